From an optimization exercise on the open Yosys and OpenROAD flow, aimed at small area; shortcuts taken in it are not production practice.
At most, simulation tests tie the RTL to the original design; equivalence was not proved.
Order is by start time. A run may have started before the one above it ended, and the first run may already hold edits.
Some runs may be left out. An edit can pass the tests and still lose a function that they never use.
Function not checked in run 1: the RTL went through the layout flow alone.
Power and IR drop assume default switching activity.

==> design.v <==
`timescale 1ns / 1ps
module ALU32Bit(ALUControl, A, B, ALUResult, ALUHiResult, Zero);
	input [4:0] ALUControl;  
	input [31:0] A, B;	     
	integer i;
	reg [31:0] A_temp;
	output reg [31:0] ALUResult;	 
	output reg [31:0] ALUHiResult;   
	output reg Zero;	     
     always @(*) begin
          if(ALUResult == 0)
          begin
               Zero = 1;
          end
          else
          begin
               Zero = 0;
          end
     end
    always @(*) 
    begin
          ALUHiResult = 32'b0;
          ALUResult = 32'b0;
          case(ALUControl)
               5'b00000:
               begin
                    ALUResult = A + B;
               end
               5'b00001:
               begin
                    ALUResult = A - B;
               end
               5'b00010:
               begin 
                    {ALUHiResult, ALUResult} = A * B;
               end
               5'b00011:
               begin
                    ALUResult = 32'b0;  
               end
               5'b00100:
               begin 
                    ALUResult = B << A;
               end
               5'b00101:
               begin
                    ALUResult = B >> A;
               end
               5'b00110: 
               begin  
                    ALUResult = (B[10:6] != 0) ? {A[30:0],A[31]} : A;  
               end
               5'b00111: begin
                    ALUResult = (B[10:6] != 0) ? {A[0], A[31:1]} : A;  
               end
               5'b01000:
               begin
                    ALUResult = A & B;
               end
               5'b01001:
               begin 
                    ALUResult = A | B;
               end
               5'b01010:
               begin
                    ALUResult =  A ^ B;
               end
               5'b01011:
               begin
                    ALUResult = ~(A | B);
               end
               5'b01100:
               begin 
                    ALUResult = ~(A & B);
               end
               5'b01101:
               begin
                    ALUResult = ~(A ^ B);
               end
               5'b01110:
               begin
                    if (!(A>B)) 
                    begin
                         ALUResult = 0;
                    end
                    else 
                    begin
                         ALUResult = 1;
                    end
               end    
               5'b01111:
               begin
                    if (A < B) begin
                         ALUResult = 1;
                    end 
                    else
                    begin
                         ALUResult = 0;
                    end
               end
               5'b10000:
               begin
                    if(A >= 0)
                    begin
                         ALUResult = 1;
                    end
                    else
                    begin
                         ALUResult = 0;
                    end
               end
               5'b10001:
               begin
                    if(A <= 0)
                    begin
                         ALUResult = 1;
                    end
                    else
                    begin
                         ALUResult = 0;
                    end
               end
               5'b10010:
               begin 
                    if(A == B)
                    begin
                         ALUResult = 1;
                    end
                    else
                    begin
                         ALUResult = 0;
                    end
               end
               5'b10011:
               begin
                    if(~(A == B))
                    begin
                         ALUResult = 1;
                    end
                    else
                    begin
                         ALUResult = 0;
                    end
               end
               5'b10100:
               begin 
                    if(A < 0)
                    begin
                         ALUResult = 1;
                    end
                    else
                    begin
                         ALUResult = 0;
                    end
               end
               5'b10101:
               begin
                    if(A > 0)
                    begin
                         ALUResult = 1;
                    end
                    else
                    begin
                         ALUResult = 0;
                    end
               end
               5'b10110: 
               begin
                    ALUResult = B >> A;
               end
               5'b10111: 
               begin
                    ALUResult = A >>> B[4:0];
               end
               5'b11000:
               begin
                    ALUResult = A >>> B[10:6];
               end
               5'b11001:
               begin 
                    if (A == 0) begin
                        ALUResult = B;
                    end
               end
               5'b11010:
               begin
                    if (A != 0) begin
                        ALUResult = B;
                    end
               end
               5'b11011:
               begin
                    ALUResult = 0;
               end
               5'b11100:
               begin 
               end
               5'b11101:
               begin
               end
               5'b11110:
               begin
               end    
               5'b11111:
               begin
               end
               default: 
               begin
                ALUResult = 32'b0;
               end
          endcase
     end
endmodule
`timescale 1ns / 1ps
module Add4_32Bit(
    in, out
    );
    input [31:0] in;
    output reg [31:0] out;
    always @(*)
    begin
    out <= in + 32'h4;
    end
endmodule
`timescale 1ns / 1ps
module Adder_32Bit(
    inA,
    inB,
    out
    );
    input [31:0]inA;
    input [31:0]inB;
    output reg [31:0]out;
    always @(*)
    begin
        out <= inA + inB;
    end
endmodule
`timescale 1ns / 1ps
module Adder_Subtractor_64Bit(
    inA,
    inB,
    out,
    control
    );
    input [63:0]inA;
    input [63:0]inB;
    input control;
    output reg [63:0]out;
    always @(*)
    begin
        if(control == 1)
        begin
            out <= inA + inB;    
        end
        else 
        begin
            out <= inA - inB;
        end
    end
endmodule
`timescale 1ns / 1ps
module Branch_ALU(instruction, rs, rt, opcode, control,  branchFlag, SEL_OP);
input [31:0] instruction; 
input [31:0]rs;
input [31:0]rt; 
input [5:0]opcode;
input control;
output reg branchFlag;
output reg [1:0]SEL_OP;
always@(*) begin
    if (control == 0 ) begin
      branchFlag <=0;
      SEL_OP <= 2'b00; 
    end
    else begin
    case(opcode)
    6'b000001:
    if (rs >= 0) begin
    branchFlag <= 1; 
    SEL_OP  <= 2'b10;
    end
    else begin
    branchFlag <= 0;
    SEL_OP <= 2'b00;
    end
    6'b000100:
    if(rs == rt) begin
    branchFlag <= 1;
    SEL_OP <= 2'b10;
    end
    else begin
    branchFlag <= 0; 
    SEL_OP <= 2'b00;
    end
     6'b000101:
    if(!(rs == rt)) begin
    branchFlag <= 1;
    SEL_OP <= 2'b10;
    end
    else begin
    branchFlag <= 0; 
    SEL_OP <= 2'b00;
    end
    6'b000111:
    if(rs > 0 ) begin
    branchFlag <= 1; 
    SEL_OP <= 2'b10;
    end
    else begin
    branchFlag <= 0;
    SEL_OP <= 2'b00;
    end
    6'b000110:
    if( rs <= 0) begin
    branchFlag <= 1;
    SEL_OP <= 2'b10;
    end
    else begin
    branchFlag <= 0;
    SEL_OP <= 2'b00;
    end
    6'b000001:
    if ( rs < 0) begin
    branchFlag <= 1;
    SEL_OP <= 2'b10;
    end
    else begin
    branchFlag <= 0;
    SEL_OP <= 2'b00;
    end
    6'b000010:
    begin
    branchFlag <= 0;
    SEL_OP <= 2'b01;
    end 
    6'b000000:
    begin
    if (instruction == 32'h00000000)begin
    branchFlag <= 0;
    SEL_OP <= 2'b0;
    end
    else begin
    branchFlag  <= 0;
    SEL_OP <= 2'b11;  
    end
    end
    6'b000011:
    begin
    branchFlag <= 0;
    SEL_OP <= 2'b01;
    end
     default: 
    begin
    branchFlag <= 0;
    SEL_OP <= 2'b00;
    end
    endcase
end
end
endmodule
`timescale 1ns / 1ps
module Comparitor(
sadAdderFinal,
minSad,
out
    );
    input [31:0] sadAdderFinal;
    input [31:0] minSad; 
    output reg [31:0]out;
    always@ (*) begin
    if (sadAdderFinal <=  minSad) begin
    out <= sadAdderFinal; 
    end
    else begin
    out <= minSad;
    end
    end
endmodule
`timescale 1ns / 1ps
module Controller(instruction, ALUOp, RegDst, SEH_Mux, RegWrite, ALUSrc,
MemWrite, MemRead, MemToReg, BitsIn, Branch_ALU_op, JAL_Mux, MAS_Control, HiLo_Zero,
HiLoOut, WriteDataHi, WriteDataLo, HiLoWB, SeOpt, Sel_MAdd, HiLoSel, Alu_RS_mux,
D1_sadMux_sel, D1_sadMem_control,D1_sadRegWrite,D1_minRegWrite);
input [31:0]instruction;
wire [5:0]FunctCode;
wire [5:0]instruct;
output reg [4:0]ALUOp; 
output reg [1:0]RegDst;
output reg [1:0]SEH_Mux;
output reg RegWrite;
output reg ALUSrc;
output reg MemWrite;
output reg MemRead;
output reg MemToReg; 
output reg [1:0]BitsIn;
output reg Branch_ALU_op;
output reg JAL_Mux;
output reg MAS_Control;
output reg HiLo_Zero;
output reg HiLoOut;
output reg WriteDataHi;
output reg WriteDataLo;
output reg Sel_MAdd;
output reg SeOpt;
output reg HiLoSel;
output reg HiLoWB; 
output reg Alu_RS_mux;
output reg D1_sadMux_sel;
output reg D1_sadMem_control;
output reg [1:0]D1_sadRegWrite;
output reg D1_minRegWrite;
assign FunctCode = instruction[5:0];
assign instruct = instruction[31:26];
always @(instruction,instruct, FunctCode)
begin
    Alu_RS_mux <= 0;
    ALUOp <= 5'b00000; RegDst <= 2'b00; SEH_Mux <= 2'b00; RegWrite <= 0;
    ALUSrc <= 0; MemWrite <= 0; MemRead <= 0; MemToReg <= 0; BitsIn <= 2'b00;
    Branch_ALU_op <= 0; JAL_Mux <= 0; MAS_Control <= 0; HiLo_Zero <= 0;
    HiLoOut <= 0; WriteDataHi <= 0; WriteDataLo <= 0; HiLoWB <= 0; SeOpt <= 0;
    Sel_MAdd <= 0; HiLoSel <= 0; D1_sadMux_sel <= 0; D1_sadMem_control <= 0;
    D1_sadRegWrite <= 0; D1_minRegWrite <= 0;
  case (instruct)
        6'b000000:
        begin
          case (FunctCode)
            6'b100000:
            begin
              ALUOp <= 5'b00000;
              RegDst <= 2'b01;
              SEH_Mux <= 2'b01;
              RegWrite <= 1;
              ALUSrc <= 0;
              MemWrite <= 0;
              MemRead <= 0;
              MemToReg <= 0;
              BitsIn <= 2'b00;
              Branch_ALU_op <= 0;
              JAL_Mux <= 0;
              MAS_Control <= 0;
              HiLo_Zero <= 0;
              HiLoOut <= 0;
              WriteDataHi <= 0;
              WriteDataLo <= 0;
              HiLoWB <= 0;
              SeOpt <= 0;
              Sel_MAdd <= 0;
              HiLoSel <= 0;
              Alu_RS_mux <= 0;
              D1_sadMux_sel <= 0; 
              D1_sadMem_control<=0;
              D1_sadRegWrite <= 0;
              D1_minRegWrite <= 0;
            end
            6'b100001:
            begin
              ALUOp <= 5'b00000;
              RegDst<= 2'b01;
              SEH_Mux <= 2'b01;
              RegWrite <= 1;
              ALUSrc <= 0;
              MemWrite <= 0;
              MemRead <= 0;
              MemToReg <= 0;
              BitsIn <= 2'b00;
              Branch_ALU_op <= 0;
              JAL_Mux <= 0;
              MAS_Control <= 0;
              HiLo_Zero <= 0;
              HiLoOut <= 0;
              WriteDataHi <= 0;
              WriteDataLo <= 0;
              HiLoWB <= 0;
              SeOpt <= 1;
              Sel_MAdd <= 0;
              HiLoSel <= 0;
              D1_sadMux_sel <= 0; 
              D1_sadMem_control<=0;
              D1_sadRegWrite <= 0;
              D1_minRegWrite <= 0;
            end
            6'b100010:
            begin
              ALUOp <= 5'b00001;
              RegDst<= 2'b01;
              SEH_Mux <= 2'b01;
              RegWrite <= 1;
              ALUSrc <= 0;
              MemWrite <= 0;
              MemRead <= 0;
              MemToReg <= 0;
              BitsIn <= 2'b00;
              Branch_ALU_op <= 0;
              JAL_Mux <= 0;
              MAS_Control <= 0;
              HiLo_Zero <= 0;
              HiLoOut <= 0;
              WriteDataHi <= 0;
              WriteDataLo <= 0;
              HiLoWB <= 0;
              SeOpt <= 0;
              Sel_MAdd <= 0;
              HiLoSel <= 0;
              D1_sadMux_sel <= 0; 
              D1_sadMem_control<=0;
              D1_sadRegWrite <= 0;
              D1_minRegWrite <= 0;
            end
            6'b011000: 
            begin
              ALUOp <= 5'b00010;
              RegDst<= 2'b01;
              SEH_Mux <= 2'b01;
              RegWrite <= 0;
              ALUSrc <= 0;
              MemWrite <= 0;
              MemRead <= 0;
              MemToReg <= 0;
              BitsIn <= 2'b00;
              Branch_ALU_op <= 0;
              JAL_Mux <= 0;
              MAS_Control <= 0;
              HiLo_Zero <= 0;
              HiLoOut <= 0;
              WriteDataHi <= 1;
              WriteDataLo <= 1;
              HiLoWB <= 0;
              SeOpt <= 1;
              Sel_MAdd <= 0;
              HiLoSel <= 0;
              D1_sadMux_sel <= 0; 
              D1_sadMem_control<=0;
              D1_sadRegWrite <= 0;
              D1_minRegWrite <= 0;
            end
            6'b011001:
            begin
              ALUOp <= 5'b00010;
              RegDst<= 2'b01;
              SEH_Mux <= 2'b01;
              RegWrite <= 0;
              ALUSrc <= 0;
              MemWrite <= 0;
              MemRead <= 0;
              MemToReg <= 0;
              BitsIn <= 2'b00;
              Branch_ALU_op <= 0;
              JAL_Mux <= 0;
              MAS_Control <= 0;
              HiLo_Zero <= 0;
              HiLoOut <= 0;
              WriteDataHi <= 1;
              WriteDataLo <= 1;
              HiLoWB <= 0;
              SeOpt <= 0;
              Sel_MAdd <= 0;
              HiLoSel <= 0;
              D1_sadMux_sel <= 0; 
              D1_sadMem_control<=0;
              D1_sadRegWrite <= 0;
              D1_minRegWrite <= 0;
            end
            6'b001000:
            begin
              ALUOp <= 5'b00000;
              RegDst<= 2'b00;
              SEH_Mux <= 2'b01;
              RegWrite <= 0;
              ALUSrc <= 0;
              MemWrite <= 0;
              MemRead <= 0;
              MemToReg <= 0;
              BitsIn <= 2'b00;
              Branch_ALU_op <= 1;
              JAL_Mux <= 0;
              MAS_Control <= 0;
              HiLo_Zero <= 0;
              HiLoOut <= 0;
              WriteDataHi <= 0;
              WriteDataLo <= 0;
              HiLoWB <= 0;
              SeOpt <= 1;
              Sel_MAdd <= 0;
              HiLoSel <= 0;
              D1_sadMux_sel <= 0; 
              D1_sadMem_control<=0;
              D1_sadRegWrite <= 0;
              D1_minRegWrite <= 0;
            end
            6'b100100: 
            begin
              ALUOp <= 5'b01000;
              RegDst<= 2'b01;
              SEH_Mux <= 2'b01;
              RegWrite <= 1;
              ALUSrc <= 0;
              MemWrite <= 0;
              MemRead <= 0;
              MemToReg <= 0;
              BitsIn <= 2'b00;
              Branch_ALU_op <= 0;
              JAL_Mux <= 0;
              MAS_Control <= 0;
              HiLo_Zero <= 0;
              HiLoOut <= 0;
              WriteDataHi <= 0;
              WriteDataLo <= 0;
              HiLoWB <= 0;
              SeOpt <= 1;
              Sel_MAdd <= 0;
              HiLoSel <= 0;
              D1_sadMux_sel <= 0; 
              D1_sadMem_control<=0;
              D1_sadRegWrite <= 0;
              D1_minRegWrite <= 0;
            end
            6'b100101: 
            begin
              ALUOp <= 5'b01001;
              RegDst<= 2'b01;
              SEH_Mux <= 2'b01;
              RegWrite <= 1;
              ALUSrc <= 0;
              MemWrite <= 0;
              MemRead <= 0;
              MemToReg <= 0;
              BitsIn <= 2'b00;
              Branch_ALU_op <= 0;
              JAL_Mux <= 0;
              MAS_Control <= 0;
              HiLo_Zero <= 0;
              HiLoOut <= 0;
              WriteDataHi <= 0;
              WriteDataLo <= 0;
              HiLoWB <= 0;
              SeOpt <= 1;
              Sel_MAdd <= 0;
              HiLoSel <= 0;
              D1_sadMux_sel <= 0; 
              D1_sadMem_control<=0;
              D1_sadRegWrite <= 0;
              D1_minRegWrite <= 0;
            end
            6'b100111: 
            begin
              ALUOp <= 5'b01011;
              RegDst<= 2'b01;
              SEH_Mux <= 2'b01;
              RegWrite <= 1;
              ALUSrc <= 0;
              MemWrite <= 0;
              MemRead <= 0;
              MemToReg <= 0;
              BitsIn <= 2'b00;
              Branch_ALU_op <= 0;
              JAL_Mux <= 0;
              MAS_Control <= 0;
              HiLo_Zero <= 0;
              HiLoOut <= 0;
              WriteDataHi <= 0;
              WriteDataLo <= 0;
              HiLoWB <= 0;
              SeOpt <= 1;
              Sel_MAdd <= 0;
              HiLoSel <= 0;
              D1_sadMux_sel <= 0;
              D1_sadMem_control<=0; 
              D1_sadRegWrite <= 0;
              D1_minRegWrite <= 0;
            end
            6'b100110: 
            begin
              ALUOp <= 5'b01010;
              RegDst<= 2'b01;
              SEH_Mux <= 2'b01;
              RegWrite <= 1;
              ALUSrc <= 0;
              MemWrite <= 0;
              MemRead <= 0;
              MemToReg <= 0;
              BitsIn <= 2'b00;
              Branch_ALU_op <= 0;
              JAL_Mux <= 0;
              MAS_Control <= 0;
              HiLo_Zero <= 0;
              HiLoOut <= 0;
              WriteDataHi <= 0;
              WriteDataLo <= 0;
              HiLoWB <= 0;
              SeOpt <= 1;
              Sel_MAdd <= 0;
              HiLoSel <= 0;
              D1_sadMux_sel <= 0; 
              D1_sadMem_control<=0;
              D1_sadRegWrite <= 0;
              D1_minRegWrite <= 0;
            end
            6'b000000: 
            begin
              ALUOp <= 5'b00100;
              RegDst<= 2'b01;
              SEH_Mux <= 2'b10;
              RegWrite <= 1;
              ALUSrc <= 0;
              MemWrite <= 0;
              MemRead <= 0;
              MemToReg <= 0;
              BitsIn <= 2'b00;
              Branch_ALU_op <= 0;
              JAL_Mux <= 0;
              MAS_Control <= 0;
              HiLo_Zero <= 0;
              HiLoOut <= 0;
              WriteDataHi <= 0;
              WriteDataLo <= 0;
              HiLoWB <= 0;
              SeOpt <= 1;
              Sel_MAdd <= 0;
              HiLoSel <= 0;
              Alu_RS_mux <= 1;
              D1_sadMux_sel <= 0;
              D1_sadMem_control<=0; 
              D1_sadRegWrite <= 0;
              D1_minRegWrite <= 0;
            end
            6'b000010: 
            begin
              ALUOp <= 5'b00101;
              RegDst<= 2'b01;
              SEH_Mux <= 2'b10;
              RegWrite <= 1;
              ALUSrc <= 0;
              MemWrite <= 0;
              MemRead <= 0;
              MemToReg <= 0;
              BitsIn <= 2'b00;
              Branch_ALU_op <= 0;
              JAL_Mux <= 0;
              MAS_Control <= 0;
              HiLo_Zero <= 0;
              HiLoOut <= 0;
              WriteDataHi <= 0;
              WriteDataLo <= 0;
              HiLoWB <= 0;
              SeOpt <= 1;
              Sel_MAdd <= 0;
              HiLoSel <= 0;
              Alu_RS_mux <= 1;
              D1_sadMux_sel <= 0; 
              D1_sadMem_control<=0;
              D1_sadRegWrite <= 0;
              D1_minRegWrite <= 0;
            end
            6'b000110: 
            begin
              ALUOp <= 5'b10110;
              RegDst<= 2'b01;
              SEH_Mux <= 2'b01;
              RegWrite <= 1;
              ALUSrc <= 0;
              MemWrite <= 0;
              MemRead <= 0;
              MemToReg <= 0;
              BitsIn <= 2'b00;
              Branch_ALU_op <= 0;
              JAL_Mux <= 0;
              MAS_Control <= 0;
              HiLo_Zero <= 0;
              HiLoOut <= 0;
              WriteDataHi <= 0;
              WriteDataLo <= 0;
              HiLoWB <= 0;
              SeOpt <= 1;
              Sel_MAdd <= 0;
              HiLoSel <= 0;
              D1_sadMux_sel <= 0; 
              D1_sadMem_control<=0;
              D1_sadRegWrite <= 0;
              D1_minRegWrite <= 0;
            end
            6'b101010: 
            begin
              ALUOp <= 5'b01111;
              RegDst<= 2'b01;
              SEH_Mux <= 2'b01;
              RegWrite <= 1;
              ALUSrc <= 0;
              MemWrite <= 0;
              MemRead <= 0;
              MemToReg <= 0;
              BitsIn <= 2'b00;
              Branch_ALU_op <= 0;
              JAL_Mux <= 0;
              MAS_Control <= 0;
              HiLo_Zero <= 0;
              HiLoOut <= 0;
              WriteDataHi <= 0;
              WriteDataLo <= 0;
              HiLoWB <= 0;
              SeOpt <= 1;
              Sel_MAdd <= 0;
              HiLoSel <= 0;
              D1_sadMux_sel <= 0; 
              D1_sadMem_control<=0;
              D1_sadRegWrite <= 0;
              D1_minRegWrite <= 0;
            end
            6'b001011: 
            begin
              ALUOp <= 5'b11010;
              RegDst<= 2'b01;
              SEH_Mux <= 2'b01;
              RegWrite <= 1;
              ALUSrc <= 0;
              MemWrite <= 0;
              MemRead <= 0;
              MemToReg <= 0;
              BitsIn <= 2'b00;
              Branch_ALU_op <= 0;
              JAL_Mux <= 0;
              MAS_Control <= 0;
              HiLo_Zero <= 0;
              HiLoOut <= 0;
              WriteDataHi <= 0;
              WriteDataLo <= 0;
              HiLoWB <= 0;
              SeOpt <= 1;
              Sel_MAdd <= 0;
              HiLoSel <= 0;
              D1_sadMux_sel <= 0; 
              D1_sadMem_control<=0;
              D1_sadRegWrite <= 0;
              D1_minRegWrite <= 0;
            end
            6'b001010: 
            begin
              ALUOp <= 5'b11001;
              RegDst<= 2'b01;
              SEH_Mux <= 2'b01;
              RegWrite <= 1;
              ALUSrc <= 0;
              MemWrite <= 0;
              MemRead <= 0;
              MemToReg <= 0;
              BitsIn <= 2'b00;
              Branch_ALU_op <= 0;
              JAL_Mux <= 0;
              MAS_Control <= 0;
              HiLo_Zero <= 0;
              HiLoOut <= 0;
              WriteDataHi <= 0;
              WriteDataLo <= 0;
              HiLoWB <= 0;
              SeOpt <= 1;
              Sel_MAdd <= 0;
              HiLoSel <= 0;
              D1_sadMux_sel <= 0; 
              D1_sadMem_control<=0;
              D1_sadRegWrite <= 0;
              D1_minRegWrite <= 0;
            end
            6'b000110:
            begin
              ALUOp <= 5'b00111;
              RegDst<= 2'b01;
              SEH_Mux <= 2'b01;
              RegWrite <= 1;
              ALUSrc <= 0;
              MemWrite <= 0;
              MemRead <= 0;
              MemToReg <= 0;
              BitsIn <= 2'b00;
              Branch_ALU_op <= 0;
              JAL_Mux <= 0;
              MAS_Control <= 0;
              HiLo_Zero <= 0;
              HiLoOut <= 0;
              WriteDataHi <= 0;
              WriteDataLo <= 0;
              HiLoWB <= 0;
              SeOpt <= 1;
              Sel_MAdd <= 0;
              HiLoSel <= 0;
              D1_sadMux_sel <= 0; 
              D1_sadMem_control<=0;
              D1_sadRegWrite <= 0;
              D1_minRegWrite <= 0;
            end
            6'b000011: 
            begin
              ALUOp <= 5'b11000;
              RegDst<= 2'b01;
              SEH_Mux <= 2'b01;
              RegWrite <= 1;
              ALUSrc <= 1;
              MemWrite <= 0;
              MemRead <= 0;
              MemToReg <= 0;
              BitsIn <= 2'b00;
              Branch_ALU_op <= 0;
              JAL_Mux <= 0;
              MAS_Control <= 0;
              HiLo_Zero <= 0;
              HiLoOut <= 0;
              WriteDataHi <= 0;
              WriteDataLo <= 0;
              HiLoWB <= 0;
              SeOpt <= 1;
              Sel_MAdd <= 0;
              HiLoSel <= 0;
              D1_sadMux_sel <= 0; 
              D1_sadMem_control<=0;
              D1_sadRegWrite <= 0;
              D1_minRegWrite <= 0;
            end
            6'b000111: 
            begin
              ALUOp <= 5'b10111;
              RegDst<= 2'b01;
              SEH_Mux <= 2'b01;
              RegWrite <= 1;
              ALUSrc <= 0;
              MemWrite <= 0;
              MemRead <= 0;
              MemToReg <= 0;
              BitsIn <= 2'b00;
              Branch_ALU_op <= 0;
              JAL_Mux <= 0;
              MAS_Control <= 0;
              HiLo_Zero <= 0;
              HiLoOut <= 0;
              WriteDataHi <= 0;
              WriteDataLo <= 0;
              HiLoWB <= 0;
              SeOpt <= 1;
              Sel_MAdd <= 0;
              HiLoSel <= 0;
              D1_sadMux_sel <= 0; 
              D1_sadMem_control<=0;
              D1_sadRegWrite <= 0;
              D1_minRegWrite <= 0;
            end
            6'b101011: 
            begin
              ALUOp <= 5'b01111;
              RegDst<= 2'b00;
              SEH_Mux <= 2'b01;
              RegWrite <= 1;
              ALUSrc <= 0;
              MemWrite <= 0;
              MemRead <= 0;
              MemToReg <= 0;
              BitsIn <= 2'b00;
              Branch_ALU_op <= 0;
              JAL_Mux <= 0;
              MAS_Control <= 0;
              HiLo_Zero <= 0;
              HiLoOut <= 0;
              WriteDataHi <= 0;
              WriteDataLo <= 0;
              HiLoWB <= 0;
              SeOpt <= 1;
              Sel_MAdd <= 0;
              HiLoSel <= 0;
              D1_sadMux_sel <= 0; 
              D1_sadMem_control<=0;
              D1_sadRegWrite <= 0;
              D1_minRegWrite <= 0;
            end
            6'b010000: 
            begin
              ALUOp <= 5'b00000;
              RegDst<= 2'b01;
              SEH_Mux <= 2'b01;
              RegWrite <= 1;
              ALUSrc <= 0;
              MemWrite <= 0;
              MemRead <= 0;
              MemToReg <= 0;
              BitsIn <= 2'b00;
              Branch_ALU_op <= 0;
              JAL_Mux <= 0;
              MAS_Control <= 0;
              HiLo_Zero <= 0;
              HiLoOut <= 0;
              WriteDataHi <= 1;
              WriteDataLo <= 0;
              HiLoWB <= 1;
              SeOpt <= 1;
              Sel_MAdd <= 0;
              HiLoSel <= 1;
              D1_sadMux_sel <= 0; 
              D1_sadMem_control<=0;
              D1_sadRegWrite <= 0;
              D1_minRegWrite <= 0;
            end
            6'b010010:
            begin
              ALUOp <= 5'b00000;
              RegDst<= 2'b01;
              SEH_Mux <= 2'b01;
              RegWrite <= 1;
              ALUSrc <= 0;
              MemWrite <= 0;
              MemRead <= 0;
              MemToReg <= 0;
              BitsIn <= 2'b00;
              Branch_ALU_op <= 0;
              JAL_Mux <= 0;
              MAS_Control <= 0;
              HiLo_Zero <= 0;
              HiLoOut <= 0;
              WriteDataHi <= 0;
              WriteDataLo <= 1;
              HiLoWB <= 1;
              SeOpt <= 1;
              Sel_MAdd <= 0;
              HiLoSel <= 0;
              D1_sadMux_sel <= 0; 
              D1_sadMem_control<=0;
              D1_sadRegWrite <= 0;
              D1_minRegWrite <= 0;
            end
     default:
        begin
              ALUOp <= 5'b00000;
              RegDst <= 2'b00;
              SEH_Mux <= 2'b00;
              RegWrite <= 0;
              ALUSrc <= 0;
              MemWrite <= 0;
              MemRead <= 0;
              MemToReg <= 0;
              BitsIn <= 2'b00;
              Branch_ALU_op <= 0;
              JAL_Mux <= 0;
              MAS_Control <= 0;
              HiLo_Zero <= 0;
              HiLoOut <= 0;
              WriteDataHi <= 0;
              WriteDataLo <= 0;
              HiLoWB <= 0;
              SeOpt <= 0;
              Sel_MAdd <= 0;
              HiLoSel <= 0;
              D1_sadMux_sel <= 0; 
              D1_sadMem_control<=0;
              D1_sadRegWrite <= 0;
              D1_minRegWrite <= 0;
        end
          endcase
        end
        6'b001001:
        begin
              ALUOp <= 5'b00000;
              RegDst<= 2'b00;
              SEH_Mux <= 2'b01;
              RegWrite <= 1;
              ALUSrc <= 1;
              MemWrite <= 0;
              MemRead <= 0;
              MemToReg <= 0;
              BitsIn <= 2'b00;
              Branch_ALU_op <= 0;
              JAL_Mux <= 0;
              MAS_Control <= 0;
              HiLo_Zero <= 0;
              HiLoOut <= 0;
              WriteDataHi <= 0;
              WriteDataLo <= 0;
              HiLoWB <= 0;
              SeOpt <= 0;
              Sel_MAdd <= 0;
              HiLoSel <= 0;
              D1_sadMux_sel <= 0; 
              D1_sadMem_control<=0;
              D1_sadRegWrite <= 0;
              D1_minRegWrite <= 0;
        end
        6'b001000:
        begin
              ALUOp <= 5'b00000;
              RegDst<= 2'b00;
              SEH_Mux <= 2'b01;
              RegWrite <= 1;
              ALUSrc <= 1;
              MemWrite <= 0;
              MemRead <= 0;
              MemToReg <= 0;
              BitsIn <= 2'b00;
              Branch_ALU_op <= 0;
              JAL_Mux <= 0;
              MAS_Control <= 0;
              HiLo_Zero <= 0;
              HiLoOut <= 0;
              WriteDataHi <= 0;
              WriteDataLo <= 0;
              HiLoWB <= 0;
              SeOpt <= 1;
              Sel_MAdd <= 0;
              HiLoSel <= 0;
              D1_sadMux_sel <= 0; 
              D1_sadMem_control<=0;
              D1_sadRegWrite <= 0;
              D1_minRegWrite <= 0;
        end
        6'b011100:
        begin
          if (FunctCode == 6'b000000) begin
              ALUOp <= 5'b00010;
              RegDst<= 2'b01;
              SEH_Mux <= 2'b01;
              RegWrite <= 0;
              ALUSrc <= 0;
              MemWrite <= 0;
              MemRead <= 0;
              MemToReg <= 0;
              BitsIn <= 2'b00;
              Branch_ALU_op <= 0;
              JAL_Mux <= 0;
              MAS_Control <= 1;
              HiLo_Zero <= 1;
              HiLoOut <= 0;
              WriteDataHi <= 1;
              WriteDataLo <= 1;
              HiLoWB <= 0;
              SeOpt <= 1;
              Sel_MAdd <= 1;
              HiLoSel <= 0;
              D1_sadMux_sel <= 0; 
              D1_sadMem_control<=0;
              D1_sadRegWrite <= 0;
              D1_minRegWrite <= 0;
          end
          else if (FunctCode == 6'b000100) begin
              ALUOp <= 5'b00010;
              RegDst<= 2'b01;
              SEH_Mux <= 2'b01;
              RegWrite <= 0;
              ALUSrc <= 0;
              MemWrite <= 0;
              MemRead <= 0;
              MemToReg <= 0;
              BitsIn <= 2'b00;
              Branch_ALU_op <= 0;
              JAL_Mux <= 0;
              MAS_Control <= 0;
              HiLo_Zero <= 1;
              HiLoOut <= 1;
              WriteDataHi <= 1;
              WriteDataLo <= 1;
              HiLoWB <= 0;
              SeOpt <= 1;
              Sel_MAdd <= 1;
              HiLoSel <= 0;
              D1_sadMux_sel <= 0; 
              D1_sadMem_control<=0;
              D1_sadRegWrite <= 0;
              D1_minRegWrite <= 0;
          end
          else if (FunctCode == 6'b000010) begin
              ALUOp <= 5'b00010;
              RegDst<= 2'b01;
              SEH_Mux <= 2'b01;
              RegWrite <= 1;
              ALUSrc <= 0;
              MemWrite <= 0;
              MemRead <= 0;
              MemToReg <= 0;
              BitsIn <= 2'b00;
              Branch_ALU_op <= 0;
              JAL_Mux <= 0;
              MAS_Control <= 0;
              HiLo_Zero <= 0;
              HiLoOut <= 0;
              WriteDataHi <= 0;
              WriteDataLo <= 0;
              HiLoWB <= 0;
              SeOpt <= 1;
              Sel_MAdd <= 0;
              HiLoSel <= 0;
              D1_sadMux_sel <= 0; 
              D1_sadMem_control<=0;
              D1_sadRegWrite <= 0;
              D1_minRegWrite <= 0;
            end
        end
        6'b100011:
        begin
              ALUOp <= 5'b00000;
              RegDst<= 2'b00;
              SEH_Mux <= 2'b01;
              RegWrite <= 1;
              ALUSrc <= 1;
              MemWrite <= 0;
              MemRead <= 1;
              MemToReg <= 1;
              BitsIn <= 2'b00;
              Branch_ALU_op <= 0;
              JAL_Mux <= 0;
              MAS_Control <= 0;
              HiLo_Zero <= 0;
              HiLoOut <= 0;
              WriteDataHi <= 0;
              WriteDataLo <= 0;
              HiLoWB <= 0;
              SeOpt <= 1;
              Sel_MAdd <= 0;
              HiLoSel <= 0;
              D1_sadMux_sel <= 0; 
              D1_sadMem_control<=0;
              D1_sadRegWrite <= 0;
              D1_minRegWrite <= 0;
        end
        6'b101011:
        begin
              ALUOp <= 5'b00000;
              RegDst<= 2'b01;
              SEH_Mux <= 2'b01;
              RegWrite <= 0;
              ALUSrc <= 1;
              MemWrite <= 1;
              MemRead <= 0;
              MemToReg <= 0;
              BitsIn <= 2'b00;
              Branch_ALU_op <= 0;
              JAL_Mux <= 0;
              MAS_Control <= 0;
              HiLo_Zero <= 0;
              HiLoOut <= 0;
              WriteDataHi <= 0;
              WriteDataLo <= 0;
              HiLoWB <= 0;
              SeOpt <= 1;
              Sel_MAdd <= 0;
              HiLoSel <= 0;
              D1_sadMux_sel <= 0; 
              D1_sadMem_control<=0;
              D1_sadRegWrite <= 0;
              D1_minRegWrite <= 0;
        end
        6'b101000:
        begin
              ALUOp <= 5'b00000;
              RegDst<= 2'b00;
              SEH_Mux <= 2'b01;
              RegWrite <= 0;
              ALUSrc <= 1;
              MemWrite <= 1;
              MemRead <= 0;
              MemToReg <= 0;
              BitsIn <= 2'b10;
              Branch_ALU_op <= 0;
              JAL_Mux <= 0;
              MAS_Control <= 0;
              HiLo_Zero <= 0;
              HiLoOut <= 0;
              WriteDataHi <= 0;
              WriteDataLo <= 0;
              HiLoWB <= 0;
              SeOpt <= 1;
              Sel_MAdd <= 0;
              HiLoSel <= 0;
              D1_sadMux_sel <= 0; 
              D1_sadMem_control<=0;
              D1_sadRegWrite <= 0;
              D1_minRegWrite <= 0;
        end
        6'b100001:
        begin
              ALUOp <= 5'b00000;
              RegDst<= 2'b00;
              SEH_Mux <= 2'b01;
              RegWrite <= 1;
              ALUSrc <= 1;
              MemWrite <= 0;
              MemRead <= 1;
              MemToReg <= 1;
              BitsIn <= 2'b01;
              Branch_ALU_op <= 0;
              JAL_Mux <= 0;
              MAS_Control <= 0;
              HiLo_Zero <= 0;
              HiLoOut <= 0;
              WriteDataHi <= 0;
              WriteDataLo <= 0;
              HiLoWB <= 0;
              SeOpt <= 1;
              Sel_MAdd <= 0;
              HiLoSel <= 0;
              D1_sadMux_sel <= 0; 
              D1_sadMem_control<=0;
              D1_sadRegWrite <= 0;
              D1_minRegWrite <= 0;
        end
        6'b100000:
        begin
              ALUOp <= 5'b00000;
              RegDst<= 2'b00;
              SEH_Mux <= 2'b01;
              RegWrite <= 1;
              ALUSrc <= 1;
              MemWrite <= 0;
              MemRead <= 1;
              MemToReg <= 1;
              BitsIn <= 2'b10;
              Branch_ALU_op <= 0;
              JAL_Mux <= 0;
              MAS_Control <= 0;
              HiLo_Zero <= 0;
              HiLoOut <= 0;
              WriteDataHi <= 0;
              WriteDataLo <= 0;
              HiLoWB <= 0;
              SeOpt <= 1;
              Sel_MAdd <= 0;
              HiLoSel <= 0;
              D1_sadMux_sel <= 0; 
              D1_sadMem_control<=0;
              D1_sadRegWrite <= 0;
              D1_minRegWrite <= 0;
        end
        6'b101001:
        begin
              ALUOp <= 5'b00000;
              RegDst<= 2'b00;
              SEH_Mux <= 2'b01;
              RegWrite <= 0;
              ALUSrc <= 1;
              MemWrite <= 1;
              MemRead <= 0;
              MemToReg <= 0;
              BitsIn <= 2'b01;
              Branch_ALU_op <= 0;
              JAL_Mux <= 0;
              MAS_Control <= 0;
              HiLo_Zero <= 0;
              HiLoOut <= 0;
              WriteDataHi <= 0;
              WriteDataLo <= 0;
              HiLoWB <= 0;
              SeOpt <= 1;
              Sel_MAdd <= 0;
              HiLoSel <= 0;
              D1_sadMux_sel <= 0; 
              D1_sadMem_control<=0;
              D1_sadRegWrite <= 0;
              D1_minRegWrite <= 0;
        end
        6'b001111:
        begin
              ALUOp <= 5'b00000;
              RegDst<= 2'b00;
              SEH_Mux <= 2'b01;
              RegWrite <= 1;
              ALUSrc <= 1;
              MemWrite <= 0;
              MemRead <= 0;
              MemToReg <= 0;
              BitsIn <= 2'b00;
              Branch_ALU_op <= 0;
              JAL_Mux <= 0;
              MAS_Control <= 0;
              HiLo_Zero <= 0;
              HiLoOut <= 0;
              WriteDataHi <= 0;
              WriteDataLo <= 0;
              HiLoWB <= 0;
              SeOpt <= 0;
              Sel_MAdd <= 0;
              HiLoSel <= 0;
              D1_sadMux_sel <= 0; 
              D1_sadMem_control<=0;
              D1_sadRegWrite <= 0;
              D1_minRegWrite <= 0;
        end
        6'b000001:
        begin
          if (instruction [16] == 1 ) begin
              ALUOp <= 5'b10100;
              RegDst<= 2'b00;
              SEH_Mux <= 2'b01;
              RegWrite <= 0;
              ALUSrc <= 1;
              MemWrite <= 0;
              MemRead <= 0;
              MemToReg <= 0;
              BitsIn <= 2'b00;
              Branch_ALU_op <= 1;
              JAL_Mux <= 0;
              MAS_Control <= 0;
              HiLo_Zero <= 0;
              HiLoOut <= 0;
              WriteDataHi <= 0;
              WriteDataLo <= 0;
              HiLoWB <= 0;
              SeOpt <= 1;
              Sel_MAdd <= 0;
              HiLoSel <= 0;
              D1_sadMux_sel <= 0; 
              D1_sadMem_control<=0;
              D1_sadRegWrite <= 0;
              D1_minRegWrite <= 0;
          end
          else 
          begin
              ALUOp <= 5'b10000;
              RegDst<= 2'b00;
              SEH_Mux <= 2'b01;
              RegWrite <= 0;
              ALUSrc <= 1;
              MemWrite <= 0;
              MemRead <= 0;
              MemToReg <= 0;
              BitsIn <= 2'b00;
              Branch_ALU_op <= 1;
              JAL_Mux <= 0;
              MAS_Control <= 0;
              HiLo_Zero <= 0;
              HiLoOut <= 0;
              WriteDataHi <= 0;
              WriteDataLo <= 0;
              HiLoWB <= 0;
              SeOpt <= 1;
              Sel_MAdd <= 0;
              HiLoSel <= 0;
              D1_sadMux_sel <= 0;
              D1_sadMem_control<=0; 
              D1_sadRegWrite <= 0;
              D1_minRegWrite <= 0;
          end
        end
        6'b000100:
        begin
              ALUOp <= 5'b10011;
              RegDst<= 2'b01;
              SEH_Mux <= 2'b01;
              RegWrite <= 1'b0;
              ALUSrc <= 1;
              MemWrite <= 0;
              MemRead <= 0;
              MemToReg <= 0;
              BitsIn <= 2'b00;
              Branch_ALU_op <= 1;
              JAL_Mux <= 0;
              MAS_Control <= 0;
              HiLo_Zero <= 0;
              HiLoOut <= 0;
              WriteDataHi <= 0;
              WriteDataLo <= 0;
              HiLoWB <= 0;
              SeOpt <= 1;
              Sel_MAdd <= 0;
              HiLoSel <= 0;
              D1_sadMux_sel <= 0; 
              D1_sadMem_control<=0;
              D1_sadRegWrite <= 0;
              D1_minRegWrite <= 0;
        end
        6'b000101:
        begin
              ALUOp <= 5'b10010;
              RegDst<= 2'b01;
              SEH_Mux <= 2'b01;
              RegWrite <= 0;
              ALUSrc <= 1;
              MemWrite <= 0;
              MemRead <= 0;
              MemToReg <= 0;
              BitsIn <= 2'b00;
              Branch_ALU_op <= 1;
              JAL_Mux <= 0;
              MAS_Control <= 0;
              HiLo_Zero <= 0;
              HiLoOut <= 0;
              WriteDataHi <= 0;
              WriteDataLo <= 0;
              HiLoWB <= 0;
              SeOpt <= 1;
              Sel_MAdd <= 0;
              HiLoSel <= 0;
              D1_sadMux_sel <= 0; 
              D1_sadMem_control<=0;
              D1_sadRegWrite <= 0;
              D1_minRegWrite <= 0;
        end
        6'b000111:
        begin
              ALUOp <= 5'b10001;
              RegDst<= 2'b01;
              SEH_Mux <= 2'b01;
              RegWrite <= 0;
              ALUSrc <= 1;
              MemWrite <= 0;
              MemRead <= 0;
              MemToReg <= 0;
              BitsIn <= 2'b00;
              Branch_ALU_op <= 1;
              JAL_Mux <= 0;
              MAS_Control <= 0;
              HiLo_Zero <= 0;
              HiLoOut <= 0;
              WriteDataHi <= 0;
              WriteDataLo <= 0;
              HiLoWB <= 0;
              SeOpt <= 1;
              Sel_MAdd <= 0;
              HiLoSel <= 0;
              D1_sadMux_sel <= 0; 
              D1_sadMem_control<=0;
              D1_sadRegWrite <= 0;
              D1_minRegWrite <= 0;
        end
        6'b000110:
        begin
            ALUOp <= 5'b10101;
              RegDst<= 2'b01;
              SEH_Mux <= 2'b01;
              RegWrite <= 0;
              ALUSrc <= 1;
              MemWrite <= 0;
              MemRead <= 0;
              MemToReg <= 0;
              BitsIn <= 2'b00;
              Branch_ALU_op <= 1;
              JAL_Mux <= 0;
              MAS_Control <= 0;
              HiLo_Zero <= 0;
              HiLoOut <= 0;
              WriteDataHi <= 0;
              WriteDataLo <= 0;
              HiLoWB <= 0;
              SeOpt <= 1;
              Sel_MAdd <= 0;
              HiLoSel <= 0;
              D1_sadMux_sel <= 0;
              D1_sadMem_control<=0; 
              D1_sadRegWrite <= 0;
              D1_minRegWrite <= 0;
        end
        6'b000010:
        begin
              ALUOp <= 5'b00000;
              RegDst<= 2'b00;
              SEH_Mux <= 2'b01;
              RegWrite <= 0;
              ALUSrc <= 0;
              MemWrite <= 0;
              MemRead <= 0;
              MemToReg <= 0;
              BitsIn <= 2'b00;
              Branch_ALU_op <= 1;
              JAL_Mux <= 0;
              MAS_Control <= 0;
              HiLo_Zero <= 0;
              HiLoOut <= 0;
              WriteDataHi <= 0;
              WriteDataLo <= 0;
              HiLoWB <= 0;
              SeOpt <= 1;
              Sel_MAdd <= 0;
              HiLoSel <= 0;
              D1_sadMux_sel <= 0; 
              D1_sadMem_control<=0;
              D1_sadRegWrite <= 0;
              D1_minRegWrite <= 0;
        end
        6'b000011:
        begin
          ALUOp <= 5'b00000;
          RegDst<= 2'b10;
          SEH_Mux <= 2'b01;
          RegWrite <= 1;
          ALUSrc <= 0;
          MemWrite <= 0;
          MemRead <= 0;
          MemToReg <= 0;
          BitsIn <= 2'b00;
          Branch_ALU_op <= 1;
          JAL_Mux <= 1;
          MAS_Control <= 0;
          HiLo_Zero <= 0;
          HiLoOut <= 0;
          WriteDataHi <= 0;
          WriteDataLo <= 0;
          HiLoWB <= 0;
          SeOpt <= 1;
          Sel_MAdd <= 0;
          HiLoSel <= 0;
          D1_sadMux_sel <= 0;
          D1_sadMem_control<=0; 
          D1_sadRegWrite <= 0;
          D1_minRegWrite <= 0;
        end 
        6'b001100:
        begin
          ALUOp <= 5'b01000;
          RegDst<= 2'b00;
          SEH_Mux <= 2'b01;
          RegWrite <= 1;
          ALUSrc <= 1;
          MemWrite <= 0;
          MemRead <= 0;
          MemToReg <= 0;
          BitsIn <= 2'b00;
          Branch_ALU_op <= 0;
          JAL_Mux <= 0;
          MAS_Control <= 0;
          HiLo_Zero <= 0;
          HiLoOut <= 0;
          WriteDataHi <= 0;
          WriteDataLo <= 0;
          HiLoWB <= 0;
          SeOpt <= 1;
          Sel_MAdd <= 0;
          HiLoSel <= 0;
          D1_sadMux_sel <= 0; 
          D1_sadMem_control<=0;
          D1_sadRegWrite <= 0;
          D1_minRegWrite <= 0;
        end
        6'b001101:
        begin
          ALUOp <= 5'b01001;
          RegDst<= 2'b00;
          SEH_Mux <= 2'b01;
          RegWrite <= 1;
          ALUSrc <= 1;
          MemWrite <= 0;
          MemRead <= 0;
          MemToReg <= 0;
          BitsIn <= 2'b00;
          Branch_ALU_op <= 0;
          JAL_Mux <= 0;
          MAS_Control <= 0;
          HiLo_Zero <= 0;
          HiLoOut <= 0;
          WriteDataHi <= 0;
          WriteDataLo <= 0;
          HiLoWB <= 0;
          SeOpt <= 0;
          Sel_MAdd <= 0;
          HiLoSel <= 0;
          D1_sadMux_sel <= 0; 
          D1_sadMem_control<=0;
          D1_sadRegWrite <= 0;
          D1_minRegWrite <= 0;
        end
        6'b001110:
        begin
          ALUOp <= 5'b01010;
          RegDst<= 2'b00;
          SEH_Mux <= 2'b01;
          RegWrite <= 1;
          ALUSrc <= 1;
          MemWrite <= 0;
          MemRead <= 0;
          MemToReg <= 0;
          BitsIn <= 2'b00;
          Branch_ALU_op <= 0;
          JAL_Mux <= 0;
          MAS_Control <= 0;
          HiLo_Zero <= 0;
          HiLoOut <= 0;
          WriteDataHi <= 0;
          WriteDataLo <= 0;
          HiLoWB <= 0;
          SeOpt <= 1;
          Sel_MAdd <= 0;
          HiLoSel <= 0;
          D1_sadMux_sel <= 0;
          D1_sadMem_control<=0; 
          D1_sadRegWrite <= 0;
          D1_minRegWrite <= 0;
        end
        6'b011111:
        begin
          ALUOp <= 5'b00000;
          RegDst<= 2'b01;
          SEH_Mux <= 2'b00;
          RegWrite <= 1;
          ALUSrc <= 1;
          MemWrite <= 0;
          MemRead <= 0;
          MemToReg <= 0;
          BitsIn <= 2'b00;
          Branch_ALU_op <= 0;
          JAL_Mux <= 0;
          MAS_Control <= 0;
          HiLo_Zero <= 0;
          HiLoOut <= 0;
          WriteDataHi <= 0;
          WriteDataLo <= 0;
          HiLoWB <= 0;
          SeOpt <= 1;
          Sel_MAdd <= 0;
          HiLoSel <= 0;
          D1_sadMux_sel <= 0; 
          D1_sadMem_control<=0;
          D1_sadRegWrite <= 0;
          D1_minRegWrite <= 0;
        end
        6'b001010:
        begin
          ALUOp <= 5'b01111;
          RegDst<= 2'b00;
          SEH_Mux <= 2'b01;
          RegWrite <= 1;
          ALUSrc <= 1;
          MemWrite <= 0;
          MemRead <= 0;
          MemToReg <= 0;
          BitsIn <= 2'b00;
          Branch_ALU_op <= 0;
          JAL_Mux <= 0;
          MAS_Control <= 0;
          HiLo_Zero <= 0;
          HiLoOut <= 0;
          WriteDataHi <= 0;
          WriteDataLo <= 0;
          HiLoWB <= 0;
          SeOpt <= 1;
          Sel_MAdd <= 0;
          HiLoSel <= 0;
          D1_sadMux_sel <= 0;
          D1_sadMem_control<=0; 
          D1_sadRegWrite <= 0;
          D1_minRegWrite <= 0;
        end
        6'b011111:
        begin
          ALUOp <= 5'b00000;
          RegDst<= 2'b01;
          SEH_Mux <= 2'b01;
          RegWrite <= 1;
          ALUSrc <= 0;
          MemWrite <= 0;
          MemRead <= 0;
          MemToReg <= 0;
          BitsIn <= 2'b00;
          Branch_ALU_op <= 0;
          JAL_Mux <= 0;
          MAS_Control <= 0;
          HiLo_Zero <= 0;
          HiLoOut <= 0;
          WriteDataHi <= 0;
          WriteDataLo <= 0;
          HiLoWB <= 0;
          SeOpt <= 1;
          Sel_MAdd <= 0;
          HiLoSel <= 0;
          D1_sadMux_sel <= 0; 
          D1_sadMem_control<=0;
          D1_sadRegWrite <= 0;
          D1_minRegWrite <= 0;
        end
        6'b001011:
        begin
          ALUOp <= 5'b01111;
          RegDst<= 2'b00;
          SEH_Mux <= 2'b01;
          RegWrite <= 1;
          ALUSrc <= 1;
          MemWrite <= 0;
          MemRead <= 0;
          MemToReg <= 0;
          BitsIn <= 2'b00;
          Branch_ALU_op <= 0;
          JAL_Mux <= 0;
          MAS_Control <= 0;
          HiLo_Zero <= 0;
          HiLoOut <= 0;
          WriteDataHi <= 0;
          WriteDataLo <= 0;
          HiLoWB <= 0;
          SeOpt <= 1;
          Sel_MAdd <= 0;
          HiLoSel <= 0;
          D1_sadMux_sel <= 0; 
          D1_sadMem_control<=0;
          D1_sadRegWrite <= 0;
          D1_minRegWrite <= 0;
        end
        6'b010000:
        begin
          ALUOp <= 5'b00000;
          RegDst<= 2'b01;
          SEH_Mux <= 2'b01;
          RegWrite <= 0;
          ALUSrc <= 1;
          MemWrite <= 0;
          MemRead <= 0;
          MemToReg <= 0;
          BitsIn <= 2'b11;
          Branch_ALU_op <= 0;
          JAL_Mux <= 0;
          MAS_Control <= 0;
          HiLo_Zero <= 0;
          HiLoOut <= 0;
          WriteDataHi <= 0;
          WriteDataLo <= 0;
          HiLoWB <= 0;
          SeOpt <= 0;
          Sel_MAdd <= 0;
          HiLoSel <= 0;
          D1_sadMux_sel <= 0; 
          D1_sadMem_control<=1;
          D1_sadRegWrite <= 2'b01;
          D1_minRegWrite <= 0;
        end
        6'b010001:
        begin
          ALUOp <= 5'b00000;
          RegDst<= 2'b01;
          SEH_Mux <= 2'b01;
          RegWrite <= 0;
          ALUSrc <= 1;
          MemWrite <= 0;
          MemRead <= 0;
          MemToReg <= 0;
          BitsIn <= 2'b11;
          Branch_ALU_op <= 0;
          JAL_Mux <= 0;
          MAS_Control <= 0;
          HiLo_Zero <= 0;
          HiLoOut <= 0;
          WriteDataHi <= 0;
          WriteDataLo <= 0;
          HiLoWB <= 0;
          SeOpt <= 0;
          Sel_MAdd <= 0;
          HiLoSel <= 0;
          D1_sadMux_sel <= 1; 
          D1_sadMem_control<=1;
          D1_sadRegWrite <= 2'b11;
          D1_minRegWrite <= 1;
        end
        6'b010010:
        begin
          ALUOp <= 5'b00000;
          RegDst<= 2'b00;
          SEH_Mux <= 2'b01;
          RegWrite <= 1;
          ALUSrc <= 1;
          MemWrite <= 0;
          MemRead <= 0;
          MemToReg <= 0;
          BitsIn <= 2'b11;
          Branch_ALU_op <= 0;
          JAL_Mux <= 0;
          MAS_Control <= 0;
          HiLo_Zero <= 0;
          HiLoOut <= 0;
          WriteDataHi <= 0;
          WriteDataLo <= 0;
          HiLoWB <= 0;
          SeOpt <= 0;
          Sel_MAdd <= 0;
          HiLoSel <= 0;
          D1_sadMux_sel <= 0; 
          D1_sadMem_control<=0;
          D1_sadRegWrite <= 2'b00;
          D1_minRegWrite <= 0;
        end        
        default:
        begin
              ALUOp <= 5'b00000;
              RegDst <= 2'b00;
              SEH_Mux <= 2'b00;
              RegWrite <= 0;
              ALUSrc <= 0;
              MemWrite <= 0;
              MemRead <= 0;
              MemToReg <= 0;
              BitsIn <= 2'b00;
              Branch_ALU_op <= 0;
              JAL_Mux <= 0;
              MAS_Control <= 0;
              HiLo_Zero <= 0;
              HiLoOut <= 0;
              WriteDataHi <= 0;
              WriteDataLo <= 0;
              HiLoWB <= 0;
              SeOpt <= 0;
              Sel_MAdd <= 0;
              HiLoSel <= 0;
              D1_sadMux_sel <= 0; 
              D1_sadMem_control<=0;
              D1_sadRegWrite <= 0;
              D1_minRegWrite <= 0;
        end
    endcase
    if (instruction == 32'h00000000) begin
              ALUOp <= 5'b00000;
              RegDst <= 2'b00;
              SEH_Mux <= 2'b00;
              RegWrite <= 0;
              ALUSrc <= 0;
              MemWrite <= 0;
              MemRead <= 0;
              MemToReg <= 0;
              BitsIn <= 2'b00;
              Branch_ALU_op <= 0;
              JAL_Mux <= 0;
              MAS_Control <= 0;
              HiLo_Zero <= 0;
              HiLoOut <= 0;
              WriteDataHi <= 0;
              WriteDataLo <= 0;
              HiLoWB <= 0;
              SeOpt <= 0;
              Sel_MAdd <= 0;
              HiLoSel <= 0;
              D1_sadMux_sel <= 0; 
              D1_sadMem_control<=0;
              D1_sadRegWrite <= 0;
              D1_minRegWrite <= 0;
          end
  end
endmodule
`timescale 1ns / 1ps
module EX_MEM_piplineRegister(
    EX_Instruction,
    EX_PC_Add4,
    EX_Address,
    EX_toMemToReg,
    EX_Rt,
    EX_ALUResult,
    EX_HiLoMadd,
    EX_ReadHiLo,
    EX_WriteRegCarry,
    EX_sadRegWrite,
    EX_MemWrite,
	EX_MemRead,
	EX_MAS,
	EX_MemToReg,
	EX_BitsIn,
	EX_Jal_Mux,
	EX_SEL_Madd,
	EX_HiLo_WB,
	EX_RegWrite,
	EX_WriteDataHi,
	EX_WriteDataLo,
	EX_sadMux_sel,
	EX_sadMem_control,
	EX_minRegWrite, 
    MEM_Instruction,
    MEM_PC_Add4,
    MEM_Address,
    MEM_toMemToReg,
    MEM_Rt,
    MEM_ALUResult,
    MEM_HiLoMadd,
    MEM_ReadHiLo,
    MEM_WriteRegCarry,
    MEM_sadRegWrite,
    MEM_MemWrite,
	MEM_MemRead,
	MEM_MAS,
	MEM_MemToReg,
	MEM_BitsIn,
	MEM_Jal_Mux,
	MEM_SEL_Madd,
	MEM_HiLo_WB,
    MEM_RegWrite,
    MEM_WriteDataHi,
    MEM_WriteDataLo,
    MEM_sadMux_sel,
	MEM_sadMem_control,
	MEM_minRegWrite,
    Clk,  
    Reset
    );
    input Clk;
    input Reset;
    input [31:0]EX_Instruction;
    input [31:0]EX_PC_Add4;
    input [31:0]EX_Address;
    input [31:0]EX_toMemToReg;
    input [31:0]EX_Rt;  
    input [63:0]EX_ALUResult;
    input [63:0]EX_HiLoMadd;
    input [31:0]EX_ReadHiLo;
    input [4:0]EX_WriteRegCarry;
    input [1:0] EX_sadRegWrite;
    input EX_MemWrite;
	input EX_MemRead;
	input EX_MAS;
	input EX_MemToReg;
	input [1:0]EX_BitsIn;
	input EX_Jal_Mux;
	input EX_SEL_Madd;
	input EX_HiLo_WB;
	input EX_RegWrite;
	input EX_WriteDataHi;
	input EX_WriteDataLo;
	input EX_sadMux_sel;
	input EX_sadMem_control;
	input EX_minRegWrite; 
    output reg [31:0]MEM_Instruction;
    output reg [31:0]MEM_PC_Add4;
    output reg [31:0]MEM_Address;
    output reg [31:0]MEM_toMemToReg;
    output reg [31:0]MEM_Rt; 
    output reg [63:0]MEM_ALUResult;
    output reg [63:0]MEM_HiLoMadd;
    output reg [31:0]MEM_ReadHiLo;
    output reg [4:0]MEM_WriteRegCarry;
    output reg [1:0] MEM_sadRegWrite;
    output reg MEM_MemWrite;
	output reg MEM_MemRead;
	output reg MEM_MAS;
	output reg MEM_MemToReg;
	output reg [1:0]MEM_BitsIn;
	output reg MEM_Jal_Mux;
	output reg MEM_SEL_Madd;
	output reg MEM_HiLo_WB;
	output reg MEM_RegWrite;
	output reg MEM_WriteDataHi;
	output reg MEM_WriteDataLo;
	output reg MEM_sadMux_sel;
	output reg MEM_sadMem_control;
	output reg MEM_minRegWrite;
    always @(posedge Clk)
    begin
    if (Reset == 1) begin
    MEM_Instruction <= 0;
    MEM_PC_Add4 <= 0;
        MEM_Address <= 0;
        MEM_toMemToReg <= 0;
        MEM_Rt <= 0;
        MEM_ALUResult <= 0;
        MEM_HiLoMadd <= 0;
        MEM_ReadHiLo <= 0;
        MEM_MemWrite <= 0;
	    MEM_MemRead <= 0;
	    MEM_MAS <= 0;
        MEM_MemToReg <= 0;
        MEM_BitsIn <= 0;
        MEM_Jal_Mux <= 0;
	    MEM_SEL_Madd <= 0;
	    MEM_HiLo_WB <= 0;    
	    MEM_RegWrite <= 0;
	    MEM_WriteRegCarry <= 0;
        MEM_WriteDataHi <= 0;        
        MEM_WriteDataLo <= 0;
        MEM_sadMux_sel <= 0;
    	MEM_sadMem_control <= 0;
    	MEM_sadRegWrite <= 0;
    	MEM_minRegWrite <= 0; 
    end
    else begin
        MEM_Instruction <= EX_Instruction;
        MEM_PC_Add4 <= EX_PC_Add4;
        MEM_Address <= EX_Address;
        MEM_toMemToReg <= EX_toMemToReg;
        MEM_Rt <= EX_Rt;
        MEM_ALUResult <= EX_ALUResult;
        MEM_HiLoMadd <= EX_HiLoMadd;
        MEM_ReadHiLo <= EX_ReadHiLo;
        MEM_MemWrite <= EX_MemWrite;
	    MEM_MemRead <= EX_MemRead;
	    MEM_MAS <= EX_MAS;
        MEM_MemToReg <= EX_MemToReg;
        MEM_BitsIn <= EX_BitsIn;
        MEM_Jal_Mux <= EX_Jal_Mux;
	    MEM_SEL_Madd <= EX_SEL_Madd;
	    MEM_HiLo_WB <= EX_HiLo_WB;    
	    MEM_RegWrite <= EX_RegWrite;
	    MEM_WriteRegCarry <= EX_WriteRegCarry;
        MEM_WriteDataHi <= EX_WriteDataHi;        
        MEM_WriteDataLo <= EX_WriteDataLo;
        MEM_sadMux_sel <= EX_sadMux_sel;
	    MEM_sadMem_control <= EX_sadMem_control;
	    MEM_sadRegWrite <= EX_sadRegWrite;
	    MEM_minRegWrite <= EX_minRegWrite;
    end
    end
endmodule
`timescale 1ns / 1ps
module HazardMux(ALUOp, RegDst, SEH_Mux, RegWrite, ALUSrc,
MemWrite, MemRead, MemToReg, BitsIn, Branch_ALU_op, JAL_Mux, MAS_Control, HiLo_Zero,
HiLoOut, WriteDataHi, WriteDataLo, HiLoWB, SeOpt, Sel_MAdd, HiLoSel, Alu_RS_mux,D2_sadMux_sel,
D2_sadMem_control,D2_sadRegWrite,D2_minRegWrite,
in_ALUOp, in_RegDst, in_SEH_Mux, in_RegWrite, in_ALUSrc,
in_MemWrite, in_MemRead, in_MemToReg, in_BitsIn, in_Branch_ALU_op, in_JAL_Mux, in_MAS_Control, in_HiLo_Zero,
in_HiLoOut, in_WriteDataHi, in_WriteDataLo, in_HiLoWB, in_SeOpt, in_Sel_MAdd, in_HiLoSel, in_Alu_RS_mux, HazardControl,D1_sadMux_sel,
D1_sadMem_control,D1_sadRegWrite, D1_minRegWrite);
input [4:0]in_ALUOp; 
input [1:0]in_RegDst;
input [1:0]in_SEH_Mux;
input in_RegWrite;
input in_ALUSrc;
input in_MemWrite;
input in_MemRead;
input in_MemToReg; 
input [1:0]in_BitsIn;
input in_Branch_ALU_op;
input in_JAL_Mux;
input in_MAS_Control;
input in_HiLo_Zero;
input in_HiLoOut;
input in_WriteDataHi;
input in_WriteDataLo;
input in_Sel_MAdd;
input in_SeOpt;
input in_HiLoSel;
input in_HiLoWB; 
input in_Alu_RS_mux;
input HazardControl;
input D1_sadMux_sel;
input D1_sadMem_control;
input [1:0] D1_sadRegWrite;
input D1_minRegWrite;
output reg [4:0]ALUOp; 
output reg [1:0]RegDst;
output reg [1:0]SEH_Mux;
output reg RegWrite;
output reg ALUSrc;
output reg MemWrite;
output reg MemRead;
output reg MemToReg; 
output reg [1:0]BitsIn;
output reg Branch_ALU_op;
output reg JAL_Mux;
output reg MAS_Control;
output reg HiLo_Zero;
output reg HiLoOut;
output reg WriteDataHi;
output reg WriteDataLo;
output reg Sel_MAdd;
output reg SeOpt;
output reg HiLoSel;
output reg HiLoWB; 
output reg Alu_RS_mux;
output reg D2_sadMux_sel;
output reg D2_sadMem_control;
output reg [1:0] D2_sadRegWrite;
output reg D2_minRegWrite; 
always @(*)begin
    if (HazardControl == 0) begin
        ALUOp <= in_ALUOp; 
        RegDst <= in_RegDst;
        SEH_Mux <= in_SEH_Mux;
        RegWrite <= in_RegWrite;
        ALUSrc <= in_ALUSrc;
        MemWrite <= in_MemWrite;
        MemRead <= in_MemRead;
        MemToReg <= in_MemToReg; 
        BitsIn <= in_BitsIn;
        Branch_ALU_op <= in_Branch_ALU_op;
        JAL_Mux <= in_JAL_Mux;
        MAS_Control <= in_MAS_Control;
        HiLo_Zero <= in_HiLo_Zero;
        HiLoOut <= in_HiLoOut;
        WriteDataHi <= in_WriteDataHi;
        WriteDataLo <= in_WriteDataLo;
        Sel_MAdd <= in_Sel_MAdd;
        SeOpt <= in_SeOpt;
        HiLoSel <= in_HiLoSel;
        HiLoWB <= in_HiLoWB; 
        Alu_RS_mux <= in_Alu_RS_mux;
        D2_sadMux_sel <= D1_sadMux_sel;
        D2_sadRegWrite <= D1_sadRegWrite;
        D2_minRegWrite <= D1_minRegWrite;
        D2_sadMem_control <= D1_sadMem_control;
    end
    else begin
        ALUOp <= 5'b11011; 
        RegDst <= in_RegDst; 
        SEH_Mux <= 0;
        RegWrite <= 0;
        ALUSrc <= 0;
        MemWrite <= 0;
        MemRead <= 0;
        MemToReg <= 0; 
        BitsIn <= 0;
        Branch_ALU_op <= 0;
        JAL_Mux <= 0;
        MAS_Control <= 0;
        HiLo_Zero <= 0;
        HiLoOut <= 0;
        WriteDataHi <= 0;
        WriteDataLo <= 0;
        Sel_MAdd <= 0;
        SeOpt <= 0;
        HiLoSel <= 0;
        HiLoWB <= 0; 
        Alu_RS_mux <= 0;
        D2_sadMux_sel <=0;
        D2_sadRegWrite <= 0;
        D2_minRegWrite <= 0;
        D2_sadMem_control <= 0;
    end
end
endmodule
`timescale 1ns / 1ps
module ID_EX_piplineRegister(
    ID_Instruction,
    ID_PCAdd4,
    ID_ReadData1,
    ID_ReadData2,
    ID_Hi,
    ID_Lo,
    ID_SignExtentsion,
    ID_WriteRegCarry,
    ID_ALUOp,
	ID_ALUSrc,
	ID_HiLo_Sel,
	ID_HiLo_Zero,
	ID_MemWrite,
	ID_MemRead,
	ID_MAS,
	ID_MemToReg,
	ID_BitsIn,
	ID_Jal_Mux,
	ID_SEL_Madd,
	ID_HiLo_WB,
	ID_RegWrite,
	ID_WriteDataHi,
	ID_WriteDataLo,
	ID_Alu_RS_mux_D,
	D2_sadMux_sel,
    D2_sadMem_control,
    D2_sadRegWrite,
    D2_minRegWrite,
    EX_Instruction,
    EX_PCAdd4,
    EX_ReadData1,
    EX_ReadData2,
    EX_Hi,
    EX_Lo,
    EX_SignExtentsion,
    EX_WriteRegCarry,
    EX_ALUOp,
	EX_ALUSrc,
	EX_HiLo_Sel,
	EX_HiLo_Zero,
	EX_MemWrite,
	EX_MemRead,
	EX_MAS,
	EX_MemToReg,
	EX_BitsIn,
	EX_Jal_Mux,
	EX_SEL_Madd,
	EX_HiLo_WB,
    EX_RegWrite,
    EX_WriteDataHi,
    EX_WriteDataLo,
    EX_Alu_RS_mux_D,
    EX_sadMux_sel,
    EX_sadMem_control,
    EX_sadRegWrite,
    EX_minRegWrite,
    Clk,  
    Reset
    );
    input Clk;
    input Reset;
    input [31:0] ID_Instruction;
    input [31:0]ID_PCAdd4;
    input [31:0]ID_ReadData1;
    input [31:0]ID_ReadData2;
    input [31:0]ID_Hi;
    input [31:0]ID_Lo;
    input [31:0]ID_SignExtentsion;
    input [4:0] ID_WriteRegCarry;
    input ID_Alu_RS_mux_D;
    input [4:0]ID_ALUOp;
	input ID_ALUSrc;
	input ID_HiLo_Sel;
	input ID_HiLo_Zero;
	input ID_MemWrite;
	input ID_MemRead;
	input ID_MAS;
	input ID_MemToReg;
	input [1:0]ID_BitsIn;
	input ID_Jal_Mux;
	input ID_SEL_Madd;
	input ID_HiLo_WB;
    input ID_RegWrite;
    input ID_WriteDataHi;
    input ID_WriteDataLo;
    input D2_sadMux_sel;
    input D2_sadMem_control;
    input [1:0] D2_sadRegWrite;
    input D2_minRegWrite; 
    output reg [31:0]EX_Instruction;
    output reg [31:0]EX_ReadData1;  
    output reg [31:0]EX_ReadData2;  
    output reg [31:0]EX_Hi;  
    output reg [31:0]EX_Lo;   
    output reg [31:0]EX_SignExtentsion;
    output reg [4:0]EX_WriteRegCarry;
    output reg [31:0]EX_PCAdd4;
    output reg [4:0]EX_ALUOp;
	output reg EX_ALUSrc;
	output reg EX_HiLo_Sel;
	output reg EX_HiLo_Zero;
	output reg EX_MemWrite;
	output reg EX_MemRead;
	output reg EX_MAS;
	output reg EX_MemToReg;
	output reg [1:0]EX_BitsIn;
	output reg EX_Jal_Mux;
	output reg EX_SEL_Madd;
	output reg EX_HiLo_WB;
	output reg EX_RegWrite;
    output reg EX_WriteDataHi;
    output reg EX_WriteDataLo;
    output reg EX_Alu_RS_mux_D;
    output reg EX_sadMux_sel;
    output reg EX_sadMem_control;
    output reg [1:0] EX_sadRegWrite;
    output reg EX_minRegWrite;
    always @(posedge Clk)
    begin
        if (Reset == 1)begin
        EX_Instruction <= 0 ;
        EX_PCAdd4 <= 0;
        EX_ReadData1 <= 0;
        EX_ReadData2 <= 0;
        EX_Hi <= 0;
        EX_Lo <= 0;
        EX_SignExtentsion <= 0;
        EX_WriteRegCarry <= 0;
    EX_ALUOp <= 0;
	EX_ALUSrc <= 0;
	EX_HiLo_Sel <= 0;
	EX_HiLo_Zero <= 0;
	EX_MemWrite <= 0;
	EX_MemRead <= 0;
	EX_MAS <= 0;
	EX_MemToReg <= 0;
	EX_BitsIn <= 0;
	EX_Jal_Mux <= 0;
	EX_SEL_Madd <= 0;
    EX_HiLo_WB <= 0;
    EX_RegWrite <= 0;
    EX_WriteDataHi <= 0;
    EX_WriteDataLo <= 0;
    EX_Alu_RS_mux_D <= 0;
    EX_sadMux_sel <= 0;
    EX_sadMem_control <= 0;
    EX_sadRegWrite <= 0;
    EX_minRegWrite <= 0; 
        end
        else begin
        EX_Instruction <= ID_Instruction;
        EX_PCAdd4 <= ID_PCAdd4;
        EX_ReadData1 <= ID_ReadData1;
        EX_ReadData2 <= ID_ReadData2;
        EX_Hi <= ID_Hi;
        EX_Lo <= ID_Lo;
        EX_SignExtentsion <= ID_SignExtentsion;
        EX_WriteRegCarry <= ID_WriteRegCarry;
    EX_ALUOp <= ID_ALUOp;
	EX_ALUSrc <= ID_ALUSrc;
	EX_HiLo_Sel <= ID_HiLo_Sel;
	EX_HiLo_Zero <= ID_HiLo_Zero;
	EX_MemWrite <= ID_MemWrite;
	EX_MemRead <= ID_MemRead;
	EX_MAS <= ID_MAS;
	EX_MemToReg <= ID_MemToReg;
	EX_BitsIn <= ID_BitsIn;
	EX_Jal_Mux <= ID_Jal_Mux;
	EX_SEL_Madd <= ID_SEL_Madd;
    EX_HiLo_WB <= ID_HiLo_WB;
    EX_RegWrite <= ID_RegWrite;
    EX_WriteDataHi <= ID_WriteDataHi;
    EX_WriteDataLo <= ID_WriteDataLo;
    EX_Alu_RS_mux_D <= ID_Alu_RS_mux_D;
    EX_sadMux_sel <= D2_sadMux_sel;
    EX_sadMem_control <= D2_sadMem_control;
    EX_sadRegWrite <= D2_sadRegWrite;
    EX_minRegWrite <= D2_minRegWrite;
    end
    end
endmodule
`timescale 1ns / 1ps
module IF_ID_piplineRegister(
	IF_PCAdd4,
	IF_InstructionMemory,
	ID_PCAdd4,
	ID_InstructionMemory,	
	Clk,
	Reset,  
    IF_ID_Write);
	input Clk;
	input [31:0]IF_PCAdd4;
	input [31:0]IF_InstructionMemory;
	input Reset;
    input IF_ID_Write;
	output reg [31:0]ID_PCAdd4;
	output reg [31:0]ID_InstructionMemory;
	always @(posedge Clk)    
	begin
	   if (Reset == 1) begin
		  ID_InstructionMemory <= 0;
		  ID_PCAdd4 <= 0;	
		end
		else if (IF_ID_Write != 1) begin
		 ID_InstructionMemory <= IF_InstructionMemory;
	     ID_PCAdd4 <= IF_PCAdd4;
		end
	end
endmodule
`timescale 1ns / 1ps
module MEM_X1_pipelineRegister(
    MEM_Instruction,
    MEM_PCAdd4,
    MEM_DataMemOut,
    MEM_ALUOut,
    MEM_MaddOut,
    MEM_HiLoOut,
    MEM_WriteRegCarry,
    MEM_MemToReg,
	MEM_BitsIn,
	MEM_Jal_Mux,
	MEM_SEL_Madd,
	MEM_HiLo_WB,
	MEM_RegWrite,
	MEM_WriteDataHi,
	MEM_WriteDataLo,
	MEM_sadRegWrite,
	MEM_sadMem0_out,
	MEM_sadMem1_out,
	MEM_sadMem2_out,
	MEM_sadMem3_out,
	MEM_sadMem4_out,
	MEM_sadMem5_out,
	MEM_sadMem6_out,
	MEM_sadMem7_out,
	MEM_sadMem8_out,
	MEM_sadMem9_out,
	MEM_sadMem10_out,
	MEM_sadMem11_out,
	MEM_sadMem12_out,
	MEM_sadMem13_out,
	MEM_sadMem14_out,
	MEM_sadMem15_out,
	MEM_minRegWrite,
    X1_Instruction,
    X1_PCAdd4,
    X1_DataMemOut,
    X1_ALUOut,
    X1_MaddOut,
    X1_HiLoOut,
    X1_WriteRegCarry,
    X1_MemToReg,
	X1_BitsIn,
	X1_Jal_Mux,
	X1_SEL_Madd,
	X1_HiLo_WB,
	X1_RegWrite,
	X1_WriteDataHi,
	X1_WriteDataLo,
    X1_sadRegWrite,
   	X1_sadMem0_out,
	X1_sadMem1_out,
	X1_sadMem2_out,
	X1_sadMem3_out,
	X1_sadMem4_out,
	X1_sadMem5_out,
	X1_sadMem6_out,
	X1_sadMem7_out,
	X1_sadMem8_out,
	X1_sadMem9_out,
	X1_sadMem10_out,
	X1_sadMem11_out,
	X1_sadMem12_out,
	X1_sadMem13_out,
	X1_sadMem14_out,
	X1_sadMem15_out,
	X1_minRegWrite,
    Clk,
    Reset
    );
    input Clk;
    input Reset;
    input [31:0] MEM_Instruction;
    input [31:0]MEM_PCAdd4;
    input [31:0]MEM_DataMemOut;
    input [31:0]MEM_ALUOut;
    input [63:0]MEM_MaddOut;
    input [31:0]MEM_HiLoOut;
    input [4:0]MEM_WriteRegCarry;
    input MEM_MemToReg;
	input [1:0]MEM_BitsIn;
	input MEM_Jal_Mux;
	input MEM_SEL_Madd;
	input MEM_HiLo_WB;
	input MEM_RegWrite;
	input MEM_WriteDataHi;
	input MEM_WriteDataLo;
	input [1:0] MEM_sadRegWrite;
    input [31:0]MEM_sadMem0_out;
	input [31:0]MEM_sadMem1_out;
	input [31:0]MEM_sadMem2_out;
	input [31:0]MEM_sadMem3_out;
	input [31:0]MEM_sadMem4_out;
	input [31:0]MEM_sadMem5_out;
	input [31:0]MEM_sadMem6_out;
	input [31:0]MEM_sadMem7_out;
	input [31:0]MEM_sadMem8_out;
	input [31:0]MEM_sadMem9_out;
	input [31:0]MEM_sadMem10_out;
	input [31:0]MEM_sadMem11_out;
	input [31:0]MEM_sadMem12_out;
	input [31:0]MEM_sadMem13_out;
	input [31:0]MEM_sadMem14_out;
	input [31:0]MEM_sadMem15_out;
	input MEM_minRegWrite; 
    output reg [31:0]X1_Instruction;
    output reg [31:0]X1_PCAdd4;
    output reg [31:0]X1_DataMemOut;
    output reg [31:0]X1_ALUOut;
    output reg [63:0]X1_MaddOut;
    output reg [31:0]X1_HiLoOut;
    output reg [4:0]X1_WriteRegCarry;
    output reg X1_MemToReg;
	output reg [1:0]X1_BitsIn;
	output reg X1_Jal_Mux;
	output reg X1_SEL_Madd;
	output reg X1_HiLo_WB;
	output reg X1_RegWrite;
	output reg X1_WriteDataHi;
	output reg X1_WriteDataLo;
	output reg [1:0] X1_sadRegWrite;
    output reg [31:0]X1_sadMem0_out;
	output reg [31:0]X1_sadMem1_out;
	output reg [31:0]X1_sadMem2_out;
	output reg [31:0]X1_sadMem3_out;
	output reg [31:0]X1_sadMem4_out;
	output reg [31:0]X1_sadMem5_out;
	output reg [31:0]X1_sadMem6_out;
	output reg [31:0]X1_sadMem7_out;
	output reg [31:0]X1_sadMem8_out;
	output reg [31:0]X1_sadMem9_out;
	output reg [31:0]X1_sadMem10_out;
	output reg [31:0]X1_sadMem11_out;
	output reg [31:0]X1_sadMem12_out;
	output reg [31:0]X1_sadMem13_out;
	output reg [31:0]X1_sadMem14_out;
	output reg [31:0]X1_sadMem15_out;
	output reg X1_minRegWrite;
    always @(posedge Clk)
    begin
    if(Reset == 1) begin
        X1_Instruction <= 0;
        X1_PCAdd4 <= 0;
        X1_DataMemOut <= 0;
        X1_ALUOut <= 0;
        X1_MaddOut <= 0;
        X1_HiLoOut <= 0;
        X1_MemToReg <= 0;
	    X1_BitsIn <= 0;
	    X1_Jal_Mux <= 0;
	    X1_SEL_Madd <= 0;
	    X1_HiLo_WB <= 0;
	    X1_RegWrite <= 0;
	    X1_WriteRegCarry <= 0;
	    X1_WriteDataHi <= 0;
	    X1_WriteDataLo <= 0;
	    X1_sadRegWrite <= 0;
	    X1_sadMem0_out <= 0;
	    X1_sadMem1_out <= 0;
	    X1_sadMem2_out <= 0;
	    X1_sadMem3_out <= 0;
	    X1_sadMem4_out <= 0;
	    X1_sadMem5_out <= 0;
	    X1_sadMem6_out <= 0;
	    X1_sadMem7_out <= 0;
	    X1_sadMem8_out <= 0;
	    X1_sadMem9_out <= 0;
	    X1_sadMem10_out <= 0;
	    X1_sadMem11_out <= 0;
	    X1_sadMem12_out <= 0;
	    X1_sadMem13_out <= 0;
	    X1_sadMem14_out <= 0;
	    X1_sadMem15_out <= 0;
	    X1_minRegWrite <= 0;
    end
    else begin
        X1_Instruction <= MEM_Instruction;
        X1_PCAdd4 <= MEM_PCAdd4;
        X1_DataMemOut <= MEM_DataMemOut;
        X1_ALUOut <= MEM_ALUOut;
        X1_MaddOut <= MEM_MaddOut;
        X1_HiLoOut <= MEM_HiLoOut;
        X1_MemToReg <= MEM_MemToReg;
	    X1_BitsIn <= MEM_BitsIn;
	    X1_Jal_Mux <= MEM_Jal_Mux;
	    X1_SEL_Madd <= MEM_SEL_Madd;
	    X1_HiLo_WB <= MEM_HiLo_WB;
	    X1_RegWrite <= MEM_RegWrite;
	    X1_WriteRegCarry <= MEM_WriteRegCarry;
	    X1_WriteDataHi <= MEM_WriteDataHi;
	    X1_WriteDataLo <= MEM_WriteDataLo;
	    X1_sadRegWrite <= MEM_sadRegWrite;
	    X1_sadMem0_out <= MEM_sadMem0_out;
	    X1_sadMem1_out <= MEM_sadMem1_out;
	    X1_sadMem2_out <= MEM_sadMem2_out;
	    X1_sadMem3_out <= MEM_sadMem3_out;
	    X1_sadMem4_out <= MEM_sadMem4_out;
	    X1_sadMem5_out <= MEM_sadMem5_out;
	    X1_sadMem6_out <= MEM_sadMem6_out;
	    X1_sadMem7_out <= MEM_sadMem7_out;
	    X1_sadMem8_out <= MEM_sadMem8_out;
	    X1_sadMem9_out <= MEM_sadMem9_out;
	    X1_sadMem10_out <= MEM_sadMem10_out;
	    X1_sadMem11_out <= MEM_sadMem11_out;
	    X1_sadMem12_out <= MEM_sadMem12_out;
	    X1_sadMem13_out <= MEM_sadMem13_out;
	    X1_sadMem14_out <= MEM_sadMem14_out;
	    X1_sadMem15_out <= MEM_sadMem15_out;
	    X1_minRegWrite <= MEM_minRegWrite;
    end
    end
endmodule
`timescale 1ns / 1ps
module MINregister(
        dataIn, dataOut, WriteEnable, Clk, Reset 
    );
input [31:0]dataIn;
output reg[31:0] dataOut;
input WriteEnable;
input Clk;
input Reset;
always @(posedge Clk)
begin
    if (Reset) begin
        dataOut <= 32'h00FFFFFF;
    end
    else if (WriteEnable == 1) begin
        dataOut <= dataIn;
    end
end
endmodule
`timescale 1ns / 1ps
module Mux_1Bit_2To1(out, inA, inB, select);
    input inA;
    input inB;
    input select;
    output reg out;
    always @(*)begin 
        case (select)
            1'b0:
            begin
                out <= inA;
            end
            1'b1:
            begin
                out <= inB;
            end
        endcase
    end
endmodule
`timescale 1ns / 1ps
module Mux_32Bit_2To1(
    out,
    inA,
    inB,
    sel
    );
    output reg [31:0] out;
    input [31:0] inA;
    input [31:0] inB;
    input sel;
    always @(*)begin 
        if(sel == 0)begin
            out <= inA;
        end
        else begin 
            out <= inB;
        end
    end
endmodule
`timescale 1ns / 1ps
module Mux_32Bit_4To1(out, inA, inB, inC, inD, select);
    output reg [31:0] out;
    input [31:0] inA;
    input [31:0] inB;
    input [31:0] inC;
    input [31:0] inD;
    input [1:0]select;
    always @(*)begin 
        case (select)
            4'b00:
            begin
                out <= inA;
            end
            4'b01:
            begin
                out <= inB;
            end
            4'b10:
            begin
                out <= inC;
            end
            4'b11:
            begin
                out <= inD;
            end
        endcase
    end
endmodule
`timescale 1ns / 1ps
module Mux_5Bit_4To1(out, inA, inB, inC, inD, select);
    input [4:0] inA;
    input [4:0] inB;
    input [4:0] inC;
    input [4:0] inD;
    input [1:0]select;
    output reg [4:0] out;
    always @(*)begin 
        case (select)
            2'b00:
            begin
                out <= inA;
            end
            2'b01:
            begin
                out <= inB;
            end
            2'b10:
            begin
                out <= inC;
            end
            2'b11:
            begin
                out <= inD;
            end
        endcase
    end
endmodule
`timescale 1ns / 1ps
module Mux_64Bit_2To1(
    out,
    inA,
    inB,
    sel
    );
    output reg [63:0] out;
    input [63:0] inA;
    input [63:0] inB;
    input sel;
    always @(*)begin 
        if(sel == 0)begin
        out <= inA;
        end
        else begin 
        out <= inB;
        end
    end
endmodule
`timescale 1ns / 1ps
module Mux_PC(
    out,
    inA,
    inB,
    sel
    );
    output reg [31:0] out;
    input [31:0] inA;
    input [31:0] inB;
    input sel;
    always @(*)begin 
        if (sel == 1) begin 
            out <= inB;
        end
        else begin
            out <= inA;
        end
    end
endmodule
`timescale 1ns / 1ps
module ProgramCounter(PCIn, PCOut,Clk,Reset,PCWrite);
    input [31:0] PCIn;
    input Clk;
    input Reset;
    input PCWrite;
    output reg [31:0] PCOut;
    always @(posedge Clk) begin
        if ( Reset == 1) begin
                PCOut <= 0;
            end
            else if (PCWrite != 1)  begin
                PCOut <= PCIn;
            end
    end
endmodule
`timescale 1ns / 1ps
module RegisterFile(ReadRegister1, ReadRegister2, WriteRegister, WriteData, RegWrite, Clk, ReadData1, ReadData2, Reset,v0,
   v1
    );
    input [4:0] ReadRegister1;
    input [4:0] ReadRegister2;
    input [4:0] WriteRegister;
    input [31:0] WriteData;
    input RegWrite;
    input Clk;
    input Reset;
    integer i;
    reg [31:0] registers[31:0]; 
    output reg [31:0] ReadData1;
    output reg [31:0] ReadData2;
    output [31:0] v0;
    output [31:0] v1;
	always @(negedge Clk)begin 
	   ReadData1 <= registers[ReadRegister1]; 
	   ReadData2 <= registers[ReadRegister2]; 
	end
	always@ (posedge Clk)begin
        if (Reset) begin
            for (i = 0; i < 32; i = i + 1) begin
                registers[i] <= 32'b0;
            end
        end
	    else if(RegWrite == 1) begin 
	       registers[WriteRegister] <= WriteData;
	   end
	end
    assign v0 = registers[2];
    assign  v1 = registers[3];
endmodule
`timescale 1ns / 1ps
module SadRegister(
RegWrite,
Clk,
Reset,
WriteData0,
WriteData1,
WriteData2,
WriteData3,
WriteData4,
WriteData5,
WriteData6,
WriteData7,
WriteData8,
WriteData9,
WriteData10,
WriteData11,
WriteData12,
WriteData13,
WriteData14,
WriteData15,
OutWindowRegister0,
OutWindowRegister1,
OutWindowRegister2,
OutWindowRegister3,
OutWindowRegister4,
OutWindowRegister5,
OutWindowRegister6,
OutWindowRegister7,
OutWindowRegister8,
OutWindowRegister9,
OutWindowRegister10,
OutWindowRegister11,
OutWindowRegister12,
OutWindowRegister13,
OutWindowRegister14,
OutWindowRegister15,
OutFrameRegister0,
OutFrameRegister1,
OutFrameRegister2,
OutFrameRegister3,
OutFrameRegister4,
OutFrameRegister5,
OutFrameRegister6,
OutFrameRegister7,
OutFrameRegister8,
OutFrameRegister9,
OutFrameRegister10,
OutFrameRegister11,
OutFrameRegister12,
OutFrameRegister13,
OutFrameRegister14,
OutFrameRegister15
);
    input [31:0] WriteData0;
    input [31:0] WriteData1;
    input [31:0] WriteData2;
    input [31:0] WriteData3;
    input [31:0] WriteData4;
    input [31:0] WriteData5;
    input [31:0] WriteData6;
    input [31:0] WriteData7;
    input [31:0] WriteData8;
    input [31:0] WriteData9;
    input [31:0] WriteData10;
    input [31:0] WriteData11;
    input [31:0] WriteData12;
    input [31:0] WriteData13;
    input [31:0] WriteData14;
    input [31:0] WriteData15;
    output reg [31:0] OutWindowRegister0;
    output reg [31:0] OutWindowRegister1;
    output reg [31:0] OutWindowRegister2;
    output reg [31:0] OutWindowRegister3;
    output reg [31:0] OutWindowRegister4;
    output reg [31:0] OutWindowRegister5;
    output reg [31:0] OutWindowRegister6;
    output reg [31:0] OutWindowRegister7;
    output reg [31:0] OutWindowRegister8;
    output reg [31:0] OutWindowRegister9;
    output reg [31:0] OutWindowRegister10;
    output reg [31:0] OutWindowRegister11;
    output reg [31:0] OutWindowRegister12;
    output reg [31:0] OutWindowRegister13;
    output reg [31:0] OutWindowRegister14;
    output reg [31:0] OutWindowRegister15;
    output reg [31:0] OutFrameRegister0;
    output reg [31:0] OutFrameRegister1;
    output reg [31:0] OutFrameRegister2;
    output reg [31:0] OutFrameRegister3;
    output reg [31:0] OutFrameRegister4;
    output reg [31:0] OutFrameRegister5;
    output reg [31:0] OutFrameRegister6;
    output reg [31:0] OutFrameRegister7;
    output reg [31:0] OutFrameRegister8;
    output reg [31:0] OutFrameRegister9;
    output reg [31:0] OutFrameRegister10;
    output reg [31:0] OutFrameRegister11;
    output reg [31:0] OutFrameRegister12;
    output reg [31:0] OutFrameRegister13;
    output reg [31:0] OutFrameRegister14;
    output reg [31:0] OutFrameRegister15;
    input [1:0] RegWrite;
    input Clk;
    input Reset;
    integer i;
    reg [31:0] registers[31:0];
	always @(*) begin 
        OutWindowRegister0 <= registers[0];
        OutWindowRegister1 <= registers[1];
        OutWindowRegister2 <= registers[2];
        OutWindowRegister3 <= registers[3];
        OutWindowRegister4 <= registers[4];
        OutWindowRegister5 <= registers[5];
        OutWindowRegister6 <= registers[6];
        OutWindowRegister7 <= registers[7];
        OutWindowRegister8 <= registers[8];
        OutWindowRegister9 <= registers[9];
        OutWindowRegister10 <= registers[10];
        OutWindowRegister11 <= registers[11];
        OutWindowRegister12 <= registers[12];
        OutWindowRegister13 <= registers[13];
        OutWindowRegister14 <= registers[14];
        OutWindowRegister15 <= registers[15];
        OutFrameRegister0 <= registers[16];
        OutFrameRegister1 <= registers[17];
        OutFrameRegister2 <= registers[18];
        OutFrameRegister3 <= registers[19];
        OutFrameRegister4 <= registers[20];
        OutFrameRegister5 <= registers[21];
        OutFrameRegister6 <= registers[22];
        OutFrameRegister7 <= registers[23];
        OutFrameRegister8 <= registers[24];
        OutFrameRegister9 <= registers[25];
        OutFrameRegister10 <= registers[26];
        OutFrameRegister11 <= registers[27];
        OutFrameRegister12 <= registers[28];
        OutFrameRegister13 <= registers[29];
        OutFrameRegister14 <= registers[30];
        OutFrameRegister15 <= registers[31];
	end
	always @(negedge Clk) begin
        if (Reset) begin
            for (i = 0; i < 32; i = i + 1) begin
                registers[i] <= 32'b0;
            end
        end
	    else if(RegWrite == 2'b01) begin
	       registers[0] <= WriteData0;
	       registers[1] <= WriteData1;
	       registers[2] <= WriteData2;
	       registers[3] <= WriteData3;
	       registers[4] <= WriteData4;
	       registers[5] <= WriteData5;
	       registers[6] <= WriteData6;
	       registers[7] <= WriteData7;
	       registers[8] <= WriteData8;
	       registers[9] <= WriteData9;
	       registers[10] <= WriteData10;
	       registers[11] <= WriteData11;
	       registers[12] <= WriteData12;
	       registers[13] <= WriteData13;
	       registers[14] <= WriteData14;
	       registers[15] <= WriteData15;
	    end
	    else if(RegWrite == 2'b11) begin
	       registers[16] <= WriteData0;
	       registers[17] <= WriteData1;
	       registers[18] <= WriteData2;
	       registers[19] <= WriteData3;
	       registers[20] <= WriteData4;
	       registers[21] <= WriteData5;
	       registers[22] <= WriteData6;
	       registers[23] <= WriteData7;
	       registers[24] <= WriteData8;
	       registers[25] <= WriteData9;
	       registers[26] <= WriteData10;
	       registers[27] <= WriteData11;
	       registers[28] <= WriteData12;
	       registers[29] <= WriteData13;
	       registers[30] <= WriteData14;
	       registers[31] <= WriteData15;
	   end
	end
endmodule
`timescale 1ns / 1ps
module ShiftLeft2_26Bit(in, out);
    input [25:0] in;
    output reg [27:0] out;
    always @(*)
    begin
        out <= in << 2;
    end
endmodule
`timescale 1ns / 1ps
module ShiftLeft2_32Bit(in, out);
    input [31:0] in;
    output reg [31:0] out;
    always @(*)
    begin
        out <= in << 2;
    end
endmodule
`timescale 1ns / 1ps
module SignExtension_16Bit_to_32_bit(in, out, control);
    input [15:0] in;
    input control;
    output reg [31:0] out;
    always @(*)
    begin
        if(control == 0)
        begin
            out <= {16'b0, in[15:0]};
        end
        else
        begin
            out <= { { 16 {in[15]} }, in[15:0] };
        end
    end
endmodule
`timescale 1ns / 1ps
module Subber(inA, inB, out);
    input [31:0] inA;
    input [31:0] inB; 
    output reg [31:0] out; 
    always @ (*) begin
        if(inA >= inB) begin
            out <= inA - inB;
        end
        else begin
            out <= inB - inA;
        end
    end
endmodule
`timescale 1ns / 1ps
module X1_X2_pipelineRegister(
    X1_Instruction,
    X1_PCAdd4,
    X1_DataMemOut,
    X1_ALUOut,
    X1_MaddOut,
    X1_HiLoOut,
    X1_WriteRegCarry,
    X1_MemToReg,
	X1_BitsIn,
	X1_Jal_Mux,
	X1_SEL_Madd,
	X1_HiLo_WB,
	X1_RegWrite,
	X1_WriteDataHi,
	X1_WriteDataLo,
	X1_Subber0_out,
	X1_Subber1_out,
	X1_Subber2_out,
	X1_Subber3_out,
	X1_Subber4_out,
	X1_Subber5_out,
	X1_Subber6_out,
	X1_Subber7_out,
	X1_Subber8_out,
	X1_Subber9_out,
	X1_Subber10_out,
	X1_Subber11_out,
	X1_Subber12_out,
	X1_Subber13_out,
	X1_Subber14_out,
	X1_Subber15_out,
	X1_minRegWrite, 
    X2_Instruction,
    X2_PCAdd4,
    X2_DataMemOut,
    X2_ALUOut,
    X2_MaddOut,
    X2_HiLoOut,
    X2_WriteRegCarry,
    X2_MemToReg,
	X2_BitsIn,
	X2_Jal_Mux,
	X2_SEL_Madd,
	X2_HiLo_WB,
	X2_RegWrite,
	X2_WriteDataHi,
	X2_WriteDataLo,
	X2_Subber0_out,
	X2_Subber1_out,
	X2_Subber2_out,
	X2_Subber3_out,
	X2_Subber4_out,
	X2_Subber5_out,
	X2_Subber6_out,
	X2_Subber7_out,
	X2_Subber8_out,
	X2_Subber9_out,
	X2_Subber10_out,
	X2_Subber11_out,
	X2_Subber12_out,
	X2_Subber13_out,
	X2_Subber14_out,
	X2_Subber15_out,
	X2_minRegWrite,
    Clk,
    Reset
    );
    input Clk;
    input Reset;
    input [31:0] X1_Instruction;
    input [31:0]X1_PCAdd4;
    input [31:0]X1_DataMemOut;
    input [31:0]X1_ALUOut;
    input [63:0]X1_MaddOut;
    input [31:0]X1_HiLoOut;
    input [4:0]X1_WriteRegCarry;
    input X1_MemToReg;
	input [1:0]X1_BitsIn;
	input X1_Jal_Mux;
	input X1_SEL_Madd;
	input X1_HiLo_WB;
	input X1_RegWrite;
	input X1_WriteDataHi;
	input X1_WriteDataLo;
    input [31:0] X1_Subber0_out;
	input [31:0] X1_Subber1_out;
	input [31:0] X1_Subber2_out;
	input [31:0] X1_Subber3_out;
	input [31:0] X1_Subber4_out;
	input [31:0] X1_Subber5_out;
	input [31:0] X1_Subber6_out;
	input [31:0] X1_Subber7_out;
	input [31:0] X1_Subber8_out;
	input [31:0] X1_Subber9_out;
	input [31:0] X1_Subber10_out;
	input [31:0] X1_Subber11_out;
	input [31:0] X1_Subber12_out;
	input [31:0] X1_Subber13_out;
	input [31:0] X1_Subber14_out;
	input [31:0] X1_Subber15_out;
	input X1_minRegWrite;
    output reg [31:0]X2_Instruction;
    output reg [31:0]X2_PCAdd4;
    output reg [31:0]X2_DataMemOut;
    output reg [31:0]X2_ALUOut;
    output reg [63:0]X2_MaddOut;
    output reg [31:0]X2_HiLoOut;
    output reg [4:0]X2_WriteRegCarry;
    output reg X2_MemToReg;
	output reg [1:0]X2_BitsIn;
	output reg X2_Jal_Mux;
	output reg X2_SEL_Madd;
	output reg X2_HiLo_WB;
	output reg X2_RegWrite;
	output reg X2_WriteDataHi;
	output reg X2_WriteDataLo;
	output reg [31:0] X2_Subber0_out;
	output reg [31:0] X2_Subber1_out;
	output reg [31:0] X2_Subber2_out;
	output reg [31:0] X2_Subber3_out;
	output reg [31:0] X2_Subber4_out;
	output reg [31:0] X2_Subber5_out;
	output reg [31:0] X2_Subber6_out;
	output reg [31:0] X2_Subber7_out;
	output reg [31:0] X2_Subber8_out;
	output reg [31:0] X2_Subber9_out;
	output reg [31:0] X2_Subber10_out;
	output reg [31:0] X2_Subber11_out;
	output reg [31:0] X2_Subber12_out;
	output reg [31:0] X2_Subber13_out;
	output reg [31:0] X2_Subber14_out;
	output reg [31:0] X2_Subber15_out;
	output reg X2_minRegWrite;
    always @(posedge Clk)
    begin
    if(Reset == 1) begin
        X2_Instruction <= 0;
        X2_PCAdd4 <= 0;
        X2_DataMemOut <= 0;
        X2_ALUOut <= 0;
        X2_MaddOut <= 0;
        X2_HiLoOut <= 0;
        X2_MemToReg <= 0;
	    X2_BitsIn <= 0;
	    X2_Jal_Mux <= 0;
	    X2_SEL_Madd <= 0;
	    X2_HiLo_WB <= 0;
	    X2_RegWrite <= 0;
	    X2_WriteRegCarry <= 0;
	    X2_WriteDataHi <= 0;
	    X2_WriteDataLo <= 0;
	    X2_Subber0_out <= 0;
	    X2_Subber1_out <= 0;
        X2_Subber2_out <= 0;
	    X2_Subber3_out <= 0;
	    X2_Subber4_out <= 0;
	    X2_Subber5_out <= 0;
	    X2_Subber6_out <= 0;
	    X2_Subber7_out <= 0;
	    X2_Subber8_out <= 0;
	    X2_Subber9_out <= 0;
	    X2_Subber10_out <= 0;
	    X2_Subber11_out <= 0;
	    X2_Subber12_out <= 0;
	    X2_Subber13_out <= 0;
	    X2_Subber14_out <= 0;
	    X2_Subber15_out <= 0;
	    X2_minRegWrite <= 0;
    end
    else begin
        X2_Instruction <= X1_Instruction;
        X2_PCAdd4 <= X1_PCAdd4;
        X2_DataMemOut <= X1_DataMemOut;
        X2_ALUOut <= X1_ALUOut;
        X2_MaddOut <= X1_MaddOut;
        X2_HiLoOut <= X1_HiLoOut;
        X2_MemToReg <= X1_MemToReg;
	    X2_BitsIn <= X1_BitsIn;
	    X2_Jal_Mux <= X1_Jal_Mux;
	    X2_SEL_Madd <= X1_SEL_Madd;
	    X2_HiLo_WB <= X1_HiLo_WB;
	    X2_RegWrite <= X1_RegWrite;
	    X2_WriteRegCarry <= X1_WriteRegCarry;
	    X2_WriteDataHi <= X1_WriteDataHi;
	    X2_WriteDataLo <= X1_WriteDataLo;
	    X2_Subber0_out <= X1_Subber0_out;
	    X2_Subber1_out <= X1_Subber1_out;
        X2_Subber2_out <= X1_Subber2_out;
	    X2_Subber3_out <= X1_Subber3_out;
	    X2_Subber4_out <= X1_Subber4_out;
	    X2_Subber5_out <= X1_Subber5_out;
	    X2_Subber6_out <= X1_Subber6_out;
	    X2_Subber7_out <= X1_Subber7_out;
	    X2_Subber8_out <= X1_Subber8_out;
	    X2_Subber9_out <= X1_Subber9_out;
	    X2_Subber10_out <= X1_Subber10_out;
	    X2_Subber11_out <= X1_Subber11_out;
	    X2_Subber12_out <= X1_Subber12_out;
	    X2_Subber13_out <= X1_Subber13_out;
	    X2_Subber14_out <= X1_Subber14_out;
	    X2_Subber15_out <= X1_Subber15_out;
	    X2_minRegWrite <= X1_minRegWrite;
    end
    end
endmodule
`timescale 1ns / 1ps
module X2_X3_pipelineRegister(
    X2_Instruction,
    X2_PCAdd4,
    X2_DataMemOut,
    X2_ALUOut,
    X2_MaddOut,
    X2_HiLoOut,
    X2_WriteRegCarry,
    X2_MemToReg,
	X2_BitsIn,
	X2_Jal_Mux,
	X2_SEL_Madd,
	X2_HiLo_WB,
	X2_RegWrite,
	X2_WriteDataHi,
	X2_WriteDataLo,
	X2_sad_add_b0_out,
	X2_sad_add_b1_out,
	X2_sad_add_b2_out,
	X2_sad_add_b3_out,
	X2_minRegWrite, 
    X3_Instruction,
    X3_PCAdd4,
    X3_DataMemOut,
    X3_ALUOut,
    X3_MaddOut,
    X3_HiLoOut,
    X3_WriteRegCarry,
    X3_MemToReg,
	X3_BitsIn,
	X3_Jal_Mux,
	X3_SEL_Madd,
	X3_HiLo_WB,
	X3_RegWrite,
	X3_WriteDataHi,
	X3_WriteDataLo,
	X3_sad_add_b0_out,
	X3_sad_add_b1_out,
	X3_sad_add_b2_out,
	X3_sad_add_b3_out,
	X3_minRegWrite,
    Clk,
    Reset
    );
    input Clk;
    input Reset;
    input [31:0] X2_Instruction;
    input [31:0]X2_PCAdd4;
    input [31:0]X2_DataMemOut;
    input [31:0]X2_ALUOut;
    input [63:0]X2_MaddOut;
    input [31:0]X2_HiLoOut;
    input [4:0]X2_WriteRegCarry;
    input X2_MemToReg;
	input [1:0]X2_BitsIn;
	input X2_Jal_Mux;
	input X2_SEL_Madd;
	input X2_HiLo_WB;
	input X2_RegWrite;
	input X2_WriteDataHi;
	input X2_WriteDataLo;
	input [31:0]X2_sad_add_b0_out;
	input [31:0]X2_sad_add_b1_out;
	input [31:0]X2_sad_add_b2_out;
	input [31:0]X2_sad_add_b3_out;
	input X2_minRegWrite;
    output reg [31:0]X3_Instruction;
    output reg [31:0]X3_PCAdd4;
    output reg [31:0]X3_DataMemOut;
    output reg [31:0]X3_ALUOut;
    output reg [63:0]X3_MaddOut;
    output reg [31:0]X3_HiLoOut;
    output reg [4:0]X3_WriteRegCarry;
    output reg X3_MemToReg;
	output reg [1:0]X3_BitsIn;
	output reg X3_Jal_Mux;
	output reg X3_SEL_Madd;
	output reg X3_HiLo_WB;
	output reg X3_RegWrite;
	output reg X3_WriteDataHi;
	output reg X3_WriteDataLo;
	output reg [31:0]X3_sad_add_b0_out;
	output reg [31:0]X3_sad_add_b1_out;
	output reg [31:0]X3_sad_add_b2_out;
	output reg [31:0]X3_sad_add_b3_out;
	output reg X3_minRegWrite;
    always @(posedge Clk)
    begin
    if(Reset == 1) begin
        X3_Instruction <= 0;
        X3_PCAdd4 <= 0;
        X3_DataMemOut <= 0;
        X3_ALUOut <= 0;
        X3_MaddOut <= 0;
        X3_HiLoOut <= 0;
        X3_MemToReg <= 0;
	    X3_BitsIn <= 0;
	    X3_Jal_Mux <= 0;
	    X3_SEL_Madd <= 0;
	    X3_HiLo_WB <= 0;
	    X3_RegWrite <= 0;
	    X3_WriteRegCarry <= 0;
	    X3_WriteDataHi <= 0;
	    X3_WriteDataLo <= 0;
	    X3_sad_add_b0_out <= 0;
	    X3_sad_add_b1_out <= 0;
	    X3_sad_add_b2_out <= 0;
	    X3_sad_add_b3_out <= 0;
	    X3_minRegWrite <= 0;
    end
    else begin
        X3_Instruction <= X2_Instruction;
        X3_PCAdd4 <= X2_PCAdd4;
        X3_DataMemOut <= X2_DataMemOut;
        X3_ALUOut <= X2_ALUOut;
        X3_MaddOut <= X2_MaddOut;
        X3_HiLoOut <= X2_HiLoOut;
        X3_MemToReg <= X2_MemToReg;
	    X3_BitsIn <= X2_BitsIn;
	    X3_Jal_Mux <= X2_Jal_Mux;
	    X3_SEL_Madd <= X2_SEL_Madd;
	    X3_HiLo_WB <= X2_HiLo_WB;
	    X3_RegWrite <= X2_RegWrite;
	    X3_WriteRegCarry <= X2_WriteRegCarry;
	    X3_WriteDataHi <= X2_WriteDataHi;
	    X3_WriteDataLo <= X2_WriteDataLo;
	    X3_sad_add_b0_out <= X2_sad_add_b0_out;
	    X3_sad_add_b1_out <= X2_sad_add_b1_out;
	    X3_sad_add_b2_out <= X2_sad_add_b2_out;
	    X3_sad_add_b3_out <= X2_sad_add_b3_out;
	    X3_minRegWrite <= X2_minRegWrite;
    end
    end
endmodule
`timescale 1ns / 1ps
module X3_WB_pipelineRegister(
    X3_Instruction,
    X3_PCAdd4,
    X3_DataMemOut,
    X3_ALUOut,
    X3_MaddOut,
    X3_HiLoOut,
    X3_WriteRegCarry,
    X3_MemToReg,
	X3_BitsIn,
	X3_Jal_Mux,
	X3_SEL_Madd,
	X3_HiLo_WB,
	X3_RegWrite,
	X3_WriteDataHi,
	X3_WriteDataLo,
	X3_sad_add_d0_out,
	X3_minVal,
	X3_minRegWrite,
    WB_Instruction,
    WB_PCAdd4,
    WB_DataMemOut,
    WB_ALUOut,
    WB_MaddOut,
    WB_HiLoOut,
    WB_WriteRegCarry,
    WB_MemToReg,
	WB_BitsIn,
	WB_Jal_Mux,
	WB_SEL_Madd,
	WB_HiLo_WB,
	WB_RegWrite,
	WB_WriteDataHi,
	WB_WriteDataLo,
	WB_sad_add_d0_out,
	WB_minVal,
	WB_minRegWrite,
    Clk,
    Reset
    );
    input Clk;
    input Reset;
    input [31:0] X3_Instruction;
    input [31:0]X3_PCAdd4;
    input [31:0]X3_DataMemOut;
    input [31:0]X3_ALUOut;
    input [63:0]X3_MaddOut;
    input [31:0]X3_HiLoOut;
    input [4:0]X3_WriteRegCarry;
    input X3_MemToReg;
	input [1:0]X3_BitsIn;
	input X3_Jal_Mux;
	input X3_SEL_Madd;
	input X3_HiLo_WB;
	input X3_RegWrite;
	input X3_WriteDataHi;
	input X3_WriteDataLo;
	input [31:0]X3_sad_add_d0_out;
	input [31:0]X3_minVal;
	input X3_minRegWrite; 
    output reg [31:0]WB_Instruction;
    output reg [31:0]WB_PCAdd4;
    output reg [31:0]WB_DataMemOut;
    output reg [31:0]WB_ALUOut;
    output reg [63:0]WB_MaddOut;
    output reg [31:0]WB_HiLoOut;
    output reg [4:0]WB_WriteRegCarry;
    output reg WB_MemToReg;
	output reg [1:0]WB_BitsIn;
	output reg WB_Jal_Mux;
	output reg WB_SEL_Madd;
	output reg WB_HiLo_WB;
	output reg WB_RegWrite;
	output reg WB_WriteDataHi;
	output reg WB_WriteDataLo;
	output reg [31:0]WB_sad_add_d0_out;
	output reg [31:0]WB_minVal;
	output reg WB_minRegWrite; 
    always @(posedge Clk)
    begin
    if(Reset == 1) begin
        WB_Instruction <= 0;
        WB_PCAdd4 <= 0;
        WB_DataMemOut <= 0;
        WB_ALUOut <= 0;
        WB_MaddOut <= 0;
        WB_HiLoOut <= 0;
        WB_MemToReg <= 0;
	    WB_BitsIn <= 0;
	    WB_Jal_Mux <= 0;
	    WB_SEL_Madd <= 0;
	    WB_HiLo_WB <= 0;
	    WB_RegWrite <= 0;
	    WB_WriteRegCarry <= 0;
	    WB_WriteDataHi <= 0;
	    WB_WriteDataLo <= 0;
	    WB_sad_add_d0_out <= 0;
	    WB_minVal <= 0;
	    WB_minRegWrite <= 0; 
    end
    else begin
        WB_Instruction <= X3_Instruction;
        WB_PCAdd4 <= X3_PCAdd4;
        WB_DataMemOut <= X3_DataMemOut;
        WB_ALUOut <= X3_ALUOut;
        WB_MaddOut <= X3_MaddOut;
        WB_HiLoOut <= X3_HiLoOut;
        WB_MemToReg <= X3_MemToReg;
	    WB_BitsIn <= X3_BitsIn;
	    WB_Jal_Mux <= X3_Jal_Mux;
	    WB_SEL_Madd <= X3_SEL_Madd;
	    WB_HiLo_WB <= X3_HiLo_WB;
	    WB_RegWrite <= X3_RegWrite;
	    WB_WriteRegCarry <= X3_WriteRegCarry;
	    WB_WriteDataHi <= X3_WriteDataHi;
	    WB_WriteDataLo <= X3_WriteDataLo;
	    WB_sad_add_d0_out <= X3_sad_add_d0_out;
	    WB_minVal <= X3_minVal;
	    WB_minRegWrite <= X3_minRegWrite;
    end
    end
endmodule
`timescale 1ns/1ps
module hazardDetection (
   RegDst,
   ID_EX_Rt,
   IF_ID_Rs,
   IF_ID_Rt,
   Sel_Op,
   ID_EX_memRead,
   PC_Write,
   flush,
   IF_ID_Write,
   hazardMuxControl,
   OpCode,
   EX_WriteRegCarry,
   MEM_WriteRegCarry,
   WB_WriteRegCarry,
   X1_WriteRegCarry,
   X2_WriteRegCarry,
   X3_WriteRegCarry,
   EX_RegWrite,
   MEM_RegWrite,
   WB_RegWrite,
   X1_RegWrite,
   X2_RegWrite,
   X3_RegWrite
);
input [1:0] RegDst;
input [4:0] ID_EX_Rt;
input [4:0] IF_ID_Rs;
input [4:0] IF_ID_Rt;
input [1:0] Sel_Op;
input [4:0] EX_WriteRegCarry;
input [4:0] MEM_WriteRegCarry;
input [4:0] WB_WriteRegCarry;
input [4:0] X1_WriteRegCarry;
input [4:0] X2_WriteRegCarry;
input [4:0] X3_WriteRegCarry;
input ID_EX_memRead;
input EX_RegWrite;
input MEM_RegWrite;
input WB_RegWrite;
input X1_RegWrite;
input X2_RegWrite;
input X3_RegWrite;
input [5:0] OpCode;
output reg PC_Write;
output reg flush; 
output reg IF_ID_Write;
output reg hazardMuxControl;
reg branchFlag;
always @(*)
begin
    PC_Write = 0;
    IF_ID_Write = 0;
    hazardMuxControl = 0;
    flush = 0;
    branchFlag = 0;
    case (OpCode)
        6'b000001: branchFlag = 1;
        6'b000100: branchFlag = 1;
        6'b000101: branchFlag = 1;
        6'b000111: branchFlag = 1;
        6'b000110: branchFlag = 1;
        default: branchFlag = 0;
    endcase
    if ((EX_RegWrite == 1) && ((EX_WriteRegCarry == IF_ID_Rs) || ((RegDst == 2'b01) && EX_WriteRegCarry == IF_ID_Rt))) begin
        PC_Write = 1;
        IF_ID_Write = 1;
        hazardMuxControl = 1;
    end
    else if ((MEM_RegWrite == 1) && ((MEM_WriteRegCarry == IF_ID_Rs) || ((RegDst == 2'b01) && MEM_WriteRegCarry == IF_ID_Rt))) begin
        PC_Write = 1;
        IF_ID_Write = 1;
        hazardMuxControl = 1;
    end
    else if ((X1_RegWrite == 1) && ((X1_WriteRegCarry == IF_ID_Rs) || ((RegDst == 2'b01) && X1_WriteRegCarry == IF_ID_Rt))) begin
        PC_Write = 1;
        IF_ID_Write = 1;
        hazardMuxControl = 1;
    end
    else if ((X2_RegWrite == 1) && ((X2_WriteRegCarry == IF_ID_Rs) || ((RegDst == 2'b01) && X2_WriteRegCarry == IF_ID_Rt))) begin
        PC_Write = 1;
        IF_ID_Write = 1;
        hazardMuxControl = 1;
    end
    else if ((X3_RegWrite == 1) && ((X3_WriteRegCarry == IF_ID_Rs) || ((RegDst == 2'b01) && X3_WriteRegCarry == IF_ID_Rt))) begin
        PC_Write = 1;
        IF_ID_Write = 1;
        hazardMuxControl = 1;
    end
    else if ((WB_RegWrite == 1) && ((WB_WriteRegCarry == IF_ID_Rs) || ((RegDst == 2'b01) && WB_WriteRegCarry == IF_ID_Rt))) begin
        PC_Write = 1;
        IF_ID_Write = 1;
        hazardMuxControl = 1;
    end
    else if (Sel_Op != 0) begin  
        flush = 1;
    end
end
endmodule
`timescale 1ns / 1ps
module hiLoRegister(
        dataIn, dataOut, WriteEnable, Clk, Reset 
    );
input [31:0]dataIn;
output reg[31:0] dataOut;
input WriteEnable;
input Clk;
input Reset;
always @(posedge Clk)
begin
    if (Reset) begin
        dataOut <= 0;
    end
    else if(WriteEnable == 1) begin
        dataOut <= dataIn;
    end
end
endmodule
`timescale 1ns / 1ps
module sadMemoryMux(
 address, 
 inA,
 inB, 
 sel,
 outReg
    );
    input [31:0]address;   
    input [31:0]inA; 
    input [31:0]inB;  
    input sel;
    output reg [31:0] outReg;
    always@ (*) begin
    if (sel) begin
    outReg <= address + inB; 
    end
    else begin
    outReg <= address + inA;
    end
    end
endmodule
`timescale 1ns / 1ps
module TopLevel(Clk, Rst, v0, v1, imem_addr, imem_data, dmem_addr, dmem_wdata, dmem_we, dmem_re, dmem_rdata, sad_re, sad_addr, sad_rdata);
input Clk, Rst;
output  [31:0] v0;
output  [31:0] v1;
output [9:0]   imem_addr;    
input  [31:0]  imem_data;    
output [14:0]  dmem_addr;    
output [31:0]  dmem_wdata;
output         dmem_we;      
output         dmem_re;
input  [31:0]  dmem_rdata;   
output         sad_re;       
output [239:0] sad_addr;     
input  [511:0] sad_rdata;    
wire [1:0] SEH_Mux;
wire [31:0]memToRegMuxOut;
wire [31:0]SE_byteOut;
wire [31:0]SE_halfWordOut;
wire [31:0]bitsInMuxOut;
wire [31:0]JAL_MuxOut;
wire [31:0]MaddMsubMuxOut; 
wire [31:0]hiLoWriteBackMuxOut;
wire [31:0]PCOut;
wire [31:0]PCAddOut_F;
wire [31:0]Instruction_F;
wire [31:0]PCAddOut_D;
wire [31:0]Instruction_D;
wire [31:0]Instruction_E;
wire [31:0]Instruction_M;
wire [31:0]Instruction_W;
wire [31:0]Trash;
wire [4:0]RegDstMuxOut;
wire [31:0]rt_D;
wire [31:0]SEHMuxOut;
wire [31:0]SignExtendOut;
wire [31:0]WriteData_D;
wire [31:0]Hi_D;
wire [31:0]Lo_D;
wire [31:0]rs_D;
wire BranchFlag_D; 
wire [1:0]SelOP_D;
wire [27:0]shiftOut;
wire [31:0]PCAddyMux_E;
wire [31:0]JumpLink_E;
wire [31:0]PCPlusFour_E;
wire [31:0]Branch_E;
wire [31:0]BranchFlag_E;
wire [31:0]SelOP_E;
wire [31:0]rs_E;
wire [31:0]rt_E;
wire [31:0]Hi_E;
wire [31:0]Lo_E;
wire [31:0]Alu_A;
wire [31:0]EX_ALU_A;
wire [31:0]SignExtend_E;
wire [31:0]WriteData_E;
wire [31:0]BranchSignExtendOut;
wire [31:0]BranchMuxIn;
wire [31:0]ALUResult;
wire [31:0]ALUHiResult;
wire Zero;
wire [31:0]MemoryPR_to_PcAdd4PR;
wire [31:0]MemoryPR_to_Address;
wire [31:0]MemoryPR_to_memToRegPR;
wire [31:0]MemoryPR_to_WriteDataMem;
wire [63:0]MemoryPR_to_MaubMsub_input0_ALU;
wire [63:0]MemoryPR_to_MaubMsub_input1_ALU;
wire [31:0]MemoryPR_to_HiLo;
wire [31:0]writeBackPR_to_MemoryPR;
wire [31:0]ALUMuxOut;
wire [63:0]MaddMsubOut;
wire [31:0]ReadHiLo_E;
wire [63:0]HiLoMadd_E;
wire [31:0]writeBackPR_to_PcAdd4Mux;
wire [31:0]writeBackPR_to_in0_memToRegMux;
wire [31:0]writeBackPR_to_in1_memToRegMux;
wire [63:0]writeBackPR_to_MaddMsubMux;
wire [31:0]writebackPR_to_HiLoWbMux;
wire [31:0] dataMemoryOut;
wire [31:0] PCMuxOut;
wire [31:0] _v0;
wire [31:0] _v1;
wire [1:0]ID_BitsIn; 
wire [4:0]ALUOp;
wire [4:0]EX_ALUOp;
wire EX_ALUSrc;
wire EX_HiLo_Sel;
wire EX_HiLo_Zero;
wire EX_MemWrite;
wire EX_MemRead;
wire EX_MAS;
wire EX_MemToReg;
wire [1:0]EX_BitsIn;
wire EX_Jal_Mux;
wire EX_SEL_Madd;
wire EX_HiLo_WB;
wire EX_RegWrite;
wire MEM1_MemWrite;
wire MEM1_MemRead;
wire MEM1_MAS;
wire MEM1_MemToReg;
wire [1:0]MEM1_BitsIn;
wire MEM1_Jal_Mux;
wire MEM1_SEL_Madd;
wire MEM1_HiLo_WB;
wire MEM_RegWrite;
wire WB_MemToReg;
wire [1:0]WB_BitsIn;
wire WB_Jal_Mux;
wire WB_SEL_Madd;
wire WB_HiLo_WB;
wire WB_RegWrite;
wire [4:0] ID_WriteRegCarry;
wire [4:0] EX_WriteRegCarry;
wire [4:0] MEM_WriteRegCarry;
wire [4:0] WB_WriteRegCarry;
wire WriteDataHi_E;
wire WriteDataLo_E;
wire WriteDataHi_M;
wire WriteDataLo_M;
wire WriteDataHi_W;
wire WriteDataLo_W;
wire Alu_RS_mux_D; 
wire Alu_RS_mux_E; 
wire [1:0]RegDst;
wire [1:0]BitsIn;
wire WriteDataHi;
wire WriteDataLo;
wire flush;
wire flushMuxOut;
wire [4:0]in_ALUOp; 
wire [1:0]in_RegDst;
wire [1:0]in_SEH_Mux;
wire in_RegWrite;
wire in_ALUSrc;
wire in_MemWrite;
wire in_MemRead;
wire in_MemToReg; 
wire [1:0]in_BitsIn;
wire in_Branch_ALU_op;
wire in_JAL_Mux;
wire in_MAS_Control;
wire in_HiLo_Zero;
wire in_HiLoOut;
wire in_WriteDataHi;
wire in_WriteDataLo;
wire in_Sel_MAdd;
wire in_SeOpt;
wire in_HiLoSel;
wire in_HiLoWB; 
wire in_Alu_RS_mux;
wire hazardMuxControl;
wire PCWrite;
wire rt_forward_D;
wire rd_forward_D;
wire rs_forward_D;
wire rt_forward_E;
wire rd_forward_E;
wire rs_forward_E;
wire rt_rd_mux_out_D;
wire rt_rd_mux_out_M;
wire [4:0] X1_WriteRegCarry;
wire [4:0] X2_WriteRegCarry;
wire [4:0] X3_WriteRegCarry;
wire X1_RegWrite;
wire X2_RegWrite;
wire X3_RegWrite;
wire [31:0] X1_Instruction_W;
wire [31:0] X1_writeBackPR_to_PcAdd4Mux;
wire [31:0] X1_writeBackPR_to_in0_memToRegMux;
wire [31:0] X1_writeBackPR_to_in1_memToRegMux;
wire [63:0] X1_writeBackPR_to_MaddMsubMux;
wire [31:0] X1_writebackPR_to_HiLoWbMux;
wire X1_MemToReg;
wire [1:0] X1_BitsIn;
wire X1_Jal_Mux;
wire X1_SEL_Madd;
wire X1_HiLo_WB;
wire X1_WriteDataHi_W;
wire X1_WriteDataLo_W;
wire [31:0] X2_Instruction_W;
wire [31:0] X2_writeBackPR_to_PcAdd4Mux;
wire [31:0] X2_writeBackPR_to_in0_memToRegMux;
wire [31:0] X2_writeBackPR_to_in1_memToRegMux;
wire [63:0] X2_writeBackPR_to_MaddMsubMux;
wire [31:0] X2_writebackPR_to_HiLoWbMux;
wire X2_MemToReg;
wire [1:0] X2_BitsIn;
wire X2_Jal_Mux;
wire X2_SEL_Madd;
wire X2_HiLo_WB;
wire X2_WriteDataHi_W;
wire X2_WriteDataLo_W;
wire [31:0] X3_Instruction_W;
wire [31:0] X3_writeBackPR_to_PcAdd4Mux;
wire [31:0] X3_writeBackPR_to_in0_memToRegMux;
wire [31:0] X3_writeBackPR_to_in1_memToRegMux;
wire [63:0] X3_writeBackPR_to_MaddMsubMux;
wire [31:0] X3_writebackPR_to_HiLoWbMux;
wire X3_MemToReg;
wire [1:0] X3_BitsIn;
wire X3_Jal_Mux;
wire X3_SEL_Madd;
wire X3_HiLo_WB;
wire X3_WriteDataHi_W;
wire X3_WriteDataLo_W;
wire D1_sadMux_sel; 
wire D2_sadMux_sel;
wire EX_sadMux_sel;
wire MEM_sadMux_sel;
wire D1_sadMem_control;
wire D2_sadMem_control;
wire EX_sadMem_control;
wire MEM_sadMem_control;
wire [31:0]sadMux0_Out;
wire [31:0]sadMux1_Out;
wire [31:0]sadMux2_Out;
wire [31:0]sadMux3_Out;
wire [31:0]sadMux4_Out;
wire [31:0]sadMux5_Out;
wire [31:0]sadMux6_Out;
wire [31:0]sadMux7_Out;
wire [31:0]sadMux8_Out;
wire [31:0]sadMux9_Out;
wire [31:0]sadMux10_Out;
wire [31:0]sadMux11_Out;
wire [31:0]sadMux12_Out;
wire [31:0]sadMux13_Out;
wire [31:0]sadMux14_Out;
wire [31:0]sadMux15_Out;
assign sad_re = MEM_sadMem_control;
wire [31:0]sadMem0_out;
wire [31:0]sadMem1_out;
wire [31:0]sadMem2_out;
wire [31:0]sadMem3_out;
wire [31:0]sadMem4_out;
wire [31:0]sadMem5_out;
wire [31:0]sadMem6_out;
wire [31:0]sadMem7_out;
wire [31:0]sadMem8_out;
wire [31:0]sadMem9_out;
wire [31:0]sadMem10_out;
wire [31:0]sadMem11_out;
wire [31:0]sadMem12_out;
wire [31:0]sadMem13_out;
wire [31:0]sadMem14_out;
wire [31:0]sadMem15_out;
wire [31:0] X1_sadMem0_out;
wire [31:0] X1_sadMem1_out;
wire [31:0] X1_sadMem2_out;
wire [31:0] X1_sadMem3_out;
wire [31:0] X1_sadMem4_out;
wire [31:0] X1_sadMem5_out;
wire [31:0] X1_sadMem6_out;
wire [31:0] X1_sadMem7_out;
wire [31:0] X1_sadMem8_out;
wire [31:0] X1_sadMem9_out;
wire [31:0] X1_sadMem10_out;
wire [31:0] X1_sadMem11_out;
wire [31:0] X1_sadMem12_out;
wire [31:0] X1_sadMem13_out;
wire [31:0] X1_sadMem14_out;
wire [31:0] X1_sadMem15_out;
wire [1:0] D1_sadRegWrite;
wire [1:0] D2_sadRegWrite;
wire [1:0] EX_sadRegWrite;
wire [1:0] MEM_sadRegWrite;
wire [1:0] X1_sadRegWrite;
wire [31:0] OutFrameRegister0;
wire [31:0] OutFrameRegister1;
wire [31:0] OutFrameRegister2;
wire [31:0] OutFrameRegister3;
wire [31:0] OutFrameRegister4;
wire [31:0] OutFrameRegister5;
wire [31:0] OutFrameRegister6;
wire [31:0] OutFrameRegister7;
wire [31:0] OutFrameRegister8;
wire [31:0] OutFrameRegister9;
wire [31:0] OutFrameRegister10;
wire [31:0] OutFrameRegister11;
wire [31:0] OutFrameRegister12;
wire [31:0] OutFrameRegister13;
wire [31:0] OutFrameRegister14;
wire [31:0] OutFrameRegister15;
wire [31:0] OutWindowRegister0;
wire [31:0] OutWindowRegister1;
wire [31:0] OutWindowRegister2;
wire [31:0] OutWindowRegister3;
wire [31:0] OutWindowRegister4;
wire [31:0] OutWindowRegister5;
wire [31:0] OutWindowRegister6;
wire [31:0] OutWindowRegister7;
wire [31:0] OutWindowRegister8;
wire [31:0] OutWindowRegister9;
wire [31:0] OutWindowRegister10;
wire [31:0] OutWindowRegister11;
wire [31:0] OutWindowRegister12;
wire [31:0] OutWindowRegister13;
wire [31:0] OutWindowRegister14;
wire [31:0] OutWindowRegister15;
wire [31:0] Subber0_out;
wire [31:0] Subber1_out;
wire [31:0] Subber2_out;
wire [31:0] Subber3_out;
wire [31:0] Subber4_out;
wire [31:0] Subber5_out;
wire [31:0] Subber6_out;
wire [31:0] Subber7_out;
wire [31:0] Subber8_out;
wire [31:0] Subber9_out;
wire [31:0] Subber10_out;
wire [31:0] Subber11_out;
wire [31:0] Subber12_out;
wire [31:0] Subber13_out;
wire [31:0] Subber14_out;
wire [31:0] Subber15_out;
wire [31:0] X2_Subber0_out;
wire [31:0] X2_Subber1_out;
wire [31:0] X2_Subber2_out;
wire [31:0] X2_Subber3_out;
wire [31:0] X2_Subber4_out;
wire [31:0] X2_Subber5_out;
wire [31:0] X2_Subber6_out;
wire [31:0] X2_Subber7_out;
wire [31:0] X2_Subber8_out;
wire [31:0] X2_Subber9_out;
wire [31:0] X2_Subber10_out;
wire [31:0] X2_Subber11_out;
wire [31:0] X2_Subber12_out;
wire [31:0] X2_Subber13_out;
wire [31:0] X2_Subber14_out;
wire [31:0] X2_Subber15_out;
wire [31:0] sad_add_a0_out;
wire [31:0] sad_add_a1_out;
wire [31:0] sad_add_a2_out;
wire [31:0] sad_add_a3_out;
wire [31:0] sad_add_a4_out;
wire [31:0] sad_add_a5_out;
wire [31:0] sad_add_a6_out;
wire [31:0] sad_add_a7_out;
wire [31:0] sad_add_b0_out;
wire [31:0] sad_add_b1_out;
wire [31:0] sad_add_b2_out;
wire [31:0] sad_add_b3_out;
wire [31:0] X3_sad_add_b0_out;
wire [31:0] X3_sad_add_b1_out;
wire [31:0] X3_sad_add_b2_out;
wire [31:0] X3_sad_add_b3_out;
wire [31: 0] sad_add_c0_out;
wire [31: 0] sad_add_c1_out;
wire [31: 0] sad_add_d0_out;
wire [31: 0] WB_sad_add_c0_out;
wire [31:0] sad_Comparitor_out;
wire WB_minRegWrite;
wire X3_minRegWrite;
wire X2_minRegWrite;
wire X1_minRegWrite;
wire MEM_minRegWrite;
wire EX_minRegWrite;
wire D2_minRegWrite;
wire D1_minRegWrite;
wire [31:0] X3_minVal; 
wire [31:0]WB_sad_add_d0_out;
wire [31:0]WB_minVal;
ProgramCounter PCComponent(
    .PCIn(PCMuxOut),
    .PCOut(PCOut),
    .Clk(Clk),
    .Reset(Rst),
    .PCWrite(PCWrite)
);
Mux_PC PCFeeder(
    .out(PCMuxOut),
    .inA(PCAddOut_F),
    .inB(PCAddyMux_E),
    .sel(SelOP_D[1]||SelOP_D[0])
);
Add4_32Bit PCAdd(
    .in(PCOut),
    .out(PCAddOut_F)
);
assign imem_addr = PCOut[11:2];
assign Instruction_F = imem_data;
Mux_1Bit_2To1 flushMux(flushMuxOut, Rst, 1'b1, flush);
IF_ID_piplineRegister FDPipelineReg (PCAddOut_F, Instruction_F, PCAddOut_D, Instruction_D, Clk, flushMuxOut,IF_ID_Write );
Mux_5Bit_4To1 RegDstMux( RegDstMuxOut, Instruction_D[20:16], Instruction_D[15:11], 5'b11111, 5'b0, RegDst);
Mux_32Bit_4To1 SEHMuxComponent(SEHMuxOut, rt_D, {16'b0,Instruction_D[15:0]},{27'b0,Instruction_D[10:6]}, 32'b0, SEH_Mux); 
SignExtension_16Bit_to_32_bit SignExtend(SEHMuxOut[15:0], SignExtendOut, SeOpt);
hiLoRegister Hi(writeBackPR_to_MaddMsubMux[63:32], Hi_D, WriteDataHi_W, Clk,Rst);
hiLoRegister Lo(hiLoWriteBackMuxOut, Lo_D, WriteDataLo_W, Clk, Rst);
RegisterFile Register(Instruction_D[25:21], Instruction_D[20:16], WB_WriteRegCarry, hiLoWriteBackMuxOut, WB_RegWrite, Clk, rs_D, rt_D, Rst,_v0,_v1);
Branch_ALU BlackBox(.instruction(Instruction_D),
        .rs(rs_D),
        .rt(rt_D),
        .opcode(Instruction_D[31:26]),
        .control(Branch_ALU_op),
        .branchFlag(BranchFlag_D),
        .SEL_OP( SelOP_D));
ShiftLeft2_26Bit shift1(.in(Instruction_D[25:0]), .out(shiftOut));
Controller ControllerModule(Instruction_D, in_ALUOp, in_RegDst, in_SEH_Mux, in_RegWrite, in_ALUSrc,
 in_MemWrite, in_MemRead, in_MemToReg, in_BitsIn, in_Branch_ALU_op, in_JAL_Mux, in_MAS_Control, in_HiLo_Zero,
 in_HiLoOut, in_WriteDataHi, in_WriteDataLo, in_HiLoWB, in_SeOpt, in_Sel_MAdd, in_HiLoSel, in_Alu_RS_mux_D,
 D1_sadMux_sel,D1_sadMem_control,D1_sadRegWrite, D1_minRegWrite
 );
hazardDetection Hazard_Detection(
   .RegDst(RegDst),
   .ID_EX_Rt(rt_E),
   .IF_ID_Rs(Instruction_D[25:21]),
   .IF_ID_Rt(Instruction_D[20:16]),
   .Sel_Op(SelOP_D),
   .ID_EX_memRead(EX_MemRead),
   .PC_Write(PCWrite),
   .flush(flush),
   .IF_ID_Write(IF_ID_Write),
   .hazardMuxControl(hazardMuxControl),
   .OpCode(Instruction_D[31:26]),
   .EX_WriteRegCarry(EX_WriteRegCarry),
   .MEM_WriteRegCarry(MEM_WriteRegCarry),
   .WB_WriteRegCarry(WB_WriteRegCarry),
   .X1_WriteRegCarry(X1_WriteRegCarry),
   .X2_WriteRegCarry(X2_WriteRegCarry),
   .X3_WriteRegCarry(X3_WriteRegCarry),
   .EX_RegWrite(EX_RegWrite),
   .MEM_RegWrite(MEM_RegWrite),
   .WB_RegWrite(WB_RegWrite),
   .X1_RegWrite(X1_RegWrite),
   .X2_RegWrite(X2_RegWrite),
   .X3_RegWrite(X3_RegWrite)
);
HazardMux Hazard_MUX(
.ALUOp(ALUOp),
.RegDst(RegDst),
.SEH_Mux(SEH_Mux),
.RegWrite(RegWrite),
.ALUSrc(ALUSrc),
.MemWrite(MemWrite),
.MemRead(MemRead),
.MemToReg(MemToReg),
.BitsIn(BitsIn),
.Branch_ALU_op(Branch_ALU_op),
.JAL_Mux(JAL_Mux),
.MAS_Control(MAS_Control),
.HiLo_Zero(HiLo_Zero),
.HiLoOut(HiLoOut),
.WriteDataHi(WriteDataHi),
.WriteDataLo(WriteDataLo),
.HiLoWB(HiLoWB),
.SeOpt(SeOpt),
.Sel_MAdd(Sel_MAdd),
.HiLoSel(HiLoSel),
.Alu_RS_mux(Alu_RS_mux_D),
.D2_sadMux_sel(D2_sadMux_sel),
.D2_sadMem_control(D2_sadMem_control),
.D2_sadRegWrite(D2_sadRegWrite),
.D2_minRegWrite(D2_minRegWrite),
.in_ALUOp(in_ALUOp),
.in_RegDst(in_RegDst),
.in_SEH_Mux(in_SEH_Mux),
.in_RegWrite(in_RegWrite),
.in_ALUSrc(in_ALUSrc),
.in_MemWrite(in_MemWrite),
.in_MemRead(in_MemRead),
.in_MemToReg(in_MemToReg),
.in_BitsIn(in_BitsIn),
.in_Branch_ALU_op(in_Branch_ALU_op),
.in_JAL_Mux(in_JAL_Mux),
.in_MAS_Control(in_MAS_Control),
.in_HiLo_Zero(in_HiLo_Zero),
.in_HiLoOut(in_HiLoOut),
.in_WriteDataHi(in_WriteDataHi),
.in_WriteDataLo(in_WriteDataLo),
.in_HiLoWB(in_HiLoWB),
.in_SeOpt(in_SeOpt),
.in_Sel_MAdd(in_Sel_MAdd),
.in_HiLoSel(in_HiLoSel),
.in_Alu_RS_mux(in_Alu_RS_mux_D),
.HazardControl(hazardMuxControl),
.D1_sadMux_sel(D1_sadMux_sel),
.D1_sadMem_control(D1_sadMem_control),
.D1_sadRegWrite(D1_sadRegWrite),
.D1_minRegWrite(D1_minRegWrite)
);
ShiftLeft2_32Bit shift2(SignExtendOut, BranchSignExtendOut);
Adder_32Bit BranchAdd(PCAddOut_D, BranchSignExtendOut, BranchMuxIn);
Mux_32Bit_4To1 BranchMuxComponent(PCAddyMux_E, PCAddOut_D, {PCAddOut_D[31:28],shiftOut[27:0]}, BranchMuxIn, rs_D, SelOP_D);
 ID_EX_piplineRegister DE_Pipeline(
    .ID_Instruction(Instruction_D),
    .ID_PCAdd4(PCAddOut_D),
    .ID_ReadData1(rs_D),
    .ID_ReadData2(rt_D),
    .ID_Hi(Hi_D),
    .ID_Lo(Lo_D),
    .ID_SignExtentsion(SignExtendOut),
    .ID_WriteRegCarry(RegDstMuxOut),
    .D2_sadRegWrite(D2_sadRegWrite),
    .D2_minRegWrite(D2_minRegWrite),
    .ID_ALUOp(ALUOp),
	.ID_ALUSrc(ALUSrc),
	.ID_HiLo_Sel(HiLoSel),
	.ID_HiLo_Zero(HiLo_Zero),
	.ID_MemWrite(MemWrite),
	.ID_MemRead(MemRead),
	.ID_MAS(MAS_Control),
	.ID_MemToReg(MemToReg),
	.ID_BitsIn(BitsIn),
	.ID_Jal_Mux(JAL_Mux),
	.ID_SEL_Madd(Sel_MAdd),
	.ID_HiLo_WB(HiLoWB),
	.ID_RegWrite(RegWrite),
	.ID_WriteDataHi(WriteDataHi),
	.ID_WriteDataLo(WriteDataLo),
	.ID_Alu_RS_mux_D(Alu_RS_mux_D),
    .D2_sadMux_sel(D2_sadMux_sel),
    .D2_sadMem_control(D2_sadMem_control),
    .EX_Instruction(Instruction_E),
    .EX_PCAdd4(PCPlusFour_E),
    .EX_ReadData1(rs_E),
    .EX_ReadData2(rt_E),
    .EX_Hi(Hi_E),
    .EX_Lo(Lo_E),
    .EX_SignExtentsion(SignExtend_E),
    .EX_WriteRegCarry(EX_WriteRegCarry),
    .EX_sadRegWrite(EX_sadRegWrite),
    .EX_ALUOp(EX_ALUOp),
	.EX_ALUSrc(EX_ALUSrc),
	.EX_HiLo_Sel(EX_HiLo_Sel),
	.EX_HiLo_Zero(EX_HiLo_Zero),
	.EX_MemWrite(EX_MemWrite),
	.EX_MemRead(EX_MemRead),
	.EX_MAS(EX_MAS),
	.EX_MemToReg(EX_MemToReg),
	.EX_BitsIn(EX_BitsIn),
	.EX_Jal_Mux(EX_Jal_Mux),
	.EX_SEL_Madd(EX_SEL_Madd),
	.EX_HiLo_WB(EX_HiLo_WB),
	.EX_RegWrite(EX_RegWrite),
	.EX_WriteDataHi(WriteDataHi_E),
	.EX_WriteDataLo(WriteDataLo_E),
	.EX_Alu_RS_mux_D(Alu_RS_mux_E),
	.EX_sadMux_sel(EX_sadMux_sel),
	.EX_sadMem_control(EX_sadMem_control),
	.EX_minRegWrite(EX_minRegWrite),
    .Clk(Clk),  
    .Reset(Rst)
    );
Mux_32Bit_2To1 ALUSrcMux (ALUMuxOut, rt_E, SignExtend_E, EX_ALUSrc);
Mux_32Bit_2To1 SLMUX (Alu_A, rs_E, SignExtend_E, Alu_RS_mux_E);
ALU32Bit ALU(EX_ALUOp, Alu_A, ALUMuxOut, ALUResult, ALUHiResult, Zero);
Mux_32Bit_2To1 HiLoReadMux(ReadHiLo_E, Lo_E, Hi_E, HiLoSel);
Mux_64Bit_2To1 HiLoZeroMux(HiLoMadd_E, 64'h0000000000000000, {Hi_E,Lo_E}, EX_HiLo_Zero);
EX_MEM_piplineRegister EM_MEM(
    .EX_Instruction(Instruction_E),
    .EX_PC_Add4(PCPlusFour_E),
    .EX_Address(ALUResult[31:0]),
    .EX_toMemToReg(ALUResult[31:0]),
    .EX_Rt(rt_E),
    .EX_ALUResult({ALUHiResult, ALUResult}),
    .EX_HiLoMadd(HiLoMadd_E),
    .EX_ReadHiLo(ReadHiLo_E),
    .EX_sadRegWrite(EX_sadRegWrite),
    .EX_MemWrite(EX_MemWrite),
	.EX_MemRead(EX_MemRead),
	.EX_MAS(EX_MAS),
	.EX_MemToReg(EX_MemToReg),
	.EX_BitsIn(EX_BitsIn),
	.EX_Jal_Mux(EX_Jal_Mux),
	.EX_SEL_Madd(EX_SEL_Madd),
	.EX_HiLo_WB(EX_HiLo_WB),
	.EX_RegWrite(EX_RegWrite),
	.EX_WriteRegCarry(EX_WriteRegCarry),
	.EX_WriteDataHi(WriteDataHi_E),
	.EX_WriteDataLo(WriteDataLo_E),
	.EX_sadMux_sel(EX_sadMux_sel),
	.EX_sadMem_control(EX_sadMem_control),
	.EX_minRegWrite(EX_minRegWrite),
    .MEM_Instruction(Instruction_M),
    .MEM_PC_Add4(MemoryPR_to_PcAdd4PR), 
    .MEM_Address(MemoryPR_to_Address), 
    .MEM_toMemToReg(MemoryPR_to_memToRegPR), 
    .MEM_Rt(MemoryPR_to_WriteDataMem), 
    .MEM_ALUResult(MemoryPR_to_MaubMsub_input0_ALU), 
    .MEM_HiLoMadd(MemoryPR_to_MaubMsub_input1_ALU), 
    .MEM_ReadHiLo(MemoryPR_to_HiLo), 
    .MEM_sadRegWrite(MEM_sadRegWrite),
    .MEM_MemWrite(MEM1_MemWrite),
	.MEM_MemRead(MEM1_MemRead),
	.MEM_MAS(MEM1_MAS),
	.MEM_MemToReg(MEM1_MemToReg),
	.MEM_BitsIn(MEM1_BitsIn),
	.MEM_Jal_Mux(MEM1_Jal_Mux),
	.MEM_SEL_Madd(MEM1_SEL_Madd),
	.MEM_HiLo_WB(MEM1_HiLo_WB),
	.MEM_RegWrite(MEM_RegWrite),
	.MEM_WriteRegCarry(MEM_WriteRegCarry),
	.MEM_WriteDataHi(WriteDataHi_M),
	.MEM_WriteDataLo(WriteDataLo_M),
	.MEM_sadMux_sel(MEM_sadMux_sel),
	.MEM_sadMem_control(MEM_sadMem_control),
	.MEM_minRegWrite(MEM_minRegWrite),
    .Clk(Clk),
    .Reset(Rst)
);
Adder_Subtractor_64Bit MaddMsubAdderSubtractor(
    .inA(MemoryPR_to_MaubMsub_input0_ALU),
    .inB(MemoryPR_to_MaubMsub_input1_ALU),
    .out(MaddMsubOut),
    .control(MEM1_MAS)
);
assign dmem_addr = MemoryPR_to_Address[16:2];
assign dmem_wdata = MemoryPR_to_WriteDataMem;
assign dmem_we = MEM1_MemWrite;
assign dmem_re = MEM1_MemRead;
assign dataMemoryOut = MEM1_MemRead ? dmem_rdata : 32'b0;
sadMemoryMux sadMux0(
 .address(MemoryPR_to_Address), 
 .inA(32'd0),
 .inB(32'd0), 
 .sel(MEM_sadMux_sel),
 .outReg(sadMux0_Out)
 );
 sadMemoryMux sadMux1(
 .address(MemoryPR_to_Address), 
 .inA(32'd4),
 .inB(32'd4), 
 .sel(MEM_sadMux_sel),
 .outReg(sadMux1_Out)
 );
 sadMemoryMux sadMux2(
 .address(MemoryPR_to_Address), 
 .inA(32'd8),
 .inB(32'd8), 
 .sel(MEM_sadMux_sel),
 .outReg(sadMux2_Out)
 );
 sadMemoryMux sadMux3(
 .address(MemoryPR_to_Address), 
 .inA(32'd12),
 .inB(32'd12), 
 .sel(MEM_sadMux_sel),
 .outReg(sadMux3_Out)
 );
 sadMemoryMux sadMux4(
 .address(MemoryPR_to_Address), 
 .inA(32'd16),
 .inB(32'd256), 
 .sel(MEM_sadMux_sel),
 .outReg(sadMux4_Out)
 );
 sadMemoryMux sadMux5(
 .address(MemoryPR_to_Address), 
 .inA(32'd20),
 .inB(32'd260), 
 .sel(MEM_sadMux_sel),
 .outReg(sadMux5_Out)
 );
 sadMemoryMux sadMux6(
 .address(MemoryPR_to_Address), 
 .inA(32'd24),
 .inB(32'd264), 
 .sel(MEM_sadMux_sel),
 .outReg(sadMux6_Out)
 );
 sadMemoryMux sadMux7(
 .address(MemoryPR_to_Address), 
 .inA(32'd28),
 .inB(32'd268), 
 .sel(MEM_sadMux_sel),
 .outReg(sadMux7_Out)
 );
 sadMemoryMux sadMux8(
 .address(MemoryPR_to_Address), 
 .inA(32'd32),
 .inB(32'd512), 
 .sel(MEM_sadMux_sel),
 .outReg(sadMux8_Out)
 );
 sadMemoryMux sadMux9(
 .address(MemoryPR_to_Address), 
 .inA(32'd36),
 .inB(32'd516), 
 .sel(MEM_sadMux_sel),
 .outReg(sadMux9_Out)
 );
 sadMemoryMux sadMux10(
 .address(MemoryPR_to_Address), 
 .inA(32'd40),
 .inB(32'd520), 
 .sel(MEM_sadMux_sel),
 .outReg(sadMux10_Out)
 );
 sadMemoryMux sadMux11(
 .address(MemoryPR_to_Address), 
 .inA(32'd44),
 .inB(32'd524), 
 .sel(MEM_sadMux_sel),
 .outReg(sadMux11_Out)
 );
 sadMemoryMux sadMux12(
 .address(MemoryPR_to_Address), 
 .inA(32'd48),
 .inB(32'd768), 
 .sel(MEM_sadMux_sel),
 .outReg(sadMux12_Out)
 );
 sadMemoryMux sadMux13(
 .address(MemoryPR_to_Address), 
 .inA(32'd52),
 .inB(32'd772), 
 .sel(MEM_sadMux_sel),
 .outReg(sadMux13_Out)
 );
 sadMemoryMux sadMux14(
 .address(MemoryPR_to_Address), 
 .inA(32'd56),
 .inB(32'd776), 
 .sel(MEM_sadMux_sel),
 .outReg(sadMux14_Out)
 );
 sadMemoryMux sadMux15(
 .address(MemoryPR_to_Address), 
 .inA(32'd60),
 .inB(32'd780), 
 .sel(MEM_sadMux_sel),
 .outReg(sadMux15_Out)
 );
assign sad_addr[0 +: 15] = sadMux0_Out[16:2];
assign sadMem0_out = MEM_sadMem_control ? sad_rdata[0 +: 32] : 32'b0;
assign sad_addr[15 +: 15] = sadMux1_Out[16:2];
assign sadMem1_out = MEM_sadMem_control ? sad_rdata[32 +: 32] : 32'b0;
assign sad_addr[30 +: 15] = sadMux2_Out[16:2];
assign sadMem2_out = MEM_sadMem_control ? sad_rdata[64 +: 32] : 32'b0;
assign sad_addr[45 +: 15] = sadMux3_Out[16:2];
assign sadMem3_out = MEM_sadMem_control ? sad_rdata[96 +: 32] : 32'b0;
assign sad_addr[60 +: 15] = sadMux4_Out[16:2];
assign sadMem4_out = MEM_sadMem_control ? sad_rdata[128 +: 32] : 32'b0;
assign sad_addr[75 +: 15] = sadMux5_Out[16:2];
assign sadMem5_out = MEM_sadMem_control ? sad_rdata[160 +: 32] : 32'b0;
assign sad_addr[90 +: 15] = sadMux6_Out[16:2];
assign sadMem6_out = MEM_sadMem_control ? sad_rdata[192 +: 32] : 32'b0;
assign sad_addr[105 +: 15] = sadMux7_Out[16:2];
assign sadMem7_out = MEM_sadMem_control ? sad_rdata[224 +: 32] : 32'b0;
assign sad_addr[120 +: 15] = sadMux8_Out[16:2];
assign sadMem8_out = MEM_sadMem_control ? sad_rdata[256 +: 32] : 32'b0;
assign sad_addr[135 +: 15] = sadMux9_Out[16:2];
assign sadMem9_out = MEM_sadMem_control ? sad_rdata[288 +: 32] : 32'b0;
assign sad_addr[150 +: 15] = sadMux10_Out[16:2];
assign sadMem10_out = MEM_sadMem_control ? sad_rdata[320 +: 32] : 32'b0;
assign sad_addr[165 +: 15] = sadMux11_Out[16:2];
assign sadMem11_out = MEM_sadMem_control ? sad_rdata[352 +: 32] : 32'b0;
assign sad_addr[180 +: 15] = sadMux12_Out[16:2];
assign sadMem12_out = MEM_sadMem_control ? sad_rdata[384 +: 32] : 32'b0;
assign sad_addr[195 +: 15] = sadMux13_Out[16:2];
assign sadMem13_out = MEM_sadMem_control ? sad_rdata[416 +: 32] : 32'b0;
assign sad_addr[210 +: 15] = sadMux14_Out[16:2];
assign sadMem14_out = MEM_sadMem_control ? sad_rdata[448 +: 32] : 32'b0;
assign sad_addr[225 +: 15] = sadMux15_Out[16:2];
assign sadMem15_out = MEM_sadMem_control ? sad_rdata[480 +: 32] : 32'b0;
MEM_X1_pipelineRegister MEM_X1(
    .MEM_Instruction(Instruction_M),
    .MEM_PCAdd4(MemoryPR_to_PcAdd4PR), 
    .MEM_DataMemOut(dataMemoryOut), 
    .MEM_ALUOut(MemoryPR_to_memToRegPR), 
    .MEM_MaddOut(MaddMsubOut),
    .MEM_HiLoOut(MemoryPR_to_HiLo),
    .MEM_MemToReg(MEM1_MemToReg),
	.MEM_BitsIn(MEM1_BitsIn),
	.MEM_Jal_Mux(MEM1_Jal_Mux),
	.MEM_SEL_Madd(MEM1_SEL_Madd),
	.MEM_HiLo_WB(MEM1_HiLo_WB), 
	.MEM_RegWrite(MEM_RegWrite),
	.MEM_WriteRegCarry(MEM_WriteRegCarry),
	.MEM_WriteDataHi(WriteDataHi_M),
	.MEM_WriteDataLo(WriteDataLo_M),
    .MEM_sadRegWrite(MEM_sadRegWrite),
	.MEM_sadMem0_out(sadMem0_out),
	.MEM_sadMem1_out(sadMem1_out),
	.MEM_sadMem2_out(sadMem2_out),
	.MEM_sadMem3_out(sadMem3_out),
	.MEM_sadMem4_out(sadMem4_out),
	.MEM_sadMem5_out(sadMem5_out),
	.MEM_sadMem6_out(sadMem6_out),
	.MEM_sadMem7_out(sadMem7_out),
	.MEM_sadMem8_out(sadMem8_out),
	.MEM_sadMem9_out(sadMem9_out),
	.MEM_sadMem10_out(sadMem10_out),
	.MEM_sadMem11_out(sadMem11_out),
	.MEM_sadMem12_out(sadMem12_out),
	.MEM_sadMem13_out(sadMem13_out),
	.MEM_sadMem14_out(sadMem14_out),
	.MEM_sadMem15_out(sadMem15_out),
	.MEM_minRegWrite(MEM_minRegWrite),
    .X1_Instruction(X1_Instruction_W),
    .X1_PCAdd4(X1_writeBackPR_to_PcAdd4Mux), 
    .X1_DataMemOut(X1_writeBackPR_to_in0_memToRegMux), 
    .X1_ALUOut(X1_writeBackPR_to_in1_memToRegMux),  
    .X1_MaddOut(X1_writeBackPR_to_MaddMsubMux), 
    .X1_HiLoOut(X1_writebackPR_to_HiLoWbMux), 
    .X1_MemToReg(X1_MemToReg),
	.X1_BitsIn(X1_BitsIn),
	.X1_Jal_Mux(X1_Jal_Mux),
	.X1_SEL_Madd(X1_SEL_Madd),
	.X1_HiLo_WB(X1_HiLo_WB),
	.X1_RegWrite(X1_RegWrite),
	.X1_WriteRegCarry(X1_WriteRegCarry),
	.X1_WriteDataHi(X1_WriteDataHi_W),
	.X1_WriteDataLo(X1_WriteDataLo_W),
	.X1_sadRegWrite(X1_sadRegWrite),
	.X1_sadMem0_out(X1_sadMem0_out),
	.X1_sadMem1_out(X1_sadMem1_out),
	.X1_sadMem2_out(X1_sadMem2_out),
	.X1_sadMem3_out(X1_sadMem3_out),
	.X1_sadMem4_out(X1_sadMem4_out),
	.X1_sadMem5_out(X1_sadMem5_out),
	.X1_sadMem6_out(X1_sadMem6_out),
	.X1_sadMem7_out(X1_sadMem7_out),
	.X1_sadMem8_out(X1_sadMem8_out),
	.X1_sadMem9_out(X1_sadMem9_out),
	.X1_sadMem10_out(X1_sadMem10_out),
	.X1_sadMem11_out(X1_sadMem11_out),
	.X1_sadMem12_out(X1_sadMem12_out),
	.X1_sadMem13_out(X1_sadMem13_out),
	.X1_sadMem14_out(X1_sadMem14_out),
	.X1_sadMem15_out(X1_sadMem15_out),
	.X1_minRegWrite(X1_minRegWrite),
    .Clk(Clk),
    .Reset(Rst)
);
SadRegister SadRegister(
.RegWrite(X1_sadRegWrite),
.Clk(Clk),
.Reset(Rst),
.WriteData0(X1_sadMem0_out),
.WriteData1(X1_sadMem1_out),
.WriteData2(X1_sadMem2_out),
.WriteData3(X1_sadMem3_out),
.WriteData4(X1_sadMem4_out),
.WriteData5(X1_sadMem5_out),
.WriteData6(X1_sadMem6_out),
.WriteData7(X1_sadMem7_out),
.WriteData8(X1_sadMem8_out),
.WriteData9(X1_sadMem9_out),
.WriteData10(X1_sadMem10_out),
.WriteData11(X1_sadMem11_out),
.WriteData12(X1_sadMem12_out),
.WriteData13(X1_sadMem13_out),
.WriteData14(X1_sadMem14_out),
.WriteData15(X1_sadMem15_out),
.OutWindowRegister0(OutWindowRegister0),
.OutWindowRegister1(OutWindowRegister1),
.OutWindowRegister2(OutWindowRegister2),
.OutWindowRegister3(OutWindowRegister3),
.OutWindowRegister4(OutWindowRegister4),
.OutWindowRegister5(OutWindowRegister5),
.OutWindowRegister6(OutWindowRegister6),
.OutWindowRegister7(OutWindowRegister7),
.OutWindowRegister8(OutWindowRegister8),
.OutWindowRegister9(OutWindowRegister9),
.OutWindowRegister10(OutWindowRegister10),
.OutWindowRegister11(OutWindowRegister11),
.OutWindowRegister12(OutWindowRegister12),
.OutWindowRegister13(OutWindowRegister13),
.OutWindowRegister14(OutWindowRegister14),
.OutWindowRegister15(OutWindowRegister15),
.OutFrameRegister0(OutFrameRegister0),
.OutFrameRegister1(OutFrameRegister1),
.OutFrameRegister2(OutFrameRegister2),
.OutFrameRegister3(OutFrameRegister3),
.OutFrameRegister4(OutFrameRegister4),
.OutFrameRegister5(OutFrameRegister5),
.OutFrameRegister6(OutFrameRegister6),
.OutFrameRegister7(OutFrameRegister7),
.OutFrameRegister8(OutFrameRegister8),
.OutFrameRegister9(OutFrameRegister9),
.OutFrameRegister10(OutFrameRegister10),
.OutFrameRegister11(OutFrameRegister11),
.OutFrameRegister12(OutFrameRegister12),
.OutFrameRegister13(OutFrameRegister13),
.OutFrameRegister14(OutFrameRegister14),
.OutFrameRegister15(OutFrameRegister15)
);
Subber Subber0(
    .inA(OutWindowRegister0),
    .inB(OutFrameRegister0),
    .out(Subber0_out)
    );
Subber Subber1(
    .inA(OutWindowRegister1),
    .inB(OutFrameRegister1),
    .out(Subber1_out)
    );
Subber Subber2(
    .inA(OutWindowRegister2),
    .inB(OutFrameRegister2),
    .out(Subber2_out)
    );
Subber Subber3(
    .inA(OutWindowRegister3),
    .inB(OutFrameRegister3),
    .out(Subber3_out)
    );
Subber Subber4(
    .inA(OutWindowRegister4),
    .inB(OutFrameRegister4),
    .out(Subber4_out)
    );
Subber Subber5(
    .inA(OutWindowRegister5),
    .inB(OutFrameRegister5),
    .out(Subber5_out)
    );
Subber Subber6(
    .inA(OutWindowRegister6),
    .inB(OutFrameRegister6),
    .out(Subber6_out)
    );
Subber Subber7(
    .inA(OutWindowRegister7),
    .inB(OutFrameRegister7),
    .out(Subber7_out)
    );
Subber Subber8(
    .inA(OutWindowRegister8),
    .inB(OutFrameRegister8),
    .out(Subber8_out)
    );
Subber Subber9(
    .inA(OutWindowRegister9),
    .inB(OutFrameRegister9),
    .out(Subber9_out)
    );
Subber Subber10(
    .inA(OutWindowRegister10),
    .inB(OutFrameRegister10),
    .out(Subber10_out)
    );
Subber Subber11(
    .inA(OutWindowRegister11),
    .inB(OutFrameRegister11),
    .out(Subber11_out)
    );
Subber Subber12(
    .inA(OutWindowRegister12),
    .inB(OutFrameRegister12),
    .out(Subber12_out)
    );
Subber Subber13(
    .inA(OutWindowRegister13),
    .inB(OutFrameRegister13),
    .out(Subber13_out)
    );
Subber Subber14(
    .inA(OutWindowRegister14),
    .inB(OutFrameRegister14),
    .out(Subber14_out)
    );
Subber Subber15(
    .inA(OutWindowRegister15),
    .inB(OutFrameRegister15),
    .out(Subber15_out)
    );
X1_X2_pipelineRegister X1_X2(
    .X1_Instruction(X1_Instruction_W),
    .X1_PCAdd4(X1_writeBackPR_to_PcAdd4Mux), 
    .X1_DataMemOut(X1_writeBackPR_to_in0_memToRegMux), 
    .X1_ALUOut(X1_writeBackPR_to_in1_memToRegMux),  
    .X1_MaddOut(X1_writeBackPR_to_MaddMsubMux), 
    .X1_HiLoOut(X1_writebackPR_to_HiLoWbMux), 
    .X1_MemToReg(X1_MemToReg),
	.X1_BitsIn(X1_BitsIn),
	.X1_Jal_Mux(X1_Jal_Mux),
	.X1_SEL_Madd(X1_SEL_Madd),
	.X1_HiLo_WB(X1_HiLo_WB),
	.X1_RegWrite(X1_RegWrite),
	.X1_WriteRegCarry(X1_WriteRegCarry),
	.X1_WriteDataHi(X1_WriteDataHi_W),
	.X1_WriteDataLo(X1_WriteDataLo_W),
	.X1_Subber0_out(Subber0_out),
	.X1_Subber1_out(Subber1_out),
	.X1_Subber2_out(Subber2_out),
	.X1_Subber3_out(Subber3_out),
	.X1_Subber4_out(Subber4_out),
	.X1_Subber5_out(Subber5_out),
	.X1_Subber6_out(Subber6_out),
	.X1_Subber7_out(Subber7_out),
	.X1_Subber8_out(Subber8_out),
	.X1_Subber9_out(Subber9_out),
	.X1_Subber10_out(Subber10_out),
	.X1_Subber11_out(Subber11_out),
	.X1_Subber12_out(Subber12_out),
	.X1_Subber13_out(Subber13_out),
	.X1_Subber14_out(Subber14_out),
	.X1_Subber15_out(Subber15_out),	
	.X1_minRegWrite(X1_minRegWrite),
    .X2_Instruction(X2_Instruction_W),
    .X2_PCAdd4(X2_writeBackPR_to_PcAdd4Mux), 
    .X2_DataMemOut(X2_writeBackPR_to_in0_memToRegMux), 
    .X2_ALUOut(X2_writeBackPR_to_in1_memToRegMux),  
    .X2_MaddOut(X2_writeBackPR_to_MaddMsubMux), 
    .X2_HiLoOut(X2_writebackPR_to_HiLoWbMux), 
    .X2_MemToReg(X2_MemToReg),
	.X2_BitsIn(X2_BitsIn),
	.X2_Jal_Mux(X2_Jal_Mux),
	.X2_SEL_Madd(X2_SEL_Madd),
	.X2_HiLo_WB(X2_HiLo_WB),
	.X2_RegWrite(X2_RegWrite),
	.X2_WriteRegCarry(X2_WriteRegCarry),
	.X2_WriteDataHi(X2_WriteDataHi_W),
	.X2_WriteDataLo(X2_WriteDataLo_W),
	.X2_Subber0_out(X2_Subber0_out),
	.X2_Subber1_out(X2_Subber1_out),
	.X2_Subber2_out(X2_Subber2_out),
	.X2_Subber3_out(X2_Subber3_out),
	.X2_Subber4_out(X2_Subber4_out),
	.X2_Subber5_out(X2_Subber5_out),
	.X2_Subber6_out(X2_Subber6_out),
	.X2_Subber7_out(X2_Subber7_out),
	.X2_Subber8_out(X2_Subber8_out),
	.X2_Subber9_out(X2_Subber9_out),
	.X2_Subber10_out(X2_Subber10_out),
	.X2_Subber11_out(X2_Subber11_out),
	.X2_Subber12_out(X2_Subber12_out),
	.X2_Subber13_out(X2_Subber13_out),
	.X2_Subber14_out(X2_Subber14_out),
	.X2_Subber15_out(X2_Subber15_out),
	.X2_minRegWrite(X2_minRegWrite),
    .Clk(Clk),
    .Reset(Rst)
);
Adder_32Bit sad_add_a0(
    .inA(X2_Subber0_out),
    .inB(X2_Subber1_out),
    .out(sad_add_a0_out)
    );
Adder_32Bit sad_add_a1(
    .inA(X2_Subber2_out),
    .inB(X2_Subber3_out),
    .out(sad_add_a1_out)
    );
Adder_32Bit sad_add_a2(
    .inA(X2_Subber4_out),
    .inB(X2_Subber5_out),
    .out(sad_add_a2_out)
    );
Adder_32Bit sad_add_a3(
    .inA(X2_Subber6_out),
    .inB(X2_Subber7_out),
    .out(sad_add_a3_out)
    );
Adder_32Bit sad_add_a4(
    .inA(X2_Subber8_out),
    .inB(X2_Subber9_out),
    .out(sad_add_a4_out)
    );
Adder_32Bit sad_add_a5(
    .inA(X2_Subber10_out),
    .inB(X2_Subber11_out),
    .out(sad_add_a5_out)
    );
Adder_32Bit sad_add_a6(
    .inA(X2_Subber12_out),
    .inB(X2_Subber13_out),
    .out(sad_add_a6_out)
    );
Adder_32Bit sad_add_a7(
    .inA(X2_Subber14_out),
    .inB(X2_Subber15_out),
    .out(sad_add_a7_out)
    );
    Adder_32Bit sad_add_b0(
    .inA(sad_add_a0_out),
    .inB(sad_add_a1_out),
    .out(sad_add_b0_out)
    );
    Adder_32Bit sad_add_b1(
    .inA(sad_add_a2_out),
    .inB(sad_add_a3_out),
    .out(sad_add_b1_out)
    );
    Adder_32Bit sad_add_b2(
    .inA(sad_add_a4_out),
    .inB(sad_add_a5_out),
    .out(sad_add_b2_out)
    );
    Adder_32Bit sad_add_b3(
    .inA(sad_add_a6_out),
    .inB(sad_add_a7_out),
    .out(sad_add_b3_out)
    );
X2_X3_pipelineRegister X2_X3(
    .X2_Instruction(X2_Instruction_W),
    .X2_PCAdd4(X2_writeBackPR_to_PcAdd4Mux), 
    .X2_DataMemOut(X2_writeBackPR_to_in0_memToRegMux), 
    .X2_ALUOut(X2_writeBackPR_to_in1_memToRegMux),  
    .X2_MaddOut(X2_writeBackPR_to_MaddMsubMux), 
    .X2_HiLoOut(X2_writebackPR_to_HiLoWbMux), 
    .X2_MemToReg(X2_MemToReg),
	.X2_BitsIn(X2_BitsIn),
	.X2_Jal_Mux(X2_Jal_Mux),
	.X2_SEL_Madd(X2_SEL_Madd),
	.X2_HiLo_WB(X2_HiLo_WB),
	.X2_RegWrite(X2_RegWrite),
	.X2_WriteRegCarry(X2_WriteRegCarry),
	.X2_WriteDataHi(X2_WriteDataHi_W),
	.X2_WriteDataLo(X2_WriteDataLo_W),
	.X2_sad_add_b0_out(sad_add_b0_out),
	.X2_sad_add_b1_out(sad_add_b1_out),
	.X2_sad_add_b2_out(sad_add_b2_out),
	.X2_sad_add_b3_out(sad_add_b3_out),
	.X2_minRegWrite(X2_minRegWrite),
    .X3_Instruction(X3_Instruction_W),
    .X3_PCAdd4(X3_writeBackPR_to_PcAdd4Mux), 
    .X3_DataMemOut(X3_writeBackPR_to_in0_memToRegMux), 
    .X3_ALUOut(X3_writeBackPR_to_in1_memToRegMux),  
    .X3_MaddOut(X3_writeBackPR_to_MaddMsubMux), 
    .X3_HiLoOut(X3_writebackPR_to_HiLoWbMux), 
    .X3_MemToReg(X3_MemToReg),
	.X3_BitsIn(X3_BitsIn),
	.X3_Jal_Mux(X3_Jal_Mux),
	.X3_SEL_Madd(X3_SEL_Madd),
	.X3_HiLo_WB(X3_HiLo_WB),
	.X3_RegWrite(X3_RegWrite),
	.X3_WriteRegCarry(X3_WriteRegCarry),
	.X3_WriteDataHi(X3_WriteDataHi_W),
	.X3_WriteDataLo(X3_WriteDataLo_W),
	.X3_sad_add_b0_out(X3_sad_add_b0_out),
	.X3_sad_add_b1_out(X3_sad_add_b1_out),
	.X3_sad_add_b2_out(X3_sad_add_b2_out),
	.X3_sad_add_b3_out(X3_sad_add_b3_out),
	.X3_minRegWrite(X3_minRegWrite),
    .Clk(Clk),
    .Reset(Rst)
);
     Adder_32Bit sad_add_c0(
    .inA(X3_sad_add_b0_out),
    .inB(X3_sad_add_b1_out),
    .out(sad_add_c0_out)
    );
     Adder_32Bit sad_add_c1(
    .inA(X3_sad_add_b2_out),
    .inB(X3_sad_add_b3_out),
    .out(sad_add_c1_out)
    );
    Adder_32Bit sad_add_d0(
    .inA(sad_add_c0_out),
    .inB(sad_add_c1_out),
    .out(sad_add_d0_out)
    );
MINregister minregister(
   .dataIn(sad_Comparitor_out), 
   .dataOut(X3_minVal), 
   .WriteEnable(WB_minRegWrite), 
   .Clk(Clk), 
   .Reset(Rst) 
    );
X3_WB_pipelineRegister X3_WB(
    .X3_Instruction(X3_Instruction_W),
    .X3_PCAdd4(X3_writeBackPR_to_PcAdd4Mux), 
    .X3_DataMemOut(X3_writeBackPR_to_in0_memToRegMux), 
    .X3_ALUOut(X3_writeBackPR_to_in1_memToRegMux),  
    .X3_MaddOut(X3_writeBackPR_to_MaddMsubMux), 
    .X3_HiLoOut(X3_writebackPR_to_HiLoWbMux), 
    .X3_MemToReg(X3_MemToReg),
	.X3_BitsIn(X3_BitsIn),
	.X3_Jal_Mux(X3_Jal_Mux),
	.X3_SEL_Madd(X3_SEL_Madd),
	.X3_HiLo_WB(X3_HiLo_WB),
	.X3_RegWrite(X3_RegWrite),
	.X3_WriteRegCarry(X3_WriteRegCarry),
	.X3_WriteDataHi(X3_WriteDataHi_W),
	.X3_WriteDataLo(X3_WriteDataLo_W),
	.X3_sad_add_d0_out(sad_add_d0_out),
	.X3_minVal(X3_minVal),
	.X3_minRegWrite(X3_minRegWrite),
    .WB_Instruction(Instruction_W),
    .WB_PCAdd4(writeBackPR_to_PcAdd4Mux), 
    .WB_DataMemOut(writeBackPR_to_in0_memToRegMux), 
    .WB_ALUOut(writeBackPR_to_in1_memToRegMux),  
    .WB_MaddOut(writeBackPR_to_MaddMsubMux), 
    .WB_HiLoOut(writebackPR_to_HiLoWbMux), 
    .WB_MemToReg(WB_MemToReg),
	.WB_BitsIn(WB_BitsIn),
	.WB_Jal_Mux(WB_Jal_Mux),
	.WB_SEL_Madd(WB_SEL_Madd),
	.WB_HiLo_WB(WB_HiLo_WB),
	.WB_RegWrite(WB_RegWrite),
	.WB_WriteRegCarry(WB_WriteRegCarry),
	.WB_WriteDataHi(WriteDataHi_W),
	.WB_WriteDataLo(WriteDataLo_W),
	.WB_sad_add_d0_out(WB_sad_add_d0_out),
	.WB_minVal(WB_minVal),
	.WB_minRegWrite(WB_minRegWrite),
    .Clk(Clk),
    .Reset(Rst)
);
Comparitor comparitor(
.sadAdderFinal(WB_sad_add_d0_out),
.minSad(WB_minVal),
.out(sad_Comparitor_out)
);
Mux_32Bit_2To1 memToRegMux(
    .out(memToRegMuxOut), 
    .inA(writeBackPR_to_in1_memToRegMux),
    .inB(writeBackPR_to_in0_memToRegMux),
    .sel(WB_MemToReg)
);
SignExtension_16Bit_to_32_bit SE_halfWord(
    .in(memToRegMuxOut[15:0]), 
    .out(SE_halfWordOut), 
    .control(0)
);
SignExtension_16Bit_to_32_bit SE_byte(
    .in(memToRegMuxOut[15:0]), 
    .out(SE_byteOut), 
    .control(0)
);
Mux_32Bit_4To1 bitsInMux(
    .out(bitsInMuxOut), 
    .inA(memToRegMuxOut), 
    .inB(SE_halfWordOut), 
    .inC(SE_byteOut), 
    .inD(sad_Comparitor_out), 
    .select(WB_BitsIn)
);
Mux_32Bit_2To1 JalMux(
    .out(JAL_MuxOut), 
    .inA(bitsInMuxOut), 
    .inB(writeBackPR_to_PcAdd4Mux), 
    .sel(WB_Jal_Mux)
);
Mux_32Bit_2To1 MaddMsubMux(
    .out(MaddMsubMuxOut), 
    .inA(JAL_MuxOut), 
    .inB(writeBackPR_to_MaddMsubMux[31:0]), 
    .sel(WB_SEL_Madd)
);
Mux_32Bit_2To1 HiLoWriteBackMux(
    .out(hiLoWriteBackMuxOut), 
    .inA(MaddMsubMuxOut), 
    .inB(writebackPR_to_HiLoWbMux), 
    .sel(WB_HiLo_WB)
);
   assign v0 = _v0;
   assign v1 = _v1;
endmodule
==> run.sh <==
#!/bin/bash
# synth_recipe.tcl (not shown) runs the flow's synth.tcl, then flattens the netlist and writes it again
# the make line also repeats each setting of config.mk as NAME=value (left out here)
make -C /OpenROAD-flow-scripts/flow DESIGN_CONFIG=/design/flow/config.mk WORK_HOME=/design/flow/orfs CLKGATE_MAP_FILE= SYNTH_SCRIPT=/design/flow/synth_recipe.tcl finish
==> config.mk <==
export PLATFORM = sky130hd
export DESIGN_NAME = TopLevel
export DESIGN_NICKNAME = TopLevel
export VERILOG_FILES = /design/flow/design.v
export SDC_FILE = /design/flow/constraint.sdc
export NUM_CORES = 4
export LEC_CHECK = 0
export CAP_MARGIN = 20
export CORE_MARGIN = 2
export CORE_UTILIZATION = 30
export PLACE_DENSITY = 0.45
export SLEW_MARGIN = 20
==> constraint.sdc <==
create_clock -name core_clock -period 20.0 [get_ports {Clk}]
set_input_delay 4.0000 -clock core_clock [delete_from_list [all_inputs] [get_ports {Clk}]]
set_output_delay 4.0000 -clock core_clock [all_outputs]
set_load 0.01 [all_outputs]
==> notes.md, run 1 <==
Run status
The run finished with no timing, DRC or antenna violations.

STA
The worst pin sits at a relative slew slack of 13.6%. The maximum clock skew at final layout is 89.9 ps. For the pin with the worst max-slew slack, the measured transition is 1290 ps. The max-slew violation count was 0.

After routing, the total negative slack on setup checks comes to 0 ps. The number of failing hold endpoints at the final stage is 0. The total of endpoints with negative setup slack in the final report is 0. Setup repair after global routing left no endpoint under its margin.

Global route
The number of antenna violations at the first check in global routing was 150. The overall routing resource usage is 24.4%. Entering global routing, the biggest net connects 214 pins. The total overflow left after global routing is 0.

The first global-routing pass estimated 1740000 um of wire. The number of global-route vias before repair was 237119.

Layout
After the last flow step, the layout net total stands at 36545. The layout cell share with drive strength beyond 1 is 7.62%. Leaving out fill and tap cells, the most frequent cell in the layout is sky130_fd_sc_hd__nand2_1.

For this run, the number of standard cells in the final layout without fillers is 46557. The post-synthesis to final-layout area growth is 15.9%. Leaving out fill and tap cells, the most frequent cells in the layout are sky130_fd_sc_hd__nand2_1 (4068), sky130_fd_sc_hd__dfxtp_1 (3736), sky130_fd_sc_hd__inv_1 (3522), sky130_fd_sc_hd__nor2_1 (3127), sky130_fd_sc_hd__a21oi_1 (2920). The filler cell count is 99500.

CTS
The later-pin clock latency in the skew report is 1090 ps. In this run, post-CTS hold repair placed 0 buffers. Buffers inserted during clock tree synthesis total 592. In this run the post-CTS setup repair buffer count came out at 0. The clock-pin slew on the worst setup and hold paths is 60 ps. The H-tree depth is 6. Clock tree synthesis found a total of 4794 sinks.

In this run, post-CTS repair resized a total of 0 instances. The CTS root buffer is sky130_fd_sc_hd__clkbuf_16. The maximum number of buffers from clock root to sink is 5.

TritonCTS built the clock tree.

Worst setup path
The gate family responsible for the most delay along the worst path is compound AO/OA/AOI/OAI gates. The kind of end point of the critical path is a flip-flop. The library cell contributing the largest single delay on the critical path is sky130_fd_sc_hd__a31oi_4.

The number of buffer and inverter instances along the worst setup path is 2. The maximum net fanout on the critical path is 27. The arrival time at the worst endpoint is 16020 ps. The endpoint required time on the critical path is 20930 ps. In this design, the stage delay of the slowest critical-path cell is 710 ps. The cell with the most instances on the worst path is sky130_fd_sc_hd__o21ai_0. Walking the worst path, the cells encountered are inv_1 -> ha_1 -> nand4_1 -> nor3_1 -> o21ai_0 -> a21oi_1 -> o211ai_1 -> a31oi_4 -> buf_4 -> mux2i_1 -> o31a_1 -> o21ai_0 -> a221oi_1 -> mux2_2. The kind of start point of the critical path is a flip-flop.

The class of the most critical setup path is flip-flop to flip-flop.

Pwr
The part of the total power dissipated in sequential elements is 28.7%. The switching share of power is 42.1%. Per report_power, the combinational group accounts for 41.4% of the total. For this design the ratio of total power to cell area is 116 mW/mm2. In this run the static leakage power is 139 nW. The internal power of the cells totals 22.5 mW. The largest vdd supply drop is 0.241 mV. In this run, the clock network consumes 29.9% of the power. The switching power total is 16.4 mW.

Synth
The number of nets handed over by synthesis was 35521. In the post-synthesis netlist, the biggest area contributors are sky130_fd_sc_hd__dfxtp_1 (26%), sky130_fd_sc_hd__edfxtp_1 (11%), sky130_fd_sc_hd__fa_1 (8.6%), sky130_fd_sc_hd__ha_1 (7.2%), sky130_fd_sc_hd__nand2_1 (5.3%). Yosys printed 52 warnings. The number of distinct library cells after synthesis is 105. The largest total area in the synthesized netlist belongs to sky130_fd_sc_hd__dfxtp_1.

Of all flip-flops after synthesis, the portion carrying an async set or reset was 0%. Sequential cells were found to cover 36.7% of the synthesized design area. For this run, the leading register cell type out of synthesis is sky130_fd_sc_hd__dfxtp_1. The post-synthesis register bit count is 4794.

Yosys mapped a number of flops with a built-in enable equal to 1024. In the synthesized netlist, the number of instances is 32031. A synthesized cell averages 9.04 um2. After synthesis the cells add up to 0.289 mm2. The share of the synthesized area in the top cell type is 26.1%.

Place
Port buffering added 941 buffers. At the end of routability-driven placement, the weighted congestion stood at 0.953. The number of placed instances with taps included is 44225.

The HPWL after detailed placement is 919000 um.

Drt
The remaining number of nets flagged by the antenna check after routing is 0. The via count of the routed design is 238639. The highest layer touched by signal routing is met5.

After detailed routing, the average wire length per cell comes to 26.3 um. The per-cell via count in the routed design is 5.13. The number of design-rule violations left by the first detailed-router iteration is 20154. For this block, the routed nets add up to 1220000 um of wire.

The detailed-routing iteration count for the pre-antenna-repair pass is 6. After detailed routing, the wire length on met1 is 532000 um. Summed over all nets, wire length on met2 after detailed routing comes to 569000 um. The routed wire length on met3 is 66600 um. The number of remaining DRC errors is 0.

Die
The area of the die is 0.973 mm2. The horizontal die dimension is 986 um. 942 I/O pins were placed. The area of the core is 0.961 mm2.

The floorplan has 360 rows. The initial core utilization is 30.1%. The die extent in y is 986 um.

Min path
The tightest min-delay check is of the flip-flop to flip-flop type.

Job
Max-cap violations in this run came to 0.
==> sequential cells by signal, indices dropped and copies added (netlist names), 64 cells and up <==
signal,count
SadRegister.registers,1024
X3_WB.WB_MaddOut,64
MEM_X1.X1_MaddOut,64
X1_X2.X2_MaddOut,64
EM_MEM.MEM_HiLoMadd,64
Register.registers,1024
X2_X3.X3_MaddOut,64
==> layer usage <==
layer,up-vias,global-route usage [%]
met4,46,10.0
li1,110166,-
met3,1865,3.49
met1,118842,32.2
met2,7720,40.0
met5,-,0
==> power groups by stage <==
stage                     Sequential [mW]  Combinational, mW  Clock, mW
after detailed placement             11.3               15.8      0.328
after global placement               11.3               15.8      0.328
after floorplan                      10.7               9.16      0.328
final                                11.1               16.1       11.6
after global routing                 11.2               17.0       12.5
after CTS                            11.2               15.9       11.9
==> worst paths after layout <==
| path | slack [ps] | end | from | cells after the start |
|---|---|---|---|---|
| max reg2reg | 4910 | X1_X2.X2_Subber12_out[30] | SadRegister.registers[28][14] | 14 |
| max | 4910 | X1_X2.X2_Subber12_out[30] | SadRegister.registers[28][14] | 14 |
| min | 360 | X3_WB.WB_DataMemOut[22] | X2_X3.X3_DataMemOut[22] | 1 |
| min reg2reg | 360 | X3_WB.WB_DataMemOut[22] | X2_X3.X3_DataMemOut[22] | 1 |
==> stage by stage <==
step           area (um2)  setup WS (ps)  hold WS, ps  util, %  total power [mW]
2_1_floorplan      289000           4730          414        -              20.2
3_3_place_gp       312000           4080          414     32.4              27.4
3_5_place_dp       312000           3900          420     32.4              27.4
4_1_cts            335000           4980          373     34.9              38.9
5_1_grt            335000           4630          388     34.9              40.7
6_report           336000           4910          362     34.9              38.8
==> worst register-to-register path, stage by stage, from the launching register on <==
cell and delay [ps]:
sky130_fd_sc_hd__dfxtp_1 350, sky130_fd_sc_hd__inv_1 50, sky130_fd_sc_hd__ha_1 510, sky130_fd_sc_hd__nand4_1 270
sky130_fd_sc_hd__nor3_1 390, sky130_fd_sc_hd__o21ai_0 170, sky130_fd_sc_hd__a21oi_1 270, sky130_fd_sc_hd__o211ai_1 180
sky130_fd_sc_hd__a31oi_4 710, sky130_fd_sc_hd__buf_4 480, sky130_fd_sc_hd__mux2i_1 390, sky130_fd_sc_hd__o31a_1 230
sky130_fd_sc_hd__o21ai_0 200, sky130_fd_sc_hd__a221oi_1 370, sky130_fd_sc_hd__mux2_2 380
==> area by class of cell <==
class / instances / area [um2] / area share [%]
multi-input combinational: 22645 / 167000 / 49.7
clock inverter: 1333 / 6440 / 1.92
tap: 12851 / 16100 / 4.79
antenna: 216 / 541 / 0.161
timing repair buffer: 1457 / 13600 / 4.04
sequential: 4794 / 106000 / 31.7
clock buffer: 784 / 16700 / 4.99
inverter: 2477 / 9300 / 2.77
==> synth_stat cells (108+ instances only) <==
cell                       count
sky130_fd_sc_hd__nand2_1    4076
sky130_fd_sc_hd__dfxtp_1    3770
sky130_fd_sc_hd__nor2_1     3131
sky130_fd_sc_hd__a21oi_1    2927
sky130_fd_sc_hd__inv_1      2454
sky130_fd_sc_hd__clkbuf_1   1779
sky130_fd_sc_hd__ha_1       1669
sky130_fd_sc_hd__nor2b_1    1257
sky130_fd_sc_hd__fa_1       1243
sky130_fd_sc_hd__edfxtp_1   1024
sky130_fd_sc_hd__o21ai_0     984
sky130_fd_sc_hd__and2_1      702
sky130_fd_sc_hd__a21o_1      669
sky130_fd_sc_hd__mux4_2      642
sky130_fd_sc_hd__xnor2_1     622
sky130_fd_sc_hd__xor2_1      509
sky130_fd_sc_hd__mux2i_1     362
sky130_fd_sc_hd__nor3_1      360
sky130_fd_sc_hd__o21bai_1    321
sky130_fd_sc_hd__a211oi_1    292
sky130_fd_sc_hd__nand4_1     248
sky130_fd_sc_hd__nand3_1     244
sky130_fd_sc_hd__buf_1       222
sky130_fd_sc_hd__mux2_2      214
sky130_fd_sc_hd__a31oi_1     171
sky130_fd_sc_hd__nand2b_1    171
sky130_fd_sc_hd__o22ai_1     150
sky130_fd_sc_hd__o211ai_1    147
sky130_fd_sc_hd__o21a_1      137
sky130_fd_sc_hd__and3_1      131
sky130_fd_sc_hd__a221oi_1    129
sky130_fd_sc_hd__nor4_1      108
==> kinds of logic after synthesis <==
family	count (synthesis)	synth area share (%)
muxes	1221	7.09
AOI/OAI and AO/OA	6677	14.2
adders and majority gates	2912	15.8
and+or+nand+nor	10704	16.7
buffers and inverters	4592	6.07
xor gates and xnor gates	1131	3.42
DFF	4794	36.7
==> run 2, diff against run 1 <==
==> design.v (replaced) <==
`timescale 1ns / 1ps
module ALU32Bit(ALUControl, A, B, ALUResult, ALUHiResult, Zero);
	input [4:0] ALUControl;  
	input [31:0] A, B;	     
	integer i;
	reg [31:0] A_temp;
	output reg [31:0] ALUResult;	 
	output reg [31:0] ALUHiResult;   
	output reg Zero;	     
     always @(*) begin
          if(ALUResult == 0)
          begin
               Zero = 1;
          end
          else
          begin
               Zero = 0;
          end
     end
    always @(*) 
    begin
          ALUHiResult = 32'b0;
          ALUResult = 32'b0;
          case(ALUControl)
               5'b00000:
               begin
                    ALUResult = A + B;
               end
               5'b00001:
               begin
                    ALUResult = A - B;
               end
               5'b00010:
               begin 
                    {ALUHiResult, ALUResult} = A * B;
               end
               5'b00011:
               begin
                    ALUResult = 32'b0;  
               end
               5'b00100:
               begin 
                    ALUResult = B << A;
               end
               5'b00101:
               begin
                    ALUResult = B >> A;
               end
               5'b00110: 
               begin  
                    ALUResult = (B[10:6] != 0) ? {A[30:0],A[31]} : A;  
               end
               5'b00111: begin
                    ALUResult = (B[10:6] != 0) ? {A[0], A[31:1]} : A;  
               end
               5'b01000:
               begin
                    ALUResult = A & B;
               end
               5'b01001:
               begin 
                    ALUResult = A | B;
               end
               5'b01010:
               begin
                    ALUResult =  A ^ B;
               end
               5'b01011:
               begin
                    ALUResult = ~(A | B);
               end
               5'b01100:
               begin 
                    ALUResult = ~(A & B);
               end
               5'b01101:
               begin
                    ALUResult = ~(A ^ B);
               end
               5'b01110:
               begin
                    if (!(A>B)) 
                    begin
                         ALUResult = 0;
                    end
                    else 
                    begin
                         ALUResult = 1;
                    end
               end    
               5'b01111:
               begin
                    if (A < B) begin
                         ALUResult = 1;
                    end 
                    else
                    begin
                         ALUResult = 0;
                    end
               end
               5'b10000:
               begin
                    if(A >= 0)
                    begin
                         ALUResult = 1;
                    end
                    else
                    begin
                         ALUResult = 0;
                    end
               end
               5'b10001:
               begin
                    if(A <= 0)
                    begin
                         ALUResult = 1;
                    end
                    else
                    begin
                         ALUResult = 0;
                    end
               end
               5'b10010:
               begin 
                    if(A == B)
                    begin
                         ALUResult = 1;
                    end
                    else
                    begin
                         ALUResult = 0;
                    end
               end
               5'b10011:
               begin
                    if(~(A == B))
                    begin
                         ALUResult = 1;
                    end
                    else
                    begin
                         ALUResult = 0;
                    end
               end
               5'b10100:
               begin 
                    if(A < 0)
                    begin
                         ALUResult = 1;
                    end
                    else
                    begin
                         ALUResult = 0;
                    end
               end
               5'b10101:
               begin
                    if(A > 0)
                    begin
                         ALUResult = 1;
                    end
                    else
                    begin
                         ALUResult = 0;
                    end
               end
               5'b10110: 
               begin
                    ALUResult = B >> A;
               end
               5'b10111: 
               begin
                    ALUResult = A >>> B[4:0];
               end
               5'b11000:
               begin
                    ALUResult = A >>> B[10:6];
               end
               5'b11001:
               begin 
                    if (A == 0) begin
                        ALUResult = B;
                    end
               end
               5'b11010:
               begin
                    if (A != 0) begin
                        ALUResult = B;
                    end
               end
               5'b11011:
               begin
                    ALUResult = 0;
               end
               5'b11100:
               begin 
               end
               5'b11101:
               begin
               end
               5'b11110:
               begin
               end    
               5'b11111:
               begin
               end
               default: 
               begin
                ALUResult = 32'b0;
               end
          endcase
     end
endmodule
`timescale 1ns / 1ps
module Branch_ALU(instruction, rs, rt, opcode, control,  branchFlag, SEL_OP);
input [31:0] instruction; 
input [31:0]rs;
input [31:0]rt; 
input [5:0]opcode;
input control;
output reg branchFlag;
output reg [1:0]SEL_OP;
always@(*) begin
    if (control == 0 ) begin
      branchFlag <=0;
      SEL_OP <= 2'b00; 
    end
    else begin
    case(opcode)
    6'b000001:
    if (rs >= 0) begin
    branchFlag <= 1; 
    SEL_OP  <= 2'b10;
    end
    else begin
    branchFlag <= 0;
    SEL_OP <= 2'b00;
    end
    6'b000100:
    if(rs == rt) begin
    branchFlag <= 1;
    SEL_OP <= 2'b10;
    end
    else begin
    branchFlag <= 0; 
    SEL_OP <= 2'b00;
    end
     6'b000101:
    if(!(rs == rt)) begin
    branchFlag <= 1;
    SEL_OP <= 2'b10;
    end
    else begin
    branchFlag <= 0; 
    SEL_OP <= 2'b00;
    end
    6'b000111:
    if(rs > 0 ) begin
    branchFlag <= 1; 
    SEL_OP <= 2'b10;
    end
    else begin
    branchFlag <= 0;
    SEL_OP <= 2'b00;
    end
    6'b000110:
    if( rs <= 0) begin
    branchFlag <= 1;
    SEL_OP <= 2'b10;
    end
    else begin
    branchFlag <= 0;
    SEL_OP <= 2'b00;
    end
    6'b000001:
    if ( rs < 0) begin
    branchFlag <= 1;
    SEL_OP <= 2'b10;
    end
    else begin
    branchFlag <= 0;
    SEL_OP <= 2'b00;
    end
    6'b000010:
    begin
    branchFlag <= 0;
    SEL_OP <= 2'b01;
    end 
    6'b000000:
    begin
    if (instruction == 32'h00000000)begin
    branchFlag <= 0;
    SEL_OP <= 2'b0;
    end
    else begin
    branchFlag  <= 0;
    SEL_OP <= 2'b11;  
    end
    end
    6'b000011:
    begin
    branchFlag <= 0;
    SEL_OP <= 2'b01;
    end
     default: 
    begin
    branchFlag <= 0;
    SEL_OP <= 2'b00;
    end
    endcase
end
end
endmodule
`timescale 1ns / 1ps
module Controller(instruction, ALUOp, RegDst, SEH_Mux, RegWrite, ALUSrc,
MemWrite, MemRead, MemToReg, BitsIn, Branch_ALU_op, JAL_Mux, MAS_Control, HiLo_Zero,
HiLoOut, WriteDataHi, WriteDataLo, HiLoWB, SeOpt, Sel_MAdd, HiLoSel, Alu_RS_mux,
D1_sadMux_sel, D1_sadMem_control,D1_sadRegWrite,D1_minRegWrite);
input [31:0]instruction;
wire [5:0]FunctCode;
wire [5:0]instruct;
output reg [4:0]ALUOp; 
output reg [1:0]RegDst;
output reg [1:0]SEH_Mux;
output reg RegWrite;
output reg ALUSrc;
output reg MemWrite;
output reg MemRead;
output reg MemToReg; 
output reg [1:0]BitsIn;
output reg Branch_ALU_op;
output reg JAL_Mux;
output reg MAS_Control;
output reg HiLo_Zero;
output reg HiLoOut;
output reg WriteDataHi;
output reg WriteDataLo;
output reg Sel_MAdd;
output reg SeOpt;
output reg HiLoSel;
output reg HiLoWB; 
output reg Alu_RS_mux;
output reg D1_sadMux_sel;
output reg D1_sadMem_control;
output reg [1:0]D1_sadRegWrite;
output reg D1_minRegWrite;
assign FunctCode = instruction[5:0];
assign instruct = instruction[31:26];
always @(instruction,instruct, FunctCode)
begin
    Alu_RS_mux <= 0;
    ALUOp <= 5'b00000; RegDst <= 2'b00; SEH_Mux <= 2'b00; RegWrite <= 0;
    ALUSrc <= 0; MemWrite <= 0; MemRead <= 0; MemToReg <= 0; BitsIn <= 2'b00;
    Branch_ALU_op <= 0; JAL_Mux <= 0; MAS_Control <= 0; HiLo_Zero <= 0;
    HiLoOut <= 0; WriteDataHi <= 0; WriteDataLo <= 0; HiLoWB <= 0; SeOpt <= 0;
    Sel_MAdd <= 0; HiLoSel <= 0; D1_sadMux_sel <= 0; D1_sadMem_control <= 0;
    D1_sadRegWrite <= 0; D1_minRegWrite <= 0;
  case (instruct)
        6'b000000:
        begin
          case (FunctCode)
            6'b100000:
            begin
              ALUOp <= 5'b00000;
              RegDst <= 2'b01;
              SEH_Mux <= 2'b01;
              RegWrite <= 1;
              ALUSrc <= 0;
              MemWrite <= 0;
              MemRead <= 0;
              MemToReg <= 0;
              BitsIn <= 2'b00;
              Branch_ALU_op <= 0;
              JAL_Mux <= 0;
              MAS_Control <= 0;
              HiLo_Zero <= 0;
              HiLoOut <= 0;
              WriteDataHi <= 0;
              WriteDataLo <= 0;
              HiLoWB <= 0;
              SeOpt <= 0;
              Sel_MAdd <= 0;
              HiLoSel <= 0;
              Alu_RS_mux <= 0;
              D1_sadMux_sel <= 0; 
              D1_sadMem_control<=0;
              D1_sadRegWrite <= 0;
              D1_minRegWrite <= 0;
            end
            6'b100001:
            begin
              ALUOp <= 5'b00000;
              RegDst<= 2'b01;
              SEH_Mux <= 2'b01;
              RegWrite <= 1;
              ALUSrc <= 0;
              MemWrite <= 0;
              MemRead <= 0;
              MemToReg <= 0;
              BitsIn <= 2'b00;
              Branch_ALU_op <= 0;
              JAL_Mux <= 0;
              MAS_Control <= 0;
              HiLo_Zero <= 0;
              HiLoOut <= 0;
              WriteDataHi <= 0;
              WriteDataLo <= 0;
              HiLoWB <= 0;
              SeOpt <= 1;
              Sel_MAdd <= 0;
              HiLoSel <= 0;
              D1_sadMux_sel <= 0; 
              D1_sadMem_control<=0;
              D1_sadRegWrite <= 0;
              D1_minRegWrite <= 0;
            end
            6'b100010:
            begin
              ALUOp <= 5'b00001;
              RegDst<= 2'b01;
              SEH_Mux <= 2'b01;
              RegWrite <= 1;
              ALUSrc <= 0;
              MemWrite <= 0;
              MemRead <= 0;
              MemToReg <= 0;
              BitsIn <= 2'b00;
              Branch_ALU_op <= 0;
              JAL_Mux <= 0;
              MAS_Control <= 0;
              HiLo_Zero <= 0;
              HiLoOut <= 0;
              WriteDataHi <= 0;
              WriteDataLo <= 0;
              HiLoWB <= 0;
              SeOpt <= 0;
              Sel_MAdd <= 0;
              HiLoSel <= 0;
              D1_sadMux_sel <= 0; 
              D1_sadMem_control<=0;
              D1_sadRegWrite <= 0;
              D1_minRegWrite <= 0;
            end
            6'b011000: 
            begin
              ALUOp <= 5'b00010;
              RegDst<= 2'b01;
              SEH_Mux <= 2'b01;
              RegWrite <= 0;
              ALUSrc <= 0;
              MemWrite <= 0;
              MemRead <= 0;
              MemToReg <= 0;
              BitsIn <= 2'b00;
              Branch_ALU_op <= 0;
              JAL_Mux <= 0;
              MAS_Control <= 0;
              HiLo_Zero <= 0;
              HiLoOut <= 0;
              WriteDataHi <= 1;
              WriteDataLo <= 1;
              HiLoWB <= 0;
              SeOpt <= 1;
              Sel_MAdd <= 0;
              HiLoSel <= 0;
              D1_sadMux_sel <= 0; 
              D1_sadMem_control<=0;
              D1_sadRegWrite <= 0;
              D1_minRegWrite <= 0;
            end
            6'b011001:
            begin
              ALUOp <= 5'b00010;
              RegDst<= 2'b01;
              SEH_Mux <= 2'b01;
              RegWrite <= 0;
              ALUSrc <= 0;
              MemWrite <= 0;
              MemRead <= 0;
              MemToReg <= 0;
              BitsIn <= 2'b00;
              Branch_ALU_op <= 0;
              JAL_Mux <= 0;
              MAS_Control <= 0;
              HiLo_Zero <= 0;
              HiLoOut <= 0;
              WriteDataHi <= 1;
              WriteDataLo <= 1;
              HiLoWB <= 0;
              SeOpt <= 0;
              Sel_MAdd <= 0;
              HiLoSel <= 0;
              D1_sadMux_sel <= 0; 
              D1_sadMem_control<=0;
              D1_sadRegWrite <= 0;
              D1_minRegWrite <= 0;
            end
            6'b001000:
            begin
              ALUOp <= 5'b00000;
              RegDst<= 2'b00;
              SEH_Mux <= 2'b01;
              RegWrite <= 0;
              ALUSrc <= 0;
              MemWrite <= 0;
              MemRead <= 0;
              MemToReg <= 0;
              BitsIn <= 2'b00;
              Branch_ALU_op <= 1;
              JAL_Mux <= 0;
              MAS_Control <= 0;
              HiLo_Zero <= 0;
              HiLoOut <= 0;
              WriteDataHi <= 0;
              WriteDataLo <= 0;
              HiLoWB <= 0;
              SeOpt <= 1;
              Sel_MAdd <= 0;
              HiLoSel <= 0;
              D1_sadMux_sel <= 0; 
              D1_sadMem_control<=0;
              D1_sadRegWrite <= 0;
              D1_minRegWrite <= 0;
            end
            6'b100100: 
            begin
              ALUOp <= 5'b01000;
              RegDst<= 2'b01;
              SEH_Mux <= 2'b01;
              RegWrite <= 1;
              ALUSrc <= 0;
              MemWrite <= 0;
              MemRead <= 0;
              MemToReg <= 0;
              BitsIn <= 2'b00;
              Branch_ALU_op <= 0;
              JAL_Mux <= 0;
              MAS_Control <= 0;
              HiLo_Zero <= 0;
              HiLoOut <= 0;
              WriteDataHi <= 0;
              WriteDataLo <= 0;
              HiLoWB <= 0;
              SeOpt <= 1;
              Sel_MAdd <= 0;
              HiLoSel <= 0;
              D1_sadMux_sel <= 0; 
              D1_sadMem_control<=0;
              D1_sadRegWrite <= 0;
              D1_minRegWrite <= 0;
            end
            6'b100101: 
            begin
              ALUOp <= 5'b01001;
              RegDst<= 2'b01;
              SEH_Mux <= 2'b01;
              RegWrite <= 1;
              ALUSrc <= 0;
              MemWrite <= 0;
              MemRead <= 0;
              MemToReg <= 0;
              BitsIn <= 2'b00;
              Branch_ALU_op <= 0;
              JAL_Mux <= 0;
              MAS_Control <= 0;
              HiLo_Zero <= 0;
              HiLoOut <= 0;
              WriteDataHi <= 0;
              WriteDataLo <= 0;
              HiLoWB <= 0;
              SeOpt <= 1;
              Sel_MAdd <= 0;
              HiLoSel <= 0;
              D1_sadMux_sel <= 0; 
              D1_sadMem_control<=0;
              D1_sadRegWrite <= 0;
              D1_minRegWrite <= 0;
            end
            6'b100111: 
            begin
              ALUOp <= 5'b01011;
              RegDst<= 2'b01;
              SEH_Mux <= 2'b01;
              RegWrite <= 1;
              ALUSrc <= 0;
              MemWrite <= 0;
              MemRead <= 0;
              MemToReg <= 0;
              BitsIn <= 2'b00;
              Branch_ALU_op <= 0;
              JAL_Mux <= 0;
              MAS_Control <= 0;
              HiLo_Zero <= 0;
              HiLoOut <= 0;
              WriteDataHi <= 0;
              WriteDataLo <= 0;
              HiLoWB <= 0;
              SeOpt <= 1;
              Sel_MAdd <= 0;
              HiLoSel <= 0;
              D1_sadMux_sel <= 0;
              D1_sadMem_control<=0; 
              D1_sadRegWrite <= 0;
              D1_minRegWrite <= 0;
            end
            6'b100110: 
            begin
              ALUOp <= 5'b01010;
              RegDst<= 2'b01;
              SEH_Mux <= 2'b01;
              RegWrite <= 1;
              ALUSrc <= 0;
              MemWrite <= 0;
              MemRead <= 0;
              MemToReg <= 0;
              BitsIn <= 2'b00;
              Branch_ALU_op <= 0;
              JAL_Mux <= 0;
              MAS_Control <= 0;
              HiLo_Zero <= 0;
              HiLoOut <= 0;
              WriteDataHi <= 0;
              WriteDataLo <= 0;
              HiLoWB <= 0;
              SeOpt <= 1;
              Sel_MAdd <= 0;
              HiLoSel <= 0;
              D1_sadMux_sel <= 0; 
              D1_sadMem_control<=0;
              D1_sadRegWrite <= 0;
              D1_minRegWrite <= 0;
            end
            6'b000000: 
            begin
              ALUOp <= 5'b00100;
              RegDst<= 2'b01;
              SEH_Mux <= 2'b10;
              RegWrite <= 1;
              ALUSrc <= 0;
              MemWrite <= 0;
              MemRead <= 0;
              MemToReg <= 0;
              BitsIn <= 2'b00;
              Branch_ALU_op <= 0;
              JAL_Mux <= 0;
              MAS_Control <= 0;
              HiLo_Zero <= 0;
              HiLoOut <= 0;
              WriteDataHi <= 0;
              WriteDataLo <= 0;
              HiLoWB <= 0;
              SeOpt <= 1;
              Sel_MAdd <= 0;
              HiLoSel <= 0;
              Alu_RS_mux <= 1;
              D1_sadMux_sel <= 0;
              D1_sadMem_control<=0; 
              D1_sadRegWrite <= 0;
              D1_minRegWrite <= 0;
            end
            6'b000010: 
            begin
              ALUOp <= 5'b00101;
              RegDst<= 2'b01;
              SEH_Mux <= 2'b10;
              RegWrite <= 1;
              ALUSrc <= 0;
              MemWrite <= 0;
              MemRead <= 0;
              MemToReg <= 0;
              BitsIn <= 2'b00;
              Branch_ALU_op <= 0;
              JAL_Mux <= 0;
              MAS_Control <= 0;
              HiLo_Zero <= 0;
              HiLoOut <= 0;
              WriteDataHi <= 0;
              WriteDataLo <= 0;
              HiLoWB <= 0;
              SeOpt <= 1;
              Sel_MAdd <= 0;
              HiLoSel <= 0;
              Alu_RS_mux <= 1;
              D1_sadMux_sel <= 0; 
              D1_sadMem_control<=0;
              D1_sadRegWrite <= 0;
              D1_minRegWrite <= 0;
            end
            6'b000110: 
            begin
              ALUOp <= 5'b10110;
              RegDst<= 2'b01;
              SEH_Mux <= 2'b01;
              RegWrite <= 1;
              ALUSrc <= 0;
              MemWrite <= 0;
              MemRead <= 0;
              MemToReg <= 0;
              BitsIn <= 2'b00;
              Branch_ALU_op <= 0;
              JAL_Mux <= 0;
              MAS_Control <= 0;
              HiLo_Zero <= 0;
              HiLoOut <= 0;
              WriteDataHi <= 0;
              WriteDataLo <= 0;
              HiLoWB <= 0;
              SeOpt <= 1;
              Sel_MAdd <= 0;
              HiLoSel <= 0;
              D1_sadMux_sel <= 0; 
              D1_sadMem_control<=0;
              D1_sadRegWrite <= 0;
              D1_minRegWrite <= 0;
            end
            6'b101010: 
            begin
              ALUOp <= 5'b01111;
              RegDst<= 2'b01;
              SEH_Mux <= 2'b01;
              RegWrite <= 1;
              ALUSrc <= 0;
              MemWrite <= 0;
              MemRead <= 0;
              MemToReg <= 0;
              BitsIn <= 2'b00;
              Branch_ALU_op <= 0;
              JAL_Mux <= 0;
              MAS_Control <= 0;
              HiLo_Zero <= 0;
              HiLoOut <= 0;
              WriteDataHi <= 0;
              WriteDataLo <= 0;
              HiLoWB <= 0;
              SeOpt <= 1;
              Sel_MAdd <= 0;
              HiLoSel <= 0;
              D1_sadMux_sel <= 0; 
              D1_sadMem_control<=0;
              D1_sadRegWrite <= 0;
              D1_minRegWrite <= 0;
            end
            6'b001011: 
            begin
              ALUOp <= 5'b11010;
              RegDst<= 2'b01;
              SEH_Mux <= 2'b01;
              RegWrite <= 1;
              ALUSrc <= 0;
              MemWrite <= 0;
              MemRead <= 0;
              MemToReg <= 0;
              BitsIn <= 2'b00;
              Branch_ALU_op <= 0;
              JAL_Mux <= 0;
              MAS_Control <= 0;
              HiLo_Zero <= 0;
              HiLoOut <= 0;
              WriteDataHi <= 0;
              WriteDataLo <= 0;
              HiLoWB <= 0;
              SeOpt <= 1;
              Sel_MAdd <= 0;
              HiLoSel <= 0;
              D1_sadMux_sel <= 0; 
              D1_sadMem_control<=0;
              D1_sadRegWrite <= 0;
              D1_minRegWrite <= 0;
            end
            6'b001010: 
            begin
              ALUOp <= 5'b11001;
              RegDst<= 2'b01;
              SEH_Mux <= 2'b01;
              RegWrite <= 1;
              ALUSrc <= 0;
              MemWrite <= 0;
              MemRead <= 0;
              MemToReg <= 0;
              BitsIn <= 2'b00;
              Branch_ALU_op <= 0;
              JAL_Mux <= 0;
              MAS_Control <= 0;
              HiLo_Zero <= 0;
              HiLoOut <= 0;
              WriteDataHi <= 0;
              WriteDataLo <= 0;
              HiLoWB <= 0;
              SeOpt <= 1;
              Sel_MAdd <= 0;
              HiLoSel <= 0;
              D1_sadMux_sel <= 0; 
              D1_sadMem_control<=0;
              D1_sadRegWrite <= 0;
              D1_minRegWrite <= 0;
            end
            6'b000110:
            begin
              ALUOp <= 5'b00111;
              RegDst<= 2'b01;
              SEH_Mux <= 2'b01;
              RegWrite <= 1;
              ALUSrc <= 0;
              MemWrite <= 0;
              MemRead <= 0;
              MemToReg <= 0;
              BitsIn <= 2'b00;
              Branch_ALU_op <= 0;
              JAL_Mux <= 0;
              MAS_Control <= 0;
              HiLo_Zero <= 0;
              HiLoOut <= 0;
              WriteDataHi <= 0;
              WriteDataLo <= 0;
              HiLoWB <= 0;
              SeOpt <= 1;
              Sel_MAdd <= 0;
              HiLoSel <= 0;
              D1_sadMux_sel <= 0; 
              D1_sadMem_control<=0;
              D1_sadRegWrite <= 0;
              D1_minRegWrite <= 0;
            end
            6'b000011: 
            begin
              ALUOp <= 5'b11000;
              RegDst<= 2'b01;
              SEH_Mux <= 2'b01;
              RegWrite <= 1;
              ALUSrc <= 1;
              MemWrite <= 0;
              MemRead <= 0;
              MemToReg <= 0;
              BitsIn <= 2'b00;
              Branch_ALU_op <= 0;
              JAL_Mux <= 0;
              MAS_Control <= 0;
              HiLo_Zero <= 0;
              HiLoOut <= 0;
              WriteDataHi <= 0;
              WriteDataLo <= 0;
              HiLoWB <= 0;
              SeOpt <= 1;
              Sel_MAdd <= 0;
              HiLoSel <= 0;
              D1_sadMux_sel <= 0; 
              D1_sadMem_control<=0;
              D1_sadRegWrite <= 0;
              D1_minRegWrite <= 0;
            end
            6'b000111: 
            begin
              ALUOp <= 5'b10111;
              RegDst<= 2'b01;
              SEH_Mux <= 2'b01;
              RegWrite <= 1;
              ALUSrc <= 0;
              MemWrite <= 0;
              MemRead <= 0;
              MemToReg <= 0;
              BitsIn <= 2'b00;
              Branch_ALU_op <= 0;
              JAL_Mux <= 0;
              MAS_Control <= 0;
              HiLo_Zero <= 0;
              HiLoOut <= 0;
              WriteDataHi <= 0;
              WriteDataLo <= 0;
              HiLoWB <= 0;
              SeOpt <= 1;
              Sel_MAdd <= 0;
              HiLoSel <= 0;
              D1_sadMux_sel <= 0; 
              D1_sadMem_control<=0;
              D1_sadRegWrite <= 0;
              D1_minRegWrite <= 0;
            end
            6'b101011: 
            begin
              ALUOp <= 5'b01111;
              RegDst<= 2'b00;
              SEH_Mux <= 2'b01;
              RegWrite <= 1;
              ALUSrc <= 0;
              MemWrite <= 0;
              MemRead <= 0;
              MemToReg <= 0;
              BitsIn <= 2'b00;
              Branch_ALU_op <= 0;
              JAL_Mux <= 0;
              MAS_Control <= 0;
              HiLo_Zero <= 0;
              HiLoOut <= 0;
              WriteDataHi <= 0;
              WriteDataLo <= 0;
              HiLoWB <= 0;
              SeOpt <= 1;
              Sel_MAdd <= 0;
              HiLoSel <= 0;
              D1_sadMux_sel <= 0; 
              D1_sadMem_control<=0;
              D1_sadRegWrite <= 0;
              D1_minRegWrite <= 0;
            end
            6'b010000: 
            begin
              ALUOp <= 5'b00000;
              RegDst<= 2'b01;
              SEH_Mux <= 2'b01;
              RegWrite <= 1;
              ALUSrc <= 0;
              MemWrite <= 0;
              MemRead <= 0;
              MemToReg <= 0;
              BitsIn <= 2'b00;
              Branch_ALU_op <= 0;
              JAL_Mux <= 0;
              MAS_Control <= 0;
              HiLo_Zero <= 0;
              HiLoOut <= 0;
              WriteDataHi <= 1;
              WriteDataLo <= 0;
              HiLoWB <= 1;
              SeOpt <= 1;
              Sel_MAdd <= 0;
              HiLoSel <= 1;
              D1_sadMux_sel <= 0; 
              D1_sadMem_control<=0;
              D1_sadRegWrite <= 0;
              D1_minRegWrite <= 0;
            end
            6'b010010:
            begin
              ALUOp <= 5'b00000;
              RegDst<= 2'b01;
              SEH_Mux <= 2'b01;
              RegWrite <= 1;
              ALUSrc <= 0;
              MemWrite <= 0;
              MemRead <= 0;
              MemToReg <= 0;
              BitsIn <= 2'b00;
              Branch_ALU_op <= 0;
              JAL_Mux <= 0;
              MAS_Control <= 0;
              HiLo_Zero <= 0;
              HiLoOut <= 0;
              WriteDataHi <= 0;
              WriteDataLo <= 1;
              HiLoWB <= 1;
              SeOpt <= 1;
              Sel_MAdd <= 0;
              HiLoSel <= 0;
              D1_sadMux_sel <= 0; 
              D1_sadMem_control<=0;
              D1_sadRegWrite <= 0;
              D1_minRegWrite <= 0;
            end
     default:
        begin
              ALUOp <= 5'b00000;
              RegDst <= 2'b00;
              SEH_Mux <= 2'b00;
              RegWrite <= 0;
              ALUSrc <= 0;
              MemWrite <= 0;
              MemRead <= 0;
              MemToReg <= 0;
              BitsIn <= 2'b00;
              Branch_ALU_op <= 0;
              JAL_Mux <= 0;
              MAS_Control <= 0;
              HiLo_Zero <= 0;
              HiLoOut <= 0;
              WriteDataHi <= 0;
              WriteDataLo <= 0;
              HiLoWB <= 0;
              SeOpt <= 0;
              Sel_MAdd <= 0;
              HiLoSel <= 0;
              D1_sadMux_sel <= 0; 
              D1_sadMem_control<=0;
              D1_sadRegWrite <= 0;
              D1_minRegWrite <= 0;
        end
          endcase
        end
        6'b001001:
        begin
              ALUOp <= 5'b00000;
              RegDst<= 2'b00;
              SEH_Mux <= 2'b01;
              RegWrite <= 1;
              ALUSrc <= 1;
              MemWrite <= 0;
              MemRead <= 0;
              MemToReg <= 0;
              BitsIn <= 2'b00;
              Branch_ALU_op <= 0;
              JAL_Mux <= 0;
              MAS_Control <= 0;
              HiLo_Zero <= 0;
              HiLoOut <= 0;
              WriteDataHi <= 0;
              WriteDataLo <= 0;
              HiLoWB <= 0;
              SeOpt <= 0;
              Sel_MAdd <= 0;
              HiLoSel <= 0;
              D1_sadMux_sel <= 0; 
              D1_sadMem_control<=0;
              D1_sadRegWrite <= 0;
              D1_minRegWrite <= 0;
        end
        6'b001000:
        begin
              ALUOp <= 5'b00000;
              RegDst<= 2'b00;
              SEH_Mux <= 2'b01;
              RegWrite <= 1;
              ALUSrc <= 1;
              MemWrite <= 0;
              MemRead <= 0;
              MemToReg <= 0;
              BitsIn <= 2'b00;
              Branch_ALU_op <= 0;
              JAL_Mux <= 0;
              MAS_Control <= 0;
              HiLo_Zero <= 0;
              HiLoOut <= 0;
              WriteDataHi <= 0;
              WriteDataLo <= 0;
              HiLoWB <= 0;
              SeOpt <= 1;
              Sel_MAdd <= 0;
              HiLoSel <= 0;
              D1_sadMux_sel <= 0; 
              D1_sadMem_control<=0;
              D1_sadRegWrite <= 0;
              D1_minRegWrite <= 0;
        end
        6'b011100:
        begin
          if (FunctCode == 6'b000000) begin
              ALUOp <= 5'b00010;
              RegDst<= 2'b01;
              SEH_Mux <= 2'b01;
              RegWrite <= 0;
              ALUSrc <= 0;
              MemWrite <= 0;
              MemRead <= 0;
              MemToReg <= 0;
              BitsIn <= 2'b00;
              Branch_ALU_op <= 0;
              JAL_Mux <= 0;
              MAS_Control <= 1;
              HiLo_Zero <= 1;
              HiLoOut <= 0;
              WriteDataHi <= 1;
              WriteDataLo <= 1;
              HiLoWB <= 0;
              SeOpt <= 1;
              Sel_MAdd <= 1;
              HiLoSel <= 0;
              D1_sadMux_sel <= 0; 
              D1_sadMem_control<=0;
              D1_sadRegWrite <= 0;
              D1_minRegWrite <= 0;
          end
          else if (FunctCode == 6'b000100) begin
              ALUOp <= 5'b00010;
              RegDst<= 2'b01;
              SEH_Mux <= 2'b01;
              RegWrite <= 0;
              ALUSrc <= 0;
              MemWrite <= 0;
              MemRead <= 0;
              MemToReg <= 0;
              BitsIn <= 2'b00;
              Branch_ALU_op <= 0;
              JAL_Mux <= 0;
              MAS_Control <= 0;
              HiLo_Zero <= 1;
              HiLoOut <= 1;
              WriteDataHi <= 1;
              WriteDataLo <= 1;
              HiLoWB <= 0;
              SeOpt <= 1;
              Sel_MAdd <= 1;
              HiLoSel <= 0;
              D1_sadMux_sel <= 0; 
              D1_sadMem_control<=0;
              D1_sadRegWrite <= 0;
              D1_minRegWrite <= 0;
          end
          else if (FunctCode == 6'b000010) begin
              ALUOp <= 5'b00010;
              RegDst<= 2'b01;
              SEH_Mux <= 2'b01;
              RegWrite <= 1;
              ALUSrc <= 0;
              MemWrite <= 0;
              MemRead <= 0;
              MemToReg <= 0;
              BitsIn <= 2'b00;
              Branch_ALU_op <= 0;
              JAL_Mux <= 0;
              MAS_Control <= 0;
              HiLo_Zero <= 0;
              HiLoOut <= 0;
              WriteDataHi <= 0;
              WriteDataLo <= 0;
              HiLoWB <= 0;
              SeOpt <= 1;
              Sel_MAdd <= 0;
              HiLoSel <= 0;
              D1_sadMux_sel <= 0; 
              D1_sadMem_control<=0;
              D1_sadRegWrite <= 0;
              D1_minRegWrite <= 0;
            end
        end
        6'b100011:
        begin
              ALUOp <= 5'b00000;
              RegDst<= 2'b00;
              SEH_Mux <= 2'b01;
              RegWrite <= 1;
              ALUSrc <= 1;
              MemWrite <= 0;
              MemRead <= 1;
              MemToReg <= 1;
              BitsIn <= 2'b00;
              Branch_ALU_op <= 0;
              JAL_Mux <= 0;
              MAS_Control <= 0;
              HiLo_Zero <= 0;
              HiLoOut <= 0;
              WriteDataHi <= 0;
              WriteDataLo <= 0;
              HiLoWB <= 0;
              SeOpt <= 1;
              Sel_MAdd <= 0;
              HiLoSel <= 0;
              D1_sadMux_sel <= 0; 
              D1_sadMem_control<=0;
              D1_sadRegWrite <= 0;
              D1_minRegWrite <= 0;
        end
        6'b101011:
        begin
              ALUOp <= 5'b00000;
              RegDst<= 2'b01;
              SEH_Mux <= 2'b01;
              RegWrite <= 0;
              ALUSrc <= 1;
              MemWrite <= 1;
              MemRead <= 0;
              MemToReg <= 0;
              BitsIn <= 2'b00;
              Branch_ALU_op <= 0;
              JAL_Mux <= 0;
              MAS_Control <= 0;
              HiLo_Zero <= 0;
              HiLoOut <= 0;
              WriteDataHi <= 0;
              WriteDataLo <= 0;
              HiLoWB <= 0;
              SeOpt <= 1;
              Sel_MAdd <= 0;
              HiLoSel <= 0;
              D1_sadMux_sel <= 0; 
              D1_sadMem_control<=0;
              D1_sadRegWrite <= 0;
              D1_minRegWrite <= 0;
        end
        6'b101000:
        begin
              ALUOp <= 5'b00000;
              RegDst<= 2'b00;
              SEH_Mux <= 2'b01;
              RegWrite <= 0;
              ALUSrc <= 1;
              MemWrite <= 1;
              MemRead <= 0;
              MemToReg <= 0;
              BitsIn <= 2'b10;
              Branch_ALU_op <= 0;
              JAL_Mux <= 0;
              MAS_Control <= 0;
              HiLo_Zero <= 0;
              HiLoOut <= 0;
              WriteDataHi <= 0;
              WriteDataLo <= 0;
              HiLoWB <= 0;
              SeOpt <= 1;
              Sel_MAdd <= 0;
              HiLoSel <= 0;
              D1_sadMux_sel <= 0; 
              D1_sadMem_control<=0;
              D1_sadRegWrite <= 0;
              D1_minRegWrite <= 0;
        end
        6'b100001:
        begin
              ALUOp <= 5'b00000;
              RegDst<= 2'b00;
              SEH_Mux <= 2'b01;
              RegWrite <= 1;
              ALUSrc <= 1;
              MemWrite <= 0;
              MemRead <= 1;
              MemToReg <= 1;
              BitsIn <= 2'b01;
              Branch_ALU_op <= 0;
              JAL_Mux <= 0;
              MAS_Control <= 0;
              HiLo_Zero <= 0;
              HiLoOut <= 0;
              WriteDataHi <= 0;
              WriteDataLo <= 0;
              HiLoWB <= 0;
              SeOpt <= 1;
              Sel_MAdd <= 0;
              HiLoSel <= 0;
              D1_sadMux_sel <= 0; 
              D1_sadMem_control<=0;
              D1_sadRegWrite <= 0;
              D1_minRegWrite <= 0;
        end
        6'b100000:
        begin
              ALUOp <= 5'b00000;
              RegDst<= 2'b00;
              SEH_Mux <= 2'b01;
              RegWrite <= 1;
              ALUSrc <= 1;
              MemWrite <= 0;
              MemRead <= 1;
              MemToReg <= 1;
              BitsIn <= 2'b10;
              Branch_ALU_op <= 0;
              JAL_Mux <= 0;
              MAS_Control <= 0;
              HiLo_Zero <= 0;
              HiLoOut <= 0;
              WriteDataHi <= 0;
              WriteDataLo <= 0;
              HiLoWB <= 0;
              SeOpt <= 1;
              Sel_MAdd <= 0;
              HiLoSel <= 0;
              D1_sadMux_sel <= 0; 
              D1_sadMem_control<=0;
              D1_sadRegWrite <= 0;
              D1_minRegWrite <= 0;
        end
        6'b101001:
        begin
              ALUOp <= 5'b00000;
              RegDst<= 2'b00;
              SEH_Mux <= 2'b01;
              RegWrite <= 0;
              ALUSrc <= 1;
              MemWrite <= 1;
              MemRead <= 0;
              MemToReg <= 0;
              BitsIn <= 2'b01;
              Branch_ALU_op <= 0;
              JAL_Mux <= 0;
              MAS_Control <= 0;
              HiLo_Zero <= 0;
              HiLoOut <= 0;
              WriteDataHi <= 0;
              WriteDataLo <= 0;
              HiLoWB <= 0;
              SeOpt <= 1;
              Sel_MAdd <= 0;
              HiLoSel <= 0;
              D1_sadMux_sel <= 0; 
              D1_sadMem_control<=0;
              D1_sadRegWrite <= 0;
              D1_minRegWrite <= 0;
        end
        6'b001111:
        begin
              ALUOp <= 5'b00000;
              RegDst<= 2'b00;
              SEH_Mux <= 2'b01;
              RegWrite <= 1;
              ALUSrc <= 1;
              MemWrite <= 0;
              MemRead <= 0;
              MemToReg <= 0;
              BitsIn <= 2'b00;
              Branch_ALU_op <= 0;
              JAL_Mux <= 0;
              MAS_Control <= 0;
              HiLo_Zero <= 0;
              HiLoOut <= 0;
              WriteDataHi <= 0;
              WriteDataLo <= 0;
              HiLoWB <= 0;
              SeOpt <= 0;
              Sel_MAdd <= 0;
              HiLoSel <= 0;
              D1_sadMux_sel <= 0; 
              D1_sadMem_control<=0;
              D1_sadRegWrite <= 0;
              D1_minRegWrite <= 0;
        end
        6'b000001:
        begin
          if (instruction [16] == 1 ) begin
              ALUOp <= 5'b10100;
              RegDst<= 2'b00;
              SEH_Mux <= 2'b01;
              RegWrite <= 0;
              ALUSrc <= 1;
              MemWrite <= 0;
              MemRead <= 0;
              MemToReg <= 0;
              BitsIn <= 2'b00;
              Branch_ALU_op <= 1;
              JAL_Mux <= 0;
              MAS_Control <= 0;
              HiLo_Zero <= 0;
              HiLoOut <= 0;
              WriteDataHi <= 0;
              WriteDataLo <= 0;
              HiLoWB <= 0;
              SeOpt <= 1;
              Sel_MAdd <= 0;
              HiLoSel <= 0;
              D1_sadMux_sel <= 0; 
              D1_sadMem_control<=0;
              D1_sadRegWrite <= 0;
              D1_minRegWrite <= 0;
          end
          else 
          begin
              ALUOp <= 5'b10000;
              RegDst<= 2'b00;
              SEH_Mux <= 2'b01;
              RegWrite <= 0;
              ALUSrc <= 1;
              MemWrite <= 0;
              MemRead <= 0;
              MemToReg <= 0;
              BitsIn <= 2'b00;
              Branch_ALU_op <= 1;
              JAL_Mux <= 0;
              MAS_Control <= 0;
              HiLo_Zero <= 0;
              HiLoOut <= 0;
              WriteDataHi <= 0;
              WriteDataLo <= 0;
              HiLoWB <= 0;
              SeOpt <= 1;
              Sel_MAdd <= 0;
              HiLoSel <= 0;
              D1_sadMux_sel <= 0;
              D1_sadMem_control<=0; 
              D1_sadRegWrite <= 0;
              D1_minRegWrite <= 0;
          end
        end
        6'b000100:
        begin
              ALUOp <= 5'b10011;
              RegDst<= 2'b01;
              SEH_Mux <= 2'b01;
              RegWrite <= 1'b0;
              ALUSrc <= 1;
              MemWrite <= 0;
              MemRead <= 0;
              MemToReg <= 0;
              BitsIn <= 2'b00;
              Branch_ALU_op <= 1;
              JAL_Mux <= 0;
              MAS_Control <= 0;
              HiLo_Zero <= 0;
              HiLoOut <= 0;
              WriteDataHi <= 0;
              WriteDataLo <= 0;
              HiLoWB <= 0;
              SeOpt <= 1;
              Sel_MAdd <= 0;
              HiLoSel <= 0;
              D1_sadMux_sel <= 0; 
              D1_sadMem_control<=0;
              D1_sadRegWrite <= 0;
              D1_minRegWrite <= 0;
        end
        6'b000101:
        begin
              ALUOp <= 5'b10010;
              RegDst<= 2'b01;
              SEH_Mux <= 2'b01;
              RegWrite <= 0;
              ALUSrc <= 1;
              MemWrite <= 0;
              MemRead <= 0;
              MemToReg <= 0;
              BitsIn <= 2'b00;
              Branch_ALU_op <= 1;
              JAL_Mux <= 0;
              MAS_Control <= 0;
              HiLo_Zero <= 0;
              HiLoOut <= 0;
              WriteDataHi <= 0;
              WriteDataLo <= 0;
              HiLoWB <= 0;
              SeOpt <= 1;
              Sel_MAdd <= 0;
              HiLoSel <= 0;
              D1_sadMux_sel <= 0; 
              D1_sadMem_control<=0;
              D1_sadRegWrite <= 0;
              D1_minRegWrite <= 0;
        end
        6'b000111:
        begin
              ALUOp <= 5'b10001;
              RegDst<= 2'b01;
              SEH_Mux <= 2'b01;
              RegWrite <= 0;
              ALUSrc <= 1;
              MemWrite <= 0;
              MemRead <= 0;
              MemToReg <= 0;
              BitsIn <= 2'b00;
              Branch_ALU_op <= 1;
              JAL_Mux <= 0;
              MAS_Control <= 0;
              HiLo_Zero <= 0;
              HiLoOut <= 0;
              WriteDataHi <= 0;
              WriteDataLo <= 0;
              HiLoWB <= 0;
              SeOpt <= 1;
              Sel_MAdd <= 0;
              HiLoSel <= 0;
              D1_sadMux_sel <= 0; 
              D1_sadMem_control<=0;
              D1_sadRegWrite <= 0;
              D1_minRegWrite <= 0;
        end
        6'b000110:
        begin
            ALUOp <= 5'b10101;
              RegDst<= 2'b01;
              SEH_Mux <= 2'b01;
              RegWrite <= 0;
              ALUSrc <= 1;
              MemWrite <= 0;
              MemRead <= 0;
              MemToReg <= 0;
              BitsIn <= 2'b00;
              Branch_ALU_op <= 1;
              JAL_Mux <= 0;
              MAS_Control <= 0;
              HiLo_Zero <= 0;
              HiLoOut <= 0;
              WriteDataHi <= 0;
              WriteDataLo <= 0;
              HiLoWB <= 0;
              SeOpt <= 1;
              Sel_MAdd <= 0;
              HiLoSel <= 0;
              D1_sadMux_sel <= 0;
              D1_sadMem_control<=0; 
              D1_sadRegWrite <= 0;
              D1_minRegWrite <= 0;
        end
        6'b000010:
        begin
              ALUOp <= 5'b00000;
              RegDst<= 2'b00;
              SEH_Mux <= 2'b01;
              RegWrite <= 0;
              ALUSrc <= 0;
              MemWrite <= 0;
              MemRead <= 0;
              MemToReg <= 0;
              BitsIn <= 2'b00;
              Branch_ALU_op <= 1;
              JAL_Mux <= 0;
              MAS_Control <= 0;
              HiLo_Zero <= 0;
              HiLoOut <= 0;
              WriteDataHi <= 0;
              WriteDataLo <= 0;
              HiLoWB <= 0;
              SeOpt <= 1;
              Sel_MAdd <= 0;
              HiLoSel <= 0;
              D1_sadMux_sel <= 0; 
              D1_sadMem_control<=0;
              D1_sadRegWrite <= 0;
              D1_minRegWrite <= 0;
        end
        6'b000011:
        begin
          ALUOp <= 5'b00000;
          RegDst<= 2'b10;
          SEH_Mux <= 2'b01;
          RegWrite <= 1;
          ALUSrc <= 0;
          MemWrite <= 0;
          MemRead <= 0;
          MemToReg <= 0;
          BitsIn <= 2'b00;
          Branch_ALU_op <= 1;
          JAL_Mux <= 1;
          MAS_Control <= 0;
          HiLo_Zero <= 0;
          HiLoOut <= 0;
          WriteDataHi <= 0;
          WriteDataLo <= 0;
          HiLoWB <= 0;
          SeOpt <= 1;
          Sel_MAdd <= 0;
          HiLoSel <= 0;
          D1_sadMux_sel <= 0;
          D1_sadMem_control<=0; 
          D1_sadRegWrite <= 0;
          D1_minRegWrite <= 0;
        end 
        6'b001100:
        begin
          ALUOp <= 5'b01000;
          RegDst<= 2'b00;
          SEH_Mux <= 2'b01;
          RegWrite <= 1;
          ALUSrc <= 1;
          MemWrite <= 0;
          MemRead <= 0;
          MemToReg <= 0;
          BitsIn <= 2'b00;
          Branch_ALU_op <= 0;
          JAL_Mux <= 0;
          MAS_Control <= 0;
          HiLo_Zero <= 0;
          HiLoOut <= 0;
          WriteDataHi <= 0;
          WriteDataLo <= 0;
          HiLoWB <= 0;
          SeOpt <= 1;
          Sel_MAdd <= 0;
          HiLoSel <= 0;
          D1_sadMux_sel <= 0; 
          D1_sadMem_control<=0;
          D1_sadRegWrite <= 0;
          D1_minRegWrite <= 0;
        end
        6'b001101:
        begin
          ALUOp <= 5'b01001;
          RegDst<= 2'b00;
          SEH_Mux <= 2'b01;
          RegWrite <= 1;
          ALUSrc <= 1;
          MemWrite <= 0;
          MemRead <= 0;
          MemToReg <= 0;
          BitsIn <= 2'b00;
          Branch_ALU_op <= 0;
          JAL_Mux <= 0;
          MAS_Control <= 0;
          HiLo_Zero <= 0;
          HiLoOut <= 0;
          WriteDataHi <= 0;
          WriteDataLo <= 0;
          HiLoWB <= 0;
          SeOpt <= 0;
          Sel_MAdd <= 0;
          HiLoSel <= 0;
          D1_sadMux_sel <= 0; 
          D1_sadMem_control<=0;
          D1_sadRegWrite <= 0;
          D1_minRegWrite <= 0;
        end
        6'b001110:
        begin
          ALUOp <= 5'b01010;
          RegDst<= 2'b00;
          SEH_Mux <= 2'b01;
          RegWrite <= 1;
          ALUSrc <= 1;
          MemWrite <= 0;
          MemRead <= 0;
          MemToReg <= 0;
          BitsIn <= 2'b00;
          Branch_ALU_op <= 0;
          JAL_Mux <= 0;
          MAS_Control <= 0;
          HiLo_Zero <= 0;
          HiLoOut <= 0;
          WriteDataHi <= 0;
          WriteDataLo <= 0;
          HiLoWB <= 0;
          SeOpt <= 1;
          Sel_MAdd <= 0;
          HiLoSel <= 0;
          D1_sadMux_sel <= 0;
          D1_sadMem_control<=0; 
          D1_sadRegWrite <= 0;
          D1_minRegWrite <= 0;
        end
        6'b011111:
        begin
          ALUOp <= 5'b00000;
          RegDst<= 2'b01;
          SEH_Mux <= 2'b00;
          RegWrite <= 1;
          ALUSrc <= 1;
          MemWrite <= 0;
          MemRead <= 0;
          MemToReg <= 0;
          BitsIn <= 2'b00;
          Branch_ALU_op <= 0;
          JAL_Mux <= 0;
          MAS_Control <= 0;
          HiLo_Zero <= 0;
          HiLoOut <= 0;
          WriteDataHi <= 0;
          WriteDataLo <= 0;
          HiLoWB <= 0;
          SeOpt <= 1;
          Sel_MAdd <= 0;
          HiLoSel <= 0;
          D1_sadMux_sel <= 0; 
          D1_sadMem_control<=0;
          D1_sadRegWrite <= 0;
          D1_minRegWrite <= 0;
        end
        6'b001010:
        begin
          ALUOp <= 5'b01111;
          RegDst<= 2'b00;
          SEH_Mux <= 2'b01;
          RegWrite <= 1;
          ALUSrc <= 1;
          MemWrite <= 0;
          MemRead <= 0;
          MemToReg <= 0;
          BitsIn <= 2'b00;
          Branch_ALU_op <= 0;
          JAL_Mux <= 0;
          MAS_Control <= 0;
          HiLo_Zero <= 0;
          HiLoOut <= 0;
          WriteDataHi <= 0;
          WriteDataLo <= 0;
          HiLoWB <= 0;
          SeOpt <= 1;
          Sel_MAdd <= 0;
          HiLoSel <= 0;
          D1_sadMux_sel <= 0;
          D1_sadMem_control<=0; 
          D1_sadRegWrite <= 0;
          D1_minRegWrite <= 0;
        end
        6'b011111:
        begin
          ALUOp <= 5'b00000;
          RegDst<= 2'b01;
          SEH_Mux <= 2'b01;
          RegWrite <= 1;
          ALUSrc <= 0;
          MemWrite <= 0;
          MemRead <= 0;
          MemToReg <= 0;
          BitsIn <= 2'b00;
          Branch_ALU_op <= 0;
          JAL_Mux <= 0;
          MAS_Control <= 0;
          HiLo_Zero <= 0;
          HiLoOut <= 0;
          WriteDataHi <= 0;
          WriteDataLo <= 0;
          HiLoWB <= 0;
          SeOpt <= 1;
          Sel_MAdd <= 0;
          HiLoSel <= 0;
          D1_sadMux_sel <= 0; 
          D1_sadMem_control<=0;
          D1_sadRegWrite <= 0;
          D1_minRegWrite <= 0;
        end
        6'b001011:
        begin
          ALUOp <= 5'b01111;
          RegDst<= 2'b00;
          SEH_Mux <= 2'b01;
          RegWrite <= 1;
          ALUSrc <= 1;
          MemWrite <= 0;
          MemRead <= 0;
          MemToReg <= 0;
          BitsIn <= 2'b00;
          Branch_ALU_op <= 0;
          JAL_Mux <= 0;
          MAS_Control <= 0;
          HiLo_Zero <= 0;
          HiLoOut <= 0;
          WriteDataHi <= 0;
          WriteDataLo <= 0;
          HiLoWB <= 0;
          SeOpt <= 1;
          Sel_MAdd <= 0;
          HiLoSel <= 0;
          D1_sadMux_sel <= 0; 
          D1_sadMem_control<=0;
          D1_sadRegWrite <= 0;
          D1_minRegWrite <= 0;
        end
        6'b010000:
        begin
          ALUOp <= 5'b00000;
          RegDst<= 2'b01;
          SEH_Mux <= 2'b01;
          RegWrite <= 0;
          ALUSrc <= 1;
          MemWrite <= 0;
          MemRead <= 0;
          MemToReg <= 0;
          BitsIn <= 2'b11;
          Branch_ALU_op <= 0;
          JAL_Mux <= 0;
          MAS_Control <= 0;
          HiLo_Zero <= 0;
          HiLoOut <= 0;
          WriteDataHi <= 0;
          WriteDataLo <= 0;
          HiLoWB <= 0;
          SeOpt <= 0;
          Sel_MAdd <= 0;
          HiLoSel <= 0;
          D1_sadMux_sel <= 0; 
          D1_sadMem_control<=1;
          D1_sadRegWrite <= 2'b01;
          D1_minRegWrite <= 0;
        end
        6'b010001:
        begin
          ALUOp <= 5'b00000;
          RegDst<= 2'b01;
          SEH_Mux <= 2'b01;
          RegWrite <= 0;
          ALUSrc <= 1;
          MemWrite <= 0;
          MemRead <= 0;
          MemToReg <= 0;
          BitsIn <= 2'b11;
          Branch_ALU_op <= 0;
          JAL_Mux <= 0;
          MAS_Control <= 0;
          HiLo_Zero <= 0;
          HiLoOut <= 0;
          WriteDataHi <= 0;
          WriteDataLo <= 0;
          HiLoWB <= 0;
          SeOpt <= 0;
          Sel_MAdd <= 0;
          HiLoSel <= 0;
          D1_sadMux_sel <= 1; 
          D1_sadMem_control<=1;
          D1_sadRegWrite <= 2'b11;
          D1_minRegWrite <= 1;
        end
        6'b010010:
        begin
          ALUOp <= 5'b00000;
          RegDst<= 2'b00;
          SEH_Mux <= 2'b01;
          RegWrite <= 1;
          ALUSrc <= 1;
          MemWrite <= 0;
          MemRead <= 0;
          MemToReg <= 0;
          BitsIn <= 2'b11;
          Branch_ALU_op <= 0;
          JAL_Mux <= 0;
          MAS_Control <= 0;
          HiLo_Zero <= 0;
          HiLoOut <= 0;
          WriteDataHi <= 0;
          WriteDataLo <= 0;
          HiLoWB <= 0;
          SeOpt <= 0;
          Sel_MAdd <= 0;
          HiLoSel <= 0;
          D1_sadMux_sel <= 0; 
          D1_sadMem_control<=0;
          D1_sadRegWrite <= 2'b00;
          D1_minRegWrite <= 0;
        end        
        default:
        begin
              ALUOp <= 5'b00000;
              RegDst <= 2'b00;
              SEH_Mux <= 2'b00;
              RegWrite <= 0;
              ALUSrc <= 0;
              MemWrite <= 0;
              MemRead <= 0;
              MemToReg <= 0;
              BitsIn <= 2'b00;
              Branch_ALU_op <= 0;
              JAL_Mux <= 0;
              MAS_Control <= 0;
              HiLo_Zero <= 0;
              HiLoOut <= 0;
              WriteDataHi <= 0;
              WriteDataLo <= 0;
              HiLoWB <= 0;
              SeOpt <= 0;
              Sel_MAdd <= 0;
              HiLoSel <= 0;
              D1_sadMux_sel <= 0; 
              D1_sadMem_control<=0;
              D1_sadRegWrite <= 0;
              D1_minRegWrite <= 0;
        end
    endcase
    if (instruction == 32'h00000000) begin
              ALUOp <= 5'b00000;
              RegDst <= 2'b00;
              SEH_Mux <= 2'b00;
              RegWrite <= 0;
              ALUSrc <= 0;
              MemWrite <= 0;
              MemRead <= 0;
              MemToReg <= 0;
              BitsIn <= 2'b00;
              Branch_ALU_op <= 0;
              JAL_Mux <= 0;
              MAS_Control <= 0;
              HiLo_Zero <= 0;
              HiLoOut <= 0;
              WriteDataHi <= 0;
              WriteDataLo <= 0;
              HiLoWB <= 0;
              SeOpt <= 0;
              Sel_MAdd <= 0;
              HiLoSel <= 0;
              D1_sadMux_sel <= 0; 
              D1_sadMem_control<=0;
              D1_sadRegWrite <= 0;
              D1_minRegWrite <= 0;
          end
  end
endmodule
`timescale 1ns / 1ps
module TopLevel(Clk, Rst, v0, v1, imem_addr, imem_data, dmem_addr, dmem_wdata, dmem_we, dmem_re, dmem_rdata, sad_re, sad_addr, sad_rdata);
input Clk, Rst;
output  [31:0] v0;
output  [31:0] v1;
output [9:0]   imem_addr;
input  [31:0]  imem_data;
output [14:0]  dmem_addr;
output [31:0]  dmem_wdata;
output         dmem_we;
output         dmem_re;
input  [31:0]  dmem_rdata;
output         sad_re;
output [239:0] sad_addr;
input  [511:0] sad_rdata;
integer k;
reg  [31:0] PC;
reg  [31:0] Instr_D;
reg         fl_D;           
wire [31:0] PC4_F = PC + 32'd4;
assign imem_addr = PC[11:2];
wire [31:0] PC4_D = fl_D ? 32'd0 : PC;
wire [4:0] rs_n = Instr_D[25:21];
wire [4:0] rt_n = Instr_D[20:16];
wire [4:0] rd_n = Instr_D[15:11];
wire [4:0] c_ALUOp; wire [1:0] c_RegDst, c_SEH_Mux, c_BitsIn, c_sadRW;
wire c_RegWrite, c_ALUSrc, c_MemWrite, c_MemRead, c_MemToReg, c_Branch, c_Jal, c_MAS,
     c_HiLoZero, c_HiLoOut, c_WDHi, c_WDLo, c_HiLoWB, c_SeOpt, c_SelMadd, c_HiLoSel,
     c_RSmux, c_sadSel, c_sadMem, c_minRW;
Controller ctl(Instr_D, c_ALUOp, c_RegDst, c_SEH_Mux, c_RegWrite, c_ALUSrc,
  c_MemWrite, c_MemRead, c_MemToReg, c_BitsIn, c_Branch, c_Jal, c_MAS, c_HiLoZero,
  c_HiLoOut, c_WDHi, c_WDLo, c_HiLoWB, c_SeOpt, c_SelMadd, c_HiLoSel, c_RSmux,
  c_sadSel, c_sadMem, c_sadRW, c_minRW);
reg        rw_E, rw_M, rw_1, rw_2, rw_3, rw_W;
reg [4:0]  ds_E, ds_M, ds_1, ds_2, ds_3, ds_W;
wire rtchk = (c_RegDst == 2'b01);
wire stall = (rw_E & ((ds_E == rs_n) | (rtchk & (ds_E == rt_n)))) |
             (rw_M & ((ds_M == rs_n) | (rtchk & (ds_M == rt_n)))) |
             (rw_1 & ((ds_1 == rs_n) | (rtchk & (ds_1 == rt_n)))) |
             (rw_2 & ((ds_2 == rs_n) | (rtchk & (ds_2 == rt_n)))) |
             (rw_3 & ((ds_3 == rs_n) | (rtchk & (ds_3 == rt_n)))) |
             (rw_W & ((ds_W == rs_n) | (rtchk & (ds_W == rt_n))));
wire go = ~stall;
reg  [31:0] rf [0:31];
wire [31:0] rs_D = rf[rs_n];
wire [31:0] rt_D = rf[rt_n];
assign v0 = rf[2];
assign v1 = rf[3];
reg  [31:0] Hi, Lo;
wire [1:0]  seh = go ? c_SEH_Mux : 2'b00;
wire        seo = go & c_SeOpt;
reg  [15:0] seh_v;
always @(*) begin
  case (seh)
    2'b00: seh_v = rt_D[15:0];
    2'b01: seh_v = Instr_D[15:0];
    2'b10: seh_v = {11'b0, Instr_D[10:6]};
    default: seh_v = 16'b0;
  endcase
end
wire        se_hi = seo & seh_v[15];
wire [31:0] SE_D  = {{16{se_hi}}, seh_v};
wire       brFlag;
wire [1:0] SelOP;
Branch_ALU bra(.instruction(Instr_D), .rs(rs_D), .rt(rt_D), .opcode(Instr_D[31:26]),
               .control(go & c_Branch), .branchFlag(brFlag), .SEL_OP(SelOP));
wire taken = (SelOP != 2'b00);
reg [31:0] target;
always @(*) begin
  case (SelOP)
    2'b01: target = {PC4_D[31:28], Instr_D[25:0], 2'b00};
    2'b10: target = PC4_D + {SE_D[29:0], 2'b00};
    default: target = rs_D;
  endcase
end
reg [4:0] dest_D;
always @(*) begin
  case (c_RegDst)
    2'b00: dest_D = rt_n;
    2'b01: dest_D = rd_n;
    2'b10: dest_D = 5'd31;
    default: dest_D = 5'd0;
  endcase
end
always @(posedge Clk) begin
  if (Rst) PC <= 32'd0;
  else if (go) PC <= taken ? target : PC4_F;
end
always @(posedge Clk) begin
  if (Rst | (go & taken)) begin
    Instr_D <= 32'd0;
    fl_D <= ~Rst;
  end else if (go) begin
    Instr_D <= imem_data;
    fl_D <= 1'b0;
  end
end
reg [31:0] rs_E, rt_E, Hi_E, Lo_E, PC4_E;
reg [15:0] se_E;
reg        sehi_E;
reg [4:0]  aop_E;
reg        asrc_E, hlz_E, mw_E, mr_E, mas_E, m2r_E, jal_E, smadd_E, hlwb_E,
           wdh_E, wdl_E, rsm_E, ssel_E, smem_E, minrw_E;
reg [1:0]  bits_E, srw_E;
always @(posedge Clk) begin
  if (Rst) begin
    rs_E <= 0; rt_E <= 0; Hi_E <= 0; Lo_E <= 0; PC4_E <= 0; se_E <= 0; sehi_E <= 0;
    aop_E <= 0; asrc_E <= 0; hlz_E <= 0; mw_E <= 0; mr_E <= 0; mas_E <= 0; m2r_E <= 0;
    jal_E <= 0; smadd_E <= 0; hlwb_E <= 0; wdh_E <= 0; wdl_E <= 0; rsm_E <= 0;
    ssel_E <= 0; smem_E <= 0; minrw_E <= 0; bits_E <= 0; srw_E <= 0;
    rw_E <= 0; ds_E <= 0;
  end else begin
    rs_E <= rs_D; rt_E <= rt_D; Hi_E <= Hi; Lo_E <= Lo; PC4_E <= PC4_D;
    se_E <= SE_D[15:0]; sehi_E <= se_hi;
    ds_E <= dest_D;
    aop_E   <= go ? c_ALUOp : 5'b11011;
    asrc_E  <= go & c_ALUSrc;
    hlz_E   <= go & c_HiLoZero;
    mw_E    <= go & c_MemWrite;
    mr_E    <= go & c_MemRead;
    mas_E   <= go & c_MAS;
    m2r_E   <= go & c_MemToReg;
    jal_E   <= go & c_Jal;
    smadd_E <= go & c_SelMadd;
    hlwb_E  <= go & c_HiLoWB;
    wdh_E   <= go & c_WDHi;
    wdl_E   <= go & c_WDLo;
    rsm_E   <= go & c_RSmux;
    ssel_E  <= go & c_sadSel;
    smem_E  <= go & c_sadMem;
    minrw_E <= go & c_minRW;
    bits_E  <= go ? c_BitsIn : 2'b00;
    srw_E   <= go ? c_sadRW : 2'b00;
    rw_E    <= go & c_RegWrite;
  end
end
wire [31:0] SE_E = {{16{sehi_E}}, se_E};
wire [31:0] aluB = asrc_E ? SE_E : rt_E;
wire [31:0] aluA = rsm_E ? SE_E : rs_E;
wire [31:0] aluLo, aluHi;
wire        aluZero;
ALU32Bit alu(aop_E, aluA, aluB, aluLo, aluHi, aluZero);
wire [31:0] readHiLo = (go & c_HiLoSel) ? Hi_E : Lo_E;
wire [63:0] hlm  = hlz_E ? {Hi_E, Lo_E} : 64'd0;
wire [63:0] madd = mas_E ? ({aluHi, aluLo} + hlm) : ({aluHi, aluLo} - hlm);
wire        altp_E = hlwb_E | smadd_E | jal_E;
wire [31:0] lo_X = hlwb_E ? readHiLo : smadd_E ? madd[31:0] : jal_E ? PC4_E : aluLo;
wire [31:0] hs_X = mw_E ? rt_E : madd[63:32];
reg [31:0] lo_M, hs_M;
reg        mw_M, mr_M, m2r_M, wdh_M, wdl_M, ssel_M, smem_M, minrw_M;
reg [1:0]  bits_M, srw_M;
always @(posedge Clk) begin
  if (Rst) begin
    lo_M <= 0; hs_M <= 0; mw_M <= 0; mr_M <= 0; m2r_M <= 0; wdh_M <= 0; wdl_M <= 0;
    ssel_M <= 0; smem_M <= 0; minrw_M <= 0; bits_M <= 0; srw_M <= 0; rw_M <= 0; ds_M <= 0;
  end else begin
    lo_M <= lo_X; hs_M <= hs_X;
    mw_M <= mw_E; mr_M <= mr_E; m2r_M <= m2r_E & ~altp_E;
    wdh_M <= wdh_E; wdl_M <= wdl_E; ssel_M <= ssel_E; smem_M <= smem_E; minrw_M <= minrw_E;
    bits_M <= altp_E ? 2'b00 : bits_E;
    srw_M <= srw_E; rw_M <= rw_E; ds_M <= ds_E;
  end
end
assign dmem_addr  = lo_M[16:2];
assign dmem_wdata = hs_M;
assign dmem_we    = mw_M;
assign dmem_re    = mr_M;
assign sad_re     = smem_M;
genvar gi;
generate
  for (gi = 0; gi < 16; gi = gi + 1) begin : sadaddr
    localparam [14:0] OFFA = gi;
    localparam [14:0] OFFB = (gi / 4) * 64 + (gi % 4);
    assign sad_addr[15*gi +: 15] = lo_M[16:2] + (ssel_M ? OFFB : OFFA);
  end
endgenerate
wire [31:0] memv = m2r_M ? (mr_M ? dmem_rdata : 32'd0) : lo_M;
wire        ext16 = bits_M[0] ^ bits_M[1];
wire [31:0] wd_X1 = ext16 ? {16'd0, memv[15:0]} : memv;
wire        usad_X1 = (bits_M == 2'b11);
reg [31:0] Wr [0:15];
reg [31:0] Fr [0:15];
always @(posedge Clk) begin
  if (Rst) begin
    for (k = 0; k < 16; k = k + 1) begin
      Wr[k] <= 32'd0;
      Fr[k] <= 32'd0;
    end
  end else if (srw_M == 2'b01) begin
    for (k = 0; k < 16; k = k + 1) Wr[k] <= sad_rdata[32*k +: 32];
  end else if (srw_M == 2'b11) begin
    for (k = 0; k < 16; k = k + 1) Fr[k] <= sad_rdata[32*k +: 32];
  end
end
reg [31:0] sadS;
reg [32:0] tt;
always @(*) begin
  sadS = 32'd0;
  for (k = 0; k < 16; k = k + 1) begin
    tt = {1'b0, Wr[k]} + {1'b0, ~Fr[k]};
    sadS = sadS + (tt[31:0] ^ {32{~tt[32]}}) + {31'd0, tt[32]};
  end
end
reg [31:0] wd_1, wd_2, wd_3, wd_W;
reg [31:0] hi_1, hi_2, hi_3, hi_W;
reg        wdh_1, wdh_2, wdh_3, wdh_W;
reg        wdl_1, wdl_2, wdl_3, wdl_W;
reg        us_1, us_2, us_3, us_W;
reg        mn_1, mn_2, mn_3, mn_W;
reg [31:0] sp_1, sp_2, sp_W;      
reg [31:0] MINr, minv_W;
always @(posedge Clk) begin
  if (Rst) begin
    wd_1 <= 0; wd_2 <= 0; wd_3 <= 0; wd_W <= 0;
    hi_1 <= 0; hi_2 <= 0; hi_3 <= 0; hi_W <= 0;
    wdh_1 <= 0; wdh_2 <= 0; wdh_3 <= 0; wdh_W <= 0;
    wdl_1 <= 0; wdl_2 <= 0; wdl_3 <= 0; wdl_W <= 0;
    us_1 <= 0; us_2 <= 0; us_3 <= 0; us_W <= 0;
    mn_1 <= 0; mn_2 <= 0; mn_3 <= 0; mn_W <= 0;
    rw_1 <= 0; rw_2 <= 0; rw_3 <= 0; rw_W <= 0;
    ds_1 <= 0; ds_2 <= 0; ds_3 <= 0; ds_W <= 0;
    sp_1 <= 0; sp_2 <= 0; sp_W <= 0;
    minv_W <= 0;
  end else begin
    wd_1 <= wd_X1; wd_2 <= wd_1; wd_3 <= wd_2; wd_W <= wd_3;
    hi_1 <= hs_M;  hi_2 <= hi_1; hi_3 <= hi_2; hi_W <= hi_3;
    wdh_1 <= wdh_M; wdh_2 <= wdh_1; wdh_3 <= wdh_2; wdh_W <= wdh_3;
    wdl_1 <= wdl_M; wdl_2 <= wdl_1; wdl_3 <= wdl_2; wdl_W <= wdl_3;
    us_1 <= usad_X1; us_2 <= us_1; us_3 <= us_2; us_W <= us_3;
    mn_1 <= minrw_M; mn_2 <= mn_1; mn_3 <= mn_2; mn_W <= mn_3;
    rw_1 <= rw_M; rw_2 <= rw_1; rw_3 <= rw_2; rw_W <= rw_3;
    ds_1 <= ds_M; ds_2 <= ds_1; ds_3 <= ds_2; ds_W <= ds_3;
    sp_1 <= sadS; sp_2 <= sp_1; sp_W <= sp_2;
    minv_W <= MINr;
  end
end
wire [31:0] cmp  = (sp_W <= minv_W) ? sp_W : minv_W;
wire [31:0] WD   = us_W ? cmp : wd_W;
always @(posedge Clk) begin
  if (Rst) MINr <= 32'h00FFFFFF;
  else if (mn_W) MINr <= cmp;
end
always @(posedge Clk) begin
  if (Rst) begin
    Hi <= 0; Lo <= 0;
  end else begin
    if (wdh_W) Hi <= hi_W;
    if (wdl_W) Lo <= WD;
  end
end
always @(posedge Clk) begin
  if (Rst) begin
    for (k = 0; k < 32; k = k + 1) rf[k] <= 32'd0;
  end else if (rw_W) begin
    rf[ds_W] <= WD;
  end
end
endmodule
==> run 2 against run 1 <==
- still clean on timing, DRC and antenna
- sequential share of layout area decreased by 3.3 points
- non-clock buffer count decreased by 38
- clock skew increased by 23 ps
- wire length decreased by 23%
- critical path depth increased by 34
- flip-flop and latch count decreased by 1866
- synthesized cell count decreased by 27%
- worst hold slack improved by 46 ps
- global-route usage increased by 1.3 points
- setup slack improved by 460 ps
- critical path type unchanged
- critical endpoint is now hs_M[30]
==> notes.md, run 2 <==
Layout
From synthesis to final layout, the design area changed by 14.8%. More flip-flops sit in one register than any other, and that register is rf. Counting the fill cells in the layout gives 72592. The largest registers in the layout are rf x1024, Fr x512, Wr x512.

Cells with a size suffix above 1 make up 8.31% of the layout. The area of all placed cells without fillers is 0.243 mm2. The area of the multi-input gates is 0.130 mm2. Leaving out fill and tap cells, the most frequent cells in the layout are sky130_fd_sc_hd__nand2_1 (3337), sky130_fd_sc_hd__nor2_1 (2586), sky130_fd_sc_hd__inv_1 (2148), sky130_fd_sc_hd__a21oi_1 (2010), sky130_fd_sc_hd__dfxtp_1 (1881). The net count of the finished layout is 26545. The area taken by flip-flops and latches is 0.0689 mm2.

The commonest non-fill, non-tap cell in the layout is sky130_fd_sc_hd__nand2_1. The flip-flop count of the largest register, all copies and words added is 1024.

CTS
The clock tree from TritonCTS is built. The clock-pin slew on the worst setup and hold paths is 70 ps. CTS placed an instance of sky130_fd_sc_hd__clkbuf_16 at the clock tree root.

Once the clock tree was built, the setup fixing pass inserted 0 buffers. The clock sink count is 2928. The number of gates resized after CTS was 0.

The H-tree depth is 5. Clock latency on the worst-skew pair, taken at its later pin, is 1060 ps. The number of clock buffers added by TritonCTS is 344.

The longest clock path from root to sink contains 4 buffers. The hold buffer count at CTS is 0.

Drt
After the first detailed-routing iteration, the DRC count stood at 17353. The remaining number of nets flagged by the antenna check after routing is 0. The detailed-routing iteration count for the pre-antenna-repair pass is 6. The sum of routed wire length over all layers is 948000 um. The average wire per standard cell is 28.6 um. The per-cell via count in the routed design is 5.24.

The via count of the routed design is 173836. In the routed design, unresolved DRC markers number 0.

Synth
The number of nets in the synthesized netlist is 26291. Counting distinct cell types in the post-synthesis netlist gives 97. The cell count after synthesis is 23285. After synthesis, the share of flip-flops with an asynchronous set or reset is 0%. The sequential element share of the synthesized area is 32.5%. The count of flip-flops with a built-in enable after synthesis is 1025.

The most used flip-flop cell after synthesis is sky130_fd_sc_hd__dfxtp_1. The post-synthesis register bit count is 2928. The commonest cells after synthesis are sky130_fd_sc_hd__nand2_1 (3340), sky130_fd_sc_hd__nor2_1 (2590), sky130_fd_sc_hd__inv_1 (2157), sky130_fd_sc_hd__a21oi_1 (2024), sky130_fd_sc_hd__dfxtp_1 (1903).

Yosys printed 6 warnings. The cell area after synthesis is 0.212 mm2. The post-synthesis cell type with the largest combined area is sky130_fd_sc_hd__dfxtp_1.

In the post-synthesis netlist, the biggest area contributors are sky130_fd_sc_hd__dfxtp_1 (18%), sky130_fd_sc_hd__edfxtp_1 (15%), sky130_fd_sc_hd__fa_1 (13%), sky130_fd_sc_hd__mux4_2 (6.9%), sky130_fd_sc_hd__ha_1 (6.3%). The top cell type by area accounts for 18.0% of the synthesized area. The dominant cell by count in the synthesized netlist is sky130_fd_sc_hd__nand2_1. The synthesized area divided by synthesized cell count is 9.10 um2.

Run status
The flow ran to the end and the layout has no timing, DRC or antenna violations.

STA
Clock skew on the completed layout was measured at 113 ps. After routing, the total negative slack on setup checks comes to 0 ps. Setup repair after global routing left no endpoint under its margin. The least setup slack across all paths after layout is 5370 ps.

Setup violations remaining at the end of the flow were counted as 0. The worst path uses 73.2% of the clock period. Derived from the worst setup path, the maximum achievable clock frequency is 68.3 MHz. The number of failing hold endpoints at the final stage is 0. The worst slew slack as a fraction of its limit is 17.3%. Counting I/O delays and the setup requirement, the final critical path takes 14630 ps. The minimum hold slack is 408 ps. At the pin with the least slew margin, the transition time is 1210 ps.

The max-slew violation count was 0.

Global route
Entering global routing, the biggest net connects 172 pins. Across every metal layer, demand over resource in global routing totals 25.7%. The number of antenna violations at the first check in global routing is 78. The number of global-route vias before repair is 170269.

The global-route wire length before repair is 1320000 um. The total global routing overflow is 0.

Job
Across the run, the number of max-cap violations was 0.

Min path
The path class of the tightest hold or removal check is flip-flop to flip-flop. The worst hold path begins at hi_1[22].

Die
The floorplan has 308 rows. The core region is 0.704 mm2. Pin placement for this block handled 942 I/O pins. The initial core utilization is 30.1%. The die extent in y is 844 um. From left edge to right edge, the die measures 844 um. The die covers 0.713 mm2.

Worst setup path
Along the worst path, the maximum fanout reaches 21. The worst register-to-register path begins at rsm_E. The arrival time at the worst endpoint is 15560 ps. Tracing the worst setup path back leads to its startpoint at rsm_E. The kind of end point of the critical path is a flip-flop. The class of the most critical setup path is flip-flop to flip-flop.

For this run, the slowest stage of the critical path takes 850 ps. The kind of start point of the critical path is a flip-flop. On the critical path, the stage with the largest delay is an instance of sky130_fd_sc_hd__a221oi_1. In this design, the largest share of critical-path delay is due to compound AO/OA/AOI/OAI gates. Data on the critical path is required at its endpoint by 20920 ps. By instance count, the cell type seen most on the critical path is sky130_fd_sc_hd__fa_1. The number of buffer and inverter instances along the worst setup path is 7.

Place
The final weighted congestion in routability-driven placement is 0.980. The number of I/O port buffers is 941. The worst slack at placement is 5730 ps. The wire-length estimate of the detail-placed layout is 708000 um.

The instance area after placement is 0.231 mm2.
## run 2: changes by cell type in the layout (fill, tap and decap cells not counted), moves of 311 or more
cell and change:
sky130_fd_sc_hd__a21o_1 -311, sky130_fd_sc_hd__a21oi_1 -910, sky130_fd_sc_hd__and2_1 -606, sky130_fd_sc_hd__dfxtp_1 -1855, sky130_fd_sc_hd__ha_1 -595, sky130_fd_sc_hd__inv_1 -1374
sky130_fd_sc_hd__nand2_1 -731, sky130_fd_sc_hd__nor2_1 -541, sky130_fd_sc_hd__nor2b_1 -644, sky130_fd_sc_hd__o21ai_0 -351, sky130_fd_sc_hd__xnor2_1 +395
## run 2: area by class of cell
type	count	area share [%]
antenna	52	0.0535
clock buffer	450	3.91
clock inverter	173	0.831
inverter	2185	3.37
multi-input combinational	16661	53.3
sequential	2928	28.3
tap	9300	4.79
timing repair buffer	1419	5.40
## run 2: metrics by stage
stage                     utilization [%]  std cells
after global placement               32.9      32493
after CTS                            34.5      33116
after detailed placement             32.9      32493
final                                34.6      33168
after global routing                 34.6      33156
after floorplan                         -      23285
## run 2: path summary, 6_finish.rpt
kind | end | slack, ps | cells after the start
max | hs_M[30] | 5370 | 48
min | hi_2[22] | 410 | 1
max reg2reg | hs_M[30] | 5370 | 48
min reg2reg | hi_2[22] | 410 | 1
## run 2: logic make-up after synthesis
family	Yosys count	share of synthesized area, %
mux	968	8.42
xor+xnor	1421	5.92
simple gates	7671	15.5
compound gates	4173	11.9
flops	2928	32.5
buf+inv	3696	6.68
fa+ha+maj	2428	19.1
## run 2: layer usage
metal	GRT usage, %	part of all wire (%)	up-vias
met5	0	0.023	-
met4	11.1	5.0	36
met3	4.27	7.2	1464
met2	40.4	45	6761
met1	35.0	43	87427
li1	-	-	78148
Power of run 2 is not shown: default switching activity piles up to over one toggle a cycle in this logic, so the estimate is an artifact.
==> run 3, diff against run 2 <==
--- a/design.v
+++ b/design.v
@@ -1,214 +1,51 @@
 `timescale 1ns / 1ps
-module ALU32Bit(ALUControl, A, B, ALUResult, ALUHiResult, Zero);
-	input [4:0] ALUControl;  
-	input [31:0] A, B;	     
-	integer i;
-	reg [31:0] A_temp;
-	output reg [31:0] ALUResult;	 
-	output reg [31:0] ALUHiResult;   
-	output reg Zero;	     
-     always @(*) begin
-          if(ALUResult == 0)
-          begin
-               Zero = 1;
-          end
-          else
-          begin
-               Zero = 0;
-          end
-     end
-    always @(*) 
-    begin
-          ALUHiResult = 32'b0;
-          ALUResult = 32'b0;
-          case(ALUControl)
-               5'b00000:
-               begin
-                    ALUResult = A + B;
-               end
-               5'b00001:
-               begin
-                    ALUResult = A - B;
-               end
-               5'b00010:
-               begin 
-                    {ALUHiResult, ALUResult} = A * B;
-               end
-               5'b00011:
-               begin
-                    ALUResult = 32'b0;  
-               end
-               5'b00100:
-               begin 
-                    ALUResult = B << A;
-               end
-               5'b00101:
-               begin
-                    ALUResult = B >> A;
-               end
-               5'b00110: 
-               begin  
-                    ALUResult = (B[10:6] != 0) ? {A[30:0],A[31]} : A;  
-               end
-               5'b00111: begin
-                    ALUResult = (B[10:6] != 0) ? {A[0], A[31:1]} : A;  
-               end
-               5'b01000:
-               begin
-                    ALUResult = A & B;
-               end
-               5'b01001:
-               begin 
-                    ALUResult = A | B;
-               end
-               5'b01010:
-               begin
-                    ALUResult =  A ^ B;
-               end
-               5'b01011:
-               begin
-                    ALUResult = ~(A | B);
-               end
-               5'b01100:
-               begin 
-                    ALUResult = ~(A & B);
-               end
-               5'b01101:
-               begin
-                    ALUResult = ~(A ^ B);
-               end
-               5'b01110:
-               begin
-                    if (!(A>B)) 
-                    begin
-                         ALUResult = 0;
-                    end
-                    else 
-                    begin
-                         ALUResult = 1;
-                    end
-               end    
-               5'b01111:
-               begin
-                    if (A < B) begin
-                         ALUResult = 1;
-                    end 
-                    else
-                    begin
-                         ALUResult = 0;
-                    end
-               end
-               5'b10000:
-               begin
-                    if(A >= 0)
-                    begin
-                         ALUResult = 1;
-                    end
-                    else
-                    begin
-                         ALUResult = 0;
-                    end
-               end
-               5'b10001:
-               begin
-                    if(A <= 0)
-                    begin
-                         ALUResult = 1;
-                    end
-                    else
-                    begin
-                         ALUResult = 0;
-                    end
-               end
-               5'b10010:
-               begin 
-                    if(A == B)
-                    begin
-                         ALUResult = 1;
-                    end
-                    else
-                    begin
-                         ALUResult = 0;
-                    end
-               end
-               5'b10011:
-               begin
-                    if(~(A == B))
-                    begin
-                         ALUResult = 1;
-                    end
-                    else
-                    begin
-                         ALUResult = 0;
-                    end
-               end
-               5'b10100:
-               begin 
-                    if(A < 0)
-                    begin
-                         ALUResult = 1;
-                    end
-                    else
-                    begin
-                         ALUResult = 0;
-                    end
-               end
-               5'b10101:
-               begin
-                    if(A > 0)
-                    begin
-                         ALUResult = 1;
-                    end
-                    else
-                    begin
-                         ALUResult = 0;
-                    end
-               end
-               5'b10110: 
-               begin
-                    ALUResult = B >> A;
-               end
-               5'b10111: 
-               begin
-                    ALUResult = A >>> B[4:0];
-               end
-               5'b11000:
-               begin
-                    ALUResult = A >>> B[10:6];
-               end
-               5'b11001:
-               begin 
-                    if (A == 0) begin
-                        ALUResult = B;
-                    end
-               end
-               5'b11010:
-               begin
-                    if (A != 0) begin
-                        ALUResult = B;
-                    end
-               end
-               5'b11011:
-               begin
-                    ALUResult = 0;
-               end
-               5'b11100:
-               begin 
-               end
-               5'b11101:
-               begin
-               end
-               5'b11110:
-               begin
-               end    
-               5'b11111:
-               begin
-               end
-               default: 
-               begin
-                ALUResult = 32'b0;
-               end
-          endcase
-     end
+module rca #(parameter N = 32) (a, b, ci, s, co);
+  input  [N-1:0] a, b;
+  input          ci;
+  output [N-1:0] s;
+  output         co;
+  wire [N:0] cy;
+  assign cy[0] = ci;
+  genvar j;
+  generate
+    for (j = 0; j < N; j = j + 1) begin : bit_
+      wire p = a[j] ^ b[j];
+      assign s[j] = p ^ cy[j];
+      assign cy[j+1] = (a[j] & b[j]) | (cy[j] & p);
+    end
+  endgenerate
+  assign co = cy[N];
+endmodule
+`timescale 1ns / 1ps
+module boothmul(a, b, add, ci, p);
+  input  [31:0] a, b;
+  input  [63:0] add;
+  input         ci;
+  output reg [63:0] p;
+  wire [34:0] bb = {2'b00, b, 1'b0};
+  wire [32:0] ax0 = {1'b0, a};
+  wire [32:0] ax1 = {a, 1'b0};
+  wire [63:0] row [0:16];
+  wire [16:0] neg;
+  genvar j;
+  generate
+    for (j = 0; j < 17; j = j + 1) begin : pp_
+      wire y2 = bb[2*j+2], y1 = bb[2*j+1], y0 = bb[2*j];
+      wire one = y1 ^ y0;
+      wire two = (y2 & ~y1 & ~y0) | (~y2 & y1 & y0);
+      wire [32:0] mag = ({33{one}} & ax0) | ({33{two}} & ax1);
+      wire [33:0] pp  = {~y2, mag ^ {33{y2}}};
+      assign neg[j] = y2;
+      assign row[j] = {30'd0, pp} << (2*j);
+    end
+  endgenerate
+  reg [63:0] cst;
+  integer i;
+  always @(*) begin
+    cst = 64'd0;
+    for (i = 0; i < 17; i = i + 1) cst = cst - (64'd1 << (33 + 2*i));
+    p = cst + add + {63'd0, ci};
+    for (i = 0; i < 17; i = i + 1) p = p + row[i] + ({63'd0, neg[i]} << (2*i));
+  end
 endmodule
 `timescale 1ns / 1ps
@@ -1855,4 +1692,13 @@
 endmodule
 `timescale 1ns / 1ps
+module absd(w, f, v, c);
+  input  [31:0] w, f;
+  output [31:0] v;
+  output        c;
+  wire [31:0] t;
+  rca #(32) sub(.a(w), .b(~f), .ci(1'b0), .s(t), .co(c));
+  assign v = t ^ {32{~c}};
+endmodule
+`timescale 1ns / 1ps
 module TopLevel(Clk, Rst, v0, v1, imem_addr, imem_data, dmem_addr, dmem_wdata, dmem_we, dmem_re, dmem_rdata, sad_re, sad_addr, sad_rdata);
 input Clk, Rst;
@@ -1873,5 +1719,8 @@
 reg  [31:0] Instr_D;
 reg         fl_D;           
-wire [31:0] PC4_F = PC + 32'd4;
+wire [29:0] pcinc;
+wire        pcinc_co;
+rca #(30) pcadd(.a(PC[31:2]), .b(30'd0), .ci(1'b1), .s(pcinc), .co(pcinc_co));
+wire [31:0] PC4_F = {pcinc, PC[1:0]};
 assign imem_addr = PC[11:2];
 wire [31:0] PC4_D = fl_D ? 32'd0 : PC;
@@ -1921,9 +1770,12 @@
                .control(go & c_Branch), .branchFlag(brFlag), .SEL_OP(SelOP));
 wire taken = (SelOP != 2'b00);
+wire [31:0] brt;
+wire        brt_co;
+rca #(32) bradd(.a(PC4_D), .b({SE_D[29:0], 2'b00}), .ci(1'b0), .s(brt), .co(brt_co));
 reg [31:0] target;
 always @(*) begin
   case (SelOP)
     2'b01: target = {PC4_D[31:28], Instr_D[25:0], 2'b00};
-    2'b10: target = PC4_D + {SE_D[29:0], 2'b00};
+    2'b10: target = brt;
     default: target = rs_D;
   endcase
@@ -1993,10 +1845,54 @@
 wire [31:0] aluB = asrc_E ? SE_E : rt_E;
 wire [31:0] aluA = rsm_E ? SE_E : rs_E;
-wire [31:0] aluLo, aluHi;
-wire        aluZero;
-ALU32Bit alu(aop_E, aluA, aluB, aluLo, aluHi, aluZero);
+wire        isMul = (aop_E == 5'b00010);
+wire [63:0] hlm   = hlz_E ? {Hi_E, Lo_E} : 64'd0;
+wire [63:0] fused;
+boothmul mul(.a(aluA), .b(aluB), .add(mas_E ? hlm : ~hlm), .ci(~mas_E), .p(fused));
+wire        addop = (aop_E == 5'b00000);
+wire [31:0] sumv;
+wire        cout;                        
+rca #(32) addsub(.a(aluA), .b(addop ? aluB : ~aluB), .ci(~addop), .s(sumv), .co(cout));
+wire        eqAB  = (aluA == aluB);
+wire        azero = (aluA == 32'd0);
+wire        rotnz = |aluB[10:6];
+wire        shB   = (aop_E == 5'b00100) | (aop_E == 5'b00101) | (aop_E == 5'b10110);
+wire        shL   = (aop_E == 5'b00100);
+wire [31:0] shx   = shB ? aluB : aluA;
+wire [4:0]  sha   = shB ? aluA[4:0] : ((aop_E == 5'b11000) ? aluB[10:6] : aluB[4:0]);
+wire        shbig = shB & (|aluA[31:5]);
+reg  [31:0] shin, shout;
+wire [31:0] shr = shin >> sha;
+always @(*) begin
+  for (k = 0; k < 32; k = k + 1) shin[k] = shL ? shx[31-k] : shx[k];
+  for (k = 0; k < 32; k = k + 1) shout[k] = shbig ? 1'b0 : (shL ? shr[31-k] : shr[k]);
+end
+reg [31:0] aluLo;
+always @(*) begin
+  case (aop_E)
+    5'b00000, 5'b00001: aluLo = sumv;
+    5'b00010: aluLo = fused[31:0];
+    5'b00100, 5'b00101, 5'b10110, 5'b10111, 5'b11000: aluLo = shout;
+    5'b00110: aluLo = rotnz ? {aluA[30:0], aluA[31]} : aluA;
+    5'b00111: aluLo = rotnz ? {aluA[0], aluA[31:1]} : aluA;
+    5'b01000: aluLo = aluA & aluB;
+    5'b01001: aluLo = aluA | aluB;
+    5'b01010: aluLo = aluA ^ aluB;
+    5'b01011: aluLo = ~(aluA | aluB);
+    5'b01100: aluLo = ~(aluA & aluB);
+    5'b01101: aluLo = ~(aluA ^ aluB);
+    5'b01110: aluLo = {31'd0, cout & ~eqAB};
+    5'b01111: aluLo = {31'd0, ~cout};
+    5'b10000: aluLo = 32'd1;
+    5'b10001: aluLo = {31'd0, azero};
+    5'b10010: aluLo = {31'd0, eqAB};
+    5'b10011: aluLo = {31'd0, ~eqAB};
+    5'b10101: aluLo = {31'd0, ~azero};
+    5'b11001: aluLo = azero ? aluB : 32'd0;
+    5'b11010: aluLo = azero ? 32'd0 : aluB;
+    default:  aluLo = 32'd0;
+  endcase
+end
 wire [31:0] readHiLo = (go & c_HiLoSel) ? Hi_E : Lo_E;
-wire [63:0] hlm  = hlz_E ? {Hi_E, Lo_E} : 64'd0;
-wire [63:0] madd = mas_E ? ({aluHi, aluLo} + hlm) : ({aluHi, aluLo} - hlm);
+wire [63:0] madd = isMul ? fused : {32'd0, aluLo};
 wire        altp_E = hlwb_E | smadd_E | jal_E;
 wire [31:0] lo_X = hlwb_E ? readHiLo : smadd_E ? madd[31:0] : jal_E ? PC4_E : aluLo;
@@ -2027,5 +1923,6 @@
     localparam [14:0] OFFA = gi;
     localparam [14:0] OFFB = (gi / 4) * 64 + (gi % 4);
-    assign sad_addr[15*gi +: 15] = lo_M[16:2] + (ssel_M ? OFFB : OFFA);
+    wire co;
+    rca #(15) sa(.a(lo_M[16:2]), .b(ssel_M ? OFFB : OFFA), .ci(1'b0), .s(sad_addr[15*gi +: 15]), .co(co));
   end
 endgenerate
@@ -2048,12 +1945,15 @@
   end
 end
+wire [31:0] adv [0:15];
+wire [15:0] adc;
+generate
+  for (gi = 0; gi < 16; gi = gi + 1) begin : absd_
+    absd u(.w(Wr[gi]), .f(Fr[gi]), .v(adv[gi]), .c(adc[gi]));
+  end
+endgenerate
 reg [31:0] sadS;
-reg [32:0] tt;
 always @(*) begin
   sadS = 32'd0;
-  for (k = 0; k < 16; k = k + 1) begin
-    tt = {1'b0, Wr[k]} + {1'b0, ~Fr[k]};
-    sadS = sadS + (tt[31:0] ^ {32{~tt[32]}}) + {31'd0, tt[32]};
-  end
+  for (k = 0; k < 16; k = k + 1) sadS = sadS + adv[k] + {31'd0, adc[k]};
 end
 reg [31:0] wd_1, wd_2, wd_3, wd_W;
==> run 3 against run 2 <==
- first-iteration DRC count increased by 3.6%
- flip-flop and latch count unchanged
- largest cell class unchanged
- core utilization increased by 0.39 points
- synthesized area decreased by 10%
- via count decreased by 12%
- critical path depth increased by 9
- sequential share of layout area increased by 2.8 points
- cell count decreased by 15%
- clock skew about the same
- die area decreased by 10%
- critical path type unchanged
==> notes.md, run 3 <==
Run status
The flow ran to the end and the layout has no timing, DRC or antenna violations.

Place
The worst slack at placement is 257 ps. The HPWL after detailed placement is 665000 um. The final weighted congestion in routability-driven placement is 1.01. The number of I/O port buffers is 941.

Worst setup path
The number of buffer and inverter instances along the worst setup path is 5. The gate family responsible for the most delay along the worst path is adder cells. Data on the critical path is required at its endpoint by 20860 ps. The maximum net fanout on the critical path is 8. The kind of end point of the critical path is a flip-flop. The cell with the most instances on the worst path is sky130_fd_sc_hd__fa_1.

The arrival time at the worst endpoint is 20230 ps. The library cell contributing the largest single delay on the critical path is sky130_fd_sc_hd__fa_1. The class of the most critical setup path is flip-flop to flip-flop. STA classifies the critical path startpoint as a flip-flop. The biggest cell delay along the critical path is 640 ps.

Drt
The sum of routed wire length over all layers is 899000 um. The detailed router finished its first iteration with 17984 violations. The via count of the routed design is 152884.

For this run, the detailed router's first-pass iteration total came to 9. The per-cell via count in the routed design is 5.40. The average wire per standard cell is 31.8 um.

The number of remaining DRC errors is 0. In this run the remaining antenna-violating nets after routing total 0.

Die
The floorplan step defined a die boundary enclosing 0.642 mm2. From left edge to right edge, the die measures 801 um. The count of boundary I/O pins is 942.

Once the floorplan was initialized, standard cells occupied 30.1% of the core. The number of core rows is 292. After floorplanning, the core was sized to cover 0.633 mm2. Measured along the y axis, the die boundary spans 801 um.

Synth
The fraction of registers with async set or reset after synthesis is 0%. Counting every instance in the synthesized netlist gives 19410. The post-synthesis cell type with the largest combined area is sky130_fd_sc_hd__dfxtp_1. In the synthesized netlist the dominant register cell turns out to be sky130_fd_sc_hd__dfxtp_1. The post-synthesis register bit count is 2928. The synthesized area divided by synthesized cell count is 9.82 um2. Summed over its instances, the top area cell type makes up 20.0% of the synthesized netlist area. In this run, distinct cell masters in the synthesized netlist total 95.

After synthesis, the cell types taking the most area are sky130_fd_sc_hd__dfxtp_1 (20%), sky130_fd_sc_hd__edfxtp_1 (16%), sky130_fd_sc_hd__fa_1 (16%), sky130_fd_sc_hd__mux4_2 (6.7%), sky130_fd_sc_hd__nand2_1 (4.9%). Ranked by instance count, the synthesized netlist is headed by sky130_fd_sc_hd__nand2_1 (2492), sky130_fd_sc_hd__dfxtp_1 (1903), sky130_fd_sc_hd__a21oi_1 (1706), sky130_fd_sc_hd__nor2_1 (1628), sky130_fd_sc_hd__inv_1 (1613). The count of flip-flops with a built-in enable after synthesis is 1025. The Yosys step of the flow raised 8 warnings.

Among all cell types in the netlist, the one instantiated most often is sky130_fd_sc_hd__nand2_1. In this run the cell area of the synthesized design comes to 0.191 mm2. The sequential element share of the synthesized area is 36.1%. When the netlist entered floorplanning its net count stood at 22090.

Layout
rf holds more flip-flops than any other register. In the final layout, the share of cells above drive strength 1 is 9.62%. The register with the most flip-flops in the layout has 1024 of them.

Relative to the synthesized area, the layout overhead comes to 16.0%. Leaving out fill and tap cells, the most frequent cell in the layout is sky130_fd_sc_hd__nand2_1. The largest registers in the layout are rf x1024, Fr x512, Wr x512.

The final-stage net count is 22296. The top cell types in the final layout, fill and taps aside, are sky130_fd_sc_hd__nand2_1 (2459), sky130_fd_sc_hd__dfxtp_1 (1885), sky130_fd_sc_hd__a21oi_1 (1685), sky130_fd_sc_hd__nor2_1 (1622), sky130_fd_sc_hd__inv_1 (1606).

Min path
The path class of the tightest hold or removal check is flip-flop to flip-flop.

CTS
In this run, CTS created clock tree buffers numbering 354. CTS placed an instance of sky130_fd_sc_hd__clkbuf_16 at the clock tree root. The later pin in the worst-skew pair is clocked with a latency of 1050 ps.

The clock tree from TritonCTS is built. After clock tree synthesis, the clock-pin slew on the worst setup and hold paths is 60 ps. In this run the number of H-tree levels came out at 5. CTS saw 2928 sinks. The number of hold buffers added after CTS was 0.

The maximum number of buffers from clock root to sink is 4.

Global route
The number of antenna violations at the first check in global routing came to 54. Entering global routing, the biggest net connects 169 pins. In the global route stage, overall resource usage came out at 27.0%. The first global-routing pass estimated 1230000 um of wire. The total global routing overflow is 0.

The number of global-route vias before repair is 148864.

STA
Setup total negative slack on the finished layout was measured at 0 ps. The transition time of the tightest slew-check pin is 1290 ps. The worst pin sits at a relative slew slack of 11.5%. The number of failing hold endpoints at the final stage is 0. The fmax is 51.6 MHz. Setup violations remaining at the end of the flow were counted as 0. The final period utilization is 96.8%. The least setup slack across all paths after layout is 636 ps. For the finished layout, the period the worst path requires is 19360 ps. The max-slew violation count is 0. The tightest hold path in the finished design has a slack of 378 ps. Between clock sinks in the finished design, the worst skew comes to 112 ps.

Job
The count of max-cap constraint violations is 0.
[run 3: cell types whose count changed in the layout (fill, tap and decap cells not counted), moves of 145 or more]
cell / previous run / this run
sky130_fd_sc_hd__o21ai_0: 626 / 481
sky130_fd_sc_hd__a21o_1: 358 / 109
sky130_fd_sc_hd__inv_1: 2148 / 1606
sky130_fd_sc_hd__o22ai_1: 88 / 501
sky130_fd_sc_hd__xnor2_1: 1015 / 677
sky130_fd_sc_hd__nand2_1: 3337 / 2459
sky130_fd_sc_hd__ha_1: 1074 / 572
sky130_fd_sc_hd__fa_1: 1354 / 1511
sky130_fd_sc_hd__a22oi_1: 28 / 184
sky130_fd_sc_hd__nor2_1: 2586 / 1622
sky130_fd_sc_hd__a21oi_1: 2010 / 1685
[run 3: timing repair]
action	CTS	global route
setup buffers	0	52
endpoints found under the hold margin	0	0
gates resized for setup	0	14
setup endpoints to repair	0	11
[run 3: cell type report]
class / instances / area, um2
Clock buffer: 488 / 9950
Timing Repair Buffer: 1525 / 13900
Multi-Input combinational cell: 13167 / 110000
Clock inverter: 150 / 1730
Sequential cell: 2928 / 68900
Fill cell: 64451 / 412000
Antenna cell: 37 / 92.6
Inverter: 1640 / 6160
Tap cell: 8379 / 10500
[run 3: kinds of logic (layout without fill, tap and decap cells)]
group                      after synthesis  count (layout)  synth area share, %
muxes                                  962             962                 8.76
DFF                                   2928            2928                 36.1
AOI/OAI and AO/OA                     3728            3728                 11.7
adders and majority gates             2102            2102                 19.8
buffers and inverters                 3315            3803                 6.78
other                                    0              37                    0
xor gates and xnor gates              1116            1116                 5.13
and+or+nand+nor                       5259            5259                 11.7
[run 3: path summary, 6_finish.rpt]
check / from / to / depth (start not counted) / slack (ps)
worst max-delay path: Fr[7][0] / sp_1[28] / 57 / 640
worst min-delay path: wd_3[4] / wd_W[4] / 1 / 380
worst min register to register: wd_3[4] / wd_W[4] / 1 / 380
worst max register to register: Fr[7][0] / sp_1[28] / 57 / 640
[run 3: per-stage QoR]
stage / instances / area (um2) / utilization (%)
after floorplan: 19410 / 191000 / -
after global placement: 27585 / 209000 / 33.0
after detailed placement: 27586 / 209000 / 33.0
after CTS: 28224 / 221000 / 34.9
after global routing: 28291 / 221000 / 34.9
final: 28314 / 221000 / 34.9
[run 3: routing by layer]
metal / track usage, % / wire length [um] / vias to the layer above
met3: 5.70 / 74600 / 1767
met4: 14.6 / 59800 / 28
li1: - / - / 65768
met2: 41.4 / 396000 / 7429
met1: 35.7 / 369000 / 77892
met5: 0 / 185 / -
Power of run 3 is left out for the same reason.
==> run 4, diff against run 3 <==
--- a/config.mk
+++ b/config.mk
@@ -8,5 +8,7 @@
 export CAP_MARGIN = 20
 export CORE_MARGIN = 2
-export CORE_UTILIZATION = 30
-export PLACE_DENSITY = 0.45
+export CORE_UTILIZATION = 55
+export CTS_BUF_LIST = sky130_fd_sc_hd__clkbuf_8
+export CTS_CLUSTER_SIZE = 25
+export PLACE_DENSITY = 0.7
 export SLEW_MARGIN = 20
==> run 4 against run 3 <==
- flip-flop and latch count unchanged
- clock-buffer cell count up 63
- cell count down 13%
- synthesized cell count unchanged
- worst hold slack worse by 74 ps
- critical path type unchanged
- highest routed layer unchanged
==> notes.md, run 4 <==
Worst setup path
The gate family responsible for the most delay along the worst path is adder cells. The critical path contains buffers and inverters numbering 7 combined. The startpoint of the worst-slack reg-to-reg timing path is Fr[12][0]. The library cell contributing the largest single delay on the critical path is sky130_fd_sc_hd__fa_2. The cell with the most instances on the worst path is sky130_fd_sc_hd__fa_1. The critical path is of the flip-flop to flip-flop type.

The critical path crosses 57 cells after its start point. The kind of start point of the critical path is a flip-flop. The logic depth of the worst register-to-register path is 57.

The worst reg2reg path endpoint is sp_1[23]. The critical path capture point is sp_1[23]. STA classifies the critical path endpoint as a flip-flop. The endpoint required time on the critical path is 20880 ps. The source of the critical timing path is Fr[12][0]. The worst setup slack for register-to-register paths is 540 ps. On the worst path, the slowest cell contributes a delay of 620 ps. The arrival time at the worst endpoint is 20330 ps. Along the worst path, the maximum fanout reaches 11.

STA
The final period utilization is 97.3%. Setup repair after global routing left no endpoint under its margin. Headroom to the max-slew limit came out at 7.28%. The total of endpoints with negative setup slack in the final report is 0.

The fmax is 51.4 MHz. The max-slew violation count is 0. Across all hold checks on the routed design, the worst slack comes to 304 ps. Subtracting the final worst setup slack from the clock period gives 19460 ps. The number of failing hold endpoints at the final stage came to 0. For the pin with the worst max-slew slack, the measured transition is 1390 ps. The final sum of negative setup slack is 0 ps. The maximum clock skew at final layout is 168 ps.

Synth
The share of the synthesized area in the top cell type is 20.0%. The commonest cells after synthesis are sky130_fd_sc_hd__nand2_1 (2492), sky130_fd_sc_hd__dfxtp_1 (1903), sky130_fd_sc_hd__a21oi_1 (1706), sky130_fd_sc_hd__nor2_1 (1628), sky130_fd_sc_hd__inv_1 (1613). In the synthesized netlist the dominant register cell turns out to be sky130_fd_sc_hd__dfxtp_1. The dominant cell by count in the synthesized netlist is sky130_fd_sc_hd__nand2_1.

Synthesis instantiated 95 different standard cells from the library. When the netlist entered floorplanning its net count stood at 22090. The synthesized netlist occupies a cell area of 0.191 mm2. The cell count after synthesis came out at 19410. Yosys attributes the largest share of cell area to sky130_fd_sc_hd__dfxtp_1 (20%), sky130_fd_sc_hd__edfxtp_1 (16%), sky130_fd_sc_hd__fa_1 (16%), sky130_fd_sc_hd__mux4_2 (6.7%), sky130_fd_sc_hd__nand2_1 (4.9%). In this run, synthesis inferred 1025 flip-flops with an integrated enable. The largest total area in the synthesized netlist belongs to sky130_fd_sc_hd__dfxtp_1. The sequential element share of the synthesized area is 36.1%. The synthesized area divided by synthesized cell count is 9.82 um2. Yosys printed 8 warnings.

The post-synthesis register bit count is 2928. The fraction of registers with async set or reset after synthesis is 0%.

Place
The wire-length estimate of the detail-placed layout is 554000 um. Buffers placed on the I/O ports in this run total 941. The final weighted congestion in routability-driven placement is 1.08.

Min path
The min-delay analysis places its worst path in the category flip-flop to flip-flop.

Die
The initial core utilization is 55.2%. The horizontal die dimension is 593 um. The area of the core is 0.346 mm2.

During I/O placement, the number of pins put on the boundary was 942. The area of the die is 0.351 mm2. The die is 593 um tall.

The number of core rows is 216.

Drt
For this block, wires on met1 add up to 279000 um. After detailed routing, the number of remaining DRC violations is 0. After detailed routing, the met2 layer carries 327000 um of wire.

The routed layout has 156363 vias. The first TritonRoute pass finished after 10 iterations. In this run the remaining antenna-violating nets after routing total 0. The final layout contains routed wiring with a total length of 766000 um.

Signal routing reaches up to met5. After detailed routing, the average wire length per cell comes to 31.1 um. The per-cell via count in the routed design is 6.35. The number of design-rule violations left by the first detailed-router iteration is 24247. The routed design uses 100000 um of met3 wire.

Layout
Relative to the synthesized area, the layout overhead comes to 11.9%. In the layout the commonest cells are sky130_fd_sc_hd__nand2_1 (2483), sky130_fd_sc_hd__dfxtp_1 (1888), sky130_fd_sc_hd__inv_1 (1767), sky130_fd_sc_hd__a21oi_1 (1685), sky130_fd_sc_hd__nor2_1 (1620). In the final layout, the share of cells above drive strength 1 is 9.60%. Counting the fill cells in the layout gives 28727.

The area taken by flip-flops and latches is 0.0689 mm2. The register name with the most flops is rf. The area of the multi-input gates is 0.110 mm2.

The largest registers in the layout are rf x1024, Fr x512, Wr x512. The commonest non-fill, non-tap cell in the layout is sky130_fd_sc_hd__nand2_1. The final layout contains 22296 nets. The flip-flop count of the largest register, all copies and words added is 1024.

Job
The count of max-cap constraint violations is 0.

CTS
The clock-pin slew on the worst setup and hold paths is 60 ps. The CTS root buffer is sky130_fd_sc_hd__clkbuf_8. TritonCTS built the clock tree. The clock sink count is 2928.

The number of buffers created by CTS is 462. The longest clock path from root to sink contains 4 buffers. For the worst-skew pair, the clock arrives at the later sink with an insertion delay of 1200 ps. The H-tree depth is 5.

Global route
The number of global-route vias before repair is 149731. The number of antenna violations at the first check in global routing is 49. The maximum number of pins on one net before global-route repair is 214. The first global-routing pass estimated 1080000 um of wire. Global routing used 42.9% of the available tracks across all layers. For this run the aggregate overflow at the end of global routing stands at 0.

Run status
The run finished with no timing, DRC or antenna violations.
-- run 4: worst min-delay path by stage --
stage	startpoint	endpoint	slack (ps)	cells past startpoint
6_report	sp_1[30]	sp_2[30]	300	1
4_1_cts	sp_1[30]	sp_2[30]	330	1
3_5_place_dp	bits_E[0]	bits_M[0]	410	1
2_1_floorplan	bits_E[0]	bits_M[0]	410	1
5_1_grt	sp_1[30]	sp_2[30]	360	1
3_3_place_gp	hi_2[19]	hi_3[19]	410	1
-- run 4: metrics by stage --
stage	instance area, um2	util [%]	worst slack [ps]	std cells
3_3_place_gp	204000	58.9	554	23716
5_1_grt	213000	61.7	0.815	24592
2_1_floorplan	191000	-	1340	19410
6_report	213000	61.7	542	24616
3_5_place_dp	204000	58.9	402	23718
4_1_cts	213000	61.6	273	24574
-- run 4: cell families (layout without fill, tap and decap cells) --
| group | count (synthesis) | after routing | share of synthesized area (%) |
|---|---|---|---|
| other | 0 | 30 | 0 |
| AOI/OAI and AO/OA | 3728 | 3728 | 11.7 |
| DFF | 2928 | 2928 | 36.1 |
| adders and majority gates | 2102 | 2102 | 19.8 |
| xor gates and xnor gates | 1116 | 1116 | 5.13 |
| buffers and inverters | 3315 | 3913 | 6.78 |
| and+or+nand+nor | 5259 | 5259 | 11.7 |
| muxes | 962 | 962 | 8.76 |
-- run 4: repair_timing --
item / in CTS / in global routing
hold buffers: 0 / 0
setup buffers: 0 / 8
endpoints found under the setup margin: 0 / 12
resized for setup: 0 / 19
-- run 4: routing by layer --
layer  GRT usage, %  vias to the layer above
li1               -                    65796
met1           55.7                    76380
met2           62.5                    11431
met3           13.6                     2704
met4           26.2                       52
met5           1.34                        -
-- run 4: cell type report --
cell class	count	area share [%]
Inverter	1640	2.89
Sequential cell	2928	32.3
Timing Repair Buffer	1417	6.19
Clock inverter	305	0.855
Clock buffer	551	3.56
Multi-Input combinational cell	13167	51.5
Tap cell	4578	2.69
Antenna cell	30	0.0352
-- run 4: worst register-to-register path: cells and delay by family (launching register included) --
family | cells | cell delay (ps)
compound gates | 7 | 1740
flops | 1 | 330
xor+xnor | 2 | 410
buf+inv | 7 | 560
fa+ha+maj | 39 | 15930
simple gates | 2 | 290
Power of run 4 is left out for the same reason.
==> run 5, diff against run 4 <==
--- a/design.v
+++ b/design.v
@@ -1803,5 +1803,5 @@
   end
 end
-reg [31:0] rs_E, rt_E, Hi_E, Lo_E, PC4_E;
+reg [31:0] rs_E, rt_E, Hi_E, Lo_E;
 reg [15:0] se_E;
 reg        sehi_E;
@@ -1811,14 +1811,16 @@
 reg [1:0]  bits_E, srw_E;
 always @(posedge Clk) begin
+  rs_E <= c_Jal ? PC4_D : rs_D;    
+  rt_E <= rt_D; Hi_E <= Hi; Lo_E <= Lo;
+  se_E <= SE_D[15:0]; sehi_E <= se_hi;
+  ds_E <= dest_D;
+end
+always @(posedge Clk) begin
   if (Rst) begin
-    rs_E <= 0; rt_E <= 0; Hi_E <= 0; Lo_E <= 0; PC4_E <= 0; se_E <= 0; sehi_E <= 0;
     aop_E <= 0; asrc_E <= 0; hlz_E <= 0; mw_E <= 0; mr_E <= 0; mas_E <= 0; m2r_E <= 0;
     jal_E <= 0; smadd_E <= 0; hlwb_E <= 0; wdh_E <= 0; wdl_E <= 0; rsm_E <= 0;
     ssel_E <= 0; smem_E <= 0; minrw_E <= 0; bits_E <= 0; srw_E <= 0;
-    rw_E <= 0; ds_E <= 0;
+    rw_E <= 0;
   end else begin
-    rs_E <= rs_D; rt_E <= rt_D; Hi_E <= Hi; Lo_E <= Lo; PC4_E <= PC4_D;
-    se_E <= SE_D[15:0]; sehi_E <= se_hi;
-    ds_E <= dest_D;
     aop_E   <= go ? c_ALUOp : 5'b11011;
     asrc_E  <= go & c_ALUSrc;
@@ -1896,5 +1898,5 @@
 wire [63:0] madd = isMul ? fused : {32'd0, aluLo};
 wire        altp_E = hlwb_E | smadd_E | jal_E;
-wire [31:0] lo_X = hlwb_E ? readHiLo : smadd_E ? madd[31:0] : jal_E ? PC4_E : aluLo;
+wire [31:0] lo_X = hlwb_E ? readHiLo : smadd_E ? madd[31:0] : jal_E ? rs_E : aluLo;
 wire [31:0] hs_X = mw_E ? rt_E : madd[63:32];
 reg [31:0] lo_M, hs_M;
@@ -1902,13 +1904,15 @@
 reg [1:0]  bits_M, srw_M;
 always @(posedge Clk) begin
+  lo_M <= lo_X; hs_M <= hs_X; ds_M <= ds_E;
+end
+always @(posedge Clk) begin
   if (Rst) begin
-    lo_M <= 0; hs_M <= 0; mw_M <= 0; mr_M <= 0; m2r_M <= 0; wdh_M <= 0; wdl_M <= 0;
-    ssel_M <= 0; smem_M <= 0; minrw_M <= 0; bits_M <= 0; srw_M <= 0; rw_M <= 0; ds_M <= 0;
+    mw_M <= 0; mr_M <= 0; m2r_M <= 0; wdh_M <= 0; wdl_M <= 0;
+    ssel_M <= 0; smem_M <= 0; minrw_M <= 0; bits_M <= 0; srw_M <= 0; rw_M <= 0;
   end else begin
-    lo_M <= lo_X; hs_M <= hs_X;
     mw_M <= mw_E; mr_M <= mr_E; m2r_M <= m2r_E & ~altp_E;
     wdh_M <= wdh_E; wdl_M <= wdl_E; ssel_M <= ssel_E; smem_M <= smem_E; minrw_M <= minrw_E;
     bits_M <= altp_E ? 2'b00 : bits_E;
-    srw_M <= srw_E; rw_M <= rw_E; ds_M <= ds_E;
+    srw_M <= srw_E; rw_M <= rw_E;
   end
 end
@@ -1966,7 +1970,12 @@
 reg [31:0] MINr, minv_W;
 always @(posedge Clk) begin
+  wd_1 <= wd_X1; wd_2 <= wd_1; wd_3 <= wd_2; wd_W <= wd_3;
+  hi_1 <= hs_M;  hi_2 <= hi_1; hi_3 <= hi_2; hi_W <= hi_3;
+  ds_1 <= ds_M; ds_2 <= ds_1; ds_3 <= ds_2; ds_W <= ds_3;
+  sp_1 <= sadS; sp_2 <= sp_1; sp_W <= sp_2;
+  minv_W <= MINr;
+end
+always @(posedge Clk) begin
   if (Rst) begin
-    wd_1 <= 0; wd_2 <= 0; wd_3 <= 0; wd_W <= 0;
-    hi_1 <= 0; hi_2 <= 0; hi_3 <= 0; hi_W <= 0;
     wdh_1 <= 0; wdh_2 <= 0; wdh_3 <= 0; wdh_W <= 0;
     wdl_1 <= 0; wdl_2 <= 0; wdl_3 <= 0; wdl_W <= 0;
@@ -1974,10 +1983,5 @@
     mn_1 <= 0; mn_2 <= 0; mn_3 <= 0; mn_W <= 0;
     rw_1 <= 0; rw_2 <= 0; rw_3 <= 0; rw_W <= 0;
-    ds_1 <= 0; ds_2 <= 0; ds_3 <= 0; ds_W <= 0;
-    sp_1 <= 0; sp_2 <= 0; sp_W <= 0;
-    minv_W <= 0;
   end else begin
-    wd_1 <= wd_X1; wd_2 <= wd_1; wd_3 <= wd_2; wd_W <= wd_3;
-    hi_1 <= hs_M;  hi_2 <= hi_1; hi_3 <= hi_2; hi_W <= hi_3;
     wdh_1 <= wdh_M; wdh_2 <= wdh_1; wdh_3 <= wdh_2; wdh_W <= wdh_3;
     wdl_1 <= wdl_M; wdl_2 <= wdl_1; wdl_3 <= wdl_2; wdl_W <= wdl_3;
@@ -1985,7 +1989,4 @@
     mn_1 <= minrw_M; mn_2 <= mn_1; mn_3 <= mn_2; mn_W <= mn_3;
     rw_1 <= rw_M; rw_2 <= rw_1; rw_3 <= rw_2; rw_W <= rw_3;
-    ds_1 <= ds_M; ds_2 <= ds_1; ds_3 <= ds_2; ds_W <= ds_3;
-    sp_1 <= sadS; sp_2 <= sp_1; sp_W <= sp_2;
-    minv_W <= MINr;
   end
 end
--- a/config.mk
+++ b/config.mk
@@ -8,7 +8,5 @@
 export CAP_MARGIN = 20
 export CORE_MARGIN = 2
-export CORE_UTILIZATION = 55
-export CTS_BUF_LIST = sky130_fd_sc_hd__clkbuf_8
-export CTS_CLUSTER_SIZE = 25
-export PLACE_DENSITY = 0.7
+export CORE_UTILIZATION = 30
+export PLACE_DENSITY = 0.45
 export SLEW_MARGIN = 20
==> run 5 against run 4 <==
- flip-flop and latch count decreased by 32
- cell count increased by 15%
- critical path type unchanged
- still clean on timing, DRC and antenna
- worst hold slack got worse by 28 ps
- setup slack improved by 99 ps
- highest routed layer unchanged
- register-to-register slack improved by 99 ps
==> notes.md, run 5 <==
Job
Max-cap violations in this run came to 0.

CTS
In this run the number of H-tree levels came out at 5. The maximum number of buffers from clock root to sink is 4. In this run the clock root is driven by a sky130_fd_sc_hd__clkbuf_16.

The number of buffers created by CTS is 347. The clock-pin slew on the worst setup and hold paths is 60 ps. The clock sink count is 2896. The clock reaches the later pin of the worst-skew pair after 1050 ps. Hold repair after CTS inserted 0 buffers. The clock tree from TritonCTS is built.

Layout
The post-route netlist has 9.24% of its cells at a drive strength greater than 1. The flip-flop count of the largest register, all copies and words added is 1024. Compared with the post-synthesis result, the final layout area differs by 16.0%.

At the end of the flow, the number of nets in the layout was 22269. More flip-flops sit in one register than any other, and that register is rf. The commonest non-fill, non-tap cell in the layout is sky130_fd_sc_hd__nand2_1. For this run, the share of the core covered by cells in the final layout is 34.9%. The largest registers in the layout are rf x1024, Fr x512, Wr x512.

The top cell types in the final layout, fill and taps aside, are sky130_fd_sc_hd__nand2_1 (2635), sky130_fd_sc_hd__dfxtp_1 (1853), sky130_fd_sc_hd__a21oi_1 (1725), sky130_fd_sc_hd__inv_1 (1632), sky130_fd_sc_hd__nor2_1 (1517).

Synth
The share of the synthesized area in the top cell type is 19.9%. The cell count after synthesis came out at 19364. By count the netlist is led by sky130_fd_sc_hd__nand2_1 (2638), sky130_fd_sc_hd__dfxtp_1 (1871), sky130_fd_sc_hd__a21oi_1 (1744), sky130_fd_sc_hd__inv_1 (1636), sky130_fd_sc_hd__fa_1 (1528). The count of flip-flops with a built-in enable after synthesis is 1025.

The count of synthesis-stage warnings from yosys is 8. In the synthesized netlist the async set-or-reset flop fraction comes to 0%. After synthesis, flip-flops and latches occupy 36.2% of the total area. A synthesized cell averages 9.74 um2. In this run the cell area of the synthesized design comes to 0.189 mm2. The primary flip-flop cell chosen by synthesis mapping is sky130_fd_sc_hd__dfxtp_1.

When the netlist entered floorplanning its net count stood at 22044. The number of distinct library cells after synthesis is 100. sky130_fd_sc_hd__dfxtp_1 takes more of the synthesized area than any other cell.

The post-synthesis register bit count is 2896. The dominant cell by count in the synthesized netlist is sky130_fd_sc_hd__nand2_1. By area the synthesized netlist is led by sky130_fd_sc_hd__dfxtp_1 (20%), sky130_fd_sc_hd__edfxtp_1 (16%), sky130_fd_sc_hd__fa_1 (16%), sky130_fd_sc_hd__nand2_1 (5.3%), sky130_fd_sc_hd__mux4_2 (5.1%).

Drt
Across all layers, the routed design uses 155063 vias. Once detail routing completed, the nets flagged for antenna violations numbered 0. The number of design-rule violations left by the first detailed-router iteration is 19023. The average wire per standard cell is 32.3 um. The detailed-routing iteration count for the pre-antenna-repair pass is 13.

In the routed design, unresolved DRC markers number 0. After detailed routing, the total wire length is 913000 um. After detailed routing, the number of vias per cell comes to 5.49.

Worst setup path
The number of cells on the worst reg-to-reg path is 56. The worst reg2reg path endpoint is sp_1[30]. The worst setup slack for register-to-register paths is 640 ps. The worst setup path is of the flip-flop to flip-flop kind. STA puts the critical path data required time at 20870 ps. The startpoint identified for the worst register-to-register timing path is Fr[4][0].

The biggest cell delay along the critical path is 630 ps. The cell with the most instances on the worst path is sky130_fd_sc_hd__fa_1. The kind of start point of the critical path is a flip-flop.

STA classifies the critical path endpoint as a flip-flop. The library cell contributing the largest single delay on the critical path is sky130_fd_sc_hd__fa_1. Data arrives at the worst endpoint at 20220 ps. The maximum net fanout on the critical path is 19.

Global route
The overall routing resource usage is 27.8%. The number of global-route vias before repair is 150114. The total overflow left after global routing is 0. The global-route wire length before repair is 1250000 um. The number of antenna violations at the first check in global routing is 82. Entering global routing, the biggest net connects 176 pins.

STA
At the pin with the least slew margin, the transition time is 1430 ps. Adding up every negative setup slack in the final design gives 0 ps. After layout, the worst path uses 96.8% of the clock period. The fmax is 51.7 MHz. The shortest period the worst path allows is 19360 ps. The number of failing hold endpoints at the final stage is 0. The max-slew violation count is 0. The worst pin sits at a relative slew slack of 3.99%.

On the final layout, the worst clock skew is 143 ps. Setup repair after global routing left no endpoint under its margin. The minimum hold slack is 276 ps. The total of endpoints with negative setup slack in the final report is 0. The least setup slack across all paths after layout is 641 ps.

Die
The floorplan step defined a die boundary enclosing 0.635 mm2. The floorplan step set the die width to 797 um. In this run the core area contains 291 standard-cell rows.

In this run the standard cell core region covers 0.627 mm2. The initial core utilization is 30.1%. The die extent in y is 797 um. In this run the count of I/O pins placed on the die edge is 942.

Place
After legalization and detailed placement, the total HPWL measured 669000 um. The number of I/O port buffers is 941. The worst slack at placement is 511 ps. The final weighted congestion in routability-driven placement is 1.00.

Min path
For hold timing, the worst endpoint is hi_2[19]. Counting instances, the worst hold path has a depth of 0. In this run the most critical hold path is launched from hi_1[19]. The path class of the tightest hold or removal check is flip-flop to flip-flop.

Run status
The flow ran to the end and the layout has no timing, DRC or antenna violations.
## run 5: cell types whose count changed after synthesis, moves of 104 or more
| cell | change |
|---|---|
| sky130_fd_sc_hd__nand2_1 | +146 |
| sky130_fd_sc_hd__mux4_2 | -134 |
| sky130_fd_sc_hd__nor2b_1 | -396 |
| sky130_fd_sc_hd__nor2_1 | -107 |
| sky130_fd_sc_hd__clkbuf_1 | -104 |
| sky130_fd_sc_hd__o21ai_0 | +106 |
## run 5: cell families (layout without fill, tap and decap cells)
family	after synthesis	in the layout	synth area share (%)
muxes	870	870	7.51
adders and majority gates	2102	2102	20.0
buffers and inverters	3325	3831	6.98
DFF	2896	2896	36.2
and+or+nand+nor	4963	4963	10.9
other	0	39	0
xor gates and xnor gates	1119	1119	5.20
AOI/OAI and AO/OA	4089	4089	13.2
## run 5: area by class of cell
type | instances | area (um2)
Inverter | 1669 | 6260
Fill cell | 64002 | 408000
Multi-Input combinational cell | 13143 | 108000
Timing Repair Buffer | 1532 | 14100
Tap cell | 8350 | 10400
Clock inverter | 130 | 1500
Sequential cell | 2896 | 68300
Antenna cell | 39 | 97.6
Clock buffer | 500 | 9920
## run 5: worst max-delay path by stage
stage               from        to  slack (ps)  cells after the start
2_1_floorplan  Fr[13][0]  sp_1[30]        1430                     60
3_3_place_gp   Fr[13][0]  sp_1[30]         640                     58
3_5_place_dp   Fr[13][0]  sp_1[30]         510                     58
4_1_cts         Fr[5][0]  sp_1[30]         410                     56
5_1_grt         Fr[5][0]  sp_1[29]          50                     56
6_report        Fr[4][0]  sp_1[30]         640                     56
## run 5: per-stage QoR
stage / area [um2] / cells
5_1_grt: 219000 / 28234
6_report: 219000 / 28259
3_5_place_dp: 207000 / 27571
3_3_place_gp: 207000 / 27570
4_1_cts: 219000 / 28201
2_1_floorplan: 189000 / 19364
## run 5: layer usage
layer	vias to the layer above	wire [um]	track usage (%)
met5	-	735	0.355
met4	63	57300	14.1
met3	1882	81400	6.26
met2	7975	399000	42.3
met1	79064	375000	37.1
li1	66079	-	-
## run 5: critical path: cells and delay by family, from the launching register on
kind                       cells  cell delay, ps
AOI/OAI and AO/OA              6            1290
and+or+nand+nor                3             590
buffers and inverters          6             580
xor gates and xnor gates       2             400
DFF                            1             330
adders and majority gates     39           15970
## run 5: what timing repair did
item / CTS / global route
buffers inserted: 0 / 14
setup endpoints to repair: 0 / 5
endpoints found under the hold margin: 0 / 0
gates resized for setup: 0 / 6
Power of run 5 is left out for the same reason.
==> run 6, diff against run 5 <==
--- a/design.v
+++ b/design.v
@@ -150,4 +150,1029 @@
 endmodule
 `timescale 1ns / 1ps
+module sadcsa(v, c, r0, r1);
+  input  [511:0] v;
+  input  [15:0]  c;
+  output [31:0]  r0, r1;
+  wire n1 = v[0] ^ v[32] ^ v[64];
+  wire n2 = (v[0] & v[32]) | (v[64] & (v[0] ^ v[32]));
+  wire n3 = v[96] ^ v[128] ^ v[160];
+  wire n4 = (v[96] & v[128]) | (v[160] & (v[96] ^ v[128]));
+  wire n5 = n1 ^ n3 ^ v[192];
+  wire n6 = (n1 & n3) | (v[192] & (n1 ^ n3));
+  wire n7 = v[224] ^ v[256] ^ v[288];
+  wire n8 = (v[224] & v[256]) | (v[288] & (v[224] ^ v[256]));
+  wire n9 = v[320] ^ v[352] ^ v[384];
+  wire n10 = (v[320] & v[352]) | (v[384] & (v[320] ^ v[352]));
+  wire n11 = v[416] ^ v[448] ^ v[480];
+  wire n12 = (v[416] & v[448]) | (v[480] & (v[416] ^ v[448]));
+  wire n13 = c[0] ^ c[1];
+  wire n14 = c[0] & c[1];
+  wire n15 = v[1] ^ v[33] ^ v[65];
+  wire n16 = (v[1] & v[33]) | (v[65] & (v[1] ^ v[33]));
+  wire n17 = v[97] ^ v[129] ^ v[161];
+  wire n18 = (v[97] & v[129]) | (v[161] & (v[97] ^ v[129]));
+  wire n19 = n5 ^ n7 ^ n9;
+  wire n20 = (n5 & n7) | (n9 & (n5 ^ n7));
+  wire n21 = n11 ^ n13 ^ c[2];
+  wire n22 = (n11 & n13) | (c[2] & (n11 ^ n13));
+  wire n23 = c[3] ^ c[4] ^ c[5];
+  wire n24 = (c[3] & c[4]) | (c[5] & (c[3] ^ c[4]));
+  wire n25 = n15 ^ n17 ^ v[193];
+  wire n26 = (n15 & n17) | (v[193] & (n15 ^ n17));
+  wire n27 = v[225] ^ v[257] ^ v[289];
+  wire n28 = (v[225] & v[257]) | (v[289] & (v[225] ^ v[257]));
+  wire n29 = v[321] ^ v[353] ^ v[385];
+  wire n30 = (v[321] & v[353]) | (v[385] & (v[321] ^ v[353]));
+  wire n31 = v[417] ^ v[449] ^ v[481];
+  wire n32 = (v[417] & v[449]) | (v[481] & (v[417] ^ v[449]));
+  wire n33 = n2 ^ n4;
+  wire n34 = n2 & n4;
+  wire n35 = v[2] ^ v[34] ^ v[66];
+  wire n36 = (v[2] & v[34]) | (v[66] & (v[2] ^ v[34]));
+  wire n37 = v[98] ^ v[130] ^ v[162];
+  wire n38 = (v[98] & v[130]) | (v[162] & (v[98] ^ v[130]));
+  wire n39 = v[194] ^ v[226] ^ v[258];
+  wire n40 = (v[194] & v[226]) | (v[258] & (v[194] ^ v[226]));
+  wire n41 = v[290] ^ v[322] ^ v[354];
+  wire n42 = (v[290] & v[322]) | (v[354] & (v[290] ^ v[322]));
+  wire n43 = v[386] ^ v[418] ^ v[450];
+  wire n44 = (v[386] & v[418]) | (v[450] & (v[386] ^ v[418]));
+  wire n45 = v[3] ^ v[35] ^ v[67];
+  wire n46 = (v[3] & v[35]) | (v[67] & (v[3] ^ v[35]));
+  wire n47 = v[99] ^ v[131] ^ v[163];
+  wire n48 = (v[99] & v[131]) | (v[163] & (v[99] ^ v[131]));
+  wire n49 = v[195] ^ v[227] ^ v[259];
+  wire n50 = (v[195] & v[227]) | (v[259] & (v[195] ^ v[227]));
+  wire n51 = v[291] ^ v[323] ^ v[355];
+  wire n52 = (v[291] & v[323]) | (v[355] & (v[291] ^ v[323]));
+  wire n53 = v[4] ^ v[36] ^ v[68];
+  wire n54 = (v[4] & v[36]) | (v[68] & (v[4] ^ v[36]));
+  wire n55 = v[100] ^ v[132] ^ v[164];
+  wire n56 = (v[100] & v[132]) | (v[164] & (v[100] ^ v[132]));
+  wire n57 = v[196] ^ v[228] ^ v[260];
+  wire n58 = (v[196] & v[228]) | (v[260] & (v[196] ^ v[228]));
+  wire n59 = v[292] ^ v[324];
+  wire n60 = v[292] & v[324];
+  wire n61 = v[5] ^ v[37] ^ v[69];
+  wire n62 = (v[5] & v[37]) | (v[69] & (v[5] ^ v[37]));
+  wire n63 = v[101] ^ v[133] ^ v[165];
+  wire n64 = (v[101] & v[133]) | (v[165] & (v[101] ^ v[133]));
+  wire n65 = v[197] ^ v[229] ^ v[261];
+  wire n66 = (v[197] & v[229]) | (v[261] & (v[197] ^ v[229]));
+  wire n67 = v[293] ^ v[325];
+  wire n68 = v[293] & v[325];
+  wire n69 = v[6] ^ v[38] ^ v[70];
+  wire n70 = (v[6] & v[38]) | (v[70] & (v[6] ^ v[38]));
+  wire n71 = v[102] ^ v[134] ^ v[166];
+  wire n72 = (v[102] & v[134]) | (v[166] & (v[102] ^ v[134]));
+  wire n73 = v[198] ^ v[230] ^ v[262];
+  wire n74 = (v[198] & v[230]) | (v[262] & (v[198] ^ v[230]));
+  wire n75 = v[294] ^ v[326];
+  wire n76 = v[294] & v[326];
+  wire n77 = v[7] ^ v[39] ^ v[71];
+  wire n78 = (v[7] & v[39]) | (v[71] & (v[7] ^ v[39]));
+  wire n79 = v[103] ^ v[135] ^ v[167];
+  wire n80 = (v[103] & v[135]) | (v[167] & (v[103] ^ v[135]));
+  wire n81 = v[199] ^ v[231] ^ v[263];
+  wire n82 = (v[199] & v[231]) | (v[263] & (v[199] ^ v[231]));
+  wire n83 = v[295] ^ v[327];
+  wire n84 = v[295] & v[327];
+  wire n85 = v[8] ^ v[40] ^ v[72];
+  wire n86 = (v[8] & v[40]) | (v[72] & (v[8] ^ v[40]));
+  wire n87 = v[104] ^ v[136] ^ v[168];
+  wire n88 = (v[104] & v[136]) | (v[168] & (v[104] ^ v[136]));
+  wire n89 = v[200] ^ v[232] ^ v[264];
+  wire n90 = (v[200] & v[232]) | (v[264] & (v[200] ^ v[232]));
+  wire n91 = v[296] ^ v[328];
+  wire n92 = v[296] & v[328];
+  wire n93 = v[9] ^ v[41] ^ v[73];
+  wire n94 = (v[9] & v[41]) | (v[73] & (v[9] ^ v[41]));
+  wire n95 = v[105] ^ v[137] ^ v[169];
+  wire n96 = (v[105] & v[137]) | (v[169] & (v[105] ^ v[137]));
+  wire n97 = v[201] ^ v[233] ^ v[265];
+  wire n98 = (v[201] & v[233]) | (v[265] & (v[201] ^ v[233]));
+  wire n99 = v[297] ^ v[329];
+  wire n100 = v[297] & v[329];
+  wire n101 = v[10] ^ v[42] ^ v[74];
+  wire n102 = (v[10] & v[42]) | (v[74] & (v[10] ^ v[42]));
+  wire n103 = v[106] ^ v[138] ^ v[170];
+  wire n104 = (v[106] & v[138]) | (v[170] & (v[106] ^ v[138]));
+  wire n105 = v[202] ^ v[234] ^ v[266];
+  wire n106 = (v[202] & v[234]) | (v[266] & (v[202] ^ v[234]));
+  wire n107 = v[298] ^ v[330];
+  wire n108 = v[298] & v[330];
+  wire n109 = v[11] ^ v[43] ^ v[75];
+  wire n110 = (v[11] & v[43]) | (v[75] & (v[11] ^ v[43]));
+  wire n111 = v[107] ^ v[139] ^ v[171];
+  wire n112 = (v[107] & v[139]) | (v[171] & (v[107] ^ v[139]));
+  wire n113 = v[203] ^ v[235] ^ v[267];
+  wire n114 = (v[203] & v[235]) | (v[267] & (v[203] ^ v[235]));
+  wire n115 = v[299] ^ v[331];
+  wire n116 = v[299] & v[331];
+  wire n117 = v[12] ^ v[44] ^ v[76];
+  wire n118 = (v[12] & v[44]) | (v[76] & (v[12] ^ v[44]));
+  wire n119 = v[108] ^ v[140] ^ v[172];
+  wire n120 = (v[108] & v[140]) | (v[172] & (v[108] ^ v[140]));
+  wire n121 = v[204] ^ v[236] ^ v[268];
+  wire n122 = (v[204] & v[236]) | (v[268] & (v[204] ^ v[236]));
+  wire n123 = v[300] ^ v[332];
+  wire n124 = v[300] & v[332];
+  wire n125 = v[13] ^ v[45] ^ v[77];
+  wire n126 = (v[13] & v[45]) | (v[77] & (v[13] ^ v[45]));
+  wire n127 = v[109] ^ v[141] ^ v[173];
+  wire n128 = (v[109] & v[141]) | (v[173] & (v[109] ^ v[141]));
+  wire n129 = v[205] ^ v[237] ^ v[269];
+  wire n130 = (v[205] & v[237]) | (v[269] & (v[205] ^ v[237]));
+  wire n131 = v[301] ^ v[333];
+  wire n132 = v[301] & v[333];
+  wire n133 = v[14] ^ v[46] ^ v[78];
+  wire n134 = (v[14] & v[46]) | (v[78] & (v[14] ^ v[46]));
+  wire n135 = v[110] ^ v[142] ^ v[174];
+  wire n136 = (v[110] & v[142]) | (v[174] & (v[110] ^ v[142]));
+  wire n137 = v[206] ^ v[238] ^ v[270];
+  wire n138 = (v[206] & v[238]) | (v[270] & (v[206] ^ v[238]));
+  wire n139 = v[302] ^ v[334];
+  wire n140 = v[302] & v[334];
+  wire n141 = v[15] ^ v[47] ^ v[79];
+  wire n142 = (v[15] & v[47]) | (v[79] & (v[15] ^ v[47]));
+  wire n143 = v[111] ^ v[143] ^ v[175];
+  wire n144 = (v[111] & v[143]) | (v[175] & (v[111] ^ v[143]));
+  wire n145 = v[207] ^ v[239] ^ v[271];
+  wire n146 = (v[207] & v[239]) | (v[271] & (v[207] ^ v[239]));
+  wire n147 = v[303] ^ v[335];
+  wire n148 = v[303] & v[335];
+  wire n149 = v[16] ^ v[48] ^ v[80];
+  wire n150 = (v[16] & v[48]) | (v[80] & (v[16] ^ v[48]));
+  wire n151 = v[112] ^ v[144] ^ v[176];
+  wire n152 = (v[112] & v[144]) | (v[176] & (v[112] ^ v[144]));
+  wire n153 = v[208] ^ v[240] ^ v[272];
+  wire n154 = (v[208] & v[240]) | (v[272] & (v[208] ^ v[240]));
+  wire n155 = v[304] ^ v[336];
+  wire n156 = v[304] & v[336];
+  wire n157 = v[17] ^ v[49] ^ v[81];
+  wire n158 = (v[17] & v[49]) | (v[81] & (v[17] ^ v[49]));
+  wire n159 = v[113] ^ v[145] ^ v[177];
+  wire n160 = (v[113] & v[145]) | (v[177] & (v[113] ^ v[145]));
+  wire n161 = v[209] ^ v[241] ^ v[273];
+  wire n162 = (v[209] & v[241]) | (v[273] & (v[209] ^ v[241]));
+  wire n163 = v[305] ^ v[337];
+  wire n164 = v[305] & v[337];
+  wire n165 = v[18] ^ v[50] ^ v[82];
+  wire n166 = (v[18] & v[50]) | (v[82] & (v[18] ^ v[50]));
+  wire n167 = v[114] ^ v[146] ^ v[178];
+  wire n168 = (v[114] & v[146]) | (v[178] & (v[114] ^ v[146]));
+  wire n169 = v[210] ^ v[242] ^ v[274];
+  wire n170 = (v[210] & v[242]) | (v[274] & (v[210] ^ v[242]));
+  wire n171 = v[306] ^ v[338];
+  wire n172 = v[306] & v[338];
+  wire n173 = v[19] ^ v[51] ^ v[83];
+  wire n174 = (v[19] & v[51]) | (v[83] & (v[19] ^ v[51]));
+  wire n175 = v[115] ^ v[147] ^ v[179];
+  wire n176 = (v[115] & v[147]) | (v[179] & (v[115] ^ v[147]));
+  wire n177 = v[211] ^ v[243] ^ v[275];
+  wire n178 = (v[211] & v[243]) | (v[275] & (v[211] ^ v[243]));
+  wire n179 = v[307] ^ v[339];
+  wire n180 = v[307] & v[339];
+  wire n181 = v[20] ^ v[52] ^ v[84];
+  wire n182 = (v[20] & v[52]) | (v[84] & (v[20] ^ v[52]));
+  wire n183 = v[116] ^ v[148] ^ v[180];
+  wire n184 = (v[116] & v[148]) | (v[180] & (v[116] ^ v[148]));
+  wire n185 = v[212] ^ v[244] ^ v[276];
+  wire n186 = (v[212] & v[244]) | (v[276] & (v[212] ^ v[244]));
+  wire n187 = v[308] ^ v[340];
+  wire n188 = v[308] & v[340];
+  wire n189 = v[21] ^ v[53] ^ v[85];
+  wire n190 = (v[21] & v[53]) | (v[85] & (v[21] ^ v[53]));
+  wire n191 = v[117] ^ v[149] ^ v[181];
+  wire n192 = (v[117] & v[149]) | (v[181] & (v[117] ^ v[149]));
+  wire n193 = v[213] ^ v[245] ^ v[277];
+  wire n194 = (v[213] & v[245]) | (v[277] & (v[213] ^ v[245]));
+  wire n195 = v[309] ^ v[341];
+  wire n196 = v[309] & v[341];
+  wire n197 = v[22] ^ v[54] ^ v[86];
+  wire n198 = (v[22] & v[54]) | (v[86] & (v[22] ^ v[54]));
+  wire n199 = v[118] ^ v[150] ^ v[182];
+  wire n200 = (v[118] & v[150]) | (v[182] & (v[118] ^ v[150]));
+  wire n201 = v[214] ^ v[246] ^ v[278];
+  wire n202 = (v[214] & v[246]) | (v[278] & (v[214] ^ v[246]));
+  wire n203 = v[310] ^ v[342];
+  wire n204 = v[310] & v[342];
+  wire n205 = v[23] ^ v[55] ^ v[87];
+  wire n206 = (v[23] & v[55]) | (v[87] & (v[23] ^ v[55]));
+  wire n207 = v[119] ^ v[151] ^ v[183];
+  wire n208 = (v[119] & v[151]) | (v[183] & (v[119] ^ v[151]));
+  wire n209 = v[215] ^ v[247] ^ v[279];
+  wire n210 = (v[215] & v[247]) | (v[279] & (v[215] ^ v[247]));
+  wire n211 = v[311] ^ v[343];
+  wire n212 = v[311] & v[343];
+  wire n213 = v[24] ^ v[56] ^ v[88];
+  wire n214 = (v[24] & v[56]) | (v[88] & (v[24] ^ v[56]));
+  wire n215 = v[120] ^ v[152] ^ v[184];
+  wire n216 = (v[120] & v[152]) | (v[184] & (v[120] ^ v[152]));
+  wire n217 = v[216] ^ v[248] ^ v[280];
+  wire n218 = (v[216] & v[248]) | (v[280] & (v[216] ^ v[248]));
+  wire n219 = v[312] ^ v[344];
+  wire n220 = v[312] & v[344];
+  wire n221 = v[25] ^ v[57] ^ v[89];
+  wire n222 = (v[25] & v[57]) | (v[89] & (v[25] ^ v[57]));
+  wire n223 = v[121] ^ v[153] ^ v[185];
+  wire n224 = (v[121] & v[153]) | (v[185] & (v[121] ^ v[153]));
+  wire n225 = v[217] ^ v[249] ^ v[281];
+  wire n226 = (v[217] & v[249]) | (v[281] & (v[217] ^ v[249]));
+  wire n227 = v[313] ^ v[345];
+  wire n228 = v[313] & v[345];
+  wire n229 = v[26] ^ v[58] ^ v[90];
+  wire n230 = (v[26] & v[58]) | (v[90] & (v[26] ^ v[58]));
+  wire n231 = v[122] ^ v[154] ^ v[186];
+  wire n232 = (v[122] & v[154]) | (v[186] & (v[122] ^ v[154]));
+  wire n233 = v[218] ^ v[250] ^ v[282];
+  wire n234 = (v[218] & v[250]) | (v[282] & (v[218] ^ v[250]));
+  wire n235 = v[314] ^ v[346];
+  wire n236 = v[314] & v[346];
+  wire n237 = v[27] ^ v[59] ^ v[91];
+  wire n238 = (v[27] & v[59]) | (v[91] & (v[27] ^ v[59]));
+  wire n239 = v[123] ^ v[155] ^ v[187];
+  wire n240 = (v[123] & v[155]) | (v[187] & (v[123] ^ v[155]));
+  wire n241 = v[219] ^ v[251] ^ v[283];
+  wire n242 = (v[219] & v[251]) | (v[283] & (v[219] ^ v[251]));
+  wire n243 = v[315] ^ v[347];
+  wire n244 = v[315] & v[347];
+  wire n245 = v[28] ^ v[60] ^ v[92];
+  wire n246 = (v[28] & v[60]) | (v[92] & (v[28] ^ v[60]));
+  wire n247 = v[124] ^ v[156] ^ v[188];
+  wire n248 = (v[124] & v[156]) | (v[188] & (v[124] ^ v[156]));
+  wire n249 = v[220] ^ v[252] ^ v[284];
+  wire n250 = (v[220] & v[252]) | (v[284] & (v[220] ^ v[252]));
+  wire n251 = v[316] ^ v[348];
+  wire n252 = v[316] & v[348];
+  wire n253 = v[29] ^ v[61] ^ v[93];
+  wire n254 = (v[29] & v[61]) | (v[93] & (v[29] ^ v[61]));
+  wire n255 = v[125] ^ v[157] ^ v[189];
+  wire n256 = (v[125] & v[157]) | (v[189] & (v[125] ^ v[157]));
+  wire n257 = v[221] ^ v[253] ^ v[285];
+  wire n258 = (v[221] & v[253]) | (v[285] & (v[221] ^ v[253]));
+  wire n259 = v[317] ^ v[349];
+  wire n260 = v[317] & v[349];
+  wire n261 = v[30] ^ v[62] ^ v[94];
+  wire n262 = (v[30] & v[62]) | (v[94] & (v[30] ^ v[62]));
+  wire n263 = v[126] ^ v[158] ^ v[190];
+  wire n264 = (v[126] & v[158]) | (v[190] & (v[126] ^ v[158]));
+  wire n265 = v[222] ^ v[254] ^ v[286];
+  wire n266 = (v[222] & v[254]) | (v[286] & (v[222] ^ v[254]));
+  wire n267 = v[318] ^ v[350];
+  wire n268 = v[318] & v[350];
+  wire n269 = v[31] ^ v[63] ^ v[95];
+  wire n270 = v[127] ^ v[159] ^ v[191];
+  wire n271 = v[223] ^ v[255] ^ v[287];
+  wire n272 = v[319] ^ v[351];
+  wire n273 = n19 ^ n21 ^ n23;
+  wire n274 = (n19 & n21) | (n23 & (n19 ^ n21));
+  wire n275 = c[6] ^ c[7] ^ c[8];
+  wire n276 = (c[6] & c[7]) | (c[8] & (c[6] ^ c[7]));
+  wire n277 = n25 ^ n27 ^ n29;
+  wire n278 = (n25 & n27) | (n29 & (n25 ^ n27));
+  wire n279 = n31 ^ n33 ^ n6;
+  wire n280 = (n31 & n33) | (n6 & (n31 ^ n33));
+  wire n281 = n8 ^ n10 ^ n12;
+  wire n282 = (n8 & n10) | (n12 & (n8 ^ n10));
+  wire n283 = n35 ^ n37 ^ n39;
+  wire n284 = (n35 & n37) | (n39 & (n35 ^ n37));
+  wire n285 = n41 ^ n43 ^ v[482];
+  wire n286 = (n41 & n43) | (v[482] & (n41 ^ n43));
+  wire n287 = n16 ^ n18 ^ n26;
+  wire n288 = (n16 & n18) | (n26 & (n16 ^ n18));
+  wire n289 = n28 ^ n30;
+  wire n290 = n28 & n30;
+  wire n291 = n45 ^ n47 ^ n49;
+  wire n292 = (n45 & n47) | (n49 & (n45 ^ n47));
+  wire n293 = n51 ^ v[387] ^ v[419];
+  wire n294 = (n51 & v[387]) | (v[419] & (n51 ^ v[387]));
+  wire n295 = v[451] ^ v[483] ^ n36;
+  wire n296 = (v[451] & v[483]) | (n36 & (v[451] ^ v[483]));
+  wire n297 = n38 ^ n40 ^ n42;
+  wire n298 = (n38 & n40) | (n42 & (n38 ^ n40));
+  wire n299 = n53 ^ n55 ^ n57;
+  wire n300 = (n53 & n55) | (n57 & (n53 ^ n55));
+  wire n301 = n59 ^ v[356] ^ v[388];
+  wire n302 = (n59 & v[356]) | (v[388] & (n59 ^ v[356]));
+  wire n303 = v[420] ^ v[452] ^ v[484];
+  wire n304 = (v[420] & v[452]) | (v[484] & (v[420] ^ v[452]));
+  wire n305 = n46 ^ n48 ^ n50;
+  wire n306 = (n46 & n48) | (n50 & (n46 ^ n48));
+  wire n307 = n61 ^ n63 ^ n65;
+  wire n308 = (n61 & n63) | (n65 & (n61 ^ n63));
+  wire n309 = n67 ^ v[357] ^ v[389];
+  wire n310 = (n67 & v[357]) | (v[389] & (n67 ^ v[357]));
+  wire n311 = v[421] ^ v[453] ^ v[485];
+  wire n312 = (v[421] & v[453]) | (v[485] & (v[421] ^ v[453]));
+  wire n313 = n54 ^ n56 ^ n58;
+  wire n314 = (n54 & n56) | (n58 & (n54 ^ n56));
+  wire n315 = n69 ^ n71 ^ n73;
+  wire n316 = (n69 & n71) | (n73 & (n69 ^ n71));
+  wire n317 = n75 ^ v[358] ^ v[390];
+  wire n318 = (n75 & v[358]) | (v[390] & (n75 ^ v[358]));
+  wire n319 = v[422] ^ v[454] ^ v[486];
+  wire n320 = (v[422] & v[454]) | (v[486] & (v[422] ^ v[454]));
+  wire n321 = n62 ^ n64 ^ n66;
+  wire n322 = (n62 & n64) | (n66 & (n62 ^ n64));
+  wire n323 = n77 ^ n79 ^ n81;
+  wire n324 = (n77 & n79) | (n81 & (n77 ^ n79));
+  wire n325 = n83 ^ v[359] ^ v[391];
+  wire n326 = (n83 & v[359]) | (v[391] & (n83 ^ v[359]));
+  wire n327 = v[423] ^ v[455] ^ v[487];
+  wire n328 = (v[423] & v[455]) | (v[487] & (v[423] ^ v[455]));
+  wire n329 = n70 ^ n72 ^ n74;
+  wire n330 = (n70 & n72) | (n74 & (n70 ^ n72));
+  wire n331 = n85 ^ n87 ^ n89;
+  wire n332 = (n85 & n87) | (n89 & (n85 ^ n87));
+  wire n333 = n91 ^ v[360] ^ v[392];
+  wire n334 = (n91 & v[360]) | (v[392] & (n91 ^ v[360]));
+  wire n335 = v[424] ^ v[456] ^ v[488];
+  wire n336 = (v[424] & v[456]) | (v[488] & (v[424] ^ v[456]));
+  wire n337 = n78 ^ n80 ^ n82;
+  wire n338 = (n78 & n80) | (n82 & (n78 ^ n80));
+  wire n339 = n93 ^ n95 ^ n97;
+  wire n340 = (n93 & n95) | (n97 & (n93 ^ n95));
+  wire n341 = n99 ^ v[361] ^ v[393];
+  wire n342 = (n99 & v[361]) | (v[393] & (n99 ^ v[361]));
+  wire n343 = v[425] ^ v[457] ^ v[489];
+  wire n344 = (v[425] & v[457]) | (v[489] & (v[425] ^ v[457]));
+  wire n345 = n86 ^ n88 ^ n90;
+  wire n346 = (n86 & n88) | (n90 & (n86 ^ n88));
+  wire n347 = n101 ^ n103 ^ n105;
+  wire n348 = (n101 & n103) | (n105 & (n101 ^ n103));
+  wire n349 = n107 ^ v[362] ^ v[394];
+  wire n350 = (n107 & v[362]) | (v[394] & (n107 ^ v[362]));
+  wire n351 = v[426] ^ v[458] ^ v[490];
+  wire n352 = (v[426] & v[458]) | (v[490] & (v[426] ^ v[458]));
+  wire n353 = n94 ^ n96 ^ n98;
+  wire n354 = (n94 & n96) | (n98 & (n94 ^ n96));
+  wire n355 = n109 ^ n111 ^ n113;
+  wire n356 = (n109 & n111) | (n113 & (n109 ^ n111));
+  wire n357 = n115 ^ v[363] ^ v[395];
+  wire n358 = (n115 & v[363]) | (v[395] & (n115 ^ v[363]));
+  wire n359 = v[427] ^ v[459] ^ v[491];
+  wire n360 = (v[427] & v[459]) | (v[491] & (v[427] ^ v[459]));
+  wire n361 = n102 ^ n104 ^ n106;
+  wire n362 = (n102 & n104) | (n106 & (n102 ^ n104));
+  wire n363 = n117 ^ n119 ^ n121;
+  wire n364 = (n117 & n119) | (n121 & (n117 ^ n119));
+  wire n365 = n123 ^ v[364] ^ v[396];
+  wire n366 = (n123 & v[364]) | (v[396] & (n123 ^ v[364]));
+  wire n367 = v[428] ^ v[460] ^ v[492];
+  wire n368 = (v[428] & v[460]) | (v[492] & (v[428] ^ v[460]));
+  wire n369 = n110 ^ n112 ^ n114;
+  wire n370 = (n110 & n112) | (n114 & (n110 ^ n112));
+  wire n371 = n125 ^ n127 ^ n129;
+  wire n372 = (n125 & n127) | (n129 & (n125 ^ n127));
+  wire n373 = n131 ^ v[365] ^ v[397];
+  wire n374 = (n131 & v[365]) | (v[397] & (n131 ^ v[365]));
+  wire n375 = v[429] ^ v[461] ^ v[493];
+  wire n376 = (v[429] & v[461]) | (v[493] & (v[429] ^ v[461]));
+  wire n377 = n118 ^ n120 ^ n122;
+  wire n378 = (n118 & n120) | (n122 & (n118 ^ n120));
+  wire n379 = n133 ^ n135 ^ n137;
+  wire n380 = (n133 & n135) | (n137 & (n133 ^ n135));
+  wire n381 = n139 ^ v[366] ^ v[398];
+  wire n382 = (n139 & v[366]) | (v[398] & (n139 ^ v[366]));
+  wire n383 = v[430] ^ v[462] ^ v[494];
+  wire n384 = (v[430] & v[462]) | (v[494] & (v[430] ^ v[462]));
+  wire n385 = n126 ^ n128 ^ n130;
+  wire n386 = (n126 & n128) | (n130 & (n126 ^ n128));
+  wire n387 = n141 ^ n143 ^ n145;
+  wire n388 = (n141 & n143) | (n145 & (n141 ^ n143));
+  wire n389 = n147 ^ v[367] ^ v[399];
+  wire n390 = (n147 & v[367]) | (v[399] & (n147 ^ v[367]));
+  wire n391 = v[431] ^ v[463] ^ v[495];
+  wire n392 = (v[431] & v[463]) | (v[495] & (v[431] ^ v[463]));
+  wire n393 = n134 ^ n136 ^ n138;
+  wire n394 = (n134 & n136) | (n138 & (n134 ^ n136));
+  wire n395 = n149 ^ n151 ^ n153;
+  wire n396 = (n149 & n151) | (n153 & (n149 ^ n151));
+  wire n397 = n155 ^ v[368] ^ v[400];
+  wire n398 = (n155 & v[368]) | (v[400] & (n155 ^ v[368]));
+  wire n399 = v[432] ^ v[464] ^ v[496];
+  wire n400 = (v[432] & v[464]) | (v[496] & (v[432] ^ v[464]));
+  wire n401 = n142 ^ n144 ^ n146;
+  wire n402 = (n142 & n144) | (n146 & (n142 ^ n144));
+  wire n403 = n157 ^ n159 ^ n161;
+  wire n404 = (n157 & n159) | (n161 & (n157 ^ n159));
+  wire n405 = n163 ^ v[369] ^ v[401];
+  wire n406 = (n163 & v[369]) | (v[401] & (n163 ^ v[369]));
+  wire n407 = v[433] ^ v[465] ^ v[497];
+  wire n408 = (v[433] & v[465]) | (v[497] & (v[433] ^ v[465]));
+  wire n409 = n150 ^ n152 ^ n154;
+  wire n410 = (n150 & n152) | (n154 & (n150 ^ n152));
+  wire n411 = n165 ^ n167 ^ n169;
+  wire n412 = (n165 & n167) | (n169 & (n165 ^ n167));
+  wire n413 = n171 ^ v[370] ^ v[402];
+  wire n414 = (n171 & v[370]) | (v[402] & (n171 ^ v[370]));
+  wire n415 = v[434] ^ v[466] ^ v[498];
+  wire n416 = (v[434] & v[466]) | (v[498] & (v[434] ^ v[466]));
+  wire n417 = n158 ^ n160 ^ n162;
+  wire n418 = (n158 & n160) | (n162 & (n158 ^ n160));
+  wire n419 = n173 ^ n175 ^ n177;
+  wire n420 = (n173 & n175) | (n177 & (n173 ^ n175));
+  wire n421 = n179 ^ v[371] ^ v[403];
+  wire n422 = (n179 & v[371]) | (v[403] & (n179 ^ v[371]));
+  wire n423 = v[435] ^ v[467] ^ v[499];
+  wire n424 = (v[435] & v[467]) | (v[499] & (v[435] ^ v[467]));
+  wire n425 = n166 ^ n168 ^ n170;
+  wire n426 = (n166 & n168) | (n170 & (n166 ^ n168));
+  wire n427 = n181 ^ n183 ^ n185;
+  wire n428 = (n181 & n183) | (n185 & (n181 ^ n183));
+  wire n429 = n187 ^ v[372] ^ v[404];
+  wire n430 = (n187 & v[372]) | (v[404] & (n187 ^ v[372]));
+  wire n431 = v[436] ^ v[468] ^ v[500];
+  wire n432 = (v[436] & v[468]) | (v[500] & (v[436] ^ v[468]));
+  wire n433 = n174 ^ n176 ^ n178;
+  wire n434 = (n174 & n176) | (n178 & (n174 ^ n176));
+  wire n435 = n189 ^ n191 ^ n193;
+  wire n436 = (n189 & n191) | (n193 & (n189 ^ n191));
+  wire n437 = n195 ^ v[373] ^ v[405];
+  wire n438 = (n195 & v[373]) | (v[405] & (n195 ^ v[373]));
+  wire n439 = v[437] ^ v[469] ^ v[501];
+  wire n440 = (v[437] & v[469]) | (v[501] & (v[437] ^ v[469]));
+  wire n441 = n182 ^ n184 ^ n186;
+  wire n442 = (n182 & n184) | (n186 & (n182 ^ n184));
+  wire n443 = n197 ^ n199 ^ n201;
+  wire n444 = (n197 & n199) | (n201 & (n197 ^ n199));
+  wire n445 = n203 ^ v[374] ^ v[406];
+  wire n446 = (n203 & v[374]) | (v[406] & (n203 ^ v[374]));
+  wire n447 = v[438] ^ v[470] ^ v[502];
+  wire n448 = (v[438] & v[470]) | (v[502] & (v[438] ^ v[470]));
+  wire n449 = n190 ^ n192 ^ n194;
+  wire n450 = (n190 & n192) | (n194 & (n190 ^ n192));
+  wire n451 = n205 ^ n207 ^ n209;
+  wire n452 = (n205 & n207) | (n209 & (n205 ^ n207));
+  wire n453 = n211 ^ v[375] ^ v[407];
+  wire n454 = (n211 & v[375]) | (v[407] & (n211 ^ v[375]));
+  wire n455 = v[439] ^ v[471] ^ v[503];
+  wire n456 = (v[439] & v[471]) | (v[503] & (v[439] ^ v[471]));
+  wire n457 = n198 ^ n200 ^ n202;
+  wire n458 = (n198 & n200) | (n202 & (n198 ^ n200));
+  wire n459 = n213 ^ n215 ^ n217;
+  wire n460 = (n213 & n215) | (n217 & (n213 ^ n215));
+  wire n461 = n219 ^ v[376] ^ v[408];
+  wire n462 = (n219 & v[376]) | (v[408] & (n219 ^ v[376]));
+  wire n463 = v[440] ^ v[472] ^ v[504];
+  wire n464 = (v[440] & v[472]) | (v[504] & (v[440] ^ v[472]));
+  wire n465 = n206 ^ n208 ^ n210;
+  wire n466 = (n206 & n208) | (n210 & (n206 ^ n208));
+  wire n467 = n221 ^ n223 ^ n225;
+  wire n468 = (n221 & n223) | (n225 & (n221 ^ n223));
+  wire n469 = n227 ^ v[377] ^ v[409];
+  wire n470 = (n227 & v[377]) | (v[409] & (n227 ^ v[377]));
+  wire n471 = v[441] ^ v[473] ^ v[505];
+  wire n472 = (v[441] & v[473]) | (v[505] & (v[441] ^ v[473]));
+  wire n473 = n214 ^ n216 ^ n218;
+  wire n474 = (n214 & n216) | (n218 & (n214 ^ n216));
+  wire n475 = n229 ^ n231 ^ n233;
+  wire n476 = (n229 & n231) | (n233 & (n229 ^ n231));
+  wire n477 = n235 ^ v[378] ^ v[410];
+  wire n478 = (n235 & v[378]) | (v[410] & (n235 ^ v[378]));
+  wire n479 = v[442] ^ v[474] ^ v[506];
+  wire n480 = (v[442] & v[474]) | (v[506] & (v[442] ^ v[474]));
+  wire n481 = n222 ^ n224 ^ n226;
+  wire n482 = (n222 & n224) | (n226 & (n222 ^ n224));
+  wire n483 = n237 ^ n239 ^ n241;
+  wire n484 = (n237 & n239) | (n241 & (n237 ^ n239));
+  wire n485 = n243 ^ v[379] ^ v[411];
+  wire n486 = (n243 & v[379]) | (v[411] & (n243 ^ v[379]));
+  wire n487 = v[443] ^ v[475] ^ v[507];
+  wire n488 = (v[443] & v[475]) | (v[507] & (v[443] ^ v[475]));
+  wire n489 = n230 ^ n232 ^ n234;
+  wire n490 = (n230 & n232) | (n234 & (n230 ^ n232));
+  wire n491 = n245 ^ n247 ^ n249;
+  wire n492 = (n245 & n247) | (n249 & (n245 ^ n247));
+  wire n493 = n251 ^ v[380] ^ v[412];
+  wire n494 = (n251 & v[380]) | (v[412] & (n251 ^ v[380]));
+  wire n495 = v[444] ^ v[476] ^ v[508];
+  wire n496 = (v[444] & v[476]) | (v[508] & (v[444] ^ v[476]));
+  wire n497 = n238 ^ n240 ^ n242;
+  wire n498 = (n238 & n240) | (n242 & (n238 ^ n240));
+  wire n499 = n253 ^ n255 ^ n257;
+  wire n500 = (n253 & n255) | (n257 & (n253 ^ n255));
+  wire n501 = n259 ^ v[381] ^ v[413];
+  wire n502 = (n259 & v[381]) | (v[413] & (n259 ^ v[381]));
+  wire n503 = v[445] ^ v[477] ^ v[509];
+  wire n504 = (v[445] & v[477]) | (v[509] & (v[445] ^ v[477]));
+  wire n505 = n246 ^ n248 ^ n250;
+  wire n506 = (n246 & n248) | (n250 & (n246 ^ n248));
+  wire n507 = n261 ^ n263 ^ n265;
+  wire n508 = (n261 & n263) | (n265 & (n261 ^ n263));
+  wire n509 = n267 ^ v[382] ^ v[414];
+  wire n510 = (n267 & v[382]) | (v[414] & (n267 ^ v[382]));
+  wire n511 = v[446] ^ v[478] ^ v[510];
+  wire n512 = (v[446] & v[478]) | (v[510] & (v[446] ^ v[478]));
+  wire n513 = n254 ^ n256 ^ n258;
+  wire n514 = (n254 & n256) | (n258 & (n254 ^ n256));
+  wire n515 = n269 ^ n270 ^ n271;
+  wire n516 = n272 ^ v[383] ^ v[415];
+  wire n517 = v[447] ^ v[479] ^ v[511];
+  wire n518 = n262 ^ n264 ^ n266;
+  wire n519 = n273 ^ n275 ^ c[9];
+  wire n520 = (n273 & n275) | (c[9] & (n273 ^ n275));
+  wire n521 = c[10] ^ c[11];
+  wire n522 = c[10] & c[11];
+  wire n523 = n277 ^ n279 ^ n281;
+  wire n524 = (n277 & n279) | (n281 & (n277 ^ n279));
+  wire n525 = n14 ^ n20 ^ n22;
+  wire n526 = (n14 & n20) | (n22 & (n14 ^ n20));
+  wire n527 = n24 ^ n274;
+  wire n528 = n24 & n274;
+  wire n529 = n283 ^ n285 ^ n287;
+  wire n530 = (n283 & n285) | (n287 & (n283 ^ n285));
+  wire n531 = n289 ^ n32 ^ n34;
+  wire n532 = (n289 & n32) | (n34 & (n289 ^ n32));
+  wire n533 = n278 ^ n280 ^ n282;
+  wire n534 = (n278 & n280) | (n282 & (n278 ^ n280));
+  wire n535 = n291 ^ n293 ^ n295;
+  wire n536 = (n291 & n293) | (n295 & (n291 ^ n293));
+  wire n537 = n297 ^ n44 ^ n284;
+  wire n538 = (n297 & n44) | (n284 & (n297 ^ n44));
+  wire n539 = n286 ^ n288 ^ n290;
+  wire n540 = (n286 & n288) | (n290 & (n286 ^ n288));
+  wire n541 = n299 ^ n301 ^ n303;
+  wire n542 = (n299 & n301) | (n303 & (n299 ^ n301));
+  wire n543 = n305 ^ n52 ^ n292;
+  wire n544 = (n305 & n52) | (n292 & (n305 ^ n52));
+  wire n545 = n294 ^ n296 ^ n298;
+  wire n546 = (n294 & n296) | (n298 & (n294 ^ n296));
+  wire n547 = n307 ^ n309 ^ n311;
+  wire n548 = (n307 & n309) | (n311 & (n307 ^ n309));
+  wire n549 = n313 ^ n60 ^ n300;
+  wire n550 = (n313 & n60) | (n300 & (n313 ^ n60));
+  wire n551 = n302 ^ n304 ^ n306;
+  wire n552 = (n302 & n304) | (n306 & (n302 ^ n304));
+  wire n553 = n315 ^ n317 ^ n319;
+  wire n554 = (n315 & n317) | (n319 & (n315 ^ n317));
+  wire n555 = n321 ^ n68 ^ n308;
+  wire n556 = (n321 & n68) | (n308 & (n321 ^ n68));
+  wire n557 = n310 ^ n312 ^ n314;
+  wire n558 = (n310 & n312) | (n314 & (n310 ^ n312));
+  wire n559 = n323 ^ n325 ^ n327;
+  wire n560 = (n323 & n325) | (n327 & (n323 ^ n325));
+  wire n561 = n329 ^ n76 ^ n316;
+  wire n562 = (n329 & n76) | (n316 & (n329 ^ n76));
+  wire n563 = n318 ^ n320 ^ n322;
+  wire n564 = (n318 & n320) | (n322 & (n318 ^ n320));
+  wire n565 = n331 ^ n333 ^ n335;
+  wire n566 = (n331 & n333) | (n335 & (n331 ^ n333));
+  wire n567 = n337 ^ n84 ^ n324;
+  wire n568 = (n337 & n84) | (n324 & (n337 ^ n84));
+  wire n569 = n326 ^ n328 ^ n330;
+  wire n570 = (n326 & n328) | (n330 & (n326 ^ n328));
+  wire n571 = n339 ^ n341 ^ n343;
+  wire n572 = (n339 & n341) | (n343 & (n339 ^ n341));
+  wire n573 = n345 ^ n92 ^ n332;
+  wire n574 = (n345 & n92) | (n332 & (n345 ^ n92));
+  wire n575 = n334 ^ n336 ^ n338;
+  wire n576 = (n334 & n336) | (n338 & (n334 ^ n336));
+  wire n577 = n347 ^ n349 ^ n351;
+  wire n578 = (n347 & n349) | (n351 & (n347 ^ n349));
+  wire n579 = n353 ^ n100 ^ n340;
+  wire n580 = (n353 & n100) | (n340 & (n353 ^ n100));
+  wire n581 = n342 ^ n344 ^ n346;
+  wire n582 = (n342 & n344) | (n346 & (n342 ^ n344));
+  wire n583 = n355 ^ n357 ^ n359;
+  wire n584 = (n355 & n357) | (n359 & (n355 ^ n357));
+  wire n585 = n361 ^ n108 ^ n348;
+  wire n586 = (n361 & n108) | (n348 & (n361 ^ n108));
+  wire n587 = n350 ^ n352 ^ n354;
+  wire n588 = (n350 & n352) | (n354 & (n350 ^ n352));
+  wire n589 = n363 ^ n365 ^ n367;
+  wire n590 = (n363 & n365) | (n367 & (n363 ^ n365));
+  wire n591 = n369 ^ n116 ^ n356;
+  wire n592 = (n369 & n116) | (n356 & (n369 ^ n116));
+  wire n593 = n358 ^ n360 ^ n362;
+  wire n594 = (n358 & n360) | (n362 & (n358 ^ n360));
+  wire n595 = n371 ^ n373 ^ n375;
+  wire n596 = (n371 & n373) | (n375 & (n371 ^ n373));
+  wire n597 = n377 ^ n124 ^ n364;
+  wire n598 = (n377 & n124) | (n364 & (n377 ^ n124));
+  wire n599 = n366 ^ n368 ^ n370;
+  wire n600 = (n366 & n368) | (n370 & (n366 ^ n368));
+  wire n601 = n379 ^ n381 ^ n383;
+  wire n602 = (n379 & n381) | (n383 & (n379 ^ n381));
+  wire n603 = n385 ^ n132 ^ n372;
+  wire n604 = (n385 & n132) | (n372 & (n385 ^ n132));
+  wire n605 = n374 ^ n376 ^ n378;
+  wire n606 = (n374 & n376) | (n378 & (n374 ^ n376));
+  wire n607 = n387 ^ n389 ^ n391;
+  wire n608 = (n387 & n389) | (n391 & (n387 ^ n389));
+  wire n609 = n393 ^ n140 ^ n380;
+  wire n610 = (n393 & n140) | (n380 & (n393 ^ n140));
+  wire n611 = n382 ^ n384 ^ n386;
+  wire n612 = (n382 & n384) | (n386 & (n382 ^ n384));
+  wire n613 = n395 ^ n397 ^ n399;
+  wire n614 = (n395 & n397) | (n399 & (n395 ^ n397));
+  wire n615 = n401 ^ n148 ^ n388;
+  wire n616 = (n401 & n148) | (n388 & (n401 ^ n148));
+  wire n617 = n390 ^ n392 ^ n394;
+  wire n618 = (n390 & n392) | (n394 & (n390 ^ n392));
+  wire n619 = n403 ^ n405 ^ n407;
+  wire n620 = (n403 & n405) | (n407 & (n403 ^ n405));
+  wire n621 = n409 ^ n156 ^ n396;
+  wire n622 = (n409 & n156) | (n396 & (n409 ^ n156));
+  wire n623 = n398 ^ n400 ^ n402;
+  wire n624 = (n398 & n400) | (n402 & (n398 ^ n400));
+  wire n625 = n411 ^ n413 ^ n415;
+  wire n626 = (n411 & n413) | (n415 & (n411 ^ n413));
+  wire n627 = n417 ^ n164 ^ n404;
+  wire n628 = (n417 & n164) | (n404 & (n417 ^ n164));
+  wire n629 = n406 ^ n408 ^ n410;
+  wire n630 = (n406 & n408) | (n410 & (n406 ^ n408));
+  wire n631 = n419 ^ n421 ^ n423;
+  wire n632 = (n419 & n421) | (n423 & (n419 ^ n421));
+  wire n633 = n425 ^ n172 ^ n412;
+  wire n634 = (n425 & n172) | (n412 & (n425 ^ n172));
+  wire n635 = n414 ^ n416 ^ n418;
+  wire n636 = (n414 & n416) | (n418 & (n414 ^ n416));
+  wire n637 = n427 ^ n429 ^ n431;
+  wire n638 = (n427 & n429) | (n431 & (n427 ^ n429));
+  wire n639 = n433 ^ n180 ^ n420;
+  wire n640 = (n433 & n180) | (n420 & (n433 ^ n180));
+  wire n641 = n422 ^ n424 ^ n426;
+  wire n642 = (n422 & n424) | (n426 & (n422 ^ n424));
+  wire n643 = n435 ^ n437 ^ n439;
+  wire n644 = (n435 & n437) | (n439 & (n435 ^ n437));
+  wire n645 = n441 ^ n188 ^ n428;
+  wire n646 = (n441 & n188) | (n428 & (n441 ^ n188));
+  wire n647 = n430 ^ n432 ^ n434;
+  wire n648 = (n430 & n432) | (n434 & (n430 ^ n432));
+  wire n649 = n443 ^ n445 ^ n447;
+  wire n650 = (n443 & n445) | (n447 & (n443 ^ n445));
+  wire n651 = n449 ^ n196 ^ n436;
+  wire n652 = (n449 & n196) | (n436 & (n449 ^ n196));
+  wire n653 = n438 ^ n440 ^ n442;
+  wire n654 = (n438 & n440) | (n442 & (n438 ^ n440));
+  wire n655 = n451 ^ n453 ^ n455;
+  wire n656 = (n451 & n453) | (n455 & (n451 ^ n453));
+  wire n657 = n457 ^ n204 ^ n444;
+  wire n658 = (n457 & n204) | (n444 & (n457 ^ n204));
+  wire n659 = n446 ^ n448 ^ n450;
+  wire n660 = (n446 & n448) | (n450 & (n446 ^ n448));
+  wire n661 = n459 ^ n461 ^ n463;
+  wire n662 = (n459 & n461) | (n463 & (n459 ^ n461));
+  wire n663 = n465 ^ n212 ^ n452;
+  wire n664 = (n465 & n212) | (n452 & (n465 ^ n212));
+  wire n665 = n454 ^ n456 ^ n458;
+  wire n666 = (n454 & n456) | (n458 & (n454 ^ n456));
+  wire n667 = n467 ^ n469 ^ n471;
+  wire n668 = (n467 & n469) | (n471 & (n467 ^ n469));
+  wire n669 = n473 ^ n220 ^ n460;
+  wire n670 = (n473 & n220) | (n460 & (n473 ^ n220));
+  wire n671 = n462 ^ n464 ^ n466;
+  wire n672 = (n462 & n464) | (n466 & (n462 ^ n464));
+  wire n673 = n475 ^ n477 ^ n479;
+  wire n674 = (n475 & n477) | (n479 & (n475 ^ n477));
+  wire n675 = n481 ^ n228 ^ n468;
+  wire n676 = (n481 & n228) | (n468 & (n481 ^ n228));
+  wire n677 = n470 ^ n472 ^ n474;
+  wire n678 = (n470 & n472) | (n474 & (n470 ^ n472));
+  wire n679 = n483 ^ n485 ^ n487;
+  wire n680 = (n483 & n485) | (n487 & (n483 ^ n485));
+  wire n681 = n489 ^ n236 ^ n476;
+  wire n682 = (n489 & n236) | (n476 & (n489 ^ n236));
+  wire n683 = n478 ^ n480 ^ n482;
+  wire n684 = (n478 & n480) | (n482 & (n478 ^ n480));
+  wire n685 = n491 ^ n493 ^ n495;
+  wire n686 = (n491 & n493) | (n495 & (n491 ^ n493));
+  wire n687 = n497 ^ n244 ^ n484;
+  wire n688 = (n497 & n244) | (n484 & (n497 ^ n244));
+  wire n689 = n486 ^ n488 ^ n490;
+  wire n690 = (n486 & n488) | (n490 & (n486 ^ n488));
+  wire n691 = n499 ^ n501 ^ n503;
+  wire n692 = (n499 & n501) | (n503 & (n499 ^ n501));
+  wire n693 = n505 ^ n252 ^ n492;
+  wire n694 = (n505 & n252) | (n492 & (n505 ^ n252));
+  wire n695 = n494 ^ n496 ^ n498;
+  wire n696 = (n494 & n496) | (n498 & (n494 ^ n496));
+  wire n697 = n507 ^ n509 ^ n511;
+  wire n698 = (n507 & n509) | (n511 & (n507 ^ n509));
+  wire n699 = n513 ^ n260 ^ n500;
+  wire n700 = (n513 & n260) | (n500 & (n513 ^ n260));
+  wire n701 = n502 ^ n504 ^ n506;
+  wire n702 = (n502 & n504) | (n506 & (n502 ^ n504));
+  wire n703 = n515 ^ n516 ^ n517;
+  wire n704 = n518 ^ n268 ^ n508;
+  wire n705 = n510 ^ n512 ^ n514;
+  wire n706 = n519 ^ n521 ^ c[12];
+  wire n707 = (n519 & n521) | (c[12] & (n519 ^ n521));
+  wire n708 = n523 ^ n525 ^ n527;
+  wire n709 = (n523 & n525) | (n527 & (n523 ^ n525));
+  wire n710 = n276 ^ n520;
+  wire n711 = n276 & n520;
+  wire n712 = n529 ^ n531 ^ n533;
+  wire n713 = (n529 & n531) | (n533 & (n529 ^ n531));
+  wire n714 = n524 ^ n526 ^ n528;
+  wire n715 = (n524 & n526) | (n528 & (n524 ^ n526));
+  wire n716 = n535 ^ n537 ^ n539;
+  wire n717 = (n535 & n537) | (n539 & (n535 ^ n537));
+  wire n718 = n530 ^ n532 ^ n534;
+  wire n719 = (n530 & n532) | (n534 & (n530 ^ n532));
+  wire n720 = n541 ^ n543 ^ n545;
+  wire n721 = (n541 & n543) | (n545 & (n541 ^ n543));
+  wire n722 = n536 ^ n538 ^ n540;
+  wire n723 = (n536 & n538) | (n540 & (n536 ^ n538));
+  wire n724 = n547 ^ n549 ^ n551;
+  wire n725 = (n547 & n549) | (n551 & (n547 ^ n549));
+  wire n726 = n542 ^ n544 ^ n546;
+  wire n727 = (n542 & n544) | (n546 & (n542 ^ n544));
+  wire n728 = n553 ^ n555 ^ n557;
+  wire n729 = (n553 & n555) | (n557 & (n553 ^ n555));
+  wire n730 = n548 ^ n550 ^ n552;
+  wire n731 = (n548 & n550) | (n552 & (n548 ^ n550));
+  wire n732 = n559 ^ n561 ^ n563;
+  wire n733 = (n559 & n561) | (n563 & (n559 ^ n561));
+  wire n734 = n554 ^ n556 ^ n558;
+  wire n735 = (n554 & n556) | (n558 & (n554 ^ n556));
+  wire n736 = n565 ^ n567 ^ n569;
+  wire n737 = (n565 & n567) | (n569 & (n565 ^ n567));
+  wire n738 = n560 ^ n562 ^ n564;
+  wire n739 = (n560 & n562) | (n564 & (n560 ^ n562));
+  wire n740 = n571 ^ n573 ^ n575;
+  wire n741 = (n571 & n573) | (n575 & (n571 ^ n573));
+  wire n742 = n566 ^ n568 ^ n570;
+  wire n743 = (n566 & n568) | (n570 & (n566 ^ n568));
+  wire n744 = n577 ^ n579 ^ n581;
+  wire n745 = (n577 & n579) | (n581 & (n577 ^ n579));
+  wire n746 = n572 ^ n574 ^ n576;
+  wire n747 = (n572 & n574) | (n576 & (n572 ^ n574));
+  wire n748 = n583 ^ n585 ^ n587;
+  wire n749 = (n583 & n585) | (n587 & (n583 ^ n585));
+  wire n750 = n578 ^ n580 ^ n582;
+  wire n751 = (n578 & n580) | (n582 & (n578 ^ n580));
+  wire n752 = n589 ^ n591 ^ n593;
+  wire n753 = (n589 & n591) | (n593 & (n589 ^ n591));
+  wire n754 = n584 ^ n586 ^ n588;
+  wire n755 = (n584 & n586) | (n588 & (n584 ^ n586));
+  wire n756 = n595 ^ n597 ^ n599;
+  wire n757 = (n595 & n597) | (n599 & (n595 ^ n597));
+  wire n758 = n590 ^ n592 ^ n594;
+  wire n759 = (n590 & n592) | (n594 & (n590 ^ n592));
+  wire n760 = n601 ^ n603 ^ n605;
+  wire n761 = (n601 & n603) | (n605 & (n601 ^ n603));
+  wire n762 = n596 ^ n598 ^ n600;
+  wire n763 = (n596 & n598) | (n600 & (n596 ^ n598));
+  wire n764 = n607 ^ n609 ^ n611;
+  wire n765 = (n607 & n609) | (n611 & (n607 ^ n609));
+  wire n766 = n602 ^ n604 ^ n606;
+  wire n767 = (n602 & n604) | (n606 & (n602 ^ n604));
+  wire n768 = n613 ^ n615 ^ n617;
+  wire n769 = (n613 & n615) | (n617 & (n613 ^ n615));
+  wire n770 = n608 ^ n610 ^ n612;
+  wire n771 = (n608 & n610) | (n612 & (n608 ^ n610));
+  wire n772 = n619 ^ n621 ^ n623;
+  wire n773 = (n619 & n621) | (n623 & (n619 ^ n621));
+  wire n774 = n614 ^ n616 ^ n618;
+  wire n775 = (n614 & n616) | (n618 & (n614 ^ n616));
+  wire n776 = n625 ^ n627 ^ n629;
+  wire n777 = (n625 & n627) | (n629 & (n625 ^ n627));
+  wire n778 = n620 ^ n622 ^ n624;
+  wire n779 = (n620 & n622) | (n624 & (n620 ^ n622));
+  wire n780 = n631 ^ n633 ^ n635;
+  wire n781 = (n631 & n633) | (n635 & (n631 ^ n633));
+  wire n782 = n626 ^ n628 ^ n630;
+  wire n783 = (n626 & n628) | (n630 & (n626 ^ n628));
+  wire n784 = n637 ^ n639 ^ n641;
+  wire n785 = (n637 & n639) | (n641 & (n637 ^ n639));
+  wire n786 = n632 ^ n634 ^ n636;
+  wire n787 = (n632 & n634) | (n636 & (n632 ^ n634));
+  wire n788 = n643 ^ n645 ^ n647;
+  wire n789 = (n643 & n645) | (n647 & (n643 ^ n645));
+  wire n790 = n638 ^ n640 ^ n642;
+  wire n791 = (n638 & n640) | (n642 & (n638 ^ n640));
+  wire n792 = n649 ^ n651 ^ n653;
+  wire n793 = (n649 & n651) | (n653 & (n649 ^ n651));
+  wire n794 = n644 ^ n646 ^ n648;
+  wire n795 = (n644 & n646) | (n648 & (n644 ^ n646));
+  wire n796 = n655 ^ n657 ^ n659;
+  wire n797 = (n655 & n657) | (n659 & (n655 ^ n657));
+  wire n798 = n650 ^ n652 ^ n654;
+  wire n799 = (n650 & n652) | (n654 & (n650 ^ n652));
+  wire n800 = n661 ^ n663 ^ n665;
+  wire n801 = (n661 & n663) | (n665 & (n661 ^ n663));
+  wire n802 = n656 ^ n658 ^ n660;
+  wire n803 = (n656 & n658) | (n660 & (n656 ^ n658));
+  wire n804 = n667 ^ n669 ^ n671;
+  wire n805 = (n667 & n669) | (n671 & (n667 ^ n669));
+  wire n806 = n662 ^ n664 ^ n666;
+  wire n807 = (n662 & n664) | (n666 & (n662 ^ n664));
+  wire n808 = n673 ^ n675 ^ n677;
+  wire n809 = (n673 & n675) | (n677 & (n673 ^ n675));
+  wire n810 = n668 ^ n670 ^ n672;
+  wire n811 = (n668 & n670) | (n672 & (n668 ^ n670));
+  wire n812 = n679 ^ n681 ^ n683;
+  wire n813 = (n679 & n681) | (n683 & (n679 ^ n681));
+  wire n814 = n674 ^ n676 ^ n678;
+  wire n815 = (n674 & n676) | (n678 & (n674 ^ n676));
+  wire n816 = n685 ^ n687 ^ n689;
+  wire n817 = (n685 & n687) | (n689 & (n685 ^ n687));
+  wire n818 = n680 ^ n682 ^ n684;
+  wire n819 = (n680 & n682) | (n684 & (n680 ^ n682));
+  wire n820 = n691 ^ n693 ^ n695;
+  wire n821 = (n691 & n693) | (n695 & (n691 ^ n693));
+  wire n822 = n686 ^ n688 ^ n690;
+  wire n823 = (n686 & n688) | (n690 & (n686 ^ n688));
+  wire n824 = n697 ^ n699 ^ n701;
+  wire n825 = (n697 & n699) | (n701 & (n697 ^ n699));
+  wire n826 = n692 ^ n694 ^ n696;
+  wire n827 = (n692 & n694) | (n696 & (n692 ^ n694));
+  wire n828 = n703 ^ n704 ^ n705;
+  wire n829 = n698 ^ n700 ^ n702;
+  wire n830 = n706 ^ c[13];
+  wire n831 = n706 & c[13];
+  wire n832 = n708 ^ n710 ^ n522;
+  wire n833 = (n708 & n710) | (n522 & (n708 ^ n710));
+  wire n834 = n712 ^ n714 ^ n709;
+  wire n835 = (n712 & n714) | (n709 & (n712 ^ n714));
+  wire n836 = n716 ^ n718 ^ n713;
+  wire n837 = (n716 & n718) | (n713 & (n716 ^ n718));
+  wire n838 = n720 ^ n722 ^ n717;
+  wire n839 = (n720 & n722) | (n717 & (n720 ^ n722));
+  wire n840 = n724 ^ n726 ^ n721;
+  wire n841 = (n724 & n726) | (n721 & (n724 ^ n726));
+  wire n842 = n728 ^ n730 ^ n725;
+  wire n843 = (n728 & n730) | (n725 & (n728 ^ n730));
+  wire n844 = n732 ^ n734 ^ n729;
+  wire n845 = (n732 & n734) | (n729 & (n732 ^ n734));
+  wire n846 = n736 ^ n738 ^ n733;
+  wire n847 = (n736 & n738) | (n733 & (n736 ^ n738));
+  wire n848 = n740 ^ n742 ^ n737;
+  wire n849 = (n740 & n742) | (n737 & (n740 ^ n742));
+  wire n850 = n744 ^ n746 ^ n741;
+  wire n851 = (n744 & n746) | (n741 & (n744 ^ n746));
+  wire n852 = n748 ^ n750 ^ n745;
+  wire n853 = (n748 & n750) | (n745 & (n748 ^ n750));
+  wire n854 = n752 ^ n754 ^ n749;
+  wire n855 = (n752 & n754) | (n749 & (n752 ^ n754));
+  wire n856 = n756 ^ n758 ^ n753;
+  wire n857 = (n756 & n758) | (n753 & (n756 ^ n758));
+  wire n858 = n760 ^ n762 ^ n757;
+  wire n859 = (n760 & n762) | (n757 & (n760 ^ n762));
+  wire n860 = n764 ^ n766 ^ n761;
+  wire n861 = (n764 & n766) | (n761 & (n764 ^ n766));
+  wire n862 = n768 ^ n770 ^ n765;
+  wire n863 = (n768 & n770) | (n765 & (n768 ^ n770));
+  wire n864 = n772 ^ n774 ^ n769;
+  wire n865 = (n772 & n774) | (n769 & (n772 ^ n774));
+  wire n866 = n776 ^ n778 ^ n773;
+  wire n867 = (n776 & n778) | (n773 & (n776 ^ n778));
+  wire n868 = n780 ^ n782 ^ n777;
+  wire n869 = (n780 & n782) | (n777 & (n780 ^ n782));
+  wire n870 = n784 ^ n786 ^ n781;
+  wire n871 = (n784 & n786) | (n781 & (n784 ^ n786));
+  wire n872 = n788 ^ n790 ^ n785;
+  wire n873 = (n788 & n790) | (n785 & (n788 ^ n790));
+  wire n874 = n792 ^ n794 ^ n789;
+  wire n875 = (n792 & n794) | (n789 & (n792 ^ n794));
+  wire n876 = n796 ^ n798 ^ n793;
+  wire n877 = (n796 & n798) | (n793 & (n796 ^ n798));
+  wire n878 = n800 ^ n802 ^ n797;
+  wire n879 = (n800 & n802) | (n797 & (n800 ^ n802));
+  wire n880 = n804 ^ n806 ^ n801;
+  wire n881 = (n804 & n806) | (n801 & (n804 ^ n806));
+  wire n882 = n808 ^ n810 ^ n805;
+  wire n883 = (n808 & n810) | (n805 & (n808 ^ n810));
+  wire n884 = n812 ^ n814 ^ n809;
+  wire n885 = (n812 & n814) | (n809 & (n812 ^ n814));
+  wire n886 = n816 ^ n818 ^ n813;
+  wire n887 = (n816 & n818) | (n813 & (n816 ^ n818));
+  wire n888 = n820 ^ n822 ^ n817;
+  wire n889 = (n820 & n822) | (n817 & (n820 ^ n822));
+  wire n890 = n824 ^ n826 ^ n821;
+  wire n891 = (n824 & n826) | (n821 & (n824 ^ n826));
+  wire n892 = n828 ^ n829 ^ n825;
+  wire n893 = n830 ^ c[14];
+  wire n894 = n830 & c[14];
+  wire n895 = n832 ^ n707 ^ n831;
+  wire n896 = (n832 & n707) | (n831 & (n832 ^ n707));
+  wire n897 = n834 ^ n711 ^ n833;
+  wire n898 = (n834 & n711) | (n833 & (n834 ^ n711));
+  wire n899 = n836 ^ n715 ^ n835;
+  wire n900 = (n836 & n715) | (n835 & (n836 ^ n715));
+  wire n901 = n838 ^ n719 ^ n837;
+  wire n902 = (n838 & n719) | (n837 & (n838 ^ n719));
+  wire n903 = n840 ^ n723 ^ n839;
+  wire n904 = (n840 & n723) | (n839 & (n840 ^ n723));
+  wire n905 = n842 ^ n727 ^ n841;
+  wire n906 = (n842 & n727) | (n841 & (n842 ^ n727));
+  wire n907 = n844 ^ n731 ^ n843;
+  wire n908 = (n844 & n731) | (n843 & (n844 ^ n731));
+  wire n909 = n846 ^ n735 ^ n845;
+  wire n910 = (n846 & n735) | (n845 & (n846 ^ n735));
+  wire n911 = n848 ^ n739 ^ n847;
+  wire n912 = (n848 & n739) | (n847 & (n848 ^ n739));
+  wire n913 = n850 ^ n743 ^ n849;
+  wire n914 = (n850 & n743) | (n849 & (n850 ^ n743));
+  wire n915 = n852 ^ n747 ^ n851;
+  wire n916 = (n852 & n747) | (n851 & (n852 ^ n747));
+  wire n917 = n854 ^ n751 ^ n853;
+  wire n918 = (n854 & n751) | (n853 & (n854 ^ n751));
+  wire n919 = n856 ^ n755 ^ n855;
+  wire n920 = (n856 & n755) | (n855 & (n856 ^ n755));
+  wire n921 = n858 ^ n759 ^ n857;
+  wire n922 = (n858 & n759) | (n857 & (n858 ^ n759));
+  wire n923 = n860 ^ n763 ^ n859;
+  wire n924 = (n860 & n763) | (n859 & (n860 ^ n763));
+  wire n925 = n862 ^ n767 ^ n861;
+  wire n926 = (n862 & n767) | (n861 & (n862 ^ n767));
+  wire n927 = n864 ^ n771 ^ n863;
+  wire n928 = (n864 & n771) | (n863 & (n864 ^ n771));
+  wire n929 = n866 ^ n775 ^ n865;
+  wire n930 = (n866 & n775) | (n865 & (n866 ^ n775));
+  wire n931 = n868 ^ n779 ^ n867;
+  wire n932 = (n868 & n779) | (n867 & (n868 ^ n779));
+  wire n933 = n870 ^ n783 ^ n869;
+  wire n934 = (n870 & n783) | (n869 & (n870 ^ n783));
+  wire n935 = n872 ^ n787 ^ n871;
+  wire n936 = (n872 & n787) | (n871 & (n872 ^ n787));
+  wire n937 = n874 ^ n791 ^ n873;
+  wire n938 = (n874 & n791) | (n873 & (n874 ^ n791));
+  wire n939 = n876 ^ n795 ^ n875;
+  wire n940 = (n876 & n795) | (n875 & (n876 ^ n795));
+  wire n941 = n878 ^ n799 ^ n877;
+  wire n942 = (n878 & n799) | (n877 & (n878 ^ n799));
+  wire n943 = n880 ^ n803 ^ n879;
+  wire n944 = (n880 & n803) | (n879 & (n880 ^ n803));
+  wire n945 = n882 ^ n807 ^ n881;
+  wire n946 = (n882 & n807) | (n881 & (n882 ^ n807));
+  wire n947 = n884 ^ n811 ^ n883;
+  wire n948 = (n884 & n811) | (n883 & (n884 ^ n811));
+  wire n949 = n886 ^ n815 ^ n885;
+  wire n950 = (n886 & n815) | (n885 & (n886 ^ n815));
+  wire n951 = n888 ^ n819 ^ n887;
+  wire n952 = (n888 & n819) | (n887 & (n888 ^ n819));
+  wire n953 = n890 ^ n823 ^ n889;
+  wire n954 = (n890 & n823) | (n889 & (n890 ^ n823));
+  wire n955 = n892 ^ n827 ^ n891;
+  assign r0[0] = n893;
+  assign r1[0] = c[15];
+  assign r0[1] = n895;
+  assign r1[1] = n894;
+  assign r0[2] = n897;
+  assign r1[2] = n896;
+  assign r0[3] = n899;
+  assign r1[3] = n898;
+  assign r0[4] = n901;
+  assign r1[4] = n900;
+  assign r0[5] = n903;
+  assign r1[5] = n902;
+  assign r0[6] = n905;
+  assign r1[6] = n904;
+  assign r0[7] = n907;
+  assign r1[7] = n906;
+  assign r0[8] = n909;
+  assign r1[8] = n908;
+  assign r0[9] = n911;
+  assign r1[9] = n910;
+  assign r0[10] = n913;
+  assign r1[10] = n912;
+  assign r0[11] = n915;
+  assign r1[11] = n914;
+  assign r0[12] = n917;
+  assign r1[12] = n916;
+  assign r0[13] = n919;
+  assign r1[13] = n918;
+  assign r0[14] = n921;
+  assign r1[14] = n920;
+  assign r0[15] = n923;
+  assign r1[15] = n922;
+  assign r0[16] = n925;
+  assign r1[16] = n924;
+  assign r0[17] = n927;
+  assign r1[17] = n926;
+  assign r0[18] = n929;
+  assign r1[18] = n928;
+  assign r0[19] = n931;
+  assign r1[19] = n930;
+  assign r0[20] = n933;
+  assign r1[20] = n932;
+  assign r0[21] = n935;
+  assign r1[21] = n934;
+  assign r0[22] = n937;
+  assign r1[22] = n936;
+  assign r0[23] = n939;
+  assign r1[23] = n938;
+  assign r0[24] = n941;
+  assign r1[24] = n940;
+  assign r0[25] = n943;
+  assign r1[25] = n942;
+  assign r0[26] = n945;
+  assign r1[26] = n944;
+  assign r0[27] = n947;
+  assign r1[27] = n946;
+  assign r0[28] = n949;
+  assign r1[28] = n948;
+  assign r0[29] = n951;
+  assign r1[29] = n950;
+  assign r0[30] = n953;
+  assign r1[30] = n952;
+  assign r0[31] = n955;
+  assign r1[31] = n954;
+endmodule
+`timescale 1ns / 1ps
 module Controller(instruction, ALUOp, RegDst, SEH_Mux, RegWrite, ALUSrc,
 MemWrite, MemRead, MemToReg, BitsIn, Branch_ALU_op, JAL_Mux, MAS_Control, HiLo_Zero,
@@ -1956,9 +2981,12 @@
   end
 endgenerate
-reg [31:0] sadS;
-always @(*) begin
-  sadS = 32'd0;
-  for (k = 0; k < 16; k = k + 1) sadS = sadS + adv[k] + {31'd0, adc[k]};
-end
+wire [511:0] advf;
+generate
+  for (gi = 0; gi < 16; gi = gi + 1) begin : advf_
+    assign advf[32*gi +: 32] = adv[gi];
+  end
+endgenerate
+wire [31:0] sr0, sr1;
+sadcsa csa(.v(advf), .c(adc), .r0(sr0), .r1(sr1));
 reg [31:0] wd_1, wd_2, wd_3, wd_W;
 reg [31:0] hi_1, hi_2, hi_3, hi_W;
@@ -1967,5 +2995,8 @@
 reg        us_1, us_2, us_3, us_W;
 reg        mn_1, mn_2, mn_3, mn_W;
-reg [31:0] sp_1, sp_2, sp_W;      
+reg [31:0] sp_1a, sp_1b, sp_2, sp_W;      
+wire [31:0] sp_1;
+wire        sp_co;
+rca #(32) spadd(.a(sp_1a), .b(sp_1b), .ci(1'b0), .s(sp_1), .co(sp_co));
 reg [31:0] MINr, minv_W;
 always @(posedge Clk) begin
@@ -1973,5 +3004,5 @@
   hi_1 <= hs_M;  hi_2 <= hi_1; hi_3 <= hi_2; hi_W <= hi_3;
   ds_1 <= ds_M; ds_2 <= ds_1; ds_3 <= ds_2; ds_W <= ds_3;
-  sp_1 <= sadS; sp_2 <= sp_1; sp_W <= sp_2;
+  sp_1a <= sr0; sp_1b <= sr1; sp_2 <= sp_1; sp_W <= sp_2;
   minv_W <= MINr;
 end
==> run 6 against run 5 <==
- clock-buffer cell count down 31
- still clean on timing, DRC and antenna
- critical endpoint is now sp_1a[2]
- first-iteration DRC count down 11%
- via count down 3.8%
- synthesized cell count down 2.1%
- setup slack better by 1800 ps
- non-clock buffer count down 60
- cell count down 2.2%
- clock skew down 2.6 ps
- synthesized area down 1.5%
- core utilization up 0.059 points
==> notes.md, run 6 <==
Run status
The flow ran to the end and the layout has no timing, DRC or antenna violations.

Synth
In the synthesized netlist the dominant register cell turns out to be sky130_fd_sc_hd__dfxtp_1. Counting flops with an async set or reset pin after synthesis yields a share of 0%. By instance count, the leading cell after synthesis is sky130_fd_sc_hd__nand2_1.

The post-synthesis register bit count is 2928. The cell area after synthesis is 0.186 mm2. A synthesized cell averages 9.79 um2. The post-synthesis mux area share is 7.49%. After Yosys synthesis, XOR and XNOR cells account for 5.14% of the synthesized area. After synthesis, flip-flops and latches occupy 37.1% of the total area.

After synthesis, the netlist uses 99 different library cells. Yosys attributes the largest share of cell area to sky130_fd_sc_hd__dfxtp_1 (21%), sky130_fd_sc_hd__fa_1 (17%), sky130_fd_sc_hd__edfxtp_1 (17%), sky130_fd_sc_hd__nand2_1 (5.2%), sky130_fd_sc_hd__mux2i_1 (4.5%). Synthesis produced a netlist whose cell count is 18964.

Summed over its instances, the top area cell type makes up 20.5% of the synthesized netlist area. The synthesized netlist devotes 20.5% of its cell area to adder and majority cells. sky130_fd_sc_hd__dfxtp_1 takes more of the synthesized area than any other cell. When the netlist entered floorplanning its net count stood at 21649. After synthesis, the largest family of logic cells by area is adder cells. Counting instances in the post-synthesis netlist gives the leading cell types as sky130_fd_sc_hd__nand2_1 (2592), sky130_fd_sc_hd__dfxtp_1 (1903), sky130_fd_sc_hd__a21oi_1 (1673), sky130_fd_sc_hd__fa_1 (1558), sky130_fd_sc_hd__nor2_1 (1474). The area fraction in and, or, nand and nor cells after synthesis is 10.7%.

The count of flip-flops with a built-in enable after synthesis is 1025. For this run, the number of Yosys warnings is 8. The fraction of the mapped netlist area in compound gates is 12.4%.

CTS
Buffers inserted during clock tree synthesis total 347. In this run the post-CTS setup repair buffer count came out at 0. For this design, the sink count on the clock tree is 2928. For the worst-skew pair, the clock arrives at the later sink with an insertion delay of 1070 ps. After clock tree synthesis, the clock-pin slew on the worst setup and hold paths is 60 ps. The maximum number of buffers from clock root to sink is 4. The CTS root buffer is sky130_fd_sc_hd__clkbuf_16.

The clock tree from TritonCTS is built. The H-tree depth is 5. The number of resized instances in the post-cts repair step is 0.

Buffers inserted to repair hold after CTS numbered 0.

Place
The HPWL after detailed placement is 658000 um. The final weighted congestion in routability-driven placement is 0.989. The number of I/O port buffers is 941.

Drt
The detailed-routing iteration count for the pre-antenna-repair pass is 9. Across all layers, the routed design uses 149214 vias. Using the TritonRoute via totals, the vias-per-cell ratio works out to 5.40. The sum of routed wire length over all layers is 891000 um. In the routed design, unresolved DRC markers number 0.

The average wire per standard cell is 32.2 um. The count of nets left with antenna violations once routing finished came out at 0. In this run, the number of DRC markers left after iteration 0 of detailed routing was 16932.

STA
The max-slew violation count came to 0. The final sum of negative setup slack is 0 ps. For the pin with the worst max-slew slack, the measured transition is 1370 ps. Setup violations remaining at the end of the flow were counted as 0. Setup repair after global routing left no endpoint under its margin. The worst slew slack as a fraction of its limit is 8.37%. The worst path needs 17580 ps of the cycle, external delays included. The final period utilization is 87.9%.

Static timing analysis puts the maximum clock frequency at 56.9 MHz. The maximum clock skew at final layout is 141 ps. The number of failing hold endpoints at the final stage is 0.

Layout
The flip-flop count of the largest register, all copies and words added is 1024. Cells with a size suffix above 1 make up 8.05% of the layout. After the last flow step, the layout net total stands at 21866. Leaving out fill and tap cells, the most frequent cells in the layout are sky130_fd_sc_hd__nand2_1 (2583), sky130_fd_sc_hd__dfxtp_1 (1888), sky130_fd_sc_hd__a21oi_1 (1668), sky130_fd_sc_hd__fa_1 (1542), sky130_fd_sc_hd__nor2_1 (1463). Compared with the post-synthesis result, the final layout area differs by 16.0%. The commonest non-fill, non-tap cell in the layout is sky130_fd_sc_hd__nand2_1. The largest registers in the layout are rf x1024, Fr x512, Wr x512. The register with the most flip-flops in the final layout is rf.

Die
The horizontal die dimension is 791 um. The count of boundary I/O pins is 942. The number of core rows is 288. The area of the core is 0.616 mm2. The die covers 0.625 mm2. The initial utilization of the core area, before any placement, comes to 30.2%.

In this run the vertical extent of the chip is 791 um.

Worst setup path
The startpoint of the worst-slack reg-to-reg timing path is Fr[1][0]. The endpoint required time on the critical path is 20840 ps. In this run the critical register-to-register path is captured at sp_1a[2].

STA classifies the critical path startpoint as a flip-flop. The worst register-to-register path has a setup slack of 2420 ps. The logic depth of the worst register-to-register path is 44.

The cell with the most instances on the worst path is sky130_fd_sc_hd__fa_1. On the worst path, the slowest cell contributes a delay of 600 ps. Data on the critical path arrives at its endpoint at 18420 ps. The library cell contributing the largest single delay on the critical path is sky130_fd_sc_hd__buf_4. The class of the most critical setup path is flip-flop to flip-flop. STA classifies the critical path endpoint as a flip-flop. Along the worst path, the maximum fanout reaches 32.

Job
Max-cap violations in this run came to 0.

Global route
Global routing finished with a remaining overflow of 0. The number of antenna violations at the first check in global routing is 108. The maximum number of pins on one net before global-route repair is 174. The global-route wire length before repair is 1210000 um. The number of global-route vias before repair was 144170.

The overall routing resource usage is 27.5%.

Min path
The cell depth of the worst hold path is 0. The hold-critical path endpoint is hi_W[1]. The worst hold path startpoint is hi_3[1]. The tightest min-delay check is of the flip-flop to flip-flop type.
-- run 6: changes by cell type after synthesis, sizes merged, moves of 71 or more --
cell    delta
mux4     -215
buf       -71
o22ai     +94
a22oi    -122
xnor2    +157
mux2i    +412
a211oi    -81
inv      -172
xor2     -186
-- run 6: area by class of cell --
class | instances | area [um2]
fillers | 62787 | 401000
multi-input cells | 12939 | 105000
flip-flops and latches | 2928 | 68900
repair buffers | 1472 | 13500
well taps | 8120 | 10200
clock buffers | 469 | 9760
inverters | 1493 | 5600
clock inverters | 161 | 1930
diodes | 65 | 163
-- run 6: worst max-delay path: cells and delay by family (launching register included) --
| family | cells | cell delay [ps] |
|---|---|---|
| buffers and inverters | 4 | 780 |
| flip-flops | 1 | 330 |
| adder cells (fa/ha/maj) | 39 | 16120 |
| XOR/XNOR | 1 | 200 |
-- run 6: cells by family after synthesis --
group                      after synthesis
and+or+nand+nor                       4809
DFF                                   2928
AOI/OAI and AO/OA                     3821
xor gates and xnor gates              1090
buffers and inverters                 3097
muxes                                 1112
adders and majority gates             2107
-- run 6: worst max-delay path by stage --
stage	to	cells past startpoint	slack, ps	startpoint
finish	sp_1a[2]	44	2420	Fr[1][0]
detailed placement	sp_1a[1]	47	2400	Fr[0][0]
global route	PC[30]	46	1850	Instr_D[30]
floorplan	sp_1a[1]	49	3240	Fr[2][0]
global placement	PC[30]	46	2180	Instr_D[22]
CTS	sp_1a[1]	47	2490	Fr[0][0]
-- run 6: per-stage QoR --
stage	util [%]	cell area [um2]	setup WS, ps	cells	hold slack (ps)
after floorplan	-	186000	3240	18964	310
after global placement	33.0	203000	2180	26946	310
after detailed placement	33.0	203000	2400	26948	312
after CTS	34.9	215000	2490	27578	258
after global routing	35.0	215000	1850	27631	286
final	35.0	215000	2420	27647	274
-- run 6: routing by layer --
metal / wire length (um) / global-route usage, % / up-vias
met3: 70200 / 5.06 / 1453
met1: 364000 / 36.3 / 76224
met2: 405000 / 43.6 / 7052
met4: 52200 / 13.2 / 36
met5: 246 / 0 / -
li1: - / - / 64449
Power of run 6 is left out for the same reason.
==> run 7, diff against run 6 <==
==> flow/run.sh (new file) <==
#!/bin/bash
# The standard layout (standard.sh: standard synthesis, floorplan,
# placement, CTS, routing, finish) with three layout choices changed:
#  - the port buffers are the smallest buffer cell (buf_1) instead of the
#    resizer's default pick; every port still gets its own buffer;
#  - CTS uses clkbuf_8 and inserts no dummy balancing loads;
#  - after routing-stage timing repair, non-critical gates are downsized.
set -euo pipefail
export BUFFER_PORTS_ARGS="-buffer_cell sky130_fd_sc_hd__buf_1"
export CTS_ARGS="-sink_clustering_enable -repair_clock_nets -buf_list sky130_fd_sc_hd__clkbuf_8 -dont_use_dummy_load"
export RECOVER_POWER=100
bash standard.sh finish > standard_flow.log 2>&1
==> standard.sh (new file) <==
#!/bin/bash
# synth_recipe.tcl (not shown) runs the flow's synth.tcl, then flattens the netlist and writes it again
# the make line also repeats each setting of config.mk as NAME=value (left out here)
make -C /OpenROAD-flow-scripts/flow DESIGN_CONFIG=/design/flow/config.mk WORK_HOME=/design/flow/orfs CLKGATE_MAP_FILE= SYNTH_SCRIPT=/design/flow/synth_recipe.tcl "${@:-finish}"
--- a/config.mk
+++ b/config.mk
@@ -6,7 +6,8 @@
 export NUM_CORES = 4
 export LEC_CHECK = 0
+export ABC_AREA = 1
 export CAP_MARGIN = 20
 export CORE_MARGIN = 2
-export CORE_UTILIZATION = 30
-export PLACE_DENSITY = 0.45
+export CORE_UTILIZATION = 40
+export PLACE_DENSITY = 0.55
 export SLEW_MARGIN = 20
removed: run.sh
==> run 7 against run 6 <==
- now fails the layout checks on max-capacitance violations, max-slew violations
- design area decreased by 8.3%
- via count increased by 4.1%
- synthesized area decreased by 1.6%
- flip-flop and latch count unchanged
- register-to-register slack got worse by 1200 ps
- synthesized cell count increased by 8.2%
- wire length decreased by 9.9%
==> notes.md, run 7 <==
Die
The initial core utilization is 40.1%. After floorplanning, the core was sized to cover 0.456 mm2. The die extent in y is 680 um. The floorplan step defined a die boundary enclosing 0.462 mm2.

The count of boundary I/O pins is 942. Row generation in the floorplan step produced 248 rows. Measured along the x axis, the die boundary spans 680 um.

STA
Setup repair after global routing left no endpoint under its margin. The total of endpoints with negative setup slack in the final report is 0. The final period utilization is 93.7%.

The transition time of the tightest slew-check pin is 8430 ps. The max-slew violation count is 4442. The worst slew slack as a fraction of its limit is -462%. Clock skew on the completed layout was measured at 172 ps.

The number of failing hold endpoints at the final stage came to 0. For this run, the top clock speed supported by timing is 53.3 MHz. The smallest clock period supported by the final layout is computed as 18750 ps. The final sum of negative setup slack is 0 ps.

Global route
For this run, global-route usage on met3 was measured as 6.94%. The number of global-route vias before repair is 148117. Entering global routing, the biggest net connects 256 pins. For met2 alone, demand over resource in global routing was 51.9%.

The number of antenna violations at the first check in global routing is 84. The global-route wire length before repair is 1120000 um. The routing usage on met1 is 44.1%.

The most congested layer reported by global routing is met2. Global routing used 33.7% of the available tracks. The total global routing overflow is 0.

Worst setup path
The library cell contributing the largest single delay on the critical path is sky130_fd_sc_hd__clkbuf_1. The worst setup slack for register-to-register paths is 1250 ps. The logic depth of the worst register-to-register path is 47.

The worst reg2reg path endpoint is sp_1a[31]. The number of logic stages on the critical path including buffering is 47. The gate family responsible for the most delay along the worst path is adder cells. The most critical setup path has its endpoint at sp_1a[31].

The biggest cell delay along the critical path is 1600 ps. The worst setup path is captured at a flip-flop. The class of the most critical setup path is flip-flop to flip-flop. Among the stages of the critical path, the cell type that occurs most often is sky130_fd_sc_hd__fa_1. The endpoint required time on the critical path is 21110 ps. The source of the critical timing path is Fr[2][0].

Data arrives at the worst endpoint at 19860 ps. The number of buffer and inverter instances along the worst setup path is 5. STA classifies the critical path startpoint as a flip-flop. In this run the critical register-to-register path is launched from Fr[2][0]. Of all nets on the critical path, the largest fanout is 21.

CTS
The number of buffers inserted to repair setup after CTS is 0. The CTS root buffer is sky130_fd_sc_hd__clkbuf_8. In this run, CTS created clock tree buffers numbering 525.

The clock tree from TritonCTS is built. The hold buffer count at CTS is 0. The clock sink count is 2928. Counting along the longest clock path gives a buffer depth of 4. The clock-pin slew on the worst setup and hold paths is 60 ps.

The number of resized instances in the post-cts repair step is 0. The H-tree depth is 6. For the worst-skew pair, the clock arrives at the later sink with an insertion delay of 1260 ps.

Job
The count of max-cap constraint violations is 106.

Layout
The library cells used most frequently in the layout, excluding fill and tap cells, are sky130_fd_sc_hd__nor2_1 (3522), sky130_fd_sc_hd__o21ai_0 (2587), sky130_fd_sc_hd__dfxtp_1 (1891), sky130_fd_sc_hd__inv_1 (1851), sky130_fd_sc_hd__fa_1 (1545). The post-route netlist has 4.86% of its cells at a drive strength greater than 1. The flip-flop count of the largest register, all copies and words added is 1024.

With fillers left out, the area of the finished cells amounts to 0.198 mm2. Leaving out fill and tap cells, the most frequent cell in the layout is sky130_fd_sc_hd__nor2_1. The post-synthesis to final-layout area growth is 8.05%. rf holds more flip-flops than any other register. The largest registers in the layout are rf x1024, Fr x512, Wr x512. At the end of the flow, the number of nets in the layout was 23453.

Synth
The area fraction in and, or, nand and nor cells after synthesis is 12.2%. The number of nets handed over by synthesis was 23205. The count of flip-flops with a built-in enable after synthesis is 1025. Summing the sequential cell areas from Yosys gives 37.7% of the chip area.

Synthesis handed over a netlist of 20520 instances. The post-synthesis cell type with the largest combined area is sky130_fd_sc_hd__dfxtp_1. The adder-cell share of the synthesized area is 20.8%. The cell area after synthesis is 0.183 mm2.

In the post-synthesis netlist, the cell with the most instances is sky130_fd_sc_hd__nor2_1. The post-synthesis register bit count is 2928. The number of different library cells used by synthesis comes to 67. The fraction of the mapped netlist area in compound gates is 15.7%. By area the synthesized netlist is led by sky130_fd_sc_hd__dfxtp_1 (21%), sky130_fd_sc_hd__fa_1 (17%), sky130_fd_sc_hd__edfxtp_1 (17%), sky130_fd_sc_hd__nor2_1 (7.2%), sky130_fd_sc_hd__o21ai_0 (7.0%). The post-synthesis xor/xnor area fraction is 6.01%. By count the netlist is led by sky130_fd_sc_hd__nor2_1 (3526), sky130_fd_sc_hd__o21ai_0 (2573), sky130_fd_sc_hd__dfxtp_1 (1903), sky130_fd_sc_hd__inv_1 (1852), sky130_fd_sc_hd__fa_1 (1558). The fraction of registers with async set or reset after synthesis is 0%. The count of synthesis-stage warnings from yosys is 8.

The portion of synthesized area spent on multiplexers is 0.0438%. The dominant combinational cell family by area after synthesis is adder cells. The synthesized area divided by synthesized cell count is 8.91 um2. The share of the synthesized area in the top cell type is 20.8%. The most used flip-flop cell after synthesis is sky130_fd_sc_hd__dfxtp_1.

Drt
Dividing the detail-routed wire length by the instance count gives 30.0 um. After detailed routing, the number of remaining DRC violations is 0. The via count of the routed design is 155302. The remaining number of nets flagged by the antenna check after routing is 0. The detailed-routing iteration count for the pre-antenna-repair pass is 7. The number of design-rule violations left by the first detailed-router iteration is 18918. The per-cell via count in the routed design is 5.79. The sum of routed wire length over all layers is 803000 um.

Place
The instance area after placement is 0.191 mm2. The HPWL after detailed placement is 585000 um. Port buffering added 941 buffers. The final weighted congestion in routability-driven placement is 1.05.

Min path
In this run the most critical hold path is launched from hi_1[11]. The cell depth of the worst hold path is 0. In this run the worst hold path is classified as flip-flop to flip-flop. The hold-critical path endpoint is hi_2[11].

Run status
A clean result was blocked by max-capacitance violations, max-slew violations. The run finished, with violations left.
-- run 7: layout make-up --
type / count / area (um2)
Clock buffer: 525 / 7230
Inverter: 1931 / 7300
Antenna cell: 38 / 95.1
Fill cell: 45489 / 258000
Timing Repair Buffer: 1345 / 6300
Tap cell: 6000 / 7510
Multi-Input combinational cell: 14037 / 100000
Sequential cell: 2928 / 68900
-- run 7: routing by layer --
layer  part of all wire, %  vias up
met3                   9.8     1656
met5                 0.029        -
met2                    44     8848
met4                   6.9       32
met1                    39    76732
li1                      -    68034
-- run 7: logic make-up after synthesis --
logic type,Yosys count
simple gates,5639
compound gates,5028
buf+inv,3555
flops,2928
fa+ha+maj,2107
xor+xnor,1255
mux,8
-- run 7: through the flow --
step / util, % / std cells / setup slack, ps / hold WS (ps)
finish: 43.4 / 26804 / 1250 / 295
global route: 43.3 / 26776 / 857 / 301
CTS: 43.5 / 26766 / 2400 / 296
detailed placement: 41.9 / 26241 / 2480 / 312
global placement: 41.9 / 26241 / 2500 / 310
floorplan: - / 20520 / 3250 / 310
-- run 7: worst max path at each step --
| stage | slack [ps] | endpoint | from |
|---|---|---|---|
| floorplan | 3250 | sp_1a[1] | Fr[2][0] |
| global placement | 2500 | sp_1a[1] | Fr[5][0] |
| detailed placement | 2480 | sp_1a[1] | Fr[5][0] |
| CTS | 2400 | sp_1a[1] | Fr[5][0] |
Power of run 7 is not shown: the default activity estimate is doubtful for this run.
==> run 8, diff against run 7 <==
==> flow/run.sh (replaced) <==
#!/bin/bash
# The standard layout (standard.sh: standard synthesis, floorplan,
# placement, CTS, routing, finish) with two layout choices changed:
#  - the port buffers are the smallest buffer cell (buf_1) instead of the
#    resizer's default pick; every port still gets its own buffer;
#  - CTS builds the tree from clkbuf_16 with larger sink clusters and inserts
#    no dummy balancing loads.
# The make output goes to standard_flow.log; ORFS keeps each step's log
# under orfs/logs.
set -euo pipefail
export BUFFER_PORTS_ARGS="-buffer_cell sky130_fd_sc_hd__buf_1"
export CTS_ARGS="-sink_clustering_enable -repair_clock_nets -buf_list sky130_fd_sc_hd__clkbuf_16 -sink_clustering_size 30 -sink_clustering_max_diameter 80 -dont_use_dummy_load"
bash standard.sh finish > standard_flow.log 2>&1
==> run 8 against run 7 <==
- wire length is 0.75% lower
- sequential share of layout area is 0.46 points higher
- largest cell class unchanged
- global-route usage is 0.27 points lower
- the run now finishes clean
- clock skew is 61 ps lower
- register-to-register slack better by 1200 ps
- synthesized area stayed put
- non-clock buffer count stayed put
- worst hold slack worse by 16 ps
- die area stayed put
- cell count is 1.4% lower
- critical path depth stayed put
- clock-buffer cell count is 362 lower
==> notes.md, run 8 <==
Run status
The run finished with no timing, DRC or antenna violations.

Drt
The number of remaining DRC errors is 0. The per-cell via count in the routed design is 5.79. The via count of the routed design is 153168.

The number of design-rule violations left by the first detailed-router iteration is 18866. The remaining number of nets flagged by the antenna check after routing is 0. Wires add up to 797000 um. The pre-antenna-repair detailed-routing pass consisted of 9 iterations. The average wire per standard cell is 30.1 um.

Synth
The cell area after synthesis is 0.183 mm2. The primary flip-flop cell chosen by synthesis mapping is sky130_fd_sc_hd__dfxtp_1. The biggest area contributor in the post-synthesis netlist is sky130_fd_sc_hd__dfxtp_1. The synthesized design contains 1025 enable-type register cells. The commonest cells after synthesis are sky130_fd_sc_hd__nor2_1 (3526), sky130_fd_sc_hd__o21ai_0 (2573), sky130_fd_sc_hd__dfxtp_1 (1903), sky130_fd_sc_hd__inv_1 (1852), sky130_fd_sc_hd__fa_1 (1558). The number of distinct library cells after synthesis is 67. The sequential element share of the synthesized area is 37.7%.

The count of synthesis-stage warnings from yosys is 8. The post-synthesis register bit count is 2928. Sorting the synthesized cells by area gives the leading types as sky130_fd_sc_hd__dfxtp_1 (21%), sky130_fd_sc_hd__fa_1 (17%), sky130_fd_sc_hd__edfxtp_1 (17%), sky130_fd_sc_hd__nor2_1 (7.2%), sky130_fd_sc_hd__o21ai_0 (7.0%). In this run the biggest area consumer among cell types represents 20.8% of the synthesized area. After technology mapping, the gate count stands at 20520. Synthesis produced a netlist with a net count of 23205. After synthesis, the share of flip-flops with an asynchronous set or reset is 0%. Among all cell types in the netlist, the one instantiated most often is sky130_fd_sc_hd__nor2_1. A synthesized cell averages 8.91 um2.

Place
The HPWL after detailed placement is 585000 um. The congestion estimate from routability-driven global placement came to 1.05. The number of I/O port buffers is 941.

Worst setup path
The cell family contributing the most delay on the critical path is adder cells. The endpoint required time on the critical path is 20850 ps. The largest individual stage delay along the critical path comes from the cell sky130_fd_sc_hd__buf_4.

The biggest cell delay along the critical path is 600 ps. The kind of start point of the critical path is a flip-flop. The number of buffer and inverter instances along the worst setup path is 6. The arrival time at the worst endpoint is 18350 ps. Among the stages of the critical path, the cell type that occurs most often is sky130_fd_sc_hd__fa_1. In this run the worst path has a maximum fanout of 33. The kind of end point of the critical path is a flip-flop. The setup path with the least slack is of type flip-flop to flip-flop.

Layout
rf holds more flip-flops than any other register. The layout has 45496 filler cells. In the layout the commonest cells are sky130_fd_sc_hd__nor2_1 (3519), sky130_fd_sc_hd__o21ai_0 (2567), sky130_fd_sc_hd__dfxtp_1 (1888), sky130_fd_sc_hd__inv_1 (1846), sky130_fd_sc_hd__fa_1 (1542). The layout cell share with drive strength beyond 1 is 3.96%. The largest registers in the layout are rf x1024, Fr x512, Wr x512. Compared with the post-synthesis result, the final layout area differs by 6.66%.

The register with the most flip-flops in the layout has 1024 of them. The final-stage net count is 23091. Leaving out fill and tap cells, the most frequent cell in the layout is sky130_fd_sc_hd__nor2_1.

Global route
The first global-routing pass estimated 1110000 um of wire. The overall routing resource usage is 33.4%. Entering global routing, the biggest net connects 256 pins. The number of global-route vias before repair was 145232. The number of antenna violations at the first check in global routing is 83. For this run the aggregate overflow at the end of global routing stands at 0.

Die
The initial utilization of the core area, before any placement, comes to 40.1%. The number of core rows is 248. Measured along the y axis, the die boundary spans 680 um. The area of the die is 0.462 mm2. In this run the horizontal extent of the chip is 680 um. The count of boundary I/O pins is 942.

The total area inside the core boundary comes to 0.456 mm2.

CTS
For this design, the sink count on the clock tree is 2928. The clock-pin slew on the worst setup and hold paths is 100 ps. The clock passes through at most 4 buffers. The clock reaches the later pin of the worst-skew pair after 980 ps. Clock tree synthesis selected as its root buffer the cell sky130_fd_sc_hd__clkbuf_16. The hold buffer count at CTS is 0.

The number of resized instances in the post-cts repair step is 0. The number of setup buffers added after CTS is 0. The number of buffers created by CTS is 163. The H-tree depth is 4. TritonCTS built the clock tree.

STA
The worst slew slack as a fraction of its limit is 6.10%. The maximum clock skew at final layout is 111 ps. The routed design could run at a clock period as short as 17500 ps. The max-slew violation count is 0.

The number of failing hold endpoints at the final stage is 0. After routing, the total negative slack on setup checks comes to 0 ps. The final period utilization is 87.5%. Setup repair after global routing left no endpoint under its margin. At the pin with the least slew margin, the transition time is 1390 ps. Static timing analysis puts the maximum clock frequency at 57.1 MHz. The total of endpoints with negative setup slack in the final report is 0.

Job
Max-cap violations in this run came to 0.

Min path
The min-delay analysis places its worst path in the category flip-flop to flip-flop.
## run 8: changes by cell type in the layout (fill, tap and decap cells not counted), sizes merged
cell,before,now
clkbuf,677,164
buf,1192,1344
diode,38,35
clkinvlp,2,0
inv,1911,1913
clkdlybuf4s25,1,0
## run 8: path summary, 6_finish.rpt
kind            start  slack [ps]        to  depth (start not counted)
max          Fr[5][0]        2500  sp_1a[1]                         47
min          wd_1[14]         280  wd_2[14]                          0
max reg2reg  Fr[5][0]        2500  sp_1a[1]                         47
min reg2reg  wd_1[14]         280  wd_2[14]                          0
## run 8: metrics by stage
step,cell area (um2),cells,hold slack (ps),util [%],worst slack (ps)
2_1_floorplan,183000,20520,310,-,3250
5_1_grt,195000,26412,282,42.8,1730
6_report,195000,26439,279,42.8,2500
4_1_cts,195000,26404,287,42.8,2480
3_3_place_gp,191000,26241,310,41.9,2500
3_5_place_dp,191000,26241,312,41.9,2480
## run 8: metal layers
| layer | GRT usage (%) | share of wire [%] |
|---|---|---|
| met5 | 0.167 | 0.040 |
| met4 | 18.6 | 6.8 |
| met3 | 6.22 | 9.4 |
| met2 | 51.7 | 44 |
| met1 | 44.2 | 40 |
## run 8: layout make-up
class                   instances  area [um2]  area share [%]
inverters                    1931        7320            3.75
clock buffers                 163        4080            2.09
repair buffers               1345        6790            3.48
well taps                    6000        7510            3.85
multi-input cells           14037      100000            51.4
flip-flops and latches       2928       68900            35.3
diodes                         35        87.6          0.0449
## run 8: cell families after synthesis
logic type               share of synthesized area, %
AO/OA/AOI/OAI                                    15.7
XOR/XNOR                                         6.01
adder cells (fa/ha/maj)                          20.8
buffers and inverters                            7.61
flip-flops                                       37.7
multiplexers                                   0.0438
AND/OR/NAND/NOR                                  12.2
Power of run 8 is not shown: default switching activity piles up to over one toggle a cycle in this logic, so the estimate is an artifact.
==> run 9, diff against run 8 <==
--- a/config.mk
+++ b/config.mk
@@ -7,7 +7,7 @@
 export LEC_CHECK = 0
 export ABC_AREA = 1
-export CAP_MARGIN = 20
+export CAP_MARGIN = 35
 export CORE_MARGIN = 2
 export CORE_UTILIZATION = 40
 export PLACE_DENSITY = 0.55
-export SLEW_MARGIN = 20
+export SLEW_MARGIN = 30
==> run 9 against run 8 <==
- still clean on timing, DRC and antenna
- flip-flop and latch count is the same
- design area up 0.20%
- non-clock buffer count grew 26
- global-route usage about the same
- clock skew increased by 29 ps
- core utilization up 0.084 points
- setup slack got worse by 61 ps
- fmax decreased by 0.35%
- die area did not move
- synthesized area unchanged
- first-iteration DRC count decreased by 1.7%
- critical path depth stayed put
- critical path type unchanged
- critical endpoint unchanged
==> notes.md, run 9 <==
Layout
In the final layout, the multi-input gates occupy 0.100 mm2. The final-stage net count is 23116. The layout cell share with drive strength beyond 1 is 4.10%. The post-synthesis to final-layout area growth is 6.87%. The area taken by flip-flops and latches is 0.0689 mm2. The top cell types in the final layout, fill and taps aside, are sky130_fd_sc_hd__nor2_1 (3519), sky130_fd_sc_hd__o21ai_0 (2560), sky130_fd_sc_hd__dfxtp_1 (1887), sky130_fd_sc_hd__inv_1 (1845), sky130_fd_sc_hd__fa_1 (1542). The finished cells cover 0.195 mm2.

The largest registers in the layout are rf x1024, Fr x512, Wr x512. The register with the most flip-flops in the layout has 1024 of them. The library cell used most frequently in the layout, excluding fill and tap cells, is sky130_fd_sc_hd__nor2_1. The filler cell count is 45319. The register with the most flip-flops in the final layout is rf.

Synth
Of all cell types, the one taking the most synthesized area is sky130_fd_sc_hd__dfxtp_1. In the synthesized netlist the async set-or-reset flop fraction comes to 0%. By count the netlist is led by sky130_fd_sc_hd__nor2_1 (3526), sky130_fd_sc_hd__o21ai_0 (2573), sky130_fd_sc_hd__dfxtp_1 (1903), sky130_fd_sc_hd__inv_1 (1852), sky130_fd_sc_hd__fa_1 (1558). The synthesized design contains 2928 register bits.

Ranked by total cell area, the synthesized netlist is headed by sky130_fd_sc_hd__dfxtp_1 (21%), sky130_fd_sc_hd__fa_1 (17%), sky130_fd_sc_hd__edfxtp_1 (17%), sky130_fd_sc_hd__nor2_1 (7.2%), sky130_fd_sc_hd__o21ai_0 (7.0%). Summed over its instances, the top area cell type makes up 20.8% of the synthesized netlist area. The cell area that synthesis handed to floorplanning was 0.183 mm2. The number of distinct library cells after synthesis is 67. When the netlist entered floorplanning its net count stood at 23205. Sequential elements use 37.7% of the synthesized area. The cell count after synthesis is 20520. For this run, the number of Yosys warnings is 8.

The dominant cell by count in the synthesized netlist is sky130_fd_sc_hd__nor2_1. The primary flip-flop cell chosen by synthesis mapping is sky130_fd_sc_hd__dfxtp_1. The average instance in the mapped netlist occupies 8.91 um2.

The count of flip-flops with a built-in enable after synthesis is 1025.

Job
The count of max-cap constraint violations is 0.

Drt
Summing over every cut layer, the via total after detailed routing is 153324. The detailed-routing iteration count for the pre-antenna-repair pass is 10. The average wire per standard cell is 30.1 um. In the routed layout, each cell is associated on average with a via count of 5.79. The final layout contains routed wiring with a total length of 796000 um.

For this run, design rule violations remaining after detail routing come to 0. Once detail routing completed, the nets flagged for antenna violations numbered 0. The first routing iteration left 18543 violations.

CTS
The maximum number of buffers from clock root to sink is 4. The number of buffers inserted to repair setup after CTS is 0. Clock latency on the worst-skew pair, taken at its later pin, is 990 ps.

The number of buffers created by CTS is 162. CTS placed an instance of sky130_fd_sc_hd__clkbuf_16 at the clock tree root. In this run, post-CTS repair resized a total of 0 instances. Clock-pin slew was measured on the worst setup and hold paths at 120 ps. The tree built by TritonCTS fans out to 2928 sinks.

Buffers inserted to repair hold after CTS numbered 0. TritonCTS built the clock tree. The H-tree depth is 4.

Die
For this configuration, the core starts out at a cell density of 40.1%. In this run the count of I/O pins placed on the die edge is 942. The floorplan step defined a core boundary enclosing 0.456 mm2. The floorplan step defined a die boundary enclosing 0.462 mm2. The floorplan has 248 rows. In this run the vertical extent of the chip is 680 um. In this run the horizontal extent of the chip is 680 um.

Global route
The overall routing resource usage is 33.4%. The number of antenna violations at the first check in global routing is 93. The total global routing overflow is 0. The number of global-route vias before repair is 145119.

The global-route wire length before repair is 1110000 um. Entering global routing, the biggest net connects 256 pins.

STA
The worst pin sits at a relative slew slack of 20.3%. Static timing analysis puts the maximum clock frequency at 56.9 MHz. Between clock sinks in the finished design, the worst skew comes to 140 ps. The max-slew violation count came to 0. The transition time of the tightest slew-check pin is 1190 ps. The number of failing hold endpoints at the final stage is 0. The final sum of negative setup slack is 0 ps. Setup repair after global routing left no endpoint under its margin.

The final period utilization is 87.8%. The shortest period the worst path allows is 17560 ps. Setup violations remaining at the end of the flow were counted as 0.

Worst setup path
The cell with the most instances on the worst path is sky130_fd_sc_hd__fa_1. The slowest stage of the critical path belongs to the cell sky130_fd_sc_hd__fa_1. At the worst endpoint, the arrival time is 18380 ps. The kind of start point of the critical path is a flip-flop. In this run the worst path has a maximum fanout of 33.

By startpoint and endpoint, the worst setup path is classified as flip-flop to flip-flop. On the worst path, the slowest cell contributes a delay of 600 ps. The worst setup path is captured at a flip-flop. Data on the critical path is required at its endpoint by 20820 ps.

Place
In this run the tool buffered the top-level ports with 941 buffer cells. The instance area after placement is 0.191 mm2. Once detailed placement completed, the half-perimeter wirelength came to 585000 um. Routability-driven placement finished with a final weighted congestion of 1.05.

Run status
The run finished with no timing, DRC or antenna violations.

Min path
The tightest min-delay check is of the flip-flop to flip-flop type.
==> run 9: path summary, 6_finish.rpt <==
check	startpoint	to	slack, ps	cells after the start
worst min register to register	hi_1[2]	hi_2[2]	290	0
worst max register to register	Fr[5][0]	sp_1a[1]	2440	47
worst max-delay path	Fr[5][0]	sp_1a[1]	2440	47
worst min-delay path	hi_1[2]	hi_2[2]	290	0
==> run 9: cells by family after synthesis <==
logic type               synth area share, %
flip-flops                              37.7
buffers and inverters                   7.61
AND/OR/NAND/NOR                         12.2
AO/OA/AOI/OAI                           15.7
multiplexers                          0.0438
adder cells (fa/ha/maj)                 20.8
XOR/XNOR                                6.01
==> run 9: worst max-delay path, delay by kind of cell (launching register included) <==
| kind | cells | cell delay (ps) |
|---|---|---|
| xor+xnor | 1 | 190 |
| fa+ha+maj | 40 | 15980 |
| buf+inv | 6 | 840 |
| flops | 1 | 330 |
==> run 9: through the flow <==
stage	std cells	hold slack [ps]	util, %	worst slack, ps
floorplan	20520	310	-	3250
global placement	26241	310	41.9	2500
detailed placement	26256	312	41.9	2500
CTS	26418	305	42.8	2420
global route	26442	316	42.9	1940
finish	26473	295	42.9	2440
==> run 9: cell type report <==
class                   instances  share of cell area, %
clock buffers                 162                   2.08
diodes                         44                 0.0564
well taps                    6000                   3.84
multi-input cells           14037                   51.3
flip-flops and latches       2928                   35.3
repair buffers               1371                   3.66
inverters                    1931                   3.74
==> run 9: layer usage <==
layer / vias up / GRT usage [%] / part of all wire [%]
met5: - / 0 / 0.025
met3: 1384 / 6.01 / 8.9
met1: 76470 / 44.3 / 40
met4: 36 / 18.0 / 6.7
li1: 67399 / - / -
met2: 8035 / 52.0 / 44
Power of run 9 is left out for the same reason.
==> run 10, diff against run 9 <==
--- a/flow/run.sh
+++ b/flow/run.sh
@@ -10,4 +10,4 @@
 set -euo pipefail
 export BUFFER_PORTS_ARGS="-buffer_cell sky130_fd_sc_hd__buf_1"
-export CTS_ARGS="-sink_clustering_enable -repair_clock_nets -buf_list sky130_fd_sc_hd__clkbuf_16 -sink_clustering_size 30 -sink_clustering_max_diameter 80 -dont_use_dummy_load"
+export CTS_ARGS="-sink_clustering_enable -repair_clock_nets -buf_list sky130_fd_sc_hd__clkbuf_16 -sink_clustering_size 20 -sink_clustering_max_diameter 60 -dont_use_dummy_load"
 bash standard.sh finish > standard_flow.log 2>&1
==> run 10 against run 9 <==
- design area increased by 1.7%
- largest cell class unchanged
- highest routed layer unchanged
- critical endpoint unchanged
- clock-buffer cell count increased by 132
- synthesized cell count unchanged
- worst hold slack got worse by 14 ps
- register-to-register slack got worse by 20 ps
- via count increased by 0.55%
- cell count increased by 0.50%
==> notes.md, run 10 <==
Run status
The run finished with no timing, DRC or antenna violations.

Synth
The number of distinct library cells after synthesis is 67. After synthesis, the cell types taking the most area are sky130_fd_sc_hd__dfxtp_1 (21%), sky130_fd_sc_hd__fa_1 (17%), sky130_fd_sc_hd__edfxtp_1 (17%), sky130_fd_sc_hd__nor2_1 (7.2%), sky130_fd_sc_hd__o21ai_0 (7.0%). In the synthesized netlist, the cells that appear most often are sky130_fd_sc_hd__nor2_1 (3526), sky130_fd_sc_hd__o21ai_0 (2573), sky130_fd_sc_hd__dfxtp_1 (1903), sky130_fd_sc_hd__inv_1 (1852), sky130_fd_sc_hd__fa_1 (1558).

The count of flip-flops with a built-in enable after synthesis is 1025. For this run, the number of Yosys warnings is 8. When the netlist entered floorplanning its net count stood at 23205.

The synthesized design contains 2928 register bits. The primary flip-flop cell chosen by synthesis mapping is sky130_fd_sc_hd__dfxtp_1. The cell count after synthesis is 20520. Of the synthesized area, sequential elements account for 37.7%. The share of the synthesized area in the top cell type is 20.8%. In the synthesized netlist the async set-or-reset flop fraction comes to 0%.

The synthesized netlist occupies a cell area of 0.183 mm2. The synthesized area divided by synthesized cell count is 8.91 um2. The post-synthesis cell type with the largest combined area is sky130_fd_sc_hd__dfxtp_1. The dominant cell by count in the synthesized netlist is sky130_fd_sc_hd__nor2_1.

Worst setup path
Among the stages of the critical path, the cell type that occurs most often is sky130_fd_sc_hd__fa_1. The endpoint required time on the critical path is 20810 ps. In this run the worst path has a maximum fanout of 33.

STA classifies the critical path endpoint as a flip-flop. The worst setup path is launched from a flip-flop. At the worst endpoint, the arrival time is 18390 ps.

For this design, the slowest cell found on the critical path is sky130_fd_sc_hd__fa_1. The class of the most critical setup path is flip-flop to flip-flop. The biggest cell delay along the critical path is 610 ps.

Drt
In the routed design, unresolved DRC markers number 0. The detailed router placed 154170 vias in this run. The number of design-rule violations left by the first detailed-router iteration is 19220.

Before antenna repair, the detailed router went through 8 iterations. The count of nets left with antenna violations once routing finished came out at 0. Using the TritonRoute via totals, the vias-per-cell ratio works out to 5.79.

The average wire per standard cell is 30.0 um. The routed design has 799000 um of wire.

STA
The maximum clock skew at final layout is 137 ps. The final critical path takes up 87.9% of the cycle. The total of endpoints with negative setup slack in the final report is 0. Setup repair after global routing left no endpoint under its margin. Derived from the worst setup path, the maximum achievable clock frequency is 56.9 MHz.

The transition time of the tightest slew-check pin is 1190 ps. The final sum of negative setup slack is 0 ps. Across all hold checks on the routed design, the worst slack comes to 280 ps.

The max-slew violation count is 0. The least setup slack across all paths after layout is 2420 ps. The number of failing hold endpoints at the final stage is 0.

The worst path in the final design needs a cycle of 17580 ps, including I/O delays and setup. The worst slew slack as a fraction of its limit is 21.0%.

Die
The initial core utilization is 40.1%. In this run the vertical extent of the chip is 680 um. The number of core rows is 248. In this run the horizontal extent of the chip is 680 um.

The core region is 0.456 mm2. The area of the die is 0.462 mm2. 942 I/O pins were placed.

Layout
At the end of the flow, the number of nets in the layout was 23248. The area of all placed cells without fillers is 0.199 mm2. The filler cell count is 45025. The post-synthesis to final-layout area growth is 8.68%.

The flip-flop count of the largest register, all copies and words added is 1024. The register name with the most flops is rf. Of the cells placed in the final design, the portion with a size suffix greater than 1 is 4.71%. The commonest non-fill, non-tap cell in the layout is sky130_fd_sc_hd__nor2_1. In the layout the commonest cells are sky130_fd_sc_hd__nor2_1 (3519), sky130_fd_sc_hd__o21ai_0 (2561), sky130_fd_sc_hd__dfxtp_1 (1887), sky130_fd_sc_hd__inv_1 (1845), sky130_fd_sc_hd__fa_1 (1542). The largest registers in the layout are rf x1024, Fr x512, Wr x512.

CTS
The number of resized instances in the post-cts repair step is 0. Hold repair after CTS inserted 0 buffers. Buffers inserted during clock tree synthesis total 294. The maximum number of buffers from clock root to sink is 4. The clock-pin slew on the worst setup and hold paths is 80 ps. The CTS root buffer is sky130_fd_sc_hd__clkbuf_16. Counting every sink on the clock net gives 2928. The clock tree from TritonCTS is built. The H-tree depth is 5. Clock latency on the worst-skew pair, taken at its later pin, is 970 ps. Buffers added to address setup during post-CTS repair amount to 0.

Place
OpenSTA, run right after detailed placement, puts the worst setup slack at 2500 ps. The instance area after placement is 0.191 mm2. The number of I/O port buffers is 941.

The HPWL after detailed placement is 585000 um. The final weighted congestion in routability-driven placement is 1.05.

Global route
The maximum number of pins on one net before global-route repair is 256. The number of antenna violations at the first check in global routing is 88. The number of global-route vias before repair is 146480. The first global-routing pass estimated 1120000 um of wire.

After global routing the overflow that remains totals 0. Global routing consumed, over all layers together, 33.6% of the routing resources.

Min path
The worst hold-check path type is flip-flop to flip-flop.

Job
The count of max-cap constraint violations is 0.
-- run 10: cell counts after synthesis --
No cell type changed its count.
-- run 10: kinds of logic (layout without fill, tap and decap cells) --
family / count (synthesis) / count (layout) / share of synthesized area (%)
other cells: 0 / 44 / 0
fa+ha+maj: 2107 / 2107 / 20.8
mux: 8 / 8 / 0.0438
buf+inv: 3555 / 3596 / 7.61
xor+xnor: 1255 / 1255 / 6.01
compound gates: 5028 / 5028 / 15.7
simple gates: 5639 / 5639 / 12.2
flops: 2928 / 2928 / 37.7
-- run 10: critical path, delay by kind of cell, from the launching register on --
family	cells	cell delay, ps
buffers and inverters	6	870
XOR/XNOR	1	190
flip-flops	1	310
adder cells (fa/ha/maj)	40	16000
-- run 10: path summary, 6_finish.rpt --
kind / startpoint / end / slack, ps / depth (start not counted)
max: Fr[5][0] / sp_1a[1] / 2420 / 47
min: wd_2[3] / wd_3[3] / 280 / 0
max reg2reg: Fr[5][0] / sp_1a[1] / 2420 / 47
min reg2reg: wd_2[3] / wd_3[3] / 280 / 0
-- run 10: final cells by class --
cell class | instances | area, um2 | area share, %
Antenna cell | 44 | 110 | 0.0554
Tap cell | 6000 | 7510 | 3.78
Clock buffer | 294 | 7360 | 3.70
Inverter | 1931 | 7320 | 3.68
Sequential cell | 2928 | 68900 | 34.7
Timing Repair Buffer | 1371 | 7150 | 3.60
Multi-Input combinational cell | 14037 | 100000 | 50.5
-- run 10: per-stage QoR --
stage          util, %  instances
2_1_floorplan        -      20520
3_3_place_gp      41.9      26241
3_5_place_dp      41.9      26256
4_1_cts           43.5      26550
5_1_grt           43.6      26573
6_report          43.6      26605
-- run 10: metal layers --
metal	wire length, um	up-vias	GRT usage [%]
met5	226	-	0
met4	55300	38	18.7
li1	-	67693	-
met1	316000	76530	44.2
met2	352000	8417	51.9
met3	74600	1492	6.44
Power of run 10 is left out for the same reason.
--- run 11: outline of the changes from run 10 ---
design.v: 3045 -> 4960 lines; modules unchanged: 6
  boothmul: edited, 31 -> 1946 lines, shown in part
==> module boothmul, changes in run 11, first 45 of 1970 lines <==
@@ -3,29 +3,1944 @@
   input  [63:0] add;
   input         ci;
-  output reg [63:0] p;
+  output [63:0] p;
   wire [34:0] bb = {2'b00, b, 1'b0};
-  wire [32:0] ax0 = {1'b0, a};
-  wire [32:0] ax1 = {a, 1'b0};
-  wire [63:0] row [0:16];
-  wire [16:0] neg;
-  genvar j;
-  generate
-    for (j = 0; j < 17; j = j + 1) begin : pp_
-      wire y2 = bb[2*j+2], y1 = bb[2*j+1], y0 = bb[2*j];
-      wire one = y1 ^ y0;
-      wire two = (y2 & ~y1 & ~y0) | (~y2 & y1 & y0);
-      wire [32:0] mag = ({33{one}} & ax0) | ({33{two}} & ax1);
-      wire [33:0] pp  = {~y2, mag ^ {33{y2}}};
-      assign neg[j] = y2;
-      assign row[j] = {30'd0, pp} << (2*j);
-    end
-  endgenerate
-  reg [63:0] cst;
-  integer i;
-  always @(*) begin
-    cst = 64'd0;
-    for (i = 0; i < 17; i = i + 1) cst = cst - (64'd1 << (33 + 2*i));
-    p = cst + add + {63'd0, ci};
-    for (i = 0; i < 17; i = i + 1) p = p + row[i] + ({63'd0, neg[i]} << (2*i));
-  end
+  wire y2_0 = bb[2], y1_0 = bb[1], y0_0 = bb[0];
+  wire one_0 = y1_0 ^ y0_0;
+  wire two_0 = (y2_0 & ~y1_0 & ~y0_0) | (~y2_0 & y1_0 & y0_0);
+  wire pp0_0 = ((one_0 & a[0]) | (two_0 & 1'b0)) ^ y2_0;
+  wire pp0_1 = ((one_0 & a[1]) | (two_0 & a[0])) ^ y2_0;
+  wire pp0_2 = ((one_0 & a[2]) | (two_0 & a[1])) ^ y2_0;
+  wire pp0_3 = ((one_0 & a[3]) | (two_0 & a[2])) ^ y2_0;
+  wire pp0_4 = ((one_0 & a[4]) | (two_0 & a[3])) ^ y2_0;
+  wire pp0_5 = ((one_0 & a[5]) | (two_0 & a[4])) ^ y2_0;
+  wire pp0_6 = ((one_0 & a[6]) | (two_0 & a[5])) ^ y2_0;
+  wire pp0_7 = ((one_0 & a[7]) | (two_0 & a[6])) ^ y2_0;
+  wire pp0_8 = ((one_0 & a[8]) | (two_0 & a[7])) ^ y2_0;
+  wire pp0_9 = ((one_0 & a[9]) | (two_0 & a[8])) ^ y2_0;
+  wire pp0_10 = ((one_0 & a[10]) | (two_0 & a[9])) ^ y2_0;
+  wire pp0_11 = ((one_0 & a[11]) | (two_0 & a[10])) ^ y2_0;
--- a/flow/run.sh
+++ b/flow/run.sh
@@ -10,4 +10,4 @@
 set -euo pipefail
 export BUFFER_PORTS_ARGS="-buffer_cell sky130_fd_sc_hd__buf_1"
-export CTS_ARGS="-sink_clustering_enable -repair_clock_nets -buf_list sky130_fd_sc_hd__clkbuf_16 -sink_clustering_size 20 -sink_clustering_max_diameter 60 -dont_use_dummy_load"
+export CTS_ARGS="-sink_clustering_enable -repair_clock_nets -buf_list sky130_fd_sc_hd__clkbuf_16 -sink_clustering_size 30 -sink_clustering_max_diameter 80 -dont_use_dummy_load"
 bash standard.sh finish > standard_flow.log 2>&1
==> run 11 against run 10 <==
- still clean on timing, DRC and antenna
- setup slack lost 1800 ps
- sequential share of layout area grew 0.78 points
- via count is essentially flat
- die area shrank 0.91%
- clock skew shrank 16 ps
- non-clock buffer count shrank 7
- synthesized area shrank 0.91%
- global-route usage grew 1.1 points
- critical path type unchanged
==> notes.md, run 11 <==
Run status
The run finished with no timing, DRC or antenna violations.

CTS
The number of buffers inserted to repair setup after CTS is 0. Buffers inserted during clock tree synthesis total 167. Clock-pin slew was measured on the worst setup and hold paths at 110 ps. The clock tree from TritonCTS is built. The number of hold buffers added after CTS was 0. The longest clock path from root to sink contains 4 buffers.

The CTS root buffer is sky130_fd_sc_hd__clkbuf_16. The clock sink count is 2928. In this run the number of H-tree levels came out at 4. The later-pin clock latency in the skew report is 1000 ps.

Place
The HPWL after detailed placement is 598000 um. The final weighted congestion in routability-driven placement is 1.05. The number of I/O port buffers is 941.

STA
The number of failing hold endpoints at the final stage is 0. The maximum clock skew at final layout is 121 ps. The shortest period the worst path allows is 19380 ps.

After routing, the total negative slack on setup checks comes to 0 ps. Setup repair after global routing left no endpoint under its margin. The total of endpoints with negative setup slack in the final report is 0. At the pin with the least slew margin, the transition time is 1220 ps.

The max-slew violation count is 0. Of the available clock period, the critical path in the final layout requires 96.9%. The fmax is 51.6 MHz. The worst pin sits at a relative slew slack of 18.3%.

Worst setup path
The startpoint of the worst-slack reg-to-reg timing path is Fr[0][0]. The logic depth of the worst register-to-register path is 46. The worst setup path is captured at a flip-flop. For the worst setup path, the data arrival time is 20220 ps.

The cell with the most instances on the worst path is sky130_fd_sc_hd__fa_1. The library cell contributing the largest single delay on the critical path is sky130_fd_sc_hd__fa_1. STA puts the critical path data required time at 20840 ps. The worst reg2reg path endpoint is sp_1a[1]. Setup slack on the worst reg-to-reg path comes out at 620 ps. The kind of start point of the critical path is a flip-flop. The maximum net fanout on the critical path is 4. The biggest cell delay along the critical path is 560 ps. The class of the most critical setup path is flip-flop to flip-flop.

Die
The die covers 0.458 mm2. For this configuration, the core starts out at a cell density of 40.1%. The die extent in y is 677 um. The floorplan step defined a core boundary enclosing 0.452 mm2. The floorplan step set the die width to 677 um. The count of boundary I/O pins is 942. The number of core rows is 247.

Synth
The synthesized netlist occupies a cell area of 0.181 mm2. The number of distinct library cells after synthesis is 63. In the post-synthesis netlist, the cell with the most instances is sky130_fd_sc_hd__nor2_1. The Yosys step of the flow raised 7 warnings. When the netlist entered floorplanning its net count stood at 22895. In the post-synthesis netlist, the biggest area contributors are sky130_fd_sc_hd__dfxtp_1 (21%), sky130_fd_sc_hd__fa_1 (17%), sky130_fd_sc_hd__edfxtp_1 (17%), sky130_fd_sc_hd__nor2_1 (7.4%), sky130_fd_sc_hd__o21ai_0 (7.1%). The primary flip-flop cell chosen by synthesis mapping is sky130_fd_sc_hd__dfxtp_1. The sequential element share of the synthesized area is 38.0%. Counting flops with an async set or reset pin after synthesis yields a share of 0%. The synthesized area divided by synthesized cell count is 8.92 um2.

The post-synthesis register bit count is 2928. The cell count after synthesis is 20299. In this run, synthesis inferred 1025 flip-flops with an integrated enable. The share of the synthesized area in the top cell type is 21.0%. By count the netlist is led by sky130_fd_sc_hd__nor2_1 (3582), sky130_fd_sc_hd__o21ai_0 (2570), sky130_fd_sc_hd__dfxtp_1 (1903), sky130_fd_sc_hd__inv_1 (1651), sky130_fd_sc_hd__fa_1 (1568). The post-synthesis cell type with the largest combined area is sky130_fd_sc_hd__dfxtp_1.

Job
Across the run, the number of max-cap violations was 0.

Layout
Of the cells placed in the final design, the portion with a size suffix greater than 1 is 4.17%. Compared with the post-synthesis result, the final layout area differs by 7.29%. In the final layout, the registers with the most flip-flops are rf x1024, Fr x512, Wr x512. The final-stage net count is 22811. The register name with the most flops is rf. Leaving out fill and tap cells, the most frequent cells in the layout are sky130_fd_sc_hd__nor2_1 (3573), sky130_fd_sc_hd__o21ai_0 (2564), sky130_fd_sc_hd__dfxtp_1 (1885), sky130_fd_sc_hd__inv_1 (1633), sky130_fd_sc_hd__fa_1 (1548).

The library cell used most frequently in the layout, excluding fill and tap cells, is sky130_fd_sc_hd__nor2_1. The register with the most flip-flops in the layout has 1024 of them.

Drt
The detailed router finished its first iteration with 21772 violations. Wires add up to 821000 um. The average wire per standard cell is 31.3 um. The detailed-routing iteration count for the pre-antenna-repair pass is 7. In the routed layout, each cell is associated on average with a via count of 5.88. Summing over every cut layer, the via total after detailed routing is 154296. The detail route stage leaves a number of antenna-violating nets equal to 0. After detailed routing, the number of remaining DRC violations is 0.

Global route
Entering global routing, the biggest net connects 248 pins. The total global routing overflow is 0. The first global-routing pass estimated 1140000 um of wire. The overall routing resource usage is 34.6%.

The number of antenna violations at the first check in global routing came to 100. The number of global-route vias before repair is 144662.

Min path
The cell depth of the worst hold path is 0. The min-delay analysis places its worst path in the category flip-flop to flip-flop. For hold timing, the worst endpoint is wd_2[26]. The worst hold path begins at wd_1[26].
[run 11: worst max-delay path by stage]
stage	startpoint	to	depth (start not counted)
after floorplan	Fr[0][0]	sp_1a[1]	48
after global placement	Fr[0][0]	sp_1a[1]	43
after detailed placement	Fr[0][0]	sp_1a[1]	43
after CTS	Fr[0][0]	sp_1a[1]	43
after global routing	Fr[1][0]	sp_1a[1]	47
final	Fr[0][0]	sp_1a[1]	46
[run 11: cells by family after synthesis]
logic type | count (synthesis) | synth area share, %
adder cells (fa/ha/maj) | 2018 | 20.4
XOR/XNOR | 1254 | 6.06
AND/OR/NAND/NOR | 5733 | 12.5
buffers and inverters | 3327 | 7.19
flip-flops | 2928 | 38.0
multiplexers | 15 | 0.0836
AO/OA/AOI/OAI | 5024 | 15.7
[run 11: repair_timing]
item | in CTS | in global routing
hold endpoints to repair | 0 | 0
setup endpoints to repair | 0 | 2
resized for setup | 0 | 9
[run 11: routing by layer]
| metal | vias to the layer above | GRT usage (%) | part of all wire, % |
|---|---|---|---|
| li1 | 66834 | - | - |
| met1 | 76139 | 45.0 | 39 |
| met2 | 9500 | 52.6 | 43 |
| met3 | 1769 | 9.20 | 11 |
| met4 | 54 | 18.7 | 6.8 |
| met5 | - | 0 | 0.10 |
[run 11: final cells by class]
class | instances | area (um2)
flip-flops and latches | 2928 | 68900
fillers | 44718 | 257000
well taps | 5976 | 7480
clock buffers | 167 | 4180
diodes | 43 | 108
repair buffers | 1364 | 7230
multi-input cells | 14044 | 99900
inverters | 1710 | 6480
[run 11: worst max-delay path: cells and delay by family (launching register included)]
kind                     cells  cell delay (ps)
adder cells (fa/ha/maj)     40            18520
buffers and inverters        5              260
flip-flops                   1              320
XOR/XNOR                     1              180
[run 11: per-stage QoR]
step           std cells  instance area (um2)  hold slack, ps  utilization, %  setup WS (ps)
2_1_floorplan      20299               181000             310               -            775
3_3_place_gp       25996               189000             310            41.9            376
3_5_place_dp       26015               190000             312            42.0            263
4_1_cts            26182               194000             260            42.9            321
5_1_grt            26199               194000             260            43.0           8.56
6_report           26232               194000             284            43.0            616
Power of run 11 is left out for the same reason.
==> run 12, diff against run 11 <==
--- a/config.mk
+++ b/config.mk
@@ -9,5 +9,5 @@
 export CAP_MARGIN = 35
 export CORE_MARGIN = 2
-export CORE_UTILIZATION = 40
-export PLACE_DENSITY = 0.55
+export CORE_UTILIZATION = 50
+export PLACE_DENSITY = 0.62
 export SLEW_MARGIN = 30
==> run 12 against run 11 <==
- still clean on timing, DRC and antenna
- cell count shrank 4.5%
- register-to-register slack improved by 50 ps
- synthesized area unchanged
- flip-flop and latch count unchanged
- critical path depth is the same
- first-iteration DRC count grew 8.5%
- clock-buffer cell count is 11 lower
- critical endpoint unchanged
==> notes.md, run 12 <==
Synth
Counting every instance in the synthesized netlist gives 20299. sky130_fd_sc_hd__dfxtp_1 takes more of the synthesized area than any other cell. Counting instances in the post-synthesis netlist gives the leading cell types as sky130_fd_sc_hd__nor2_1 (3582), sky130_fd_sc_hd__o21ai_0 (2570), sky130_fd_sc_hd__dfxtp_1 (1903), sky130_fd_sc_hd__inv_1 (1651), sky130_fd_sc_hd__fa_1 (1568). The count of synthesis-stage warnings from yosys is 7.

The share of the synthesized area in the top cell type is 21.0%. The dominant cell by count in the synthesized netlist is sky130_fd_sc_hd__nor2_1. Summing every instance area after synthesis gives 0.181 mm2. Counting flops with a built-in enable in the synthesized netlist gives 1025. The synthesized area divided by synthesized cell count is 8.92 um2. Synthesis instantiated 63 different standard cells from the library.

The post-synthesis register bit count is 2928. Counting every net in the synthesized netlist gives 22895. Among all flip-flop cells after synthesis, the most frequent one is sky130_fd_sc_hd__dfxtp_1. The sequential element share of the synthesized area is 38.0%. After synthesis, the cell types taking the most area are sky130_fd_sc_hd__dfxtp_1 (21%), sky130_fd_sc_hd__fa_1 (17%), sky130_fd_sc_hd__edfxtp_1 (17%), sky130_fd_sc_hd__nor2_1 (7.4%), sky130_fd_sc_hd__o21ai_0 (7.1%). Counting flops with an async set or reset pin after synthesis yields a share of 0%.

Layout
Of the cells placed in the final design, the portion with a size suffix greater than 1 is 4.13%. The library cell used most frequently in the layout, excluding fill and tap cells, is sky130_fd_sc_hd__nor2_1. The post-synthesis to final-layout area growth is 6.35%. The library cells used most frequently in the layout, excluding fill and tap cells, are sky130_fd_sc_hd__nor2_1 (3577), sky130_fd_sc_hd__o21ai_0 (2560), sky130_fd_sc_hd__dfxtp_1 (1887), sky130_fd_sc_hd__inv_1 (1639), sky130_fd_sc_hd__fa_1 (1547). The largest registers in the layout are rf x1024, Fr x512, Wr x512. The register with the most flip-flops in the layout has 1024 of them. The final-stage net count is 22817. The register name with the most flops is rf.

STA
Timing would allow up to 51.7 MHz. The shortest period the worst path allows is 19340 ps. The total of endpoints with negative setup slack in the final report is 0. The final sum of negative setup slack is 0 ps. Dividing the final minimum period by the clock period gives 96.7%. For the pin with the worst max-slew slack, the measured transition is 1210 ps. The max-slew violation count is 0. The least setup slack across all paths after layout is 663 ps. The worst slew slack as a fraction of its limit is 19.0%.

The maximum clock skew at final layout is 178 ps. Setup repair after global routing left no endpoint under its margin. The number of failing hold endpoints at the final stage came to 0.

CTS
Clock-pin slew was measured on the worst setup and hold paths at 100 ps. The number of buffers created by CTS is 156. The number of buffers inserted to repair setup after CTS is 0. The CTS root buffer is sky130_fd_sc_hd__clkbuf_16. After clock tree synthesis, the flow added hold-fix buffers numbering 0.

The later-pin clock latency in the skew report is 990 ps. No sink is reached through more buffers than the 4 on the longest clock path. Counting every sink on the clock net gives 2928. The H-tree was split into 4 levels. The clock tree from TritonCTS is built.

Die
The number of core rows is 221. The die extent in y is 606 um. The area of the core is 0.361 mm2.

The area of the die is 0.367 mm2. Pin placement for this block handled 942 I/O pins. The horizontal die dimension is 606 um.

Once the floorplan was initialized, standard cells occupied 50.1% of the core.

Drt
The first detailed-routing pass took 9 iterations. The per-cell via count in the routed design is 6.22. For this block, the initial DRC count from the detailed router was 23624. The number of remaining DRC errors is 0. The sum of routed wire length over all layers is 786000 um.

The remaining number of nets flagged by the antenna check after routing is 0. The average wire per standard cell is 31.4 um. The final route contains 155794 vias.

Worst setup path
The kind of end point of the critical path is a flip-flop. The library cell contributing the largest single delay on the critical path is sky130_fd_sc_hd__fa_2. The class of the most critical setup path is flip-flop to flip-flop. The endpoint required time on the critical path is 20830 ps.

The biggest cell delay along the critical path is 650 ps. Measured in cells, the most critical reg-to-reg path has a length of 46. The arrival time at the worst endpoint is 20170 ps.

The worst register-to-register path ends at sp_1a[1]. The most numerous cell type found on the critical path is sky130_fd_sc_hd__fa_1. The startpoint of the worst-slack reg-to-reg timing path is Fr[0][0]. Of all nets on the critical path, the largest fanout is 3.

The kind of start point of the critical path is a flip-flop. The setup check on the worst reg-to-reg path leaves a slack of 660 ps.

Global route
The number of antenna violations at the first check in global routing came to 71. The number of global-route vias before repair is 145586. Entering global routing, the biggest net connects 255 pins. The overall routing resource usage is 41.9%. The first global-routing pass estimated 1100000 um of wire. After global routing the overflow that remains totals 0.

Min path
The worst hold path belongs to the class flip-flop to flip-flop. The cell depth of the worst hold path is 0. The hold-critical path endpoint is ds_1[0]. The worst hold path startpoint is ds_M[0].

Place
The worst slack at placement is 229 ps. The number of I/O port buffers is 941. The congestion estimate from routability-driven global placement came to 1.09.

The HPWL after detailed placement is 567000 um.

Run status
The run finished with no timing, DRC or antenna violations.

Job
Across the run, the number of max-cap violations was 0.
[run 12: worst max-delay path by stage]
stage	start	end	slack, ps
CTS	Fr[0][0]	sp_1a[1]	200
finish	Fr[0][0]	sp_1a[1]	660
global placement	Fr[0][0]	sp_1a[1]	290
detailed placement	Fr[0][0]	sp_1a[1]	230
global route	Fr[2][0]	sp_1a[1]	6
floorplan	Fr[0][0]	sp_1a[1]	770
[run 12: critical path, delay by kind of cell (launching register included)]
family / cells / cell delay, ps
buffers and inverters: 5 / 260
XOR/XNOR: 1 / 170
adder cells (fa/ha/maj): 40 / 18480
flip-flops: 1 / 320
[run 12: through the flow]
step / cell area, um2 / cells / utilization, % / hold WS [ps]
6_report: 193000 / 25051 / 53.3 / 232
4_1_cts: 192000 / 24997 / 53.2 / 226
2_1_floorplan: 181000 / 20299 / - / 310
5_1_grt: 193000 / 25030 / 53.3 / 244
3_3_place_gp: 188000 / 24821 / 52.0 / 311
3_5_place_dp: 188000 / 24841 / 52.1 / 312
[run 12: repair_timing]
action,4_1_cts,5_1_grt
resized for setup,0,5
endpoints found under the hold margin,0,0
endpoints found under the setup margin,0,7
[run 12: final cells by class]
type | count | area [um2]
Tap cell | 4794 | 6000
Clock buffer | 156 | 3900
Timing Repair Buffer | 1381 | 7260
Fill cell | 33638 | 169000
Inverter | 1710 | 6470
Antenna cell | 38 | 95.1
Multi-Input combinational cell | 14044 | 100000
Sequential cell | 2928 | 68900
[run 12: logic make-up after synthesis]
| family | Yosys count | synth area share, % |
|---|---|---|
| buffers and inverters | 3327 | 7.19 |
| xor gates and xnor gates | 1254 | 6.06 |
| muxes | 15 | 0.0836 |
| AOI/OAI and AO/OA | 5024 | 15.7 |
| DFF | 2928 | 38.0 |
| and+or+nand+nor | 5733 | 12.5 |
| adders and majority gates | 2018 | 20.4 |
[run 12: layer usage]
metal / vias to the layer above / share of wire, % / track usage [%]
li1: 66887 / - / -
met1: 75948 / 37 / 53.8
met2: 10807 / 42 / 61.2
met3: 2106 / 13 / 12.0
met4: 46 / 8.5 / 28.4
met5: - / 0.071 / 0.562
Power of run 12 is left out for the same reason.

-- re-timing with driven ports --
No port has a modelled driver above. Below, the same layouts with a new extraction and two added sets of constraints. Step 1 assumes that a clkbuf_16 drives the clock port and a buf_2 every other input. Step 2 also shifts input and output timing later by t, the mid clock arrival at the registers, as if the neighbouring blocks saw the same clock. Slacks: no drivers / after step 1 / after step 2; pairs: no drivers / after step 1.
run | shift t [ns] | setup WS [ns] | worst setup path at the end | worst register clock-pin slew, ns
run 2 | 1.134 | 5.367 / 5.367 / 5.367 | register to register | 0.07 / 0.07
run 3 | 1.123 | 0.636 / 0.636 / 0.636 | register to register | 0.09 / 0.09
run 4 | 1.196 | 0.542 / 0.542 / 0.542 | register to register | 0.08 / 0.08
run 5 | 1.078 | 0.641 / 0.641 / 0.641 | register to register | 0.10 / 0.10
run 6 | 1.124 | 2.419 / 2.419 / 2.419 | register to register | 0.07 / 0.07
run 7 | 1.291 | 1.254 / 1.254 / 1.107 | input to register | 0.07 / 0.07
run 8 | 1.056 | 2.499 / 2.499 / 2.499 | register to register | 0.12 / 0.12
run 9 | 1.035 | 2.438 / 2.438 / 2.438 | register to register | 0.12 / 0.12
run 10 | 1.026 | 2.421 / 2.421 / 2.421 | register to register | 0.08 / 0.08
run 11 | 1.075 | 0.616 / 0.616 / 0.616 | register to register | 0.12 / 0.12
run 12 | 1.027 | 0.663 / 0.663 / 0.663 | register to register | 0.12 / 0.12
The setup slack of run 7, which loses most, moves by 0.000 ns with the drivers and by -0.147 ns with both steps.
